Background: an optimization exercise with open tools, aiming at small area. Do not read the settings as production practice. At most, simulation tests tie the RTL to the original design; equivalence was not proved. Order is by start time. A run may have started before the one above it ended, and the first run may already hold edits. Not every run is shown, and edits may drop behaviour that the tests do not exercise. Only the layout flow was run in runs 1 to 11 and 13 to 17; the RTL was not checked for function there. No activity file was given, so power comes from the tool's default toggle rates.

==> design/flow/config.mk <==
export PLATFORM = sky130hd
export DESIGN_NAME = TopDesign
export DESIGN_NICKNAME = TopDesign
export VERILOG_FILES = /design/flow/design.v
export SDC_FILE = /design/flow/constraint.sdc
export NUM_CORES = 4
export LEC_CHECK = 0
export CAP_MARGIN = 20
export CORE_MARGIN = 2
export CORE_UTILIZATION = 40
export SLEW_MARGIN = 20
==> design/flow/run.sh <==
#!/bin/bash
# synth_recipe.tcl (not shown) runs the flow's synth.tcl, then flattens the netlist and writes it again
# the make line also repeats each setting of config.mk as NAME=value (left out here)
make -C /OpenROAD-flow-scripts/flow DESIGN_CONFIG=/design/flow/config.mk WORK_HOME=/design/flow/orfs CLKGATE_MAP_FILE= SYNTH_SCRIPT=/design/flow/synth_recipe.tcl finish
==> design/flow/design.v <==
module ALU(       
input logic [7:0] a, 
input logic [7:0] b,
input logic [2:0] aluControl,     
output logic [7:0] aluResult);
always_comb 
 begin   
      case(aluControl)  
      3'b000: aluResult = 0;
      3'b001: aluResult = 0;
      3'b010: aluResult = a + b; 
      3'b101: aluResult = ~(a ^ b);  
      3'b111: aluResult = 0;
      default: aluResult = 0;
      endcase  
 end  
 endmodule  
module Controller(
    input logic reset,
    input logic [2:0] operationCode,
    output logic stop, add, branch, registerWriteEnable, memoryWriteEnable,
    output logic [2:0] aluControl);
    always_comb
    begin
        if( reset) 
        begin
            add = 0;
            branch = 0;
            stop = 0;
            memoryWriteEnable = 0;
            registerWriteEnable = 0;
            aluControl = 3'b000;
        end
        else begin
        case(operationCode)
            3'b000:  
            begin 
                add = 0;
                branch = 0;
                stop = 0;
                memoryWriteEnable = 1;
                registerWriteEnable = 0;
                aluControl = 3'b000;
            end
            3'b001:   
            begin
                add = 0;
                branch = 0;
                stop = 0;
                memoryWriteEnable = 0;
                registerWriteEnable = 1;
                aluControl = 3'b001;
            end
            3'b010:  
            begin
                add = 1;
                stop = 0;
                branch = 0;
                memoryWriteEnable = 0;
                registerWriteEnable = 1;
                aluControl = 3'b010;
            end
            3'b101:  
            begin
                add = 0;
                stop = 0;
                branch = 1;
                memoryWriteEnable = 0;
                registerWriteEnable = 0;
                aluControl = 3'b101;
            end
            3'b111:  
            begin
                add = 0;
                stop = 1;
                branch = 0;
                memoryWriteEnable = 0;
                registerWriteEnable = 0;
                aluControl = 3'b000;
            end
            default:
            begin
                add = 0;
                stop = 0;
                branch = 0;
                memoryWriteEnable = 0;
                registerWriteEnable = 0;
                aluControl = 3'b000;
            end
         endcase
        end
    end
endmodule
module Multiplexer(
    input logic controlInput,
    input logic [7:0] a, b,
    output logic [7:0] out);
always_comb
    begin
        case (controlInput)
            0: out = a;
            1: out = b;
        endcase
    end
endmodule
module MultiplexerAddress(
    input logic controlInput,
    input logic [3:0] a, b,
    output logic [3:0] out);
always_comb
    begin
        case (controlInput)
            0: out = a;
            1: out = b;
        endcase
    end
endmodule
module MultiplexerBranch(
    input logic controlInput,
    input logic a, b,
    output logic out);
always_comb
    begin
        case (controlInput)
            0: out = a;
            1: out = b;
        endcase
    end
endmodule
module RegisterFile(
input logic clk, 
input logic reset, 
input logic rst, 
input logic regWriteEnable,  
input logic [3:0] regWriteAddress,  
input logic [7:0] regWriteData,  
input logic [3:0] regReadAddress1,  
input logic [3:0] regReadAddress2,
output logic [7:0] regReadData1,  
output logic [7:0] regReadData2);  
      logic [7:0] regMem[15:0];  
      always_ff@ (posedge clk) begin  
        if(reset || rst) 
            begin  
                regMem[0] <= 8'b0;
                regMem[1] <= 8'b0;
                regMem[2] <= 8'b0;
                regMem[3] <= 8'b0;
                regMem[4] <= 8'b0;
                regMem[5] <= 8'b0;
                regMem[6] <= 8'b0;
                regMem[7] <= 8'b0;
                regMem[8] <= 8'b0;
                regMem[9] <= 8'b0;
                regMem[10] <= 8'b0;
                regMem[11] <= 8'b0;
                regMem[12] <= 8'b0;
                regMem[13] <= 8'b0;
                regMem[14] <= 8'b0;
                regMem[15] <= 8'b0;          
           end  
           else 
            begin  
                if(regWriteEnable == 1) 
                    begin  
                     regMem[regWriteAddress] <= regWriteData;  
                end  
           end 
           end
      assign regReadData1 = regMem[regReadAddress1];  
      assign regReadData2 = regMem[regReadAddress2];  
 endmodule 
module DataMemory( 
input logic clk,
input logic reset,
input logic rst,
input logic writeEnable,
input logic [3:0] writeAddress,
input logic [7:0] writeData,
input logic [3:0] readAddress1,
input logic [3:0] readAddress2,
output logic [7:0] readData1,
output logic [7:0] readData2);
logic [7:0] mem [15:0];
always_ff @(posedge clk)
    begin
    if(reset || rst) begin  
                mem[0] <= 8'b0;
                mem[1] <= 8'b0;
                mem[2] <= 8'b0;
                mem[3] <= 8'b0;
                mem[4] <= 8'b0;
                mem[5] <= 8'b0;
                mem[6] <= 8'b0;
                mem[7] <= 8'b0;
                mem[8] <= 8'b0;
                mem[9] <= 8'b0;
                mem[10] <= 8'b0;
                mem[11] <= 8'b0;
                mem[12] <= 8'b0;
                mem[13] <= 8'b0;
                mem[14] <= 8'b0;
                mem[15] <= 8'b0;          
           end  
    else
        if (writeEnable == 1)
        mem[writeAddress] <= writeData;         
    end
    assign readData1 = mem[readAddress1];
    assign readData2 = mem[readAddress2]; 
endmodule
module Debouncer #(parameter DEBOUNCE_CYCLES = 250)
(input logic clk, input logic rst, input logic button,output logic pulse );
logic [$clog2(DEBOUNCE_CYCLES+1)-1:0] timer;
typedef enum logic [1:0]{S0,S1,S2,S3} states;
states state, nextState;
logic gotInput;
always_ff@(posedge clk)
    begin    
        if (rst)
            state <= S0;
        else
            state <= nextState;
        if(gotInput)
            timer <= DEBOUNCE_CYCLES;
        else
            timer <= timer - 1;
    end
always_comb
    case(state)
        S0: if(button) 
            begin  
                nextState = S1;    
                gotInput = 1;
            end
            else begin nextState = S0; gotInput = 0; end
        S1: begin nextState = S2; gotInput = 0; end
        S2: begin nextState = S3; gotInput = 0; end
        S3: begin if(timer == 0) nextState = S0; else nextState = S3; gotInput = 0; end
        default: begin nextState = S0; gotInput = 0; end
        endcase
assign pulse = ( state == S1 );
endmodule
module SevenSegmentDisplay(
 input clk, 
 input rst,
 input [3:0] in3, in2, in1, in0,  
 output [6:0]seg, output logic dp,  
 output [3:0] an    
 );
localparam N = 10;
logic [N-1:0] count;
always@ (posedge clk)
	if (rst)
		count <= {N{1'b0}};
	else
		count <= count + 1;
logic [4:0]digit_val;  
logic [3:0]digit_en;   
always@ (*)
 begin
 digit_en = 4'b1111;  
 digit_val = in0;  
  case(count[N-1:N-2])  
   2'b00 :   
    begin
     digit_val = {1'b0, in0};
     digit_en = 4'b1110;
    end
   2'b01:   
    begin
     digit_val = {1'b0, in1};
     digit_en = 4'b1101;
    end
   2'b10:   
    begin
     digit_val = {1'b1, in2};
     digit_en = 4'b1011;
    end
   2'b11:   
    begin
     digit_val = {1'b0, in3};
     digit_en = 4'b0111;
    end
  endcase
 end
logic [6:0] sseg_LEDs; 
always @(*)
 begin 
  sseg_LEDs = 7'b1111111;  
  case( digit_val)
   5'd0 : sseg_LEDs = 7'b1000000;  
   5'd1 : sseg_LEDs = 7'b1111001;  
   5'd2 : sseg_LEDs = 7'b0100100;  
   5'd3 : sseg_LEDs = 7'b0110000;  
   5'd4 : sseg_LEDs = 7'b0011001;  
   5'd5 : sseg_LEDs = 7'b0010010;  
   5'd6 : sseg_LEDs = 7'b0000010;  
   5'd7 : sseg_LEDs = 7'b1111000;  
   5'd8 : sseg_LEDs = 7'b0000000;  
   5'd9 : sseg_LEDs = 7'b0010000;  
   5'd10: sseg_LEDs = 7'b0001000;  
   5'd11: sseg_LEDs = 7'b0000011;  
   5'd12: sseg_LEDs = 7'b1000110;  
   5'd13: sseg_LEDs = 7'b0100001;  
   5'd14: sseg_LEDs = 7'b0000110;  
   5'd15: sseg_LEDs = 7'b0001110;  
   5'd16: sseg_LEDs = 7'b0110111;  
   default : sseg_LEDs = 7'b0111111;  
  endcase
 end
assign an = digit_en;
assign seg = sseg_LEDs; 
assign dp = 1'b1;  
endmodule
module InstructionMemory(
input logic [4:0] readAddress, 
output logic [15:0] readData, readData2);
logic [15:0] rom[31:0];  
always_comb  
      begin
        rom[0] = 16'b001_0_0000_00000000;
        rom[1] = 16'b001_0_0000_00010001;
        rom[2] = 16'b001_1_0010_00000000;  
        rom[3] = 16'b001_1_0011_00000000;
        rom[4] = 16'b001_1_0100_00000001;
        rom[5] = 16'b101_0_1001_00100001;
        rom[6] = 16'b010_0_0011_00110000;
        rom[7] = 16'b010_0_0010_00100100;
        rom[8] = 16'b101_0_0101_0000_0000;
        rom[9] = 16'b000_0_0000_0011_0011;
        rom[10] = 16'b000_0_0000_0010_0010;
        rom[11] = 16'b000_0_0000_0011_0011;
        rom[12] = 16'b010_0_0101_0000_0001;
        rom[13] = 16'b010_0_0110_0001_0010;
        rom[14] = 16'b010_0_0111_0010_0011;
        rom[15] = 16'b010_0_1000_0011_0100;
        rom[16] = 16'b010_0_1000_0000_0001;
        rom[17] = 16'b010_0_1001_0010_0011;
        rom[18] = 16'b010_0_1010_0100_0101;
        rom[19] = 16'b010_0_1011_0110_0111;
        rom[20] = 16'b010_0_1100_1000_1001;
        rom[21] = 16'b010_0_1101_1010_1011;
        rom[22] = 16'b101_0000000000000;
        rom[23] = 16'b101_0000000000000;
        rom[24] = 16'b101_0000000000000; 
        rom[25] = 16'b101_0000000000000;
        rom[26] = 16'b101_00110_1000_1101;
        rom[27] = 16'b101_00010_1001_1011;
        rom[28] = 16'b011_0000000000000;
        rom[29] = 16'b100_0000000000000;
        rom[30] = 16'b101_0000000000000;
        rom[31] = 16'b111_0000000000000;
    end 
    assign readData = rom[readAddress];
    assign readData2 = rom[readAddress + 5'd1];
endmodule
module TopDesign
    (
    input logic clk,
    input logic rst,
    input logic [15:0] swIns,
    input logic [4:0] debouncer,
    output logic [15:0] insLed, 
    output logic [6:0]seg, 
    output logic dp,
    output logic[3:0] an
    );
    logic previous, next, getFromSwitches, getFromMemory, reset; 
    logic branch, stop, add;
    logic [7:0] data1;
    logic [3:0] data2;
    logic registerWriteEnable;
    logic [3:0] writeRegisterAddress;
    logic [7:0] readRegisterData1, readRegisterData2, writeRegisterData; 
    logic [4:0] romMemoryAddress;
    logic [15:0] instruction;
    logic [15:0] romMemoryInstruction; 
    logic memoryWriteEnable;
    logic [3:0] writeDataAddress;
    logic [3:0] memoryAddress;
    logic [7:0] readRamData1, readRamData2, writeData;  
    logic [2:0] aluControl;
    logic [7:0] aluResult;
    logic branchEnable;
    logic resetAny;
    assign resetAny = reset | rst;
    Debouncer upButton( clk, rst, debouncer[1], reset);
    Debouncer centerButton( clk, rst, debouncer[0], getFromSwitches);
    Debouncer rightButton( clk, rst, debouncer[3], next);
    Debouncer leftButton( clk, rst, debouncer[2], previous);
    Debouncer downButton( clk, rst, debouncer[4], getFromMemory);
    always_ff@(posedge clk) 
    begin
        if (rst)
            begin
            romMemoryAddress <= 5'b00000;
            memoryAddress <= 4'b0000;
            instruction <= 16'b1000000000000000;
            end
        else if (reset)
            begin
            romMemoryAddress <= 5'b00000;
            end
        else begin 
        if (!stop) 
        begin
        instruction <= 16'b1000000000000000;
            if (previous)
                if (memoryAddress == 4'b0000)
                   memoryAddress <= 4'b1111;
                else
                   memoryAddress <= memoryAddress - 1;
            else if (next)
                 if (memoryAddress == 4'b1111)
                     memoryAddress <= 4'b0000;
                 else
                     memoryAddress <= memoryAddress + 1;
             else if (getFromMemory) 
                begin
                instruction <= romMemoryInstruction;  
                if (romMemoryAddress == 5'b11111)
                   romMemoryAddress <= 5'b00000;
                else
                   romMemoryAddress <= romMemoryAddress + 1; 
            end
            else if (getFromSwitches)
                instruction <= swIns;
            else if (branch)
                romMemoryAddress <= instruction[12:8];
        end
        end
    end
    Controller controlUnit( resetAny, instruction[15:13], stop, add, branchEnable, registerWriteEnable, memoryWriteEnable, aluControl);
    Multiplexer multiplexer1(instruction[12], readRegisterData1, instruction[7:0], writeData);
    Multiplexer multiplexer2(instruction[12], readRamData1, instruction[7:0], data1);
    Multiplexer multiplexer3(add, data1, aluResult, writeRegisterData);
    MultiplexerBranch multiplexer4(branchEnable, 1'b0, aluResult[0], branch);
    MultiplexerAddress multiplexer5(instruction[12], instruction[7:4], instruction[11:8], writeDataAddress);
    MultiplexerAddress multiplexer6(instruction[12], instruction[7:4], instruction[11:8], data2);
    MultiplexerAddress multiplexer7(add, data2, instruction[11:8], writeRegisterAddress);
    DataMemory memory(clk, reset, rst, memoryWriteEnable, writeDataAddress, writeData, instruction[3:0], memoryAddress, readRamData1, readRamData2 );
    InstructionMemory instructions(romMemoryAddress, romMemoryInstruction, insLed);
    ALU alu(readRegisterData1, readRegisterData2, aluControl, aluResult);
    RegisterFile registerFile(clk, reset, rst, registerWriteEnable, writeRegisterAddress, writeRegisterData, instruction[3:0], instruction[7:4], readRegisterData1, readRegisterData2);
    SevenSegmentDisplay sevenSegmentDisplay(clk, rst, memoryAddress, 4'd1, readRamData2[7:4], readRamData2[3:0], seg, dp, an);
endmodule
==> design/flow/constraint.sdc <==
create_clock -name core_clock -period 10.0 [get_ports {clk}]
set_input_delay 2.0000 -clock core_clock [delete_from_list [all_inputs] [get_ports {clk}]]
set_output_delay 2.0000 -clock core_clock [all_outputs]
set_load 0.01 [all_outputs]
==> flow_metrics.env, run 1 <==
export IMPL_vias_per_cell=5.95
export IMPL_worst_pin_slew_ns=1.06
export IMPL_worstSkewPairLatency_ns=0.56
export IMPL_synth_ff_type="edfxtp_1"
export IMPL_yosysSeqAreaShare_pct=49.4
export IMPL_grt_pass1_vias=13300
export IMPL_fp_dieH_um=225
export IMPL_fin_cells=2325
export IMPL_layout_common_cells="nor2_1, edfxtp_1, nand2_1, mux4_2, dfxtp_1"
export IMPL_max_freq_mhz=159
export IMPL_dpl_cell_count=2255
export IMPL_r2r_slack_ns=4.64
export IMPL_synth_edf_count=256
export IMPL_avgRoutedWirePerCell_um=22.4
export IMPL_timing_hold_ws_ns=0.436
export IMPL_path_class="flip-flop to primary output"
export IMPL_cts_clk_slew_worst_paths_ns=0.06
export IMPL_setup_slack_ns=3.70
export IMPL_power_mw=4.08
export IMPL_grt_max_degree=64
export IMPL_vias=13800
export IMPL_grt_first_pass_wirelength_um=80400
export IMPL_fp_row_count=80
export IMPL_drt_iter0_drc=1672
export IMPL_cts_made_buffers=38
export IMPL_grt_usage_pct=20.8
export IMPL_rsz0062_at_grt="false"
export IMPL_clock_sinks=353
export IMPL_setup_viol=0
export IMPL_area_growth_syn_to_layout_pct=10.4
export IMPL_start_util_pct=40.6
export IMPL_core_um2=47900
export IMPL_cts_tree="done"
export IMPL_vdd_drop_max_v=0.000131
export IMPL_p_leak_nw=7.36
export IMPL_post_place_ws_ns=4.35
export IMPL_crit_path_max_fanout=37
export IMPL_arrival_ns=4.30
export IMPL_gp_congestion=0.882
export IMPL_layout_commonest_cell="nor2_1"
export IMPL_antenna_left=0
export IMPL_post_cts_buffers=0
export IMPL_netlist_area_um2=19500
export IMPL_cts_resized=0
export IMPL_firstDrtPassIters=7
export IMPL_htreeDepth=2
export IMPL_fin_tns_setup_ns=0
export IMPL_io_pins=51
export IMPL_place_area_um2=20300
export IMPL_post_route_min_period_ns=6.30
export IMPL_io_buffers=49
export IMPL_synth_seq_cells=353
export IMPL_status="no timing/DRC/antenna violations"
export IMPL_drv_cap=0
export IMPL_final_util_pct=44.9
export IMPL_drive_gt1_share_pct=15.0
export IMPL_post_route_period_util_pct=63.0
export IMPL_hold_class="flip-flop to flip-flop"
export IMPL_ys_types=79
export IMPL_postRouteWirelength_um=52000
export IMPL_clock_skew_ns=0.0229
export IMPL_hold_buffers=0
export IMPL_powerDensity_nw_per_um2=190
export IMPL_final_area_um2=21500
export IMPL_cts_path_max_buffers=3
export IMPL_crit_path_start_kind="flip-flop"
export IMPL_fin_nets=1735
export IMPL_grt_antenna_before_repair=0
export IMPL_yosys_warnings=12
export IMPL_dpl_hpwl_um=36300
export IMPL_maxSlewViolCount=0
export IMPL_hold_viol=0
export IMPL_diodes=0
export IMPL_worstPathRequired_ns=8.00
export IMPL_synthArstFlopShare_pct=0
export IMPL_clockRootBuffer="clkbuf_16"
export IMPL_syn_nets=1747
export IMPL_fillers=4395
export IMPL_syn_inst=1692
export IMPL_fp_dieW_um=225
export IMPL_avgSynthCellArea_um2=11.5
export IMPL_die_area_um2=50500
export IMPL_grt_overflow=0
export IMPL_endpoint_kind="primary output"
export IMPL_relSlewSlack_pct=28.6
export IMPL_drc=0
[synthesized netlist by cell type, types with 8 or more instances]
library cell,n,area share (%)
a211oi_1,12,0.46
nand3_1,25,0.64
xnor2_1,26,1.2
clkbuf_1,59,1.1
or3_1,8,0.26
a21oi_1,77,2.0
inv_1,35,0.67
edfxtp_1,256,39
a222oi_1,9,0.46
mux4_2,136,16
buf_2,17,0.44
buf_1,10,0.19
o21ai_0,52,1.3
dfxtp_1,97,10
nor2b_1,21,0.67
mux2i_1,41,2.1
and3_1,15,0.48
nor4_1,9,0.29
nor3_1,16,0.41
nand2_1,148,2.9
xor2_1,11,0.49
nand2b_1,18,0.58
buf_4,24,0.92
ha_1,31,2.0
mux2_2,10,0.58
nor2_1,362,7.0
a31oi_1,11,0.35
a22oi_1,11,0.42
[where the power goes]
part	internal [mW]	switching, mW
combinational	0.361	0.487
clock	0.801	0.594
sequential	1.71	0.125
[critical path, cell delays in order (launching register included)]
cell and delay, ns:
dfxtp_2 0.96, nand2_1 0.25, o221ai_1 0.33, o32ai_1 0.14
a2111oi_2 0.51, nor2_1 0.18, inv_1 0.14, ha_1 0.25
o21ai_0 0.13, a211oi_1 0.25, a21oi_1 0.07, clkdlybuf4s50_1 0.49
[routing by layer]
layer	up-vias	GRT usage, %	wire, µm
li1	6284	-	-
met1	6886	29.6	22200
met2	570	33.4	24700
met3	99	2.81	3620
met4	0	6.39	1500
met5	-	0	0
[area by class of cell]
class	instances	area [µm²]	share of cell area, %
clock buffers	51	1050	4.90
clock inverters	19	188	0.872
inverters	36	135	0.628
multi-input cells	1188	9140	42.5
flip-flops and latches	353	9640	44.8
well taps	615	769	3.58
repair buffers	63	591	2.75
[logic make-up after synthesis]
logic type / count (synthesis) / share of synthesized area, %
AND/OR/NAND/NOR: 665 / 14.9
flip-flops: 353 / 49.4
AO/OA/AOI/OAI: 256 / 8.62
multiplexers: 197 / 19.6
buffers and inverters: 151 / 3.67
XOR/XNOR: 37 / 1.66
adder cells (fa/ha/maj): 32 / 2.09
other: 1 / 0.0193
[sequential cells by signal, indices dropped and copies added (netlist names), named ones only]
signal and count:
leftButton.timer 8, instruction 16, rightButton.timer 8, upButton.state 2, memory.mem 128, registerFile.regMem 128, sevenSegmentDisplay.count 10, centerButton.timer 8
rightButton.state 2, downButton.timer 8, upButton.timer 8, memoryAddress 4, centerButton.state 2, romMemoryAddress 5, downButton.state 2, leftButton.state 2
[worst paths after layout]
kind | to | depth (start not counted) | startpoint
worst max-delay path | seg[3] | 11 | flip-flop
worst min-delay path | rightButton.timer[0]$_SDFF_PP0_ | 1 | rightButton.timer[0]$_SDFF_PP0_
worst max register to register | registerFile.regMem[10][6]$_SDFFCE_PN0P_ | 12 | flip-flop
worst min register to register | rightButton.timer[0]$_SDFF_PP0_ | 1 | rightButton.timer[0]$_SDFF_PP0_
==> inputs of run 2 (changes only) <==
==> design/flow/design.v (replaced) <==
module Debouncer #(parameter DEBOUNCE_CYCLES = 250)
(input logic clk, input logic rst, input logic button, output logic pulse);
localparam logic [7:0] START = DEBOUNCE_CYCLES + 1;
logic [7:0] cnt;
always_ff @(posedge clk)
    if (rst)
        cnt <= 8'd0;
    else if (cnt != 8'd0)
        cnt <= cnt - 8'd1;
    else if (button)
        cnt <= START;
assign pulse = (cnt == START);
endmodule
module TopDesign
    (
    input logic clk,
    input logic rst,
    input logic [15:0] swIns,
    input logic [4:0] debouncer,
    output logic [15:0] insLed,
    output logic [6:0] seg,
    output logic dp,
    output logic [3:0] an
    );
    function automatic logic [15:0] rom(input logic [4:0] a);
        case (a)
            5'd0:  rom = 16'h2000;
            5'd1:  rom = 16'h2011;
            5'd2:  rom = 16'h3200;
            5'd3:  rom = 16'h3300;
            5'd4:  rom = 16'h3401;
            5'd5:  rom = 16'ha921;
            5'd6:  rom = 16'h4330;
            5'd7:  rom = 16'h4224;
            5'd8:  rom = 16'ha500;
            5'd9:  rom = 16'h0033;
            5'd10: rom = 16'h0022;
            5'd11: rom = 16'h0033;
            5'd12: rom = 16'h4501;
            5'd13: rom = 16'h4612;
            5'd14: rom = 16'h4723;
            5'd15: rom = 16'h4834;
            5'd16: rom = 16'h4801;
            5'd17: rom = 16'h4923;
            5'd18: rom = 16'h4a45;
            5'd19: rom = 16'h4b67;
            5'd20: rom = 16'h4c89;
            5'd21: rom = 16'h4dab;
            5'd22: rom = 16'ha000;
            5'd23: rom = 16'ha000;
            5'd24: rom = 16'ha000;
            5'd25: rom = 16'ha000;
            5'd26: rom = 16'ha68d;
            5'd27: rom = 16'ha29b;
            5'd28: rom = 16'h6000;
            5'd29: rom = 16'h8000;
            5'd30: rom = 16'ha000;
            default: rom = 16'he000;
        endcase
    endfunction
    logic up, centre, left, right, down;
    Debouncer upButton    (clk, rst, debouncer[1], up);
    Debouncer centerButton(clk, rst, debouncer[0], centre);
    Debouncer rightButton (clk, rst, debouncer[3], right);
    Debouncer leftButton  (clk, rst, debouncer[2], left);
    Debouncer downButton  (clk, rst, debouncer[4], down);
    logic [4:0] pc;
    logic [3:0] memoryAddress;
    logic [15:0] ir;        
    logic irValid;          
    logic [7:0] regs [15:0];
    logic [7:0] mem [15:0];
    logic [2:0] op;
    logic clr, run, isStore, isLoad, isAdd, isBranch, stop;
    assign op = ir[15:13];
    assign clr = rst | up;
    assign run = irValid & ~clr;
    assign isStore  = run & (op == 3'b000);
    assign isLoad   = run & (op == 3'b001);
    assign isAdd    = run & (op == 3'b010);
    assign isBranch = run & (op == 3'b101);
    assign stop     = run & (op == 3'b111);
    logic [7:0] regA, regB, memP, memD;
    assign regA = regs[ir[3:0]];
    assign regB = regs[ir[7:4]];
    assign memP = mem[ir[3:0]];
    assign memD = mem[memoryAddress];
    logic [3:0] wAddr;
    logic [7:0] wData, dIn;
    assign wAddr = (ir[12] | op[1]) ? ir[11:8] : ir[7:4];
    always_comb
        if (op[1])
            wData = regA + regB;
        else if (ir[12])
            wData = ir[7:0];
        else if (op[0])
            wData = memP;
        else
            wData = regA;
    assign dIn = wData & {8{~clr}};
    always_ff @(posedge clk)
        for (int w = 0; w < 16; w++) begin
            if (clr | ((isLoad | isAdd) & (wAddr == w)))
                regs[w] <= dIn;
            if (clr | (isStore & (wAddr == w)))
                mem[w] <= dIn;
        end
    logic pcHit, anyButton, load;
    assign anyButton = left | right | down | centre;
    assign load = (down | centre) & ~left & ~right;
    logic [4:0] pcNext;
    assign pcNext = pc + 5'd1;
    always_ff @(posedge clk) begin
        if (rst) begin
            pc <= 5'd0;
            memoryAddress <= 4'd0;
            irValid <= 1'b0;
        end else if (up) begin
            pc <= 5'd0;
        end else if (!stop) begin
            irValid <= load;
            if (left)
                memoryAddress <= memoryAddress - 4'd1;
            else if (right)
                memoryAddress <= memoryAddress + 4'd1;
            else if (down)
                pc <= pcNext;
            else if (!centre && isBranch && (regA[0] == regB[0]))
                pc <= ir[12:8];
        end
        if (!clr && !stop && load)
            ir <= down ? rom(pc) : swIns;
    end
    assign insLed = rom(pcNext);
    logic [9:0] count;
    always_ff @(posedge clk)
        if (rst)
            count <= 10'd0;
        else
            count <= count + 10'd1;
    logic [3:0] nib;
    always_comb begin
        case (count[9:8])
            2'b00: begin nib = memD[3:0]; an = 4'b1110; end
            2'b01: begin nib = memD[7:4]; an = 4'b1101; end
            2'b10: begin nib = 4'd0;      an = 4'b1011; end
            default: begin nib = memoryAddress; an = 4'b0111; end
        endcase
        if (count[9:8] == 2'b10)
            seg = 7'b0111111;
        else
            case (nib)
                4'd0 : seg = 7'b1000000;
                4'd1 : seg = 7'b1111001;
                4'd2 : seg = 7'b0100100;
                4'd3 : seg = 7'b0110000;
                4'd4 : seg = 7'b0011001;
                4'd5 : seg = 7'b0010010;
                4'd6 : seg = 7'b0000010;
                4'd7 : seg = 7'b1111000;
                4'd8 : seg = 7'b0000000;
                4'd9 : seg = 7'b0010000;
                4'd10: seg = 7'b0001000;
                4'd11: seg = 7'b0000011;
                4'd12: seg = 7'b1000110;
                4'd13: seg = 7'b0100001;
                4'd14: seg = 7'b0000110;
                default: seg = 7'b0001110;
            endcase
    end
    assign dp = 1'b1;
endmodule
==> flow_metrics.env, run 2 <==
export IMPL_status="no timing/DRC/antenna violations"
export IMPL_rsz0062_at_grt="false"
export IMPL_maxSlewViolCount=0
export IMPL_synth_top_area_share_pct=45.3
export IMPL_diodes=0
export IMPL_synthTopCellsByArea="edfxtp_1, dfxtp_1, a22oi_1"
export IMPL_hold_viol=0
export IMPL_die_area_um2=46800
export IMPL_drive_gt1_share_pct=11.6
export IMPL_hold_buffers=0
export IMPL_postRouteWirelength_um=59200
export IMPL_cts_tree="done"
export IMPL_reg_top3="mem (128), regs (128), ir (16)"
export IMPL_fin_nets=1782
export IMPL_arrival_ns=5.05
export IMPL_sw_frac_of_total_pct=26.2
export IMPL_grt_usage_pct=24.8
export IMPL_post_cts_buffers=0
export IMPL_relSlewSlack_pct=26.1
export IMPL_layout_commonest_cell="edfxtp_1"
export IMPL_post_route_min_period_ns=7.05
export IMPL_synth_most_common_cell="edfxtp_1"
export IMPL_yosysSeqAreaShare_pct=53.6
export IMPL_power_mw=3.72
export IMPL_fin_tns_setup_ns=0
export IMPL_hold_class="flip-flop to flip-flop"
export IMPL_io_pins=51
export IMPL_setup_viol=0
export IMPL_start_util_pct=40.6
export IMPL_ys_types=97
export IMPL_avgRoutedWirePerCell_um=25.4
export IMPL_synth_seq_cells=347
export IMPL_antenna_left=0
export IMPL_netlist_area_um2=18000
export IMPL_crit_path_start_kind="flip-flop"
export IMPL_vias_per_cell=6.37
export IMPL_drv_cap=0
export IMPL_cts_clk_slew_worst_paths_ns=0.06
export IMPL_layout_common_cells="edfxtp_1, nand2_1, nor2_1, a21oi_1, a22oi_1"
export IMPL_yosys_top_cells_count="edfxtp_1, nand2_1, nor2_1"
export IMPL_fillers=4030
export IMPL_fp_dieW_um=216
export IMPL_area_growth_syn_to_layout_pct=14.6
export IMPL_endpoint_kind="primary output"
export IMPL_vdd_drop_max_v=0.000169
export IMPL_p_leak_nw=7.46
export IMPL_dpl_hpwl_um=37100
export IMPL_grt_max_degree=60
export IMPL_synth_ff_type="edfxtp_1"
export IMPL_drc=0
export IMPL_fp_dieH_um=216
export IMPL_vias=14800
export IMPL_synth_edf_count=272
export IMPL_grt_pass1_vias=14200
export IMPL_worst_pin_slew_ns=1.11
export IMPL_synthArstFlopShare_pct=0
export IMPL_fp_row_count=77
export IMPL_post_route_period_util_pct=70.5
export IMPL_clock_sinks=347
export IMPL_p_int_mw=2.75
export IMPL_grt_first_pass_wirelength_um=87900
export IMPL_avgSynthCellArea_um2=10.9
export IMPL_power_switching_mw=0.975
export IMPL_firstDrtPassIters=8
export IMPL_syn_nets=1734
export IMPL_worstSkewPairLatency_ns=0.57
export IMPL_syn_inst=1661
export IMPL_max_freq_mhz=142
export IMPL_p_clk_share_pct=38.9
export IMPL_grt_antenna_before_repair=0
export IMPL_grt_overflow=0
export IMPL_gp_congestion=0.916
export IMPL_powerDensity_nw_per_um2=180
export IMPL_yosys_warnings=4
export IMPL_drt_iter0_drc=2238
export IMPL_cts_made_buffers=39
export IMPL_clock_skew_ns=0.0287
export IMPL_seqPwrFrac_pct=48.4
export IMPL_cts_resized=0
export IMPL_final_util_pct=46.6
export IMPL_htreeDepth=2
export IMPL_comb_power_share_pct=12.7
export IMPL_core_um2=44400
export IMPL_crit_path_max_fanout=25
export IMPL_clockRootBuffer="clkbuf_16"
export IMPL_synth_top_cell_by_area="edfxtp_1"
export IMPL_io_buffers=49
export IMPL_cts_path_max_buffers=3
export IMPL_path_class="flip-flop to primary output"
export IMPL_worstPathRequired_ns=8.00
-- run 2: power by group through the flow --
stage | clock network [mW] | logic [mW] | registers, mW
after floorplan | 0 | 0.353 | 1.79
after global placement | 0 | 0.456 | 1.82
after detailed placement | 0 | 0.470 | 1.82
after CTS | 1.47 | 0.472 | 1.80
after global routing | 1.53 | 0.539 | 1.82
final | 1.45 | 0.473 | 1.80
-- run 2: cell type report --
type                            count  area [µm²]  share of cell area (%)
Multi-Input combinational cell   1154        7810                    37.8
Timing Repair Buffer              119        1010                    4.90
Clock inverter                     20         206                   0.998
Tap cell                          592         741                    3.58
Sequential cell                   347        9670                    46.7
Clock buffer                       48        1060                    5.13
Inverter                           48         185                   0.895
-- run 2: final timing paths --
check	startpoint	end	slack (ns)	depth (start not counted)
max	memoryAddress[0]$_SDFFE_PP0P_	seg[3]	2.95	14
min	count[0]$_SDFF_PP0_	count[0]$_SDFF_PP0_	0.44	1
max reg2reg	ir[5]$_DFFE_PP_	flip-flop	4.90	16
min reg2reg	count[0]$_SDFF_PP0_	count[0]$_SDFF_PP0_	0.44	1
-- run 2: logic make-up (layout without fill, tap and decap cells) --
kind of cell	count (synthesis)	in the layout	synth area share, %
buffers and inverters	160	235	3.81
adders and majority gates	50	50	3.51
other	1	1	0.0208
AOI/OAI and AO/OA	532	532	20.4
muxes	53	53	3.43
and+or+nand+nor	487	487	13.7
xor gates and xnor gates	31	31	1.50
DFF	347	347	53.6
-- run 2: metrics by stage --
stage               hold slack [ns]  instance area [µm²]  std cells  setup slack, ns
floorplan                     0.413                18000       1661             5.04
global placement              0.424                19400       2259             3.73
detailed placement            0.434                19400       2260             3.62
CTS                           0.446                20700       2328             2.98
global route                  0.474                20700       2328             2.54
finish                        0.443                20700       2328             2.95
-- run 2: layer usage --
metal  track usage, %  routed length, µm  vias to the layer above
li1                 -                  -                     6536
met4             10.9               2690                        2
met1             33.3              23700                     7075
met3             7.41               7660                      207
met2             37.0              25000                     1010
met5            0.938                 57                        -
-- run 2: worst max-delay path, stage by stage (launching register included) --
cell and delay (ns):
dfxtp_1 0.36, inv_1 0.13, ha_1 0.91, a22o_1 0.24
o21ai_0 0.07, o21ai_0 0.12, a221o_1 0.18, a211oi_1 0.05
o41ai_1 0.87, inv_1 0.24, ha_1 0.38, mux2i_1 0.14
nor2_1 0.05, a31oi_1 0.18, clkdlybuf4s50_1 0.56
==> inputs of run 3 (changes only) <==
==> design/flow/design.v (replaced) <==
module RegisterFile(
    input logic clk,
    input logic clr,
    input logic we,
    input logic [3:0] wa,
    input logic [7:0] wd,
    input logic [3:0] ra1, ra2,
    output logic [7:0] rd1, rd2);
    logic [7:0] m [15:0];
    logic [7:0] d;
    assign d = wd & {8{~clr}};
    always_ff @(posedge clk)
        for (int w = 0; w < 16; w++)
            if (clr | (we & (wa == w)))
                m[w] <= d;
    logic [7:0] a1 [3:0], a2 [3:0];
    always_comb begin
        for (int g = 0; g < 4; g++) begin
            a1[g] = m[4*g + ra1[1:0]];
            a2[g] = m[4*g + ra2[1:0]];
        end
        rd1 = a1[ra1[3:2]];
        rd2 = a2[ra2[3:2]];
    end
endmodule
module Debouncer #(parameter DEBOUNCE_CYCLES = 250)
(input logic clk, input logic rst, input logic button, output logic pulse);
logic [7:0] t;
always_ff @(posedge clk)
    if (rst || t == 8'b01101000) t <= 8'd0;
    else if (t == 8'd0) t <= {7'd0, button};
    else t <= {t[6:0], t[7]^t[5]^t[4]^t[3]};
assign pulse = (t == 8'd1);
endmodule
module SevenSegmentDisplay(
    input logic clk,
    input logic rst,
    input logic [3:0] addr,
    input logic [7:0] data,
    output logic [6:0] seg,
    output logic [3:0] an);
    logic [9:0] count;
    always_ff @(posedge clk)
        if (rst)
            count <= 10'd0;
        else
            count <= count + 10'd1;
    logic [3:0] nib;
    always_comb begin
        case (count[9:8])
            2'b00: begin nib = data[3:0]; an = 4'b1110; end
            2'b01: begin nib = data[7:4]; an = 4'b1101; end
            2'b10: begin nib = 4'd0;      an = 4'b1011; end
            default: begin nib = addr;    an = 4'b0111; end
        endcase
        if (count[9:8] == 2'b10)
            seg = 7'b0111111;
        else
            case (nib)
                4'd0 : seg = 7'b1000000;
                4'd1 : seg = 7'b1111001;
                4'd2 : seg = 7'b0100100;
                4'd3 : seg = 7'b0110000;
                4'd4 : seg = 7'b0011001;
                4'd5 : seg = 7'b0010010;
                4'd6 : seg = 7'b0000010;
                4'd7 : seg = 7'b1111000;
                4'd8 : seg = 7'b0000000;
                4'd9 : seg = 7'b0010000;
                4'd10: seg = 7'b0001000;
                4'd11: seg = 7'b0000011;
                4'd12: seg = 7'b1000110;
                4'd13: seg = 7'b0100001;
                4'd14: seg = 7'b0000110;
                default: seg = 7'b0001110;
            endcase
    end
endmodule
module InstructionMemory(
    input logic [4:0] readAddress,
    output logic [15:0] readData, readData2);
    function automatic logic [15:0] rom(input logic [4:0] a);
        case (a)
            5'd0:  rom = 16'h2000;
            5'd1:  rom = 16'h2011;
            5'd2:  rom = 16'h3200;
            5'd3:  rom = 16'h3300;
            5'd4:  rom = 16'h3401;
            5'd5:  rom = 16'ha921;
            5'd6:  rom = 16'h4330;
            5'd7:  rom = 16'h4224;
            5'd8:  rom = 16'ha500;
            5'd9:  rom = 16'h0033;
            5'd10: rom = 16'h0022;
            5'd11: rom = 16'h0033;
            5'd12: rom = 16'h4501;
            5'd13: rom = 16'h4612;
            5'd14: rom = 16'h4723;
            5'd15: rom = 16'h4834;
            5'd16: rom = 16'h4801;
            5'd17: rom = 16'h4923;
            5'd18: rom = 16'h4a45;
            5'd19: rom = 16'h4b67;
            5'd20: rom = 16'h4c89;
            5'd21: rom = 16'h4dab;
            5'd22: rom = 16'ha000;
            5'd23: rom = 16'ha000;
            5'd24: rom = 16'ha000;
            5'd25: rom = 16'ha000;
            5'd26: rom = 16'ha68d;
            5'd27: rom = 16'ha29b;
            5'd28: rom = 16'h6000;
            5'd29: rom = 16'h8000;
            5'd30: rom = 16'ha000;
            default: rom = 16'he000;
        endcase
    endfunction
    assign readData = rom(readAddress);
    assign readData2 = rom(readAddress + 5'd1);
endmodule
module TopDesign
    (
    input logic clk,
    input logic rst,
    input logic [15:0] swIns,
    input logic [4:0] debouncer,
    output logic [15:0] insLed,
    output logic [6:0] seg,
    output logic dp,
    output logic [3:0] an
    );
    logic up, centre, left, right, down;
    Debouncer upButton    (clk, rst, debouncer[1], up);
    Debouncer centerButton(clk, rst, debouncer[0], centre);
    Debouncer rightButton (clk, rst, debouncer[3], right);
    Debouncer leftButton  (clk, rst, debouncer[2], left);
    Debouncer downButton  (clk, rst, debouncer[4], down);
    logic [4:0] pc;
    logic [3:0] memoryAddress;
    logic [15:0] ir;        
    logic irValid;          
    logic [2:0] op;
    logic clr, run, isStore, isLoad, isAdd, isBranch, stop;
    assign op = ir[15:13];
    assign clr = rst | up;
    assign run = irValid & ~clr;
    assign isStore  = run & (op == 3'b000);
    assign isLoad   = run & (op == 3'b001);
    assign isAdd    = run & (op == 3'b010);
    assign isBranch = run & (op == 3'b101);
    assign stop     = run & (op == 3'b111);
    logic [7:0] regA, regB, memP, memD;
    logic [3:0] wAddr;
    logic [7:0] wData;
    assign wAddr = (ir[12] | op[1]) ? ir[11:8] : ir[7:4];
    always_comb
        if (op[1])
            wData = regA + regB;
        else if (ir[12])
            wData = ir[7:0];
        else if (op[0])
            wData = memP;
        else
            wData = regA;
    RegisterFile registerFile(clk, clr, isLoad | isAdd, wAddr, wData, ir[3:0], ir[7:4], regA, regB);
    RegisterFile memory(clk, clr, isStore, wAddr, wData, ir[3:0], memoryAddress, memP, memD);
    logic load;
    logic [4:0] pcNext;
    logic [15:0] romWord;
    assign load = (down | centre) & ~left & ~right;
    assign pcNext = pc + 5'd1;
    InstructionMemory instructions(pc, romWord, insLed);
    always_ff @(posedge clk) begin
        if (rst) begin
            pc <= 5'd0;
            memoryAddress <= 4'd0;
            irValid <= 1'b0;
        end else if (up) begin
            pc <= 5'd0;
        end else if (!stop) begin
            irValid <= load;
            if (left)
                memoryAddress <= memoryAddress - 4'd1;
            else if (right)
                memoryAddress <= memoryAddress + 4'd1;
            else if (down)
                pc <= pcNext;
            else if (!centre && isBranch && (regA[0] == regB[0]))
                pc <= ir[12:8];
        end
        if (!clr && !stop && load)
            ir <= down ? romWord : swIns;
    end
    SevenSegmentDisplay display(clk, rst, memoryAddress, memD, seg, an);
    assign dp = 1'b1;
endmodule
--- a/design/flow/config.mk
+++ b/design/flow/config.mk
@@ -8,4 +8,5 @@
 export CAP_MARGIN = 20
 export CORE_MARGIN = 2
 export CORE_UTILIZATION = 40
+export CTS_BUF_LIST = sky130_fd_sc_hd__clkbuf_4
 export SLEW_MARGIN = 20
==> flow_metrics.env, run 3 <==
export IMPL_avgRoutedWirePerCell_um=21.5
export IMPL_fp_dieW_um=213
export IMPL_drive_gt1_share_pct=27.4
export IMPL_rsz0062_at_grt="false"
export IMPL_final_area_um2=19900
export IMPL_wl_met2_um=20100
export IMPL_clockRootBuffer="clkbuf_4"
export IMPL_gp_congestion=0.815
export IMPL_fillers=3781
export IMPL_htreeDepth=3
export IMPL_vdd_drop_max_v=0.000135
export IMPL_hold_viol=0
export IMPL_fp_row_count=76
export IMPL_path_class="flip-flop to primary output"
export IMPL_p_leak_nw=6.98
export IMPL_synth_edf_count=272
export IMPL_crit_family="multiplexers"
export IMPL_cts_made_buffers=90
export IMPL_maxSlewViolCount=0
export IMPL_cts_tree="done"
export IMPL_fin_nets=1359
export IMPL_timing_hold_ws_ns=0.459
export IMPL_hold_buffers=0
export IMPL_core_um2=43100
export IMPL_synth_seq_cells=347
export IMPL_grt_antenna_before_repair=1
export IMPL_synth_top_area_share_pct=46.7
export IMPL_clock_skew_ns=0.0555
export IMPL_fin_cells=1950
export IMPL_grt_first_pass_wirelength_um=63800
export IMPL_post_route_period_util_pct=67.0
export IMPL_relSlewSlack_pct=26.8
export IMPL_fin_tns_setup_ns=0
export IMPL_cts_resized=0
export IMPL_crit_slowest_cell="dfxtp_2"
export IMPL_drv_cap=0
export IMPL_reg_top3="memory.m (128), registerFile.m (128), ir (16)"
export IMPL_cpPeakStageDelay_ns=1.01
export IMPL_io_pins=51
export IMPL_powerDensity_nw_per_um2=243
export IMPL_grt_overflow=0
export IMPL_place_area_um2=18700
export IMPL_multi_input_area_um2=7420
export IMPL_post_route_min_period_ns=6.70
export IMPL_synth_most_common_cell="edfxtp_1"
export IMPL_synthTopCellsByArea="edfxtp_1, mux4_2, dfxtp_1"
export IMPL_power_mw=4.83
export IMPL_post_cts_buffers=0
export IMPL_crit_path_max_fanout=36
export IMPL_layout_commonest_cell="edfxtp_1"
export IMPL_synthArstFlopShare_pct=0
export IMPL_netlist_area_um2=17500
export IMPL_vias_per_cell=5.74
export IMPL_area_growth_syn_to_layout_pct=13.6
export IMPL_top_layer="met4"
export IMPL_dpl_hpwl_um=27400
export IMPL_syn_inst=1208
export IMPL_yosys_top_cells_count="edfxtp_1, mux4_2, nand2_1"
export IMPL_cts_clk_slew_worst_paths_ns=0.07
export IMPL_yosysSeqAreaShare_pct=55.3
export IMPL_ys_types=82
export IMPL_arrival_ns=4.70
export IMPL_max_freq_mhz=149
export IMPL_r2r_cells=12
export IMPL_met3_wirelength_um=3200
export IMPL_post_place_ws_ns=4.04
export IMPL_vias=11200
export IMPL_layout_common_cells="edfxtp_1, mux4_2, clkbuf_4, nand2_1, dfxtp_1"
export IMPL_synth_ff_type="edfxtp_1"
export IMPL_status="no timing/DRC/antenna violations"
export IMPL_hold_class="flip-flop to flip-flop"
export IMPL_clock_sinks=347
export IMPL_endpoint_kind="primary output"
export IMPL_die_area_um2=45400
export IMPL_yosys_warnings=8
export IMPL_worst_pin_slew_ns=1.09
export IMPL_min_delay_path_depth=1
export IMPL_setup_slack_ns=3.30
export IMPL_crit_path_start_kind="flip-flop"
export IMPL_cts_path_max_buffers=3
export IMPL_grt_usage_pct=18.8
export IMPL_avgSynthCellArea_um2=14.5
export IMPL_io_buffers=49
export IMPL_syn_nets=1265
export IMPL_grt_max_degree=56
export IMPL_start_util_pct=40.6
export IMPL_firstDrtPassIters=5
export IMPL_routedLengthMet1_um=17600
export IMPL_path_cells="mux4_2, mux4_2, mux2i_1, o22a_1, inv_1, ha_1, inv_1, nor2_1, a21oi_1, o221ai_1, clkdlybuf4s50_1"
export IMPL_critPathBufInv=3
export IMPL_dpl_cell_count=1795
export IMPL_drc=0
export IMPL_synth_top_cell_by_area="edfxtp_1"
export IMPL_postRouteWirelength_um=41900
export IMPL_grt_pass1_vias=11000
export IMPL_seq_area_um2=9670
export IMPL_cp_depth=11
export IMPL_fp_dieH_um=213
export IMPL_final_util_pct=46.1
export IMPL_worstSkewPairLatency_ns=0.78
export IMPL_setup_viol=0
export IMPL_worstPathRequired_ns=8.00
export IMPL_antenna_left=0
export IMPL_drt_iter0_drc=962
==> run 3: changes by cell type in the layout (fill, tap and decap cells not counted), moves of 39 or more <==
cell / previous run / this run
nor2_1: 124 / 58
o21ai_0: 76 / 32
a21oi_1: 114 / 44
clkbuf_4: 0 / 128
nand2_1: 139 / 98
clkbuf_16: 40 / 0
mux4_2: 5 / 154
buf_4: 71 / 32
a22oi_1: 112 / 7
==> run 3: layer usage <==
| metal | global-route usage, % | vias up |
|---|---|---|
| met1 | 26.0 | 5655 |
| met3 | 3.68 | 64 |
| met4 | 6.20 | 0 |
| met5 | 0 | - |
| li1 | - | 5027 |
| met2 | 30.0 | 449 |
==> run 3: cells by family (layout without fill, tap and decap cells) <==
group / Yosys count / in the layout / synth area share, %
AOI/OAI and AO/OA: 219 / 219 / 8.25
and+or+nand+nor: 273 / 273 / 7.91
adders and majority gates: 34 / 34 / 2.52
muxes: 181 / 181 / 21.5
buffers and inverters: 121 / 277 / 2.91
other: 1 / 2 / 0.0215
DFF: 347 / 347 / 55.3
xor gates and xnor gates: 32 / 32 / 1.60
==> run 3: worst paths after layout <==
kind | start | endpoint | slack [ns]
setup / recovery | memoryAddress[1]$_SDFFE_PP0P_ | seg[5] | 3.30
setup reg to reg | ir[0]$_DFFE_PP_ | memory.m[13][7]$_DFFE_PP_ | 5.00
hold reg to reg | display.count[0]$_SDFF_PP0_ | display.count[0]$_SDFF_PP0_ | 0.46
hold / removal | display.count[0]$_SDFF_PP0_ | display.count[0]$_SDFF_PP0_ | 0.46
==> run 3: final cells by class <==
class | count | area share [%]
antenna | 1 | 0.0126
clock buffer | 128 | 4.84
clock inverter | 26 | 0.951
inverter | 42 | 0.794
multi-input combinational | 740 | 37.4
sequential | 347 | 48.7
tap | 585 | 3.69
timing repair buffer | 81 | 3.65
==> run 3: where the power goes <==
part           switching [mW]  total [mW]  internal, mW
logic                   0.694        1.37         0.676
registers               0.188        2.23          2.04
clock network           0.570        1.23         0.664
==> inputs of run 4 (changes only) <==
--- a/design/flow/config.mk
+++ b/design/flow/config.mk
@@ -7,6 +7,7 @@
 export LEC_CHECK = 0
 export CAP_MARGIN = 20
 export CORE_MARGIN = 2
-export CORE_UTILIZATION = 40
-export CTS_BUF_LIST = sky130_fd_sc_hd__clkbuf_4
+export CORE_UTILIZATION = 60
+export CTS_BUF_LIST = sky130_fd_sc_hd__clkbuf_2
+export CTS_CLUSTER_SIZE = 20
 export SLEW_MARGIN = 20
==> flow_metrics.env, run 4 <==
export IMPL_layout_common_cells="edfxtp_1, mux4_2, clkbuf_2, nand2_1, dfxtp_1"
export IMPL_io_buffers=49
export IMPL_io_pins=51
export IMPL_worst_pin_slew_ns=1.18
export IMPL_htreeDepth=3
export IMPL_gp_congestion=0.848
export IMPL_drv_cap=0
export IMPL_vdd_drop_max_v=0.000125
export IMPL_worstPathRequired_ns=8.00
export IMPL_arrival_ns=4.64
export IMPL_powerDensity_nw_per_um2=233
export IMPL_post_route_min_period_ns=6.64
export IMPL_rsz0062_at_grt="false"
export IMPL_reg_top3="memory.m (128), registerFile.m (128), ir (16)"
export IMPL_reg2reg_from="ir[0]$_DFFE_PP_"
export IMPL_synthArstFlopShare_pct=0
export IMPL_fillers=2095
export IMPL_grt_max_degree=56
export IMPL_cts_clk_slew_worst_paths_ns=0.10
export IMPL_status="no timing/DRC/antenna violations"
export IMPL_crit_path_max_fanout=33
export IMPL_endpoint_kind="primary output"
export IMPL_worstSkewPairLatency_ns=0.91
export IMPL_cts_made_buffers=88
export IMPL_cts_path_max_buffers=3
export IMPL_final_util_pct=66.8
export IMPL_post_cts_buffers=0
export IMPL_hold_class="flip-flop to flip-flop"
export IMPL_start_util_pct=60.9
export IMPL_drive_gt1_share_pct=26.2
export IMPL_worstHoldStart="upButton.t[2]$_SDFF_PP0_"
export IMPL_cts_tree="done"
export IMPL_synth_top_cell_by_area="edfxtp_1"
export IMPL_yosys_top_cells_count="edfxtp_1, mux4_2, nand2_1"
export IMPL_synth_top_area_share_pct=46.7
export IMPL_yosysSeqAreaShare_pct=55.3
export IMPL_vias_per_cell=6.36
export IMPL_fp_dieH_um=175
export IMPL_min_delay_path_depth=1
export IMPL_relSlewSlack_pct=20.9
export IMPL_r2r_cells=12
export IMPL_crit_path_start_kind="flip-flop"
export IMPL_synth_ff_type="edfxtp_1"
export IMPL_clock_skew_ns=0.0898
export IMPL_synth_most_common_cell="edfxtp_1"
export IMPL_postRouteWirelength_um=40400
export IMPL_yosys_warnings=8
export IMPL_drt_iter0_drc=1412
export IMPL_area_growth_syn_to_layout_pct=9.71
export IMPL_setup_viol=0
export IMPL_max_freq_mhz=151
export IMPL_hold_buffers=0
export IMPL_clock_sinks=347
export IMPL_die_area_um2=30500
export IMPL_cts_resized=0
export IMPL_ys_types=82
export IMPL_grt_first_pass_wirelength_um=63300
export IMPL_grt_usage_pct=27.5
export IMPL_p_leak_nw=6.85
export IMPL_clockRootBuffer="clkbuf_2"
export IMPL_firstDrtPassIters=6
export IMPL_seq_area_um2=9670
export IMPL_grt_antenna_before_repair=2
export IMPL_netlist_area_um2=17500
export IMPL_syn_inst=1208
export IMPL_grt_pass1_vias=11200
export IMPL_path_class="flip-flop to primary output"
export IMPL_post_route_period_util_pct=66.4
export IMPL_synth_edf_count=272
export IMPL_synthTopCellsByArea="edfxtp_1, mux4_2, dfxtp_1"
export IMPL_antenna_left=0
export IMPL_avgRoutedWirePerCell_um=23.1
export IMPL_multi_input_area_um2=7400
export IMPL_grt_overflow=0
export IMPL_fin_nets=1355
export IMPL_drc=0
export IMPL_avgSynthCellArea_um2=14.5
export IMPL_maxSlewViolCount=0
export IMPL_fp_dieW_um=175
export IMPL_synth_seq_cells=347
export IMPL_hold_viol=0
export IMPL_layout_commonest_cell="edfxtp_1"
export IMPL_fp_row_count=62
export IMPL_dpl_hpwl_um=25800
export IMPL_timing_critical_path_from="memoryAddress[0]$_SDFFE_PP0P_"
export IMPL_core_um2=28700
export IMPL_fin_tns_setup_ns=0
export IMPL_syn_nets=1265
export IMPL_vias=11100
[run 4: cell types whose count changed in the layout (fill, tap and decap cells not counted), moves of 2 or more]
cell / change
o21ai_2: -3
clkbuf_2: +113
bufinv_16: -3
clkbuf_4: -128
clkinv_1: +13
clkinv_2: +3
buf_4: -2
[run 4: path summary, 6_finish.rpt]
check	end	slack, ns
setup / recovery	seg[5]	3.36
hold reg to reg	upButton.t[3]$_SDFF_PP0_	0.41
hold / removal	upButton.t[3]$_SDFF_PP0_	0.41
setup reg to reg	romWord[10]$_DFF_P_	4.48
[run 4: final cells by class]
class	instances	area share, %
timing repair buffer	79	3.71
multi-input combinational	740	38.6
inverter	42	0.822
sequential	347	50.4
antenna	2	0.0261
clock inverter	41	0.959
clock buffer	113	2.95
tap	384	2.51
[run 4: logic make-up after synthesis]
kind of cell	synth area share, %
AO/OA/AOI/OAI	8.25
XOR/XNOR	1.60
adder cells (fa/ha/maj)	2.52
buffers and inverters	2.91
flip-flops	55.3
multiplexers	21.5
other	0.0215
AND/OR/NAND/NOR	7.91
[run 4: per-layer routing]
layer / GRT usage [%] / wire, µm / up-vias
met5: 0 / 0 / -
met1: 37.7 / 16600 / 5551
li1: - / - / 5015
met3: 5.22 / 2790 / 95
met4: 8.85 / 1050 / 0
met2: 45.2 / 20000 / 461
[run 4: where the power goes]
| part | internal [mW] | total (mW) | switching (mW) |
|---|---|---|---|
| combinational | 0.675 | 1.38 | 0.702 |
| clock | 0.317 | 0.887 | 0.570 |
| sequential | 2.03 | 2.21 | 0.173 |
| total | 3.03 | 4.47 | 1.45 |
[run 4: per-stage QoR]
stage | setup slack, ns | instance area, µm² | instances | total power, mW | hold slack (ns)
4_1_cts | 3.27 | 19100 | 1746 | 4.49 | 0.398
2_1_floorplan | 4.98 | 17500 | 1208 | 3.14 | 0.426
5_1_grt | 2.97 | 19200 | 1748 | 4.73 | 0.419
6_report | 3.36 | 19200 | 1748 | 4.47 | 0.411
3_3_place_gp | 4.31 | 18400 | 1591 | 3.56 | 0.441
3_5_place_dp | 4.25 | 18400 | 1592 | 3.60 | 0.447
[run 4: worst max-delay path, stage by stage, from the launching register on]
cell and delay, ns:
dfxtp_2 0.33, buf_4 0.48, mux4_2 0.57, mux2_2 0.27
a32o_1 0.26, a21oi_1 0.44, ha_1 0.34, inv_1 0.07
nor2_1 0.11, a21oi_1 0.06, o221ai_1 0.22, clkdlybuf4s50_1 0.56
==> inputs of run 5 (changes only) <==
--- a/design/flow/design.v
+++ b/design/flow/design.v
@@ -1,26 +1,70 @@
+module SelPair(input logic d0, s0, d1, s1, output logic y);
+    assign y = ~((d0 | s0) & (d1 | s1));
+endmodule
+module Nor8(input logic [7:0] a, output logic y);
+    assign y = ~|a;
+endmodule
+module Sel16(input logic [15:0] d, input logic [15:0] sn, output logic y);
+    logic [7:0] p;
+    for (genvar i = 0; i < 8; i++) begin : pair
+        SelPair sp(d[2*i], sn[2*i], d[2*i+1], sn[2*i+1], p[i]);
+    end
+    Nor8 n(p, y);
+endmodule
+module Predecode4(input logic [1:0] a, output logic [3:0] y);
+    assign y = {a[1] & a[0], a[1] & ~a[0], ~a[1] & a[0], ~a[1] & ~a[0]};
+endmodule
+module Nand2(input logic a, b, output logic y);
+    assign y = ~(a & b);
+endmodule
+module Decode16(input logic [3:0] a, output logic [15:0] sn);
+    logic [3:0] lo, hi;
+    Predecode4 pl(a[1:0], lo);
+    Predecode4 ph(a[3:2], hi);
+    for (genvar w = 0; w < 16; w++) begin : word
+        Nand2 n(hi[w / 4], lo[w % 4], sn[w]);
+    end
+endmodule
+module Nor2(input logic a, b, output logic y);
+    assign y = ~(a | b);
+endmodule
+module WriteDecode(
+    input logic [3:0] wa,
+    input logic weR, weM, clr,
+    output logic [15:0] deR, deM);
+    logic [3:0] hiN, loRN, loMN;
+    always_comb
+        for (int i = 0; i < 4; i++) begin
+            hiN[i]  = ~clr & (wa[3:2] != i);
+            loRN[i] = ~clr & ~(weR & (wa[1:0] == i));
+            loMN[i] = ~clr & ~(weM & (wa[1:0] == i));
+        end
+    for (genvar w = 0; w < 16; w++) begin : word
+        Nor2 nr(hiN[w / 4], loRN[w % 4], deR[w]);
+        Nor2 nm(hiN[w / 4], loMN[w % 4], deM[w]);
+    end
+endmodule
 module RegisterFile(
     input logic clk,
-    input logic clr,
-    input logic we,
-    input logic [3:0] wa,
-    input logic [7:0] wd,
-    input logic [3:0] ra1, ra2,
-    output logic [7:0] rd1, rd2);
+    input logic [15:0] de,
+    input logic [7:0] d,
+    output logic [127:0] q);
     logic [7:0] m [15:0];
-    logic [7:0] d;
-    assign d = wd & {8{~clr}};
     always_ff @(posedge clk)
         for (int w = 0; w < 16; w++)
-            if (clr | (we & (wa == w)))
+            if (de[w])
                 m[w] <= d;
-    logic [7:0] a1 [3:0], a2 [3:0];
-    always_comb begin
-        for (int g = 0; g < 4; g++) begin
-            a1[g] = m[4*g + ra1[1:0]];
-            a2[g] = m[4*g + ra2[1:0]];
+    always_comb
+        for (int w = 0; w < 16; w++)
+            q[8*w +: 8] = m[w];
+endmodule
+module ReadPort(input logic [127:0] q, input logic [15:0] sn, output logic [7:0] y);
+    for (genvar b = 0; b < 8; b++) begin : bit_
+        logic [15:0] col;
+        for (genvar w = 0; w < 16; w++) begin : word
+            assign col[w] = q[8*w + b];
         end
-        rd1 = a1[ra1[3:2]];
-        rd2 = a2[ra2[3:2]];
+        Sel16 sel(col, sn, y[b]);
     end
 endmodule
 module Debouncer #(parameter DEBOUNCE_CYCLES = 250)
@@ -76,47 +120,81 @@
             endcase
     end
 endmodule
-module InstructionMemory(
-    input logic [4:0] readAddress,
-    output logic [15:0] readData, readData2);
-    function automatic logic [15:0] rom(input logic [4:0] a);
+module InstructionMemory(input logic [4:0] readAddress, output logic [15:0] readData, readData2);
+    function automatic logic [15:0] rom0(input logic [4:0] a);
         case (a)
-            5'd0:  rom = 16'h2000;
-            5'd1:  rom = 16'h2011;
-            5'd2:  rom = 16'h3200;
-            5'd3:  rom = 16'h3300;
-            5'd4:  rom = 16'h3401;
-            5'd5:  rom = 16'ha921;
-            5'd6:  rom = 16'h4330;
-            5'd7:  rom = 16'h4224;
-            5'd8:  rom = 16'ha500;
-            5'd9:  rom = 16'h0033;
-            5'd10: rom = 16'h0022;
-            5'd11: rom = 16'h0033;
-            5'd12: rom = 16'h4501;
-            5'd13: rom = 16'h4612;
-            5'd14: rom = 16'h4723;
-            5'd15: rom = 16'h4834;
-            5'd16: rom = 16'h4801;
-            5'd17: rom = 16'h4923;
-            5'd18: rom = 16'h4a45;
-            5'd19: rom = 16'h4b67;
-            5'd20: rom = 16'h4c89;
-            5'd21: rom = 16'h4dab;
-            5'd22: rom = 16'ha000;
-            5'd23: rom = 16'ha000;
-            5'd24: rom = 16'ha000;
-            5'd25: rom = 16'ha000;
-            5'd26: rom = 16'ha68d;
-            5'd27: rom = 16'ha29b;
-            5'd28: rom = 16'h6000;
-            5'd29: rom = 16'h8000;
-            5'd30: rom = 16'ha000;
-            default: rom = 16'he000;
+            5'd0: rom0 = 16'h2000;
+            5'd1: rom0 = 16'h2011;
+            5'd2: rom0 = 16'h3200;
+            5'd3: rom0 = 16'h3300;
+            5'd4: rom0 = 16'h3401;
+            5'd5: rom0 = 16'ha921;
+            5'd6: rom0 = 16'h4330;
+            5'd7: rom0 = 16'h4224;
+            5'd8: rom0 = 16'ha500;
+            5'd9: rom0 = 16'h0033;
+            5'd10: rom0 = 16'h0022;
+            5'd11: rom0 = 16'h0033;
+            5'd12: rom0 = 16'h4501;
+            5'd13: rom0 = 16'h4612;
+            5'd14: rom0 = 16'h4723;
+            5'd15: rom0 = 16'h4834;
+            5'd16: rom0 = 16'h4801;
+            5'd17: rom0 = 16'h4923;
+            5'd18: rom0 = 16'h4a45;
+            5'd19: rom0 = 16'h4b67;
+            5'd20: rom0 = 16'h4c89;
+            5'd21: rom0 = 16'h4dab;
+            5'd22: rom0 = 16'ha000;
+            5'd23: rom0 = 16'ha000;
+            5'd24: rom0 = 16'ha000;
+            5'd25: rom0 = 16'ha000;
+            5'd26: rom0 = 16'ha68d;
+            5'd27: rom0 = 16'ha29b;
+            5'd28: rom0 = 16'h6000;
+            5'd29: rom0 = 16'h8000;
+            5'd30: rom0 = 16'ha000;
+            5'd31: rom0 = 16'he000;
         endcase
     endfunction
-    assign readData = rom(readAddress);
-    assign readData2 = rom(readAddress + 5'd1);
+    function automatic logic [15:0] rom1(input logic [4:0] a);
+        case (a)
+            5'd0: rom1 = 16'h2011;
+            5'd1: rom1 = 16'h3200;
+            5'd2: rom1 = 16'h3300;
+            5'd3: rom1 = 16'h3401;
+            5'd4: rom1 = 16'ha921;
+            5'd5: rom1 = 16'h4330;
+            5'd6: rom1 = 16'h4224;
+            5'd7: rom1 = 16'ha500;
+            5'd8: rom1 = 16'h0033;
+            5'd9: rom1 = 16'h0022;
+            5'd10: rom1 = 16'h0033;
+            5'd11: rom1 = 16'h4501;
+            5'd12: rom1 = 16'h4612;
+            5'd13: rom1 = 16'h4723;
+            5'd14: rom1 = 16'h4834;
+            5'd15: rom1 = 16'h4801;
+            5'd16: rom1 = 16'h4923;
+            5'd17: rom1 = 16'h4a45;
+            5'd18: rom1 = 16'h4b67;
+            5'd19: rom1 = 16'h4c89;
+            5'd20: rom1 = 16'h4dab;
+            5'd21: rom1 = 16'ha000;
+            5'd22: rom1 = 16'ha000;
+            5'd23: rom1 = 16'ha000;
+            5'd24: rom1 = 16'ha000;
+            5'd25: rom1 = 16'ha68d;
+            5'd26: rom1 = 16'ha29b;
+            5'd27: rom1 = 16'h6000;
+            5'd28: rom1 = 16'h8000;
+            5'd29: rom1 = 16'ha000;
+            5'd30: rom1 = 16'he000;
+            5'd31: rom1 = 16'h2000;
+        endcase
+    endfunction
+    assign readData = rom0(readAddress);
+    assign readData2 = rom1(readAddress);
 endmodule
 module TopDesign
     (
@@ -162,8 +240,21 @@
             wData = memP;
         else
             wData = regA;
-    RegisterFile registerFile(clk, clr, isLoad | isAdd, wAddr, wData, ir[3:0], ir[7:4], regA, regB);
-    RegisterFile memory(clk, clr, isStore, wAddr, wData, ir[3:0], memoryAddress, memP, memD);
+    logic [127:0] regQ, memQ;
+    logic [15:0] selA, selB, selD;
+    logic [15:0] deR, deM;
+    logic [7:0] dIn;
+    assign dIn = wData & {8{~clr}};
+    WriteDecode writeDecode(wAddr, isLoad | isAdd, isStore, clr, deR, deM);
+    RegisterFile registerFile(clk, deR, dIn, regQ);
+    RegisterFile memory(clk, deM, dIn, memQ);
+    Decode16 decodeA(ir[3:0], selA);
+    Decode16 decodeB(ir[7:4], selB);
+    Decode16 decodeD(memoryAddress, selD);
+    ReadPort readA(regQ, selA, regA);
+    ReadPort readB(regQ, selB, regB);
+    ReadPort readP(memQ, selA, memP);
+    ReadPort readD(memQ, selD, memD);
     logic load;
     logic [4:0] pcNext;
     logic [15:0] romWord;
--- a/design/flow/config.mk
+++ b/design/flow/config.mk
@@ -7,7 +7,9 @@
 export LEC_CHECK = 0
 export CAP_MARGIN = 20
 export CORE_MARGIN = 2
-export CORE_UTILIZATION = 60
-export CTS_BUF_LIST = sky130_fd_sc_hd__clkbuf_2
-export CTS_CLUSTER_SIZE = 20
+export CORE_UTILIZATION = 40
+export CTS_BUF_LIST = sky130_fd_sc_hd__clkbuf_8
+export CTS_CLUSTER_DIAMETER = 50
+export CTS_CLUSTER_SIZE = 22
 export SLEW_MARGIN = 20
+export SYNTH_HIERARCHICAL = 1
==> flow_metrics.env, run 5 <==
export IMPL_synth_ff_type="edfxtp_1"
export IMPL_powerDensity_nw_per_um2=206
export IMPL_fin_nets=1445
export IMPL_netlist_area_um2=15800
export IMPL_vias_per_cell=6.16
export IMPL_yosys_warnings=13
export IMPL_io_pins=51
export IMPL_cts_path_max_buffers=3
export IMPL_gp_congestion=0.982
export IMPL_arrival_ns=4.65
export IMPL_fin_cells=1938
export IMPL_synth_xor_area_share_pct=1.44
export IMPL_post_cts_buffers=0
export IMPL_syn_inst=1329
export IMPL_synthArstFlopShare_pct=0
export IMPL_drc=0
export IMPL_grt_usage_pct=22.0
export IMPL_syn_nets=1380
export IMPL_timing_hold_ws_ns=0.463
export IMPL_vdd_drop_max_v=0.000113
export IMPL_muxShareOfSynthArea_pct=3.31
export IMPL_cts_clk_slew_worst_paths_ns=0.10
export IMPL_post_route_min_period_ns=6.65
export IMPL_crit_path_start_kind="flip-flop"
export IMPL_p_leak_nw=6.20
export IMPL_fp_dieH_um=203
export IMPL_yosys_area_share_adder_pct=2.31
export IMPL_final_util_pct=45.4
export IMPL_dpl_cell_count=1879
export IMPL_firstDrtPassIters=8
export IMPL_endpoint_kind="primary output"
export IMPL_reg_top3="memory.m (128), registerFile.m (128), ir (16)"
export IMPL_yosys_area_share_simple_pct=14.3
export IMPL_vias=11900
export IMPL_htreeDepth=1
export IMPL_worstSkewPairLatency_ns=0.65
export IMPL_power_mw=3.63
export IMPL_synth_compound_area_share_pct=17.2
export IMPL_synthTopCellsByArea="edfxtp_1, o22ai_1, dfxtp_1"
export IMPL_status="no timing/DRC/antenna violations"
export IMPL_setup_viol=0
export IMPL_start_util_pct=40.8
export IMPL_synth_seq_cells=332
export IMPL_io_buffers=49
export IMPL_max_freq_mhz=150
export IMPL_postRouteWirelength_um=46300
export IMPL_yosys_top_cells_count="edfxtp_1, o22ai_1, nor2_1"
export IMPL_hold_buffers=0
export IMPL_clockRootBuffer="clkbuf_8"
export IMPL_rsz0062_at_grt="false"
export IMPL_worst_pin_slew_ns=0.980
export IMPL_avgSynthCellArea_um2=11.9
export IMPL_synth_most_common_cell="edfxtp_1"
export IMPL_synth_edf_count=272
export IMPL_grt_max_degree=60
export IMPL_grt_first_pass_wirelength_um=68900
export IMPL_drv_cap=0
export IMPL_ys_types=84
export IMPL_relSlewSlack_pct=34.7
export IMPL_post_route_period_util_pct=66.5
export IMPL_fin_tns_setup_ns=0
export IMPL_grt_pass1_vias=11300
export IMPL_cts_tree="done"
export IMPL_drive_gt1_share_pct=10.3
export IMPL_maxSlewViolCount=0
export IMPL_grt_overflow=0
export IMPL_synth_top_area_share_pct=51.6
export IMPL_avgRoutedWirePerCell_um=23.9
export IMPL_area_growth_syn_to_layout_pct=11.3
export IMPL_cts_made_buffers=31
export IMPL_synth_top_family_by_area="compound AO/OA/AOI/OAI gates"
export IMPL_yosysSeqAreaShare_pct=59.2
export IMPL_drt_iter0_drc=1564
export IMPL_clock_sinks=332
export IMPL_path_class="flip-flop to primary output"
export IMPL_cts_resized=0
export IMPL_antenna_left=0
export IMPL_hold_viol=0
export IMPL_grt_antenna_before_repair=0
export IMPL_synth_top_cell_by_area="edfxtp_1"
export IMPL_clock_skew_ns=0.0239
export IMPL_crit_path_max_fanout=11
export IMPL_fillers=3538
export IMPL_core_um2=38800
export IMPL_layout_common_cells="edfxtp_1, o22ai_1, nor2_1, nand2_1, or4_1"
export IMPL_layout_commonest_cell="edfxtp_1"
export IMPL_die_area_um2=41200
export IMPL_worstPathRequired_ns=8.00
export IMPL_hold_class="flip-flop to flip-flop"
export IMPL_fp_row_count=72
export IMPL_fp_dieW_um=203
export IMPL_dpl_hpwl_um=32700
==> run 5: changes by cell type after synthesis, sizes merged, moves of 18 or more <==
cell / delta
o22ai: +249
mux4: -154
or4: +59
nor2: +46
clkbuf: -44
o21ai: -29
nor2b: +18
==> run 5: cells by family after synthesis <==
kind of cell	count (synthesis)
flops	332
buf+inv	72
mux	48
other cells	1
simple gates	412
xor+xnor	26
fa+ha+maj	28
compound gates	410
==> run 5: area by class of cell <==
cell class                      instances  area, µm²  area share, %
Antenna cell                            1       2.50         0.0142
Clock buffer                           32        440           2.50
Clock inverter                         26        279           1.58
Inverter                               42        158          0.895
Multi-Input combinational cell        925       6140           34.8
Sequential cell                       332       9370           53.2
Tap cell                              518        648           3.68
Timing Repair Buffer                   62        583           3.31
==> run 5: where the power goes <==
group / internal, mW / total [mW] / switching [mW]
logic: 0.302 / 0.808 / 0.505
clock network: 0.356 / 0.900 / 0.544
registers: 1.78 / 1.92 / 0.136
==> run 5: final timing paths <==
path | start | slack [ns] | to | cells past startpoint
worst min-delay path | display.count[0]$_SDFF_PP0_ | 0.46 | display.count[0]$_SDFF_PP0_ | 1
worst min register to register | display.count[0]$_SDFF_PP0_ | 0.46 | display.count[0]$_SDFF_PP0_ | 1
worst max register to register | ir[0]$_DFFE_PP_ | 5.01 | registerFile.m[14][7]$_DFFE_PP_ | 11
worst max-delay path | memoryAddress[3]$_SDFFE_PP0P_ | 3.35 | seg[3] | 13
==> run 5: modules after synthesis, one instance, submodules excluded, a selection <==
module	area [µm²]	times used	cells inside
Nand2	3.75	48	1
TopDesign	2060	1	221
Nor8	18.8	32	3
SelPair	6.26	256	1
SevenSegmentDisplay	880	1	96
InstructionMemory	970	1	147
WriteDecode	96.3	1	18
Nor2	3.75	32	1
==> run 5: per-stage QoR <==
step / setup WS (ns) / cell area, µm²
5_1_grt: 3.06 / 17600
6_report: 3.35 / 17600
2_1_floorplan: 5.17 / 15800
3_3_place_gp: 4.17 / 16900
3_5_place_dp: 4.03 / 16900
4_1_cts: 3.31 / 17600
==> run 5: metal layers <==
layer / vias up / global-route usage (%) / part of all wire, %
met4: 0 / 5.71 / 2.8
met3: 91 / 3.74 / 8.7
met5: - / 0 / 0
li1: 5446 / - / -
met2: 591 / 35.0 / 45
met1: 5809 / 31.3 / 43
==> run 5: critical path, stage by stage (launching register included) <==
cell and delay (ns):
dfxtp_1 0.67, and2b_2 0.31, nand2_1 0.22, o22ai_1 0.14, or4_1 0.51, nor2_1 0.12
mux2i_1 0.12, o2bb2ai_1 0.50, inv_1 0.20, ha_1 0.31, inv_1 0.09, mux2i_1 0.08
a32oi_1 0.17, clkdlybuf4s50_1 0.56
==> inputs of run 6 (changes only) <==
--- a/design/flow/config.mk
+++ b/design/flow/config.mk
@@ -8,8 +8,8 @@
 export CAP_MARGIN = 20
 export CORE_MARGIN = 2
 export CORE_UTILIZATION = 40
-export CTS_BUF_LIST = sky130_fd_sc_hd__clkbuf_8
-export CTS_CLUSTER_DIAMETER = 50
-export CTS_CLUSTER_SIZE = 22
+export CTS_BUF_LIST = sky130_fd_sc_hd__clkbuf_16
+export CTS_CLUSTER_DIAMETER = 60
+export CTS_CLUSTER_SIZE = 28
 export SLEW_MARGIN = 20
 export SYNTH_HIERARCHICAL = 1
==> flow_metrics.env, run 6 <==
export IMPL_status="no timing/DRC/antenna violations"
export IMPL_reg_top3="memory.m (128), registerFile.m (128), ir (16)"
export IMPL_vdd_drop_max_v=0.000137
export IMPL_worst_pin_slew_ns=1.01
export IMPL_io_pins=51
export IMPL_drc=0
export IMPL_synth_seq_cells=332
export IMPL_core_um2=38800
export IMPL_fp_dieH_um=203
export IMPL_ys_types=84
export IMPL_io_buffers=49
export IMPL_gp_congestion=0.982
export IMPL_grt_max_degree=60
export IMPL_post_cts_buffers=0
export IMPL_hold_viol=0
export IMPL_endpoint_kind="primary output"
export IMPL_vias=11900
export IMPL_min_delay_path_depth=1
export IMPL_htreeDepth=1
export IMPL_hold_class="flip-flop to flip-flop"
export IMPL_post_route_min_period_ns=6.55
export IMPL_start_util_pct=40.8
export IMPL_layout_commonest_cell="edfxtp_1"
export IMPL_worstHoldStart="display.count[0]$_SDFF_PP0_"
export IMPL_fin_cells=1925
export IMPL_crit_slowest_cell="dfxtp_1"
export IMPL_setup_viol=0
export IMPL_firstDrtPassIters=5
export IMPL_drv_cap=0
export IMPL_avgSynthCellArea_um2=11.9
export IMPL_cts_made_buffers=25
export IMPL_worstHoldEndpoint="display.count[0]$_SDFF_PP0_"
export IMPL_powerDensity_nw_per_um2=213
export IMPL_cpPeakStageDelay_ns=0.66
export IMPL_post_route_period_util_pct=65.5
export IMPL_path_class="flip-flop to primary output"
export IMPL_crit_path_max_fanout=11
export IMPL_clock_sinks=332
export IMPL_rsz0062_at_grt="false"
export IMPL_syn_inst=1329
export IMPL_crit_family="simple AND/OR/NAND/NOR gates"
export IMPL_timing_hold_ws_ns=0.454
export IMPL_crit_path_start_kind="flip-flop"
export IMPL_timing_rr_end="memory.m[12][7]$_DFFE_PP_"
export IMPL_drt_iter0_drc=1745
export IMPL_reg2reg_from="ir[0]$_DFFE_PP_"
export IMPL_p_leak_nw=6.26
export IMPL_fp_row_count=72
export IMPL_grt_pass1_vias=11200
export IMPL_fp_dieW_um=203
export IMPL_synth_top_cell_by_area="edfxtp_1"
export IMPL_clockRootBuffer="clkbuf_16"
export IMPL_worstSkewPairLatency_ns=0.56
export IMPL_synthArstFlopShare_pct=0
export IMPL_critPathBufInv=3
export IMPL_max_freq_mhz=153
export IMPL_yosys_top_cells_count="edfxtp_1, o22ai_1, nor2_1"
export IMPL_r2r_slack_ns=5.08
export IMPL_area_growth_syn_to_layout_pct=12.2
export IMPL_yosys_warnings=13
export IMPL_synth_top_area_share_pct=51.6
export IMPL_layout_common_cells="edfxtp_1, o22ai_1, nor2_1, nand2_1, or4_1"
export IMPL_avgRoutedWirePerCell_um=24.0
export IMPL_syn_nets=1380
export IMPL_grt_usage_pct=22.0
export IMPL_fin_tns_setup_ns=0
export IMPL_arrival_ns=4.55
export IMPL_dpl_hpwl_um=32700
export IMPL_antenna_left=0
export IMPL_cts_path_max_buffers=3
export IMPL_synth_most_common_cell="edfxtp_1"
export IMPL_cts_clk_slew_worst_paths_ns=0.07
export IMPL_grt_antenna_before_repair=0
export IMPL_postRouteWirelength_um=46200
export IMPL_r2r_cells=11
export IMPL_relSlewSlack_pct=32.7
export IMPL_worstPathRequired_ns=8.00
export IMPL_synth_edf_count=272
export IMPL_die_area_um2=41200
export IMPL_vias_per_cell=6.18
export IMPL_synthTopCellsByArea="edfxtp_1, o22ai_1, dfxtp_1"
export IMPL_clock_skew_ns=0.0191
export IMPL_path_cells="and2b_2, nand2_1, o22ai_1, or4_1, nor2_1, mux2i_1, o2bb2ai_1, inv_1, ha_1, inv_1, mux2i_1, a32oi_1, clkdlybuf4s50_1"
export IMPL_drive_gt1_share_pct=9.46
export IMPL_cts_resized=0
export IMPL_yosysSeqAreaShare_pct=59.2
export IMPL_fin_nets=1439
export IMPL_grt_overflow=0
export IMPL_maxSlewViolCount=0
export IMPL_cts_tree="done"
export IMPL_synth_ff_type="edfxtp_1"
export IMPL_dpl_cell_count=1879
export IMPL_grt_first_pass_wirelength_um=68800
export IMPL_netlist_area_um2=15800
export IMPL_hold_buffers=0
==> run 6: cell counts after synthesis <==
No cell type changed its count.
==> run 6: how the worst max path moves through the flow <==
| stage | startpoint | endpoint | cells past startpoint |
|---|---|---|---|
| after floorplan | memoryAddress[3]$_SDFFE_PP0P_ | seg[3] | 12 |
| after global placement | memoryAddress[3]$_SDFFE_PP0P_ | seg[3] | 13 |
| after detailed placement | memoryAddress[3]$_SDFFE_PP0P_ | seg[3] | 13 |
| after CTS | memoryAddress[3]$_SDFFE_PP0P_ | seg[3] | 13 |
| after global routing | memoryAddress[3]$_SDFFE_PP0P_ | seg[3] | 13 |
| final | memoryAddress[3]$_SDFFE_PP0P_ | seg[3] | 13 |
==> run 6: worst register-to-register path, cell delays in order (launching register included) <==
cell,delay [ns]
edfxtp_1,0.48
and2_2,0.27
nand2_1,0.61
o22ai_1,0.18
or4_1,0.63
nor2_1,0.23
ha_1,0.29
a211oi_1,0.39
o211ai_1,0.19
and3_1,0.18
or4b_1,0.82
buf_4,0.36
==> run 6: power by group <==
group | switching [mW] | internal (mW)
registers | 0.135 | 1.78
logic | 0.504 | 0.303
clock network | 0.541 | 0.521
total | 1.18 | 2.61
==> run 6: cell type report <==
type	instances	area, µm²
Tap cell	518	648
Clock buffer	25	626
Fill cell	3499	21100
Antenna cell	1	2.50
Sequential cell	332	9370
Timing Repair Buffer	62	583
Multi-Input combinational cell	925	6140
Clock inverter	20	235
Inverter	42	158
==> run 6: Yosys stat by module (local to each module, per instance), excerpt <==
module	cells inside	times used	cell area [µm²]
InstructionMemory	147	1	970
Debouncer	27	5	294
TopDesign	221	1	2060
Nand2	1	48	3.75
Nor2	1	32	3.75
Predecode4	4	6	26.3
RegisterFile	128	2	3840
SevenSegmentDisplay	96	1	880
SelPair	1	256	6.26
Nor8	3	32	18.8
==> run 6: stage by stage <==
stage                     power, mW  area (µm²)  worst slack [ns]  util, %
after floorplan                2.39       15800              5.17        -
after global placement         2.73       16900              4.17     43.5
after detailed placement       2.74       16900              4.03     43.5
after CTS                      3.80       17800              3.43     45.7
after global routing           3.95       17800              3.17     45.7
final                          3.79       17800              3.45     45.7
==> run 6: logic make-up after synthesis <==
kind of cell / after synthesis / share of synthesized area, %
AO/OA/AOI/OAI: 410 / 17.2
XOR/XNOR: 26 / 1.44
adder cells (fa/ha/maj): 28 / 2.31
buffers and inverters: 72 / 2.23
flip-flops: 332 / 59.2
multiplexers: 48 / 3.31
other: 1 / 0.0237
AND/OR/NAND/NOR: 412 / 14.3
==> run 6: routing by layer <==
metal,global-route usage (%),vias up,wire [µm]
li1,-,5438,-
met1,31.3,5823,20000
met2,35.1,558,21200
met3,3.56,76,3710
met4,5.68,0,1220
met5,0,-,0
==> inputs of run 7 (changes only) <==
==> design/flow/flow/run.sh (new file) <==
#!/bin/bash
# The standard layout (standard.sh, unchanged synthesis), with these
# changes to the later steps:
#  - port buffers use the smallest buffer cell, buf_1;
#  - clock tree from clkbuf_16 leaf clusters of up to 28 sinks, without the
#    dummy loads that CTS adds for balancing;
#  - power recovery after global routing, which downsizes gates on paths
#    with positive slack.
bash standard.sh \
  "BUFFER_PORTS_ARGS=-buffer_cell sky130_fd_sc_hd__buf_1" \
  "CTS_ARGS=-sink_clustering_enable -repair_clock_nets -sink_clustering_size 28 -sink_clustering_max_diameter 60 -buf_list sky130_fd_sc_hd__clkbuf_16 -dont_use_dummy_load" \
  RECOVER_POWER=100 \
  finish > standard.log 2>&1
==> design/flow/standard.sh (new file) <==
#!/bin/bash
# synth_recipe.tcl (not shown) runs the flow's synth.tcl, then flattens the netlist and writes it again
# the make line also repeats each setting of config.mk as NAME=value (left out here)
make -C /OpenROAD-flow-scripts/flow DESIGN_CONFIG=/design/flow/config.mk WORK_HOME=/design/flow/orfs CLKGATE_MAP_FILE= SYNTH_SCRIPT=/design/flow/synth_recipe.tcl "${@:-finish}"
--- a/design/flow/config.mk
+++ b/design/flow/config.mk
@@ -8,8 +8,5 @@
 export CAP_MARGIN = 20
 export CORE_MARGIN = 2
 export CORE_UTILIZATION = 40
-export CTS_BUF_LIST = sky130_fd_sc_hd__clkbuf_16
-export CTS_CLUSTER_DIAMETER = 60
-export CTS_CLUSTER_SIZE = 28
 export SLEW_MARGIN = 20
 export SYNTH_HIERARCHICAL = 1
removed: design/flow/run.sh
==> flow_metrics.env, run 7 <==
export IMPL_status="complete, but fails checks"
export IMPL_failed_checks="max-capacitance violations, max-slew violations"
export IMPL_drt_iter0_drc=1381
export IMPL_relSlewSlack_pct=-77.1
export IMPL_cts_resized=0
export IMPL_grt_antenna_before_repair=0
export IMPL_vdd_drop_max_v=0.000121
export IMPL_endpoint_kind="flip-flop"
export IMPL_postRouteWirelength_um=45200
export IMPL_post_route_period_util_pct=72.8
export IMPL_layout_commonest_cell="edfxtp_1"
export IMPL_fp_row_count=72
export IMPL_worstSkewPairLatency_ns=0.58
export IMPL_netlist_area_um2=15800
export IMPL_dpl_hpwl_um=32000
export IMPL_grt_usage_pct=21.5
export IMPL_synthArstFlopShare_pct=0
export IMPL_yosys_top_cells_count="edfxtp_1, o22ai_1, nor2_1"
export IMPL_path_class="input pin to flip-flop"
export IMPL_post_cts_buffers=0
export IMPL_worst_pin_slew_ns=2.66
export IMPL_clockRootBuffer="clkbuf_16"
export IMPL_powerDensity_nw_per_um2=207
export IMPL_dpl_cell_count=1880
export IMPL_power_mw=3.56
export IMPL_p_leak_nw=5.98
export IMPL_diodes=0
export IMPL_grt_pass1_vias=11200
export IMPL_maxSlewViolCount=221
export IMPL_drv_cap=6
export IMPL_clock_sinks=332
export IMPL_reg_top3="memory.m (128), registerFile.m (128), ir (16)"
export IMPL_ys_types=84
export IMPL_gp_congestion=0.949
export IMPL_p_clk_share_pct=25.1
export IMPL_crit_path_start_kind="input pin"
export IMPL_setup_slack_ns=2.72
export IMPL_comb_power_share_pct=21.0
export IMPL_hold_viol=0
export IMPL_cts_tree="done"
export IMPL_post_route_min_period_ns=7.28
export IMPL_io_buffers=49
export IMPL_fp_dieH_um=203
export IMPL_sw_frac_of_total_pct=30.0
export IMPL_vias_per_cell=6.26
export IMPL_fp_dieW_um=203
export IMPL_worstPathRequired_ns=10.09
export IMPL_power_switching_mw=1.07
export IMPL_seqPwrFrac_pct=53.9
export IMPL_arrival_ns=7.37
export IMPL_grt_overflow=0
export IMPL_syn_nets=1380
export IMPL_hold_buffers=0
export IMPL_clock_skew_ns=0.0665
export IMPL_firstDrtPassIters=5
export IMPL_synth_top_area_share_pct=51.6
export IMPL_fin_tns_setup_ns=0
export IMPL_synth_top_cell_by_area="edfxtp_1"
export IMPL_p_int_mw=2.49
export IMPL_drc=0
export IMPL_r2r_slack_ns=4.14
export IMPL_area_growth_syn_to_layout_pct=8.47
export IMPL_cts_clk_slew_worst_paths_ns=0.06
export IMPL_io_pins=51
export IMPL_hold_class="flip-flop to flip-flop"
export IMPL_fin_cells=1906
export IMPL_crit_path_max_fanout=59
export IMPL_htreeDepth=1
export IMPL_yosys_warnings=13
export IMPL_avgRoutedWirePerCell_um=23.7
export IMPL_max_freq_mhz=137
export IMPL_die_area_um2=41200
export IMPL_timing_hold_ws_ns=0.443
export IMPL_cts_made_buffers=26
export IMPL_yosysSeqAreaShare_pct=59.2
export IMPL_post_place_ws_ns=4.47
export IMPL_synthTopCellsByArea="edfxtp_1, o22ai_1, dfxtp_1"
export IMPL_vias=11900
export IMPL_grt_max_degree=60
export IMPL_fin_nets=1441
export IMPL_setup_viol=0
export IMPL_synth_edf_count=272
export IMPL_synth_seq_cells=332
export IMPL_layout_common_cells="edfxtp_1, o22ai_1, nor2_1, nand2_1, or4_1"
export IMPL_antenna_left=0
export IMPL_syn_inst=1329
export IMPL_cts_path_max_buffers=3
export IMPL_start_util_pct=40.8
export IMPL_fillers=3612
export IMPL_avgSynthCellArea_um2=11.9
export IMPL_core_um2=38800
export IMPL_grt_first_pass_wirelength_um=67800
export IMPL_synth_most_common_cell="edfxtp_1"
export IMPL_synth_ff_type="edfxtp_1"
export IMPL_rsz0062_at_grt="false"
export IMPL_drive_gt1_share_pct=5.98
[run 7: cell counts after synthesis]
Identical to the previous run, type by type.
[run 7: final cells by class]
type / count / area, µm² / share of cell area [%]
inverter: 42 / 158 / 0.918
multi-input combinational: 925 / 6090 / 35.5
tap: 518 / 648 / 3.78
sequential: 332 / 9370 / 54.6
clock buffer: 26 / 651 / 3.79
timing repair buffer: 63 / 249 / 1.45
[run 7: worst max-delay path, stage by stage]
cell and delay (ns):
clkbuf_2 0.07, clkbuf_1 1.86, nor2_1 0.86, inv_1 0.81, nor2_1 0.18, o211ai_1 0.14, or4b_1 0.78, clkbuf_1 0.59
[run 7: per-module statistics from Yosys, one instance, submodules excluded, excerpt]
module,flops+latches,copies in the design,area (µm²),cells
InstructionMemory,0,1,970,147
Nand2,0,48,3.75,1
Nor2,0,32,3.75,1
Nor8,0,32,18.8,3
Predecode4,0,6,26.3,4
RegisterFile,128,2,3840,128
SelPair,0,256,6.26,1
SevenSegmentDisplay,10,1,880,96
TopDesign,26,1,2060,221
WriteDecode,0,1,96.3,18
[run 7: layer usage]
| layer | vias to the layer above | global-route usage (%) | routed length (µm) |
|---|---|---|---|
| met5 | - | 0 | 0 |
| met4 | 0 | 7.06 | 1500 |
| met3 | 83 | 4.80 | 4150 |
| met2 | 577 | 33.4 | 20300 |
| met1 | 5850 | 30.0 | 19200 |
| li1 | 5425 | - | - |
[run 7: logic make-up after synthesis]
group / count (synthesis) / share of synthesized area (%)
and+or+nand+nor: 412 / 14.3
AOI/OAI and AO/OA: 410 / 17.2
DFF: 332 / 59.2
buffers and inverters: 72 / 2.23
muxes: 48 / 3.31
adders and majority gates: 28 / 2.31
xor gates and xnor gates: 26 / 1.44
other: 1 / 0.0237
[run 7: stage by stage]
step | util (%) | area (µm²)
floorplan | - | 15800
global placement | 42.7 | 16600
detailed placement | 42.7 | 16600
CTS | 44.4 | 17200
global route | 44.2 | 17200
finish | 44.2 | 17200
[run 7: final timing paths]
| kind | from | end | cells past startpoint |
|---|---|---|---|
| max | rst | memory.m[13][7]$_DFFE_PP_ | 8 |
| min | display.count[0]$_SDFF_PP0_ | display.count[0]$_SDFF_PP0_ | 1 |
| max reg2reg | ir[0]$_DFFE_PP_ | memory.m[13][6]$_DFFE_PP_ | 11 |
| min reg2reg | display.count[0]$_SDFF_PP0_ | display.count[0]$_SDFF_PP0_ | 1 |
[run 7: power by group through the flow]
stage | Clock, mW | Combinational [mW] | Sequential (mW)
after CTS | 0.916 | 0.753 | 1.91
after global placement | 0 | 0.742 | 1.94
after global routing | 0.967 | 0.811 | 1.94
after floorplan | 0 | 0.502 | 1.89
final | 0.895 | 0.747 | 1.92
after detailed placement | 0 | 0.753 | 1.93
==> inputs of run 8 (changes only) <==
--- a/design/flow/design.v
+++ b/design/flow/design.v
@@ -84,11 +84,19 @@
     output logic [6:0] seg,
     output logic [3:0] an);
     logic [9:0] count;
+    logic [7:0] pre;
+    logic z7;
+    assign z7 = (pre[6:0] == 7'd0);
     always_ff @(posedge clk)
-        if (rst)
-            count <= 10'd0;
-        else
-            count <= count + 10'd1;
+        if (rst) begin
+            pre <= 8'd0;
+            count[9:8] <= 2'd0;
+        end else begin
+            pre <= {pre[6:0], pre[7] ^ pre[5] ^ pre[4] ^ pre[3] ^ z7};
+            if (z7 & pre[7])
+                count[9:8] <= count[9:8] + 2'd1;
+        end
+    assign count[7:0] = pre;
     logic [3:0] nib;
     always_comb begin
         case (count[9:8])
@@ -120,7 +128,11 @@
             endcase
     end
 endmodule
-module InstructionMemory(input logic [4:0] readAddress, output logic [15:0] readData, readData2);
+module InstructionMemory(
+    input logic [4:0] readAddress,
+    input logic fromRom,
+    input logic [15:0] swIns,
+    output logic [15:0] fetched, readData2);
     function automatic logic [15:0] rom0(input logic [4:0] a);
         case (a)
             5'd0: rom0 = 16'h2000;
@@ -193,7 +205,7 @@
             5'd31: rom1 = 16'h2000;
         endcase
     endfunction
-    assign readData = rom0(readAddress);
+    assign fetched = fromRom ? rom0(readAddress) : swIns;
     assign readData2 = rom1(readAddress);
 endmodule
 module TopDesign
@@ -260,7 +272,7 @@
     logic [15:0] romWord;
     assign load = (down | centre) & ~left & ~right;
     assign pcNext = pc + 5'd1;
-    InstructionMemory instructions(pc, romWord, insLed);
+    InstructionMemory instructions(pc, down, swIns, romWord, insLed);
     always_ff @(posedge clk) begin
         if (rst) begin
             pc <= 5'd0;
@@ -280,7 +292,7 @@
                 pc <= ir[12:8];
         end
         if (!clr && !stop && load)
-            ir <= down ? romWord : swIns;
+            ir <= romWord;
     end
     SevenSegmentDisplay display(clk, rst, memoryAddress, memD, seg, an);
     assign dp = 1'b1;
==> design/flow/run.sh (new file) <==
#!/bin/bash
# synth_recipe.tcl (not shown) runs the flow's synth.tcl, then flattens the netlist and writes it again
# the make line also repeats each setting of config.mk as NAME=value (left out here)
make -C /OpenROAD-flow-scripts/flow DESIGN_CONFIG=/design/flow/config.mk WORK_HOME=/design/flow/orfs CLKGATE_MAP_FILE= SYNTH_SCRIPT=/design/flow/synth_recipe.tcl finish
--- a/design/flow/config.mk
+++ b/design/flow/config.mk
@@ -8,5 +8,8 @@
 export CAP_MARGIN = 20
 export CORE_MARGIN = 2
 export CORE_UTILIZATION = 40
+export CTS_BUF_LIST = sky130_fd_sc_hd__clkbuf_16
+export CTS_CLUSTER_DIAMETER = 60
+export CTS_CLUSTER_SIZE = 28
 export SLEW_MARGIN = 20
 export SYNTH_HIERARCHICAL = 1
removed: design/flow/flow/run.sh
removed: design/flow/standard.sh
==> flow_metrics.env, run 8 <==
export IMPL_vdd_drop_max_v=0.000122
export IMPL_powerDensity_nw_per_um2=215
export IMPL_cts_clk_slew_worst_paths_ns=0.08
export IMPL_worstHoldEndpoint="display.pre[3]$_SDFF_PP0_"
export IMPL_worstSkewPairLatency_ns=0.57
export IMPL_crit_path_start_kind="flip-flop"
export IMPL_vias=12100
export IMPL_fillers=3612
export IMPL_ys_types=74
export IMPL_htreeDepth=1
export IMPL_fp_dieH_um=202
export IMPL_syn_nets=1401
export IMPL_grt_usage_pct=22.7
export IMPL_synth_most_common_cell="edfxtp_1"
export IMPL_hold_buffers=0
export IMPL_r2r_slack_ns=5.11
export IMPL_fp_dieW_um=202
export IMPL_drv_cap=0
export IMPL_gp_congestion=0.986
export IMPL_maxSlewViolCount=0
export IMPL_post_cts_buffers=0
export IMPL_layout_common_cells="edfxtp_1, o22ai_1, nor2_1, nand2_1, or4_1"
export IMPL_seq_area_um2=9370
export IMPL_max_freq_mhz=147
export IMPL_synth_top_cell_by_area="edfxtp_1"
export IMPL_r2r_cells=13
export IMPL_cts_made_buffers=26
export IMPL_avgRoutedWirePerCell_um=24.2
export IMPL_post_route_period_util_pct=68.1
export IMPL_drive_gt1_share_pct=7.09
export IMPL_grt_antenna_before_repair=0
export IMPL_fin_nets=1458
export IMPL_syn_inst=1347
export IMPL_dpl_hpwl_um=33400
export IMPL_setup_viol=0
export IMPL_synth_compound_area_share_pct=17.5
export IMPL_start_util_pct=40.6
export IMPL_clockRootBuffer="clkbuf_16"
export IMPL_synthTopCellsByArea="edfxtp_1, o22ai_1, dfxtp_1"
export IMPL_hold_class="flip-flop to flip-flop"
export IMPL_synthArstFlopShare_pct=0
export IMPL_vias_per_cell=6.21
export IMPL_reg2reg_from="ir[2]$_DFFE_PP_"
export IMPL_multi_input_area_um2=5970
export IMPL_yosys_area_share_simple_pct=14.4
export IMPL_status="no timing/DRC/antenna violations"
export IMPL_setup_slack_ns=3.19
export IMPL_antenna_left=0
export IMPL_dpl_cell_count=1894
export IMPL_yosys_area_share_adder_pct=2.56
export IMPL_fp_row_count=72
export IMPL_fin_tns_setup_ns=0
export IMPL_muxShareOfSynthArea_pct=1.97
export IMPL_synth_top_area_share_pct=52.0
export IMPL_netlist_area_um2=15700
export IMPL_io_buffers=49
export IMPL_arrival_ns=4.81
export IMPL_cts_resized=0
export IMPL_synth_ff_type="edfxtp_1"
export IMPL_worst_pin_slew_ns=0.962
export IMPL_min_delay_path_depth=1
export IMPL_avgSynthCellArea_um2=11.7
export IMPL_drc=0
export IMPL_relSlewSlack_pct=35.7
export IMPL_core_um2=38700
export IMPL_post_route_min_period_ns=6.81
export IMPL_synth_seq_cells=332
export IMPL_synth_xor_area_share_pct=1.43
export IMPL_yosys_warnings=14
export IMPL_yosys_top_cells_count="edfxtp_1, o22ai_1, nor2_1"
export IMPL_path_class="flip-flop to primary output"
export IMPL_cts_path_max_buffers=3
export IMPL_grt_max_degree=46
export IMPL_drt_iter0_drc=1330
export IMPL_clock_sinks=332
export IMPL_synth_top_family_by_area="compound AO/OA/AOI/OAI gates"
export IMPL_grt_first_pass_wirelength_um=71300
export IMPL_die_area_um2=40900
export IMPL_yosysSeqAreaShare_pct=59.6
export IMPL_clock_skew_ns=0.0240
export IMPL_grt_overflow=0
export IMPL_timing_rr_end="memory.m[3][4]$_DFFE_PP_"
export IMPL_layout_commonest_cell="edfxtp_1"
export IMPL_fin_cells=1942
export IMPL_area_growth_syn_to_layout_pct=12.4
export IMPL_worstHoldStart="display.pre[2]$_SDFF_PP0_"
export IMPL_rsz0062_at_grt="false"
export IMPL_postRouteWirelength_um=47100
export IMPL_worstPathRequired_ns=8.00
export IMPL_firstDrtPassIters=7
export IMPL_power_mw=3.79
export IMPL_io_pins=51
export IMPL_hold_viol=0
export IMPL_grt_pass1_vias=11500
export IMPL_endpoint_kind="primary output"
export IMPL_cts_tree="done"
export IMPL_timing_hold_ws_ns=0.468
export IMPL_post_place_ws_ns=3.78
export IMPL_p_leak_nw=6.26
export IMPL_reg_top3="memory.m (128), registerFile.m (128), ir (16)"
export IMPL_diodes=0
export IMPL_crit_path_max_fanout=10
export IMPL_synth_edf_count=272
[run 8: area by class of cell]
cell class | instances | share of cell area, %
Sequential cell | 332 | 53.0
Multi-Input combinational cell | 931 | 33.8
Clock buffer | 28 | 3.97
Tap cell | 518 | 3.67
Timing Repair Buffer | 63 | 3.34
Clock inverter | 20 | 1.08
Inverter | 50 | 1.08
[run 8: critical path, cell delays in order (launching register included)]
cell	delay [ns]
dfxtp_1	0.51
and2b_2	0.29
nand2_1	0.23
o22ai_1	0.14
or4_1	0.53
nor2_1	0.14
a22oi_1	0.07
o21ai_0	0.72
inv_1	0.20
ha_1	0.38
a21oi_1	0.25
a2111oi_4	0.09
a31oi_1	0.16
clkdlybuf4s50_1	0.55
[run 8: per-stage QoR]
step | cell area (µm²) | utilization, %
after floorplan | 15700 | -
after global placement | 16800 | 43.3
after detailed placement | 16800 | 43.3
after CTS | 17700 | 45.6
after global routing | 17700 | 45.6
final | 17700 | 45.6
[run 8: per-module statistics from Yosys (local to each module, per instance), excerpt]
module	flip-flops and latches	cells inside
RegisterFile	128	128
TopDesign	26	203
InstructionMemory	0	187
SevenSegmentDisplay	10	92
Debouncer	8	27
WriteDecode	0	18
Predecode4	0	4
Nor8	0	3
SelPair	0	1
Nand2	0	1
Nor2	0	1
[run 8: cell families after synthesis]
group,after synthesis
AO/OA/AOI/OAI,431
AND/OR/NAND/NOR,414
flip-flops,332
buffers and inverters,84
adder cells (fa/ha/maj),31
multiplexers,30
XOR/XNOR,24
other,1
[run 8: how the worst max path moves through the flow]
stage | startpoint | to | slack, ns | cells after the start
2_1_floorplan | memoryAddress[1]$_SDFFE_PP0P_ | seg[3] | 4.90 | 12
3_3_place_gp | memoryAddress[3]$_SDFFE_PP0P_ | seg[3] | 3.94 | 13
3_5_place_dp | memoryAddress[3]$_SDFFE_PP0P_ | seg[3] | 3.78 | 13
4_1_cts | memoryAddress[3]$_SDFFE_PP0P_ | seg[3] | 3.18 | 13
5_1_grt | memoryAddress[3]$_SDFFE_PP0P_ | seg[3] | 2.91 | 13
6_report | memoryAddress[3]$_SDFFE_PP0P_ | seg[3] | 3.19 | 13
[run 8: report_power, final]
part | internal [mW] | total (mW) | switching [mW]
Sequential | 1.79 | 1.92 | 0.133
Combinational | 0.295 | 0.808 | 0.513
Clock | 0.537 | 1.07 | 0.530
[run 8: routing by layer]
layer	part of all wire, %	GRT usage, %
met2	47	37.1
met1	42	30.8
met4	3.6	7.64
met3	8.0	3.85
met5	0	0
==> inputs of run 9 (changes only) <==
==> design/flow/flow/run.sh (new file) <==
#!/bin/bash
# The standard layout (standard.sh, unchanged synthesis), with these
# changes to the later steps:
#  - port buffers use the smallest buffer cell, buf_1;
#  - clock tree from clkbuf_16 leaf clusters of up to 28 sinks, without the
#    dummy loads that CTS adds for balancing;
bash standard.sh \
  "BUFFER_PORTS_ARGS=-buffer_cell sky130_fd_sc_hd__buf_1" \
  "CTS_ARGS=-sink_clustering_enable -repair_clock_nets -sink_clustering_size 28 -sink_clustering_max_diameter 60 -buf_list sky130_fd_sc_hd__clkbuf_16 -dont_use_dummy_load" \
  finish > standard.log 2>&1
==> design/flow/standard.sh (new file) <==
#!/bin/bash
# synth_recipe.tcl (not shown) runs the flow's synth.tcl, then flattens the netlist and writes it again
# the make line also repeats each setting of config.mk as NAME=value (left out here)
make -C /OpenROAD-flow-scripts/flow DESIGN_CONFIG=/design/flow/config.mk WORK_HOME=/design/flow/orfs CLKGATE_MAP_FILE= SYNTH_SCRIPT=/design/flow/synth_recipe.tcl "${@:-finish}"
--- a/design/flow/config.mk
+++ b/design/flow/config.mk
@@ -8,8 +8,5 @@
 export CAP_MARGIN = 20
 export CORE_MARGIN = 2
 export CORE_UTILIZATION = 40
-export CTS_BUF_LIST = sky130_fd_sc_hd__clkbuf_16
-export CTS_CLUSTER_DIAMETER = 60
-export CTS_CLUSTER_SIZE = 28
 export SLEW_MARGIN = 20
 export SYNTH_HIERARCHICAL = 1
removed: design/flow/run.sh
==> flow_metrics.env, run 9 <==
export IMPL_reg2reg_from="ir[0]$_DFFE_PP_"
export IMPL_dpl_cell_count=1894
export IMPL_fin_tns_setup_ns=0
export IMPL_endpoint_kind="primary output"
export IMPL_r2r_slack_ns=4.95
export IMPL_final_util_pct=44.1
export IMPL_hold_class="flip-flop to flip-flop"
export IMPL_layout_common_cells="edfxtp_1, o22ai_1, nor2_1, nand2_1, or4_1"
export IMPL_avgSynthCellArea_um2=11.7
export IMPL_powerDensity_nw_per_um2=208
export IMPL_rsz0062_at_grt="false"
export IMPL_synth_ff_type="edfxtp_1"
export IMPL_postRouteWirelength_um=46600
export IMPL_grt_usage_pct=22.3
export IMPL_cts_resized=0
export IMPL_reg_top3="memory.m (128), registerFile.m (128), ir (16)"
export IMPL_drive_gt1_share_pct=5.85
export IMPL_path_class="flip-flop to primary output"
export IMPL_clockRootBuffer="clkbuf_16"
export IMPL_yosys_warnings=14
export IMPL_relSlewSlack_pct=36.1
export IMPL_worst_pin_slew_ns=0.955
export IMPL_hold_buffers=0
export IMPL_grt_pass1_vias=11200
export IMPL_synth_most_common_cell="edfxtp_1"
export IMPL_min_delay_path_depth=1
export IMPL_fp_dieH_um=202
export IMPL_vias=12000
export IMPL_fp_dieW_um=202
export IMPL_setup_viol=0
export IMPL_grt_max_degree=46
export IMPL_worstHoldStart="display.pre[1]$_SDFF_PP0_"
export IMPL_cts_tree="done"
export IMPL_power_mw=3.55
export IMPL_yosys_top_cells_count="edfxtp_1, o22ai_1, nor2_1"
export IMPL_grt_overflow=0
export IMPL_htreeDepth=1
export IMPL_post_route_min_period_ns=6.36
export IMPL_ys_types=74
export IMPL_setup_slack_ns=3.64
export IMPL_top_layer="met4"
export IMPL_netlist_area_um2=15700
export IMPL_worstSkewPairLatency_ns=0.57
export IMPL_synthArstFlopShare_pct=0
export IMPL_maxSlewViolCount=0
export IMPL_cts_made_buffers=25
export IMPL_start_util_pct=40.6
export IMPL_vdd_drop_max_v=0.000102
export IMPL_r2r_cells=11
export IMPL_grt_first_pass_wirelength_um=69700
export IMPL_area_growth_syn_to_layout_pct=8.80
export IMPL_crit_path_max_fanout=10
export IMPL_fin_cells=1919
export IMPL_drt_iter0_drc=1352
export IMPL_timing_critical_path_from="memoryAddress[3]$_SDFFE_PP0P_"
export IMPL_worstPathRequired_ns=8.00
export IMPL_core_um2=38700
export IMPL_cts_path_max_buffers=3
export IMPL_post_route_period_util_pct=63.6
export IMPL_avgRoutedWirePerCell_um=24.3
export IMPL_fp_row_count=72
export IMPL_met3_wirelength_um=3850
export IMPL_wl_met2_um=21600
export IMPL_timing_rr_end="memory.m[3][7]$_DFFE_PP_"
export IMPL_synth_top_cell_by_area="edfxtp_1"
export IMPL_synth_edf_count=272
export IMPL_dpl_hpwl_um=32400
export IMPL_hold_viol=0
export IMPL_vias_per_cell=6.27
export IMPL_p_leak_nw=5.99
export IMPL_drc=0
export IMPL_fin_nets=1457
export IMPL_syn_nets=1401
export IMPL_io_pins=51
export IMPL_synthTopCellsByArea="edfxtp_1, o22ai_1, dfxtp_1"
export IMPL_cts_clk_slew_worst_paths_ns=0.07
export IMPL_synth_seq_cells=332
export IMPL_diodes=0
export IMPL_syn_inst=1347
export IMPL_yosysSeqAreaShare_pct=59.6
export IMPL_routedLengthMet1_um=19800
export IMPL_post_place_ws_ns=4.20
export IMPL_fillers=3611
export IMPL_post_cts_buffers=0
export IMPL_synth_top_area_share_pct=52.0
export IMPL_grt_antenna_before_repair=0
export IMPL_max_freq_mhz=157
export IMPL_gp_congestion=0.932
export IMPL_clock_skew_ns=0.0680
export IMPL_antenna_left=0
export IMPL_worstHoldEndpoint="display.pre[2]$_SDFF_PP0_"
export IMPL_drv_cap=0
export IMPL_status="no timing/DRC/antenna violations"
export IMPL_io_buffers=49
export IMPL_crit_path_start_kind="flip-flop"
export IMPL_arrival_ns=4.36
export IMPL_layout_commonest_cell="edfxtp_1"
export IMPL_die_area_um2=40900
export IMPL_firstDrtPassIters=6
export IMPL_clock_sinks=332
## run 9: layout make-up
class	count	area, µm²	area share [%]
clock buffers	25	626	3.66
flip-flops and latches	332	9370	54.8
inverters	50	190	1.11
multi-input cells	931	5970	34.9
repair buffers	63	290	1.70
well taps	518	648	3.79
## run 9: how the worst max path moves through the flow
stage | to | slack, ns | cells after the start
finish | seg[3] | 3.64 | 13
global route | seg[3] | 3.36 | 13
CTS | seg[3] | 3.60 | 13
detailed placement | seg[3] | 4.20 | 13
global placement | seg[3] | 4.28 | 13
floorplan | seg[3] | 4.90 | 12
## run 9: routing by layer
layer	global-route usage, %	up-vias
met4	6.20	0
li1	-	5458
met1	31.7	5892
met3	2.74	72
met2	36.0	617
met5	0	-
## run 9: cell families (layout without fill, tap and decap cells)
kind of cell / Yosys count / after routing / synth area share, %
muxes: 30 / 30 / 1.97
buffers and inverters: 84 / 138 / 2.54
xor gates and xnor gates: 24 / 24 / 1.43
DFF: 332 / 332 / 59.6
adders and majority gates: 31 / 31 / 2.56
AOI/OAI and AO/OA: 431 / 431 / 17.5
and+or+nand+nor: 414 / 414 / 14.4
other: 1 / 1 / 0.0239
## run 9: stage by stage
step           hold slack, ns  instance area (µm²)
2_1_floorplan           0.438                15700
3_3_place_gp            0.447                16500
3_5_place_dp            0.459                16500
4_1_cts                 0.466                17100
5_1_grt                 0.484                17100
6_report                0.466                17100
## run 9: power breakdown
| part | switching [mW] | internal, mW |
|---|---|---|
| Sequential | 0.128 | 1.79 |
| Combinational | 0.507 | 0.249 |
| Clock | 0.437 | 0.439 |
## run 9: worst max-delay path, stage by stage (launching register included)
cell       delay [ns]
dfxtp_1          0.48
and2b_2          0.28
nand2_1          0.26
o22ai_1          0.14
or4_1            0.53
nor2_1           0.14
a22oi_1          0.10
o21ai_0          0.69
inv_1            0.20
ha_1             0.35
a21oi_1          0.22
a2111oi_4        0.08
a31oi_1          0.15
buf_1            0.17
## run 9: modules after synthesis (local to each module, per instance), excerpt
module | area [µm²] | cells
Debouncer | 294 | 27
InstructionMemory | 1110 | 187
Nand2 | 3.75 | 1
Nor2 | 3.75 | 1
Nor8 | 18.8 | 3
Predecode4 | 26.3 | 4
RegisterFile | 3840 | 128
SelPair | 6.26 | 1
SevenSegmentDisplay | 815 | 92
TopDesign | 1870 | 203
WriteDecode | 96.3 | 18
==> inputs of run 10 (changes only) <==
==> design/flow/flow/run.sh (replaced) <==
#!/bin/bash
bash standard.sh \
  "BUFFER_PORTS_ARGS=-buffer_cell sky130_fd_sc_hd__buf_1" \
  "CTS_ARGS=-sink_clustering_enable -repair_clock_nets -dont_use_dummy_load -sink_clustering_size 35 -sink_clustering_max_diameter 70 -buf_list sky130_fd_sc_hd__clkbuf_16" \
  finish > standard.log 2>&1
==> flow_metrics.env, run 10 <==
export IMPL_status="no timing/DRC/antenna violations"
export IMPL_htreeDepth=1
export IMPL_io_buffers=49
export IMPL_grt_antenna_before_repair=0
export IMPL_r2r_slack_ns=4.96
export IMPL_grt_pass1_vias=11200
export IMPL_synth_top_cell_by_area="edfxtp_1"
export IMPL_post_cts_buffers=0
export IMPL_muxShareOfSynthArea_pct=1.97
export IMPL_place_area_um2=16500
export IMPL_cts_path_max_buffers=3
export IMPL_arrival_ns=4.35
export IMPL_io_pins=51
export IMPL_worstSkewPairLatency_ns=0.56
export IMPL_synth_edf_count=272
export IMPL_synth_ff_type="edfxtp_1"
export IMPL_post_route_period_util_pct=63.5
export IMPL_synth_most_common_cell="edfxtp_1"
export IMPL_fp_dieW_um=202
export IMPL_yosys_area_share_adder_pct=2.56
export IMPL_setup_viol=0
export IMPL_drive_gt1_share_pct=5.65
export IMPL_postRouteWirelength_um=46400
export IMPL_powerDensity_nw_per_um2=205
export IMPL_maxSlewViolCount=0
export IMPL_die_area_um2=40900
export IMPL_rsz0062_at_grt="false"
export IMPL_synth_top_family_by_area="compound AO/OA/AOI/OAI gates"
export IMPL_drv_cap=0
export IMPL_cts_tree="done"
export IMPL_diodes=0
export IMPL_synthTopCellsByArea="edfxtp_1, o22ai_1, dfxtp_1"
export IMPL_grt_first_pass_wirelength_um=69600
export IMPL_fin_tns_setup_ns=0
export IMPL_final_area_um2=17000
export IMPL_synth_top_area_share_pct=52.0
export IMPL_yosys_top_cells_count="edfxtp_1, o22ai_1, nor2_1"
export IMPL_drt_iter0_drc=1567
export IMPL_core_um2=38700
export IMPL_synth_seq_cells=332
export IMPL_hold_buffers=0
export IMPL_avgRoutedWirePerCell_um=24.2
export IMPL_fin_nets=1454
export IMPL_post_route_min_period_ns=6.35
export IMPL_hold_class="flip-flop to flip-flop"
export IMPL_gp_congestion=0.932
export IMPL_syn_inst=1347
export IMPL_grt_usage_pct=22.3
export IMPL_clock_sinks=332
export IMPL_avgSynthCellArea_um2=11.7
export IMPL_area_growth_syn_to_layout_pct=8.32
export IMPL_antenna_left=0
export IMPL_final_util_pct=43.9
export IMPL_synthArstFlopShare_pct=0
export IMPL_firstDrtPassIters=6
export IMPL_max_freq_mhz=157
export IMPL_cts_clk_slew_worst_paths_ns=0.11
export IMPL_p_leak_nw=5.96
export IMPL_fillers=3609
export IMPL_dpl_hpwl_um=32400
export IMPL_clock_skew_ns=0.0557
export IMPL_endpoint_kind="primary output"
export IMPL_path_class="flip-flop to primary output"
export IMPL_grt_max_degree=46
export IMPL_relSlewSlack_pct=35.0
export IMPL_yosys_warnings=14
export IMPL_synth_compound_area_share_pct=17.5
export IMPL_hold_viol=0
export IMPL_cts_resized=0
export IMPL_yosysSeqAreaShare_pct=59.6
export IMPL_cts_made_buffers=22
export IMPL_layout_commonest_cell="edfxtp_1"
export IMPL_syn_nets=1401
export IMPL_ys_types=74
export IMPL_yosys_area_share_simple_pct=14.4
export IMPL_clockRootBuffer="clkbuf_16"
export IMPL_netlist_area_um2=15700
export IMPL_crit_path_start_kind="flip-flop"
export IMPL_start_util_pct=40.6
export IMPL_synth_xor_area_share_pct=1.43
export IMPL_worstPathRequired_ns=8.00
export IMPL_vias_per_cell=6.27
export IMPL_vdd_drop_max_v=0.0000965
export IMPL_fp_dieH_um=202
export IMPL_fp_row_count=72
export IMPL_grt_overflow=0
export IMPL_worst_pin_slew_ns=0.971
export IMPL_reg_top3="memory.m (128), registerFile.m (128), ir (16)"
export IMPL_vias=12000
export IMPL_layout_common_cells="edfxtp_1, o22ai_1, nor2_1, nand2_1, or4_1"
export IMPL_crit_path_max_fanout=10
export IMPL_drc=0
run 10: cell count changes in the layout (fill, tap and decap cells not counted):
cell | previous run | this run
clkbuf_16 | 25 | 22
run 10: cells by family after synthesis:
| group | after synthesis |
|---|---|
| and+or+nand+nor | 414 |
| adders and majority gates | 31 |
| other | 1 |
| AOI/OAI and AO/OA | 431 |
| muxes | 30 |
| xor gates and xnor gates | 24 |
| buffers and inverters | 84 |
| DFF | 332 |
run 10: per-layer routing:
layer	global-route usage [%]	wire, µm	up-vias
met5	0	0	-
met4	6.80	1400	0
met3	2.29	3630	71
met2	35.8	21400	607
met1	32.0	19900	5880
li1	-	-	5452
run 10: through the flow:
step	total power, mW	hold slack [ns]	cells	setup slack (ns)
2_1_floorplan	2.39	0.438	1347	4.90
3_3_place_gp	2.68	0.447	1894	4.28
3_5_place_dp	2.68	0.459	1894	4.20
4_1_cts	3.50	0.442	1916	3.64
5_1_grt	3.63	0.450	1916	3.39
6_report	3.49	0.435	1916	3.65
run 10: final timing paths:
kind	start	depth (start not counted)	to
hold / removal	display.pre[0]$_SDFF_PP0_	1	display.pre[1]$_SDFF_PP0_
setup / recovery	memoryAddress[3]$_SDFFE_PP0P_	13	seg[3]
hold reg to reg	display.pre[0]$_SDFF_PP0_	1	display.pre[1]$_SDFF_PP0_
setup reg to reg	ir[0]$_DFFE_PP_	11	memory.m[14][7]$_DFFE_PP_
run 10: critical path, cell delays in order, from the launching register on:
cell	delay [ns]
dfxtp_1	0.48
and2b_2	0.29
nand2_1	0.27
o22ai_1	0.14
or4_1	0.54
nor2_1	0.14
a22oi_1	0.10
o21ai_0	0.70
inv_1	0.20
ha_1	0.36
a21oi_1	0.23
a2111oi_4	0.08
a31oi_1	0.14
buf_1	0.17
run 10: per-module statistics from Yosys, one instance, submodules excluded, excerpt:
module / cells / copies in the design / cell area (µm²)
Nor2: 1 / 32 / 3.75
SelPair: 1 / 256 / 6.26
SevenSegmentDisplay: 92 / 1 / 815
WriteDecode: 18 / 1 / 96.3
Nor8: 3 / 32 / 18.8
Debouncer: 27 / 5 / 294
RegisterFile: 128 / 2 / 3840
Nand2: 1 / 48 / 3.75
InstructionMemory: 187 / 1 / 1110
Predecode4: 4 / 6 / 26.3
TopDesign: 203 / 1 / 1870
run 10: final cells by class:
cell class	instances	area (µm²)	share of cell area, %
clock buffers	22	551	3.23
inverters	50	190	1.12
flip-flops and latches	332	9370	55.0
well taps	518	648	3.81
repair buffers	63	290	1.71
multi-input cells	931	5970	35.1
run 10: power breakdown:
part / total [mW] / switching (mW) / leakage, nW / internal (mW)
registers: 1.92 / 0.128 / 3.18 / 1.79
clock network: 0.815 / 0.425 / 0.271 / 0.390
logic: 0.757 / 0.508 / 2.50 / 0.249
==> inputs of run 11 (changes only) <==
==> design/flow/flow/run.sh (replaced) <==
#!/bin/bash
bash standard.sh \
  "BUFFER_PORTS_ARGS=-buffer_cell sky130_fd_sc_hd__buf_1" \
  "CTS_ARGS=-sink_clustering_enable -repair_clock_nets -dont_use_dummy_load -sink_clustering_size 20 -sink_clustering_max_diameter 50 -buf_list sky130_fd_sc_hd__clkbuf_8" \
  finish > standard.log 2>&1
==> flow_metrics.env, run 11 <==
export IMPL_synthArstFlopShare_pct=0
export IMPL_synth_ff_type="edfxtp_1"
export IMPL_power_mw=3.43
export IMPL_io_buffers=49
export IMPL_worst_pin_slew_ns=0.969
export IMPL_clock_skew_ns=0.0924
export IMPL_synth_most_common_cell="edfxtp_1"
export IMPL_cts_clk_slew_worst_paths_ns=0.11
export IMPL_crit_slowest_cell="o21ai_0"
export IMPL_max_freq_mhz=156
export IMPL_synth_top_area_share_pct=52.0
export IMPL_vdd_drop_max_v=0.000104
export IMPL_start_util_pct=40.6
export IMPL_ys_types=74
export IMPL_yosys_warnings=14
export IMPL_hold_buffers=0
export IMPL_setup_viol=0
export IMPL_avgSynthCellArea_um2=11.7
export IMPL_path_cells="and2b_2, nand2_1, o22ai_1, or4_1, nor2_1, a22oi_1, o21ai_0, inv_1, ha_1, a21oi_1, a2111oi_4, a31oi_1, buf_1"
export IMPL_maxSlewViolCount=0
export IMPL_fin_nets=1468
export IMPL_grt_antenna_before_repair=0
export IMPL_synth_edf_count=272
export IMPL_drc=0
export IMPL_netlist_area_um2=15700
export IMPL_grt_max_degree=46
export IMPL_muxShareOfSynthArea_pct=1.97
export IMPL_diodes=0
export IMPL_grt_usage_pct=22.6
export IMPL_rsz0062_at_grt="false"
export IMPL_core_um2=38700
export IMPL_vias=12100
export IMPL_cts_resized=0
export IMPL_dpl_hpwl_um=32400
export IMPL_fp_dieW_um=202
export IMPL_post_cts_buffers=0
export IMPL_antenna_left=0
export IMPL_synth_top_family_by_area="compound AO/OA/AOI/OAI gates"
export IMPL_synth_compound_area_share_pct=17.5
export IMPL_yosys_area_share_simple_pct=14.4
export IMPL_drive_gt1_share_pct=6.59
export IMPL_hold_class="flip-flop to flip-flop"
export IMPL_synth_xor_area_share_pct=1.43
export IMPL_yosys_area_share_adder_pct=2.56
export IMPL_vias_per_cell=6.28
export IMPL_syn_inst=1347
export IMPL_crit_path_start_kind="flip-flop"
export IMPL_critPathBufInv=2
export IMPL_crit_path_max_fanout=10
export IMPL_yosysSeqAreaShare_pct=59.6
export IMPL_gp_congestion=0.932
export IMPL_grt_overflow=0
export IMPL_yosys_top_cells_count="edfxtp_1, o22ai_1, nor2_1"
export IMPL_cts_made_buffers=36
export IMPL_cpPeakStageDelay_ns=0.69
export IMPL_status="no timing/DRC/antenna violations"
export IMPL_drt_iter0_drc=1203
export IMPL_cts_tree="done"
export IMPL_relSlewSlack_pct=35.2
export IMPL_fin_tns_setup_ns=0
export IMPL_clock_sinks=332
export IMPL_synth_top_cell_by_area="edfxtp_1"
export IMPL_grt_first_pass_wirelength_um=70100
export IMPL_arrival_ns=4.41
export IMPL_fp_dieH_um=202
export IMPL_firstDrtPassIters=5
export IMPL_synthTopCellsByArea="edfxtp_1, o22ai_1, dfxtp_1"
export IMPL_post_route_period_util_pct=64.1
export IMPL_endpoint_kind="primary output"
export IMPL_fillers=3622
export IMPL_drv_cap=0
export IMPL_grt_pass1_vias=11300
export IMPL_hold_viol=0
export IMPL_die_area_um2=40900
export IMPL_io_pins=51
export IMPL_worstPathRequired_ns=8.00
export IMPL_area_growth_syn_to_layout_pct=7.97
export IMPL_cts_path_max_buffers=3
export IMPL_powerDensity_nw_per_um2=202
export IMPL_worstSkewPairLatency_ns=0.60
export IMPL_layout_common_cells="edfxtp_1, o22ai_1, nor2_1, nand2_1, or4_1"
export IMPL_reg_top3="memory.m (128), registerFile.m (128), ir (16)"
export IMPL_fp_row_count=72
export IMPL_clockRootBuffer="clkbuf_8"
export IMPL_post_route_min_period_ns=6.41
export IMPL_layout_commonest_cell="edfxtp_1"
export IMPL_postRouteWirelength_um=46800
export IMPL_p_leak_nw=5.95
export IMPL_crit_family="compound AO/OA/AOI/OAI gates"
export IMPL_htreeDepth=2
export IMPL_path_class="flip-flop to primary output"
export IMPL_syn_nets=1401
export IMPL_avgRoutedWirePerCell_um=24.3
export IMPL_synth_seq_cells=332
-- run 11: cell counts after synthesis --
Identical to the previous run, type by type.
-- run 11: cell type report --
type / instances / area, µm² / share of cell area (%)
clock buffers: 36 / 495 / 2.92
inverters: 50 / 190 / 1.12
flip-flops and latches: 332 / 9370 / 55.2
well taps: 518 / 648 / 3.82
multi-input cells: 931 / 5970 / 35.2
repair buffers: 63 / 290 / 1.71
-- run 11: kinds of logic after synthesis --
group | after synthesis
AOI/OAI and AO/OA | 431
DFF | 332
and+or+nand+nor | 414
xor gates and xnor gates | 24
other | 1
muxes | 30
buffers and inverters | 84
adders and majority gates | 31
-- run 11: worst paths after layout --
kind	start	end	slack (ns)	depth (start not counted)
worst max register to register	ir[2]$_DFFE_PP_	registerFile.m[12][7]$_DFFE_PP_	4.97	11
worst max-delay path	memoryAddress[3]$_SDFFE_PP0P_	seg[3]	3.59	13
worst min register to register	upButton.t[6]$_SDFF_PP0_	upButton.t[7]$_SDFF_PP0_	0.42	2
worst min-delay path	upButton.t[6]$_SDFF_PP0_	upButton.t[7]$_SDFF_PP0_	0.42	2
-- run 11: where the power goes --
group	switching, mW	internal, mW	leakage (nW)	total, mW
clock	0.437	0.321	0.259	0.758
sequential	0.128	1.79	3.18	1.92
combinational	0.508	0.249	2.50	0.757
-- run 11: Yosys stat by module, one instance, submodules excluded, a selection --
module | flops+latches | times used
Nand2 | 0 | 48
Nor8 | 0 | 32
Predecode4 | 0 | 6
SevenSegmentDisplay | 10 | 1
TopDesign | 26 | 1
WriteDecode | 0 | 1
-- run 11: worst min-delay path, stage by stage (launching register included) --
cell and delay, ns:
dfxtp_1 0.33, inv_1 0.06, a311oi_1 0.04
-- run 11: through the flow --
step	instances	hold slack (ns)	setup WS [ns]	util, %	instance area [µm²]
after global placement	1894	0.447	4.28	42.5	16500
after detailed placement	1894	0.459	4.20	42.5	16500
after global routing	1930	0.447	3.32	43.8	17000
after floorplan	1347	0.438	4.90	-	15700
after CTS	1930	0.416	3.56	43.8	17000
final	1930	0.416	3.59	43.8	17000
-- run 11: routing by layer --
layer / wire length, µm / track usage [%] / up-vias
met2: 21500 / 35.8 / 645
li1: - / - / 5477
met5: 0 / 0 / -
met1: 20100 / 31.8 / 5911
met4: 1410 / 7.87 / 0
met3: 3820 / 3.11 / 80
==> inputs of run 12 (changes only) <==
--- a/design/flow/design.v
+++ b/design/flow/design.v
@@ -1,3 +1,16 @@
+module FullAdd(input logic a, b, c, output logic s, co);
+    assign s = a ^ b ^ c;
+    assign co = (a & b) | (a & c) | (b & c);
+endmodule
+module ALU(input logic [7:0] a, b, output logic [7:0] sum);
+    logic [6:0] c;
+    assign sum[0] = a[0] ^ b[0];
+    assign c[0] = a[0] & b[0];
+    for (genvar i = 1; i < 7; i++) begin : stage
+        FullAdd fa(a[i], b[i], c[i-1], sum[i], c[i]);
+    end
+    assign sum[7] = a[7] ^ b[7] ^ c[6];
+endmodule
 module SelPair(input logic d0, s0, d1, s1, output logic y);
     assign y = ~((d0 | s0) & (d1 | s1));
 endmodule
@@ -241,11 +254,13 @@
     assign stop     = run & (op == 3'b111);
     logic [7:0] regA, regB, memP, memD;
     logic [3:0] wAddr;
+    logic [7:0] sum;
+    ALU alu(regA, regB, sum);
     logic [7:0] wData;
     assign wAddr = (ir[12] | op[1]) ? ir[11:8] : ir[7:4];
     always_comb
         if (op[1])
-            wData = regA + regB;
+            wData = sum;
         else if (ir[12])
             wData = ir[7:0];
         else if (op[0])
@@ -271,7 +286,14 @@
     logic [4:0] pcNext;
     logic [15:0] romWord;
     assign load = (down | centre) & ~left & ~right;
-    assign pcNext = pc + 5'd1;
+    always_comb
+        for (int i = 0; i < 5; i++)
+            pcNext[i] = pc[i] ^ (&(pc | ~(5'h1f >> (5 - i))));
+    logic [3:0] addrStep, flip;
+    assign flip = memoryAddress ^ {4{left}};
+    always_comb
+        for (int i = 0; i < 4; i++)
+            addrStep[i] = memoryAddress[i] ^ (&(flip | ~(4'hf >> (4 - i))));
     InstructionMemory instructions(pc, down, swIns, romWord, insLed);
     always_ff @(posedge clk) begin
         if (rst) begin
@@ -282,10 +304,8 @@
             pc <= 5'd0;
         end else if (!stop) begin
             irValid <= load;
-            if (left)
-                memoryAddress <= memoryAddress - 4'd1;
-            else if (right)
-                memoryAddress <= memoryAddress + 4'd1;
+            if (left || right)
+                memoryAddress <= addrStep;
             else if (down)
                 pc <= pcNext;
             else if (!centre && isBranch && (regA[0] == regB[0]))
==> design/flow/flow/run.sh (replaced) <==
#!/bin/bash
# Layout flow: the standard flow (standard.sh) with these changes.
#  Synthesis: ORFS's synth.tcl with two edits, made here with sed:
#   - Yosys's extract_fa (half/full adder extraction) only runs on the
#     FullAdd module, so the rest of the logic is left to ABC;
#   - ABC uses flow/abc_area.script (area-oriented mapping) instead of
#     ORFS's speed script.
#   Everything else (synth_recipe.tcl's -nofsm -noshare, flatten and renames,
#   the register mapping) is unchanged, so the registers are the standard
#   synthesis's.
#  Placement: port buffers use the smallest buffer cell, buf_1.
#  CTS: clkbuf_16 leaf clusters of up to 28 sinks, no dummy loads.
set -euo pipefail
W=$PWD
sed -e 's|^  extract_fa {\*}\[dont_use_extract_fa_args\]$|  extract_fa {*}[dont_use_extract_fa_args] FullAdd|' \
    -e 's|^  log_cmd abc {\*}\$abc_args$|  lset abc_args 1 '"$W"'/flow/abc_area.script\n  log_cmd abc {*}$abc_args|' \
    "$FLOW_HOME/scripts/synth.tcl" > own_synth.tcl
grep -q 'extract_fa {\*}\[dont_use_extract_fa_args\] FullAdd' own_synth.tcl
grep -q 'flow/abc_area.script' own_synth.tcl
sed -e "s|^source \$::env(SCRIPTS_DIR)/synth.tcl$|source $W/own_synth.tcl|" synth_recipe.tcl > own_synth_recipe.tcl
grep -q own_synth.tcl own_synth_recipe.tcl
sed -e "s|SYNTH_SCRIPT=[^ ]*|SYNTH_SCRIPT=$W/own_synth_recipe.tcl|" standard.sh > own_standard.sh
grep -q own_synth_recipe.tcl own_standard.sh
bash own_standard.sh \
  "BUFFER_PORTS_ARGS=-buffer_cell sky130_fd_sc_hd__buf_1" \
  "CTS_ARGS=-sink_clustering_enable -repair_clock_nets -sink_clustering_size 28 -sink_clustering_max_diameter 60 -buf_list sky130_fd_sc_hd__clkbuf_16 -dont_use_dummy_load" \
  finish > standard.log 2>&1
==> design/flow/flow/abc_area.script (new file) <==
&get -n
&st
&dch
&nf -R 1000
&st
&syn2
&dch
&nf -R 1000
&put
topo
stime -c
dnsize -c
==> flow_metrics.env, run 12 <==
export IMPL_ys_types=54
export IMPL_fp_dieH_um=195
export IMPL_yosys_top_cells_count="edfxtp_1, o22ai_1, nor2_1"
export IMPL_dpl_hpwl_um=32200
export IMPL_layout_common_cells="edfxtp_1, o22ai_1, nor2_1, nand2_1, or4_1"
export IMPL_syn_nets=1265
export IMPL_start_util_pct=40.4
export IMPL_cpPeakStageDelay_ns=0.66
export IMPL_path_cells="nor2b_1, nand2_1, o22ai_1, or4_1, nor2_1, and2_0, fa_1, fa_1, fa_1, fa_1, fa_1, fa_1, xnor2_1, a222oi_1, nor2_2, buf_4"
export IMPL_rsz0062_at_grt="false"
export IMPL_dpl_cell_count=1765
export IMPL_timing_critical_path_from="ir[2]$_DFFE_PP_"
export IMPL_critPathBufInv=1
export IMPL_syn_inst=1236
export IMPL_r2r_slack_ns=4.23
export IMPL_synth_edf_count=272
export IMPL_timing_rr_end="memory.m[9][7]$_DFFE_PP_"
export IMPL_grt_pass1_vias=10900
export IMPL_grt_antenna_before_repair=0
export IMPL_htreeDepth=1
export IMPL_grt_overflow=0
export IMPL_yosys_warnings=14
export IMPL_worstSkewPairLatency_ns=0.61
export IMPL_yosysSeqAreaShare_pct=63.9
export IMPL_synth_top_cell_by_area="edfxtp_1"
export IMPL_avgSynthCellArea_um2=11.9
export IMPL_synth_ff_type="edfxtp_1"
export IMPL_use_met3_pct=4.63
export IMPL_status="no timing/DRC/antenna violations"
export IMPL_drv_cap=0
export IMPL_maxSlewViolCount=0
export IMPL_area_growth_syn_to_layout_pct=10.8
export IMPL_post_cts_buffers=0
export IMPL_drt_iter0_drc=1412
export IMPL_drive_gt1_share_pct=3.77
export IMPL_top_usage_layer="met2"
export IMPL_synthTopCellsByArea="edfxtp_1, o22ai_1, dfxtp_1"
export IMPL_seq_area_um2=9370
export IMPL_vias=11500
export IMPL_relSlewSlack_pct=31.1
export IMPL_io_pins=51
export IMPL_grt_first_pass_wirelength_um=67700
export IMPL_drc=0
export IMPL_synth_top_area_share_pct=55.7
export IMPL_reg2reg_from="ir[2]$_DFFE_PP_"
export IMPL_fp_dieW_um=195
export IMPL_synth_seq_cells=332
export IMPL_antenna_left=0
export IMPL_synthArstFlopShare_pct=0
export IMPL_worstPathRequired_ns=10.41
export IMPL_vias_per_cell=6.40
export IMPL_fillers=3330
export IMPL_grt_max_degree=36
export IMPL_crit_path_start_kind="flip-flop"
export IMPL_cts_made_buffers=28
export IMPL_worst_pin_slew_ns=1.03
export IMPL_fin_cells=1793
export IMPL_cts_resized=0
export IMPL_endpoint_kind="flip-flop"
export IMPL_cts_tree="done"
export IMPL_hold_buffers=0
export IMPL_grt_usage_pct=23.3
export IMPL_final_util_pct=44.7
export IMPL_p_leak_nw=5.68
export IMPL_vdd_drop_max_v=0.000114
export IMPL_r2r_cells=16
export IMPL_post_route_period_util_pct=57.7
export IMPL_gr_usage_met2_pct=37.6
export IMPL_min_delay_path_depth=1
export IMPL_io_buffers=49
export IMPL_cts_clk_slew_worst_paths_ns=0.10
export IMPL_hold_viol=0
export IMPL_crit_end="memory.m[9][7]$_DFFE_PP_"
export IMPL_netlist_area_um2=14700
export IMPL_cp_depth=16
export IMPL_clock_skew_ns=0.103
export IMPL_path_class="flip-flop to flip-flop"
export IMPL_reg_top3="memory.m (128), registerFile.m (128), ir (16)"
export IMPL_cp_common_cell="fa_1"
export IMPL_postRouteWirelength_um=45000
export IMPL_layout_commonest_cell="edfxtp_1"
export IMPL_cts_path_max_buffers=3
export IMPL_powerDensity_nw_per_um2=198
export IMPL_synth_most_common_cell="edfxtp_1"
export IMPL_multi_input_area_um2=5230
export IMPL_core_um2=36300
export IMPL_die_area_um2=38200
export IMPL_gp_congestion=0.959
export IMPL_fin_tns_setup_ns=0
export IMPL_met1_usage_pct=31.1
export IMPL_diodes=0
export IMPL_post_route_min_period_ns=5.77
export IMPL_fp_row_count=70
export IMPL_max_freq_mhz=173
export IMPL_clockRootBuffer="clkbuf_16"
export IMPL_avgRoutedWirePerCell_um=25.1
export IMPL_clock_sinks=332
export IMPL_firstDrtPassIters=9
export IMPL_setup_viol=0
export IMPL_crit_slowest_cell="nor2_2"
export IMPL_fin_nets=1356
export IMPL_crit_family="adder cells"
export IMPL_hold_class="flip-flop to flip-flop"
export IMPL_arrival_ns=6.17
export IMPL_crit_path_max_fanout=17
==> run 12: changes by cell type in the layout (fill, tap and decap cells not counted), moves of 9 or more <==
cell,delta
nand2_1,+26
xor2_1,+14
clkbuf_8,-36
a311oi_1,-15
clkinv_1,+19
clkbuf_16,+28
mux2i_1,-22
nand3_1,+17
o21ai_0,-14
a211oi_1,-12
inv_1,-48
a21oi_1,-9
ha_1,-29
and2_0,+45
==> run 12: power by group <==
| group | total [mW] | switching [mW] | leakage, nW | internal, mW |
|---|---|---|---|---|
| logic | 0.474 | 0.328 | 2.15 | 0.146 |
| clock network | 0.935 | 0.447 | 0.345 | 0.488 |
| registers | 1.81 | 0.109 | 3.19 | 1.70 |
| total | 3.22 | 0.884 | 5.68 | 2.34 |
==> run 12: per-stage QoR <==
stage	hold WS [ns]	total power [mW]	worst slack, ns	cell area, µm²
floorplan	0.431	2.08	4.86	14700
CTS	0.411	3.23	4.24	16200
global route	0.415	3.34	3.92	16200
global placement	0.443	2.32	4.53	15500
finish	0.410	3.22	4.23	16200
detailed placement	0.451	2.30	4.25	15500
==> run 12: logic make-up after synthesis <==
| group | Yosys count | synth area share [%] |
|---|---|---|
| AND/OR/NAND/NOR | 457 | 15.8 |
| AO/OA/AOI/OAI | 382 | 16.6 |
| flip-flops | 332 | 63.9 |
| XOR/XNOR | 30 | 1.79 |
| buffers and inverters | 21 | 0.589 |
| multiplexers | 7 | 0.529 |
| adder cells (fa/ha/maj) | 6 | 0.819 |
| other | 1 | 0.0256 |
==> run 12: layout make-up <==
type | instances | share of cell area [%]
multi-input cells | 883 | 32.2
inverters | 19 | 0.439
repair buffers | 63 | 1.78
clock buffers | 28 | 4.31
flip-flops and latches | 332 | 57.7
well taps | 468 | 3.60
==> run 12: worst min-delay path by stage <==
stage / from / endpoint / slack (ns)
floorplan: centerButton.t[1]$_SDFF_PP0_ / centerButton.t[2]$_SDFF_PP0_ / 0.43
global placement: downButton.t[1]$_SDFF_PP0_ / downButton.t[2]$_SDFF_PP0_ / 0.44
detailed placement: leftButton.t[2]$_SDFF_PP0_ / leftButton.t[3]$_SDFF_PP0_ / 0.45
CTS: upButton.t[2]$_SDFF_PP0_ / upButton.t[3]$_SDFF_PP0_ / 0.41
global route: upButton.t[2]$_SDFF_PP0_ / upButton.t[3]$_SDFF_PP0_ / 0.41
finish: upButton.t[2]$_SDFF_PP0_ / upButton.t[3]$_SDFF_PP0_ / 0.41
==> run 12: per-layer routing <==
metal,up-vias,wire [µm]
met5,-,0
met4,0,1810
met3,148,4020
met2,707,20700
met1,5473,18400
li1,5148,-
==> run 12: Yosys stat by module (local to each module, per instance), excerpt <==
module / cell area (µm²) / flip-flops and latches / copies in the design / cells inside
ALU: 31.3 / 0 / 1 / 5
Nand2: 3.75 / 0 / 48 / 1
Nor2: 3.75 / 0 / 32 / 1
Nor8: 18.8 / 0 / 32 / 3
RegisterFile: 3840 / 128 / 2 / 128
SevenSegmentDisplay: 601 / 10 / 1 / 86
TopDesign: 1310 / 26 / 1 / 131
WriteDecode: 83.8 / 0 / 1 / 17
==> run 12: worst reg2reg max path, stage by stage (launching register included) <==
cell	delay, ns
edfxtp_1	0.40
nor2b_1	0.29
nand2_1	0.50
o22ai_1	0.31
or4_1	0.15
nor2_1	0.08
and2_0	0.19
fa_1	0.39
fa_1	0.40
fa_1	0.40
fa_1	0.39
fa_1	0.40
fa_1	0.39
xnor2_1	0.18
a222oi_1	0.13
nor2_2	0.66
buf_4	0.35
==> inputs of run 13 (changes only) <==
--- a/design/flow/design.v
+++ b/design/flow/design.v
@@ -1,16 +1,3 @@
-module FullAdd(input logic a, b, c, output logic s, co);
-    assign s = a ^ b ^ c;
-    assign co = (a & b) | (a & c) | (b & c);
-endmodule
-module ALU(input logic [7:0] a, b, output logic [7:0] sum);
-    logic [6:0] c;
-    assign sum[0] = a[0] ^ b[0];
-    assign c[0] = a[0] & b[0];
-    for (genvar i = 1; i < 7; i++) begin : stage
-        FullAdd fa(a[i], b[i], c[i-1], sum[i], c[i]);
-    end
-    assign sum[7] = a[7] ^ b[7] ^ c[6];
-endmodule
 module SelPair(input logic d0, s0, d1, s1, output logic y);
     assign y = ~((d0 | s0) & (d1 | s1));
 endmodule
@@ -254,13 +241,11 @@
     assign stop     = run & (op == 3'b111);
     logic [7:0] regA, regB, memP, memD;
     logic [3:0] wAddr;
-    logic [7:0] sum;
-    ALU alu(regA, regB, sum);
     logic [7:0] wData;
     assign wAddr = (ir[12] | op[1]) ? ir[11:8] : ir[7:4];
     always_comb
         if (op[1])
-            wData = sum;
+            wData = regA + regB;
         else if (ir[12])
             wData = ir[7:0];
         else if (op[0])
@@ -286,14 +271,7 @@
     logic [4:0] pcNext;
     logic [15:0] romWord;
     assign load = (down | centre) & ~left & ~right;
-    always_comb
-        for (int i = 0; i < 5; i++)
-            pcNext[i] = pc[i] ^ (&(pc | ~(5'h1f >> (5 - i))));
-    logic [3:0] addrStep, flip;
-    assign flip = memoryAddress ^ {4{left}};
-    always_comb
-        for (int i = 0; i < 4; i++)
-            addrStep[i] = memoryAddress[i] ^ (&(flip | ~(4'hf >> (4 - i))));
+    assign pcNext = pc + 5'd1;
     InstructionMemory instructions(pc, down, swIns, romWord, insLed);
     always_ff @(posedge clk) begin
         if (rst) begin
@@ -304,8 +282,10 @@
             pc <= 5'd0;
         end else if (!stop) begin
             irValid <= load;
-            if (left || right)
-                memoryAddress <= addrStep;
+            if (left)
+                memoryAddress <= memoryAddress - 4'd1;
+            else if (right)
+                memoryAddress <= memoryAddress + 4'd1;
             else if (down)
                 pc <= pcNext;
             else if (!centre && isBranch && (regA[0] == regB[0]))
==> design/flow/flow/run.sh (replaced) <==
#!/bin/bash
bash standard.sh \
  "BUFFER_PORTS_ARGS=-buffer_cell sky130_fd_sc_hd__buf_1" \
  "CTS_ARGS=-sink_clustering_enable -repair_clock_nets -dont_use_dummy_load -sink_clustering_size 28 -sink_clustering_max_diameter 60 -buf_list sky130_fd_sc_hd__clkbuf_16" \
  finish > standard.log 2>&1
--- a/design/flow/config.mk
+++ b/design/flow/config.mk
@@ -7,6 +7,6 @@
 export LEC_CHECK = 0
 export CAP_MARGIN = 20
 export CORE_MARGIN = 2
-export CORE_UTILIZATION = 40
+export CORE_UTILIZATION = 60
 export SLEW_MARGIN = 20
 export SYNTH_HIERARCHICAL = 1
removed: design/flow/flow/abc_area.script
==> flow_metrics.env, run 13 <==
export IMPL_status="no timing/DRC/antenna violations"
export IMPL_post_route_period_util_pct=63.3
export IMPL_grt_max_degree=60
export IMPL_critPathBufInv=2
export IMPL_yosys_warnings=14
export IMPL_grt_pass1_vias=11200
export IMPL_avgRoutedWirePerCell_um=24.7
export IMPL_io_pins=51
export IMPL_reg_top3="memory.m (128), registerFile.m (128), ir (16)"
export IMPL_synthTopCellsByArea="edfxtp_1, o22ai_1, dfxtp_1"
export IMPL_antenna_left=0
export IMPL_yosys_area_share_simple_pct=14.4
export IMPL_layout_commonest_cell="edfxtp_1"
export IMPL_worstPathRequired_ns=8.00
export IMPL_setup_viol=0
export IMPL_path_class="flip-flop to primary output"
export IMPL_fin_tns_setup_ns=0
export IMPL_gp_congestion=0.933
export IMPL_synth_top_cell_by_area="edfxtp_1"
export IMPL_syn_nets=1401
export IMPL_grt_antenna_before_repair=0
export IMPL_arrival_ns=4.33
export IMPL_yosys_area_share_adder_pct=2.56
export IMPL_comb_power_share_pct=21.0
export IMPL_p_int_mw=2.49
export IMPL_clock_sinks=332
export IMPL_die_area_um2=27500
export IMPL_crit_path_max_fanout=10
export IMPL_drv_cap=0
export IMPL_area_growth_syn_to_layout_pct=7.50
export IMPL_fp_dieW_um=166
export IMPL_path_cells="and2b_2, nand2_1, o22ai_1, or4_1, nor2_1, a22oi_1, o21ai_0, inv_1, ha_1, a21oi_1, a2111oi_4, a31oi_1, buf_1"
export IMPL_synth_seq_cells=332
export IMPL_start_util_pct=60.6
export IMPL_hold_class="flip-flop to flip-flop"
export IMPL_vias_per_cell=6.93
export IMPL_grt_overflow=0
export IMPL_fin_nets=1456
export IMPL_clockRootBuffer="clkbuf_16"
export IMPL_cpPeakStageDelay_ns=0.66
export IMPL_core_um2=25900
export IMPL_vdd_drop_max_v=0.000210
export IMPL_post_route_min_period_ns=6.33
export IMPL_powerDensity_nw_per_um2=210
export IMPL_diodes=0
export IMPL_io_buffers=49
export IMPL_fp_row_count=59
export IMPL_synth_xor_area_share_pct=1.43
export IMPL_muxShareOfSynthArea_pct=1.97
export IMPL_synthArstFlopShare_pct=0
export IMPL_syn_inst=1347
export IMPL_firstDrtPassIters=6
export IMPL_p_clk_share_pct=25.0
export IMPL_fp_dieH_um=166
export IMPL_cts_path_max_buffers=3
export IMPL_cts_clk_slew_worst_paths_ns=0.08
export IMPL_worstSkewPairLatency_ns=0.55
export IMPL_cts_resized=0
export IMPL_yosys_top_cells_count="edfxtp_1, o22ai_1, nor2_1"
export IMPL_drive_gt1_share_pct=5.79
export IMPL_clock_skew_ns=0.0482
export IMPL_p_leak_nw=6.00
export IMPL_grt_first_pass_wirelength_um=65700
export IMPL_cts_made_buffers=26
export IMPL_netlist_area_um2=15700
export IMPL_crit_family="compound AO/OA/AOI/OAI gates"
export IMPL_place_area_um2=16200
export IMPL_sw_frac_of_total_pct=29.9
export IMPL_cts_tree="done"
export IMPL_layout_common_cells="edfxtp_1, o22ai_1, nor2_1, nand2_1, or4_1"
export IMPL_hold_viol=0
export IMPL_final_area_um2=16900
export IMPL_htreeDepth=1
export IMPL_synth_edf_count=272
export IMPL_ys_types=74
export IMPL_maxSlewViolCount=0
export IMPL_timing_hold_ws_ns=0.441
export IMPL_power_switching_mw=1.06
export IMPL_crit_slowest_cell="o21ai_0"
export IMPL_seqPwrFrac_pct=53.9
export IMPL_worst_pin_slew_ns=0.947
export IMPL_synth_top_area_share_pct=52.0
export IMPL_synth_compound_area_share_pct=17.5
export IMPL_post_cts_buffers=0
export IMPL_dpl_hpwl_um=29800
export IMPL_drc=0
export IMPL_yosysSeqAreaShare_pct=59.6
export IMPL_relSlewSlack_pct=36.7
export IMPL_max_freq_mhz=158
export IMPL_postRouteWirelength_um=42900
export IMPL_avgSynthCellArea_um2=11.7
export IMPL_grt_usage_pct=30.6
export IMPL_vias=12000
export IMPL_synth_most_common_cell="edfxtp_1"
export IMPL_synth_ff_type="edfxtp_1"
export IMPL_drt_iter0_drc=1502
export IMPL_hold_buffers=0
export IMPL_synth_top_family_by_area="compound AO/OA/AOI/OAI gates"
export IMPL_crit_path_start_kind="flip-flop"
export IMPL_rsz0062_at_grt="false"
export IMPL_endpoint_kind="primary output"
## run 13: power groups by stage
stage               registers [mW]  clock network (mW)  logic [mW]
floorplan                     1.89                   0       0.505
global placement              1.94                   0       0.721
detailed placement            1.94                   0       0.737
CTS                           1.91               0.901       0.739
global route                  1.93               0.955       0.812
finish                        1.92               0.889       0.748
## run 13: modules after synthesis (local to each module, per instance), excerpt
module	cells inside	times used	cell area [µm²]
Nand2	1	48	3.75
Debouncer	27	5	294
SevenSegmentDisplay	92	1	815
Predecode4	4	6	26.3
SelPair	1	256	6.26
Nor2	1	32	3.75
TopDesign	203	1	1870
WriteDecode	18	1	96.3
InstructionMemory	187	1	1110
## run 13: cells by family (layout without fill, tap and decap cells)
logic type                 Yosys count  after routing
muxes                               30             30
buffers and inverters               84            137
xor gates and xnor gates            24             24
AOI/OAI and AO/OA                  431            431
other                                1              1
adders and majority gates           31             31
and+or+nand+nor                    414            414
DFF                                332            332
## run 13: stage by stage
stage / cells / setup WS (ns) / power, mW / util (%)
5_1_grt: 1735 / 3.40 / 3.70 / 65.2
6_report: 1735 / 3.67 / 3.55 / 65.2
3_5_place_dp: 1709 / 4.32 / 2.67 / 62.7
2_1_floorplan: 1347 / 4.90 / 2.39 / -
3_3_place_gp: 1709 / 4.40 / 2.66 / 62.7
4_1_cts: 1735 / 3.69 / 3.55 / 65.2
## run 13: routing by layer
layer	track usage [%]	share of wire, %
met4	12.0	4.2
met2	46.0	44
met5	0	0
met1	45.1	43
met3	4.91	9.4
## run 13: path summary, 6_finish.rpt
path / to / slack [ns] / cells past startpoint / from
min: downButton.t[3]$_SDFF_PP0_ / 0.44 / 1 / downButton.t[2]$_SDFF_PP0_
max reg2reg: registerFile.m[15][7]$_DFFE_PP_ / 5.18 / 11 / ir[2]$_DFFE_PP_
max: seg[3] / 3.67 / 13 / memoryAddress[3]$_SDFFE_PP0P_
min reg2reg: downButton.t[3]$_SDFF_PP0_ / 0.44 / 1 / downButton.t[2]$_SDFF_PP0_
## run 13: final cells by class
cell class	count	area, µm²
inverter	50	190
fill	1993	9020
sequential	332	9370
tap	335	419
timing repair buffer	61	275
clock buffer	26	651
multi-input combinational	931	5990
==> inputs of run 14 (changes only) <==
==> design/flow/flow/run.sh (replaced) <==
#!/bin/bash
bash standard.sh \
  "BUFFER_PORTS_ARGS=-buffer_cell sky130_fd_sc_hd__buf_1" \
  "CTS_ARGS=-sink_clustering_enable -repair_clock_nets -dont_use_dummy_load -sink_clustering_size 30 -sink_clustering_max_diameter 60 -buf_list {sky130_fd_sc_hd__clkbuf_8 sky130_fd_sc_hd__clkbuf_16}" \
  finish > standard.log 2>&1
--- a/design/flow/config.mk
+++ b/design/flow/config.mk
@@ -7,6 +7,6 @@
 export LEC_CHECK = 0
 export CAP_MARGIN = 20
 export CORE_MARGIN = 2
-export CORE_UTILIZATION = 60
+export CORE_UTILIZATION = 40
 export SLEW_MARGIN = 20
 export SYNTH_HIERARCHICAL = 1
==> flow_metrics.env, run 14 <==
export IMPL_status="no timing/DRC/antenna violations"
export IMPL_gp_congestion=0.932
export IMPL_netlist_area_um2=15700
export IMPL_fp_dieH_um=202
export IMPL_relSlewSlack_pct=37.6
export IMPL_power_switching_mw=1.07
export IMPL_drv_cap=0
export IMPL_worstSkewPairLatency_ns=0.58
export IMPL_cts_resized=0
export IMPL_grt_first_pass_wirelength_um=69600
export IMPL_vias=12000
export IMPL_synth_seq_cells=332
export IMPL_postRouteWirelength_um=46500
export IMPL_cts_tree="done"
export IMPL_synth_most_common_cell="edfxtp_1"
export IMPL_htreeDepth=1
export IMPL_syn_nets=1401
export IMPL_p_clk_share_pct=24.7
export IMPL_synth_top_cell_by_area="edfxtp_1"
export IMPL_synth_ff_type="edfxtp_1"
export IMPL_p_int_mw=2.48
export IMPL_post_route_period_util_pct=63.8
export IMPL_clockRootBuffer="clkbuf_16"
export IMPL_grt_overflow=0
export IMPL_dpl_cell_count=1894
export IMPL_grt_usage_pct=22.3
export IMPL_hold_class="flip-flop to flip-flop"
export IMPL_path_class="flip-flop to primary output"
export IMPL_fin_cells=1919
export IMPL_reg_top3="memory.m (128), registerFile.m (128), ir (16)"
export IMPL_arrival_ns=4.38
export IMPL_grt_pass1_vias=11200
export IMPL_yosysSeqAreaShare_pct=59.6
export IMPL_drc=0
export IMPL_area_growth_syn_to_layout_pct=8.80
export IMPL_io_pins=51
export IMPL_hold_viol=0
export IMPL_worstPathRequired_ns=8.00
export IMPL_cts_clk_slew_worst_paths_ns=0.07
export IMPL_max_freq_mhz=157
export IMPL_die_area_um2=40900
export IMPL_grt_max_degree=46
export IMPL_cts_made_buffers=25
export IMPL_crit_path_start_kind="flip-flop"
export IMPL_drt_iter0_drc=1294
export IMPL_sw_frac_of_total_pct=30.2
export IMPL_layout_common_cells="edfxtp_1, o22ai_1, nor2_1, nand2_1, or4_1"
export IMPL_start_util_pct=40.6
export IMPL_fp_row_count=72
export IMPL_clock_sinks=332
export IMPL_setup_viol=0
export IMPL_yosys_warnings=14
export IMPL_clock_skew_ns=0.0763
export IMPL_maxSlewViolCount=0
export IMPL_worst_pin_slew_ns=0.926
export IMPL_vdd_drop_max_v=0.000101
export IMPL_syn_inst=1347
export IMPL_io_buffers=49
export IMPL_fin_tns_setup_ns=0
export IMPL_dpl_hpwl_um=32400
export IMPL_post_cts_buffers=0
export IMPL_seqPwrFrac_pct=54.0
export IMPL_endpoint_kind="primary output"
export IMPL_ys_types=74
export IMPL_avgSynthCellArea_um2=11.7
export IMPL_comb_power_share_pct=21.3
export IMPL_fp_dieW_um=202
export IMPL_antenna_left=0
export IMPL_rsz0062_at_grt="false"
export IMPL_crit_path_max_fanout=10
export IMPL_synth_edf_count=272
export IMPL_core_um2=38700
export IMPL_synthArstFlopShare_pct=0
export IMPL_hold_buffers=0
export IMPL_avgRoutedWirePerCell_um=24.2
export IMPL_synth_top_area_share_pct=52.0
export IMPL_powerDensity_nw_per_um2=207
export IMPL_post_route_min_period_ns=6.38
export IMPL_vias_per_cell=6.27
export IMPL_yosys_top_cells_count="edfxtp_1, o22ai_1, nor2_1"
export IMPL_layout_commonest_cell="edfxtp_1"
export IMPL_grt_antenna_before_repair=0
export IMPL_synthTopCellsByArea="edfxtp_1, o22ai_1, dfxtp_1"
export IMPL_cts_path_max_buffers=3
export IMPL_fin_nets=1457
export IMPL_p_leak_nw=5.99
export IMPL_firstDrtPassIters=6
export IMPL_drive_gt1_share_pct=5.85
export IMPL_diodes=0
==> run 14: final timing paths <==
path / start / end / slack (ns) / cells past startpoint
min: display.pre[1]$_SDFF_PP0_ / display.pre[2]$_SDFF_PP0_ / 0.47 / 1
min reg2reg: display.pre[1]$_SDFF_PP0_ / display.pre[2]$_SDFF_PP0_ / 0.47 / 1
max reg2reg: ir[2]$_DFFE_PP_ / memory.m[3][7]$_DFFE_PP_ / 5.00 / 11
max: memoryAddress[3]$_SDFFE_PP0P_ / seg[3] / 3.62 / 13
==> run 14: metrics by stage <==
step                hold slack, ns  area [µm²]  power (mW)  utilization (%)  setup WS, ns
floorplan                    0.438       15700        2.39                -          4.90
global placement             0.447       16500        2.68             42.5          4.28
detailed placement           0.459       16500        2.68             42.5          4.20
CTS                          0.466       17100        3.55             44.1          3.60
global route                 0.484       17100        3.69             44.1          3.36
finish                       0.466       17100        3.55             44.1          3.62
==> run 14: power groups by stage <==
| stage | Sequential [mW] | Clock [mW] | Combinational [mW] |
|---|---|---|---|
| global route | 1.94 | 0.939 | 0.818 |
| finish | 1.92 | 0.874 | 0.756 |
| detailed placement | 1.94 | 0 | 0.748 |
| global placement | 1.94 | 0 | 0.736 |
| CTS | 1.91 | 0.896 | 0.749 |
| floorplan | 1.89 | 0 | 0.505 |
==> run 14: per-layer routing <==
metal  up-vias  GRT usage, %  part of all wire (%)  routed length (µm)
met2       584          36.0                    47               21700
met1      5909          31.7                    43               19800
met4         0          6.20                   2.7                1240
met5         -             0                     0                   0
met3        70          2.74                   8.1                3750
li1       5465             -                     -                   -
==> run 14: per-module statistics from Yosys (local to each module, per instance), a selection <==
module	area [µm²]	times used
TopDesign	1870	1
Nor2	3.75	32
Nand2	3.75	48
WriteDecode	96.3	1
SevenSegmentDisplay	815	1
Debouncer	294	5
RegisterFile	3840	2
Nor8	18.8	32
SelPair	6.26	256
InstructionMemory	1110	1
Predecode4	26.3	6
==> run 14: critical path, cell delays in order (launching register included) <==
cell and delay, ns:
dfxtp_1 0.49, and2b_2 0.29, nand2_1 0.27, o22ai_1 0.14
or4_1 0.53, nor2_1 0.14, a22oi_1 0.09, o21ai_0 0.70
inv_1 0.20, ha_1 0.36, a21oi_1 0.23, a2111oi_4 0.08
a31oi_1 0.15, buf_1 0.17
==> run 14: area by class of cell <==
class / count / area, µm²
inverters: 50 / 190
clock buffers: 25 / 626
multi-input cells: 931 / 5970
fillers: 3610 / 21600
well taps: 518 / 648
repair buffers: 63 / 290
flip-flops and latches: 332 / 9370
==> run 14: cells by family (layout without fill, tap and decap cells) <==
kind of cell / count (synthesis) / after routing / share of synthesized area, %
buffers and inverters: 84 / 138 / 2.54
xor gates and xnor gates: 24 / 24 / 1.43
and+or+nand+nor: 414 / 414 / 14.4
DFF: 332 / 332 / 59.6
muxes: 30 / 30 / 1.97
other: 1 / 1 / 0.0239
AOI/OAI and AO/OA: 431 / 431 / 17.5
adders and majority gates: 31 / 31 / 2.56
==> inputs of run 15 (changes only) <==
--- a/design/flow/design.v
+++ b/design/flow/design.v
@@ -1,3 +1,16 @@
+module FullAdd(input logic a, b, c, output logic s, co);
+    assign s = a ^ b ^ c;
+    assign co = (a & b) | (a & c) | (b & c);
+endmodule
+module ALU(input logic [7:0] a, b, output logic [7:0] sum);
+    logic [6:0] c;
+    assign sum[0] = a[0] ^ b[0];
+    assign c[0] = a[0] & b[0];
+    for (genvar i = 1; i < 7; i++) begin : stage
+        FullAdd fa(a[i], b[i], c[i-1], sum[i], c[i]);
+    end
+    assign sum[7] = a[7] ^ b[7] ^ c[6];
+endmodule
 module SelPair(input logic d0, s0, d1, s1, output logic y);
     assign y = ~((d0 | s0) & (d1 | s1));
 endmodule
@@ -69,12 +82,18 @@
 endmodule
 module Debouncer #(parameter DEBOUNCE_CYCLES = 250)
 (input logic clk, input logic rst, input logic button, output logic pulse);
-logic [7:0] t;
-always_ff @(posedge clk)
-    if (rst || t == 8'b01101000) t <= 8'd0;
-    else if (t == 8'd0) t <= {7'd0, button};
-    else t <= {t[6:0], t[7]^t[5]^t[4]^t[3]};
+localparam logic [7:0] INV = 8'hAA;
+localparam logic [7:0] LAST = 8'b01101000;   
+logic [7:0] u, t, tn;
+logic idle, kill, fb;
+assign t = u ^ INV;
+assign idle = (t == 8'd0);
 assign pulse = (t == 8'd1);
+assign kill = rst | (t == LAST);
+assign fb = t[7] ^ t[5] ^ t[4] ^ t[3];
+assign tn = kill ? 8'd0 : {t[6:0], fb | (idle & button)};
+always_ff @(posedge clk)
+    u <= tn ^ INV;
 endmodule
 module SevenSegmentDisplay(
     input logic clk,
@@ -241,11 +260,13 @@
     assign stop     = run & (op == 3'b111);
     logic [7:0] regA, regB, memP, memD;
     logic [3:0] wAddr;
+    logic [7:0] sum;
+    ALU alu(regA, regB, sum);
     logic [7:0] wData;
     assign wAddr = (ir[12] | op[1]) ? ir[11:8] : ir[7:4];
     always_comb
         if (op[1])
-            wData = regA + regB;
+            wData = sum;
         else if (ir[12])
             wData = ir[7:0];
         else if (op[0])
@@ -271,7 +292,14 @@
     logic [4:0] pcNext;
     logic [15:0] romWord;
     assign load = (down | centre) & ~left & ~right;
-    assign pcNext = pc + 5'd1;
+    always_comb
+        for (int i = 0; i < 5; i++)
+            pcNext[i] = pc[i] ^ (&(pc | ~(5'h1f >> (5 - i))));
+    logic [3:0] addrStep, flip;
+    assign flip = memoryAddress ^ {4{left}};
+    always_comb
+        for (int i = 0; i < 4; i++)
+            addrStep[i] = memoryAddress[i] ^ (&(flip | ~(4'hf >> (4 - i))));
     InstructionMemory instructions(pc, down, swIns, romWord, insLed);
     always_ff @(posedge clk) begin
         if (rst) begin
@@ -282,10 +310,8 @@
             pc <= 5'd0;
         end else if (!stop) begin
             irValid <= load;
-            if (left)
-                memoryAddress <= memoryAddress - 4'd1;
-            else if (right)
-                memoryAddress <= memoryAddress + 4'd1;
+            if (left || right)
+                memoryAddress <= addrStep;
             else if (down)
                 pc <= pcNext;
             else if (!centre && isBranch && (regA[0] == regB[0]))
==> design/flow/flow/run.sh (replaced) <==
#!/bin/bash
# Layout flow: the standard flow (standard.sh) with these changes.
#  Synthesis: ORFS's synth.tcl with two edits, made here with sed:
#   - Yosys's extract_fa (half/full adder extraction) only runs on the
#     FullAdd module, so the rest of the logic is left to ABC;
#   - ABC uses flow/abc_area.script (area-oriented mapping) instead of
#     ORFS's speed script.
#   Everything else (synth_recipe.tcl's -nofsm -noshare, flatten and renames,
#   the register mapping) is unchanged, so the registers are the standard
#   synthesis's.
#  Placement: port buffers use the smallest buffer cell, buf_1.
#  CTS: clkbuf_16 leaf clusters of up to 28 sinks, no dummy loads.
set -euo pipefail
W=$PWD
sed -e 's|^  extract_fa {\*}\[dont_use_extract_fa_args\]$|  extract_fa {*}[dont_use_extract_fa_args] FullAdd|' \
    -e 's|^  log_cmd abc {\*}\$abc_args$|  lset abc_args 1 '"$W"'/flow/abc_area.script\n  log_cmd abc {*}$abc_args|' \
    "$FLOW_HOME/scripts/synth.tcl" > own_synth.tcl
grep -q 'extract_fa {\*}\[dont_use_extract_fa_args\] FullAdd' own_synth.tcl
grep -q 'flow/abc_area.script' own_synth.tcl
sed -e "s|^source \$::env(SCRIPTS_DIR)/synth.tcl$|source $W/own_synth.tcl|" synth_recipe.tcl > own_synth_recipe.tcl
grep -q own_synth.tcl own_synth_recipe.tcl
sed -e "s|SYNTH_SCRIPT=[^ ]*|SYNTH_SCRIPT=$W/own_synth_recipe.tcl|" standard.sh > own_standard.sh
grep -q own_synth_recipe.tcl own_standard.sh
bash own_standard.sh \
  "BUFFER_PORTS_ARGS=-buffer_cell sky130_fd_sc_hd__buf_1" \
  "CTS_ARGS=-sink_clustering_enable -repair_clock_nets -dont_use_dummy_load -sink_clustering_size 20 -sink_clustering_max_diameter 50 -buf_list sky130_fd_sc_hd__clkbuf_8" \
  finish > standard.log 2>&1
==> design/flow/flow/abc_area.script (new file) <==
&get -n
&st
&dch
&nf -R 1000
&st
&syn2
&dch
&nf -R 1000
&put
topo
stime -c
dnsize -c
==> flow_metrics.env, run 15 <==
export IMPL_cts_tree="done"
export IMPL_powerDensity_nw_per_um2=202
export IMPL_r2r_slack_ns=4.11
export IMPL_drt_iter0_drc=1422
export IMPL_io_buffers=49
export IMPL_p_leak_nw=5.49
export IMPL_fin_nets=1366
export IMPL_fp_dieW_um=195
export IMPL_max_freq_mhz=170
export IMPL_syn_inst=1241
export IMPL_status="no timing/DRC/antenna violations"
export IMPL_ys_types=55
export IMPL_power_mw=3.23
export IMPL_worstHoldEndpoint="upButton.u[3]$_DFF_P_"
export IMPL_postRouteWirelength_um=46200
export IMPL_avgSynthCellArea_um2=11.8
export IMPL_setup_slack_ns=4.11
export IMPL_gp_congestion=0.976
export IMPL_vias_per_cell=6.50
export IMPL_grt_overflow=0
export IMPL_htreeDepth=2
export IMPL_post_cts_buffers=0
export IMPL_cts_resized=0
export IMPL_synthArstFlopShare_pct=0
export IMPL_r2r_cells=16
export IMPL_synthTopCellsByArea="edfxtp_1, o22ai_1, dfxtp_1"
export IMPL_grt_max_degree=36
export IMPL_netlist_area_um2=14600
export IMPL_firstDrtPassIters=6
export IMPL_layout_commonest_cell="edfxtp_1"
export IMPL_post_place_ws_ns=4.20
export IMPL_syn_nets=1270
export IMPL_clock_sinks=332
export IMPL_timing_rr_end="registerFile.m[9][7]$_DFFE_PP_"
export IMPL_drv_cap=0
export IMPL_crit_slowest_cell="nor2_2"
export IMPL_cpPeakStageDelay_ns=0.62
export IMPL_cts_made_buffers=34
export IMPL_cts_clk_slew_worst_paths_ns=0.09
export IMPL_synth_ff_type="edfxtp_1"
export IMPL_yosysSeqAreaShare_pct=64.1
export IMPL_min_delay_path_depth=1
export IMPL_endpoint_kind="flip-flop"
export IMPL_dpl_hpwl_um=33000
export IMPL_avgRoutedWirePerCell_um=25.6
export IMPL_hold_class="flip-flop to flip-flop"
export IMPL_hold_buffers=0
export IMPL_grt_antenna_before_repair=1
export IMPL_synth_top_area_share_pct=55.9
export IMPL_post_route_period_util_pct=58.9
export IMPL_synth_top_cell_by_area="edfxtp_1"
export IMPL_antenna_left=0
export IMPL_reg_top3="memory.m (128), registerFile.m (128), ir (16)"
export IMPL_cp_common_cell="fa_1"
export IMPL_reg2reg_from="ir[0]$_DFFE_PP_"
export IMPL_grt_usage_pct=24.0
export IMPL_fillers=3482
export IMPL_path_class="flip-flop to flip-flop"
export IMPL_post_route_min_period_ns=5.89
export IMPL_synth_most_common_cell="edfxtp_1"
export IMPL_path_cells="nor2_1, nand2_1, o22ai_1, or4_1, nor2_1, and2_0, fa_1, fa_1, fa_1, fa_1, fa_1, fa_1, xnor2_1, a222oi_1, nor2_2, buf_4"
export IMPL_worstPathRequired_ns=10.35
export IMPL_maxSlewViolCount=0
export IMPL_seq_area_um2=9370
export IMPL_synth_edf_count=272
export IMPL_die_area_um2=38100
export IMPL_io_pins=51
export IMPL_vdd_drop_max_v=0.000125
export IMPL_worst_pin_slew_ns=0.967
export IMPL_fin_tns_setup_ns=0
export IMPL_multi_input_area_um2=5170
export IMPL_arrival_ns=6.24
export IMPL_dpl_cell_count=1769
export IMPL_setup_viol=0
export IMPL_drive_gt1_share_pct=4.12
export IMPL_hold_viol=0
export IMPL_grt_first_pass_wirelength_um=68800
export IMPL_cp_depth=16
export IMPL_relSlewSlack_pct=35.3
export IMPL_grt_pass1_vias=11300
export IMPL_cts_path_max_buffers=3
export IMPL_critPathBufInv=1
export IMPL_area_growth_syn_to_layout_pct=9.20
export IMPL_yosys_top_cells_count="edfxtp_1, o22ai_1, nor2_1"
export IMPL_layout_common_cells="edfxtp_1, o22ai_1, nor2_1, nand2_1, or4_1"
export IMPL_vias=11700
export IMPL_synth_seq_cells=332
export IMPL_fp_row_count=70
export IMPL_crit_path_max_fanout=17
export IMPL_clock_skew_ns=0.0922
export IMPL_crit_family="adder cells"
export IMPL_final_util_pct=44.0
export IMPL_rsz0062_at_grt="false"
export IMPL_fin_cells=1803
export IMPL_worstSkewPairLatency_ns=0.60
export IMPL_start_util_pct=40.3
export IMPL_clockRootBuffer="clkbuf_8"
export IMPL_diodes=0
export IMPL_yosys_warnings=14
export IMPL_core_um2=36300
export IMPL_worstHoldStart="upButton.u[2]$_SDFF_PP0_"
export IMPL_drc=0
export IMPL_crit_path_start_kind="flip-flop"
export IMPL_fp_dieH_um=195
## run 15: metal layers
layer | track usage (%) | part of all wire (%)
met5 | 0 | 0
met4 | 8.62 | 3.8
met3 | 3.78 | 8.5
met2 | 40.2 | 48
met1 | 31.8 | 40
## run 15: final cells by class
class	count	share of cell area, %
flip-flops and latches	332	58.7
multi-input cells	883	32.4
well taps	468	3.67
clock buffers	34	2.93
repair buffers	62	1.76
inverters	24	0.564
## run 15: how the worst max path moves through the flow
| stage | start | end | slack, ns |
|---|---|---|---|
| after floorplan | ir[3]$_DFFE_PP_ | memory.m[0][7]$_DFFE_PP_ | 4.86 |
| after global placement | ir[1]$_DFFE_PP_ | memory.m[6][6]$_DFFE_PP_ | 4.36 |
| after detailed placement | ir[1]$_DFFE_PP_ | memory.m[2][6]$_DFFE_PP_ | 4.20 |
| after CTS | ir[0]$_DFFE_PP_ | memory.m[14][6]$_DFFE_PP_ | 4.16 |
| after global routing | ir[0]$_DFFE_PP_ | registerFile.m[10][7]$_DFFE_PP_ | 3.93 |
| final | ir[0]$_DFFE_PP_ | registerFile.m[9][7]$_DFFE_PP_ | 4.11 |
## run 15: where the power goes
group	internal [mW]	switching [mW]
sequential	1.76	0.145
clock	0.304	0.422
combinational	0.184	0.419
## run 15: logic make-up (layout without fill, tap and decap cells)
kind of cell             count (synthesis)  after routing  share of synthesized area (%)
AND/OR/NAND/NOR                        457            457                           15.4
AO/OA/AOI/OAI                          382            382                           16.6
flip-flops                             332            332                           64.1
XOR/XNOR                                30             30                           1.80
buffers and inverters                   26            120                          0.719
multiplexers                             7              7                          0.531
adder cells (fa/ha/maj)                  6              6                          0.822
other                                    1              1                         0.0257
## run 15: worst register-to-register path, delay by kind of cell, from the launching register on
kind | cells | cell delay [ns]
AOI/OAI and AO/OA | 2 | 0.45
xor gates and xnor gates | 1 | 0.18
adders and majority gates | 6 | 2.35
buffers and inverters | 1 | 0.35
DFF | 1 | 0.45
and+or+nand+nor | 6 | 1.86
## run 15: stage by stage
stage | hold WS (ns) | cell area, µm²
after floorplan | 0.367 | 14600
after global placement | 0.378 | 15500
after detailed placement | 0.383 | 15500
after CTS | 0.392 | 16000
after global routing | 0.413 | 16000
final | 0.383 | 16000
## run 15: modules after synthesis, one instance, submodules excluded, a selection
module,cells,area [µm²]
ALU,5,31.3
Nand2,1,3.75
SevenSegmentDisplay,86,601
Nor8,3,18.8
Debouncer,28,273
SelPair,1,6.26
WriteDecode,17,83.8
Predecode4,4,22.5
FullAdd,1,20.0
TopDesign,131,1310
RegisterFile,128,3840
InstructionMemory,144,788
Nor2,1,3.75
==> inputs of run 16 (changes only) <==
--- a/design/flow/flow/run.sh
+++ b/design/flow/flow/run.sh
@@ -23,5 +23,5 @@
 grep -q own_synth_recipe.tcl own_standard.sh
 bash own_standard.sh \
   "BUFFER_PORTS_ARGS=-buffer_cell sky130_fd_sc_hd__buf_1" \
-  "CTS_ARGS=-sink_clustering_enable -repair_clock_nets -dont_use_dummy_load -sink_clustering_size 20 -sink_clustering_max_diameter 50 -buf_list sky130_fd_sc_hd__clkbuf_8" \
+  "CTS_ARGS=-sink_clustering_enable -repair_clock_nets -dont_use_dummy_load -sink_clustering_size 20 -sink_clustering_max_diameter 50 -buf_list sky130_fd_sc_hd__clkbuf_4 -root_buf sky130_fd_sc_hd__clkbuf_8 -sink_clustering_buffer sky130_fd_sc_hd__clkbuf_8" \
   finish > standard.log 2>&1
==> flow_metrics.env, run 16 <==
export IMPL_worstSkewPairLatency_ns=0.60
export IMPL_fp_dieW_um=195
export IMPL_vias_per_cell=6.50
export IMPL_path_class="flip-flop to flip-flop"
export IMPL_io_pins=51
export IMPL_clock_sinks=332
export IMPL_setup_viol=0
export IMPL_power_mw=3.23
export IMPL_avgRoutedWirePerCell_um=25.6
export IMPL_gp_congestion=0.976
export IMPL_cts_made_buffers=34
export IMPL_drt_iter0_drc=1422
export IMPL_ys_types=55
export IMPL_grt_antenna_before_repair=1
export IMPL_clock_skew_ns=0.0922
export IMPL_hold_viol=0
export IMPL_synth_ff_type="edfxtp_1"
export IMPL_yosys_top_cells_count="edfxtp_1, o22ai_1, nor2_1"
export IMPL_synth_edf_count=272
export IMPL_max_freq_mhz=170
export IMPL_grt_overflow=0
export IMPL_io_buffers=49
export IMPL_endpoint_kind="flip-flop"
export IMPL_worstPathRequired_ns=10.35
export IMPL_htreeDepth=2
export IMPL_avgSynthCellArea_um2=11.8
export IMPL_crit_path_start_kind="flip-flop"
export IMPL_grt_first_pass_wirelength_um=68800
export IMPL_timing_hold_ws_ns=0.383
export IMPL_post_route_min_period_ns=5.89
export IMPL_syn_nets=1270
export IMPL_comb_power_share_pct=18.6
export IMPL_fin_nets=1366
export IMPL_p_int_mw=2.25
export IMPL_post_route_period_util_pct=58.9
export IMPL_postRouteWirelength_um=46200
export IMPL_clockRootBuffer="clkbuf_8"
export IMPL_drv_cap=0
export IMPL_grt_usage_pct=24.0
export IMPL_syn_inst=1241
export IMPL_dpl_hpwl_um=33000
export IMPL_diodes=0
export IMPL_maxSlewViolCount=0
export IMPL_p_leak_nw=5.49
export IMPL_p_clk_share_pct=22.5
export IMPL_yosys_warnings=14
export IMPL_firstDrtPassIters=6
export IMPL_start_util_pct=40.3
export IMPL_post_cts_buffers=0
export IMPL_arrival_ns=6.24
export IMPL_vias=11700
export IMPL_fp_row_count=70
export IMPL_hold_class="flip-flop to flip-flop"
export IMPL_sw_frac_of_total_pct=30.5
export IMPL_crit_path_max_fanout=17
export IMPL_grt_pass1_vias=11300
export IMPL_synth_most_common_cell="edfxtp_1"
export IMPL_synthTopCellsByArea="edfxtp_1, o22ai_1, dfxtp_1"
export IMPL_hold_buffers=0
export IMPL_cts_clk_slew_worst_paths_ns=0.09
export IMPL_powerDensity_nw_per_um2=202
export IMPL_relSlewSlack_pct=35.3
export IMPL_antenna_left=0
export IMPL_drive_gt1_share_pct=4.12
export IMPL_layout_commonest_cell="edfxtp_1"
export IMPL_status="no timing/DRC/antenna violations"
export IMPL_reg_top3="memory.m (128), registerFile.m (128), ir (16)"
export IMPL_synth_top_cell_by_area="edfxtp_1"
export IMPL_netlist_area_um2=14600
export IMPL_fp_dieH_um=195
export IMPL_area_growth_syn_to_layout_pct=9.20
export IMPL_drc=0
export IMPL_core_um2=36300
export IMPL_worst_pin_slew_ns=0.967
export IMPL_die_area_um2=38100
export IMPL_yosysSeqAreaShare_pct=64.1
export IMPL_fin_tns_setup_ns=0
export IMPL_cts_path_max_buffers=3
export IMPL_power_switching_mw=0.986
export IMPL_grt_max_degree=36
export IMPL_layout_common_cells="edfxtp_1, o22ai_1, nor2_1, nand2_1, or4_1"
export IMPL_synth_seq_cells=332
export IMPL_cts_resized=0
export IMPL_seqPwrFrac_pct=58.9
export IMPL_synth_top_area_share_pct=55.9
export IMPL_synthArstFlopShare_pct=0
export IMPL_cts_tree="done"
export IMPL_rsz0062_at_grt="false"
export IMPL_vdd_drop_max_v=0.000125
run 16: cell counts in the layout (fill, tap and decap cells not counted):
Identical to the previous run, type by type.
run 16: cell families after synthesis:
logic type      after synthesis  synth area share (%)
buf+inv                      26                 0.719
other cells                   1                0.0257
flops                       332                  64.1
xor+xnor                     30                  1.80
fa+ha+maj                     6                 0.822
compound gates              382                  16.6
simple gates                457                  15.4
mux                           7                 0.531
run 16: final timing paths:
check	startpoint	endpoint	slack [ns]	cells after the start
worst max-delay path	ir[0]$_DFFE_PP_	registerFile.m[9][7]$_DFFE_PP_	4.11	16
worst min register to register	upButton.u[2]$_SDFF_PP0_	upButton.u[3]$_DFF_P_	0.38	1
worst max register to register	ir[0]$_DFFE_PP_	registerFile.m[9][7]$_DFFE_PP_	4.11	16
worst min-delay path	upButton.u[2]$_SDFF_PP0_	upButton.u[3]$_DFF_P_	0.38	1
run 16: stage by stage:
step / util, % / setup WS, ns / std cells / cell area (µm²)
after floorplan: - / 4.86 / 1241 / 14600
after global routing: 44.0 / 3.93 / 1803 / 16000
after global placement: 42.7 / 4.36 / 1769 / 15500
after detailed placement: 42.7 / 4.20 / 1769 / 15500
final: 44.0 / 4.11 / 1803 / 16000
after CTS: 44.0 / 4.16 / 1803 / 16000
run 16: power groups by stage:
stage | combinational, mW | sequential [mW] | clock (mW)
after detailed placement | 0.593 | 1.93 | 0
after floorplan | 0.366 | 1.86 | 0
after CTS | 0.594 | 1.90 | 0.746
after global routing | 0.655 | 1.91 | 0.798
final | 0.602 | 1.90 | 0.725
after global placement | 0.585 | 1.93 | 0
run 16: cell type report:
class / count / area, µm²
timing repair buffer: 62 / 282
sequential: 332 / 9370
clock buffer: 34 / 468
tap: 468 / 586
fill: 3482 / 20300
inverter: 24 / 90.1
multi-input combinational: 883 / 5170
run 16: layer usage:
metal  global-route usage [%]  part of all wire, %  vias up
met5                        0                    0        -
met4                     8.62                  3.8        0
met3                     3.78                  8.5      144
met2                     40.2                   48      684
met1                     31.8                   40     5715
li1                         -                    -     5176
run 16: worst max-delay path, stage by stage, from the launching register on:
cell      delay [ns]
edfxtp_1        0.45
nor2_1          0.28
nand2_1         0.52
o22ai_1         0.32
or4_1           0.17
nor2_1          0.08
and2_0          0.19
fa_1            0.40
fa_1            0.40
fa_1            0.39
fa_1            0.39
fa_1            0.39
fa_1            0.38
xnor2_1         0.18
a222oi_1        0.13
nor2_2          0.62
buf_4           0.35
run 16: modules after synthesis (local to each module, per instance), excerpt:
module / cells / flops+latches / copies in the design
Debouncer: 28 / 8 / 5
Nor2: 1 / 0 / 32
SelPair: 1 / 0 / 256
Nand2: 1 / 0 / 48
RegisterFile: 128 / 128 / 2
WriteDecode: 17 / 0 / 1
SevenSegmentDisplay: 86 / 10 / 1
TopDesign: 131 / 26 / 1
InstructionMemory: 144 / 0 / 1
FullAdd: 1 / 0 / 6
Predecode4: 4 / 0 / 6
==> inputs of run 17 (changes only) <==
--- a/design/flow/design.v
+++ b/design/flow/design.v
@@ -2,10 +2,10 @@
     assign s = a ^ b ^ c;
     assign co = (a & b) | (a & c) | (b & c);
 endmodule
-module ALU(input logic [7:0] a, b, output logic [7:0] sum);
+module ALU(input logic [7:0] a, b, output logic [7:0] sum);   
     logic [6:0] c;
-    assign sum[0] = a[0] ^ b[0];
-    assign c[0] = a[0] & b[0];
+    assign sum[0] = ~(a[0] ^ b[0]);
+    assign c[0] = a[0] | b[0];
     for (genvar i = 1; i < 7; i++) begin : stage
         FullAdd fa(a[i], b[i], c[i-1], sum[i], c[i]);
     end
@@ -14,15 +14,15 @@
 module SelPair(input logic d0, s0, d1, s1, output logic y);
     assign y = ~((d0 | s0) & (d1 | s1));
 endmodule
-module Nor8(input logic [7:0] a, output logic y);
-    assign y = ~|a;
+module Or8(input logic [7:0] a, output logic y);
+    assign y = |a;
 endmodule
-module Sel16(input logic [15:0] d, input logic [15:0] sn, output logic y);
+module Sel16(input logic [15:0] d, input logic [15:0] sn, output logic yn);
     logic [7:0] p;
     for (genvar i = 0; i < 8; i++) begin : pair
         SelPair sp(d[2*i], sn[2*i], d[2*i+1], sn[2*i+1], p[i]);
     end
-    Nor8 n(p, y);
+    Or8 n(p, yn);
 endmodule
 module Predecode4(input logic [1:0] a, output logic [3:0] y);
     assign y = {a[1] & a[0], a[1] & ~a[0], ~a[1] & a[0], ~a[1] & ~a[0]};
@@ -71,13 +71,13 @@
         for (int w = 0; w < 16; w++)
             q[8*w +: 8] = m[w];
 endmodule
-module ReadPort(input logic [127:0] q, input logic [15:0] sn, output logic [7:0] y);
+module ReadPort(input logic [127:0] q, input logic [15:0] sn, output logic [7:0] yn);
     for (genvar b = 0; b < 8; b++) begin : bit_
         logic [15:0] col;
         for (genvar w = 0; w < 16; w++) begin : word
             assign col[w] = q[8*w + b];
         end
-        Sel16 sel(col, sn, y[b]);
+        Sel16 sel(col, sn, yn[b]);
     end
 endmodule
 module Debouncer #(parameter DEBOUNCE_CYCLES = 250)
@@ -99,7 +99,7 @@
     input logic clk,
     input logic rst,
     input logic [3:0] addr,
-    input logic [7:0] data,
+    input logic [7:0] dataN,       
     output logic [6:0] seg,
     output logic [3:0] an);
     logic [9:0] count;
@@ -119,8 +119,8 @@
     logic [3:0] nib;
     always_comb begin
         case (count[9:8])
-            2'b00: begin nib = data[3:0]; an = 4'b1110; end
-            2'b01: begin nib = data[7:4]; an = 4'b1101; end
+            2'b00: begin nib = ~dataN[3:0]; an = 4'b1110; end
+            2'b01: begin nib = ~dataN[7:4]; an = 4'b1101; end
             2'b10: begin nib = 4'd0;      an = 4'b1011; end
             default: begin nib = addr;    an = 4'b0111; end
         endcase
@@ -252,16 +252,21 @@
     logic clr, run, isStore, isLoad, isAdd, isBranch, stop;
     assign op = ir[15:13];
     assign clr = rst | up;
-    assign run = irValid & ~clr;
+    assign run = irValid;
     assign isStore  = run & (op == 3'b000);
     assign isLoad   = run & (op == 3'b001);
     assign isAdd    = run & (op == 3'b010);
     assign isBranch = run & (op == 3'b101);
     assign stop     = run & (op == 3'b111);
-    logic [7:0] regA, regB, memP, memD;
+    logic [7:0] regAN, regBN, memPN, memDN, regA, regB, memP, memD;
+    assign regA = ~regAN;
+    assign regB = ~regBN;
+    assign memP = ~memPN;
+    assign memD = ~memDN;
     logic [3:0] wAddr;
-    logic [7:0] sum;
-    ALU alu(regA, regB, sum);
+    logic [7:0] sum, sumN;
+    ALU alu(regAN, regBN, sumN);
+    assign sum = ~sumN;
     logic [7:0] wData;
     assign wAddr = (ir[12] | op[1]) ? ir[11:8] : ir[7:4];
     always_comb
@@ -284,10 +289,10 @@
     Decode16 decodeA(ir[3:0], selA);
     Decode16 decodeB(ir[7:4], selB);
     Decode16 decodeD(memoryAddress, selD);
-    ReadPort readA(regQ, selA, regA);
-    ReadPort readB(regQ, selB, regB);
-    ReadPort readP(memQ, selA, memP);
-    ReadPort readD(memQ, selD, memD);
+    ReadPort readA(regQ, selA, regAN);
+    ReadPort readB(regQ, selB, regBN);
+    ReadPort readP(memQ, selA, memPN);
+    ReadPort readD(memQ, selD, memDN);
     logic load;
     logic [4:0] pcNext;
     logic [15:0] romWord;
@@ -320,6 +325,6 @@
         if (!clr && !stop && load)
             ir <= romWord;
     end
-    SevenSegmentDisplay display(clk, rst, memoryAddress, memD, seg, an);
+    SevenSegmentDisplay display(clk, rst, memoryAddress, memDN, seg, an);
     assign dp = 1'b1;
 endmodule
--- a/design/flow/flow/run.sh
+++ b/design/flow/flow/run.sh
@@ -23,5 +23,5 @@
 grep -q own_synth_recipe.tcl own_standard.sh
 bash own_standard.sh \
   "BUFFER_PORTS_ARGS=-buffer_cell sky130_fd_sc_hd__buf_1" \
-  "CTS_ARGS=-sink_clustering_enable -repair_clock_nets -dont_use_dummy_load -sink_clustering_size 20 -sink_clustering_max_diameter 50 -buf_list sky130_fd_sc_hd__clkbuf_4 -root_buf sky130_fd_sc_hd__clkbuf_8 -sink_clustering_buffer sky130_fd_sc_hd__clkbuf_8" \
+  "CTS_ARGS=-sink_clustering_enable -repair_clock_nets -dont_use_dummy_load -sink_clustering_size 10 -sink_clustering_max_diameter 35 -buf_list sky130_fd_sc_hd__clkbuf_4" \
   finish > standard.log 2>&1
==> flow_metrics.env, run 17 <==
export IMPL_path_class="flip-flop to flip-flop"
export IMPL_synth_edf_count=272
export IMPL_grt_antenna_before_repair=1
export IMPL_setup_slack_ns=3.65
export IMPL_worst_pin_slew_ns=1.07
export IMPL_drt_iter0_drc=1179
export IMPL_fp_row_count=69
export IMPL_post_cts_buffers=0
export IMPL_worstPathRequired_ns=10.36
export IMPL_post_place_ws_ns=3.86
export IMPL_cts_made_buffers=56
export IMPL_avgSynthCellArea_um2=11.8
export IMPL_cts_resized=0
export IMPL_power_mw=3.20
export IMPL_status="no timing/DRC/antenna violations"
export IMPL_dpl_hpwl_um=33500
export IMPL_syn_inst=1224
export IMPL_max_freq_mhz=157
export IMPL_yosys_top_cells_count="edfxtp_1, o22ai_1, nand2_1"
export IMPL_endpoint_kind="flip-flop"
export IMPL_vias=11600
export IMPL_avgRoutedWirePerCell_um=25.8
export IMPL_powerDensity_nw_per_um2=202
export IMPL_htreeDepth=2
export IMPL_reg_top3="memory.m (128), registerFile.m (128), ir (16)"
export IMPL_grt_pass1_vias=11200
export IMPL_clockRootBuffer="clkbuf_4"
export IMPL_crit_path_start_kind="flip-flop"
export IMPL_start_util_pct=40.7
export IMPL_fp_dieH_um=194
export IMPL_fin_nets=1371
export IMPL_final_area_um2=15800
export IMPL_worstSkewPairLatency_ns=0.78
export IMPL_fp_dieW_um=194
export IMPL_arrival_ns=6.71
export IMPL_area_growth_syn_to_layout_pct=9.07
export IMPL_maxSlewViolCount=0
export IMPL_io_pins=51
export IMPL_cts_tree="done"
export IMPL_hold_viol=0
export IMPL_grt_usage_pct=24.0
export IMPL_fin_tns_setup_ns=0
export IMPL_yosys_warnings=14
export IMPL_clock_sinks=332
export IMPL_gp_congestion=0.965
export IMPL_grt_max_degree=36
export IMPL_yosysSeqAreaShare_pct=64.6
export IMPL_crit_path_max_fanout=32
export IMPL_post_route_min_period_ns=6.35
export IMPL_cts_path_max_buffers=3
export IMPL_core_um2=35700
export IMPL_gr_usage_met2_pct=40.6
export IMPL_final_util_pct=44.3
export IMPL_ys_types=52
export IMPL_use_met3_pct=4.22
export IMPL_die_area_um2=37800
export IMPL_rsz0062_at_grt="false"
export IMPL_synth_top_area_share_pct=56.3
export IMPL_place_area_um2=15400
export IMPL_layout_commonest_cell="edfxtp_1"
export IMPL_synth_seq_cells=332
export IMPL_synth_top_cell_by_area="edfxtp_1"
export IMPL_top_usage_layer="met2"
export IMPL_vdd_drop_max_v=0.000109
export IMPL_drv_cap=0
export IMPL_setup_viol=0
export IMPL_synthArstFlopShare_pct=0
export IMPL_antenna_left=0
export IMPL_netlist_area_um2=14500
export IMPL_hold_buffers=0
export IMPL_synthTopCellsByArea="edfxtp_1, o22ai_1, dfxtp_1"
export IMPL_drive_gt1_share_pct=5.82
export IMPL_postRouteWirelength_um=46400
export IMPL_vias_per_cell=6.44
export IMPL_cts_clk_slew_worst_paths_ns=0.08
export IMPL_post_route_period_util_pct=63.5
export IMPL_grt_overflow=0
export IMPL_syn_nets=1253
export IMPL_p_leak_nw=5.27
export IMPL_clock_skew_ns=0.126
export IMPL_grt_first_pass_wirelength_um=68200
export IMPL_firstDrtPassIters=6
export IMPL_relSlewSlack_pct=28.4
export IMPL_synth_most_common_cell="edfxtp_1"
export IMPL_io_buffers=49
export IMPL_drc=0
export IMPL_layout_common_cells="edfxtp_1, o22ai_1, nand2_1, nor2_1, nor4_1"
export IMPL_synth_ff_type="edfxtp_1"
export IMPL_hold_class="flip-flop to flip-flop"
export IMPL_met1_usage_pct=31.1
-- run 17: critical path, stage by stage, from the launching register on --
cell and delay, ns:
edfxtp_1 0.44, and2_0 0.24, nand2_1 0.50, o22ai_1 0.18
nor4_1 0.52, nand2_1 0.20, or2_0 0.29, fa_1 0.40
fa_1 0.39, fa_1 0.39, fa_1 0.39, fa_1 0.39
fa_1 0.39, xnor2_1 0.19, xnor2_1 0.09, a21oi_1 0.12
o21ai_0 0.15, a21oi_4 0.65
-- run 17: logic make-up (layout without fill, tap and decap cells) --
kind of cell | Yosys count | in the layout | share of synthesized area (%)
muxes | 13 | 13 | 1.00
xor gates and xnor gates | 30 | 30 | 1.81
buffers and inverters | 19 | 135 | 0.544
AOI/OAI and AO/OA | 403 | 403 | 17.3
and+or+nand+nor | 420 | 420 | 13.9
DFF | 332 | 332 | 64.6
other | 1 | 2 | 0.0259
adders and majority gates | 6 | 6 | 0.829
-- run 17: stage by stage --
stage | hold slack, ns | cells
floorplan | 0.367 | 1224
global placement | 0.374 | 1745
detailed placement | 0.381 | 1745
CTS | 0.397 | 1801
global route | 0.421 | 1802
finish | 0.389 | 1802
-- run 17: routing by layer --
| layer | routed length [µm] | share of wire, % | vias up |
|---|---|---|---|
| met5 | 0 | 0 | - |
| met1 | 18900 | 41 | 5621 |
| met2 | 22400 | 48 | 656 |
| li1 | - | - | 5189 |
| met4 | 1640 | 3.5 | 0 |
| met3 | 3480 | 7.5 | 138 |
-- run 17: power by group --
part           leakage [nW]  internal, mW  total (mW)  switching, mW
clock                 0.258         0.254       0.682          0.428
sequential             3.18          1.77        1.93          0.154
combinational          1.84         0.174       0.591          0.417
-- run 17: worst paths after layout --
path | startpoint | to | slack (ns) | cells after the start
setup / recovery | ir[2]$_DFFE_PP_ | registerFile.m[2][7]$_DFFE_PP_ | 3.65 | 17
hold / removal | upButton.u[0]$_SDFF_PP0_ | upButton.u[1]$_DFF_P_ | 0.39 | 1
setup reg to reg | ir[2]$_DFFE_PP_ | registerFile.m[2][7]$_DFFE_PP_ | 3.65 | 17
hold reg to reg | upButton.u[0]$_SDFF_PP0_ | upButton.u[1]$_DFF_P_ | 0.39 | 1
-- run 17: per-module statistics from Yosys (local to each module, per instance), excerpt --
| module | flip-flops and latches | times used | cell area [µm²] |
|---|---|---|---|
| WriteDecode | 0 | 1 | 83.8 |
| ALU | 0 | 1 | 31.3 |
| Predecode4 | 0 | 6 | 22.5 |
| SelPair | 0 | 256 | 6.26 |
| InstructionMemory | 0 | 1 | 788 |
| RegisterFile | 128 | 2 | 3840 |
| Debouncer | 8 | 5 | 273 |
| Nor2 | 0 | 32 | 3.75 |
-- run 17: area by class of cell --
| type | instances | area [µm²] |
|---|---|---|
| fillers | 3359 | 19800 |
| repair buffers | 62 | 282 |
| clock buffers | 56 | 420 |
| diodes | 1 | 2.50 |
| well taps | 461 | 577 |
| flip-flops and latches | 332 | 9370 |
| inverters | 17 | 63.8 |
| multi-input cells | 873 | 5100 |
==> inputs of run 18 (changes only) <==
--- a/design/flow/design.v
+++ b/design/flow/design.v
@@ -83,15 +83,15 @@
 module Debouncer #(parameter DEBOUNCE_CYCLES = 250)
 (input logic clk, input logic rst, input logic button, output logic pulse);
 localparam logic [7:0] INV = 8'hAA;
-localparam logic [7:0] LAST = 8'b01101000;   
+localparam logic [7:0] SEED = 8'b00010001;
 logic [7:0] u, t, tn;
-logic idle, kill, fb;
+logic z7, start, fb;
 assign t = u ^ INV;
-assign idle = (t == 8'd0);
-assign pulse = (t == 8'd1);
-assign kill = rst | (t == LAST);
-assign fb = t[7] ^ t[5] ^ t[4] ^ t[3];
-assign tn = kill ? 8'd0 : {t[6:0], fb | (idle & button)};
+assign z7 = (t[6:0] == 7'd0);                    
+assign start = z7 & ~t[7] & button;              
+assign fb = (t[7] ^ t[5] ^ t[4] ^ t[3]) & ~z7;
+assign tn = rst ? 8'd0 : {t[6:4], t[3] | start, t[2:0], fb | start};
+assign pulse = (t == SEED);
 always_ff @(posedge clk)
     u <= tn ^ INV;
 endmodule
--- a/design/flow/config.mk
+++ b/design/flow/config.mk
@@ -7,6 +7,6 @@
 export LEC_CHECK = 0
 export CAP_MARGIN = 20
 export CORE_MARGIN = 2
-export CORE_UTILIZATION = 40
+export CORE_UTILIZATION = 65
 export SLEW_MARGIN = 20
 export SYNTH_HIERARCHICAL = 1
==> flow_metrics.env, run 18 <==
export IMPL_start_util_pct=66.3
export IMPL_post_cts_buffers=0
export IMPL_powerDensity_nw_per_um2=174
export IMPL_wl_met2_um=20000
export IMPL_synth_seq_cells=332
export IMPL_grt_usage_pct=36.0
export IMPL_postRouteWirelength_um=43100
export IMPL_grt_pass1_vias=11400
export IMPL_cts_clk_slew_worst_paths_ns=0.11
export IMPL_synthTopCellsByArea="edfxtp_1, o22ai_1, dfxtp_1"
export IMPL_synth_ff_type="edfxtp_1"
export IMPL_cp_common_cell="fa_1"
export IMPL_gp_congestion=1.04
export IMPL_max_freq_mhz=159
export IMPL_crit_path_max_fanout=32
export IMPL_io_pins=51
export IMPL_yosysSeqAreaShare_pct=64.7
export IMPL_dpl_hpwl_um=30300
export IMPL_setup_viol=0
export IMPL_path_cells="and2_0, nand2_1, o22ai_1, nor4_1, nand2_1, or2_0, fa_1, fa_1, fa_1, fa_1, fa_1, fa_1, xnor2_1, xnor2_1, a21oi_1, o21ai_0, a21oi_4"
export IMPL_crit_slowest_cell="a21oi_4"
export IMPL_synthArstFlopShare_pct=0
export IMPL_cts_resized=0
export IMPL_reg_top3="memory.m (128), registerFile.m (128), ir (16)"
export IMPL_yosys_top_cells_count="edfxtp_1, o22ai_1, nand2_1"
export IMPL_path_class="flip-flop to flip-flop"
export IMPL_cts_made_buffers=45
export IMPL_yosys_warnings=14
export IMPL_top_layer="met4"
export IMPL_layout_common_cells="edfxtp_1, o22ai_1, nand2_1, nor2_1, nor4_1"
export IMPL_dpl_cell_count=1551
export IMPL_post_route_period_util_pct=62.8
export IMPL_layout_commonest_cell="edfxtp_1"
export IMPL_arrival_ns=6.58
export IMPL_avgRoutedWirePerCell_um=27.0
export IMPL_vdd_drop_max_v=0.000185
export IMPL_grt_antenna_before_repair=2
export IMPL_cts_path_max_buffers=3
export IMPL_clock_skew_ns=0.129
export IMPL_worstSkewPairLatency_ns=0.70
export IMPL_syn_nets=1243
export IMPL_fp_dieH_um=153
export IMPL_critPathBufInv=0
export IMPL_syn_inst=1214
export IMPL_htreeDepth=2
export IMPL_worst_pin_slew_ns=1.05
export IMPL_fp_dieW_um=153
export IMPL_met3_wirelength_um=5070
export IMPL_ys_types=50
export IMPL_cts_tree="done"
export IMPL_post_route_min_period_ns=6.28
export IMPL_fin_nets=1347
export IMPL_clockRootBuffer="clkbuf_4"
export IMPL_antenna_left=0
export IMPL_worstPathRequired_ns=10.30
export IMPL_rsz0062_at_grt="false"
export IMPL_grt_overflow=0
export IMPL_synth_edf_count=272
export IMPL_crit_path_start_kind="flip-flop"
export IMPL_maxSlewViolCount=0
export IMPL_vias=11900
export IMPL_drv_cap=0
export IMPL_vias_per_cell=7.44
export IMPL_io_buffers=49
export IMPL_clock_sinks=332
export IMPL_synth_top_area_share_pct=56.4
export IMPL_fin_cells=1597
export IMPL_firstDrtPassIters=8
export IMPL_relSlewSlack_pct=29.6
export IMPL_die_area_um2=23500
export IMPL_endpoint_kind="flip-flop"
export IMPL_routedLengthMet1_um=15500
export IMPL_p_leak_nw=5.10
export IMPL_crit_family="adder cells"
export IMPL_hold_viol=0
export IMPL_cpPeakStageDelay_ns=0.62
export IMPL_hold_buffers=0
export IMPL_drt_iter0_drc=1999
export IMPL_drc=0
export IMPL_grt_max_degree=57
export IMPL_drive_gt1_share_pct=5.09
export IMPL_avgSynthCellArea_um2=11.9
export IMPL_hold_class="flip-flop to flip-flop"
export IMPL_area_growth_syn_to_layout_pct=6.79
export IMPL_netlist_area_um2=14500
export IMPL_core_um2=21800
export IMPL_synth_top_cell_by_area="edfxtp_1"
export IMPL_synth_most_common_cell="edfxtp_1"
export IMPL_status="no timing/DRC/antenna violations"
export IMPL_fp_row_count=54
export IMPL_grt_first_pass_wirelength_um=64400
export IMPL_fin_tns_setup_ns=0
==> run 18: changes by cell type after synthesis, moves of 10 or more <==
cell	before	now
nand2_1	140	130
nand2b_1	7	27
nand3_1	27	17
and4_1	1	11
==> run 18: where the power goes <==
group,leakage [nW],internal [mW],total (mW),switching (mW)
clock network,0.207,0.207,0.604,0.397
registers,3.13,1.66,1.75,0.0900
logic,1.77,0.102,0.337,0.235
total,5.10,1.97,2.69,0.722
==> run 18: final timing paths <==
check                                from                              end  slack, ns  depth (start not counted)
max reg2reg               ir[2]$_DFFE_PP_  registerFile.m[11][7]$_DFFE_PP_       3.72                         17
min          centerButton.u[2]$_SDFF_PP0_        centerButton.u[3]$_DFF_P_       0.32                          1
max                       ir[2]$_DFFE_PP_  registerFile.m[11][7]$_DFFE_PP_       3.72                         17
min reg2reg  centerButton.u[2]$_SDFF_PP0_        centerButton.u[3]$_DFF_P_       0.32                          1
==> run 18: metrics by stage <==
step           worst slack (ns)  util (%)  hold slack, ns  total power, mW  area, µm²
2_1_floorplan              4.25         -           0.370             1.94      14500
3_3_place_gp               3.87      69.2           0.374             2.09      15100
3_5_place_dp               3.63      69.2           0.382             2.10      15100
4_1_cts                    3.54      70.7           0.336             2.68      15400
5_1_grt                    3.40      70.8           0.352             2.78      15500
6_report                   3.72      70.8           0.319             2.69      15500
==> run 18: layout make-up <==
type	count	area, µm²
Antenna cell	1	2.50
Tap cell	280	350
Inverter	12	45.0
Timing Repair Buffer	59	260
Multi-Input combinational cell	868	5090
Fill cell	1544	6370
Sequential cell	332	9370
Clock buffer	45	338
==> run 18: logic make-up (layout without fill, tap and decap cells) <==
logic type	count (synthesis)	in the layout	share of synthesized area (%)
mux	13	13	1.00
buf+inv	14	116	0.415
flops	332	332	64.7
compound gates	403	403	17.2
other cells	1	2	0.0259
simple gates	415	415	14.0
xor+xnor	30	30	1.82
fa+ha+maj	6	6	0.830
==> run 18: modules after synthesis, one instance, submodules excluded, excerpt <==
module	copies in the design	flip-flops and latches	cells inside
Debouncer	5	8	26
Nor2	32	0	1
SevenSegmentDisplay	1	10	75
FullAdd	6	0	1
InstructionMemory	1	0	144
Nand2	48	0	1
ALU	1	0	5
Or8	32	0	3
==> run 18: layer usage <==
| metal | global-route usage, % | up-vias |
|---|---|---|
| met5 | 0 | - |
| met4 | 15.7 | 0 |
| met3 | 7.20 | 222 |
| met2 | 58.5 | 988 |
| met1 | 47.9 | 5542 |
| li1 | - | 5122 |
==> run 18: worst reg2reg max path: stages, from the launching register on <==
cell and delay, ns:
edfxtp_1 0.46, and2_0 0.24, nand2_1 0.55, o22ai_1 0.20, nor4_1 0.40, nand2_1 0.19, or2_0 0.28, fa_1 0.40
fa_1 0.40, fa_1 0.39, fa_1 0.39, fa_1 0.40, fa_1 0.39, xnor2_1 0.15, xnor2_1 0.13, a21oi_1 0.14
o21ai_0 0.15, a21oi_4 0.62
==> inputs of run 19 (changes only) <==
--- a/design/flow/flow/run.sh
+++ b/design/flow/flow/run.sh
@@ -23,5 +23,5 @@
 grep -q own_synth_recipe.tcl own_standard.sh
 bash own_standard.sh \
   "BUFFER_PORTS_ARGS=-buffer_cell sky130_fd_sc_hd__buf_1" \
-  "CTS_ARGS=-sink_clustering_enable -repair_clock_nets -dont_use_dummy_load -sink_clustering_size 10 -sink_clustering_max_diameter 35 -buf_list sky130_fd_sc_hd__clkbuf_4" \
+  "CTS_ARGS=-sink_clustering_enable -repair_clock_nets -dont_use_dummy_load -sink_clustering_size 12 -sink_clustering_max_diameter 35 -buf_list sky130_fd_sc_hd__clkbuf_4" \
   finish > standard.log 2>&1
==> flow_metrics.env, run 19 <==
export IMPL_status="no timing/DRC/antenna violations"
export IMPL_core_um2=21800
export IMPL_crit_slowest_cell="a21oi_4"
export IMPL_synth_compound_area_share_pct=17.2
export IMPL_setup_viol=0
export IMPL_fp_dieH_um=153
export IMPL_yosys_top_cells_count="edfxtp_1, o22ai_1, nand2_1"
export IMPL_setup_slack_ns=3.67
export IMPL_netlist_area_um2=14500
export IMPL_yosys_area_share_adder_pct=0.830
export IMPL_area_growth_syn_to_layout_pct=6.75
export IMPL_p_leak_nw=5.10
export IMPL_grt_usage_pct=36.2
export IMPL_final_util_pct=70.8
export IMPL_relSlewSlack_pct=28.6
export IMPL_r2r_cells=17
export IMPL_rsz0062_at_grt="false"
export IMPL_drive_gt1_share_pct=5.02
export IMPL_ys_types=50
export IMPL_avgRoutedWirePerCell_um=27.1
export IMPL_vdd_drop_max_v=0.000157
export IMPL_post_cts_buffers=0
export IMPL_crit_end="registerFile.m[11][7]$_DFFE_PP_"
export IMPL_timing_critical_path_from="ir[2]$_DFFE_PP_"
export IMPL_io_pins=51
export IMPL_fp_row_count=54
export IMPL_syn_inst=1214
export IMPL_drc=0
export IMPL_critPathBufInv=0
export IMPL_cp_common_cell="fa_1"
export IMPL_cp_depth=17
export IMPL_synth_xor_area_share_pct=1.82
export IMPL_arrival_ns=6.62
export IMPL_synth_ff_type="edfxtp_1"
export IMPL_power_mw=2.68
export IMPL_endpoint_kind="flip-flop"
export IMPL_grt_antenna_before_repair=2
export IMPL_vias_per_cell=7.49
export IMPL_synthTopCellsByArea="edfxtp_1, o22ai_1, dfxtp_1"
export IMPL_synthArstFlopShare_pct=0
export IMPL_cts_clk_slew_worst_paths_ns=0.11
export IMPL_gp_congestion=1.04
export IMPL_drv_cap=0
export IMPL_start_util_pct=66.3
export IMPL_postRouteWirelength_um=43300
export IMPL_yosys_warnings=14
export IMPL_cpPeakStageDelay_ns=0.64
export IMPL_clock_sinks=332
export IMPL_avgSynthCellArea_um2=11.9
export IMPL_cts_resized=0
export IMPL_crit_family="adder cells"
export IMPL_timing_rr_end="registerFile.m[11][7]$_DFFE_PP_"
export IMPL_io_buffers=49
export IMPL_grt_pass1_vias=11400
export IMPL_max_freq_mhz=158
export IMPL_cts_tree="done"
export IMPL_die_area_um2=23500
export IMPL_fin_nets=1346
export IMPL_dpl_hpwl_um=30300
export IMPL_powerDensity_nw_per_um2=174
export IMPL_cts_path_max_buffers=3
export IMPL_fin_tns_setup_ns=0
export IMPL_synth_most_common_cell="edfxtp_1"
export IMPL_worst_pin_slew_ns=1.07
export IMPL_hold_class="flip-flop to flip-flop"
export IMPL_synth_seq_cells=332
export IMPL_crit_path_start_kind="flip-flop"
export IMPL_worstSkewPairLatency_ns=0.69
export IMPL_drt_iter0_drc=2201
export IMPL_hold_buffers=0
export IMPL_path_class="flip-flop to flip-flop"
export IMPL_post_place_ws_ns=3.63
export IMPL_cts_made_buffers=44
export IMPL_reg_top3="memory.m (128), registerFile.m (128), ir (16)"
export IMPL_layout_commonest_cell="edfxtp_1"
export IMPL_synth_top_family_by_area="compound AO/OA/AOI/OAI gates"
export IMPL_grt_max_degree=57
export IMPL_syn_nets=1243
export IMPL_maxSlewViolCount=0
export IMPL_layout_common_cells="edfxtp_1, o22ai_1, nand2_1, nor2_1, nor4_1"
export IMPL_hold_viol=0
export IMPL_worstPathRequired_ns=10.30
export IMPL_r2r_slack_ns=3.67
export IMPL_path_cells="and2_0, nand2_1, o22ai_1, nor4_1, nand2_1, or2_0, fa_1, fa_1, fa_1, fa_1, fa_1, fa_1, xnor2_1, xnor2_1, a21oi_1, o21ai_0, a21oi_4"
export IMPL_post_route_min_period_ns=6.33
export IMPL_clockRootBuffer="clkbuf_4"
export IMPL_worstHoldStart="centerButton.u[2]$_SDFF_PP0_"
export IMPL_antenna_left=0
export IMPL_synth_top_area_share_pct=56.4
export IMPL_crit_path_max_fanout=32
export IMPL_htreeDepth=2
export IMPL_muxShareOfSynthArea_pct=1.00
export IMPL_reg2reg_from="ir[2]$_DFFE_PP_"
export IMPL_grt_overflow=0
export IMPL_post_route_period_util_pct=63.3
export IMPL_yosys_area_share_simple_pct=14.0
export IMPL_firstDrtPassIters=8
export IMPL_grt_first_pass_wirelength_um=64700
export IMPL_fp_dieW_um=153
export IMPL_yosysSeqAreaShare_pct=64.7
export IMPL_synth_top_cell_by_area="edfxtp_1"
export IMPL_vias=12000
export IMPL_synth_edf_count=272
export IMPL_clock_skew_ns=0.135
==> run 19: changes by cell type in the layout (fill, tap and decap cells not counted), sizes merged <==
cell / delta
diode: +1
clkbuf: -1
==> run 19: worst min-delay path by stage <==
stage,end,slack (ns),cells after the start
final,centerButton.u[3]$_DFF_P_,0.34,1
after global routing,centerButton.u[3]$_DFF_P_,0.37,1
after CTS,centerButton.u[3]$_DFF_P_,0.36,1
after detailed placement,centerButton.u[3]$_DFF_P_,0.38,1
after global placement,leftButton.u[3]$_DFF_P_,0.37,1
after floorplan,centerButton.u[7]$_DFF_P_,0.37,1
==> run 19: per-layer routing <==
metal	vias to the layer above	wire [µm]	track usage [%]
li1	5125	-	-
met5	-	0	0
met3	239	5270	7.71
met4	0	2480	16.1
met2	1061	20000	58.1
met1	5530	15600	48.2
==> run 19: kinds of logic after synthesis <==
kind of cell	Yosys count
flip-flops	332
AO/OA/AOI/OAI	403
XOR/XNOR	30
adder cells (fa/ha/maj)	6
buffers and inverters	14
AND/OR/NAND/NOR	415
multiplexers	13
other	1
==> run 19: through the flow <==
stage,cell area (µm²),hold WS (ns),std cells
finish,15400,0.344,1597
global route,15400,0.368,1596
CTS,15400,0.356,1595
detailed placement,15100,0.382,1551
global placement,15100,0.374,1551
floorplan,14500,0.370,1214
==> run 19: modules after synthesis (local to each module, per instance), a selection <==
module               cells inside  copies in the design  flops+latches
TopDesign                     125                     1             26
FullAdd                         1                     6              0
Nand2                           1                    48              0
WriteDecode                    17                     1              0
ALU                             5                     1              0
SevenSegmentDisplay            75                     1             10
Debouncer                      26                     5              8
Or8                             3                    32              0
SelPair                         1                   256              0
RegisterFile                  128                     2            128
InstructionMemory             144                     1              0
Nor2                            1                    32              0
Predecode4                      4                     6              0
==> run 19: layout make-up <==
cell class	instances	area, µm²
clock buffers	44	330
inverters	12	45.0
well taps	280	350
multi-input cells	868	5090
diodes	2	5.00
repair buffers	59	260
fillers	1552	6370
flip-flops and latches	332	9370
==> run 19: report_power, final <==
group / leakage (nW) / switching, mW / total (mW) / internal (mW)
clock: 0.202 / 0.396 / 0.599 / 0.202
sequential: 3.13 / 0.0901 / 1.75 / 1.66
combinational: 1.77 / 0.236 / 0.338 / 0.102
total: 5.10 / 0.722 / 2.68 / 1.96
==> inputs of run 20 (changes only) <==
--- a/design/flow/flow/run.sh
+++ b/design/flow/flow/run.sh
@@ -23,5 +23,5 @@
 grep -q own_synth_recipe.tcl own_standard.sh
 bash own_standard.sh \
   "BUFFER_PORTS_ARGS=-buffer_cell sky130_fd_sc_hd__buf_1" \
-  "CTS_ARGS=-sink_clustering_enable -repair_clock_nets -dont_use_dummy_load -sink_clustering_size 12 -sink_clustering_max_diameter 35 -buf_list sky130_fd_sc_hd__clkbuf_4" \
+  "CTS_ARGS=-sink_clustering_enable -repair_clock_nets -dont_use_dummy_load -buf_list sky130_fd_sc_hd__clkbuf_8" \
   finish > standard.log 2>&1
==> flow_metrics.env, run 20 <==
export IMPL_cp_common_cell="fa_1"
export IMPL_final_util_pct=72.4
export IMPL_synth_seq_cells=332
export IMPL_io_buffers=49
export IMPL_yosys_top_cells_count="edfxtp_1, o22ai_1, nand2_1"
export IMPL_fin_tns_setup_ns=0
export IMPL_reg_top3="memory.m (128), registerFile.m (128), ir (16)"
export IMPL_synth_edf_count=272
export IMPL_cpPeakStageDelay_ns=0.63
export IMPL_cts_resized=0
export IMPL_path_cells="and2_0, nand2_1, o22ai_1, nor4_1, nand2_1, or2_0, fa_1, fa_1, fa_1, fa_1, fa_1, fa_1, xnor2_1, xnor2_1, a21oi_1, o21ai_0, a21oi_4"
export IMPL_critPathBufInv=0
export IMPL_die_area_um2=23500
export IMPL_layout_commonest_cell="edfxtp_1"
export IMPL_endpoint_kind="flip-flop"
export IMPL_fin_cells=1602
export IMPL_met1_usage_pct=48.3
export IMPL_ys_types=50
export IMPL_fp_dieW_um=153
export IMPL_grt_usage_pct=36.5
export IMPL_syn_nets=1243
export IMPL_timing_hold_ws_ns=0.345
export IMPL_vias_per_cell=7.53
export IMPL_clock_sinks=332
export IMPL_cts_path_max_buffers=3
export IMPL_clock_skew_ns=0.0645
export IMPL_setup_viol=0
export IMPL_grt_max_degree=57
export IMPL_gp_congestion=1.04
export IMPL_avgSynthCellArea_um2=11.9
export IMPL_synth_top_area_share_pct=56.4
export IMPL_layout_common_cells="edfxtp_1, o22ai_1, nand2_1, nor2_1, nor4_1"
export IMPL_vdd_drop_max_v=0.000159
export IMPL_vias=12100
export IMPL_hold_class="flip-flop to flip-flop"
export IMPL_postRouteWirelength_um=43700
export IMPL_start_util_pct=66.3
export IMPL_fin_nets=1352
export IMPL_post_place_ws_ns=3.63
export IMPL_hold_viol=0
export IMPL_maxSlewViolCount=0
export IMPL_netlist_area_um2=14500
export IMPL_antenna_left=0
export IMPL_hold_buffers=0
export IMPL_synth_most_common_cell="edfxtp_1"
export IMPL_p_leak_nw=5.26
export IMPL_setup_slack_ns=3.76
export IMPL_fp_row_count=54
export IMPL_synthArstFlopShare_pct=0
export IMPL_rsz0062_at_grt="false"
export IMPL_powerDensity_nw_per_um2=188
export IMPL_grt_overflow=0
export IMPL_grt_pass1_vias=11400
export IMPL_yosysSeqAreaShare_pct=64.7
export IMPL_htreeDepth=2
export IMPL_avgRoutedWirePerCell_um=27.3
export IMPL_firstDrtPassIters=6
export IMPL_post_route_period_util_pct=62.4
export IMPL_power_mw=2.98
export IMPL_gr_usage_met2_pct=58.3
export IMPL_area_growth_syn_to_layout_pct=9.21
export IMPL_drv_cap=0
export IMPL_worstPathRequired_ns=10.21
export IMPL_dpl_cell_count=1551
export IMPL_arrival_ns=6.45
export IMPL_final_area_um2=15800
export IMPL_crit_path_max_fanout=32
export IMPL_cts_clk_slew_worst_paths_ns=0.06
export IMPL_yosys_warnings=14
export IMPL_use_met3_pct=7.77
export IMPL_max_freq_mhz=160
export IMPL_synth_top_cell_by_area="edfxtp_1"
export IMPL_grt_first_pass_wirelength_um=65200
export IMPL_clockRootBuffer="clkbuf_8"
export IMPL_crit_family="adder cells"
export IMPL_worst_pin_slew_ns=1.07
export IMPL_cts_tree="done"
export IMPL_cts_made_buffers=50
export IMPL_core_um2=21800
export IMPL_top_usage_layer="met2"
export IMPL_drt_iter0_drc=2124
export IMPL_place_area_um2=15100
export IMPL_synth_ff_type="edfxtp_1"
export IMPL_status="no timing/DRC/antenna violations"
export IMPL_fillers=1493
export IMPL_worstSkewPairLatency_ns=0.58
export IMPL_crit_slowest_cell="a21oi_4"
export IMPL_path_class="flip-flop to flip-flop"
export IMPL_syn_inst=1214
export IMPL_drc=0
export IMPL_synthTopCellsByArea="edfxtp_1, o22ai_1, dfxtp_1"
export IMPL_fp_dieH_um=153
export IMPL_crit_path_start_kind="flip-flop"
export IMPL_post_route_min_period_ns=6.24
export IMPL_dpl_hpwl_um=30300
export IMPL_post_cts_buffers=0
export IMPL_relSlewSlack_pct=28.3
export IMPL_drive_gt1_share_pct=5.45
export IMPL_grt_antenna_before_repair=2
export IMPL_io_pins=51
==> run 20: logic make-up after synthesis <==
| group | count (synthesis) | synth area share (%) |
|---|---|---|
| simple gates | 415 | 14.0 |
| compound gates | 403 | 17.2 |
| flops | 332 | 64.7 |
| xor+xnor | 30 | 1.82 |
| buf+inv | 14 | 0.415 |
| mux | 13 | 1.00 |
| fa+ha+maj | 6 | 0.830 |
| other cells | 1 | 0.0259 |
==> run 20: metal layers <==
metal / wire, µm / up-vias / part of all wire, %
li1: - / 5128 / -
met5: 0 / - / 0
met4: 2600 / 0 / 6.0
met2: 20300 / 1072 / 46
met1: 15400 / 5623 / 35
met3: 5440 / 235 / 12
==> run 20: area by class of cell <==
class	count	area, µm²	share of cell area, %
well taps	280	350	2.22
multi-input cells	868	5090	32.2
flip-flops and latches	332	9370	59.3
clock buffers	50	688	4.35
diodes	1	2.50	0.0158
repair buffers	59	260	1.65
inverters	12	45.0	0.285
==> run 20: final timing paths <==
path                                     start                             end  slack, ns  cells after the start
hold / removal    centerButton.u[2]$_SDFF_PP0_       centerButton.u[3]$_DFF_P_       0.35                      1
setup / recovery               ir[2]$_DFFE_PP_  registerFile.m[8][7]$_DFFE_PP_       3.76                     17
hold reg to reg   centerButton.u[2]$_SDFF_PP0_       centerButton.u[3]$_DFF_P_       0.35                      1
setup reg to reg               ir[2]$_DFFE_PP_  registerFile.m[8][7]$_DFFE_PP_       3.76                     17
==> run 20: per-module statistics from Yosys, one instance, submodules excluded, excerpt <==
module	times used	cells
InstructionMemory	1	144
Nor2	32	1
Predecode4	6	4
Debouncer	5	26
TopDesign	1	125
SelPair	256	1
RegisterFile	2	128
Or8	32	3
FullAdd	6	1
==> run 20: power breakdown <==
part           internal (mW)  total [mW]  switching (mW)  leakage [nW]
clock network          0.440       0.888           0.448         0.360
registers               1.66        1.75          0.0904          3.13
logic                  0.102       0.338           0.236          1.77
total                   2.20        2.98           0.775          5.26
==> inputs of run 21 (changes only) <==
--- a/design/flow/flow/run.sh
+++ b/design/flow/flow/run.sh
@@ -9,7 +9,8 @@
 #   the register mapping) is unchanged, so the registers are the standard
 #   synthesis's.
 #  Placement: port buffers use the smallest buffer cell, buf_1.
-#  CTS: clkbuf_16 leaf clusters of up to 28 sinks, no dummy loads.
+#  CTS: clkbuf_4 clock buffers, leaf clusters of up to 10 sinks within
+#   35 um, no dummy loads.
 set -euo pipefail
 W=$PWD
 sed -e 's|^  extract_fa {\*}\[dont_use_extract_fa_args\]$|  extract_fa {*}[dont_use_extract_fa_args] FullAdd|' \
@@ -23,5 +24,5 @@
 grep -q own_synth_recipe.tcl own_standard.sh
 bash own_standard.sh \
   "BUFFER_PORTS_ARGS=-buffer_cell sky130_fd_sc_hd__buf_1" \
-  "CTS_ARGS=-sink_clustering_enable -repair_clock_nets -dont_use_dummy_load -buf_list sky130_fd_sc_hd__clkbuf_8" \
+  "CTS_ARGS=-sink_clustering_enable -repair_clock_nets -sink_clustering_size 10 -sink_clustering_max_diameter 35 -buf_list sky130_fd_sc_hd__clkbuf_4 -dont_use_dummy_load" \
   finish > standard.log 2>&1
==> flow_metrics.env, run 21 <==
export IMPL_setup_viol=0
export IMPL_ys_types=50
export IMPL_syn_nets=1243
export IMPL_p_int_mw=1.97
export IMPL_grt_pass1_vias=11400
export IMPL_powerDensity_nw_per_um2=174
export IMPL_grt_overflow=0
export IMPL_synth_most_common_cell="edfxtp_1"
export IMPL_io_buffers=49
export IMPL_power_switching_mw=0.722
export IMPL_sw_frac_of_total_pct=26.9
export IMPL_avgSynthCellArea_um2=11.9
export IMPL_hold_viol=0
export IMPL_worst_pin_slew_ns=1.05
export IMPL_netlist_area_um2=14500
export IMPL_comb_power_share_pct=12.6
export IMPL_layout_common_cells="edfxtp_1, o22ai_1, nand2_1, nor2_1, nor4_1"
export IMPL_die_area_um2=23500
export IMPL_clock_sinks=332
export IMPL_cpPeakStageDelay_ns=0.62
export IMPL_max_freq_mhz=159
export IMPL_relSlewSlack_pct=29.6
export IMPL_core_um2=21800
export IMPL_post_route_period_util_pct=62.8
export IMPL_cts_path_max_buffers=3
export IMPL_status="no timing/DRC/antenna violations"
export IMPL_drc=0
export IMPL_grt_first_pass_wirelength_um=64400
export IMPL_seqPwrFrac_pct=65.0
export IMPL_synthArstFlopShare_pct=0
export IMPL_path_class="flip-flop to flip-flop"
export IMPL_gp_congestion=1.04
export IMPL_cts_resized=0
export IMPL_postRouteWirelength_um=43100
export IMPL_vias=11900
export IMPL_maxSlewViolCount=0
export IMPL_firstDrtPassIters=8
export IMPL_drt_iter0_drc=1999
export IMPL_crit_slowest_cell="a21oi_4"
export IMPL_post_cts_buffers=0
export IMPL_cts_tree="done"
export IMPL_fin_tns_setup_ns=0
export IMPL_clockRootBuffer="clkbuf_4"
export IMPL_synthTopCellsByArea="edfxtp_1, o22ai_1, dfxtp_1"
export IMPL_reg_top3="memory.m (128), registerFile.m (128), ir (16)"
export IMPL_dpl_hpwl_um=30300
export IMPL_cts_made_buffers=45
export IMPL_yosys_warnings=14
export IMPL_io_pins=51
export IMPL_cp_common_cell="fa_1"
export IMPL_fp_dieW_um=153
export IMPL_cts_clk_slew_worst_paths_ns=0.11
export IMPL_hold_buffers=0
export IMPL_grt_usage_pct=36.0
export IMPL_crit_path_start_kind="flip-flop"
export IMPL_layout_commonest_cell="edfxtp_1"
export IMPL_area_growth_syn_to_layout_pct=6.79
export IMPL_drive_gt1_share_pct=5.09
export IMPL_synth_ff_type="edfxtp_1"
export IMPL_crit_family="adder cells"
export IMPL_yosys_top_cells_count="edfxtp_1, o22ai_1, nand2_1"
export IMPL_yosysSeqAreaShare_pct=64.7
export IMPL_p_clk_share_pct=22.5
export IMPL_arrival_ns=6.58
export IMPL_synth_top_cell_by_area="edfxtp_1"
export IMPL_post_route_min_period_ns=6.28
export IMPL_fp_dieH_um=153
export IMPL_synth_edf_count=272
export IMPL_p_leak_nw=5.10
export IMPL_endpoint_kind="flip-flop"
export IMPL_fp_row_count=54
export IMPL_hold_class="flip-flop to flip-flop"
export IMPL_clock_skew_ns=0.129
export IMPL_avgRoutedWirePerCell_um=27.0
export IMPL_synth_seq_cells=332
export IMPL_path_cells="and2_0, nand2_1, o22ai_1, nor4_1, nand2_1, or2_0, fa_1, fa_1, fa_1, fa_1, fa_1, fa_1, xnor2_1, xnor2_1, a21oi_1, o21ai_0, a21oi_4"
export IMPL_antenna_left=0
export IMPL_htreeDepth=2
export IMPL_drv_cap=0
export IMPL_crit_path_max_fanout=32
export IMPL_worstPathRequired_ns=10.30
export IMPL_synth_top_area_share_pct=56.4
export IMPL_start_util_pct=66.3
export IMPL_final_util_pct=70.8
export IMPL_rsz0062_at_grt="false"
export IMPL_syn_inst=1214
export IMPL_vias_per_cell=7.44
export IMPL_grt_max_degree=57
export IMPL_fin_nets=1347
export IMPL_grt_antenna_before_repair=2
export IMPL_vdd_drop_max_v=0.000185
export IMPL_worstSkewPairLatency_ns=0.70
export IMPL_critPathBufInv=0
[run 21: cell types whose count changed in the layout (fill, tap and decap cells not counted)]
cell	change
clkbuf_8	-50
clkbuf_4	+45
[run 21: worst paths after layout]
path / start / end / slack [ns] / cells past startpoint
worst min register to register: centerButton.u[2]$_SDFF_PP0_ / centerButton.u[3]$_DFF_P_ / 0.32 / 1
worst max register to register: ir[2]$_DFFE_PP_ / registerFile.m[11][7]$_DFFE_PP_ / 3.72 / 17
worst min-delay path: centerButton.u[2]$_SDFF_PP0_ / centerButton.u[3]$_DFF_P_ / 0.32 / 1
worst max-delay path: ir[2]$_DFFE_PP_ / registerFile.m[11][7]$_DFFE_PP_ / 3.72 / 17
[run 21: stage by stage]
stage          hold WS [ns]  cells  instance area [µm²]  setup slack, ns  power (mW)
2_1_floorplan         0.370   1214                14500             4.25        1.94
3_3_place_gp          0.374   1551                15100             3.87        2.09
3_5_place_dp          0.382   1551                15100             3.63        2.10
4_1_cts               0.336   1596                15400             3.54        2.68
5_1_grt               0.352   1597                15500             3.40        2.78
6_report              0.319   1597                15500             3.72        2.69
[run 21: kinds of logic (layout without fill, tap and decap cells)]
kind of cell    after synthesis  in the layout  share of synthesized area (%)
mux                          13             13                           1.00
other cells                   1              2                         0.0259
fa+ha+maj                     6              6                          0.830
flops                       332            332                           64.7
compound gates              403            403                           17.2
buf+inv                      14            116                          0.415
xor+xnor                     30             30                           1.82
simple gates                415            415                           14.0
[run 21: final cells by class]
type                            instances  area (µm²)
Sequential cell                       332        9370
Fill cell                            1544        6370
Multi-Input combinational cell        868        5090
Tap cell                              280         350
Clock buffer                           45         338
Timing Repair Buffer                   59         260
Inverter                               12        45.0
Antenna cell                            1        2.50
[run 21: modules after synthesis, one instance, submodules excluded, excerpt]
| module | cells | cell area [µm²] |
|---|---|---|
| ALU | 5 | 31.3 |
| Debouncer | 26 | 268 |
| FullAdd | 1 | 20.0 |
| InstructionMemory | 144 | 788 |
| Nand2 | 1 | 3.75 |
| Nor2 | 1 | 3.75 |
| Or8 | 3 | 16.3 |
| Predecode4 | 4 | 22.5 |
| RegisterFile | 128 | 3840 |
| SelPair | 1 | 6.26 |
| SevenSegmentDisplay | 75 | 574 |
| TopDesign | 125 | 1290 |
| WriteDecode | 17 | 83.8 |
[run 21: power groups by stage]
stage          sequential (mW)  clock (mW)  combinational [mW]
6_report                  1.75       0.604               0.337
5_1_grt                   1.75       0.664               0.364
4_1_cts                   1.74       0.614               0.328
3_5_place_dp              1.77           0               0.327
3_3_place_gp              1.77           0               0.318
2_1_floorplan             1.73           0               0.209
[run 21: per-layer routing]
layer / share of wire (%) / wire, µm / GRT usage (%)
met1: 36 / 15500 / 47.9
met2: 47 / 20000 / 58.5
met3: 12 / 5070 / 7.20
met4: 5.6 / 2420 / 15.7
met5: 0 / 0 / 0
==> inputs of run 22 (changes only) <==
--- a/design/flow/flow/run.sh
+++ b/design/flow/flow/run.sh
@@ -9,8 +9,7 @@
 #   the register mapping) is unchanged, so the registers are the standard
 #   synthesis's.
 #  Placement: port buffers use the smallest buffer cell, buf_1.
-#  CTS: clkbuf_4 clock buffers, leaf clusters of up to 10 sinks within
-#   35 um, no dummy loads.
+#  CTS: clkbuf_16 leaf clusters of up to 28 sinks, no dummy loads.
 set -euo pipefail
 W=$PWD
 sed -e 's|^  extract_fa {\*}\[dont_use_extract_fa_args\]$|  extract_fa {*}[dont_use_extract_fa_args] FullAdd|' \
@@ -24,5 +23,5 @@
 grep -q own_synth_recipe.tcl own_standard.sh
 bash own_standard.sh \
   "BUFFER_PORTS_ARGS=-buffer_cell sky130_fd_sc_hd__buf_1" \
-  "CTS_ARGS=-sink_clustering_enable -repair_clock_nets -sink_clustering_size 10 -sink_clustering_max_diameter 35 -buf_list sky130_fd_sc_hd__clkbuf_4 -dont_use_dummy_load" \
+  "CTS_ARGS=-sink_clustering_enable -repair_clock_nets -dont_use_dummy_load -buf_list sky130_fd_sc_hd__clkbuf_4" \
   finish > standard.log 2>&1
==> flow_metrics.env, run 22 <==
export IMPL_status="no timing/DRC/antenna violations"
export IMPL_worstSkewPairLatency_ns=0.70
export IMPL_drc=0
export IMPL_yosysSeqAreaShare_pct=64.7
export IMPL_syn_nets=1243
export IMPL_post_route_min_period_ns=6.24
export IMPL_final_util_pct=72.1
export IMPL_synth_top_area_share_pct=56.4
export IMPL_drive_gt1_share_pct=7.62
export IMPL_yosys_top_cells_count="edfxtp_1, o22ai_1, nand2_1"
export IMPL_synthTopCellsByArea="edfxtp_1, o22ai_1, dfxtp_1"
export IMPL_postRouteWirelength_um=43900
export IMPL_cts_made_buffers=81
export IMPL_clock_sinks=332
export IMPL_post_route_period_util_pct=62.4
export IMPL_synth_seq_cells=332
export IMPL_reg_top3="memory.m (128), registerFile.m (128), ir (16)"
export IMPL_path_cells="and2_0, nand2_1, o22ai_1, nor4_1, nand2_1, or2_0, fa_1, fa_1, fa_1, fa_1, fa_1, fa_1, xnor2_1, xnor2_1, a21oi_1, o21ai_0, a21oi_4"
export IMPL_drv_cap=0
export IMPL_maxSlewViolCount=0
export IMPL_clock_skew_ns=0.108
export IMPL_grt_first_pass_wirelength_um=65500
export IMPL_fin_nets=1383
export IMPL_grt_overflow=0
export IMPL_relSlewSlack_pct=30.4
export IMPL_dpl_hpwl_um=30300
export IMPL_vias_per_cell=7.42
export IMPL_yosys_warnings=14
export IMPL_worstPathRequired_ns=10.31
export IMPL_dpl_cell_count=1551
export IMPL_io_buffers=49
export IMPL_syn_inst=1214
export IMPL_die_area_um2=23500
export IMPL_fp_dieH_um=153
export IMPL_synthArstFlopShare_pct=0
export IMPL_synth_ff_type="edfxtp_1"
export IMPL_vias=12100
export IMPL_avgSynthCellArea_um2=11.9
export IMPL_netlist_area_um2=14500
export IMPL_crit_slowest_cell="a21oi_4"
export IMPL_hold_buffers=0
export IMPL_gr_usage_met2_pct=58.7
export IMPL_gp_congestion=1.04
export IMPL_cts_resized=0
export IMPL_fin_cells=1634
export IMPL_grt_usage_pct=36.7
export IMPL_crit_path_start_kind="flip-flop"
export IMPL_clockRootBuffer="clkbuf_4"
export IMPL_fp_row_count=54
export IMPL_drt_iter0_drc=2027
export IMPL_grt_pass1_vias=11700
export IMPL_cts_clk_slew_worst_paths_ns=0.06
export IMPL_fin_tns_setup_ns=0
export IMPL_arrival_ns=6.55
export IMPL_grt_antenna_before_repair=2
export IMPL_met1_usage_pct=48.1
export IMPL_hold_class="flip-flop to flip-flop"
export IMPL_htreeDepth=3
export IMPL_io_pins=51
export IMPL_fillers=1506
export IMPL_rsz0062_at_grt="false"
export IMPL_cts_tree="done"
export IMPL_cp_common_cell="fa_1"
export IMPL_max_freq_mhz=160
export IMPL_hold_viol=0
export IMPL_layout_commonest_cell="edfxtp_1"
export IMPL_synth_edf_count=272
export IMPL_path_class="flip-flop to flip-flop"
export IMPL_grt_max_degree=57
export IMPL_cpPeakStageDelay_ns=0.63
export IMPL_vdd_drop_max_v=0.000189
export IMPL_area_growth_syn_to_layout_pct=8.67
export IMPL_p_leak_nw=5.27
export IMPL_r2r_slack_ns=3.76
export IMPL_synth_top_cell_by_area="edfxtp_1"
export IMPL_firstDrtPassIters=8
export IMPL_top_usage_layer="met2"
export IMPL_post_cts_buffers=0
export IMPL_synth_most_common_cell="edfxtp_1"
export IMPL_core_um2=21800
export IMPL_fp_dieW_um=153
export IMPL_cts_path_max_buffers=3
export IMPL_layout_common_cells="edfxtp_1, o22ai_1, nand2_1, nor2_1, clkbuf_4"
export IMPL_crit_path_max_fanout=32
export IMPL_avgRoutedWirePerCell_um=26.9
export IMPL_start_util_pct=66.3
export IMPL_antenna_left=0
export IMPL_worst_pin_slew_ns=1.04
export IMPL_powerDensity_nw_per_um2=184
export IMPL_ys_types=50
export IMPL_timing_hold_ws_ns=0.334
export IMPL_use_met3_pct=8.19
export IMPL_setup_viol=0
export IMPL_endpoint_kind="flip-flop"
-- run 22: cell counts after synthesis --
No cell type changed its count.
-- run 22: logic make-up (layout without fill, tap and decap cells) --
group	after synthesis	in the layout	synth area share [%]
compound gates	403	403	17.2
xor+xnor	30	30	1.82
fa+ha+maj	6	6	0.830
buf+inv	14	152	0.415
flops	332	332	64.7
mux	13	13	1.00
other cells	1	3	0.0259
simple gates	415	415	14.0
-- run 22: per-stage QoR --
step	cell area, µm²	setup WS (ns)	power (mW)
floorplan	14500	4.25	1.94
global placement	15100	3.87	2.09
detailed placement	15100	3.63	2.10
CTS	15700	3.57	2.90
global route	15700	3.41	3.01
finish	15700	3.76	2.90
-- run 22: layout make-up --
| type | count | area, µm² | share of cell area (%) |
|---|---|---|---|
| inverter | 12 | 45.0 | 0.286 |
| timing repair buffer | 59 | 260 | 1.65 |
| sequential | 332 | 9370 | 59.6 |
| multi-input combinational | 868 | 5090 | 32.3 |
| antenna | 2 | 5.00 | 0.0318 |
| clock buffer | 81 | 608 | 3.87 |
| tap | 280 | 350 | 2.23 |
-- run 22: per-module statistics from Yosys, one instance, submodules excluded, excerpt --
| module | cell area [µm²] | cells | copies in the design | flops+latches |
|---|---|---|---|---|
| ALU | 31.3 | 5 | 1 | 0 |
| FullAdd | 20.0 | 1 | 6 | 0 |
| Nor2 | 3.75 | 1 | 32 | 0 |
| Predecode4 | 22.5 | 4 | 6 | 0 |
| Nand2 | 3.75 | 1 | 48 | 0 |
| WriteDecode | 83.8 | 17 | 1 | 0 |
| InstructionMemory | 788 | 144 | 1 | 0 |
| RegisterFile | 3840 | 128 | 2 | 128 |
-- run 22: worst paths after layout --
kind                                startpoint                               to  cells past startpoint
hold reg to reg   centerButton.u[2]$_SDFF_PP0_        centerButton.u[3]$_DFF_P_                      1
setup reg to reg               ir[2]$_DFFE_PP_  registerFile.m[15][7]$_DFFE_PP_                     17
hold / removal    centerButton.u[2]$_SDFF_PP0_        centerButton.u[3]$_DFF_P_                      1
setup / recovery               ir[2]$_DFFE_PP_  registerFile.m[15][7]$_DFFE_PP_                     17
-- run 22: worst max-delay path: cells and delay by family, from the launching register on --
kind,cells,cell delay [ns]
AO/OA/AOI/OAI,4,1.11
XOR/XNOR,2,0.28
adder cells (fa/ha/maj),6,2.38
flip-flops,1,0.45
AND/OR/NAND/NOR,5,1.64
-- run 22: power by group --
part           internal, mW  switching, mW
clock                 0.368          0.441
sequential             1.66         0.0904
combinational         0.102          0.236
-- run 22: metal layers --
metal | share of wire (%) | vias up
li1 | - | 5208
met1 | 35 | 5608
met2 | 47 | 1083
met3 | 13 | 221
met4 | 5.8 | 0
met5 | 0 | -
==> inputs of run 23 (changes only) <==
--- a/design/flow/flow/run.sh
+++ b/design/flow/flow/run.sh
@@ -9,7 +9,8 @@
 #   the register mapping) is unchanged, so the registers are the standard
 #   synthesis's.
 #  Placement: port buffers use the smallest buffer cell, buf_1.
-#  CTS: clkbuf_16 leaf clusters of up to 28 sinks, no dummy loads.
+#  CTS: clkbuf_4 clock buffers, leaf clusters of up to 10 sinks within
+#   35 um, no dummy loads.
 set -euo pipefail
 W=$PWD
 sed -e 's|^  extract_fa {\*}\[dont_use_extract_fa_args\]$|  extract_fa {*}[dont_use_extract_fa_args] FullAdd|' \
@@ -23,5 +24,5 @@
 grep -q own_synth_recipe.tcl own_standard.sh
 bash own_standard.sh \
   "BUFFER_PORTS_ARGS=-buffer_cell sky130_fd_sc_hd__buf_1" \
-  "CTS_ARGS=-sink_clustering_enable -repair_clock_nets -dont_use_dummy_load -buf_list sky130_fd_sc_hd__clkbuf_4" \
+  "CTS_ARGS=-sink_clustering_enable -repair_clock_nets -dont_use_dummy_load -sink_clustering_size 10 -sink_clustering_max_diameter 35 -buf_list sky130_fd_sc_hd__clkbuf_4" \
   finish > standard.log 2>&1
--- a/design/flow/config.mk
+++ b/design/flow/config.mk
@@ -7,6 +7,6 @@
 export LEC_CHECK = 0
 export CAP_MARGIN = 20
 export CORE_MARGIN = 2
-export CORE_UTILIZATION = 65
+export CORE_UTILIZATION = 75
 export SLEW_MARGIN = 20
 export SYNTH_HIERARCHICAL = 1
==> flow_metrics.env, run 23 <==
export IMPL_fin_cells=1578
export IMPL_setup_viol=0
export IMPL_post_route_period_util_pct=62.3
export IMPL_crit_slowest_cell="a21oi_4"
export IMPL_grt_first_pass_wirelength_um=65800
export IMPL_grt_overflow=0
export IMPL_crit_path_max_fanout=32
export IMPL_timing_critical_path_from="ir[2]$_DFFE_PP_"
export IMPL_fp_row_count=50
export IMPL_hold_viol=0
export IMPL_reg2reg_from="ir[2]$_DFFE_PP_"
export IMPL_cts_path_max_buffers=3
export IMPL_synth_ff_type="edfxtp_1"
export IMPL_relSlewSlack_pct=29.3
export IMPL_dpl_cell_count=1532
export IMPL_grt_antenna_before_repair=1
export IMPL_post_route_min_period_ns=6.23
export IMPL_arrival_ns=6.54
export IMPL_cts_resized=0
export IMPL_worstHoldEndpoint="leftButton.u[3]$_DFF_P_"
export IMPL_r2r_cells=17
export IMPL_clockRootBuffer="clkbuf_4"
export IMPL_p_leak_nw=5.11
export IMPL_fp_dieH_um=143
export IMPL_reg_top3="memory.m (128), registerFile.m (128), ir (16)"
export IMPL_place_area_um2=15100
export IMPL_status="no timing/DRC/antenna violations"
export IMPL_rsz0062_at_grt="false"
export IMPL_area_growth_syn_to_layout_pct=6.79
export IMPL_yosys_top_cells_count="edfxtp_1, o22ai_1, nand2_1"
export IMPL_grt_max_degree=57
export IMPL_worst_pin_slew_ns=1.06
export IMPL_fin_tns_setup_ns=0
export IMPL_grt_pass1_vias=11400
export IMPL_worstHoldStart="leftButton.u[2]$_SDFF_PP0_"
export IMPL_worstPathRequired_ns=10.31
export IMPL_synth_edf_count=272
export IMPL_cts_clk_slew_worst_paths_ns=0.10
export IMPL_fin_nets=1348
export IMPL_powerDensity_nw_per_um2=175
export IMPL_min_delay_path_depth=1
export IMPL_vias_per_cell=7.77
export IMPL_synth_seq_cells=332
export IMPL_cts_made_buffers=44
export IMPL_path_class="flip-flop to flip-flop"
export IMPL_start_util_pct=76.9
export IMPL_synthTopCellsByArea="edfxtp_1, o22ai_1, dfxtp_1"
export IMPL_fp_dieW_um=143
export IMPL_vdd_drop_max_v=0.000153
export IMPL_post_cts_buffers=0
export IMPL_firstDrtPassIters=19
export IMPL_timing_rr_end="registerFile.m[8][7]$_DFFE_PP_"
export IMPL_grt_usage_pct=43.6
export IMPL_drive_gt1_share_pct=5.09
export IMPL_syn_nets=1243
export IMPL_die_area_um2=20400
export IMPL_crit_path_start_kind="flip-flop"
export IMPL_avgSynthCellArea_um2=11.9
export IMPL_endpoint_kind="flip-flop"
export IMPL_synth_most_common_cell="edfxtp_1"
export IMPL_hold_class="flip-flop to flip-flop"
export IMPL_clock_sinks=332
export IMPL_core_um2=18800
export IMPL_layout_common_cells="edfxtp_1, o22ai_1, nand2_1, nor2_1, nor4_1"
export IMPL_worstSkewPairLatency_ns=0.69
export IMPL_yosysSeqAreaShare_pct=64.7
export IMPL_path_cells="and2_0, nand2_1, o22ai_1, nor4_1, nand2_1, or2_0, fa_1, fa_1, fa_1, fa_1, fa_1, fa_1, xnor2_1, xnor2_1, a21oi_1, o21ai_0, a21oi_4"
export IMPL_syn_inst=1214
export IMPL_antenna_left=0
export IMPL_dpl_hpwl_um=30300
export IMPL_synthArstFlopShare_pct=0
export IMPL_cp_common_cell="fa_1"
export IMPL_cpPeakStageDelay_ns=0.65
export IMPL_final_area_um2=15500
export IMPL_hold_buffers=0
export IMPL_cts_tree="done"
export IMPL_netlist_area_um2=14500
export IMPL_postRouteWirelength_um=43400
export IMPL_max_freq_mhz=160
export IMPL_yosys_warnings=14
export IMPL_clock_skew_ns=0.100
export IMPL_synth_top_area_share_pct=56.4
export IMPL_io_pins=51
export IMPL_htreeDepth=2
export IMPL_io_buffers=49
export IMPL_ys_types=50
export IMPL_drc=0
export IMPL_maxSlewViolCount=0
export IMPL_layout_commonest_cell="edfxtp_1"
export IMPL_drt_iter0_drc=2203
export IMPL_drv_cap=0
export IMPL_avgRoutedWirePerCell_um=27.5
export IMPL_vias=12300
export IMPL_r2r_slack_ns=3.77
export IMPL_gp_congestion=1.06
export IMPL_synth_top_cell_by_area="edfxtp_1"
## run 23: through the flow
step	worst slack (ns)	util [%]	power [mW]	hold WS, ns
after global routing	3.51	82.1	2.79	0.403
after CTS	3.64	81.9	2.67	0.394
after floorplan	4.25	-	1.94	0.370
after global placement	3.82	80.1	2.08	0.373
after detailed placement	3.69	80.2	2.10	0.383
final	3.77	82.1	2.70	0.393
## run 23: cells by family after synthesis
kind of cell | count (synthesis) | share of synthesized area [%]
DFF | 332 | 64.7
and+or+nand+nor | 415 | 14.0
AOI/OAI and AO/OA | 403 | 17.2
buffers and inverters | 14 | 0.415
other | 1 | 0.0259
xor gates and xnor gates | 30 | 1.82
muxes | 13 | 1.00
adders and majority gates | 6 | 0.830
## run 23: layout make-up
cell class                      instances  area [µm²]
Timing Repair Buffer                   61         279
Tap cell                              260         325
Multi-Input combinational cell        868        5100
Antenna cell                            1        2.50
Clock buffer                           44         330
Sequential cell                       332        9370
Inverter                               12        45.0
Fill cell                            1066        3380
## run 23: Yosys stat by module (local to each module, per instance), a selection
module               area, µm²  cells  flip-flops and latches
SelPair                   6.26      1                       0
WriteDecode               83.8     17                       0
Debouncer                  268     26                       8
FullAdd                   20.0      1                       0
ALU                       31.3      5                       0
Or8                       16.3      3                       0
RegisterFile              3840    128                     128
SevenSegmentDisplay        574     75                      10
InstructionMemory          788    144                       0
Nor2                      3.75      1                       0
Predecode4                22.5      4                       0
TopDesign                 1290    125                      26
Nand2                     3.75      1                       0
## run 23: how the worst max path moves through the flow
stage,to,slack [ns],cells past startpoint
4_1_cts,registerFile.m[15][7]$_DFFE_PP_,3.64,17
3_5_place_dp,memory.m[3][7]$_DFFE_PP_,3.69,17
6_report,registerFile.m[8][7]$_DFFE_PP_,3.77,17
5_1_grt,seg[1],3.51,12
3_3_place_gp,registerFile.m[11][7]$_DFFE_PP_,3.82,17
2_1_floorplan,memory.m[0][7]$_DFFE_PP_,4.25,17
## run 23: power breakdown
part           switching [mW]  internal [mW]  leakage (nW)
combinational           0.245          0.104          1.78
clock                   0.400          0.202         0.202
sequential             0.0902           1.66          3.13
## run 23: metal layers
layer	vias up	share of wire, %	global-route usage [%]
li1	5126	-	-
met1	5605	34	57.5
met2	1249	44	64.9
met3	282	16	16.7
met4	0	6.4	19.1
met5	-	0	1.50
## run 23: worst max-delay path, delay by kind of cell, from the launching register on
kind,cells,cell delay [ns]
AND/OR/NAND/NOR,5,1.55
adder cells (fa/ha/maj),6,2.40
AO/OA/AOI/OAI,4,1.15
flip-flops,1,0.47
XOR/XNOR,2,0.28
==> inputs of run 24 (changes only) <==
--- a/design/flow/flow/run.sh
+++ b/design/flow/flow/run.sh
@@ -24,5 +24,5 @@
 grep -q own_synth_recipe.tcl own_standard.sh
 bash own_standard.sh \
   "BUFFER_PORTS_ARGS=-buffer_cell sky130_fd_sc_hd__buf_1" \
-  "CTS_ARGS=-sink_clustering_enable -repair_clock_nets -dont_use_dummy_load -sink_clustering_size 10 -sink_clustering_max_diameter 35 -buf_list sky130_fd_sc_hd__clkbuf_4" \
+  "CTS_ARGS=-sink_clustering_enable -repair_clock_nets -dont_use_dummy_load -sink_clustering_size 12 -sink_clustering_max_diameter 30 -buf_list sky130_fd_sc_hd__clkbuf_4" \
   finish > standard.log 2>&1
--- a/design/flow/config.mk
+++ b/design/flow/config.mk
@@ -7,6 +7,6 @@
 export LEC_CHECK = 0
 export CAP_MARGIN = 20
 export CORE_MARGIN = 2
-export CORE_UTILIZATION = 75
+export CORE_UTILIZATION = 80
 export SLEW_MARGIN = 20
 export SYNTH_HIERARCHICAL = 1
==> flow_metrics.env, run 24 <==
export IMPL_drc=0
export IMPL_firstDrtPassIters=9
export IMPL_reg_top3="memory.m (128), registerFile.m (128), ir (16)"
export IMPL_p_leak_nw=5.10
export IMPL_met3_wirelength_um=7410
export IMPL_clock_skew_ns=0.100
export IMPL_synth_seq_cells=332
export IMPL_dpl_cell_count=1499
export IMPL_setup_viol=0
export IMPL_start_util_pct=81.1
export IMPL_vias_per_cell=8.18
export IMPL_routedLengthMet1_um=14100
export IMPL_rsz0062_at_grt="false"
export IMPL_cts_path_max_buffers=3
export IMPL_synthArstFlopShare_pct=0
export IMPL_setup_slack_ns=3.59
export IMPL_htreeDepth=2
export IMPL_max_freq_mhz=156
export IMPL_clock_sinks=332
export IMPL_grt_overflow=0
export IMPL_powerDensity_nw_per_um2=176
export IMPL_io_pins=51
export IMPL_post_route_min_period_ns=6.41
export IMPL_grt_pass1_vias=12000
export IMPL_relSlewSlack_pct=22.2
export IMPL_synthTopCellsByArea="edfxtp_1, o22ai_1, dfxtp_1"
export IMPL_hold_viol=0
export IMPL_fin_cells=1545
export IMPL_drv_cap=0
export IMPL_cts_tree="done"
export IMPL_yosys_warnings=14
export IMPL_avgRoutedWirePerCell_um=29.0
export IMPL_yosysSeqAreaShare_pct=64.7
export IMPL_io_buffers=49
export IMPL_top_layer="met4"
export IMPL_grt_antenna_before_repair=0
export IMPL_clockRootBuffer="clkbuf_4"
export IMPL_wl_met2_um=19800
export IMPL_gp_congestion=1.13
export IMPL_hold_buffers=0
export IMPL_synth_top_area_share_pct=56.4
export IMPL_drt_iter0_drc=2701
export IMPL_fillers=846
export IMPL_syn_inst=1214
export IMPL_netlist_area_um2=14500
export IMPL_maxSlewViolCount=0
export IMPL_syn_nets=1243
export IMPL_drive_gt1_share_pct=5.02
export IMPL_arrival_ns=4.41
export IMPL_dpl_hpwl_um=31300
export IMPL_core_um2=17800
export IMPL_fp_dieW_um=138
export IMPL_cts_resized=0
export IMPL_diodes=0
export IMPL_worst_pin_slew_ns=1.17
export IMPL_yosys_top_cells_count="edfxtp_1, o22ai_1, nand2_1"
export IMPL_endpoint_kind="primary output"
export IMPL_crit_path_start_kind="flip-flop"
export IMPL_fin_nets=1347
export IMPL_fin_tns_setup_ns=0
export IMPL_layout_common_cells="edfxtp_1, o22ai_1, nand2_1, nor2_1, nor4_1"
export IMPL_ys_types=50
export IMPL_post_place_ws_ns=3.56
export IMPL_worstSkewPairLatency_ns=0.69
export IMPL_status="no timing/DRC/antenna violations"
export IMPL_postRouteWirelength_um=44800
export IMPL_grt_max_degree=57
export IMPL_grt_usage_pct=46.3
export IMPL_post_cts_buffers=0
export IMPL_layout_commonest_cell="edfxtp_1"
export IMPL_hold_class="flip-flop to flip-flop"
export IMPL_antenna_left=0
export IMPL_synth_most_common_cell="edfxtp_1"
export IMPL_die_area_um2=19200
export IMPL_cts_clk_slew_worst_paths_ns=0.10
export IMPL_synth_ff_type="edfxtp_1"
export IMPL_avgSynthCellArea_um2=11.9
export IMPL_vias=12600
export IMPL_grt_first_pass_wirelength_um=68000
export IMPL_fp_row_count=49
export IMPL_synth_top_cell_by_area="edfxtp_1"
export IMPL_cts_made_buffers=45
export IMPL_worstPathRequired_ns=8.00
export IMPL_fp_dieH_um=138
export IMPL_post_route_period_util_pct=64.1
export IMPL_path_class="flip-flop to primary output"
export IMPL_area_growth_syn_to_layout_pct=6.35
export IMPL_vdd_drop_max_v=0.000133
export IMPL_synth_edf_count=272
export IMPL_crit_path_max_fanout=10
## run 24: cell families (layout without fill, tap and decap cells)
kind of cell / Yosys count / in the layout / synth area share (%)
and+or+nand+nor: 415 / 415 / 14.0
AOI/OAI and AO/OA: 403 / 403 / 17.2
DFF: 332 / 332 / 64.7
xor gates and xnor gates: 30 / 30 / 1.82
buffers and inverters: 14 / 116 / 0.415
muxes: 13 / 13 / 1.00
adders and majority gates: 6 / 6 / 0.830
other: 1 / 1 / 0.0259
## run 24: worst paths after layout
path                                               startpoint                              end  slack (ns)  depth (start not counted)
worst max-delay path            memoryAddress[1]$_SDFFE_PP0P_                           seg[1]        3.59                         12
worst min-delay path                centerButton.u[1]$_DFF_P_     centerButton.u[2]$_SDFF_PP0_        0.38                          1
worst max register to register                ir[0]$_DFFE_PP_  registerFile.m[10][7]$_DFFE_PP_        3.61                         17
worst min register to register      centerButton.u[1]$_DFF_P_     centerButton.u[2]$_SDFF_PP0_        0.38                          1
## run 24: cell type report
class | count | area [µm²] | area share [%]
inverter | 12 | 45.0 | 0.293
tap | 229 | 287 | 1.86
sequential | 332 | 9370 | 60.9
clock buffer | 45 | 338 | 2.19
multi-input combinational | 868 | 5090 | 33.1
timing repair buffer | 59 | 258 | 1.67
## run 24: per-module statistics from Yosys, one instance, submodules excluded, excerpt
module               cells inside  times used  flops+latches
WriteDecode                    17           1              0
SevenSegmentDisplay            75           1             10
SelPair                         1         256              0
InstructionMemory             144           1              0
Nand2                           1          48              0
RegisterFile                  128           2            128
Debouncer                      26           5              8
ALU                             5           1              0
FullAdd                         1           6              0
Nor2                            1          32              0
TopDesign                     125           1             26
Or8                             3          32              0
## run 24: metal layers
layer	GRT usage [%]	vias to the layer above
li1	-	5117
met1	60.3	5659
met2	71.7	1470
met3	14.2	386
met4	23.4	0
met5	0	-
## run 24: per-stage QoR
stage | instance area (µm²) | utilization [%] | hold WS [ns] | total power [mW]
CTS | 15400 | 86.1 | 0.377 | 2.68
global route | 15400 | 86.3 | 0.391 | 2.78
global placement | 15000 | 84.2 | 0.374 | 2.08
floorplan | 14500 | - | 0.370 | 1.94
finish | 15400 | 86.3 | 0.378 | 2.72
detailed placement | 15000 | 84.2 | 0.384 | 2.10
## run 24: report_power, final
| part | switching, mW | leakage (nW) | total [mW] | internal (mW) |
|---|---|---|---|---|
| registers | 0.0954 | 3.13 | 1.75 | 1.66 |
| clock network | 0.406 | 0.207 | 0.613 | 0.207 |
| logic | 0.250 | 1.77 | 0.351 | 0.102 |
## run 24: critical path, stage by stage (launching register included)
cell and delay, ns:
dfxtp_1 0.49, nor2b_1 0.36, nand2_1 0.31, o22ai_1 0.40, nor4_1 0.12, nand2_1 0.08
o22ai_1 0.08, a31oi_1 0.63, clkinv_1 0.29, and3_1 0.27, o21ai_0 0.17, o311ai_0 0.30
buf_1 0.24
==> inputs of run 25 (changes only) <==
--- a/design/flow/flow/run.sh
+++ b/design/flow/flow/run.sh
@@ -24,5 +24,5 @@
 grep -q own_synth_recipe.tcl own_standard.sh
 bash own_standard.sh \
   "BUFFER_PORTS_ARGS=-buffer_cell sky130_fd_sc_hd__buf_1" \
-  "CTS_ARGS=-sink_clustering_enable -repair_clock_nets -dont_use_dummy_load -sink_clustering_size 12 -sink_clustering_max_diameter 30 -buf_list sky130_fd_sc_hd__clkbuf_4" \
+  "CTS_ARGS=-sink_clustering_enable -repair_clock_nets -sink_clustering_size 10 -sink_clustering_max_diameter 35 -buf_list sky130_fd_sc_hd__clkbuf_4 -dont_use_dummy_load" \
   finish > standard.log 2>&1
--- a/design/flow/config.mk
+++ b/design/flow/config.mk
@@ -7,6 +7,8 @@
 export LEC_CHECK = 0
 export CAP_MARGIN = 20
 export CORE_MARGIN = 2
-export CORE_UTILIZATION = 80
+export CORE_UTILIZATION = 65
+export GPL_ROUTABILITY_DRIVEN = 0
+export GPL_TIMING_DRIVEN = 0
 export SLEW_MARGIN = 20
 export SYNTH_HIERARCHICAL = 1
==> flow_metrics.env, run 25 <==
export IMPL_status="no timing/DRC/antenna violations"
export IMPL_max_freq_mhz=154
export IMPL_worst_pin_slew_ns=1.05
export IMPL_synth_top_area_share_pct=56.4
export IMPL_fillers=1547
export IMPL_relSlewSlack_pct=30.0
export IMPL_timing_hold_ws_ns=0.396
export IMPL_htreeDepth=2
export IMPL_vias=11600
export IMPL_path_class="flip-flop to flip-flop"
export IMPL_dpl_hpwl_um=27500
export IMPL_antenna_left=0
export IMPL_syn_nets=1243
export IMPL_fp_row_count=54
export IMPL_die_area_um2=23500
export IMPL_postRouteWirelength_um=39900
export IMPL_final_util_pct=71.7
export IMPL_crit_path_start_kind="flip-flop"
export IMPL_fp_dieH_um=153
export IMPL_synth_top_cell_by_area="edfxtp_1"
export IMPL_hold_viol=0
export IMPL_avgSynthCellArea_um2=11.9
export IMPL_start_util_pct=66.3
export IMPL_worstSkewPairLatency_ns=0.67
export IMPL_synth_seq_cells=332
export IMPL_vias_per_cell=7.23
export IMPL_hold_buffers=0
export IMPL_grt_antenna_before_repair=1
export IMPL_synthTopCellsByArea="edfxtp_1, o22ai_1, dfxtp_1"
export IMPL_yosys_warnings=14
export IMPL_maxSlewViolCount=0
export IMPL_drc=0
export IMPL_cts_path_max_buffers=3
export IMPL_crit_path_max_fanout=22
export IMPL_r2r_slack_ns=3.52
export IMPL_drv_cap=0
export IMPL_fin_tns_setup_ns=0
export IMPL_reg_top3="memory.m (128), registerFile.m (128), ir (16)"
export IMPL_synth_edf_count=272
export IMPL_synth_ff_type="edfxtp_1"
export IMPL_layout_common_cells="edfxtp_1, o22ai_1, nand2_1, nor2_1, nor4_1"
export IMPL_post_route_min_period_ns=6.48
export IMPL_drive_gt1_share_pct=5.31
export IMPL_setup_viol=0
export IMPL_worstPathRequired_ns=10.47
export IMPL_hold_class="flip-flop to flip-flop"
export IMPL_yosysSeqAreaShare_pct=64.7
export IMPL_firstDrtPassIters=9
export IMPL_ys_types=50
export IMPL_avgRoutedWirePerCell_um=25.0
export IMPL_io_buffers=49
export IMPL_io_pins=51
export IMPL_grt_pass1_vias=11000
export IMPL_arrival_ns=6.95
export IMPL_fin_nets=1350
export IMPL_p_leak_nw=5.17
export IMPL_powerDensity_nw_per_um2=172
export IMPL_netlist_area_um2=14500
export IMPL_endpoint_kind="flip-flop"
export IMPL_layout_commonest_cell="edfxtp_1"
export IMPL_grt_usage_pct=33.6
export IMPL_clock_sinks=332
export IMPL_synthArstFlopShare_pct=0
export IMPL_grt_max_degree=52
export IMPL_clockRootBuffer="clkbuf_4"
export IMPL_post_route_period_util_pct=64.8
export IMPL_cts_tree="done"
export IMPL_cts_resized=0
export IMPL_grt_first_pass_wirelength_um=60600
export IMPL_syn_inst=1214
export IMPL_area_growth_syn_to_layout_pct=8.09
export IMPL_synth_most_common_cell="edfxtp_1"
export IMPL_grt_overflow=0
export IMPL_cts_clk_slew_worst_paths_ns=0.09
export IMPL_rsz0062_at_grt="false"
export IMPL_core_um2=21800
export IMPL_cts_made_buffers=45
export IMPL_clock_skew_ns=0.0667
export IMPL_drt_iter0_drc=1659
export IMPL_yosys_top_cells_count="edfxtp_1, o22ai_1, nand2_1"
export IMPL_post_cts_buffers=0
export IMPL_vdd_drop_max_v=0.000128
export IMPL_fp_dieW_um=153
[run 25: cell count changes in the layout (fill, tap and decap cells not counted), sizes merged]
cell / previous run / this run
buf: 58 / 62
clkbuf: 46 / 45
diode: 0 / 1
[run 25: final timing paths]
| kind | end | from | cells past startpoint |
|---|---|---|---|
| setup / recovery | registerFile.m[15][7]$_DFFE_PP_ | ir[2]$_DFFE_PP_ | 18 |
| hold / removal | downButton.u[2]$_SDFF_PP0_ | downButton.u[1]$_DFF_P_ | 1 |
| setup reg to reg | registerFile.m[15][7]$_DFFE_PP_ | ir[2]$_DFFE_PP_ | 18 |
| hold reg to reg | downButton.u[2]$_SDFF_PP0_ | downButton.u[1]$_DFF_P_ | 1 |
[run 25: Yosys stat by module (local to each module, per instance), excerpt]
| module | area (µm²) | flip-flops and latches | cells inside | copies in the design |
|---|---|---|---|---|
| SelPair | 6.26 | 0 | 1 | 256 |
| ALU | 31.3 | 0 | 5 | 1 |
| Or8 | 16.3 | 0 | 3 | 32 |
| Nor2 | 3.75 | 0 | 1 | 32 |
| Predecode4 | 22.5 | 0 | 4 | 6 |
| InstructionMemory | 788 | 0 | 144 | 1 |
| TopDesign | 1290 | 26 | 125 | 1 |
| Nand2 | 3.75 | 0 | 1 | 48 |
| RegisterFile | 3840 | 128 | 128 | 2 |
[run 25: worst max-delay path, stage by stage, from the launching register on]
cell      delay, ns
edfxtp_1       0.52
and2_0         0.26
nand2_1        0.63
o22ai_1        0.22
nor4_1         0.46
nand2_1        0.23
or2_0          0.29
fa_1           0.41
fa_1           0.39
fa_1           0.42
fa_1           0.40
fa_1           0.43
fa_1           0.40
xnor2_1        0.15
xnor2_1        0.14
a21oi_1        0.16
o21ai_0        0.17
a21oi_4        0.41
buf_16         0.22
[run 25: layer usage]
| metal | GRT usage [%] | vias up | wire (µm) |
|---|---|---|---|
| li1 | - | 5141 | - |
| met1 | 45.1 | 5403 | 14500 |
| met2 | 53.4 | 875 | 18700 |
| met3 | 7.57 | 154 | 5070 |
| met4 | 14.5 | 0 | 1730 |
| met5 | 0 | - | 0 |
[run 25: area by class of cell]
class                   count  area (µm²)  area share [%]
flip-flops and latches    332        9370            59.9
multi-input cells         868        5140            32.9
repair buffers             60         382            2.44
well taps                 280         350            2.24
clock buffers              45         338            2.16
inverters                  12        45.0           0.288
plain buffers               2        15.0          0.0960
diodes                      1        2.50          0.0160
[run 25: power by group]
group	internal [mW]	total [mW]	leakage, nW	switching (mW)
Sequential	1.65	1.73	3.13	0.0755
Clock	0.207	0.611	0.207	0.404
Combinational	0.116	0.349	1.83	0.233
[run 25: stage by stage]
step	std cells	setup slack, ns	cell area [µm²]	total power, mW
after detailed placement	1553	3.74	15300	2.10
after CTS	1598	3.64	15600	2.68
after global routing	1600	3.28	15600	2.78
after floorplan	1214	4.25	14500	1.94
final	1600	3.52	15600	2.69
after global placement	1543	2.18	15000	2.06
[run 25: cell families (layout without fill, tap and decap cells)]
logic type,after synthesis,count (layout),synth area share (%)
buf+inv,14,119,0.415
mux,13,13,1.00
xor+xnor,30,30,1.82
other cells,1,2,0.0259
simple gates,415,415,14.0
fa+ha+maj,6,6,0.830
compound gates,403,403,17.2
flops,332,332,64.7
==> inputs of run 26 (changes only) <==
--- a/design/flow/flow/run.sh
+++ b/design/flow/flow/run.sh
@@ -24,5 +24,5 @@
 grep -q own_synth_recipe.tcl own_standard.sh
 bash own_standard.sh \
   "BUFFER_PORTS_ARGS=-buffer_cell sky130_fd_sc_hd__buf_1" \
-  "CTS_ARGS=-sink_clustering_enable -repair_clock_nets -sink_clustering_size 10 -sink_clustering_max_diameter 35 -buf_list sky130_fd_sc_hd__clkbuf_4 -dont_use_dummy_load" \
+  "CTS_ARGS=-sink_clustering_enable -repair_clock_nets -dont_use_dummy_load -sink_clustering_size 20 -sink_clustering_max_diameter 40 -buf_list sky130_fd_sc_hd__clkbuf_8" \
   finish > standard.log 2>&1
--- a/design/flow/config.mk
+++ b/design/flow/config.mk
@@ -8,7 +8,5 @@
 export CAP_MARGIN = 20
 export CORE_MARGIN = 2
 export CORE_UTILIZATION = 65
-export GPL_ROUTABILITY_DRIVEN = 0
-export GPL_TIMING_DRIVEN = 0
 export SLEW_MARGIN = 20
 export SYNTH_HIERARCHICAL = 1
==> flow_metrics.env, run 26 <==
export IMPL_io_pins=51
export IMPL_r2r_cells=17
export IMPL_netlist_area_um2=14500
export IMPL_grt_overflow=0
export IMPL_cts_path_max_buffers=3
export IMPL_cts_clk_slew_worst_paths_ns=0.07
export IMPL_fillers=1509
export IMPL_cts_resized=0
export IMPL_clockRootBuffer="clkbuf_8"
export IMPL_crit_family="adder cells"
export IMPL_crit_path_max_fanout=32
export IMPL_worstSkewPairLatency_ns=0.57
export IMPL_die_area_um2=23500
export IMPL_cts_tree="done"
export IMPL_synth_seq_cells=332
export IMPL_drc=0
export IMPL_synth_edf_count=272
export IMPL_grt_max_degree=57
export IMPL_reg_top3="memory.m (128), registerFile.m (128), ir (16)"
export IMPL_path_class="flip-flop to flip-flop"
export IMPL_gp_congestion=1.04
export IMPL_cts_made_buffers=35
export IMPL_hold_buffers=0
export IMPL_yosysSeqAreaShare_pct=64.7
export IMPL_start_util_pct=66.3
export IMPL_min_delay_path_depth=1
export IMPL_path_cells="and2_0, nand2_1, o22ai_1, nor4_1, nand2_1, or2_0, fa_1, fa_1, fa_1, fa_1, fa_1, fa_1, xnor2_1, xnor2_1, a21oi_1, o21ai_0, a21oi_4"
export IMPL_fin_nets=1337
export IMPL_worst_pin_slew_ns=1.02
export IMPL_maxSlewViolCount=0
export IMPL_avgRoutedWirePerCell_um=27.3
export IMPL_power_mw=2.80
export IMPL_core_um2=21800
export IMPL_p_leak_nw=5.15
export IMPL_fp_dieH_um=153
export IMPL_setup_viol=0
export IMPL_endpoint_kind="flip-flop"
export IMPL_synth_most_common_cell="edfxtp_1"
export IMPL_cp_common_cell="fa_1"
export IMPL_synth_ff_type="edfxtp_1"
export IMPL_synthArstFlopShare_pct=0
export IMPL_grt_antenna_before_repair=1
export IMPL_seq_area_um2=9370
export IMPL_cp_depth=17
export IMPL_syn_nets=1243
export IMPL_multi_input_area_um2=5090
export IMPL_vias=11900
export IMPL_critPathBufInv=0
export IMPL_postRouteWirelength_um=43300
export IMPL_rsz0062_at_grt="false"
export IMPL_layout_common_cells="edfxtp_1, o22ai_1, nand2_1, nor2_1, nor4_1"
export IMPL_drt_iter0_drc=2030
export IMPL_cpPeakStageDelay_ns=0.61
export IMPL_synth_top_area_share_pct=56.4
export IMPL_post_cts_buffers=0
export IMPL_vdd_drop_max_v=0.000176
export IMPL_synth_top_cell_by_area="edfxtp_1"
export IMPL_crit_slowest_cell="a21oi_4"
export IMPL_clock_skew_ns=0.101
export IMPL_dpl_hpwl_um=30300
export IMPL_grt_pass1_vias=11400
export IMPL_relSlewSlack_pct=31.3
export IMPL_drv_cap=0
export IMPL_hold_class="flip-flop to flip-flop"
export IMPL_clock_sinks=332
export IMPL_syn_inst=1214
export IMPL_ys_types=50
export IMPL_post_route_period_util_pct=62.5
export IMPL_yosys_warnings=14
export IMPL_io_buffers=49
export IMPL_fin_tns_setup_ns=0
export IMPL_grt_first_pass_wirelength_um=65000
export IMPL_yosys_top_cells_count="edfxtp_1, o22ai_1, nand2_1"
export IMPL_drive_gt1_share_pct=4.36
export IMPL_fp_dieW_um=153
export IMPL_vias_per_cell=7.49
export IMPL_fp_row_count=54
export IMPL_crit_path_start_kind="flip-flop"
export IMPL_powerDensity_nw_per_um2=180
export IMPL_worstPathRequired_ns=10.18
export IMPL_grt_usage_pct=36.4
export IMPL_firstDrtPassIters=9
export IMPL_hold_viol=0
export IMPL_status="no timing/DRC/antenna violations"
export IMPL_avgSynthCellArea_um2=11.9
export IMPL_area_growth_syn_to_layout_pct=7.78
export IMPL_synthTopCellsByArea="edfxtp_1, o22ai_1, dfxtp_1"
export IMPL_antenna_left=0
export IMPL_arrival_ns=6.42
export IMPL_post_route_min_period_ns=6.25
export IMPL_max_freq_mhz=160
export IMPL_htreeDepth=2
export IMPL_layout_commonest_cell="edfxtp_1"
## run 26: logic make-up after synthesis
family / Yosys count / share of synthesized area [%]
xor gates and xnor gates: 30 / 1.82
muxes: 13 / 1.00
adders and majority gates: 6 / 0.830
other: 1 / 0.0259
AOI/OAI and AO/OA: 403 / 17.2
buffers and inverters: 14 / 0.415
DFF: 332 / 64.7
and+or+nand+nor: 415 / 14.0
## run 26: per-layer routing
metal  wire [µm]  vias to the layer above  GRT usage, %
met2       20000                      969          58.9
met1       15700                     5609          48.3
met5           0                        -             0
met4        2490                        0          15.9
met3        5070                      233          7.40
li1            -                     5072             -
## run 26: final timing paths
path                                startpoint                             end  slack [ns]
hold / removal    centerButton.u[2]$_SDFF_PP0_       centerButton.u[3]$_DFF_P_        0.35
setup reg to reg               ir[2]$_DFFE_PP_  registerFile.m[8][7]$_DFFE_PP_        3.75
hold reg to reg   centerButton.u[2]$_SDFF_PP0_       centerButton.u[3]$_DFF_P_        0.35
setup / recovery               ir[2]$_DFFE_PP_  registerFile.m[8][7]$_DFFE_PP_        3.75
## run 26: Yosys stat by module (local to each module, per instance), excerpt
module / cell area, µm² / cells inside / flops+latches / copies in the design
ALU: 31.3 / 5 / 0 / 1
Debouncer: 268 / 26 / 8 / 5
Nor2: 3.75 / 1 / 0 / 32
Or8: 16.3 / 3 / 0 / 32
Predecode4: 22.5 / 4 / 0 / 6
TopDesign: 1290 / 125 / 26 / 1
## run 26: final cells by class
type,count,area share [%]
sequential,332,60.1
tap,280,2.25
multi-input combinational,868,32.6
antenna,1,0.0160
inverter,12,0.289
clock buffer,35,3.09
timing repair buffer,59,1.67
## run 26: where the power goes
part           internal, mW  switching, mW
registers              1.66         0.0903
clock network         0.312          0.407
logic                 0.102          0.235
## run 26: per-stage QoR
| stage | utilization [%] | cell area (µm²) | cells | setup WS, ns | hold WS, ns |
|---|---|---|---|---|---|
| floorplan | - | 14500 | 1214 | 4.25 | 0.370 |
| global placement | 69.2 | 15100 | 1551 | 3.87 | 0.374 |
| detailed placement | 69.2 | 15100 | 1551 | 3.63 | 0.382 |
| CTS | 71.4 | 15600 | 1586 | 3.55 | 0.358 |
| global route | 71.5 | 15600 | 1586 | 3.40 | 0.374 |
| finish | 71.5 | 15600 | 1587 | 3.75 | 0.354 |
==> inputs of run 27 (changes only) <==
--- a/design/flow/flow/run.sh
+++ b/design/flow/flow/run.sh
@@ -24,5 +24,5 @@
 grep -q own_synth_recipe.tcl own_standard.sh
 bash own_standard.sh \
   "BUFFER_PORTS_ARGS=-buffer_cell sky130_fd_sc_hd__buf_1" \
-  "CTS_ARGS=-sink_clustering_enable -repair_clock_nets -dont_use_dummy_load -sink_clustering_size 20 -sink_clustering_max_diameter 40 -buf_list sky130_fd_sc_hd__clkbuf_8" \
+  "CTS_ARGS=-sink_clustering_enable -repair_clock_nets -dont_use_dummy_load -sink_clustering_size 10 -sink_clustering_max_diameter 35 -buf_list {sky130_fd_sc_hd__clkbuf_2 sky130_fd_sc_hd__clkbuf_4}" \
   finish > standard.log 2>&1
==> flow_metrics.env, run 27 <==
export IMPL_fillers=1544
export IMPL_yosys_top_cells_count="edfxtp_1, o22ai_1, nand2_1"
export IMPL_avgRoutedWirePerCell_um=27.0
export IMPL_netlist_area_um2=14500
export IMPL_die_area_um2=23500
export IMPL_drt_iter0_drc=1999
export IMPL_cts_tree="done"
export IMPL_power_switching_mw=0.722
export IMPL_cts_path_max_buffers=3
export IMPL_clock_skew_ns=0.129
export IMPL_start_util_pct=66.3
export IMPL_gp_congestion=1.04
export IMPL_cts_resized=0
export IMPL_fin_nets=1347
export IMPL_fp_row_count=54
export IMPL_worstSkewPairLatency_ns=0.70
export IMPL_fp_dieW_um=153
export IMPL_cts_clk_slew_worst_paths_ns=0.11
export IMPL_post_route_period_util_pct=62.8
export IMPL_crit_path_max_fanout=32
export IMPL_worstPathRequired_ns=10.30
export IMPL_setup_viol=0
export IMPL_drv_cap=0
export IMPL_path_class="flip-flop to flip-flop"
export IMPL_yosysSeqAreaShare_pct=64.7
export IMPL_vias_per_cell=7.44
export IMPL_post_cts_buffers=0
export IMPL_worst_pin_slew_ns=1.05
export IMPL_multi_input_area_um2=5090
export IMPL_drive_gt1_share_pct=5.09
export IMPL_endpoint_kind="flip-flop"
export IMPL_core_um2=21800
export IMPL_clockRootBuffer="clkbuf_4"
export IMPL_post_route_min_period_ns=6.28
export IMPL_avgSynthCellArea_um2=11.9
export IMPL_p_leak_nw=5.10
export IMPL_p_clk_share_pct=22.5
export IMPL_grt_first_pass_wirelength_um=64400
export IMPL_vdd_drop_max_v=0.000185
export IMPL_postRouteWirelength_um=43100
export IMPL_p_int_mw=1.97
export IMPL_powerDensity_nw_per_um2=174
export IMPL_relSlewSlack_pct=29.6
export IMPL_hold_class="flip-flop to flip-flop"
export IMPL_area_growth_syn_to_layout_pct=6.79
export IMPL_layout_commonest_cell="edfxtp_1"
export IMPL_fin_tns_setup_ns=0
export IMPL_comb_power_share_pct=12.6
export IMPL_status="no timing/DRC/antenna violations"
export IMPL_hold_viol=0
export IMPL_vias=11900
export IMPL_synth_seq_cells=332
export IMPL_seqPwrFrac_pct=65.0
export IMPL_antenna_left=0
export IMPL_fp_dieH_um=153
export IMPL_drc=0
export IMPL_grt_usage_pct=36.0
export IMPL_sw_frac_of_total_pct=26.9
export IMPL_io_buffers=49
export IMPL_seq_area_um2=9370
export IMPL_grt_antenna_before_repair=2
export IMPL_reg_top3="memory.m (128), registerFile.m (128), ir (16)"
export IMPL_io_pins=51
export IMPL_synth_most_common_cell="edfxtp_1"
export IMPL_cts_made_buffers=45
export IMPL_synthTopCellsByArea="edfxtp_1, o22ai_1, dfxtp_1"
export IMPL_dpl_hpwl_um=30300
export IMPL_synthArstFlopShare_pct=0
export IMPL_hold_buffers=0
export IMPL_arrival_ns=6.58
export IMPL_synth_ff_type="edfxtp_1"
export IMPL_grt_pass1_vias=11400
export IMPL_syn_nets=1243
export IMPL_layout_common_cells="edfxtp_1, o22ai_1, nand2_1, nor2_1, nor4_1"
export IMPL_firstDrtPassIters=8
export IMPL_max_freq_mhz=159
export IMPL_yosys_warnings=14
export IMPL_crit_path_start_kind="flip-flop"
export IMPL_htreeDepth=2
export IMPL_clock_sinks=332
export IMPL_rsz0062_at_grt="false"
export IMPL_timing_hold_ws_ns=0.319
export IMPL_syn_inst=1214
export IMPL_grt_max_degree=57
export IMPL_synth_top_area_share_pct=56.4
export IMPL_fin_cells=1597
export IMPL_grt_overflow=0
export IMPL_synth_edf_count=272
export IMPL_synth_top_cell_by_area="edfxtp_1"
export IMPL_dpl_cell_count=1551
export IMPL_maxSlewViolCount=0
export IMPL_ys_types=50
-- run 27: changes by cell type in the layout (fill, tap and decap cells not counted), sizes merged --
cell	previous run	this run
clkbuf	36	46
-- run 27: cell families after synthesis --
group | Yosys count | synth area share, %
buffers and inverters | 14 | 0.415
AO/OA/AOI/OAI | 403 | 17.2
AND/OR/NAND/NOR | 415 | 14.0
flip-flops | 332 | 64.7
other | 1 | 0.0259
adder cells (fa/ha/maj) | 6 | 0.830
XOR/XNOR | 30 | 1.82
multiplexers | 13 | 1.00
-- run 27: through the flow --
| step | setup slack [ns] | area, µm² | utilization [%] | total power [mW] |
|---|---|---|---|---|
| global route | 3.40 | 15500 | 70.8 | 2.78 |
| finish | 3.72 | 15500 | 70.8 | 2.69 |
| global placement | 3.87 | 15100 | 69.2 | 2.09 |
| detailed placement | 3.63 | 15100 | 69.2 | 2.10 |
| CTS | 3.54 | 15400 | 70.7 | 2.68 |
| floorplan | 4.25 | 14500 | - | 1.94 |
-- run 27: critical path, stage by stage (launching register included) --
cell and delay, ns:
edfxtp_1 0.46, and2_0 0.24, nand2_1 0.55, o22ai_1 0.19, nor4_1 0.40, nand2_1 0.19
or2_0 0.28, fa_1 0.40, fa_1 0.40, fa_1 0.39, fa_1 0.39, fa_1 0.40
fa_1 0.39, xnor2_1 0.15, xnor2_1 0.13, a21oi_1 0.14, o21ai_0 0.15, a21oi_4 0.62
-- run 27: worst paths after layout --
check                               start                              end  slack [ns]  cells past startpoint
min reg2reg  centerButton.u[2]$_SDFF_PP0_        centerButton.u[3]$_DFF_P_        0.32                      1
min          centerButton.u[2]$_SDFF_PP0_        centerButton.u[3]$_DFF_P_        0.32                      1
max reg2reg               ir[2]$_DFFE_PP_  registerFile.m[11][7]$_DFFE_PP_        3.72                     17
max                       ir[2]$_DFFE_PP_  registerFile.m[11][7]$_DFFE_PP_        3.72                     17
-- run 27: Yosys stat by module, one instance, submodules excluded, excerpt --
| module | area, µm² | times used | flops+latches | cells |
|---|---|---|---|---|
| RegisterFile | 3840 | 2 | 128 | 128 |
| TopDesign | 1290 | 1 | 26 | 125 |
| InstructionMemory | 788 | 1 | 0 | 144 |
| SevenSegmentDisplay | 574 | 1 | 10 | 75 |
| Debouncer | 268 | 5 | 8 | 26 |
| WriteDecode | 83.8 | 1 | 0 | 17 |
| ALU | 31.3 | 1 | 0 | 5 |
| Predecode4 | 22.5 | 6 | 0 | 4 |
| FullAdd | 20.0 | 6 | 0 | 1 |
| Or8 | 16.3 | 32 | 0 | 3 |
| SelPair | 6.26 | 256 | 0 | 1 |
| Nand2 | 3.75 | 48 | 0 | 1 |
| Nor2 | 3.75 | 32 | 0 | 1 |
-- run 27: power groups by stage --
stage	Clock [mW]	Combinational (mW)	Sequential, mW
2_1_floorplan	0	0.209	1.73
3_3_place_gp	0	0.318	1.77
3_5_place_dp	0	0.327	1.77
4_1_cts	0.614	0.328	1.74
5_1_grt	0.664	0.364	1.75
6_report	0.604	0.337	1.75
-- run 27: final cells by class --
cell class | count | share of cell area [%]
tap | 280 | 2.27
antenna | 1 | 0.0162
sequential | 332 | 60.6
multi-input combinational | 868 | 32.9
inverter | 12 | 0.291
clock buffer | 45 | 2.19
timing repair buffer | 59 | 1.68
-- run 27: per-layer routing --
| layer | vias up | track usage (%) | part of all wire, % |
|---|---|---|---|
| met5 | - | 0 | 0 |
| met3 | 222 | 7.20 | 12 |
| met2 | 988 | 58.5 | 47 |
| met4 | 0 | 15.7 | 5.6 |
| met1 | 5542 | 47.9 | 36 |
| li1 | 5122 | - | - |
==> inputs of run 28 (changes only) <==
--- a/design/flow/flow/run.sh
+++ b/design/flow/flow/run.sh
@@ -24,5 +24,5 @@
 grep -q own_synth_recipe.tcl own_standard.sh
 bash own_standard.sh \
   "BUFFER_PORTS_ARGS=-buffer_cell sky130_fd_sc_hd__buf_1" \
-  "CTS_ARGS=-sink_clustering_enable -repair_clock_nets -dont_use_dummy_load -sink_clustering_size 10 -sink_clustering_max_diameter 35 -buf_list {sky130_fd_sc_hd__clkbuf_2 sky130_fd_sc_hd__clkbuf_4}" \
+  "CTS_ARGS=-sink_clustering_enable -repair_clock_nets -dont_use_dummy_load -sink_clustering_size 11 -sink_clustering_max_diameter 30 -buf_list sky130_fd_sc_hd__clkbuf_4" \
   finish > standard.log 2>&1
==> flow_metrics.env, run 28 <==
export IMPL_status="no timing/DRC/antenna violations"
export IMPL_hold_class="flip-flop to flip-flop"
export IMPL_cp_common_cell="fa_1"
export IMPL_firstDrtPassIters=8
export IMPL_hold_viol=0
export IMPL_vias_per_cell=7.43
export IMPL_p_clk_share_pct=23.8
export IMPL_fp_dieH_um=153
export IMPL_grt_overflow=0
export IMPL_syn_nets=1243
export IMPL_cpPeakStageDelay_ns=0.63
export IMPL_critPathBufInv=0
export IMPL_post_route_period_util_pct=62.7
export IMPL_fillers=1539
export IMPL_crit_slowest_cell="a21oi_4"
export IMPL_area_growth_syn_to_layout_pct=7.22
export IMPL_worstPathRequired_ns=10.34
export IMPL_cts_made_buffers=53
export IMPL_clock_sinks=332
export IMPL_crit_end="registerFile.m[7][7]$_DFFE_PP_"
export IMPL_timing_rr_end="registerFile.m[7][7]$_DFFE_PP_"
export IMPL_seqPwrFrac_pct=63.9
export IMPL_synth_top_family_by_area="compound AO/OA/AOI/OAI gates"
export IMPL_layout_common_cells="edfxtp_1, o22ai_1, nand2_1, nor2_1, nor4_1"
export IMPL_antenna_left=0
export IMPL_vdd_drop_max_v=0.000150
export IMPL_worstSkewPairLatency_ns=0.74
export IMPL_io_buffers=49
export IMPL_fin_tns_setup_ns=0
export IMPL_reg2reg_from="ir[2]$_DFFE_PP_"
export IMPL_comb_power_share_pct=12.3
export IMPL_synth_ff_type="edfxtp_1"
export IMPL_timing_critical_path_from="ir[2]$_DFFE_PP_"
export IMPL_path_class="flip-flop to flip-flop"
export IMPL_synth_most_common_cell="edfxtp_1"
export IMPL_dpl_cell_count=1551
export IMPL_drc=0
export IMPL_sw_frac_of_total_pct=26.9
export IMPL_r2r_slack_ns=3.73
export IMPL_cts_tree="done"
export IMPL_yosys_area_share_adder_pct=0.830
export IMPL_synth_seq_cells=332
export IMPL_p_leak_nw=5.14
export IMPL_powerDensity_nw_per_um2=176
export IMPL_yosys_top_cells_count="edfxtp_1, o22ai_1, nand2_1"
export IMPL_grt_usage_pct=36.5
export IMPL_crit_family="adder cells"
export IMPL_crit_path_max_fanout=32
export IMPL_drive_gt1_share_pct=5.66
export IMPL_ys_types=50
export IMPL_rsz0062_at_grt="false"
export IMPL_io_pins=51
export IMPL_synth_top_cell_by_area="edfxtp_1"
export IMPL_core_um2=21800
export IMPL_min_delay_path_depth=1
export IMPL_synth_edf_count=272
export IMPL_power_switching_mw=0.735
export IMPL_start_util_pct=66.3
export IMPL_setup_viol=0
export IMPL_syn_inst=1214
export IMPL_maxSlewViolCount=0
export IMPL_worst_pin_slew_ns=1.10
export IMPL_path_cells="and2_0, nand2_1, o22ai_1, nor4_1, nand2_1, or2_0, fa_1, fa_1, fa_1, fa_1, fa_1, fa_1, xnor2_1, xnor2_1, a21oi_1, o21ai_0, a21oi_4"
export IMPL_post_place_ws_ns=3.63
export IMPL_setup_slack_ns=3.73
export IMPL_clockRootBuffer="clkbuf_4"
export IMPL_grt_pass1_vias=11500
export IMPL_cp_depth=17
export IMPL_postRouteWirelength_um=43500
export IMPL_cts_path_max_buffers=3
export IMPL_synth_xor_area_share_pct=1.82
export IMPL_hold_buffers=0
export IMPL_vias=11900
export IMPL_relSlewSlack_pct=26.4
export IMPL_p_int_mw=2.00
export IMPL_synthArstFlopShare_pct=0
export IMPL_fp_dieW_um=153
export IMPL_drt_iter0_drc=2083
export IMPL_die_area_um2=23500
export IMPL_grt_antenna_before_repair=2
export IMPL_gp_congestion=1.04
export IMPL_grt_max_degree=57
export IMPL_htreeDepth=2
export IMPL_fp_row_count=54
export IMPL_endpoint_kind="flip-flop"
export IMPL_dpl_hpwl_um=30300
export IMPL_r2r_cells=17
export IMPL_post_route_min_period_ns=6.27
export IMPL_avgRoutedWirePerCell_um=27.1
export IMPL_drv_cap=0
export IMPL_yosys_warnings=14
export IMPL_clock_skew_ns=0.126
export IMPL_synthTopCellsByArea="edfxtp_1, o22ai_1, dfxtp_1"
export IMPL_netlist_area_um2=14500
export IMPL_post_cts_buffers=0
export IMPL_muxShareOfSynthArea_pct=1.00
export IMPL_fin_cells=1606
export IMPL_yosysSeqAreaShare_pct=64.7
export IMPL_reg_top3="memory.m (128), registerFile.m (128), ir (16)"
export IMPL_avgSynthCellArea_um2=11.9
export IMPL_yosys_area_share_simple_pct=14.0
export IMPL_grt_first_pass_wirelength_um=65100
export IMPL_fin_nets=1355
export IMPL_synth_compound_area_share_pct=17.2
export IMPL_layout_commonest_cell="edfxtp_1"
export IMPL_synth_top_area_share_pct=56.4
export IMPL_cts_clk_slew_worst_paths_ns=0.11
export IMPL_arrival_ns=6.62
export IMPL_max_freq_mhz=159
export IMPL_crit_path_start_kind="flip-flop"
export IMPL_cts_resized=0
-- run 28: per-module statistics from Yosys, one instance, submodules excluded, excerpt --
module               times used  area [µm²]  flip-flops and latches
ALU                           1        31.3                       0
Or8                          32        16.3                       0
Predecode4                    6        22.5                       0
Debouncer                     5         268                       8
Nand2                        48        3.75                       0
FullAdd                       6        20.0                       0
SevenSegmentDisplay           1         574                      10
WriteDecode                   1        83.8                       0
Nor2                         32        3.75                       0
InstructionMemory             1         788                       0
RegisterFile                  2        3840                     128
TopDesign                     1        1290                      26
SelPair                     256        6.26                       0
-- run 28: worst reg2reg max path, cell delays in order (launching register included) --
cell	delay (ns)
edfxtp_1	0.48
and2_0	0.25
nand2_1	0.56
o22ai_1	0.19
nor4_1	0.37
nand2_1	0.18
or2_0	0.28
fa_1	0.40
fa_1	0.40
fa_1	0.39
fa_1	0.39
fa_1	0.40
fa_1	0.39
xnor2_1	0.15
xnor2_1	0.13
a21oi_1	0.14
o21ai_0	0.15
a21oi_4	0.63
-- run 28: how the worst min path moves through the flow --
stage,end,start,slack [ns]
2_1_floorplan,centerButton.u[7]$_DFF_P_,centerButton.u[6]$_SDFF_PP0_,0.37
3_3_place_gp,leftButton.u[3]$_DFF_P_,leftButton.u[2]$_SDFF_PP0_,0.37
3_5_place_dp,centerButton.u[3]$_DFF_P_,centerButton.u[2]$_SDFF_PP0_,0.38
4_1_cts,centerButton.u[3]$_DFF_P_,centerButton.u[2]$_SDFF_PP0_,0.32
5_1_grt,centerButton.u[3]$_DFF_P_,centerButton.u[2]$_SDFF_PP0_,0.36
6_report,centerButton.u[3]$_DFF_P_,centerButton.u[2]$_SDFF_PP0_,0.34
-- run 28: cell families (layout without fill, tap and decap cells) --
kind of cell,Yosys count,in the layout
compound gates,403,403
xor+xnor,30,30
fa+ha+maj,6,6
buf+inv,14,124
flops,332,332
mux,13,13
other cells,1,3
simple gates,415,415
-- run 28: through the flow --
step	cell area [µm²]	hold WS (ns)	total power [mW]	util, %
4_1_cts	15500	0.320	2.73	71.0
3_5_place_dp	15100	0.382	2.10	69.2
2_1_floorplan	14500	0.370	1.94	-
3_3_place_gp	15100	0.374	2.09	69.2
5_1_grt	15500	0.360	2.83	71.1
6_report	15500	0.340	2.74	71.1
-- run 28: layout make-up --
| cell class | instances | area, µm² | share of cell area [%] |
|---|---|---|---|
| repair buffers | 59 | 260 | 1.68 |
| flip-flops and latches | 332 | 9370 | 60.4 |
| multi-input cells | 868 | 5090 | 32.8 |
| diodes | 2 | 5.00 | 0.0323 |
| clock buffers | 53 | 398 | 2.56 |
| inverters | 12 | 45.0 | 0.290 |
| well taps | 280 | 350 | 2.26 |
-- run 28: routing by layer --
metal,GRT usage [%],vias up,share of wire (%)
met2,58.6,1063,47
li1,-,5148,-
met5,0,-,0
met3,7.88,217,13
met4,17.4,0,5.8
met1,47.9,5509,35
-- run 28: power groups by stage --
stage	logic, mW	registers, mW	clock network [mW]
final	0.337	1.75	0.651
after global routing	0.364	1.75	0.712
after CTS	0.329	1.74	0.662
after detailed placement	0.327	1.77	0
after global placement	0.318	1.77	0
after floorplan	0.209	1.73	0
==> inputs of run 29 (changes only) <==
--- a/design/flow/flow/run.sh
+++ b/design/flow/flow/run.sh
@@ -24,5 +24,5 @@
 grep -q own_synth_recipe.tcl own_standard.sh
 bash own_standard.sh \
   "BUFFER_PORTS_ARGS=-buffer_cell sky130_fd_sc_hd__buf_1" \
-  "CTS_ARGS=-sink_clustering_enable -repair_clock_nets -dont_use_dummy_load -sink_clustering_size 11 -sink_clustering_max_diameter 30 -buf_list sky130_fd_sc_hd__clkbuf_4" \
+  "CTS_ARGS=-sink_clustering_enable -repair_clock_nets -dont_use_dummy_load -sink_clustering_size 10 -sink_clustering_max_diameter 35 -buf_list sky130_fd_sc_hd__clkbuf_4" \
   finish > standard.log 2>&1
--- a/design/flow/config.mk
+++ b/design/flow/config.mk
@@ -7,6 +7,6 @@
 export LEC_CHECK = 0
 export CAP_MARGIN = 20
 export CORE_MARGIN = 2
-export CORE_UTILIZATION = 65
+export CORE_UTILIZATION = 60
 export SLEW_MARGIN = 20
 export SYNTH_HIERARCHICAL = 1
==> flow_metrics.env, run 29 <==
export IMPL_worstPathRequired_ns=8.00
export IMPL_clock_sinks=332
export IMPL_fin_tns_setup_ns=0
export IMPL_setup_viol=0
export IMPL_netlist_area_um2=14500
export IMPL_fin_nets=1349
export IMPL_synthTopCellsByArea="edfxtp_1, o22ai_1, dfxtp_1"
export IMPL_yosys_top_cells_count="edfxtp_1, o22ai_1, nand2_1"
export IMPL_syn_nets=1243
export IMPL_vias_per_cell=7.19
export IMPL_syn_inst=1214
export IMPL_relSlewSlack_pct=25.6
export IMPL_synth_seq_cells=332
export IMPL_synth_top_cell_by_area="edfxtp_1"
export IMPL_worst_pin_slew_ns=1.11
export IMPL_area_growth_syn_to_layout_pct=7.27
export IMPL_crit_path_start_kind="flip-flop"
export IMPL_r2r_slack_ns=3.83
export IMPL_avgRoutedWirePerCell_um=27.3
export IMPL_gp_congestion=1.04
export IMPL_ys_types=50
export IMPL_fp_dieH_um=159
export IMPL_grt_overflow=0
export IMPL_post_cts_buffers=0
export IMPL_grt_usage_pct=34.6
export IMPL_grt_first_pass_wirelength_um=66100
export IMPL_post_place_ws_ns=3.95
export IMPL_drv_cap=0
export IMPL_start_util_pct=61.5
export IMPL_firstDrtPassIters=6
export IMPL_post_route_period_util_pct=62.5
export IMPL_synthArstFlopShare_pct=0
export IMPL_cts_clk_slew_worst_paths_ns=0.09
export IMPL_routedLengthMet1_um=16900
export IMPL_drive_gt1_share_pct=5.08
export IMPL_synth_edf_count=272
export IMPL_layout_common_cells="edfxtp_1, o22ai_1, nand2_1, nor2_1, nor4_1"
export IMPL_synth_ff_type="edfxtp_1"
export IMPL_wl_met2_um=20700
export IMPL_dpl_hpwl_um=31500
export IMPL_p_leak_nw=5.11
export IMPL_cts_made_buffers=46
export IMPL_crit_path_max_fanout=10
export IMPL_arrival_ns=4.25
export IMPL_synth_most_common_cell="edfxtp_1"
export IMPL_status="no timing/DRC/antenna violations"
export IMPL_drt_iter0_drc=1919
export IMPL_clockRootBuffer="clkbuf_4"
export IMPL_core_um2=23500
export IMPL_avgSynthCellArea_um2=11.9
export IMPL_cts_path_max_buffers=3
export IMPL_fp_row_count=56
export IMPL_hold_viol=0
export IMPL_layout_commonest_cell="edfxtp_1"
export IMPL_worstSkewPairLatency_ns=0.73
export IMPL_yosys_warnings=14
export IMPL_synth_top_area_share_pct=56.4
export IMPL_die_area_um2=25400
export IMPL_post_route_min_period_ns=6.25
export IMPL_maxSlewViolCount=0
export IMPL_vdd_drop_max_v=0.000130
export IMPL_antenna_left=0
export IMPL_htreeDepth=2
export IMPL_top_layer="met4"
export IMPL_vias=11800
export IMPL_grt_max_degree=57
export IMPL_io_pins=51
export IMPL_met3_wirelength_um=4930
export IMPL_max_freq_mhz=160
export IMPL_yosysSeqAreaShare_pct=64.7
export IMPL_cts_tree="done"
export IMPL_endpoint_kind="primary output"
export IMPL_rsz0062_at_grt="false"
export IMPL_postRouteWirelength_um=44800
export IMPL_reg_top3="memory.m (128), registerFile.m (128), ir (16)"
export IMPL_grt_antenna_before_repair=1
export IMPL_io_buffers=49
export IMPL_setup_slack_ns=3.75
export IMPL_clock_skew_ns=0.120
export IMPL_hold_class="flip-flop to flip-flop"
export IMPL_cts_resized=0
export IMPL_grt_pass1_vias=11100
export IMPL_drc=0
export IMPL_fp_dieW_um=159
export IMPL_hold_buffers=0
export IMPL_powerDensity_nw_per_um2=174
export IMPL_path_class="flip-flop to primary output"
[run 29: cell counts after synthesis]
No cell type changed its count.
[run 29: layout make-up]
cell class / count / area, µm²
antenna: 2 / 5.00
sequential: 332 / 9370
inverter: 12 / 45.0
multi-input combinational: 868 / 5090
clock buffer: 46 / 345
tap: 319 / 399
timing repair buffer: 60 / 268
fill: 1844 / 8020
[run 29: worst max-delay path, stage by stage (launching register included)]
cell and delay, ns:
dfxtp_1 0.55, nor2b_1 0.39, nand2_1 0.32, o22ai_1 0.40, nor4_1 0.18, nand2_1 0.10
o22ai_1 0.06, a31oi_1 0.55, clkinv_1 0.25, and3_1 0.24, o21ai_0 0.15, o311ai_0 0.15
buf_1 0.18
[run 29: modules after synthesis (local to each module, per instance), excerpt]
module	cell area [µm²]	flops+latches
ALU	31.3	0
Predecode4	22.5	0
InstructionMemory	788	0
RegisterFile	3840	128
WriteDecode	83.8	0
Debouncer	268	8
Nand2	3.75	0
SevenSegmentDisplay	574	10
FullAdd	20.0	0
Nor2	3.75	0
Or8	16.3	0
SelPair	6.26	0
TopDesign	1290	26
[run 29: logic make-up (layout without fill, tap and decap cells)]
group	Yosys count	after routing	synth area share, %
AND/OR/NAND/NOR	415	415	14.0
AO/OA/AOI/OAI	403	403	17.2
flip-flops	332	332	64.7
XOR/XNOR	30	30	1.82
buffers and inverters	14	118	0.415
multiplexers	13	13	1.00
adder cells (fa/ha/maj)	6	6	0.830
other	1	3	0.0259
[run 29: routing by layer]
layer | GRT usage (%) | up-vias
met2 | 56.1 | 867
met1 | 47.1 | 5615
li1 | - | 5125
met5 | 0 | -
met4 | 14.1 | 0
met3 | 5.47 | 182
[run 29: report_power, final]
part           total (mW)  leakage, nW  switching (mW)  internal, mW
Combinational       0.339         1.78           0.237         0.102
Sequential           1.75         3.13          0.0917          1.66
Clock               0.614        0.212           0.403         0.211
Total                2.70         5.11           0.732          1.97
[run 29: worst paths after layout]
path,endpoint,cells past startpoint,start
setup / recovery,seg[1],12,memoryAddress[1]$_SDFFE_PP0P_
hold / removal,centerButton.u[7]$_DFF_P_,1,centerButton.u[6]$_SDFF_PP0_
setup reg to reg,memory.m[0][7]$_DFFE_PP_,17,ir[0]$_DFFE_PP_
hold reg to reg,centerButton.u[7]$_DFF_P_,1,centerButton.u[6]$_SDFF_PP0_
[run 29: through the flow]
step / total power, mW / area (µm²) / hold slack (ns) / cells / util, %
floorplan: 1.94 / 14500 / 0.370 / 1214 / -
global placement: 2.10 / 15200 / 0.375 / 1591 / 64.4
detailed placement: 2.11 / 15200 / 0.378 / 1591 / 64.5
CTS: 2.70 / 15500 / 0.395 / 1637 / 65.9
global route: 2.81 / 15500 / 0.408 / 1639 / 65.9
finish: 2.70 / 15500 / 0.386 / 1639 / 65.9
==> inputs of run 30 (changes only) <==
--- a/design/flow/flow/run.sh
+++ b/design/flow/flow/run.sh
@@ -24,5 +24,5 @@
 grep -q own_synth_recipe.tcl own_standard.sh
 bash own_standard.sh \
   "BUFFER_PORTS_ARGS=-buffer_cell sky130_fd_sc_hd__buf_1" \
-  "CTS_ARGS=-sink_clustering_enable -repair_clock_nets -dont_use_dummy_load -sink_clustering_size 10 -sink_clustering_max_diameter 35 -buf_list sky130_fd_sc_hd__clkbuf_4" \
+  "CTS_ARGS=-sink_clustering_enable -repair_clock_nets -sink_clustering_size 10 -sink_clustering_max_diameter 35 -buf_list sky130_fd_sc_hd__clkbuf_4 -dont_use_dummy_load" \
   finish > standard.log 2>&1
==> design/flow/config.mk (replaced) <==
export PLATFORM = sky130hd
export DESIGN_NAME = TopDesign
export DESIGN_NICKNAME = TopDesign
export VERILOG_FILES = /design/flow/design.v
export SDC_FILE = /design/flow/constraint.sdc
export NUM_CORES = 4
export LEC_CHECK = 0
export CAP_MARGIN = 0
export CORE_MARGIN = 2
export CORE_UTILIZATION = 65
export SLEW_MARGIN = 0
export SYNTH_HIERARCHICAL = 1
==> flow_metrics.env, run 30 <==
export IMPL_status="no timing/DRC/antenna violations"
export IMPL_fin_nets=1347
export IMPL_synth_edf_count=272
export IMPL_synthArstFlopShare_pct=0
export IMPL_endpoint_kind="flip-flop"
export IMPL_yosysSeqAreaShare_pct=64.7
export IMPL_layout_common_cells="edfxtp_1, o22ai_1, nand2_1, nor2_1, nor4_1"
export IMPL_hold_viol=0
export IMPL_cts_resized=0
export IMPL_cts_tree="done"
export IMPL_worstSkewPairLatency_ns=0.69
export IMPL_synth_ff_type="edfxtp_1"
export IMPL_relSlewSlack_pct=13.2
export IMPL_worst_pin_slew_ns=1.30
export IMPL_post_route_period_util_pct=66.1
export IMPL_hold_buffers=0
export IMPL_cts_made_buffers=45
export IMPL_grt_pass1_vias=11400
export IMPL_drc=0
export IMPL_sw_frac_of_total_pct=26.9
export IMPL_setup_viol=0
export IMPL_reg2reg_from="ir[2]$_DFFE_PP_"
export IMPL_avgSynthCellArea_um2=11.9
export IMPL_fp_dieH_um=153
export IMPL_io_pins=51
export IMPL_seqPwrFrac_pct=64.9
export IMPL_powerDensity_nw_per_um2=174
export IMPL_fp_dieW_um=153
export IMPL_dpl_hpwl_um=30300
export IMPL_htreeDepth=2
export IMPL_drt_iter0_drc=2098
export IMPL_cts_clk_slew_worst_paths_ns=0.11
export IMPL_netlist_area_um2=14500
export IMPL_yosys_warnings=14
export IMPL_antenna_left=0
export IMPL_fin_cells=1597
export IMPL_grt_overflow=0
export IMPL_worstPathRequired_ns=10.23
export IMPL_maxSlewViolCount=0
export IMPL_synth_top_area_share_pct=56.4
export IMPL_vias=11900
export IMPL_yosys_top_cells_count="edfxtp_1, o22ai_1, nand2_1"
export IMPL_syn_inst=1214
export IMPL_r2r_cells=17
export IMPL_max_freq_mhz=151
export IMPL_vdd_drop_max_v=0.000186
export IMPL_post_cts_buffers=0
export IMPL_drv_cap=0
export IMPL_power_switching_mw=0.724
export IMPL_p_clk_share_pct=22.6
export IMPL_fin_tns_setup_ns=0
export IMPL_p_leak_nw=5.10
export IMPL_arrival_ns=6.83
export IMPL_layout_commonest_cell="edfxtp_1"
export IMPL_gp_congestion=1.04
export IMPL_grt_usage_pct=36.0
export IMPL_r2r_slack_ns=3.39
export IMPL_clockRootBuffer="clkbuf_4"
export IMPL_vias_per_cell=7.42
export IMPL_grt_first_pass_wirelength_um=64400
export IMPL_hold_class="flip-flop to flip-flop"
export IMPL_comb_power_share_pct=12.5
export IMPL_crit_path_max_fanout=32
export IMPL_ys_types=50
export IMPL_rsz0062_at_grt="false"
export IMPL_postRouteWirelength_um=43000
export IMPL_dpl_cell_count=1551
export IMPL_core_um2=21800
export IMPL_fp_row_count=54
export IMPL_grt_antenna_before_repair=2
export IMPL_cts_path_max_buffers=3
export IMPL_drive_gt1_share_pct=4.94
export IMPL_io_buffers=49
export IMPL_post_route_min_period_ns=6.61
export IMPL_synth_seq_cells=332
export IMPL_clock_sinks=332
export IMPL_start_util_pct=66.3
export IMPL_area_growth_syn_to_layout_pct=6.71
export IMPL_avgRoutedWirePerCell_um=26.9
export IMPL_timing_rr_end="registerFile.m[11][7]$_DFFE_PP_"
export IMPL_reg_top3="memory.m (128), registerFile.m (128), ir (16)"
export IMPL_clock_skew_ns=0.122
export IMPL_die_area_um2=23500
export IMPL_synth_top_cell_by_area="edfxtp_1"
export IMPL_p_int_mw=1.97
export IMPL_worstHoldEndpoint="centerButton.u[3]$_DFF_P_"
export IMPL_min_delay_path_depth=1
export IMPL_synth_most_common_cell="edfxtp_1"
export IMPL_path_class="flip-flop to flip-flop"
export IMPL_crit_path_start_kind="flip-flop"
export IMPL_grt_max_degree=57
export IMPL_worstHoldStart="centerButton.u[2]$_SDFF_PP0_"
export IMPL_firstDrtPassIters=14
export IMPL_synthTopCellsByArea="edfxtp_1, o22ai_1, dfxtp_1"
export IMPL_syn_nets=1243
==> run 30: through the flow <==
step | area (µm²) | power (mW) | setup WS [ns] | hold slack, ns | utilization, %
4_1_cts | 15400 | 2.68 | 3.54 | 0.336 | 70.7
6_report | 15400 | 2.69 | 3.39 | 0.326 | 70.8
3_5_place_dp | 15100 | 2.10 | 3.63 | 0.382 | 69.2
2_1_floorplan | 14500 | 1.94 | 4.25 | 0.370 | -
5_1_grt | 15400 | 2.78 | 3.00 | 0.352 | 70.8
3_3_place_gp | 15100 | 2.09 | 3.87 | 0.374 | 69.2
==> run 30: worst max-delay path by stage <==
stage	startpoint	endpoint	slack, ns	cells past startpoint
final	ir[2]$_DFFE_PP_	registerFile.m[11][7]$_DFFE_PP_	3.39	17
after global routing	ir[2]$_DFFE_PP_	registerFile.m[0][7]$_DFFE_PP_	3.00	17
after CTS	ir[2]$_DFFE_PP_	registerFile.m[11][7]$_DFFE_PP_	3.54	17
after detailed placement	ir[2]$_DFFE_PP_	registerFile.m[2][7]$_DFFE_PP_	3.63	17
after global placement	ir[2]$_DFFE_PP_	memory.m[8][7]$_DFFE_PP_	3.87	17
after floorplan	ir[2]$_DFFE_PP_	memory.m[0][7]$_DFFE_PP_	4.25	17
==> run 30: modules after synthesis, one instance, submodules excluded, a selection <==
module | times used | cell area, µm²
RegisterFile | 2 | 3840
InstructionMemory | 1 | 788
Or8 | 32 | 16.3
SevenSegmentDisplay | 1 | 574
TopDesign | 1 | 1290
Nand2 | 48 | 3.75
FullAdd | 6 | 20.0
==> run 30: logic make-up (layout without fill, tap and decap cells) <==
kind of cell | count (synthesis) | after routing | synth area share, %
compound gates | 403 | 403 | 17.2
mux | 13 | 13 | 1.00
fa+ha+maj | 6 | 6 | 0.830
xor+xnor | 30 | 30 | 1.82
simple gates | 415 | 415 | 14.0
buf+inv | 14 | 116 | 0.415
flops | 332 | 332 | 64.7
other cells | 1 | 2 | 0.0259
==> run 30: power by group through the flow <==
stage / Sequential [mW] / Combinational, mW / Clock, mW
floorplan: 1.73 / 0.209 / 0
global placement: 1.77 / 0.318 / 0
detailed placement: 1.77 / 0.327 / 0
CTS: 1.74 / 0.328 / 0.614
global route: 1.75 / 0.363 / 0.664
finish: 1.75 / 0.337 / 0.607
==> run 30: layer usage <==
layer,global-route usage (%),vias up,wire length [µm]
met3,7.20,198,5260
met2,58.5,998,20300
met1,47.9,5531,15300
met4,15.7,0,2160
li1,-,5124,-
met5,0,-,0
==> run 30: layout make-up <==
type / instances / area (µm²)
antenna: 1 / 2.50
clock buffer: 45 / 338
fill: 1544 / 6380
inverter: 12 / 45.0
multi-input combinational: 868 / 5080
sequential: 332 / 9370
tap: 280 / 350
timing repair buffer: 59 / 260
==> run 30: worst max-delay path, cell delays in order, from the launching register on <==
cell	delay, ns
edfxtp_1	0.47
and2_0	0.24
nand2_1	0.54
o22ai_1	0.19
nor4_1	0.37
nand2_1	0.19
or2_0	0.28
fa_1	0.40
fa_1	0.40
fa_1	0.39
fa_1	0.39
fa_1	0.41
fa_1	0.39
xnor2_1	0.15
xnor2_1	0.13
a21oi_1	0.14
o21ai_0	0.11
a21oi_2	0.93
==> inputs of run 31 (changes only) <==
==> design/flow/flow/abc_area.script (replaced) <==
&get -n
&st
&dch
&nf -R 1000
&st
&syn2
&dch
&nf -R 1000
&put
mfs3 -ae
topo
stime -c
dnsize -c
--- a/design/flow/config.mk
+++ b/design/flow/config.mk
@@ -5,8 +5,8 @@
 export SDC_FILE = /design/flow/constraint.sdc
 export NUM_CORES = 4
 export LEC_CHECK = 0
-export CAP_MARGIN = 0
+export CAP_MARGIN = 20
 export CORE_MARGIN = 2
 export CORE_UTILIZATION = 65
-export SLEW_MARGIN = 0
+export SLEW_MARGIN = 20
 export SYNTH_HIERARCHICAL = 1
==> flow_metrics.env, run 31 <==
export IMPL_fp_dieW_um=153
export IMPL_relSlewSlack_pct=28.0
export IMPL_max_freq_mhz=160
export IMPL_arrival_ns=6.55
export IMPL_vdd_drop_max_v=0.000141
export IMPL_htreeDepth=2
export IMPL_antenna_left=0
export IMPL_layout_common_cells="edfxtp_1, o22ai_1, nand2_1, nor2_1, nor4_1"
export IMPL_ys_types=50
export IMPL_firstDrtPassIters=7
export IMPL_post_cts_buffers=0
export IMPL_area_growth_syn_to_layout_pct=7.11
export IMPL_io_buffers=49
export IMPL_fin_nets=1349
export IMPL_setup_slack_ns=3.73
export IMPL_reg_top3="memory.m (128), registerFile.m (128), ir (16)"
export IMPL_io_pins=51
export IMPL_cts_tree="done"
export IMPL_path_class="flip-flop to flip-flop"
export IMPL_fin_tns_setup_ns=0
export IMPL_worst_pin_slew_ns=1.08
export IMPL_fp_row_count=54
export IMPL_synth_top_area_share_pct=56.6
export IMPL_top_layer="met4"
export IMPL_yosys_warnings=14
export IMPL_avgSynthCellArea_um2=11.9
export IMPL_maxSlewViolCount=0
export IMPL_synth_most_common_cell="edfxtp_1"
export IMPL_syn_nets=1240
export IMPL_gp_congestion=1.03
export IMPL_worstSkewPairLatency_ns=0.69
export IMPL_cts_made_buffers=49
export IMPL_crit_path_max_fanout=32
export IMPL_multi_input_area_um2=5060
export IMPL_vias=11700
export IMPL_dpl_hpwl_um=29000
export IMPL_grt_max_degree=57
export IMPL_yosys_top_cells_count="edfxtp_1, o22ai_1, nand2_1"
export IMPL_netlist_area_um2=14400
export IMPL_synth_top_cell_by_area="edfxtp_1"
export IMPL_hold_class="flip-flop to flip-flop"
export IMPL_comb_power_share_pct=12.5
export IMPL_grt_usage_pct=35.4
export IMPL_core_um2=21800
export IMPL_post_route_period_util_pct=62.7
export IMPL_final_util_pct=70.9
export IMPL_drv_cap=0
export IMPL_layout_commonest_cell="edfxtp_1"
export IMPL_crit_path_start_kind="flip-flop"
export IMPL_power_switching_mw=0.730
export IMPL_vias_per_cell=7.35
export IMPL_hold_buffers=0
export IMPL_wl_met2_um=19500
export IMPL_hold_viol=0
export IMPL_rsz0062_at_grt="false"
export IMPL_met3_wirelength_um=5110
export IMPL_grt_overflow=0
export IMPL_synthTopCellsByArea="edfxtp_1, o22ai_1, dfxtp_1"
export IMPL_synth_edf_count=272
export IMPL_postRouteWirelength_um=42500
export IMPL_worstPathRequired_ns=10.28
export IMPL_cts_path_max_buffers=3
export IMPL_synth_seq_cells=332
export IMPL_cts_clk_slew_worst_paths_ns=0.08
export IMPL_post_place_ws_ns=3.71
export IMPL_clock_skew_ns=0.112
export IMPL_drc=0
export IMPL_powerDensity_nw_per_um2=175
export IMPL_clockRootBuffer="clkbuf_4"
export IMPL_synth_ff_type="edfxtp_1"
export IMPL_grt_first_pass_wirelength_um=63400
export IMPL_start_util_pct=66.2
export IMPL_endpoint_kind="flip-flop"
export IMPL_syn_inst=1211
export IMPL_die_area_um2=23400
export IMPL_drive_gt1_share_pct=5.39
export IMPL_yosysSeqAreaShare_pct=64.9
export IMPL_p_int_mw=1.98
export IMPL_grt_antenna_before_repair=1
export IMPL_seq_area_um2=9370
export IMPL_seqPwrFrac_pct=64.3
export IMPL_sw_frac_of_total_pct=26.9
export IMPL_avgRoutedWirePerCell_um=26.5
export IMPL_post_route_min_period_ns=6.27
export IMPL_status="no timing/DRC/antenna violations"
export IMPL_setup_viol=0
export IMPL_fillers=1593
export IMPL_cts_resized=0
export IMPL_clock_sinks=332
export IMPL_p_clk_share_pct=23.2
export IMPL_synthArstFlopShare_pct=0
export IMPL_drt_iter0_drc=1825
export IMPL_fp_dieH_um=153
export IMPL_p_leak_nw=5.16
export IMPL_grt_pass1_vias=11000
export IMPL_routedLengthMet1_um=15700
run 31: changes by cell type in the layout (fill, tap and decap cells not counted), sizes merged, moves of 2 or more:
| cell | change |
|---|---|
| nand2 | -2 |
| clkbuf | +4 |
| xnor2 | -3 |
| nor2 | -6 |
| nor3 | +4 |
| nand3 | +4 |
| and4 | -5 |
| clkinv | +2 |
run 31: final timing paths:
check | from | to | slack [ns] | cells after the start
hold / removal | centerButton.u[1]$_DFF_P_ | centerButton.u[2]$_SDFF_PP0_ | 0.37 | 1
hold reg to reg | centerButton.u[1]$_DFF_P_ | centerButton.u[2]$_SDFF_PP0_ | 0.37 | 1
setup / recovery | ir[0]$_DFFE_PP_ | registerFile.m[4][7]$_DFFE_PP_ | 3.73 | 17
setup reg to reg | ir[0]$_DFFE_PP_ | registerFile.m[4][7]$_DFFE_PP_ | 3.73 | 17
run 31: logic make-up after synthesis:
group | count (synthesis) | synth area share [%]
XOR/XNOR | 27 | 1.64
AO/OA/AOI/OAI | 404 | 17.3
adder cells (fa/ha/maj) | 6 | 0.832
AND/OR/NAND/NOR | 412 | 13.9
multiplexers | 13 | 1.01
buffers and inverters | 16 | 0.468
flip-flops | 332 | 64.9
other | 1 | 0.0260
run 31: final cells by class:
type                            count  share of cell area (%)
Tap cell                          280                    2.27
Clock buffer                       49                    2.38
Inverter                           14                   0.340
Multi-Input combinational cell    863                    32.7
Timing Repair Buffer               60                    1.73
Sequential cell                   332                    60.6
Antenna cell                        1                  0.0162
run 31: metrics by stage:
stage	instances	instance area [µm²]	power (mW)	hold WS, ns
floorplan	1211	14400	1.94	0.369
global placement	1549	15100	2.09	0.374
detailed placement	1549	15100	2.10	0.384
CTS	1598	15500	2.70	0.372
global route	1599	15500	2.81	0.390
finish	1599	15500	2.71	0.370
run 31: power groups by stage:
stage	Clock (mW)	Combinational [mW]	Sequential, mW
finish	0.630	0.339	1.74
global route	0.692	0.365	1.75
CTS	0.639	0.329	1.74
detailed placement	0	0.328	1.77
global placement	0	0.321	1.77
floorplan	0	0.209	1.73
run 31: metal layers:
metal,up-vias,track usage [%]
met3,198,7.68
met4,0,14.2
met2,918,56.4
met1,5515,48.3
li1,5115,-
met5,-,0
run 31: Yosys stat by module (local to each module, per instance), excerpt:
| module | flip-flops and latches | copies in the design | area [µm²] | cells inside |
|---|---|---|---|---|
| TopDesign | 26 | 1 | 1290 | 124 |
| Debouncer | 8 | 5 | 265 | 26 |
| Predecode4 | 0 | 6 | 22.5 | 4 |
| Nor2 | 0 | 32 | 3.75 | 1 |
| Or8 | 0 | 32 | 16.3 | 3 |
| ALU | 0 | 1 | 31.3 | 5 |
| Nand2 | 0 | 48 | 3.75 | 1 |
| InstructionMemory | 0 | 1 | 781 | 143 |
run 31: critical path, stage by stage (launching register included):
cell and delay (ns):
edfxtp_1 0.44, and2_0 0.27, nand2_1 0.57, o22ai_1 0.20, nor4_1 0.36, nand2_1 0.18
or2_0 0.28, fa_1 0.40, fa_1 0.39, fa_1 0.39, fa_1 0.40, fa_1 0.41
fa_1 0.39, xnor2_1 0.15, xnor2_1 0.14, a21oi_1 0.14, o21ai_0 0.15, a21oi_4 0.61
==> inputs of run 32 (changes only) <==
--- a/design/flow/flow/run.sh
+++ b/design/flow/flow/run.sh
@@ -24,5 +24,5 @@
 grep -q own_synth_recipe.tcl own_standard.sh
 bash own_standard.sh \
   "BUFFER_PORTS_ARGS=-buffer_cell sky130_fd_sc_hd__buf_1" \
-  "CTS_ARGS=-sink_clustering_enable -repair_clock_nets -sink_clustering_size 10 -sink_clustering_max_diameter 35 -buf_list sky130_fd_sc_hd__clkbuf_4 -dont_use_dummy_load" \
+  "CTS_ARGS=-sink_clustering_enable -repair_clock_nets -dont_use_dummy_load -sink_clustering_size 10 -sink_clustering_max_diameter 50 -buf_list sky130_fd_sc_hd__clkbuf_4" \
   finish > standard.log 2>&1
==> design/flow/flow/abc_area.script (replaced) <==
&get -n
&st
&dch
&nf -R 1000
&st
&syn2
&dch
&nf -R 1000
&put
topo
stime -c
dnsize -c
==> flow_metrics.env, run 32 <==
export IMPL_synth_ff_type="edfxtp_1"
export IMPL_cts_tree="done"
export IMPL_io_pins=51
export IMPL_synth_top_area_share_pct=56.4
export IMPL_synth_seq_cells=332
export IMPL_grt_pass1_vias=11400
export IMPL_post_route_period_util_pct=62.9
export IMPL_cts_clk_slew_worst_paths_ns=0.10
export IMPL_die_area_um2=23500
export IMPL_clockRootBuffer="clkbuf_4"
export IMPL_reg2reg_from="ir[2]$_DFFE_PP_"
export IMPL_yosys_top_cells_count="edfxtp_1, o22ai_1, nand2_1"
export IMPL_dpl_hpwl_um=30300
export IMPL_post_place_ws_ns=3.63
export IMPL_crit_path_start_kind="flip-flop"
export IMPL_status="no timing/DRC/antenna violations"
export IMPL_hold_class="flip-flop to flip-flop"
export IMPL_timing_rr_end="registerFile.m[8][7]$_DFFE_PP_"
export IMPL_grt_usage_pct=36.1
export IMPL_syn_inst=1214
export IMPL_layout_commonest_cell="edfxtp_1"
export IMPL_vias_per_cell=7.50
export IMPL_fin_tns_setup_ns=0
export IMPL_synth_top_family_by_area="compound AO/OA/AOI/OAI gates"
export IMPL_ys_types=50
export IMPL_synth_edf_count=272
export IMPL_post_route_min_period_ns=6.29
export IMPL_firstDrtPassIters=7
export IMPL_clock_sinks=332
export IMPL_layout_common_cells="edfxtp_1, o22ai_1, nand2_1, nor2_1, nor4_1"
export IMPL_syn_nets=1243
export IMPL_setup_viol=0
export IMPL_endpoint_kind="flip-flop"
export IMPL_yosys_warnings=14
export IMPL_grt_overflow=0
export IMPL_worstSkewPairLatency_ns=0.69
export IMPL_cts_made_buffers=40
export IMPL_synth_xor_area_share_pct=1.82
export IMPL_grt_antenna_before_repair=2
export IMPL_avgRoutedWirePerCell_um=27.1
export IMPL_path_class="flip-flop to flip-flop"
export IMPL_hold_viol=0
export IMPL_start_util_pct=66.3
export IMPL_gp_congestion=1.04
export IMPL_antenna_left=0
export IMPL_r2r_cells=17
export IMPL_postRouteWirelength_um=43200
export IMPL_maxSlewViolCount=0
export IMPL_yosysSeqAreaShare_pct=64.7
export IMPL_worstPathRequired_ns=10.29
export IMPL_p_leak_nw=5.08
export IMPL_post_cts_buffers=0
export IMPL_place_area_um2=15100
export IMPL_synth_most_common_cell="edfxtp_1"
export IMPL_hold_buffers=0
export IMPL_worstHoldEndpoint="centerButton.u[3]$_DFF_P_"
export IMPL_htreeDepth=2
export IMPL_powerDensity_nw_per_um2=173
export IMPL_final_util_pct=70.7
export IMPL_relSlewSlack_pct=27.4
export IMPL_yosys_area_share_simple_pct=14.0
export IMPL_area_growth_syn_to_layout_pct=6.54
export IMPL_crit_path_max_fanout=32
export IMPL_worst_pin_slew_ns=1.08
export IMPL_fin_nets=1342
export IMPL_avgSynthCellArea_um2=11.9
export IMPL_synthTopCellsByArea="edfxtp_1, o22ai_1, dfxtp_1"
export IMPL_fp_row_count=54
export IMPL_cts_resized=0
export IMPL_clock_skew_ns=0.113
export IMPL_io_buffers=49
export IMPL_drv_cap=0
export IMPL_vdd_drop_max_v=0.000148
export IMPL_core_um2=21800
export IMPL_vias=11900
export IMPL_grt_first_pass_wirelength_um=64600
export IMPL_setup_slack_ns=3.71
export IMPL_drt_iter0_drc=2133
export IMPL_max_freq_mhz=159
export IMPL_reg_top3="memory.m (128), registerFile.m (128), ir (16)"
export IMPL_min_delay_path_depth=1
export IMPL_netlist_area_um2=14500
export IMPL_muxShareOfSynthArea_pct=1.00
export IMPL_fp_dieW_um=153
export IMPL_rsz0062_at_grt="false"
export IMPL_synth_top_cell_by_area="edfxtp_1"
export IMPL_synth_compound_area_share_pct=17.2
export IMPL_cts_path_max_buffers=3
export IMPL_grt_max_degree=57
export IMPL_synthArstFlopShare_pct=0
export IMPL_arrival_ns=6.58
export IMPL_worstHoldStart="centerButton.u[2]$_SDFF_PP0_"
export IMPL_fp_dieH_um=153
export IMPL_drc=0
export IMPL_yosys_area_share_adder_pct=0.830
export IMPL_final_area_um2=15400
export IMPL_drive_gt1_share_pct=4.73
export IMPL_r2r_slack_ns=3.71
-- run 32: cell types whose count changed after synthesis, sizes merged, moves of 2 or more --
cell / change
xnor2: +3
clkinv: -2
nor3: -4
nand3: -4
nand2: +2
and4: +5
nor2: +6
-- run 32: routing by layer --
layer	global-route usage, %	vias to the layer above	part of all wire, %
li1	-	5118	-
met1	47.8	5555	36
met2	58.2	1053	46
met3	7.51	216	12
met4	16.4	0	5.5
met5	0	-	0
-- run 32: final cells by class --
type                            count  area (µm²)
Clock buffer                       40         300
Antenna cell                        2        5.00
Timing Repair Buffer               59         260
Multi-Input combinational cell    868        5090
Fill cell                        1561        6400
Sequential cell                   332        9370
Inverter                           12        45.0
Tap cell                          280         350
-- run 32: metrics by stage --
step | std cells | power (mW) | hold slack [ns]
after floorplan | 1214 | 1.94 | 0.370
after global placement | 1551 | 2.09 | 0.374
after detailed placement | 1551 | 2.10 | 0.382
after CTS | 1591 | 2.66 | 0.312
after global routing | 1592 | 2.75 | 0.329
final | 1593 | 2.67 | 0.301
-- run 32: modules after synthesis, one instance, submodules excluded, excerpt --
module / times used / cells inside / cell area, µm²
ALU: 1 / 5 / 31.3
Debouncer: 5 / 26 / 268
FullAdd: 6 / 1 / 20.0
InstructionMemory: 1 / 144 / 788
Nand2: 48 / 1 / 3.75
Nor2: 32 / 1 / 3.75
Or8: 32 / 3 / 16.3
Predecode4: 6 / 4 / 22.5
RegisterFile: 2 / 128 / 3840
SelPair: 256 / 1 / 6.26
SevenSegmentDisplay: 1 / 75 / 574
WriteDecode: 1 / 17 / 83.8
-- run 32: worst max path at each step --
stage | start | endpoint | slack (ns) | cells after the start
2_1_floorplan | ir[2]$_DFFE_PP_ | memory.m[0][7]$_DFFE_PP_ | 4.25 | 17
3_3_place_gp | ir[2]$_DFFE_PP_ | memory.m[8][7]$_DFFE_PP_ | 3.87 | 17
3_5_place_dp | ir[2]$_DFFE_PP_ | registerFile.m[2][7]$_DFFE_PP_ | 3.63 | 17
4_1_cts | ir[2]$_DFFE_PP_ | registerFile.m[10][7]$_DFFE_PP_ | 3.51 | 17
5_1_grt | ir[2]$_DFFE_PP_ | registerFile.m[9][7]$_DFFE_PP_ | 3.35 | 17
6_report | ir[2]$_DFFE_PP_ | registerFile.m[8][7]$_DFFE_PP_ | 3.71 | 17
-- run 32: kinds of logic (layout without fill, tap and decap cells) --
| family | after synthesis | after routing |
|---|---|---|
| compound gates | 403 | 403 |
| fa+ha+maj | 6 | 6 |
| other cells | 1 | 3 |
| simple gates | 415 | 415 |
| mux | 13 | 13 |
| flops | 332 | 332 |
| xor+xnor | 30 | 30 |
| buf+inv | 14 | 111 |
-- run 32: power by group --
part	switching [mW]	total, mW	internal, mW
Sequential	0.0893	1.75	1.66
Combinational	0.237	0.339	0.103
Clock	0.396	0.581	0.185
-- run 32: critical path, stage by stage, from the launching register on --
cell and delay [ns]:
edfxtp_1 0.48, and2_0 0.24, nand2_1 0.55, o22ai_1 0.20, nor4_1 0.37, nand2_1 0.18
or2_0 0.28, fa_1 0.40, fa_1 0.40, fa_1 0.39, fa_1 0.39, fa_1 0.40
fa_1 0.39, xnor2_1 0.19, xnor2_1 0.09, a21oi_1 0.14, o21ai_0 0.15, a21oi_4 0.62
==> inputs of run 33 (changes only) <==
--- a/design/flow/flow/run.sh
+++ b/design/flow/flow/run.sh
@@ -24,5 +24,5 @@
 grep -q own_synth_recipe.tcl own_standard.sh
 bash own_standard.sh \
   "BUFFER_PORTS_ARGS=-buffer_cell sky130_fd_sc_hd__buf_1" \
-  "CTS_ARGS=-sink_clustering_enable -repair_clock_nets -dont_use_dummy_load -sink_clustering_size 10 -sink_clustering_max_diameter 50 -buf_list sky130_fd_sc_hd__clkbuf_4" \
+  "CTS_ARGS=-sink_clustering_enable -repair_clock_nets -dont_use_dummy_load -sink_clustering_size 9 -sink_clustering_max_diameter 60 -buf_list sky130_fd_sc_hd__clkbuf_4" \
   finish > standard.log 2>&1
==> flow_metrics.env, run 33 <==
export IMPL_status="no timing/DRC/antenna violations"
export IMPL_final_util_pct=70.7
export IMPL_post_route_period_util_pct=62.0
export IMPL_hold_viol=0
export IMPL_synthTopCellsByArea="edfxtp_1, o22ai_1, dfxtp_1"
export IMPL_clock_sinks=332
export IMPL_reg_top3="memory.m (128), registerFile.m (128), ir (16)"
export IMPL_cp_depth=17
export IMPL_io_pins=51
export IMPL_fillers=1545
export IMPL_synth_top_cell_by_area="edfxtp_1"
export IMPL_max_freq_mhz=161
export IMPL_dpl_cell_count=1551
export IMPL_yosys_top_cells_count="edfxtp_1, o22ai_1, nand2_1"
export IMPL_grt_antenna_before_repair=2
export IMPL_post_cts_buffers=0
export IMPL_start_util_pct=66.3
export IMPL_die_area_um2=23500
export IMPL_avgSynthCellArea_um2=11.9
export IMPL_avgRoutedWirePerCell_um=27.2
export IMPL_clock_skew_ns=0.0551
export IMPL_crit_path_max_fanout=32
export IMPL_cts_resized=0
export IMPL_io_buffers=49
export IMPL_synthArstFlopShare_pct=0
export IMPL_firstDrtPassIters=8
export IMPL_hold_class="flip-flop to flip-flop"
export IMPL_r2r_slack_ns=3.80
export IMPL_worstPathRequired_ns=10.33
export IMPL_grt_max_degree=57
export IMPL_dpl_hpwl_um=30300
export IMPL_fp_dieW_um=153
export IMPL_synth_seq_cells=332
export IMPL_grt_usage_pct=36.5
export IMPL_fp_dieH_um=153
export IMPL_timing_rr_end="registerFile.m[6][7]$_DFFE_PP_"
export IMPL_syn_inst=1214
export IMPL_layout_commonest_cell="edfxtp_1"
export IMPL_final_area_um2=15400
export IMPL_post_place_ws_ns=3.63
export IMPL_fin_cells=1595
export IMPL_yosysSeqAreaShare_pct=64.7
export IMPL_netlist_area_um2=14500
export IMPL_rsz0062_at_grt="false"
export IMPL_p_leak_nw=5.09
export IMPL_fp_row_count=54
export IMPL_antenna_left=0
export IMPL_multi_input_area_um2=5090
export IMPL_r2r_cells=17
export IMPL_vias_per_cell=7.50
export IMPL_grt_pass1_vias=11400
export IMPL_hold_buffers=0
export IMPL_drv_cap=0
export IMPL_critPathBufInv=0
export IMPL_worstSkewPairLatency_ns=0.67
export IMPL_htreeDepth=2
export IMPL_ys_types=50
export IMPL_endpoint_kind="flip-flop"
export IMPL_drt_iter0_drc=2179
export IMPL_post_route_min_period_ns=6.20
export IMPL_area_growth_syn_to_layout_pct=6.68
export IMPL_relSlewSlack_pct=26.6
export IMPL_drive_gt1_share_pct=4.95
export IMPL_cp_common_cell="fa_1"
export IMPL_core_um2=21800
export IMPL_synth_ff_type="edfxtp_1"
export IMPL_drc=0
export IMPL_postRouteWirelength_um=43500
export IMPL_gp_congestion=1.04
export IMPL_power_mw=2.69
export IMPL_vdd_drop_max_v=0.000190
export IMPL_setup_slack_ns=3.80
export IMPL_timing_hold_ws_ns=0.336
export IMPL_fin_tns_setup_ns=0
export IMPL_worst_pin_slew_ns=1.10
export IMPL_maxSlewViolCount=0
export IMPL_seq_area_um2=9370
export IMPL_worstHoldEndpoint="leftButton.u[2]$_SDFF_PP0_"
export IMPL_grt_overflow=0
export IMPL_place_area_um2=15100
export IMPL_vias=12000
export IMPL_synth_most_common_cell="edfxtp_1"
export IMPL_fin_nets=1345
export IMPL_layout_common_cells="edfxtp_1, o22ai_1, nand2_1, nor2_1, nor4_1"
export IMPL_min_delay_path_depth=1
export IMPL_synth_top_area_share_pct=56.4
export IMPL_syn_nets=1243
export IMPL_cpPeakStageDelay_ns=0.66
export IMPL_cts_tree="done"
export IMPL_cts_clk_slew_worst_paths_ns=0.09
export IMPL_cts_path_max_buffers=3
export IMPL_reg2reg_from="ir[2]$_DFFE_PP_"
export IMPL_synth_edf_count=272
export IMPL_grt_first_pass_wirelength_um=65000
export IMPL_path_cells="and2_0, nand2_1, o22ai_1, nor4_1, nand2_1, or2_0, fa_1, fa_1, fa_1, fa_1, fa_1, fa_1, xnor2_1, xnor2_1, a21oi_1, o21ai_0, a21oi_4"
export IMPL_powerDensity_nw_per_um2=174
export IMPL_path_class="flip-flop to flip-flop"
export IMPL_clockRootBuffer="clkbuf_4"
export IMPL_setup_viol=0
export IMPL_crit_path_start_kind="flip-flop"
export IMPL_cts_made_buffers=43
export IMPL_yosys_warnings=14
export IMPL_crit_slowest_cell="a21oi_4"
export IMPL_crit_family="adder cells"
export IMPL_worstHoldStart="leftButton.u[1]$_DFF_P_"
export IMPL_arrival_ns=6.53
==> run 33: cell count changes in the layout (fill, tap and decap cells not counted), sizes merged <==
cell    previous run  this run
clkbuf            41        44
diode              2         1
==> run 33: Yosys stat by module (local to each module, per instance), excerpt <==
| module | flip-flops and latches | times used | cell area (µm²) | cells inside |
|---|---|---|---|---|
| ALU | 0 | 1 | 31.3 | 5 |
| Debouncer | 8 | 5 | 268 | 26 |
| FullAdd | 0 | 6 | 20.0 | 1 |
| InstructionMemory | 0 | 1 | 788 | 144 |
| Nand2 | 0 | 48 | 3.75 | 1 |
| Nor2 | 0 | 32 | 3.75 | 1 |
| Or8 | 0 | 32 | 16.3 | 3 |
| Predecode4 | 0 | 6 | 22.5 | 4 |
| RegisterFile | 128 | 2 | 3840 | 128 |
| SelPair | 0 | 256 | 6.26 | 1 |
| SevenSegmentDisplay | 10 | 1 | 574 | 75 |
| TopDesign | 26 | 1 | 1290 | 125 |
| WriteDecode | 0 | 1 | 83.8 | 17 |
==> run 33: worst max-delay path by stage <==
stage / start / end / slack, ns
after floorplan: ir[2]$_DFFE_PP_ / memory.m[0][7]$_DFFE_PP_ / 4.25
after global placement: ir[2]$_DFFE_PP_ / memory.m[8][7]$_DFFE_PP_ / 3.87
after detailed placement: ir[2]$_DFFE_PP_ / registerFile.m[2][7]$_DFFE_PP_ / 3.63
after CTS: ir[2]$_DFFE_PP_ / registerFile.m[6][7]$_DFFE_PP_ / 3.62
after global routing: ir[0]$_DFFE_PP_ / memory.m[1][7]$_DFFE_PP_ / 3.45
final: ir[2]$_DFFE_PP_ / registerFile.m[6][7]$_DFFE_PP_ / 3.80
==> run 33: layout make-up <==
cell class / instances / area share (%)
tap: 280 / 2.27
multi-input combinational: 868 / 33.0
clock buffer: 43 / 2.09
timing repair buffer: 59 / 1.69
antenna: 1 / 0.0162
inverter: 12 / 0.292
sequential: 332 / 60.7
==> run 33: kinds of logic after synthesis <==
group | Yosys count | share of synthesized area, %
xor gates and xnor gates | 30 | 1.82
and+or+nand+nor | 415 | 14.0
buffers and inverters | 14 | 0.415
AOI/OAI and AO/OA | 403 | 17.2
other | 1 | 0.0259
muxes | 13 | 1.00
DFF | 332 | 64.7
adders and majority gates | 6 | 0.830
==> run 33: report_power, final <==
part	total [mW]	internal, mW	switching, mW
clock network	0.607	0.198	0.410
registers	1.75	1.66	0.0902
logic	0.338	0.102	0.236
==> run 33: routing by layer <==
metal / GRT usage (%) / vias to the layer above / routed length [µm]
met3: 7.40 / 225 / 5310
met2: 59.1 / 1019 / 20300
li1: - / 5126 / -
met4: 15.4 / 0 / 2250
met1: 48.6 / 5600 / 15600
met5: 0 / - / 0
==> inputs of run 34 (changes only) <==
--- a/design/flow/design.v
+++ b/design/flow/design.v
@@ -102,29 +102,28 @@
     input logic [7:0] dataN,       
     output logic [6:0] seg,
     output logic [3:0] an);
-    logic [9:0] count;
+    logic [1:0] digit;
     logic [7:0] pre;
     logic z7;
     assign z7 = (pre[6:0] == 7'd0);
     always_ff @(posedge clk)
         if (rst) begin
             pre <= 8'd0;
-            count[9:8] <= 2'd0;
+            digit <= 2'd0;
         end else begin
             pre <= {pre[6:0], pre[7] ^ pre[5] ^ pre[4] ^ pre[3] ^ z7};
             if (z7 & pre[7])
-                count[9:8] <= count[9:8] + 2'd1;
+                digit <= digit + 2'd1;
         end
-    assign count[7:0] = pre;
     logic [3:0] nib;
     always_comb begin
-        case (count[9:8])
+        case (digit)
             2'b00: begin nib = ~dataN[3:0]; an = 4'b1110; end
             2'b01: begin nib = ~dataN[7:4]; an = 4'b1101; end
             2'b10: begin nib = 4'd0;      an = 4'b1011; end
             default: begin nib = addr;    an = 4'b0111; end
         endcase
-        if (count[9:8] == 2'b10)
+        if (digit == 2'b10)
             seg = 7'b0111111;
         else
             case (nib)
--- a/design/flow/flow/run.sh
+++ b/design/flow/flow/run.sh
@@ -24,5 +24,5 @@
 grep -q own_synth_recipe.tcl own_standard.sh
 bash own_standard.sh \
   "BUFFER_PORTS_ARGS=-buffer_cell sky130_fd_sc_hd__buf_1" \
-  "CTS_ARGS=-sink_clustering_enable -repair_clock_nets -dont_use_dummy_load -sink_clustering_size 9 -sink_clustering_max_diameter 60 -buf_list sky130_fd_sc_hd__clkbuf_4" \
+  "CTS_ARGS=-sink_clustering_enable -repair_clock_nets -sink_clustering_size 10 -sink_clustering_max_diameter 35 -buf_list sky130_fd_sc_hd__clkbuf_4 -dont_use_dummy_load" \
   finish > standard.log 2>&1
==> flow_metrics.env, run 34 <==
export IMPL_syn_nets=1243
export IMPL_fin_cells=1597
export IMPL_layout_commonest_cell="edfxtp_1"
export IMPL_setup_viol=0
export IMPL_dpl_hpwl_um=30300
export IMPL_grt_pass1_vias=11400
export IMPL_relSlewSlack_pct=29.3
export IMPL_yosysSeqAreaShare_pct=64.7
export IMPL_post_place_ws_ns=3.63
export IMPL_post_route_period_util_pct=62.9
export IMPL_status="no timing/DRC/antenna violations"
export IMPL_cts_clk_slew_worst_paths_ns=0.10
export IMPL_worstPathRequired_ns=10.31
export IMPL_antenna_left=0
export IMPL_final_area_um2=15500
export IMPL_avgRoutedWirePerCell_um=27.0
export IMPL_ys_types=50
export IMPL_worst_pin_slew_ns=1.06
export IMPL_synth_ff_type="edfxtp_1"
export IMPL_maxSlewViolCount=0
export IMPL_sw_frac_of_total_pct=27.0
export IMPL_fp_row_count=54
export IMPL_drt_iter0_drc=2095
export IMPL_firstDrtPassIters=6
export IMPL_synth_seq_cells=332
export IMPL_yosys_warnings=13
export IMPL_seqPwrFrac_pct=64.9
export IMPL_start_util_pct=66.3
export IMPL_io_pins=51
export IMPL_netlist_area_um2=14500
export IMPL_p_clk_share_pct=22.6
export IMPL_synth_top_area_share_pct=56.4
export IMPL_synthArstFlopShare_pct=0
export IMPL_power_switching_mw=0.725
export IMPL_fillers=1544
export IMPL_hold_buffers=0
export IMPL_core_um2=21800
export IMPL_fp_dieW_um=153
export IMPL_synthTopCellsByArea="edfxtp_1, o22ai_1, dfxtp_1"
export IMPL_seq_area_um2=9370
export IMPL_syn_inst=1214
export IMPL_reg_top3="memory.m (128), registerFile.m (128), ir (16)"
export IMPL_vias_per_cell=7.46
export IMPL_crit_family="adder cells"
export IMPL_crit_path_start_kind="flip-flop"
export IMPL_cts_resized=0
export IMPL_post_route_min_period_ns=6.29
export IMPL_cts_tree="done"
export IMPL_p_int_mw=1.97
export IMPL_fin_nets=1347
export IMPL_io_buffers=49
export IMPL_fp_dieH_um=153
export IMPL_crit_slowest_cell="a21oi_4"
export IMPL_yosys_top_cells_count="edfxtp_1, o22ai_1, nand2_1"
export IMPL_clockRootBuffer="clkbuf_4"
export IMPL_clock_sinks=332
export IMPL_cts_path_max_buffers=3
export IMPL_arrival_ns=6.59
export IMPL_drive_gt1_share_pct=5.09
export IMPL_gp_congestion=1.04
export IMPL_dpl_cell_count=1551
export IMPL_hold_viol=0
export IMPL_powerDensity_nw_per_um2=174
export IMPL_critPathBufInv=0
export IMPL_setup_slack_ns=3.71
export IMPL_multi_input_area_um2=5090
export IMPL_htreeDepth=2
export IMPL_worstSkewPairLatency_ns=0.70
export IMPL_comb_power_share_pct=12.5
export IMPL_grt_usage_pct=36.0
export IMPL_crit_path_max_fanout=32
export IMPL_hold_class="flip-flop to flip-flop"
export IMPL_drc=0
export IMPL_p_leak_nw=5.10
export IMPL_place_area_um2=15100
export IMPL_vdd_drop_max_v=0.000186
export IMPL_grt_antenna_before_repair=2
export IMPL_layout_common_cells="edfxtp_1, o22ai_1, nand2_1, nor2_1, nor4_1"
export IMPL_synth_top_cell_by_area="edfxtp_1"
export IMPL_synth_most_common_cell="edfxtp_1"
export IMPL_path_class="flip-flop to flip-flop"
export IMPL_fin_tns_setup_ns=0
export IMPL_endpoint_kind="flip-flop"
export IMPL_cpPeakStageDelay_ns=0.62
export IMPL_grt_overflow=0
export IMPL_area_growth_syn_to_layout_pct=6.79
export IMPL_grt_max_degree=57
export IMPL_vias=11900
export IMPL_post_cts_buffers=0
export IMPL_grt_first_pass_wirelength_um=64400
export IMPL_max_freq_mhz=159
export IMPL_cts_made_buffers=45
export IMPL_path_cells="and2_0, nand2_1, o22ai_1, nor4_1, nand2_1, or2_0, fa_1, fa_1, fa_1, fa_1, fa_1, fa_1, xnor2_1, xnor2_1, a21oi_1, o21ai_0, a21oi_4"
export IMPL_rsz0062_at_grt="false"
export IMPL_clock_skew_ns=0.134
export IMPL_postRouteWirelength_um=43100
export IMPL_synth_edf_count=272
export IMPL_avgSynthCellArea_um2=11.9
export IMPL_die_area_um2=23500
export IMPL_drv_cap=0
export IMPL_cp_common_cell="fa_1"
run 34: cell count changes in the layout (fill, tap and decap cells not counted), sizes merged:
cell,previous run,this run
clkbuf,44,46
run 34: area by class of cell:
cell class / instances / share of cell area [%]
diodes: 1 / 0.0162
clock buffers: 45 / 2.19
inverters: 12 / 0.291
multi-input cells: 868 / 32.9
flip-flops and latches: 332 / 60.6
well taps: 280 / 2.27
repair buffers: 59 / 1.68
run 34: worst reg2reg max path, cell delays in order (launching register included):
cell,delay [ns]
edfxtp_1,0.46
and2_0,0.24
nand2_1,0.56
o22ai_1,0.19
nor4_1,0.39
nand2_1,0.18
or2_0,0.28
fa_1,0.40
fa_1,0.40
fa_1,0.39
fa_1,0.39
fa_1,0.41
fa_1,0.39
xnor2_1,0.15
xnor2_1,0.13
a21oi_1,0.14
o21ai_0,0.15
a21oi_4,0.62
run 34: worst paths after layout:
path | startpoint | end | slack (ns) | cells after the start
worst max-delay path | ir[2]$_DFFE_PP_ | registerFile.m[11][7]$_DFFE_PP_ | 3.71 | 17
worst min-delay path | centerButton.u[2]$_SDFF_PP0_ | centerButton.u[3]$_DFF_P_ | 0.33 | 1
worst max register to register | ir[2]$_DFFE_PP_ | registerFile.m[11][7]$_DFFE_PP_ | 3.71 | 17
worst min register to register | centerButton.u[2]$_SDFF_PP0_ | centerButton.u[3]$_DFF_P_ | 0.33 | 1
run 34: through the flow:
stage	utilization, %	total power [mW]	hold WS, ns
finish	70.8	2.69	0.325
global route	70.8	2.78	0.352
CTS	70.7	2.68	0.336
detailed placement	69.2	2.10	0.382
global placement	69.2	2.09	0.374
floorplan	-	1.94	0.370
run 34: per-module statistics from Yosys, one instance, submodules excluded, a selection:
| module | times used | cells inside |
|---|---|---|
| ALU | 1 | 5 |
| Debouncer | 5 | 26 |
| FullAdd | 6 | 1 |
| InstructionMemory | 1 | 144 |
| Nand2 | 48 | 1 |
| Nor2 | 32 | 1 |
| Or8 | 32 | 3 |
| Predecode4 | 6 | 4 |
| RegisterFile | 2 | 128 |
| SelPair | 256 | 1 |
| SevenSegmentDisplay | 1 | 75 |
| TopDesign | 1 | 125 |
| WriteDecode | 1 | 17 |
run 34: power groups by stage:
stage / logic, mW / registers, mW / clock network (mW)
finish: 0.337 / 1.75 / 0.607
global placement: 0.318 / 1.77 / 0
detailed placement: 0.327 / 1.77 / 0
floorplan: 0.209 / 1.73 / 0
CTS: 0.328 / 1.74 / 0.614
global route: 0.364 / 1.75 / 0.664
run 34: logic make-up after synthesis:
| kind of cell | Yosys count | share of synthesized area [%] |
|---|---|---|
| simple gates | 415 | 14.0 |
| compound gates | 403 | 17.2 |
| flops | 332 | 64.7 |
| xor+xnor | 30 | 1.82 |
| buf+inv | 14 | 0.415 |
| mux | 13 | 1.00 |
| fa+ha+maj | 6 | 0.830 |
| other cells | 1 | 0.0259 |
run 34: per-layer routing:
layer / GRT usage, % / up-vias / wire [µm]
met5: 0 / - / 0
met4: 15.7 / 0 / 2330
met3: 7.20 / 195 / 5040
met2: 58.5 / 977 / 20100
met1: 47.9 / 5606 / 15600
li1: - / 5130 / -
==> inputs of run 35 (changes only) <==
--- a/design/flow/flow/run.sh
+++ b/design/flow/flow/run.sh
@@ -24,5 +24,5 @@
 grep -q own_synth_recipe.tcl own_standard.sh
 bash own_standard.sh \
   "BUFFER_PORTS_ARGS=-buffer_cell sky130_fd_sc_hd__buf_1" \
-  "CTS_ARGS=-sink_clustering_enable -repair_clock_nets -sink_clustering_size 10 -sink_clustering_max_diameter 35 -buf_list sky130_fd_sc_hd__clkbuf_4 -dont_use_dummy_load" \
+  "CTS_ARGS=-sink_clustering_enable -repair_clock_nets -dont_use_dummy_load -sink_clustering_size 10 -sink_clustering_max_diameter 70 -buf_list sky130_fd_sc_hd__clkbuf_4" \
   finish > standard.log 2>&1
==> flow_metrics.env, run 35 <==
export IMPL_status="no timing/DRC/antenna violations"
export IMPL_synthArstFlopShare_pct=0
export IMPL_grt_pass1_vias=11400
export IMPL_drv_cap=0
export IMPL_fp_dieW_um=153
export IMPL_fin_tns_setup_ns=0
export IMPL_rsz0062_at_grt="false"
export IMPL_synth_ff_type="edfxtp_1"
export IMPL_cts_made_buffers=39
export IMPL_arrival_ns=6.54
export IMPL_powerDensity_nw_per_um2=173
export IMPL_min_delay_path_depth=1
export IMPL_maxSlewViolCount=0
export IMPL_hold_viol=0
export IMPL_fp_dieH_um=153
export IMPL_final_util_pct=70.6
export IMPL_crit_path_max_fanout=32
export IMPL_post_cts_buffers=0
export IMPL_synth_most_common_cell="edfxtp_1"
export IMPL_synthTopCellsByArea="edfxtp_1, o22ai_1, dfxtp_1"
export IMPL_worst_pin_slew_ns=1.07
export IMPL_worstHoldEndpoint="leftButton.u[2]$_SDFF_PP0_"
export IMPL_worstSkewPairLatency_ns=0.69
export IMPL_core_um2=21800
export IMPL_endpoint_kind="flip-flop"
export IMPL_avgRoutedWirePerCell_um=27.2
export IMPL_yosys_top_cells_count="edfxtp_1, o22ai_1, nand2_1"
export IMPL_reg2reg_from="ir[3]$_DFFE_PP_"
export IMPL_area_growth_syn_to_layout_pct=6.48
export IMPL_cts_tree="done"
export IMPL_r2r_cells=17
export IMPL_max_freq_mhz=161
export IMPL_io_buffers=49
export IMPL_clockRootBuffer="clkbuf_4"
export IMPL_firstDrtPassIters=7
export IMPL_final_area_um2=15400
export IMPL_htreeDepth=2
export IMPL_grt_usage_pct=36.2
export IMPL_io_pins=51
export IMPL_cts_resized=0
export IMPL_worstHoldStart="leftButton.u[1]$_DFF_P_"
export IMPL_cts_path_max_buffers=3
export IMPL_layout_commonest_cell="edfxtp_1"
export IMPL_synth_top_cell_by_area="edfxtp_1"
export IMPL_relSlewSlack_pct=28.9
export IMPL_path_class="flip-flop to flip-flop"
export IMPL_reg_top3="memory.m (128), registerFile.m (128), ir (16)"
export IMPL_hold_buffers=0
export IMPL_grt_antenna_before_repair=2
export IMPL_postRouteWirelength_um=43300
export IMPL_setup_slack_ns=3.79
export IMPL_r2r_slack_ns=3.79
export IMPL_synth_edf_count=272
export IMPL_post_route_period_util_pct=62.1
export IMPL_gp_congestion=1.04
export IMPL_post_route_min_period_ns=6.21
export IMPL_drc=0
export IMPL_use_met3_pct=7.06
export IMPL_start_util_pct=66.3
export IMPL_drt_iter0_drc=2016
export IMPL_die_area_um2=23500
export IMPL_fin_cells=1591
export IMPL_yosysSeqAreaShare_pct=64.7
export IMPL_met1_usage_pct=48.0
export IMPL_clock_skew_ns=0.0604
export IMPL_antenna_left=0
export IMPL_fillers=1549
export IMPL_dpl_cell_count=1551
export IMPL_vdd_drop_max_v=0.000150
export IMPL_syn_inst=1214
export IMPL_hold_class="flip-flop to flip-flop"
export IMPL_fp_row_count=54
export IMPL_fin_nets=1341
export IMPL_place_area_um2=15100
export IMPL_post_place_ws_ns=3.63
export IMPL_crit_path_start_kind="flip-flop"
export IMPL_avgSynthCellArea_um2=11.9
export IMPL_drive_gt1_share_pct=4.66
export IMPL_grt_first_pass_wirelength_um=64600
export IMPL_synth_top_area_share_pct=56.4
export IMPL_ys_types=50
export IMPL_top_usage_layer="met2"
export IMPL_syn_nets=1243
export IMPL_setup_viol=0
export IMPL_timing_rr_end="registerFile.m[1][7]$_DFFE_PP_"
export IMPL_gr_usage_met2_pct=58.5
export IMPL_vias=11900
export IMPL_worstPathRequired_ns=10.33
export IMPL_p_leak_nw=5.08
export IMPL_layout_common_cells="edfxtp_1, o22ai_1, nand2_1, nor2_1, nor4_1"
export IMPL_cts_clk_slew_worst_paths_ns=0.10
export IMPL_timing_critical_path_from="ir[3]$_DFFE_PP_"
export IMPL_grt_max_degree=57
export IMPL_yosys_warnings=13
export IMPL_grt_overflow=0
export IMPL_synth_seq_cells=332
export IMPL_netlist_area_um2=14500
export IMPL_dpl_hpwl_um=30300
export IMPL_clock_sinks=332
export IMPL_vias_per_cell=7.49
run 35: cell counts after synthesis:
Identical to the previous run, type by type.
run 35: layout make-up:
class / instances / area, µm² / share of cell area, %
Antenna cell: 1 / 2.50 / 0.0162
Clock buffer: 39 / 293 / 1.90
Inverter: 12 / 45.0 / 0.292
Multi-Input combinational cell: 868 / 5090 / 33.0
Sequential cell: 332 / 9370 / 60.8
Tap cell: 280 / 350 / 2.27
Timing Repair Buffer: 59 / 260 / 1.69
run 35: routing by layer:
layer  share of wire, %  wire length [µm]
met5                  0                 0
met4                5.5              2360
met3                 12              5140
met2                 47             20200
met1                 36             15500
run 35: stage by stage:
stage          power, mW  hold slack, ns
2_1_floorplan       1.94           0.370
3_3_place_gp        2.09           0.374
3_5_place_dp        2.10           0.382
4_1_cts             2.66           0.340
5_1_grt             2.75           0.338
6_report            2.66           0.343
run 35: modules after synthesis, one instance, submodules excluded, excerpt:
module / flops+latches / area [µm²] / copies in the design / cells
ALU: 0 / 31.3 / 1 / 5
Debouncer: 8 / 268 / 5 / 26
InstructionMemory: 0 / 788 / 1 / 144
Nand2: 0 / 3.75 / 48 / 1
Nor2: 0 / 3.75 / 32 / 1
Or8: 0 / 16.3 / 32 / 3
Predecode4: 0 / 22.5 / 6 / 4
RegisterFile: 128 / 3840 / 2 / 128
SelPair: 0 / 6.26 / 256 / 1
SevenSegmentDisplay: 10 / 574 / 1 / 75
TopDesign: 26 / 1290 / 1 / 125
WriteDecode: 0 / 83.8 / 1 / 17
run 35: cells by family (layout without fill, tap and decap cells):
group | count (synthesis) | count (layout) | synth area share (%)
compound gates | 403 | 403 | 17.2
simple gates | 415 | 415 | 14.0
xor+xnor | 30 | 30 | 1.82
fa+ha+maj | 6 | 6 | 0.830
mux | 13 | 13 | 1.00
buf+inv | 14 | 110 | 0.415
flops | 332 | 332 | 64.7
other cells | 1 | 2 | 0.0259
run 35: worst max-delay path by stage:
stage                                           end  slack [ns]  cells after the start
global route         registerFile.m[8][7]$_DFFE_PP_        3.44                     17
floorplan                  memory.m[0][7]$_DFFE_PP_        4.25                     17
global placement           memory.m[8][7]$_DFFE_PP_        3.87                     17
CTS                 registerFile.m[12][7]$_DFFE_PP_        3.57                     17
detailed placement   registerFile.m[2][7]$_DFFE_PP_        3.63                     17
finish               registerFile.m[1][7]$_DFFE_PP_        3.79                     17
run 35: where the power goes:
group / total (mW) / switching [mW] / leakage [nW] / internal (mW)
sequential: 1.75 / 0.0901 / 3.13 / 1.66
clock: 0.578 / 0.398 / 0.179 / 0.180
combinational: 0.338 / 0.235 / 1.77 / 0.102
run 35: critical path, cell delays in order, from the launching register on:
cell,delay (ns)
edfxtp_1,0.48
and2_0,0.23
nand2_1,0.57
o22ai_1,0.19
nor4_1,0.37
nand2_1,0.17
or2_0,0.28
fa_1,0.40
fa_1,0.40
fa_1,0.40
fa_1,0.39
fa_1,0.40
fa_1,0.39
xnor2_1,0.15
xnor2_1,0.13
a21oi_1,0.14
o21ai_0,0.16
a21oi_4,0.60
==> inputs of run 36 (changes only) <==
--- a/design/flow/flow/run.sh
+++ b/design/flow/flow/run.sh
@@ -24,5 +24,5 @@
 grep -q own_synth_recipe.tcl own_standard.sh
 bash own_standard.sh \
   "BUFFER_PORTS_ARGS=-buffer_cell sky130_fd_sc_hd__buf_1" \
-  "CTS_ARGS=-sink_clustering_enable -repair_clock_nets -dont_use_dummy_load -sink_clustering_size 10 -sink_clustering_max_diameter 70 -buf_list sky130_fd_sc_hd__clkbuf_4" \
+  "CTS_ARGS=-sink_clustering_enable -repair_clock_nets -dont_use_dummy_load -sink_clustering_size 10 -sink_clustering_max_diameter 50 -buf_list sky130_fd_sc_hd__clkbuf_4" \
   finish > standard.log 2>&1
==> flow_metrics.env, run 36 <==
export IMPL_drive_gt1_share_pct=4.73
export IMPL_max_freq_mhz=160
export IMPL_grt_overflow=0
export IMPL_synth_ff_type="edfxtp_1"
export IMPL_clockRootBuffer="clkbuf_4"
export IMPL_grt_first_pass_wirelength_um=64600
export IMPL_antenna_left=0
export IMPL_cts_made_buffers=40
export IMPL_layout_common_cells="edfxtp_1, o22ai_1, nand2_1, nor2_1, nor4_1"
export IMPL_gp_congestion=1.04
export IMPL_yosys_top_cells_count="edfxtp_1, o22ai_1, nand2_1"
export IMPL_core_um2=21800
export IMPL_synth_seq_cells=332
export IMPL_rsz0062_at_grt="false"
export IMPL_post_route_period_util_pct=62.5
export IMPL_grt_pass1_vias=11400
export IMPL_endpoint_kind="flip-flop"
export IMPL_maxSlewViolCount=0
export IMPL_cpPeakStageDelay_ns=0.62
export IMPL_drc=0
export IMPL_final_area_um2=15400
export IMPL_synthTopCellsByArea="edfxtp_1, o22ai_1, dfxtp_1"
export IMPL_vias_per_cell=7.51
export IMPL_crit_path_max_fanout=32
export IMPL_timing_hold_ws_ns=0.315
export IMPL_yosys_warnings=13
export IMPL_min_delay_path_depth=1
export IMPL_cts_path_max_buffers=3
export IMPL_powerDensity_nw_per_um2=173
export IMPL_postRouteWirelength_um=43400
export IMPL_synthArstFlopShare_pct=0
export IMPL_crit_path_start_kind="flip-flop"
export IMPL_io_pins=51
export IMPL_drv_cap=0
export IMPL_place_area_um2=15100
export IMPL_drt_iter0_drc=1983
export IMPL_io_buffers=49
export IMPL_fp_dieW_um=153
export IMPL_start_util_pct=66.3
export IMPL_hold_buffers=0
export IMPL_ys_types=50
export IMPL_worst_pin_slew_ns=1.08
export IMPL_fin_tns_setup_ns=0
export IMPL_cts_tree="done"
export IMPL_cp_common_cell="fa_1"
export IMPL_firstDrtPassIters=8
export IMPL_p_leak_nw=5.08
export IMPL_path_cells="and2_0, nand2_1, o22ai_1, nor4_1, nand2_1, or2_0, fa_1, fa_1, fa_1, fa_1, fa_1, fa_1, xnor2_1, xnor2_1, a21oi_1, o21ai_0, a21oi_4"
export IMPL_avgSynthCellArea_um2=11.9
export IMPL_clock_skew_ns=0.105
export IMPL_arrival_ns=6.54
export IMPL_hold_class="flip-flop to flip-flop"
export IMPL_power_mw=2.67
export IMPL_worstSkewPairLatency_ns=0.69
export IMPL_path_class="flip-flop to flip-flop"
export IMPL_fp_dieH_um=153
export IMPL_grt_max_degree=57
export IMPL_syn_nets=1243
export IMPL_vdd_drop_max_v=0.000148
export IMPL_htreeDepth=2
export IMPL_reg_top3="memory.m (128), registerFile.m (128), ir (16)"
export IMPL_netlist_area_um2=14500
export IMPL_clock_sinks=332
export IMPL_grt_antenna_before_repair=2
export IMPL_synth_top_area_share_pct=56.4
export IMPL_post_route_min_period_ns=6.25
export IMPL_yosysSeqAreaShare_pct=64.7
export IMPL_fp_row_count=54
export IMPL_critPathBufInv=0
export IMPL_avgRoutedWirePerCell_um=27.2
export IMPL_cts_resized=0
export IMPL_synth_edf_count=272
export IMPL_worstPathRequired_ns=10.29
export IMPL_dpl_hpwl_um=30300
export IMPL_hold_viol=0
export IMPL_crit_slowest_cell="a21oi_4"
export IMPL_vias=12000
export IMPL_setup_viol=0
export IMPL_status="no timing/DRC/antenna violations"
export IMPL_crit_family="adder cells"
export IMPL_grt_usage_pct=36.1
export IMPL_relSlewSlack_pct=27.4
export IMPL_area_growth_syn_to_layout_pct=6.54
export IMPL_layout_commonest_cell="edfxtp_1"
export IMPL_cts_clk_slew_worst_paths_ns=0.11
export IMPL_synth_top_cell_by_area="edfxtp_1"
export IMPL_syn_inst=1214
export IMPL_die_area_um2=23500
export IMPL_fin_nets=1342
export IMPL_cp_depth=17
export IMPL_post_cts_buffers=0
export IMPL_r2r_cells=17
export IMPL_synth_most_common_cell="edfxtp_1"
[run 36: metrics by stage]
stage	std cells	setup WS (ns)	util, %
after floorplan	1214	4.25	-
after global placement	1551	3.87	69.2
after detailed placement	1551	3.63	69.2
after CTS	1591	3.51	70.6
after global routing	1592	3.35	70.6
final	1593	3.75	70.7
[run 36: path summary, 6_finish.rpt]
check / start / end / slack, ns
worst min-delay path: centerButton.u[2]$_SDFF_PP0_ / centerButton.u[3]$_DFF_P_ / 0.31
worst min register to register: centerButton.u[2]$_SDFF_PP0_ / centerButton.u[3]$_DFF_P_ / 0.31
worst max register to register: ir[2]$_DFFE_PP_ / registerFile.m[8][7]$_DFFE_PP_ / 3.75
worst max-delay path: ir[2]$_DFFE_PP_ / registerFile.m[8][7]$_DFFE_PP_ / 3.75
[run 36: modules after synthesis, one instance, submodules excluded, excerpt]
module | cell area [µm²] | flip-flops and latches | cells inside
SevenSegmentDisplay | 574 | 10 | 75
InstructionMemory | 788 | 0 | 144
SelPair | 6.26 | 0 | 1
ALU | 31.3 | 0 | 5
Debouncer | 268 | 8 | 26
TopDesign | 1290 | 26 | 125
FullAdd | 20.0 | 0 | 1
Predecode4 | 22.5 | 0 | 4
WriteDecode | 83.8 | 0 | 17
RegisterFile | 3840 | 128 | 128
Or8 | 16.3 | 0 | 3
Nand2 | 3.75 | 0 | 1
Nor2 | 3.75 | 0 | 1
[run 36: layer usage]
layer	wire [µm]	up-vias	GRT usage, %
met1	15400	5602	47.8
met5	0	-	0
met2	20300	1033	58.2
met3	5270	221	7.51
li1	-	5108	-
met4	2390	0	16.4
[run 36: final cells by class]
class	instances	area, µm²
timing repair buffer	59	260
sequential	332	9370
inverter	12	45.0
tap	280	350
multi-input combinational	868	5090
fill	1561	6400
antenna	2	5.00
clock buffer	40	300
[run 36: cell families (layout without fill, tap and decap cells)]
family	count (synthesis)	count (layout)	synth area share, %
other	1	3	0.0259
AO/OA/AOI/OAI	403	403	17.2
AND/OR/NAND/NOR	415	415	14.0
adder cells (fa/ha/maj)	6	6	0.830
XOR/XNOR	30	30	1.82
flip-flops	332	332	64.7
multiplexers	13	13	1.00
buffers and inverters	14	111	0.415
[run 36: power by group]
part | internal [mW] | switching [mW] | total (mW)
Clock | 0.185 | 0.398 | 0.583
Combinational | 0.102 | 0.236 | 0.339
Sequential | 1.66 | 0.0901 | 1.75
Total | 1.94 | 0.724 | 2.67
==> inputs of run 37 (changes only) <==
--- a/design/flow/flow/run.sh
+++ b/design/flow/flow/run.sh
@@ -24,5 +24,5 @@
 grep -q own_synth_recipe.tcl own_standard.sh
 bash own_standard.sh \
   "BUFFER_PORTS_ARGS=-buffer_cell sky130_fd_sc_hd__buf_1" \
-  "CTS_ARGS=-sink_clustering_enable -repair_clock_nets -dont_use_dummy_load -sink_clustering_size 10 -sink_clustering_max_diameter 50 -buf_list sky130_fd_sc_hd__clkbuf_4" \
+  "CTS_ARGS=-sink_clustering_enable -repair_clock_nets -dont_use_dummy_load -sink_clustering_size 9 -sink_clustering_max_diameter 100 -buf_list sky130_fd_sc_hd__clkbuf_4" \
   finish > standard.log 2>&1
==> flow_metrics.env, run 37 <==
export IMPL_grt_first_pass_wirelength_um=64700
export IMPL_layout_commonest_cell="edfxtp_1"
export IMPL_syn_nets=1243
export IMPL_post_cts_buffers=0
export IMPL_r2r_cells=17
export IMPL_post_place_ws_ns=3.63
export IMPL_postRouteWirelength_um=43300
export IMPL_io_pins=51
export IMPL_gp_congestion=1.04
export IMPL_vdd_drop_max_v=0.000166
export IMPL_rsz0062_at_grt="false"
export IMPL_synth_most_common_cell="edfxtp_1"
export IMPL_cpPeakStageDelay_ns=0.61
export IMPL_relSlewSlack_pct=26.7
export IMPL_fp_dieW_um=153
export IMPL_cts_clk_slew_worst_paths_ns=0.09
export IMPL_worstPathRequired_ns=10.30
export IMPL_crit_path_start_kind="flip-flop"
export IMPL_grt_antenna_before_repair=2
export IMPL_synth_top_area_share_pct=56.4
export IMPL_vias_per_cell=7.52
export IMPL_fin_nets=1344
export IMPL_hold_viol=0
export IMPL_reg_top3="memory.m (128), registerFile.m (128), ir (16)"
export IMPL_endpoint_kind="flip-flop"
export IMPL_antenna_left=0
export IMPL_cp_common_cell="fa_1"
export IMPL_synth_top_cell_by_area="edfxtp_1"
export IMPL_p_leak_nw=5.09
export IMPL_fp_row_count=54
export IMPL_maxSlewViolCount=0
export IMPL_vias=12000
export IMPL_muxShareOfSynthArea_pct=1.00
export IMPL_synth_top_family_by_area="compound AO/OA/AOI/OAI gates"
export IMPL_layout_common_cells="edfxtp_1, o22ai_1, nand2_1, nor2_1, nor4_1"
export IMPL_drt_iter0_drc=2083
export IMPL_post_route_period_util_pct=62.0
export IMPL_hold_buffers=0
export IMPL_synth_compound_area_share_pct=17.2
export IMPL_fp_dieH_um=153
export IMPL_post_route_min_period_ns=6.20
export IMPL_grt_pass1_vias=11400
export IMPL_powerDensity_nw_per_um2=174
export IMPL_yosys_area_share_adder_pct=0.830
export IMPL_cts_tree="done"
export IMPL_core_um2=21800
export IMPL_netlist_area_um2=14500
export IMPL_worst_pin_slew_ns=1.10
export IMPL_die_area_um2=23500
export IMPL_grt_usage_pct=36.2
export IMPL_clock_skew_ns=0.0662
export IMPL_io_buffers=49
export IMPL_path_class="flip-flop to flip-flop"
export IMPL_clock_sinks=332
export IMPL_crit_path_max_fanout=32
export IMPL_ys_types=50
export IMPL_firstDrtPassIters=9
export IMPL_htreeDepth=2
export IMPL_yosys_area_share_simple_pct=14.0
export IMPL_grt_overflow=0
export IMPL_yosys_warnings=13
export IMPL_grt_max_degree=57
export IMPL_path_cells="and2_0, nand2_1, o22ai_1, nor4_1, nand2_1, or2_0, fa_1, fa_1, fa_1, fa_1, fa_1, fa_1, xnor2_1, xnor2_1, a21oi_1, o21ai_0, a21oi_4"
export IMPL_synth_ff_type="edfxtp_1"
export IMPL_synthArstFlopShare_pct=0
export IMPL_clockRootBuffer="clkbuf_4"
export IMPL_synth_edf_count=272
export IMPL_fin_tns_setup_ns=0
export IMPL_arrival_ns=6.51
export IMPL_hold_class="flip-flop to flip-flop"
export IMPL_area_growth_syn_to_layout_pct=6.63
export IMPL_cts_path_max_buffers=3
export IMPL_drive_gt1_share_pct=4.87
export IMPL_setup_slack_ns=3.80
export IMPL_status="no timing/DRC/antenna violations"
export IMPL_yosys_top_cells_count="edfxtp_1, o22ai_1, nand2_1"
export IMPL_start_util_pct=66.3
export IMPL_cts_made_buffers=42
export IMPL_synth_seq_cells=332
export IMPL_yosysSeqAreaShare_pct=64.7
export IMPL_min_delay_path_depth=1
export IMPL_setup_viol=0
export IMPL_dpl_hpwl_um=30300
export IMPL_synthTopCellsByArea="edfxtp_1, o22ai_1, dfxtp_1"
export IMPL_worstSkewPairLatency_ns=0.66
export IMPL_power_mw=2.68
export IMPL_avgSynthCellArea_um2=11.9
export IMPL_crit_slowest_cell="a21oi_4"
export IMPL_max_freq_mhz=161
export IMPL_cts_resized=0
export IMPL_drv_cap=0
export IMPL_synth_xor_area_share_pct=1.82
export IMPL_avgRoutedWirePerCell_um=27.2
export IMPL_syn_inst=1214
export IMPL_drc=0
[run 37: cell count changes in the layout (fill, tap and decap cells not counted), sizes merged]
| cell | previous run | this run |
|---|---|---|
| diode | 2 | 1 |
| clkbuf | 41 | 43 |
[run 37: final cells by class]
cell class,instances,area [µm²]
antenna,1,2.50
fill,1543,6390
multi-input combinational,868,5090
tap,280,350
timing repair buffer,59,260
sequential,332,9370
inverter,12,45.0
clock buffer,42,315
[run 37: Yosys stat by module, one instance, submodules excluded, a selection]
module               copies in the design  cells
Or8                                    32      3
SelPair                               256      1
SevenSegmentDisplay                     1     75
TopDesign                               1    125
WriteDecode                             1     17
Predecode4                              6      4
ALU                                     1      5
InstructionMemory                       1    144
Nand2                                  48      1
Nor2                                   32      1
Debouncer                               5     26
FullAdd                                 6      1
RegisterFile                            2    128
[run 37: cells by family (layout without fill, tap and decap cells)]
family,after synthesis,in the layout
xor+xnor,30,30
buf+inv,14,113
fa+ha+maj,6,6
other cells,1,2
mux,13,13
simple gates,415,415
flops,332,332
compound gates,403,403
[run 37: power by group]
| group | leakage [nW] | internal, mW | total (mW) | switching (mW) |
|---|---|---|---|---|
| clock | 0.193 | 0.194 | 0.595 | 0.401 |
| sequential | 3.13 | 1.66 | 1.75 | 0.0899 |
| combinational | 1.77 | 0.102 | 0.337 | 0.235 |
| total | 5.09 | 1.95 | 2.68 | 0.726 |
[run 37: per-stage QoR]
stage          util (%)  std cells  instance area [µm²]  hold slack [ns]
2_1_floorplan         -       1214                14500            0.370
3_3_place_gp       69.2       1551                15100            0.374
3_5_place_dp       69.2       1551                15100            0.382
4_1_cts            70.6       1593                15400            0.347
5_1_grt            70.7       1594                15400            0.357
6_report           70.7       1594                15400            0.344
[run 37: critical path, delay by kind of cell (launching register included)]
kind            cells  cell delay, ns
compound gates      4            1.09
xor+xnor            2            0.28
fa+ha+maj           6            2.37
flops               1            0.47
simple gates        5            1.63
[run 37: path summary, 6_finish.rpt]
kind,startpoint,to,slack [ns]
worst max-delay path,ir[2]$_DFFE_PP_,registerFile.m[1][7]$_DFFE_PP_,3.80
worst min-delay path,centerButton.u[2]$_SDFF_PP0_,centerButton.u[3]$_DFF_P_,0.34
worst max register to register,ir[2]$_DFFE_PP_,registerFile.m[1][7]$_DFFE_PP_,3.80
worst min register to register,centerButton.u[2]$_SDFF_PP0_,centerButton.u[3]$_DFF_P_,0.34
[run 37: per-layer routing]
layer	vias up	GRT usage (%)	part of all wire, %
li1	5118	-	-
met1	5617	47.9	36
met2	1040	58.5	46
met3	214	7.85	12
met4	0	15.7	5.5
met5	-	0	0
==> inputs of run 38 (changes only) <==
--- a/design/flow/flow/run.sh
+++ b/design/flow/flow/run.sh
@@ -24,5 +24,5 @@
 grep -q own_synth_recipe.tcl own_standard.sh
 bash own_standard.sh \
   "BUFFER_PORTS_ARGS=-buffer_cell sky130_fd_sc_hd__buf_1" \
-  "CTS_ARGS=-sink_clustering_enable -repair_clock_nets -dont_use_dummy_load -sink_clustering_size 9 -sink_clustering_max_diameter 100 -buf_list sky130_fd_sc_hd__clkbuf_4" \
+  "CTS_ARGS=-sink_clustering_enable -repair_clock_nets -dont_use_dummy_load -sink_clustering_size 10 -sink_clustering_max_diameter 100 -buf_list sky130_fd_sc_hd__clkbuf_4" \
   finish > standard.log 2>&1
==> flow_metrics.env, run 38 <==
export IMPL_io_pins=51
export IMPL_hold_viol=0
export IMPL_crit_slowest_cell="a21oi_4"
export IMPL_netlist_area_um2=14500
export IMPL_firstDrtPassIters=8
export IMPL_reg2reg_from="ir[2]$_DFFE_PP_"
export IMPL_powerDensity_nw_per_um2=172
export IMPL_r2r_slack_ns=3.75
export IMPL_use_met3_pct=6.61
export IMPL_dpl_hpwl_um=30300
export IMPL_path_class="flip-flop to flip-flop"
export IMPL_vdd_drop_max_v=0.000146
export IMPL_timing_rr_end="registerFile.m[8][7]$_DFFE_PP_"
export IMPL_core_um2=21800
export IMPL_start_util_pct=66.3
export IMPL_fp_dieW_um=153
export IMPL_fin_tns_setup_ns=0
export IMPL_syn_nets=1243
export IMPL_worstPathRequired_ns=10.30
export IMPL_cpPeakStageDelay_ns=0.63
export IMPL_hold_class="flip-flop to flip-flop"
export IMPL_endpoint_kind="flip-flop"
export IMPL_avgRoutedWirePerCell_um=27.1
export IMPL_cts_path_max_buffers=3
export IMPL_cts_resized=0
export IMPL_clock_sinks=332
export IMPL_worstSkewPairLatency_ns=0.66
export IMPL_dpl_cell_count=1551
export IMPL_grt_usage_pct=36.1
export IMPL_post_route_min_period_ns=6.25
export IMPL_rsz0062_at_grt="false"
export IMPL_drt_iter0_drc=2183
export IMPL_drv_cap=0
export IMPL_synth_seq_cells=332
export IMPL_top_usage_layer="met2"
export IMPL_avgSynthCellArea_um2=11.9
export IMPL_area_growth_syn_to_layout_pct=6.49
export IMPL_fp_row_count=54
export IMPL_cts_made_buffers=39
export IMPL_ys_types=50
export IMPL_final_area_um2=15400
export IMPL_post_route_period_util_pct=62.5
export IMPL_max_freq_mhz=160
export IMPL_r2r_cells=17
export IMPL_synthTopCellsByArea="edfxtp_1, o22ai_1, dfxtp_1"
export IMPL_maxSlewViolCount=0
export IMPL_crit_end="registerFile.m[8][7]$_DFFE_PP_"
export IMPL_grt_pass1_vias=11300
export IMPL_cts_tree="done"
export IMPL_post_place_ws_ns=3.63
export IMPL_drc=0
export IMPL_layout_commonest_cell="edfxtp_1"
export IMPL_yosysSeqAreaShare_pct=64.7
export IMPL_crit_path_start_kind="flip-flop"
export IMPL_worst_pin_slew_ns=1.08
export IMPL_cp_common_cell="fa_1"
export IMPL_grt_antenna_before_repair=2
export IMPL_die_area_um2=23500
export IMPL_postRouteWirelength_um=43200
export IMPL_post_cts_buffers=0
export IMPL_htreeDepth=2
export IMPL_status="no timing/DRC/antenna violations"
export IMPL_layout_common_cells="edfxtp_1, o22ai_1, nand2_1, nor2_1, nor4_1"
export IMPL_drive_gt1_share_pct=4.66
export IMPL_setup_viol=0
export IMPL_final_util_pct=70.6
export IMPL_reg_top3="memory.m (128), registerFile.m (128), ir (16)"
export IMPL_synth_most_common_cell="edfxtp_1"
export IMPL_arrival_ns=6.55
export IMPL_vias=11900
export IMPL_io_buffers=49
export IMPL_cts_clk_slew_worst_paths_ns=0.10
export IMPL_gr_usage_met2_pct=58.4
export IMPL_synth_ff_type="edfxtp_1"
export IMPL_synth_top_cell_by_area="edfxtp_1"
export IMPL_yosys_warnings=13
export IMPL_fin_nets=1341
export IMPL_syn_inst=1214
export IMPL_place_area_um2=15100
export IMPL_synth_edf_count=272
export IMPL_grt_overflow=0
export IMPL_vias_per_cell=7.50
export IMPL_timing_critical_path_from="ir[2]$_DFFE_PP_"
export IMPL_crit_path_max_fanout=32
export IMPL_clock_skew_ns=0.0686
export IMPL_antenna_left=0
export IMPL_grt_max_degree=57
export IMPL_grt_first_pass_wirelength_um=64600
export IMPL_synthArstFlopShare_pct=0
export IMPL_path_cells="and2_0, nand2_1, o22ai_1, nor4_1, nand2_1, or2_0, fa_1, fa_1, fa_1, fa_1, fa_1, fa_1, xnor2_1, xnor2_1, a21oi_1, o21ai_0, a21oi_4"
export IMPL_gp_congestion=1.04
export IMPL_synth_top_area_share_pct=56.4
export IMPL_yosys_top_cells_count="edfxtp_1, o22ai_1, nand2_1"
export IMPL_clockRootBuffer="clkbuf_4"
export IMPL_fin_cells=1592
export IMPL_p_leak_nw=5.08
export IMPL_min_delay_path_depth=1
export IMPL_met1_usage_pct=48.5
export IMPL_hold_buffers=0
export IMPL_setup_slack_ns=3.75
export IMPL_fp_dieH_um=153
export IMPL_relSlewSlack_pct=28.0
## run 38: per-module statistics from Yosys, one instance, submodules excluded, a selection
| module | cell area (µm²) | cells inside | copies in the design | flip-flops and latches |
|---|---|---|---|---|
| SevenSegmentDisplay | 574 | 75 | 1 | 10 |
| RegisterFile | 3840 | 128 | 2 | 128 |
| Debouncer | 268 | 26 | 5 | 8 |
| Nor2 | 3.75 | 1 | 32 | 0 |
| TopDesign | 1290 | 125 | 1 | 26 |
| Predecode4 | 22.5 | 4 | 6 | 0 |
| InstructionMemory | 788 | 144 | 1 | 0 |
| FullAdd | 20.0 | 1 | 6 | 0 |
| ALU | 31.3 | 5 | 1 | 0 |
| Or8 | 16.3 | 3 | 32 | 0 |
## run 38: cell families (layout without fill, tap and decap cells)
logic type | count (synthesis) | after routing | synth area share [%]
simple gates | 415 | 415 | 14.0
compound gates | 403 | 403 | 17.2
flops | 332 | 332 | 64.7
other cells | 1 | 3 | 0.0259
buf+inv | 14 | 110 | 0.415
fa+ha+maj | 6 | 6 | 0.830
xor+xnor | 30 | 30 | 1.82
mux | 13 | 13 | 1.00
## run 38: per-stage QoR
stage          hold WS, ns  total power [mW]
2_1_floorplan        0.370              1.94
3_3_place_gp         0.374              2.09
3_5_place_dp         0.382              2.10
4_1_cts              0.329              2.65
5_1_grt              0.327              2.75
6_report             0.327              2.66
## run 38: final cells by class
cell class	instances	area, µm²
inverter	12	45.0
tap	280	350
clock buffer	39	293
sequential	332	9370
timing repair buffer	59	260
multi-input combinational	868	5090
antenna	2	5.00
fill	1556	6410
## run 38: per-layer routing
metal / vias up / wire (µm) / share of wire [%]
met2: 1028 / 20000 / 46
met5: - / 0 / 0
met4: 0 / 2330 / 5.4
met1: 5589 / 15500 / 36
li1: 5108 / - / -
met3: 217 / 5270 / 12
## run 38: report_power, final
| group | switching [mW] | internal (mW) |
|---|---|---|
| Combinational | 0.235 | 0.102 |
| Clock | 0.392 | 0.180 |
| Sequential | 0.0907 | 1.66 |
| Total | 0.718 | 1.94 |
## run 38: critical path: cells and delay by family, from the launching register on
family                     cells  cell delay, ns
xor gates and xnor gates       2            0.28
AOI/OAI and AO/OA              4            1.11
adders and majority gates      6            2.37
DFF                            1            0.47
and+or+nand+nor                5            1.64
## run 38: worst min-delay path by stage
stage / from / end / slack, ns
after floorplan: centerButton.u[6]$_SDFF_PP0_ / centerButton.u[7]$_DFF_P_ / 0.37
after global placement: leftButton.u[2]$_SDFF_PP0_ / leftButton.u[3]$_DFF_P_ / 0.37
after detailed placement: centerButton.u[2]$_SDFF_PP0_ / centerButton.u[3]$_DFF_P_ / 0.38
after CTS: leftButton.u[1]$_DFF_P_ / leftButton.u[2]$_SDFF_PP0_ / 0.33
after global routing: leftButton.u[1]$_DFF_P_ / leftButton.u[2]$_SDFF_PP0_ / 0.33
final: leftButton.u[1]$_DFF_P_ / leftButton.u[2]$_SDFF_PP0_ / 0.33
==> inputs of run 39 (changes only) <==
--- a/design/flow/flow/run.sh
+++ b/design/flow/flow/run.sh
@@ -10,7 +10,7 @@
 #   synthesis's.
 #  Placement: port buffers use the smallest buffer cell, buf_1.
 #  CTS: clkbuf_4 clock buffers, leaf clusters of up to 10 sinks within
-#   35 um, no dummy loads.
+#   70 um, no dummy loads.
 set -euo pipefail
 W=$PWD
 sed -e 's|^  extract_fa {\*}\[dont_use_extract_fa_args\]$|  extract_fa {*}[dont_use_extract_fa_args] FullAdd|' \
@@ -24,5 +24,5 @@
 grep -q own_synth_recipe.tcl own_standard.sh
 bash own_standard.sh \
   "BUFFER_PORTS_ARGS=-buffer_cell sky130_fd_sc_hd__buf_1" \
-  "CTS_ARGS=-sink_clustering_enable -repair_clock_nets -dont_use_dummy_load -sink_clustering_size 10 -sink_clustering_max_diameter 100 -buf_list sky130_fd_sc_hd__clkbuf_4" \
+  "CTS_ARGS=-sink_clustering_enable -repair_clock_nets -sink_clustering_size 10 -sink_clustering_max_diameter 70 -buf_list sky130_fd_sc_hd__clkbuf_4 -dont_use_dummy_load" \
   finish > standard.log 2>&1
==> flow_metrics.env, run 39 <==
export IMPL_status="no timing/DRC/antenna violations"
export IMPL_dpl_cell_count=1551
export IMPL_dpl_hpwl_um=30300
export IMPL_endpoint_kind="flip-flop"
export IMPL_area_growth_syn_to_layout_pct=6.48
export IMPL_synth_edf_count=272
export IMPL_cp_common_cell="fa_1"
export IMPL_crit_family="adder cells"
export IMPL_grt_max_degree=57
export IMPL_post_route_period_util_pct=62.1
export IMPL_synth_seq_cells=332
export IMPL_postRouteWirelength_um=43300
export IMPL_layout_common_cells="edfxtp_1, o22ai_1, nand2_1, nor2_1, nor4_1"
export IMPL_rsz0062_at_grt="false"
export IMPL_power_mw=2.66
export IMPL_place_area_um2=15100
export IMPL_cts_path_max_buffers=3
export IMPL_layout_commonest_cell="edfxtp_1"
export IMPL_timing_rr_end="registerFile.m[1][7]$_DFFE_PP_"
export IMPL_yosysSeqAreaShare_pct=64.7
export IMPL_drc=0
export IMPL_crit_path_start_kind="flip-flop"
export IMPL_vias_per_cell=7.49
export IMPL_grt_overflow=0
export IMPL_drv_cap=0
export IMPL_hold_class="flip-flop to flip-flop"
export IMPL_critPathBufInv=0
export IMPL_start_util_pct=66.3
export IMPL_min_delay_path_depth=1
export IMPL_drive_gt1_share_pct=4.66
export IMPL_max_freq_mhz=161
export IMPL_htreeDepth=2
export IMPL_grt_usage_pct=36.2
export IMPL_cts_resized=0
export IMPL_clock_sinks=332
export IMPL_worstPathRequired_ns=10.33
export IMPL_yosys_top_cells_count="edfxtp_1, o22ai_1, nand2_1"
export IMPL_reg_top3="memory.m (128), registerFile.m (128), ir (16)"
export IMPL_syn_inst=1214
export IMPL_hold_viol=0
export IMPL_multi_input_area_um2=5090
export IMPL_clock_skew_ns=0.0604
export IMPL_fin_cells=1591
export IMPL_clockRootBuffer="clkbuf_4"
export IMPL_core_um2=21800
export IMPL_synth_top_area_share_pct=56.4
export IMPL_maxSlewViolCount=0
export IMPL_fp_row_count=54
export IMPL_seq_area_um2=9370
export IMPL_vdd_drop_max_v=0.000150
export IMPL_post_cts_buffers=0
export IMPL_gp_congestion=1.04
export IMPL_worst_pin_slew_ns=1.07
export IMPL_synth_top_cell_by_area="edfxtp_1"
export IMPL_cpPeakStageDelay_ns=0.60
export IMPL_fp_dieH_um=153
export IMPL_fillers=1549
export IMPL_path_cells="and2_0, nand2_1, o22ai_1, nor4_1, nand2_1, or2_0, fa_1, fa_1, fa_1, fa_1, fa_1, fa_1, xnor2_1, xnor2_1, a21oi_1, o21ai_0, a21oi_4"
export IMPL_grt_first_pass_wirelength_um=64600
export IMPL_reg2reg_from="ir[3]$_DFFE_PP_"
export IMPL_fin_nets=1341
export IMPL_synthArstFlopShare_pct=0
export IMPL_fp_dieW_um=153
export IMPL_cts_tree="done"
export IMPL_p_leak_nw=5.08
export IMPL_arrival_ns=6.54
export IMPL_synth_ff_type="edfxtp_1"
export IMPL_die_area_um2=23500
export IMPL_crit_slowest_cell="a21oi_4"
export IMPL_fin_tns_setup_ns=0
export IMPL_r2r_slack_ns=3.79
export IMPL_worstHoldEndpoint="leftButton.u[2]$_SDFF_PP0_"
export IMPL_ys_types=50
export IMPL_yosys_warnings=13
export IMPL_powerDensity_nw_per_um2=173
export IMPL_final_area_um2=15400
export IMPL_synthTopCellsByArea="edfxtp_1, o22ai_1, dfxtp_1"
export IMPL_setup_viol=0
export IMPL_synth_most_common_cell="edfxtp_1"
export IMPL_path_class="flip-flop to flip-flop"
export IMPL_grt_pass1_vias=11400
export IMPL_firstDrtPassIters=7
export IMPL_drt_iter0_drc=2016
export IMPL_io_buffers=49
export IMPL_syn_nets=1243
export IMPL_cts_made_buffers=39
export IMPL_r2r_cells=17
export IMPL_antenna_left=0
export IMPL_crit_path_max_fanout=32
export IMPL_netlist_area_um2=14500
export IMPL_worstSkewPairLatency_ns=0.69
export IMPL_hold_buffers=0
export IMPL_cts_clk_slew_worst_paths_ns=0.10
export IMPL_io_pins=51
export IMPL_avgSynthCellArea_um2=11.9
export IMPL_relSlewSlack_pct=28.9
export IMPL_grt_antenna_before_repair=2
export IMPL_worstHoldStart="leftButton.u[1]$_DFF_P_"
export IMPL_post_route_min_period_ns=6.21
export IMPL_vias=11900
export IMPL_avgRoutedWirePerCell_um=27.2
## run 39: changes by cell type in the layout (fill, tap and decap cells not counted), sizes merged
| cell | before | now |
|---|---|---|
| diode | 2 | 1 |
## run 39: cells by family (layout without fill, tap and decap cells)
kind of cell             Yosys count  in the layout  share of synthesized area [%]
AO/OA/AOI/OAI                    403            403                           17.2
AND/OR/NAND/NOR                  415            415                           14.0
flip-flops                       332            332                           64.7
other                              1              2                         0.0259
buffers and inverters             14            110                          0.415
multiplexers                      13             13                           1.00
adder cells (fa/ha/maj)            6              6                          0.830
XOR/XNOR                          30             30                           1.82
## run 39: final cells by class
type | count | area share (%)
antenna | 1 | 0.0162
clock buffer | 39 | 1.90
inverter | 12 | 0.292
multi-input combinational | 868 | 33.0
sequential | 332 | 60.8
tap | 280 | 2.27
timing repair buffer | 59 | 1.69
## run 39: metal layers
layer | wire length [µm] | track usage, % | part of all wire [%] | vias up
met3 | 5140 | 7.06 | 12 | 207
met5 | 0 | 0 | 0 | -
met2 | 20200 | 58.5 | 47 | 1006
li1 | - | - | - | 5110
met1 | 15500 | 48.0 | 36 | 5589
met4 | 2360 | 16.4 | 5.5 | 0
## run 39: per-module statistics from Yosys (local to each module, per instance), excerpt
module,area [µm²],times used
Nand2,3.75,48
Or8,16.3,32
SelPair,6.26,256
Nor2,3.75,32
Debouncer,268,5
RegisterFile,3840,2
FullAdd,20.0,6
Predecode4,22.5,6
ALU,31.3,1
SevenSegmentDisplay,574,1
InstructionMemory,788,1
TopDesign,1290,1
WriteDecode,83.8,1
## run 39: how the worst max path moves through the flow
stage / startpoint / end / slack [ns] / depth (start not counted)
final: ir[3]$_DFFE_PP_ / registerFile.m[1][7]$_DFFE_PP_ / 3.79 / 17
after global routing: ir[2]$_DFFE_PP_ / registerFile.m[8][7]$_DFFE_PP_ / 3.44 / 17
after detailed placement: ir[2]$_DFFE_PP_ / registerFile.m[2][7]$_DFFE_PP_ / 3.63 / 17
after floorplan: ir[2]$_DFFE_PP_ / memory.m[0][7]$_DFFE_PP_ / 4.25 / 17
after global placement: ir[2]$_DFFE_PP_ / memory.m[8][7]$_DFFE_PP_ / 3.87 / 17
after CTS: ir[3]$_DFFE_PP_ / registerFile.m[12][7]$_DFFE_PP_ / 3.57 / 17
## run 39: metrics by stage
step                      util [%]  hold WS [ns]  setup WS, ns
after floorplan                  -         0.370          4.25
after global placement        69.2         0.374          3.87
after detailed placement      69.2         0.382          3.63
after CTS                     70.5         0.340          3.57
after global routing          70.6         0.338          3.44
final                         70.6         0.343          3.79
## run 39: power breakdown
group          switching [mW]  total, mW  internal [mW]
Clock                   0.398      0.578          0.180
Sequential             0.0901       1.75           1.66
Combinational           0.235      0.338          0.102
Total                   0.723       2.66           1.94
==> inputs of run 40 (changes only) <==
--- a/design/flow/design.v
+++ b/design/flow/design.v
@@ -257,11 +257,10 @@
     assign isAdd    = run & (op == 3'b010);
     assign isBranch = run & (op == 3'b101);
     assign stop     = run & (op == 3'b111);
-    logic [7:0] regAN, regBN, memPN, memDN, regA, regB, memP, memD;
+    logic [7:0] regAN, regBN, memPN, memDN, regA, regB, memP;
     assign regA = ~regAN;
     assign regB = ~regBN;
     assign memP = ~memPN;
-    assign memD = ~memDN;
     logic [3:0] wAddr;
     logic [7:0] sum, sumN;
     ALU alu(regAN, regBN, sumN);
==> flow_metrics.env, run 40 <==
export IMPL_post_cts_buffers=0
export IMPL_dpl_hpwl_um=30300
export IMPL_fp_row_count=54
export IMPL_synth_ff_type="edfxtp_1"
export IMPL_setup_viol=0
export IMPL_fp_dieH_um=153
export IMPL_cts_resized=0
export IMPL_hold_viol=0
export IMPL_firstDrtPassIters=7
export IMPL_final_util_pct=70.6
export IMPL_cts_tree="done"
export IMPL_fin_nets=1341
export IMPL_htreeDepth=2
export IMPL_clock_sinks=332
export IMPL_yosysSeqAreaShare_pct=64.7
export IMPL_r2r_cells=17
export IMPL_start_util_pct=66.3
export IMPL_area_growth_syn_to_layout_pct=6.48
export IMPL_fp_dieW_um=153
export IMPL_cts_path_max_buffers=3
export IMPL_critPathBufInv=0
export IMPL_grt_antenna_before_repair=2
export IMPL_drt_iter0_drc=2016
export IMPL_max_freq_mhz=161
export IMPL_rsz0062_at_grt="false"
export IMPL_final_area_um2=15400
export IMPL_cp_depth=17
export IMPL_cpPeakStageDelay_ns=0.60
export IMPL_timing_critical_path_from="ir[3]$_DFFE_PP_"
export IMPL_crit_slowest_cell="a21oi_4"
export IMPL_yosys_top_cells_count="edfxtp_1, o22ai_1, nand2_1"
export IMPL_layout_commonest_cell="edfxtp_1"
export IMPL_clock_skew_ns=0.0604
export IMPL_synth_seq_cells=332
export IMPL_path_class="flip-flop to flip-flop"
export IMPL_grt_pass1_vias=11400
export IMPL_maxSlewViolCount=0
export IMPL_grt_max_degree=57
export IMPL_core_um2=21800
export IMPL_post_place_ws_ns=3.63
export IMPL_powerDensity_nw_per_um2=173
export IMPL_vias=11900
export IMPL_min_delay_path_depth=1
export IMPL_cts_clk_slew_worst_paths_ns=0.10
export IMPL_avgSynthCellArea_um2=11.9
export IMPL_antenna_left=0
export IMPL_worstPathRequired_ns=10.33
export IMPL_synthArstFlopShare_pct=0
export IMPL_fin_tns_setup_ns=0
export IMPL_io_buffers=49
export IMPL_io_pins=51
export IMPL_grt_overflow=0
export IMPL_crit_path_max_fanout=32
export IMPL_path_cells="and2_0, nand2_1, o22ai_1, nor4_1, nand2_1, or2_0, fa_1, fa_1, fa_1, fa_1, fa_1, fa_1, xnor2_1, xnor2_1, a21oi_1, o21ai_0, a21oi_4"
export IMPL_synth_edf_count=272
export IMPL_hold_buffers=0
export IMPL_place_area_um2=15100
export IMPL_crit_path_start_kind="flip-flop"
export IMPL_cp_common_cell="fa_1"
export IMPL_die_area_um2=23500
export IMPL_syn_inst=1214
export IMPL_ys_types=50
export IMPL_layout_common_cells="edfxtp_1, o22ai_1, nand2_1, nor2_1, nor4_1"
export IMPL_synth_top_cell_by_area="edfxtp_1"
export IMPL_avgRoutedWirePerCell_um=27.2
export IMPL_cts_made_buffers=39
export IMPL_relSlewSlack_pct=28.9
export IMPL_synth_most_common_cell="edfxtp_1"
export IMPL_worstSkewPairLatency_ns=0.69
export IMPL_reg_top3="memory.m (128), registerFile.m (128), ir (16)"
export IMPL_gp_congestion=1.04
export IMPL_vdd_drop_max_v=0.000150
export IMPL_setup_slack_ns=3.79
export IMPL_hold_class="flip-flop to flip-flop"
export IMPL_drc=0
export IMPL_drive_gt1_share_pct=4.66
export IMPL_drv_cap=0
export IMPL_endpoint_kind="flip-flop"
export IMPL_status="no timing/DRC/antenna violations"
export IMPL_grt_first_pass_wirelength_um=64600
export IMPL_synth_top_area_share_pct=56.4
export IMPL_crit_family="adder cells"
export IMPL_syn_nets=1243
export IMPL_yosys_warnings=13
export IMPL_netlist_area_um2=14500
export IMPL_reg2reg_from="ir[3]$_DFFE_PP_"
export IMPL_post_route_period_util_pct=62.1
export IMPL_grt_usage_pct=36.2
export IMPL_p_leak_nw=5.08
export IMPL_post_route_min_period_ns=6.21
export IMPL_worstHoldStart="leftButton.u[1]$_DFF_P_"
export IMPL_worst_pin_slew_ns=1.07
export IMPL_clockRootBuffer="clkbuf_4"
export IMPL_arrival_ns=6.54
export IMPL_postRouteWirelength_um=43300
export IMPL_vias_per_cell=7.49
export IMPL_synthTopCellsByArea="edfxtp_1, o22ai_1, dfxtp_1"
## run 40: area by class of cell
cell class	instances	area [µm²]
multi-input cells	868	5090
inverters	12	45.0
clock buffers	39	293
diodes	1	2.50
fillers	1549	6410
well taps	280	350
flip-flops and latches	332	9370
repair buffers	59	260
## run 40: modules after synthesis (local to each module, per instance), a selection
| module | copies in the design | area, µm² | flip-flops and latches | cells |
|---|---|---|---|---|
| TopDesign | 1 | 1290 | 26 | 125 |
| InstructionMemory | 1 | 788 | 0 | 144 |
| SevenSegmentDisplay | 1 | 574 | 10 | 75 |
| Debouncer | 5 | 268 | 8 | 26 |
| WriteDecode | 1 | 83.8 | 0 | 17 |
| ALU | 1 | 31.3 | 0 | 5 |
| Predecode4 | 6 | 22.5 | 0 | 4 |
| FullAdd | 6 | 20.0 | 0 | 1 |
| Or8 | 32 | 16.3 | 0 | 3 |
| SelPair | 256 | 6.26 | 0 | 1 |
| Nor2 | 32 | 3.75 | 0 | 1 |
| Nand2 | 48 | 3.75 | 0 | 1 |
## run 40: routing by layer
metal  track usage, %  wire length, µm
met3             7.06             5140
met4             16.4             2360
met1             48.0            15500
met5                0                0
met2             58.5            20200
## run 40: logic make-up (layout without fill, tap and decap cells)
group,Yosys count,in the layout,synth area share [%]
compound gates,403,403,17.2
xor+xnor,30,30,1.82
fa+ha+maj,6,6,0.830
buf+inv,14,110,0.415
flops,332,332,64.7
mux,13,13,1.00
other cells,1,2,0.0259
simple gates,415,415,14.0
## run 40: worst paths after layout
check,end,slack (ns)
min,leftButton.u[2]$_SDFF_PP0_,0.34
min reg2reg,leftButton.u[2]$_SDFF_PP0_,0.34
max reg2reg,registerFile.m[1][7]$_DFFE_PP_,3.79
max,registerFile.m[1][7]$_DFFE_PP_,3.79
## run 40: where the power goes
group          switching (mW)  leakage, nW  internal, mW  total (mW)
combinational           0.235         1.77         0.102       0.338
clock                   0.398        0.179         0.180       0.578
sequential             0.0901         3.13          1.66        1.75
## run 40: through the flow
stage	cells	total power, mW	hold slack, ns
floorplan	1214	1.94	0.370
global placement	1551	2.09	0.374
detailed placement	1551	2.10	0.382
CTS	1590	2.66	0.340
global route	1591	2.75	0.338
finish	1591	2.66	0.343

[what the ideal ports hide]
How much do the figures lean on ideal ports? The routed layouts below were timed once more, with nothing changed but the port constraints.
Step 1: set_driving_cell puts a clkbuf_16 on clk and a buf_2 on each other input, an assumption about the parent block.
Step 2 times the ports against the registers' clock, not the clock port: input delays grow and output delays shrink by t, the midpoint of the rising clock arrivals with the driver on.
Slacks: ideal ports / drivers / drivers and shift; pairs: ideal ports / drivers.
run	t, ns	setup WS [ns]	worst setup path after step 2	worst slew at a driven data input, ns
run 1	0.604	3.703 / 3.649 / 4.253	register to output	0.04
run 2	0.609	2.950 / 2.896 / 3.504	register to output	0.04
run 3	0.797	3.302 / 3.255 / 4.052	register to output	0.04
run 4	0.912	3.361 / 3.314 / 4.226	register to output	0.04
run 5	0.695	3.355 / 3.302 / 3.997	register to output	0.03
run 6	0.605	3.454 / 3.399 / 4.003	register to output	0.03
run 7	0.603	2.721 / 2.753 / 2.150	input to register	0.05
run 8	0.608	3.192 / 3.139 / 3.747	register to output	0.05
run 9	0.591	3.644 / 3.590 / 4.181	register to output	0.05
run 10	0.590	3.646 / 3.588 / 4.178	register to output	0.06
run 11	0.609	3.593 / 3.541 / 4.150	register to output	0.05
run 12	0.610	4.235 / 4.205 / 4.235	register to register	0.04
run 13	0.582	3.674 / 3.622 / 4.203	register to output	0.04
run 14	0.593	3.622 / 3.567 / 4.160	register to output	0.05
run 15	0.602	4.113 / 4.113 / 4.113	register to register	0.04
run 16	0.602	4.113 / 4.113 / 4.113	register to register	0.04
run 17	0.763	3.647 / 3.647 / 3.647	register to register	0.04
run 18	0.678	3.724 / 3.724 / 3.724	register to register	0.04
run 19	0.667	3.674 / 3.674 / 3.674	register to register	0.04
run 20	0.593	3.764 / 3.764 / 3.764	register to register	0.04
run 21	0.678	3.724 / 3.724 / 3.724	register to register	0.04
run 22	0.693	3.765 / 3.765 / 3.765	register to register	0.04
run 23	0.681	3.767 / 3.730 / 3.767	register to register	0.03
run 24	0.676	3.592 / 3.553 / 3.611	register to register	0.04
run 25	0.684	3.519 / 3.519 / 3.519	register to register	0.03
run 26	0.566	3.754 / 3.754 / 3.754	register to register	0.04
run 27	0.678	3.724 / 3.724 / 3.724	register to register	0.04
run 28	0.720	3.726 / 3.726 / 3.726	register to register	0.04
run 29	0.711	3.754 / 3.712 / 3.832	register to register	0.04
run 30	0.676	3.392 / 3.392 / 3.392	register to register	0.04
run 31	0.683	3.733 / 3.733 / 3.733	register to register	0.04
run 32	0.680	3.707 / 3.707 / 3.707	register to register	0.04
run 33	0.688	3.799 / 3.799 / 3.799	register to register	0.04
run 34	0.683	3.714 / 3.714 / 3.714	register to register	0.04
run 35	0.697	3.792 / 3.792 / 3.792	register to register	0.03
run 36	0.680	3.752 / 3.752 / 3.752	register to register	0.04
run 37	0.672	3.796 / 3.796 / 3.796	register to register	0.04
run 38	0.671	3.752 / 3.752 / 3.752	register to register	0.04
run 39	0.697	3.792 / 3.792 / 3.792	register to register	0.03
run 40	0.697	3.792 / 3.792 / 3.792	register to register	0.03
For run 7, which loses most, drivers alone change the setup slack by +0.032 ns; drivers and shift together by -0.571 ns.
